From an optimization exercise on the open Yosys and OpenROAD flow, aimed at small area; shortcuts taken in it are not production practice. RTL that was checked went through simulation tests only; none was proved equivalent to the original. The runs stand in the order in which they began. Some may have run side by side, so a run need not build on the results above it, and the first need not be the original design. The series may have gaps, and a smaller design here may also do less where the tests do not look. No functional check of the RTL was part of runs 3, 4 and 7 to 10. No activity file was given, so power comes from the tool's default toggle rates.

==> design/flow/design.v <==
`timescale 1ns / 1ps
module TIMING_GEN(
    input wire clk,
    input wire rst,
    output reg hsync_out,
    output reg vsync_out,
    output wire [11:0] rgb_out,
    output wire [10:0] vcount_out,
    output wire [10:0] hcount_out,
    output reg vblank_out,
    output reg hblank_out
    );
localparam
    X_AREA = 1024,
    X_LINE = 1344,
    SYNCL_X = 136,
    SYNCP_X = 24,
    Y_AREA = 768,
    Y_LINE = 806,
    SYNCL_Y = 6,
    SYNCP_Y = 3;
reg vs_nxt, hs_nxt, hblank_nxt, vblank_nxt;
reg [10:0] hcount;
reg [10:0] vcount;
reg [10:0] hcount_nxt, vcount_nxt;
always @(posedge clk)
begin
    if (rst)
    begin
        vsync_out <= 0;
        hsync_out <= 0;
        hblank_out <= 0;
        vblank_out <= 0;
        hcount <= 0;
        vcount <= 0;
    end
    else
    begin
        vsync_out <= vs_nxt;
        hsync_out <= hs_nxt;
        hblank_out <= hblank_nxt;
        vblank_out <= vblank_nxt;
        hcount <= hcount_nxt;
        vcount <= vcount_nxt;
    end
end
always @*
begin
    if ((hcount + 1) <= X_LINE)
        begin
            hcount_nxt = hcount + 1;
            vcount_nxt = vcount;
        end
    else
        begin
            hcount_nxt = 0;
            if ((vcount + 1) < Y_LINE)
                vcount_nxt =  vcount + 1;
            else
                vcount_nxt = 0;
        end
end
always @*
begin
    if ((hcount >= (X_AREA + SYNCP_X)) && (hcount < (X_AREA + SYNCP_X + SYNCL_X)))
        hs_nxt = 1'b1;
    else
        hs_nxt = 1'b0;
    if ((vcount >= (Y_AREA + SYNCP_Y)) && (vcount < (Y_AREA + SYNCP_Y + SYNCL_Y)))
        vs_nxt = 1'b1;
    else
        vs_nxt = 1'b0;
end
always @*
begin
    if (((hcount + 1) >= X_AREA) && (hcount < X_LINE))
        hblank_nxt = 1'b1;
    else
        hblank_nxt = 1'b0;
end
always @*
begin
    if ((vcount >= Y_AREA) && ((vcount + 1) < Y_LINE))
        vblank_nxt = 1'b1;
    else
        vblank_nxt = 1'b0;
end
assign vcount_out = vcount_nxt;
assign hcount_out = hcount;
assign rgb_out = 12'h000;
endmodule
`timescale 1ns / 1ps
module GRAM_DECODER(
    input wire [10:0] hcount,
    input wire [10:0] vcount,
    input wire [15:0] block_data,
    output wire [11:0] block_addr,
    output wire [5:0] char_number,
    output wire [2:0] char_color,
    output wire [2:0] texture_number,
    output wire inversion
    );
assign char_number = block_data[5:0];
assign char_color = block_data[10:8];
assign texture_number = block_data[14:12];
assign inversion = block_data[15];
assign block_addr = (((vcount/32)*32 + (hcount/32))*4);
endmodule
`timescale 1ns / 1ps
module CLOCKER
#(parameter WIDTH = 32)
(
    input wire clk,
    input wire rst,
    input wire [WIDTH-1:0] in,
    output reg [WIDTH-1:0] out
);
always @(posedge clk)
begin
    if(rst)
        out <= 0;
    else
        out <= in;
end
endmodule
`timescale 1ns / 1ps
module FRAME_GENERATOR(
    input wire clk,
    input wire rst,
    input wire hsync,
    input wire vsync,
    input wire [10:0] vcount,
    input wire [10:0] hcount,
    input wire vblank,
    input wire hblank,
    output reg hsync_out,
    output reg vsync_out,
    output reg [11:0] rgb_out,
    output reg [10:0] vcount_out,
    output reg [10:0] hcount_out,
    output reg vblank_out,
    output reg hblank_out
    );
reg [11:0] rgb_out_nxt;
always @*
    if(hblank||vblank)
        rgb_out_nxt = 12'h000;
    else 
    begin
        if (((hcount == 0) || (hcount == 1023) || (vcount == 0) || (vcount == 767)))
            rgb_out_nxt = 12'h0f0;
        else
            rgb_out_nxt = 12'h000;
    end
always @(posedge clk)
begin
    if (rst)
    begin
    vsync_out <= 0;
    hsync_out <= 0;
    hblank_out <= 0;
    vblank_out <= 0;
    vcount_out <= 0;
    hcount_out <= 0;
    rgb_out <= 0;
    end
    else
    begin
    vsync_out <= vsync;
    hsync_out <= hsync;
    hblank_out <= hblank;
    vblank_out <= vblank;
    vcount_out <= vcount;
    hcount_out <= hcount;
    rgb_out <= rgb_out_nxt;
    end
end
endmodule
module BLOCK_GEN(
    input wire clk,
    input wire rst,
    input wire hsync,
    input wire vsync,
    input wire [10:0] vcount,
    input wire [10:0] hcount,
    input wire vblank,
    input wire hblank,
    input wire [11:0] rgb_in,
    output reg hsync_out,
    output reg vsync_out,
    output reg [11:0] rgb_out,
    output reg [10:0] vcount_out,
    output reg [10:0] hcount_out,
    output reg vblank_out,
    output reg hblank_out,
    input wire [2:0] texture_number,
    input wire inversion,
    output wire [12:0] texture_addr,
    input wire [11:0] texture_rgb
    );
reg [11:0] rgb_out_nxt;
always @*
begin
    if(hblank||vblank)
        rgb_out_nxt = 12'h000;
    else 
        if (rgb_in != 12'h0f0)
            if (inversion)
                rgb_out_nxt = ~texture_rgb;
            else
             rgb_out_nxt = texture_rgb;
        else
            rgb_out_nxt = 12'h0f0;
end
always @(posedge clk)
begin
    if (rst)
    begin
    vsync_out <= 0;
    hsync_out <= 0;
    hblank_out <= 0;
    vblank_out <= 0;
    vcount_out <= 0;
    hcount_out <= 0;
    rgb_out <= 0;
    end
    else
    begin
    vsync_out <= vsync;
    hsync_out <= hsync;
    hblank_out <= hblank;
    vblank_out <= vblank;
    vcount_out <= vcount;
    hcount_out <= hcount;
    rgb_out <= rgb_out_nxt;
    end
end
assign texture_addr[9:0] = ((vcount%32)*32 + (hcount%32));
assign texture_addr[12:10] = texture_number;
endmodule
`timescale 1ns / 1ps
module CHAR_ROM
#(parameter
    DATA_WIDTH = 32,
    ADDR_WIDTH = 11
)
(
    input wire [5:0] char_number,
    input wire [4:0] char_line,
    output wire [31:0] line_data
);
wire [ADDR_WIDTH:0] addr;
reg [DATA_WIDTH-1:0] font[0:2**ADDR_WIDTH-1];
initial $readmemh("fonts.mem",font);    
assign addr = char_number*32 + char_line;
assign line_data = font[addr];
endmodule
module TEXT_GEN(
    input wire clk,
    input wire rst,
    input wire hsync,
    input wire vsync,
    input wire [11:0] rgb,
    input wire [10:0] vcount,
    input wire [10:0] hcount,
    input wire vblank,
    input wire hblank,
    output reg hsync_out,
    output reg vsync_out,
    output reg [11:0] rgb_out,
    output reg [10:0] vcount_out,
    output reg [10:0] hcount_out,
    output reg vblank_out,
    output reg hblank_out,
    output wire [4:0] char_line,
    input wire [31:0] line_data,
    input wire [2:0] color
    );
reg [11:0] rgb_out_nxt;
wire [4:0] pixel_addr;
reg [11:0] font_color;
always @*
begin
    if(color[2])
        font_color[11:8] = 4'hf;
    else
        font_color[11:8] = 4'h0;
    if(color[1])
        font_color[7:4] = 4'hf;
    else
        font_color[7:4] = 4'h0;
    if(color[0])
        font_color[3:0] = 4'hf;
    else
        font_color[3:0] = 4'h0;
end
always @*
begin
    if(hblank||vblank)
        rgb_out_nxt = 12'h000;
    else 
        if (line_data[pixel_addr])
            rgb_out_nxt = font_color;
        else
            rgb_out_nxt = rgb;
end
always @(posedge clk)
begin
    if (rst)
    begin
    vsync_out <= 0;
    hsync_out <= 0;
    hblank_out <= 0;
    vblank_out <= 0;
    vcount_out <= 0;
    hcount_out <= 0;
    rgb_out <= 0;
    end
    else
    begin
    vsync_out <= vsync;
    hsync_out <= hsync;
    hblank_out <= hblank;
    vblank_out <= vblank;
    vcount_out <= vcount;
    hcount_out <= hcount;
    rgb_out <= rgb_out_nxt;
    end
end
assign pixel_addr = (31 - (hcount % 32));
assign char_line = vcount % 32;
endmodule
module BRAM_GPU(
        input wire vga_clk,
        input wire rst,
        output wire [3:0] r,
        output wire [3:0] g,
        output wire [3:0] b,
        output wire hs,
        output wire vs,
        output wire [11:0] bram_addr_blk,
        input wire [15:0] bram_rdata_blk,
        output wire [12:0] bram_addr_txtr,
        input wire [11:0] bram_rdata_txtr
);
wire [15:0] block_data;
wire [12:0] texture_addr;
wire [11:0] pixel;
wire [11:0] block_addr;
wire hsync_timing, vsync_timing;
wire [11:0] rgb_timing;
wire [10:0] vcount_timing, hcount_timing; 
wire vblank_timing, hblank_timing;   
TIMING_GEN timing_generator(
    .clk(vga_clk),
    .rst(rst),
    .hsync_out(hsync_timing),
    .vsync_out(vsync_timing),
    .rgb_out(rgb_timing),
    .vblank_out(vblank_timing),
    .hblank_out(hblank_timing),
    .vcount_out(vcount_timing),
    .hcount_out(hcount_timing)
);
wire hsync_block, vsync_block;
wire [11:0] rgb_block;
wire [10:0] vcount_block, hcount_block; 
wire vblank_block, hblank_block;  
wire [5:0] char_number;
wire [2:0] char_color;
wire [2:0] texture_number;
wire inversion;
GRAM_DECODER block_decoder(
    .hcount(hcount_timing),
    .vcount(vcount_timing),
    .block_data(block_data),
    .block_addr(block_addr),
    .char_number(char_number),
    .char_color(char_color),
    .texture_number(texture_number),
    .inversion(inversion)
);
wire [5:0] char_number_clocked;
wire [2:0] char_color_clocked;
CLOCKER #(.WIDTH(6)) number_clocker
(
    .clk(vga_clk),
    .rst(rst),
    .in(char_number),
    .out(char_number_clocked)
);
CLOCKER #(.WIDTH(3)) color_clocker
(
    .clk(vga_clk),
    .rst(rst),
    .in(char_color),
    .out(char_color_clocked)
);
wire hsync_frame, vsync_frame;
wire [10:0] vcount_frame, hcount_frame; 
wire vblank_frame, hblank_frame;
wire [11:0] rgb_frame;  
FRAME_GENERATOR FRAME_GEN(
    .clk(vga_clk),
    .rst(rst),
    .hsync(hsync_timing),
    .vsync(vsync_timing),
    .vblank(vblank_timing),
    .hblank(hblank_timing),
    .vcount(vcount_timing),
    .hcount(hcount_timing),
    .hsync_out(hsync_frame),
    .vsync_out(vsync_frame),
    .vblank_out(vblank_frame),
    .hblank_out(hblank_frame),
    .vcount_out(vcount_frame),
    .hcount_out(hcount_frame),
    .rgb_out(rgb_frame)
);
BLOCK_GEN block_generator(
    .clk(vga_clk),
    .rst(rst),
    .rgb_in(rgb_frame),
    .hsync(hsync_frame),
    .vsync(vsync_frame),
    .vblank(vblank_frame),
    .hblank(hblank_frame),
    .vcount(vcount_frame),
    .hcount(hcount_frame),
    .hsync_out(hsync_block),
    .vsync_out(vsync_block),
    .rgb_out(rgb_block),
    .vblank_out(vblank_block),
    .hblank_out(hblank_block),
    .vcount_out(vcount_block),
    .hcount_out(hcount_block),
    .texture_number(texture_number),
    .inversion(inversion),
    .texture_addr(texture_addr),
    .texture_rgb(pixel)
);
wire [4:0] char_line;
wire [31:0] line_data;
CHAR_ROM character_rom(
    .char_number(char_number_clocked),
    .char_line(char_line),
    .line_data(line_data)
);
TEXT_GEN text_generator(
    .clk(vga_clk),
    .rst(rst),
    .hsync(hsync_block),
    .vsync(vsync_block),
    .rgb(rgb_block),
    .vblank(vblank_block),
    .hblank(hblank_block),
    .vcount(vcount_block),
    .hcount(hcount_block),
    .hsync_out(hs),
    .vsync_out(vs),
    .rgb_out({r,g,b}),
    .vblank_out(),
    .hblank_out(),
    .vcount_out(),
    .hcount_out(),
    .color(char_color_clocked),
    .char_line(char_line),
    .line_data(line_data)
);
assign block_data = bram_rdata_blk;
assign bram_addr_blk = block_addr;
assign pixel = bram_rdata_txtr;
assign bram_addr_txtr = texture_addr;
endmodule
==> design/flow/fonts.mem <==
00000000
00000000
00000000
00000000
00000000
00000000
00000000
00000000
00000000
00000000
00000000
00000000
00000000
00000000
00000000
00000000
00000000
00000000
00000000
00000000
00000000
00000000
00000000
00000000
00000000
00000000
00000000
00000000
00000000
00000000
00000000
00000000
00000000
00000000
00000000
00000000
00ffff00
00ffff00
03f00fc0
03f00fc0
03f03fc0
03f03fc0
03f0ffc0
03f0ffc0
03f0ffc0
03f0ffc0
03f3cfc0
03f3cfc0
03f3cfc0
03f3cfc0
03ff0fc0
03ff0fc0
03ff0fc0
03ff0fc0
03fc0fc0
03fc0fc0
03f00fc0
03f00fc0
00ffff00
00ffff00
00000000
00000000
00000000
00000000
00000000
00000000
00000000
00000000
0003c000
0003c000
0003c000
0003c000
000fc000
000fc000
03ffc000
03ffc000
03ffc000
03ffc000
000fc000
000fc000
000fc000
000fc000
000fc000
000fc000
000fc000
000fc000
000fc000
000fc000
000fc000
000fc000
03ffff00
03ffff00
00000000
00000000
00000000
00000000
00000000
00000000
00000000
00000000
00fffc00
00fffc00
03f03f00
03f03f00
03f00fc0
03f00fc0
00000fc0
00000fc0
00003f00
00003f00
0000fc00
0000fc00
0003f000
0003f000
000fc000
000fc000
003f0000
003f0000
00fc0fc0
00fc0fc0
03f00fc0
03f00fc0
03ffffc0
03ffffc0
00000000
00000000
00000000
00000000
00000000
00000000
00000000
00000000
00fffc00
00fffc00
03f03f00
03f03f00
03f00fc0
03f00fc0
00000fc0
00000fc0
00003f00
00003f00
000ff000
000ff000
000ff000
000ff000
00003f00
00003f00
00000fc0
00000fc0
03f00fc0
03f00fc0
03f03f00
03f03f00
00fffc00
00fffc00
00000000
00000000
00000000
00000000
00000000
00000000
00000000
00000000
0000fc00
0000fc00
0003fc00
0003fc00
000ffc00
000ffc00
003cfc00
003cfc00
00f0fc00
00f0fc00
03c0fc00
03c0fc00
03ffffc0
03ffffc0
03ffffc0
03ffffc0
0000fc00
0000fc00
0000fc00
0000fc00
0000fc00
0000fc00
000fffc0
000fffc0
00000000
00000000
00000000
00000000
00000000
00000000
00000000
00000000
03ffffc0
03ffffc0
03f00000
03f00000
03f00000
03f00000
03f00000
03f00000
03f00000
03f00000
03fffc00
03fffc00
03ffff00
03ffff00
00003fc0
00003fc0
00000fc0
00000fc0
03f00fc0
03f00fc0
03f03f00
03f03f00
00fffc00
00fffc00
00000000
00000000
00000000
00000000
00000000
00000000
00000000
00000000
000ffc00
000ffc00
003f0000
003f0000
00fc0000
00fc0000
03f00000
03f00000
03f00000
03f00000
03ffff00
03ffff00
03ffffc0
03ffffc0
03f00fc0
03f00fc0
03f00fc0
03f00fc0
03f00fc0
03f00fc0
03f00fc0
03f00fc0
00ffff00
00ffff00
00000000
00000000
00000000
00000000
00000000
00000000
00000000
00000000
03fffff0
03fffff0
03f003f0
03f003f0
03f003f0
03f003f0
03f003f0
03f003f0
000003f0
000003f0
00000fc0
00000fc0
00003f00
00003f00
0000fc00
0000fc00
0003f000
0003f000
000fc000
000fc000
000fc000
000fc000
000fc000
000fc000
00000000
00000000
00000000
00000000
00000000
00000000
00000000
00000000
00ffff00
00ffff00
03f00fc0
03f00fc0
03f00fc0
03f00fc0
03f00fc0
03f00fc0
03ff0fc0
03ff0fc0
003ffc00
003ffc00
003ffc00
003ffc00
03f0ffc0
03f0ffc0
03f00fc0
03f00fc0
03f00fc0
03f00fc0
03f00fc0
03f00fc0
00ffff00
00ffff00
00000000
00000000
00000000
00000000
00000000
00000000
00000000
00000000
00ffff00
00ffff00
03f00fc0
03f00fc0
03f00fc0
03f00fc0
03f00fc0
03f00fc0
03f00fc0
03f00fc0
03ffffc0
03ffffc0
00ffffc0
00ffffc0
00000fc0
00000fc0
00000fc0
00000fc0
00003f00
00003f00
0000fc00
0000fc00
003ff000
003ff000
00000000
00000000
00000000
00000000
00000000
00000000
00000000
00000000
000ff000
000ff000
003ffc00
003ffc00
00fc3f00
00fc3f00
03f00fc0
03f00fc0
03f00fc0
03f00fc0
03f00fc0
03f00fc0
03f00fc0
03f00fc0
03ffffc0
03ffffc0
03f00fc0
03f00fc0
03f00fc0
03f00fc0
03f00fc0
03f00fc0
03f00fc0
03f00fc0
00000000
00000000
00000000
00000000
00000000
00000000
00000000
00000000
03ffff00
03ffff00
00fc0fc0
00fc0fc0
00fc0fc0
00fc0fc0
00fc0fc0
00fc0fc0
00fc0fc0
00fc0fc0
00ffff00
00ffff00
00ffff00
00ffff00
00fc0fc0
00fc0fc0
00fc0fc0
00fc0fc0
00fc0fc0
00fc0fc0
00fc0fc0
00fc0fc0
03ffff00
03ffff00
00000000
00000000
00000000
00000000
00000000
00000000
00000000
00000000
003fff00
003fff00
00fc0fc0
00fc0fc0
03f00fc0
03f00fc0
03f00000
03f00000
03f00000
03f00000
03f00000
03f00000
03f00000
03f00000
03f00000
03f00000
03f00000
03f00000
03f00fc0
03f00fc0
00fc0fc0
00fc0fc0
003fff00
003fff00
00000000
00000000
00000000
00000000
00000000
00000000
00000000
00000000
03fffc00
03fffc00
00fc3f00
00fc3f00
00fc0fc0
00fc0fc0
00fc0fc0
00fc0fc0
00fc0fc0
00fc0fc0
00fc0fc0
00fc0fc0
00fc0fc0
00fc0fc0
00fc0fc0
00fc0fc0
00fc0fc0
00fc0fc0
00fc0fc0
00fc0fc0
00fc3f00
00fc3f00
03fffc00
03fffc00
00000000
00000000
00000000
00000000
00000000
00000000
00000000
00000000
03ffffc0
03ffffc0
00fc03c0
00fc03c0
00fc00c0
00fc00c0
00fc0000
00fc0000
00fc0f00
00fc0f00
00ffff00
00ffff00
00ffff00
00ffff00
00fc0f00
00fc0f00
00fc0000
00fc0000
00fc00c0
00fc00c0
00fc03c0
00fc03c0
03ffffc0
03ffffc0
00000000
00000000
00000000
00000000
00000000
00000000
00000000
00000000
03ffffc0
03ffffc0
00fc03c0
00fc03c0
00fc00c0
00fc00c0
00fc0000
00fc0000
00fc0f00
00fc0f00
00ffff00
00ffff00
00ffff00
00ffff00
00fc0f00
00fc0f00
00fc0000
00fc0000
00fc0000
00fc0000
00fc0000
00fc0000
03ff0000
03ff0000
00000000
00000000
00000000
00000000
00000000
00000000
00000000
00000000
003fff00
003fff00
00fc0fc0
00fc0fc0
03f00fc0
03f00fc0
03f00fc0
03f00fc0
03f00000
03f00000
03f00000
03f00000
03f00000
03f00000
03f0ffc0
03f0ffc0
03f00fc0
03f00fc0
03f00fc0
03f00fc0
00fc0fc0
00fc0fc0
003fffc0
003fffc0
00000000
00000000
00000000
00000000
00000000
00000000
00000000
00000000
03f03f00
03f03f00
03f03f00
03f03f00
03f03f00
03f03f00
03f03f00
03f03f00
03f03f00
03f03f00
03ffff00
03ffff00
03ffff00
03ffff00
03f03f00
03f03f00
03f03f00
03f03f00
03f03f00
03f03f00
03f03f00
03f03f00
03f03f00
03f03f00
00000000
00000000
00000000
00000000
00000000
00000000
00000000
00000000
00fffc00
00fffc00
000fc000
000fc000
000fc000
000fc000
000fc000
000fc000
000fc000
000fc000
000fc000
000fc000
000fc000
000fc000
000fc000
000fc000
000fc000
000fc000
000fc000
000fc000
000fc000
000fc000
00fffc00
00fffc00
00000000
00000000
00000000
00000000
00000000
00000000
00000000
00000000
0003fff0
0003fff0
00003f00
00003f00
00003f00
00003f00
00003f00
00003f00
00003f00
00003f00
00003f00
00003f00
00003f00
00003f00
0fc03f00
0fc03f00
0fc03f00
0fc03f00
0fc03f00
0fc03f00
0fc03f00
0fc03f00
00fffc00
00fffc00
00000000
00000000
00000000
00000000
00000000
00000000
00000000
00000000
03fc0fc0
03fc0fc0
00fc0fc0
00fc0fc0
00fc3f00
00fc3f00
00fcfc00
00fcfc00
00fff000
00fff000
00ffc000
00ffc000
00ffc000
00ffc000
00fff000
00fff000
00fcfc00
00fcfc00
00fc3f00
00fc3f00
00fc0fc0
00fc0fc0
03fc0fc0
03fc0fc0
00000000
00000000
00000000
00000000
00000000
00000000
00000000
00000000
03ff0000
03ff0000
00fc0000
00fc0000
00fc0000
00fc0000
00fc0000
00fc0000
00fc0000
00fc0000
00fc0000
00fc0000
00fc0000
00fc0000
00fc0000
00fc0000
00fc00c0
00fc00c0
00fc03c0
00fc03c0
00fc0fc0
00fc0fc0
03ffffc0
03ffffc0
00000000
00000000
00000000
00000000
00000000
00000000
00000000
00000000
03f003f0
03f003f0
03fc0ff0
03fc0ff0
03ff3ff0
03ff3ff0
03fffff0
03fffff0
03fffff0
03fffff0
03f3f3f0
03f3f3f0
03f0c3f0
03f0c3f0
03f003f0
03f003f0
03f003f0
03f003f0
03f003f0
03f003f0
03f003f0
03f003f0
03f003f0
03f003f0
00000000
00000000
00000000
00000000
00000000
00000000
00000000
00000000
03f003f0
03f003f0
03f003f0
03f003f0
03fc03f0
03fc03f0
03ff03f0
03ff03f0
03ffc3f0
03ffc3f0
03f3f3f0
03f3f3f0
03f0fff0
03f0fff0
03f03ff0
03f03ff0
03f00ff0
03f00ff0
03f003f0
03f003f0
03f003f0
03f003f0
03f003f0
03f003f0
00000000
00000000
00000000
00000000
00000000
00000000
00000000
00000000
000ffc00
000ffc00
003fff00
003fff00
00fc0fc0
00fc0fc0
03f003f0
03f003f0
03f003f0
03f003f0
03f003f0
03f003f0
03f003f0
03f003f0
03f003f0
03f003f0
03f003f0
03f003f0
00fc0fc0
00fc0fc0
003fff00
003fff00
000ffc00
000ffc00
00000000
00000000
00000000
00000000
00000000
00000000
00000000
00000000
03ffff00
03ffff00
00fc0fc0
00fc0fc0
00fc0fc0
00fc0fc0
00fc0fc0
00fc0fc0
00fc0fc0
00fc0fc0
00ffff00
00ffff00
00ffff00
00ffff00
00fc0000
00fc0000
00fc0000
00fc0000
00fc0000
00fc0000
00fc0000
00fc0000
03ff0000
03ff0000
00000000
00000000
00000000
00000000
00000000
00000000
00000000
00000000
000ffc00
000ffc00
00ff3fc0
00ff3fc0
00fc0fc0
00fc0fc0
03f003f0
03f003f0
03f003f0
03f003f0
03f003f0
03f003f0
03f003f0
03f003f0
03f03ff0
03f03ff0
03f0fff0
03f0fff0
00ffffc0
00ffffc0
00ffffc0
00ffffc0
00000fc0
00000fc0
0000fff0
0000fff0
00000000
00000000
00000000
00000000
00000000
00000000
03ffff00
03ffff00
00fc0fc0
00fc0fc0
00fc0fc0
00fc0fc0
00fc0fc0
00fc0fc0
00fc0fc0
00fc0fc0
00ffff00
00ffff00
00ffff00
00ffff00
00fc3f00
00fc3f00
00fc0fc0
00fc0fc0
00fc0fc0
00fc0fc0
00fc0fc0
00fc0fc0
03fc0fc0
03fc0fc0
00000000
00000000
00000000
00000000
00000000
00000000
00000000
00000000
00ffff00
00ffff00
03f00fc0
03f00fc0
03f00fc0
03f00fc0
03f00fc0
03f00fc0
03f00000
03f00000
00fffc00
00fffc00
003fff00
003fff00
00000fc0
00000fc0
03f00fc0
03f00fc0
03f00fc0
03f00fc0
03f00fc0
03f00fc0
00ffff00
00ffff00
00000000
00000000
00000000
00000000
00000000
00000000
00000000
00000000
03fffff0
03fffff0
03c3f0f0
03c3f0f0
0303f030
0303f030
0003f000
0003f000
0003f000
0003f000
0003f000
0003f000
0003f000
0003f000
0003f000
0003f000
0003f000
0003f000
0003f000
0003f000
0003f000
0003f000
003fff00
003fff00
00000000
00000000
00000000
00000000
00000000
00000000
00000000
00000000
03f03f00
03f03f00
03f03f00
03f03f00
03f03f00
03f03f00
03f03f00
03f03f00
03f03f00
03f03f00
03f03f00
03f03f00
03f03f00
03f03f00
03f03f00
03f03f00
03f03f00
03f03f00
03f03f00
03f03f00
03f03f00
03f03f00
00fffc00
00fffc00
00000000
00000000
00000000
00000000
00000000
00000000
00000000
00000000
03f03f00
03f03f00
03f03f00
03f03f00
03f03f00
03f03f00
03f03f00
03f03f00
03f03f00
03f03f00
03f03f00
03f03f00
03f03f00
03f03f00
03f03f00
03f03f00
03f03f00
03f03f00
00fcfc00
00fcfc00
003ff000
003ff000
000fc000
000fc000
00000000
00000000
00000000
00000000
00000000
00000000
00000000
00000000
03f003f0
03f003f0
03f003f0
03f003f0
03f003f0
03f003f0
03f003f0
03f003f0
03f003f0
03f003f0
03f0c3f0
03f0c3f0
03f0c3f0
03f0c3f0
03f0c3f0
03f0c3f0
00ffffc0
00ffffc0
00ffffc0
00ffffc0
003f3f00
003f3f00
003f3f00
003f3f00
00000000
00000000
00000000
00000000
00000000
00000000
00000000
00000000
03f03f00
03f03f00
03f03f00
03f03f00
03f03f00
03f03f00
00fcfc00
00fcfc00
003ff000
003ff000
000fc000
000fc000
000fc000
000fc000
003ff000
003ff000
00fcfc00
00fcfc00
03f03f00
03f03f00
03f03f00
03f03f00
03f03f00
03f03f00
00000000
00000000
00000000
00000000
00000000
00000000
00000000
00000000
03f03f00
03f03f00
03f03f00
03f03f00
03f03f00
03f03f00
03f03f00
03f03f00
03f03f00
03f03f00
00fcfc00
00fcfc00
003ff000
003ff000
000fc000
000fc000
000fc000
000fc000
000fc000
000fc000
000fc000
000fc000
00fffc00
00fffc00
00000000
00000000
00000000
00000000
00000000
00000000
00000000
00000000
03ffffc0
03ffffc0
03f00fc0
03f00fc0
03c00fc0
03c00fc0
03003f00
03003f00
0000fc00
0000fc00
0003f000
0003f000
000fc000
000fc000
003f0000
003f0000
00fc00c0
00fc00c0
03f003c0
03f003c0
03f00fc0
03f00fc0
03ffffc0
03ffffc0
00000000
00000000
00000000
00000000
00000000
00000000
00000000
00000000
003f0000
003f0000
00ffc000
00ffc000
00ffc000
00ffc000
00ffc000
00ffc000
00ffc000
00ffc000
00ffc000
00ffc000
003f0000
003f0000
003f0000
003f0000
00000000
00000000
00000000
00000000
003f0000
003f0000
003f0000
003f0000
003f0000
003f0000
00000000
00000000
00000000
00000000
000ff000
000ff000
00ffff00
00ffff00
03fc3fc0
03fc3fc0
03c00fc0
03c00fc0
00000fc0
00000fc0
00003f00
00003f00
0000fc00
0000fc00
0003f000
0003f000
0003f000
0003f000
00000000
00000000
00000000
00000000
0003f000
0003f000
0003f000
0003f000
0003f000
0003f000
00000000
00000000
00000000
00000000
00f00f00
00f00f00
00f00f00
00f00f00
00f00f00
00f00f00
3ffffffc
3ffffffc
3ffffffc
3ffffffc
00f00f00
00f00f00
00f00f00
00f00f00
00f00f00
00f00f00
00f00f00
00f00f00
3ffffffc
3ffffffc
3ffffffc
3ffffffc
00f00f00
00f00f00
00f00f00
00f00f00
00f00f00
00f00f00
00000000
00000000
00000000
00000000
000c3000
000c3000
000c3000
000c3000
00ffffc0
00ffffc0
03ffffc0
03ffffc0
03cc3000
03cc3000
03cc3000
03cc3000
03ffff00
03ffff00
00ffffc0
00ffffc0
000c33c0
000c33c0
000c33c0
000c33c0
03ffffc0
03ffffc0
03ffff00
03ffff00
000c3000
000c3000
000c3000
000c3000
00000000
00000000
00000000
00000000
00000000
00000000
00000000
00000000
00fc0300
00fc0300
00fc0f00
00fc0f00
00fc3f00
00fc3f00
0000fc00
0000fc00
0003f000
0003f000
000fc000
000fc000
003f0000
003f0000
00fc3f00
00fc3f00
00f03f00
00f03f00
00c03f00
00c03f00
00000000
00000000
00000000
00000000
00000000
00000000
00000000
00000000
00000000
00000000
00ff0000
00ff0000
03c3c000
03c3c000
03c3c000
03c3c000
03c3c000
03c3c000
00ff0000
00ff0000
00ff00c0
00ff00c0
00ffc3c0
00ffc3c0
03c3ffc0
03c3ffc0
03c0ff00
03c0ff00
03c0fc00
03c0fc00
03c3ff00
03c3ff00
00ffc3c0
00ffc3c0
00000000
00000000
00000000
00000000
00000000
00000000
00000000
00000000
0000ff00
0000ff00
0003f000
0003f000
000fc000
000fc000
003f0000
003f0000
00fc0000
00fc0000
00fc0000
00fc0000
00fc0000
00fc0000
00fc0000
00fc0000
003f0000
003f0000
000fc000
000fc000
0003f000
0003f000
0000ff00
0000ff00
00000000
00000000
00000000
00000000
00000000
00000000
00000000
00000000
00ff0000
00ff0000
000fc000
000fc000
0003f000
0003f000
0000fc00
0000fc00
00003f00
00003f00
00003f00
00003f00
00003f00
00003f00
00003f00
00003f00
0000fc00
0000fc00
0003f000
0003f000
000fc000
000fc000
00ff0000
00ff0000
00000000
00000000
00000000
00000000
00000000
00000000
00000000
00000000
003fff00
003fff00
003f0000
003f0000
003f0000
003f0000
003f0000
003f0000
003f0000
003f0000
003f0000
003f0000
003f0000
003f0000
003f0000
003f0000
003f0000
003f0000
003f0000
003f0000
003f0000
003f0000
003fff00
003fff00
00000000
00000000
00000000
00000000
00000000
00000000
00000000
00000000
003fff00
003fff00
00003f00
00003f00
00003f00
00003f00
00003f00
00003f00
00003f00
00003f00
00003f00
00003f00
00003f00
00003f00
00003f00
00003f00
00003f00
00003f00
00003f00
00003f00
00003f00
00003f00
003fff00
003fff00
00000000
00000000
00000000
00000000
00000000
00000000
00000000
00000000
0003ffc0
0003ffc0
000fc000
000fc000
000fc000
000fc000
000fc000
000fc000
003f0000
003f0000
03f00000
03f00000
03f00000
03f00000
003f0000
003f0000
000fc000
000fc000
000fc000
000fc000
000fc000
000fc000
0003ffc0
0003ffc0
00000000
00000000
00000000
00000000
00000000
00000000
00000000
00000000
00000000
00000000
00000000
00000000
000fc000
000fc000
000fc000
000fc000
000fc000
000fc000
00000000
00000000
00000000
00000000
000fc000
000fc000
000fc000
000fc000
000fc000
000fc000
00000000
00000000
00000000
00000000
00000000
00000000
00000000
00000000
00000000
00000000
00000000
00000000
03ffc000
03ffc000
0003f000
0003f000
0003f000
0003f000
0003f000
0003f000
0000fc00
0000fc00
00000fc0
00000fc0
00000fc0
00000fc0
0000fc00
0000fc00
0003f000
0003f000
0003f000
0003f000
0003f000
0003f000
03ffc000
03ffc000
00000000
00000000
00000000
00000000
00000000
00000000
00000000
00000000
0003c000
0003c000
0303c0c0
0303c0c0
00c3c300
00c3c300
003ffc00
003ffc00
003ffc00
003ffc00
0ffffff0
0ffffff0
0ffffff0
0ffffff0
003ffc00
003ffc00
003ffc00
003ffc00
00c3c300
00c3c300
0303c0c0
0303c0c0
0003c000
0003c000
00000000
00000000
00000000
00000000
00000000
00000000
00000000
00000000
00000000
00000000
00000000
00000000
0003c000
0003c000
0003c000
0003c000
0003c000
0003c000
00ffff00
00ffff00
00ffff00
00ffff00
0003c000
0003c000
0003c000
0003c000
0003c000
0003c000
00000000
00000000
00000000
00000000
00000000
00000000
00000000
00000000
00000000
00000000
00000000
00000000
00000000
00000000
00000000
00000000
00000000
00000000
00000000
00000000
00000000
00000000
03ffffc0
03ffffc0
03ffffc0
03ffffc0
00000000
00000000
00000000
00000000
00000000
00000000
00000000
00000000
00000000
00000000
00000000
00000000
00000000
00000000
00000000
00000000
00000000
00000000
0000000c
0000000c
0000003c
0000003c
000000fc
000000fc
000003f0
000003f0
00000fc0
00000fc0
00003f00
00003f00
0000fc00
0000fc00
0003f000
0003f000
000fc000
000fc000
003f0000
003f0000
00fc0000
00fc0000
03f00000
03f00000
00000000
00000000
00000000
00000000
00000000
00000000
00003f00
00003f00
0000fc00
0000fc00
0003f000
0003f000
000fc000
000fc000
003f0000
003f0000
00fc0000
00fc0000
03f00000
03f00000
03f00000
03f00000
00fc0000
00fc0000
003f0000
003f0000
000fc000
000fc000
0003f000
0003f000
0000fc00
0000fc00
00003f00
00003f00
00000000
00000000
00000000
00000000
00000000
00000000
00000000
00000000
00000000
00000000
00000000
00000000
0ffffff0
0ffffff0
0ffffff0
0ffffff0
00000000
00000000
00000000
00000000
0ffffff0
0ffffff0
0ffffff0
0ffffff0
00000000
00000000
00000000
00000000
00000000
00000000
00000000
00000000
00000000
00000000
00000000
00000000
03f00000
03f00000
00fc0000
00fc0000
003f0000
003f0000
000fc000
000fc000
0003f000
0003f000
0000fc00
0000fc00
00003f00
00003f00
00003f00
00003f00
0000fc00
0000fc00
0003f000
0003f000
000fc000
000fc000
003f0000
003f0000
00fc0000
00fc0000
03f00000
03f00000
00000000
00000000
00000000
00000000
00000000
00000000
00C00000
00C00000
00FC0000
00FC0000
00C3C000
00C3C000
00C03C00
00C03FC0
3FDC03C0
3FC0003C
00C0003F
00C00003
00C0003C
00C0003C
00C803C0
3FDC03C0
3FC83C00
00C03C00
00C3C000
00C3C000
00FC0000
00FC0000
00C00000
00C00000
00000000
00000000
00000000
00000000
00000000
00000000
001FF87F
001FF87F
01FFFF9E
01FFFF9E
0781FE06
0781FE06
1E007E18
1E007E18
18001FF8
18001FF8
78001FFE
78001FFE
78001FFE
78001FFE
7E007FFE
7E007FFE
7F81FFFE
7F81FFFE
7FFFFFFE
7FFFFFFE
1FFFFFF8
1FFFFFF8
1FFFFFF8
1FFFFFF8
07FFFFE0
07FFFFE0
01FFFF80
01FFFF80
001FF800
001FF800
007FF800
007FFE00
01800600
01800180
06000180
0603C060
0603C060
060C3060
060C3060
060C3060
060C3060
0603C060
0603C060
06030060
018001F8
018001F8
067FFF86
067FFF86
06600606
06600606
18600006
18600006
181FFFF8
181FFFF8
18180180
18180180
181FE060
079FE060
078061E0
01F86060
01F81F80
00001F80
00030000
000FC000
000CC000
00FCFC00
00FCFC00
03030300
0F0303C0
0C0000C0
0C0000C0
0C3030C0
0C3030C0
0C3030C0
0C3030C0
0C3030C0
0C0000C0
0C0000C0
03000300
03000300
0CFFFCC0
0CFFFCC0
0CC00CC0
30C00C30
30C00C30
30F03C30
30F03C30
30C00C30
300FC030
0F0FC3C0
0F0CC3C0
0C0CC0C0
0FF03FC0
0FF03FC0
00000000
00002000
00005000
00002000
00003000
00003000
00033000
00033000
0003F000
0003F000
00030000
00030000
00030000
08330000
17330000
0BF31000
03F31800
0033FC00
0033FC00
00031800
00031600
00030600
00030600
00000600
00000600
00000600
00000200
00000500
00000200
00000000
00000000
00000000
00000000
00002000
00005000
00002000
00003000
00003000
00033000
00033000
0003F000
0003F000
00030000
00030000
00030000
08330000
17330000
0BF31000
03F31800
0033FC00
0033FC00
00031800
00031600
00030600
00030600
00000600
00000600
00000600
00000200
00000500
00000200
00000000
00000000
00000000
00000000
00002000
00005000
00002000
00003000
00003000
00033000
00033000
0003F000
0003F000
00030000
00030000
00030000
08330000
17330000
0BF31000
03F31800
0033FC00
0033FC00
00031800
00031600
00030600
00030600
00000600
00000600
00000600
00000200
00000500
00000200
00000000
00000000
00000000
==> design/flow/run.sh <==
#!/bin/bash
# synth_recipe.tcl (not shown) runs the flow's synth.tcl, then flattens the netlist and writes it again
# the make line also repeats each setting of config.mk as NAME=value (left out here)
make -C /OpenROAD-flow-scripts/flow DESIGN_CONFIG=/design/flow/config.mk WORK_HOME=/design/flow/orfs CLKGATE_MAP_FILE= SYNTH_SCRIPT=/design/flow/synth_recipe.tcl finish
==> design/flow/config.mk <==
export PLATFORM = sky130hd
export DESIGN_NAME = BRAM_GPU
export DESIGN_NICKNAME = BRAM_GPU
export VERILOG_FILES = /design/flow/design.v
export SDC_FILE = /design/flow/constraint.sdc
export NUM_CORES = 4
export LEC_CHECK = 0
export CAP_MARGIN = 20
export CORE_MARGIN = 2
export CORE_UTILIZATION = 40
export SLEW_MARGIN = 20
export SYNTH_MEMORY_MAX_BITS = 131072
==> design/flow/constraint.sdc <==
create_clock -name core_clock -period 10.0 [get_ports {vga_clk}]
set_input_delay 2.0000 -clock core_clock [delete_from_list [all_inputs] [get_ports {vga_clk}]]
set_output_delay 2.0000 -clock core_clock [all_outputs]
set_load 0.01 [all_outputs]
==> flow_summary.yaml, run 1 <==
timing:
  slew_viol_final: 0
  tightest_slew_ps: 1310
  final_hold_viol_count: 0
  rsz0062_at_grt: "false"
  min_period_ps: 6270
  setup_viol: 0
  period_share_pct: 62.7
  fmax_mhz: 159
  max_slew_margin_pct: 12.0
  skew_ps: 15.4
  setup-tns-final_ps: 0
run_status:
  outcome: "finished clean"
worst_setup_path:
  slowest_delay_ps: 710
  path_delay_family: "simple AND/OR/NAND/NOR gates"
  cpMostUsedCell: "ha_1"
  crit_type: "flip-flop to output port"
  worstSetupEndpointType: "output port"
  path_cells: "nand4_1 > or4b_2 > a32oi_1 > a221o_1 > nor2_1 > a22oi_1 > inv_1 > ha_1 > ha_1 > nand3b_1 > xnor2_1 > clkdlybuf4s50_1"
  required_ps: 8000
  startpoint_type: "flip-flop"
  critPathSlowestCell: "or4b_2"
  critPathMaxFanout: 9
  crit_buf_inv: 2
  cp_data_arrival_time_ps: 4270
power_and_ir_drop:
  power_switching_share_pct: 36.1
  seqPwrFrac_pct: 38.8
  combPwrFrac_pct: 25.0
  ir_worst_vdd_mv: 0.0887
  internal_power_mw: 0.592
  switchingPower_mw: 0.335
  power.leakage_nw: 4.20
  p_clk_share_pct: 36.2
  power_density_nw_per_um2: 71.5
floorplan:
  rows: 64
  die_w_um: 179
  dieArea_um2: 32100
  die_h_um: 179
  ios: 69
  core_um2: 30300
  start_util_pct: 40.4
clock_tree:
  path_clk_slew_ps: 80
  cts_buffers: 9
  htreeDepth: 3
  postCtsSetupRepairBufs: 0
  tritoncts: "yes"
  cts_root_buf: "clkbuf_16"
  cts_resized: 0
  cts_hold_buf: 0
  cts.sinks: 85
  clockBufferDepth: 2
  insertion_delay_ps: 350
finish:
  drive_gt1_share_pct: 8.64
  final_cell_mix: "a21oi_1, nand2_1, nor2_1"
  nFillCells: 3235
  area_growth_pct: 5.60
  fin_nets: 1754
  final_util_pct: 42.7
  multi_input_area_um2: 9230
  layout_commonest_cell: "a21oi_1"
  regArea_um2: 1720
  final_cell_area_um2: 12900
  layout.cells.non_filler: 2102
drt:
  avgRoutedWirePerCell_um: 38.3
  drt_iter0_markers: 3528
  drc: 0
  drt-total-wl_mm: 80.5
  post_drt_via_cell_ratio: 7.82
  vias: 16400
  first_pass_iters: 11
  drtAntennaViolNets: 0
place:
  globalplace.congestion: 1.13
  io_buffers: 57
  dp.cells: 2080
  place_area_um2: 12600
  dpl.hpwl_mm: 55.6
yosys:
  synth_adder_area_share_pct: 2.94
  avgSynthCellArea_um2: 6.88
  yosysUniqueCellTypes: 104
  synth_top_area_cell: "dfxtp_1"
  netlist_instances: 1782
  synth_compound_area_share_pct: 39.3
  yosysWarnings: 7
  synthArstFlopShare_pct: 0
  synth-simple-area-share_pct: 28.1
  synth_xor_area_share_pct: 2.00
  synth_top_family_by_area: "compound AO/OA/AOI/OAI gates"
  seq_area_frac_synth_pct: 13.9
  synth_flop_cell: "dfxtp_1"
  synth_edf_count: 0
  synth_seq_cells: 85
  synth_top_area_share_pct: 13.9
  netlist_area_um2: 12300
  yosys-top-cells-area: "dfxtp_1, a21oi_1, o21ai_0"
  synthMuxAreaShare_pct: 2.56
global_routing:
  antenna_found_initial: 10
  grt_max_degree: 156
  grt_overflow: 0
  grt_pass1_vias: 14800
  track_usage_pct: 49.4
  grt_first_pass_wirelength_mm: 112
worst_hold_path:
  hold_class: "flip-flop to flip-flop"
job:
  max-cap-violations: 0
-- worst paths after layout --
check                                                 from                              endpoint  slack (ps)  cells after the start
setup / recovery     timing_generator.hcount[6]$_SDFF_PP0_                     bram_addr_blk[11]        3730                     12
hold reg to reg      timing_generator.hsync_out$_SDFF_PP0_        FRAME_GEN.hsync_out$_SDFF_PP0_         450                      1
hold / removal       timing_generator.hsync_out$_SDFF_PP0_        FRAME_GEN.hsync_out$_SDFF_PP0_         450                      1
setup reg to reg  block_generator.vcount_out[2]$_SDFF_PP0_  text_generator.rgb_out[1]$_SDFF_PP0_        4010                     14
-- metrics by stage --
step / setup slack [ps] / hold WS, ps / power [mW]
after detailed placement: 4200 / 421 / 0.578
after CTS: 3780 / 447 / 0.912
final: 3730 / 447 / 0.926
after global placement: 4190 / 416 / 0.580
after floorplan: 4790 / 414 / 0.491
after global routing: 3420 / 466 / 0.947
-- registers in the layout, indices dropped and copies added, names as in the netlist, 3 cells and up --
name / cells
FRAME_GEN.hcount_out: 5
FRAME_GEN.vcount_out: 11
block_generator.hcount_out: 5
block_generator.rgb_out: 12
block_generator.vcount_out: 5
color_clocker.out: 3
number_clocker.out: 6
text_generator.rgb_out: 12
timing_generator.hcount: 11
-- synth_stat cells, types with 18 or more instances --
library cell and count:
inv_1 34, a21oi_1 139, nor2_1 130, nand2_1 133, buf_6 32, nor2b_1 80, buf_4 22, a211oi_1 31
buf_2 59, clkbuf_1 93, o211ai_1 50, nor3_1 56, nand2b_1 50, o21ai_0 129, a311oi_1 18, xnor2_1 19
ha_1 28, dfxtp_1 85, and2_1 18, o2111ai_1 20, nand3_1 56, o21ai_1 18, a31oi_1 50, o22ai_1 21
-- power groups by stage --
stage	combinational, mW	sequential, mW	clock [mW]
5_1_grt	0.231	0.361	0.355
2_1_floorplan	0.129	0.361	0
6_report	0.232	0.360	0.335
4_1_cts	0.211	0.359	0.341
3_3_place_gp	0.213	0.367	0
3_5_place_dp	0.210	0.367	0
-- per-layer routing --
metal / GRT usage [%] / wire length [um] / vias to the layer above
li1: - / - / 6577
met1: 61.5 / 29400 / 7649
met2: 65.1 / 29600 / 1655
met3: 23.4 / 13400 / 537
met4: 36.3 / 8050 / 10
met5: 0 / 61 / -
-- final cells by class --
type | instances | area share (%)
multi-input cells | 1444 | 71.3
flip-flops and latches | 85 | 13.3
repair buffers | 120 | 8.19
well taps | 396 | 3.83
clock buffers | 9 | 1.74
inverters | 36 | 1.04
clock inverters | 7 | 0.560
diodes | 5 | 0.0966
-- cells by family (layout without fill, tap and decap cells) --
family	after synthesis	in the layout
adders and majority gates	29	29
AOI/OAI and AO/OA	701	701
buffers and inverters	254	172
and+or+nand+nor	658	658
xor gates and xnor gates	28	28
muxes	26	26
other	1	7
DFF	85	85
==> run 2, diff against run 1 <==
==> design/flow/design.v (replaced) <==
module CHAR_ROM(
    input wire [5:0] char_number,
    input wire [4:0] char_line,
    input wire [4:0] column,
    output wire pixel
);
wire [15:0] a = {char_number, char_line, column};
wire y;
wire n0, n1, n2, n3, n4, n5, n6, n7, n8, n9, n10, n11, n12, n13, n14, n15, n16, n17, n18, n19, n20, n21, n22, n23, n24, n25, n26, n27, n28, n29, n30, n31, n32, n33, n34, n35, n36, n37, n38, n39, n40, n41, n42, n43, n44, n45, n46, n47, n48, n49, n50, n51, n52, n53, n54, n55, n56, n57, n58, n59, n60, n61, n62, n63, n64, n65, n66, n67, n68, n69, n70, n71, n72, n73, n74, n75, n76, n77, n78, n79, n80, n81, n82, n83, n84, n85, n86, n87, n88, n89, n90, n91, n92, n93, n94, n95, n96, n97, n98, n99, n100, n101, n102, n103, n104, n105, n106, n107, n108, n109, n110, n111, n112, n113, n114, n115, n116, n117, n118, n119, n120, n121, n122, n123, n124, n125, n126, n127, n128, n129, n130, n131, n132, n133, n134, n135, n136, n137, n138, n139, n140, n141, n142, n143, n144, n145, n146, n147, n148, n149, n150, n151, n152, n153, n154, n155, n156, n157, n158, n159, n160, n161, n162, n163, n164, n165, n166, n167, n168, n169, n170, n171, n172, n173, n174, n175, n176, n177, n178, n179, n180, n181, n182, n183, n184, n185, n186, n187, n188, n189, n190, n191, n192, n193, n194, n195, n196, n197, n198, n199, n200, n201, n202, n203, n204, n205, n206, n207, n208, n209, n210, n211, n212, n213, n214, n215, n216, n217, n218, n219, n220, n221, n222, n223, n224, n225, n226, n227, n228, n229, n230, n231, n232, n233, n234, n235, n236, n237, n238, n239, n240, n241, n242, n243, n244, n245, n246, n247, n248, n249, n250, n251, n252, n253, n254, n255, n256, n257, n258, n259, n260, n261, n262, n263, n264, n265, n266, n267, n268, n269, n270, n271, n272, n273, n274, n275, n276, n277, n278, n279, n280, n281, n282, n283, n284, n285, n286, n287, n288, n289, n290, n291, n292, n293, n294, n295, n296, n297, n298, n299, n300, n301, n302, n303, n304, n305, n306, n307, n308, n309, n310, n311, n312, n313, n314, n315, n316, n317, n318, n319, n320, n321, n322, n323, n324, n325, n326, n327, n328, n329, n330, n331, n332, n333, n334, n335, n336, n337, n338, n339, n340, n341, n342, n343, n344, n345, n346, n347, n348, n349, n350, n351, n352, n353, n354, n355, n356, n357, n358, n359, n360, n361, n362, n363, n364, n365, n366, n367, n368, n369, n370, n371, n372, n373, n374, n375, n376, n377, n378, n379, n380, n381, n382, n383, n384, n385, n386, n387, n388, n389, n390, n391, n392, n393, n394, n395, n396, n397, n398, n399, n400, n401, n402, n403, n404, n405, n406, n407, n408, n409, n410, n411, n412, n413, n414, n415, n416, n417, n418, n419, n420, n421, n422, n423, n424, n425, n426, n427, n428, n429, n430, n431, n432, n433, n434, n435, n436, n437, n438, n439, n440, n441, n442, n443, n444, n445, n446, n447, n448, n449, n450, n451, n452, n453, n454, n455, n456, n457, n458, n459, n460, n461, n462, n463, n464, n465, n466, n467, n468, n469, n470, n471, n472, n473, n474, n475, n476, n477, n478, n479, n480, n481, n482, n483, n484, n485, n486, n487, n488, n489, n490, n491, n492, n493, n494, n495, n496, n497, n498, n499, n500, n501, n502, n503, n504, n505, n506, n507, n508, n509, n510, n511, n512, n513, n514, n515, n516, n517, n518, n519, n520, n521, n522, n523, n524, n525, n526, n527, n528, n529, n530, n531, n532, n533, n534, n535, n536, n537, n538, n539, n540, n541, n542, n543, n544, n545, n546, n547, n548, n549, n550, n551, n552, n553, n554, n555, n556, n557, n558, n559, n560, n561, n562, n563, n564, n565, n566, n567, n568, n569, n570, n571, n572, n573, n574, n575, n576, n577, n578, n579, n580, n581, n582, n583, n584, n585, n586, n587, n588, n589, n590, n591, n592, n593, n594, n595, n596, n597, n598, n599, n600, n601, n602, n603, n604, n605, n606, n607, n608, n609, n610, n611, n612, n613, n614, n615, n616, n617, n618, n619, n620, n621, n622, n623, n624, n625, n626, n627, n628, n629, n630, n631, n632, n633, n634, n635, n636, n637, n638, n639, n640, n641, n642, n643, n644, n645, n646, n647, n648, n649, n650, n651, n652, n653, n654, n655, n656, n657, n658, n659, n660, n661, n662, n663, n664, n665, n666, n667, n668, n669, n670, n671, n672, n673, n674, n675, n676, n677, n678, n679, n680, n681, n682, n683, n684, n685, n686, n687, n688, n689, n690, n691, n692, n693, n694, n695, n696, n697, n698, n699, n700, n701, n702, n703, n704, n705, n706, n707, n708, n709, n710, n711, n712, n713, n714, n715, n716, n717, n718, n719, n720, n721, n722, n723, n724, n725, n726, n727, n728, n729, n730, n731, n732, n733, n734, n735, n736, n737, n738, n739, n740, n741, n742, n743, n744, n745, n746, n747, n748, n749, n750, n751, n752, n753, n754, n755, n756, n757, n758, n759, n760, n761, n762, n763, n764, n765, n766, n767, n768, n769, n770, n771, n772, n773, n774, n775, n776, n777, n778, n779, n780, n781, n782, n783, n784, n785, n786, n787, n788, n789, n790, n791, n792, n793, n794, n795, n796, n797, n798, n799, n800, n801, n802, n803, n804, n805, n806, n807, n808, n809, n810, n811, n812, n813, n814, n815, n816, n817, n818, n819, n820, n821, n822, n823, n824, n825, n826, n827, n828, n829, n830, n831, n832, n833, n834, n835, n836, n837, n838, n839, n840, n841, n842, n843, n844, n845, n846, n847, n848, n849, n850, n851, n852, n853, n854, n855, n856, n857, n858, n859, n860, n861, n862, n863, n864, n865, n866, n867, n868, n869, n870, n871, n872, n873, n874, n875, n876, n877, n878, n879, n880, n881, n882, n883, n884, n885, n886, n887, n888, n889, n890, n891, n892, n893, n894, n895, n896, n897, n898, n899, n900, n901, n902, n903, n904, n905, n906, n907, n908, n909, n910, n911, n912, n913, n914, n915, n916, n917, n918, n919, n920, n921, n922, n923, n924, n925, n926, n927, n928, n929, n930, n931, n932, n933, n934, n935, n936, n937, n938, n939, n940, n941, n942, n943, n944, n945, n946, n947, n948, n949, n950, n951, n952, n953, n954, n955, n956, n957, n958, n959, n960, n961, n962, n963, n964, n965, n966, n967, n968, n969, n970, n971, n972, n973, n974, n975, n976, n977, n978, n979, n980, n981, n982, n983, n984, n985, n986, n987, n988, n989, n990, n991, n992, n993, n994, n995, n996, n997, n998, n999, n1000, n1001, n1002, n1003, n1004, n1005, n1006, n1007, n1008, n1009, n1010, n1011, n1012, n1013, n1014, n1015, n1016, n1017, n1018, n1019, n1020, n1021, n1022, n1023, n1024, n1025, n1026, n1027, n1028, n1029, n1030, n1031, n1032, n1033, n1034, n1035, n1036, n1037, n1038, n1039, n1040, n1041, n1042, n1043, n1044, n1045, n1046, n1047, n1048, n1049, n1050, n1051, n1052, n1053, n1054, n1055, n1056, n1057, n1058, n1059, n1060, n1061, n1062, n1063, n1064, n1065, n1066, n1067, n1068, n1069, n1070, n1071, n1072, n1073, n1074, n1075, n1076, n1077, n1078, n1079, n1080, n1081, n1082, n1083, n1084, n1085, n1086, n1087, n1088, n1089, n1090, n1091, n1092, n1093, n1094, n1095, n1096, n1097, n1098, n1099, n1100, n1101, n1102, n1103, n1104, n1105, n1106, n1107, n1108, n1109, n1110, n1111, n1112, n1113, n1114, n1115, n1116, n1117, n1118, n1119, n1120, n1121, n1122, n1123, n1124, n1125, n1126, n1127, n1128, n1129, n1130, n1131, n1132, n1133, n1134, n1135, n1136, n1137, n1138, n1139, n1140, n1141, n1142, n1143, n1144, n1145, n1146, n1147, n1148, n1149, n1150, n1151, n1152, n1153, n1154, n1155, n1156, n1157, n1158, n1159, n1160, n1161, n1162, n1163, n1164, n1165, n1166, n1167, n1168, n1169, n1170, n1171, n1172, n1173, n1174, n1175, n1176, n1177, n1178, n1179, n1180, n1181, n1182, n1183, n1184, n1185, n1186, n1187, n1188, n1189, n1190, n1191, n1192, n1193, n1194, n1195, n1196, n1197, n1198, n1199, n1200, n1201, n1202, n1203, n1204, n1205, n1206, n1207, n1208, n1209, n1210, n1211, n1212, n1213, n1214, n1215, n1216, n1217, n1218, n1219, n1220, n1221, n1222, n1223, n1224, n1225, n1226, n1227, n1228, n1229, n1230, n1231, n1232, n1233, n1234, n1235, n1236, n1237, n1238, n1239, n1240, n1241, n1242, n1243, n1244, n1245, n1246, n1247, n1248, n1249, n1250, n1251, n1252, n1253, n1254, n1255, n1256, n1257, n1258, n1259, n1260, n1261, n1262, n1263, n1264, n1265, n1266, n1267, n1268, n1269, n1270, n1271, n1272, n1273, n1274, n1275, n1276, n1277, n1278, n1279, n1280, n1281, n1282, n1283, n1284, n1285, n1286, n1287, n1288, n1289, n1290, n1291, n1292, n1293, n1294, n1295, n1296, n1297, n1298, n1299, n1300, n1301, n1302, n1303, n1304, n1305, n1306, n1307;
assign n0 = (a[10]&~a[11]);
assign n1 = (~a[8]&~a[9]);
assign n2 = (a[8]&a[9]);
assign n3 = (~n1&~n2);
assign n4 = (a[1]&a[2]);
assign n5 = (~a[3]&~a[4]);
assign n6 = (n4&n5);
assign n7 = (n3&n6);
assign n8 = (a[3]&~a[4]);
assign n9 = (a[2]&n8);
assign n10 = (a[6]&a[8]);
assign n11 = (~a[6]&~a[8]);
assign n12 = (~n10&~n11);
assign n13 = (a[7]&a[9]);
assign n14 = (~a[7]&~a[9]);
assign n15 = (~n13&~n14);
assign n16 = (~n12&n15);
assign n17 = (n9&n16);
assign n18 = (a[8]&n13);
assign n19 = (~a[8]&n14);
assign n20 = (~n18&~n19);
assign n21 = (n8&n20);
assign n22 = (~n4&n21);
assign n23 = (~n17&~n22);
assign n24 = (~a[3]&a[4]);
assign n25 = (~a[1]&~a[2]);
assign n26 = (n24&n25);
assign n27 = (~n9&~n26);
assign n28 = (n3&~n27);
assign n29 = (~n23&~n28);
assign n30 = (~n7&~n29);
assign n31 = (a[9]&~n10);
assign n32 = (~a[9]&~n11);
assign n33 = (n25&~n32);
assign n34 = (~n31&n33);
assign n35 = (~n30&~n34);
assign n36 = (~a[7]&a[9]);
assign n37 = (n10&n36);
assign n38 = (a[7]&~a[9]);
assign n39 = (n11&n38);
assign n40 = (~n37&~n39);
assign n41 = (a[7]&~a[8]);
assign n42 = (a[6]&n41);
assign n43 = (~a[6]&~a[7]);
assign n44 = (a[8]&n43);
assign n45 = (~n42&~n44);
assign n46 = (a[2]&~n45);
assign n47 = (n40&~n46);
assign n48 = (n24&~n47);
assign n49 = (n40&n45);
assign n50 = (a[3]&a[4]);
assign n51 = (n25&n50);
assign n52 = (~n49&n51);
assign n53 = (n47&n52);
assign n54 = (~n48&~n53);
assign n55 = (~n35&n54);
assign n56 = (n0&~n55);
assign n57 = (n6&~n40);
assign n58 = (~n22&~n57);
assign n59 = (n8&~n40);
assign n60 = (~a[10]&~n59);
assign n61 = (n58&n60);
assign n62 = (~a[2]&~a[3]);
assign n63 = (~a[8]&n38);
assign n64 = (~a[7]&n2);
assign n65 = (~n63&~n64);
assign n66 = (n62&~n65);
assign n67 = (~a[2]&a[3]);
assign n68 = (~a[1]&n3);
assign n69 = (n67&n68);
assign n70 = (~n66&~n69);
assign n71 = (a[6]&~a[8]);
assign n72 = (~a[6]&n2);
assign n73 = (~n71&~n72);
assign n74 = (n15&n73);
assign n75 = (~n10&n26);
assign n76 = (~n74&n75);
assign n77 = (a[4]&~n76);
assign n78 = (~n70&n77);
assign n79 = (a[2]&~a[3]);
assign n80 = (a[4]&n79);
assign n81 = (a[1]&~n12);
assign n82 = (~n3&n81);
assign n83 = (n20&~n82);
assign n84 = (n80&n83);
assign n85 = (~n78&~n84);
assign n86 = (n61&n85);
assign n87 = (~n8&~n24);
assign n88 = (n16&~n87);
assign n89 = (n58&~n88);
assign n90 = (~a[1]&n44);
assign n91 = (~a[1]&n42);
assign n92 = (n15&n80);
assign n93 = (~n91&n92);
assign n94 = (~n90&n93);
assign n95 = (a[10]&~n52);
assign n96 = (~n94&n95);
assign n97 = (n89&n96);
assign n98 = (a[11]&~n97);
assign n99 = (~n86&n98);
assign n100 = (~a[10]&~a[11]);
assign n101 = (a[6]&a[9]);
assign n102 = (a[8]&n101);
assign n103 = (~a[9]&n11);
assign n104 = (~n102&~n103);
assign n105 = (~a[7]&n11);
assign n106 = (a[7]&n10);
assign n107 = (~n105&~n106);
assign n108 = (a[3]&n25);
assign n109 = (n107&n108);
assign n110 = (n104&n109);
assign n111 = (~n80&~n110);
assign n112 = (n20&~n111);
assign n113 = (n89&~n112);
assign n114 = (n100&~n113);
assign n115 = (a[12]&~n114);
assign n116 = (~n99&n115);
assign n117 = (~n56&n116);
assign n118 = (~a[8]&a[9]);
assign n119 = (~n36&~n118);
assign n120 = (a[6]&a[7]);
assign n121 = (a[1]&n120);
assign n122 = (~a[8]&~n121);
assign n123 = (~n119&~n122);
assign n124 = (~a[2]&a[4]);
assign n125 = (~a[3]&n124);
assign n126 = (~n9&~n125);
assign n127 = (n16&~n126);
assign n128 = (n51&~n103);
assign n129 = (~n80&~n128);
assign n130 = (~a[7]&a[8]);
assign n131 = (~n41&~n130);
assign n132 = (a[6]&n118);
assign n133 = (n131&~n132);
assign n134 = (~n129&~n133);
assign n135 = (~n16&n126);
assign n136 = (n134&n135);
assign n137 = (~n127&~n136);
assign n138 = (~n123&n137);
assign n139 = (~n94&~n138);
assign n140 = (~n2&n93);
assign n141 = (~n139&~n140);
assign n142 = (n24&~n141);
assign n143 = (~a[2]&n8);
assign n144 = (~a[7]&~a[8]);
assign n145 = (~a[9]&~n144);
assign n146 = (n11&n36);
assign n147 = (~n145&~n146);
assign n148 = (~n4&~n25);
assign n149 = (n20&~n148);
assign n150 = (n40&~n149);
assign n151 = (~n1&n25);
assign n152 = (n8&~n151);
assign n153 = (~n150&n152);
assign n154 = (n147&~n153);
assign n155 = (n143&~n154);
assign n156 = (~a[1]&n118);
assign n157 = (a[8]&~a[9]);
assign n158 = (~n42&~n157);
assign n159 = (~n156&n158);
assign n160 = (a[1]&n79);
assign n161 = (~n108&~n160);
assign n162 = (n87&~n161);
assign n163 = (a[7]&n101);
assign n164 = (n162&~n163);
assign n165 = (~n159&n164);
assign n166 = (~a[10]&~n17);
assign n167 = (~n165&n166);
assign n168 = (~n155&n167);
assign n169 = (~n142&n168);
assign n170 = (~a[2]&n63);
assign n171 = (n43&n157);
assign n172 = (~n63&~n171);
assign n173 = (a[1]&n157);
assign n174 = (~n172&~n173);
assign n175 = (~n170&n174);
assign n176 = (a[6]&n38);
assign n177 = (a[1]&~a[8]);
assign n178 = (n176&n177);
assign n179 = (~n1&~n18);
assign n180 = (~a[2]&n179);
assign n181 = (~n178&~n180);
assign n182 = (~n175&n181);
assign n183 = (a[6]&~a[7]);
assign n184 = (n118&n183);
assign n185 = (n182&~n184);
assign n186 = (n8&~n185);
assign n187 = (~a[6]&n14);
assign n188 = (n162&~n187);
assign n189 = (~n80&~n188);
assign n190 = (n179&~n189);
assign n191 = (~a[1]&n157);
assign n192 = (~n172&~n191);
assign n193 = (~n184&~n192);
assign n194 = (n125&~n193);
assign n195 = (n80&n91);
assign n196 = (a[10]&~n195);
assign n197 = (~n194&n196);
assign n198 = (~n190&n197);
assign n199 = (~n186&n198);
assign n200 = (a[11]&~n199);
assign n201 = (~n169&n200);
assign n202 = (~n4&~n146);
assign n203 = (~n25&~n147);
assign n204 = (~n202&n203);
assign n205 = (a[9]&~n131);
assign n206 = (n25&n205);
assign n207 = (n156&n183);
assign n208 = (~n206&~n207);
assign n209 = (~n12&n38);
assign n210 = (a[2]&n209);
assign n211 = (~n41&~n132);
assign n212 = (~a[2]&~n120);
assign n213 = (~n211&n212);
assign n214 = (~n210&~n213);
assign n215 = (n208&n214);
assign n216 = (~n204&n215);
assign n217 = (n24&~n216);
assign n218 = (a[1]&~n107);
assign n219 = (a[4]&n145);
assign n220 = (~n218&n219);
assign n221 = (n67&n220);
assign n222 = (~a[4]&n4);
assign n223 = (~n8&~n222);
assign n224 = (a[2]&a[3]);
assign n225 = (a[9]&~n224);
assign n226 = (~n223&~n225);
assign n227 = (n32&n224);
assign n228 = (~a[1]&~a[6]);
assign n229 = (n118&n228);
assign n230 = (~n131&~n229);
assign n231 = (~n227&n230);
assign n232 = (n226&n231);
assign n233 = (~n221&~n232);
assign n234 = (~n217&n233);
assign n235 = (n100&~n234);
assign n236 = (~n67&~n74);
assign n237 = (n25&~n107);
assign n238 = (n21&~n237);
assign n239 = (~n236&n238);
assign n240 = (~a[6]&a[7]);
assign n241 = (~n183&~n240);
assign n242 = (~n3&~n241);
assign n243 = (n107&~n242);
assign n244 = (n162&n243);
assign n245 = (~a[7]&n101);
assign n246 = (~a[7]&n118);
assign n247 = (~n245&~n246);
assign n248 = (~n209&n247);
assign n249 = (n125&~n248);
assign n250 = (n20&n80);
assign n251 = (~n218&n250);
assign n252 = (~n249&~n251);
assign n253 = (~n244&n252);
assign n254 = (~n239&n253);
assign n255 = (n0&~n254);
assign n256 = (~a[12]&~n255);
assign n257 = (~n235&n256);
assign n258 = (~n201&n257);
assign n259 = (~n117&~n258);
assign n260 = (a[13]&~n259);
assign n261 = (n16&n241);
assign n262 = (~n37&~n261);
assign n263 = (a[2]&~n119);
assign n264 = (~n4&n39);
assign n265 = (~n263&~n264);
assign n266 = (n262&n265);
assign n267 = (n24&~n266);
assign n268 = (~n4&n267);
assign n269 = (a[4]&~n161);
assign n270 = (a[1]&n43);
assign n271 = (a[9]&n270);
assign n272 = (~a[6]&n41);
assign n273 = (~n132&~n272);
assign n274 = (~n271&n273);
assign n275 = (n269&~n274);
assign n276 = (n6&~n102);
assign n277 = (~n143&~n276);
assign n278 = (n41&n101);
assign n279 = (~n130&~n278);
assign n280 = (n147&n279);
assign n281 = (~n277&~n280);
assign n282 = (a[1]&a[4]);
assign n283 = (~a[2]&n282);
assign n284 = (~a[3]&n283);
assign n285 = (n36&n284);
assign n286 = (a[11]&~n285);
assign n287 = (~n281&n286);
assign n288 = (~n275&n287);
assign n289 = (~n268&n288);
assign n290 = (n83&n107);
assign n291 = (~n15&n51);
assign n292 = (~n80&~n291);
assign n293 = (n290&~n292);
assign n294 = (~n49&n143);
assign n295 = (n16&n125);
assign n296 = (~a[11]&~n295);
assign n297 = (n15&n284);
assign n298 = (n6&~n45);
assign n299 = (~n297&~n298);
assign n300 = (n296&n299);
assign n301 = (~n294&n300);
assign n302 = (~n293&n301);
assign n303 = (~n289&~n302);
assign n304 = (n166&~n303);
assign n305 = (a[9]&n269);
assign n306 = (~n9&~n305);
assign n307 = (~n171&~n178);
assign n308 = (~a[7]&n191);
assign n309 = (n247&~n308);
assign n310 = (n307&n309);
assign n311 = (~n306&~n310);
assign n312 = (a[1]&n183);
assign n313 = (~a[7]&~n312);
assign n314 = (n157&~n313);
assign n315 = (~n246&~n314);
assign n316 = (~n121&n143);
assign n317 = (~n315&n316);
assign n318 = (n131&~n240);
assign n319 = (n7&n318);
assign n320 = (~n4&n24);
assign n321 = (n20&n320);
assign n322 = (n0&~n321);
assign n323 = (~n319&n322);
assign n324 = (~n317&n323);
assign n325 = (~n311&n324);
assign n326 = (n182&n262);
assign n327 = (n8&~n326);
assign n328 = (~n44&~n118);
assign n329 = (~n173&n328);
assign n330 = (n188&~n329);
assign n331 = (a[10]&a[11]);
assign n332 = (~n330&n331);
assign n333 = (~n267&n332);
assign n334 = (~n327&n333);
assign n335 = (~n325&~n334);
assign n336 = (~n304&n335);
assign n337 = (a[12]&~n336);
assign n338 = (~a[10]&a[11]);
assign n339 = (a[8]&~n241);
assign n340 = (~n224&~n339);
assign n341 = (~a[1]&n1);
assign n342 = (~n223&~n341);
assign n343 = (~n340&n342);
assign n344 = (n24&n37);
assign n345 = (~n26&~n344);
assign n346 = (~n343&n345);
assign n347 = (n338&~n346);
assign n348 = (~n245&~n272);
assign n349 = (a[9]&n91);
assign n350 = (n348&~n349);
assign n351 = (n9&~n218);
assign n352 = (n350&n351);
assign n353 = (~n3&n45);
assign n354 = (~n161&~n353);
assign n355 = (n87&~n354);
assign n356 = (~n31&~n120);
assign n357 = (n284&~n356);
assign n358 = (n0&~n357);
assign n359 = (~n76&n358);
assign n360 = (~n355&n359);
assign n361 = (~n352&n360);
assign n362 = (~n347&~n361);
assign n363 = (n20&~n362);
assign n364 = (n81&n118);
assign n365 = (n350&~n364);
assign n366 = (n9&~n365);
assign n367 = (n26&~n248);
assign n368 = (~a[9]&n10);
assign n369 = (n143&~n368);
assign n370 = (n230&n369);
assign n371 = (n51&~n279);
assign n372 = (~n295&~n371);
assign n373 = (~n370&n372);
assign n374 = (~n367&n373);
assign n375 = (~n120&n157);
assign n376 = (~n11&~n131);
assign n377 = (~n375&~n376);
assign n378 = (~a[1]&n38);
assign n379 = (n377&~n378);
assign n380 = (n6&n36);
assign n381 = (~n80&~n380);
assign n382 = (~n379&~n381);
assign n383 = (n38&n284);
assign n384 = (~n161&~n307);
assign n385 = (~n383&~n384);
assign n386 = (~n382&n385);
assign n387 = (n374&n386);
assign n388 = (~n366&n387);
assign n389 = (n331&~n388);
assign n390 = (~a[12]&~n389);
assign n391 = (~n363&n390);
assign n392 = (~n337&~n391);
assign n393 = (~a[13]&~n392);
assign n394 = (~a[14]&~n393);
assign n395 = (~n260&n394);
assign n396 = (~a[1]&n10);
assign n397 = (~a[9]&n396);
assign n398 = (~a[2]&~n14);
assign n399 = (~n131&n398);
assign n400 = (a[2]&n246);
assign n401 = (n348&~n400);
assign n402 = (~n399&n401);
assign n403 = (~n397&n402);
assign n404 = (n80&~n403);
assign n405 = (n144&~n270);
assign n406 = (n143&~n405);
assign n407 = (n6&n104);
assign n408 = (~n318&n407);
assign n409 = (~n406&~n408);
assign n410 = (n20&~n409);
assign n411 = (n137&~n410);
assign n412 = (~n404&n411);
assign n413 = (n0&~n412);
assign n414 = (a[9]&n41);
assign n415 = (n377&~n414);
assign n416 = (n51&~n415);
assign n417 = (~n209&~n246);
assign n418 = (~n87&~n101);
assign n419 = (~n284&~n418);
assign n420 = (~n417&~n419);
assign n421 = (~n250&~n420);
assign n422 = (n58&n421);
assign n423 = (~n416&n422);
assign n424 = (n100&~n423);
assign n425 = (n24&~n40);
assign n426 = (~a[10]&~n425);
assign n427 = (~n222&~n283);
assign n428 = (~n172&~n427);
assign n429 = (n20&n125);
assign n430 = (~a[1]&n124);
assign n431 = (n63&n430);
assign n432 = (~n429&~n431);
assign n433 = (~n428&n432);
assign n434 = (n426&n433);
assign n435 = (~n153&n434);
assign n436 = (n20&n24);
assign n437 = (~n25&n436);
assign n438 = (n4&n101);
assign n439 = (n437&~n438);
assign n440 = (~n37&n160);
assign n441 = (~n143&~n440);
assign n442 = (n20&~n441);
assign n443 = (~n8&~n26);
assign n444 = (n37&~n443);
assign n445 = (a[10]&~n444);
assign n446 = (~n442&n445);
assign n447 = (~n439&n446);
assign n448 = (a[11]&~n447);
assign n449 = (~n435&n448);
assign n450 = (a[12]&~n449);
assign n451 = (~n424&n450);
assign n452 = (~n413&n451);
assign n453 = (~n111&n145);
assign n454 = (n88&~n344);
assign n455 = (n58&~n454);
assign n456 = (a[11]&n455);
assign n457 = (~n453&n456);
assign n458 = (a[7]&n191);
assign n459 = (~n261&~n458);
assign n460 = (n125&~n459);
assign n461 = (n38&n396);
assign n462 = (n157&~n461);
assign n463 = (n9&~n270);
assign n464 = (n462&n463);
assign n465 = (n246&n284);
assign n466 = (~n67&~n160);
assign n467 = (n20&~n466);
assign n468 = (n118&~n120);
assign n469 = (n80&n468);
assign n470 = (~a[11]&~n469);
assign n471 = (~n467&n470);
assign n472 = (~n465&n471);
assign n473 = (~n464&n472);
assign n474 = (~n460&n473);
assign n475 = (~a[10]&~n474);
assign n476 = (~n457&n475);
assign n477 = (n62&~n157);
assign n478 = (~n10&n477);
assign n479 = (~a[1]&n79);
assign n480 = (~n478&~n479);
assign n481 = (~n32&~n318);
assign n482 = (~n25&~n211);
assign n483 = (~n44&~n482);
assign n484 = (~n481&n483);
assign n485 = (~n480&~n484);
assign n486 = (n49&n67);
assign n487 = (n161&~n486);
assign n488 = (~n36&~n72);
assign n489 = (~n3&~n42);
assign n490 = (n488&n489);
assign n491 = (~n487&~n490);
assign n492 = (a[4]&~n491);
assign n493 = (~n485&n492);
assign n494 = (a[1]&~a[9]);
assign n495 = (~n45&~n494);
assign n496 = (~n63&~n495);
assign n497 = (n224&~n496);
assign n498 = (n67&~n353);
assign n499 = (n3&n45);
assign n500 = (n160&n499);
assign n501 = (~a[4]&~n500);
assign n502 = (~n498&n501);
assign n503 = (~n497&n502);
assign n504 = (n331&~n503);
assign n505 = (~n493&n504);
assign n506 = (~a[1]&~n45);
assign n507 = (n65&~n506);
assign n508 = (n224&~n507);
assign n509 = (~a[1]&~n3);
assign n510 = (n498&~n509);
assign n511 = (~n508&~n510);
assign n512 = (n501&n511);
assign n513 = (~n87&~n160);
assign n514 = (~n40&n513);
assign n515 = (a[4]&~n514);
assign n516 = (n70&n515);
assign n517 = (n67&n499);
assign n518 = (a[1]&n3);
assign n519 = (n45&~n518);
assign n520 = (n79&~n519);
assign n521 = (~n517&~n520);
assign n522 = (n516&n521);
assign n523 = (n0&~n522);
assign n524 = (~n512&n523);
assign n525 = (~a[12]&~n524);
assign n526 = (~n505&n525);
assign n527 = (~n476&n526);
assign n528 = (a[13]&a[14]);
assign n529 = (~n527&n528);
assign n530 = (~n452&n529);
assign n531 = (~a[4]&n20);
assign n532 = (~n74&~n161);
assign n533 = (n531&n532);
assign n534 = (~n79&~n533);
assign n535 = (~n43&n118);
assign n536 = (n104&~n131);
assign n537 = (a[9]&n536);
assign n538 = (~n535&~n537);
assign n539 = (~n534&~n538);
assign n540 = (n59&~n264);
assign n541 = (~n39&~n344);
assign n542 = (n124&~n541);
assign n543 = (~n540&~n542);
assign n544 = (~n439&n543);
assign n545 = (~n539&n544);
assign n546 = (n100&~n545);
assign n547 = (a[12]&~n546);
assign n548 = (n50&n206);
assign n549 = (n80&n123);
assign n550 = (~n344&~n549);
assign n551 = (~n548&n550);
assign n552 = (n61&n551);
assign n553 = (~a[9]&n91);
assign n554 = (~n462&~n553);
assign n555 = (a[2]&~n87);
assign n556 = (~n554&n555);
assign n557 = (~n90&n157);
assign n558 = (n43&n156);
assign n559 = (~n557&~n558);
assign n560 = (n125&~n559);
assign n561 = (a[10]&~n467);
assign n562 = (~n560&n561);
assign n563 = (~n556&n562);
assign n564 = (a[11]&~n563);
assign n565 = (~n552&n564);
assign n566 = (~n124&~n148);
assign n567 = (n427&n566);
assign n568 = (n3&~n15);
assign n569 = (~n567&n568);
assign n570 = (n49&~n569);
assign n571 = (n80&~n570);
assign n572 = (~a[1]&~n499);
assign n573 = (~n218&n429);
assign n574 = (~n572&n573);
assign n575 = (n3&n574);
assign n576 = (a[8]&n38);
assign n577 = (~n246&~n576);
assign n578 = (n9&~n577);
assign n579 = (~n65&n108);
assign n580 = (~n578&~n579);
assign n581 = (n58&n580);
assign n582 = (~n575&n581);
assign n583 = (~n571&n582);
assign n584 = (n0&~n583);
assign n585 = (~n565&~n584);
assign n586 = (n547&n585);
assign n587 = (~a[13]&a[14]);
assign n588 = (~n39&~n245);
assign n589 = (n125&~n588);
assign n590 = (n0&~n589);
assign n591 = (~n134&n590);
assign n592 = (~n35&n591);
assign n593 = (n20&~n27);
assign n594 = (~n514&~n593);
assign n595 = (a[10]&~n594);
assign n596 = (a[11]&~n595);
assign n597 = (n51&~n172);
assign n598 = (~a[10]&~n597);
assign n599 = (~n140&n598);
assign n600 = (n455&n599);
assign n601 = (~n596&~n600);
assign n602 = (~n592&n601);
assign n603 = (~n224&~n430);
assign n604 = (~n261&~n603);
assign n605 = (n87&~n160);
assign n606 = (n20&n338);
assign n607 = (~n605&n606);
assign n608 = (~n604&n607);
assign n609 = (~a[12]&~n608);
assign n610 = (~n602&n609);
assign n611 = (n587&~n610);
assign n612 = (~n586&n611);
assign n613 = (~a[15]&~n612);
assign n614 = (~n530&n613);
assign n615 = (~n395&n614);
assign n616 = (~n81&n353);
assign n617 = (n9&n107);
assign n618 = (~n616&n617);
assign n619 = (n6&n261);
assign n620 = (a[10]&~n425);
assign n621 = (~n619&n620);
assign n622 = (n143&~n577);
assign n623 = (~n109&n622);
assign n624 = (a[3]&n40);
assign n625 = (~n131&n430);
assign n626 = (~n624&n625);
assign n627 = (~n623&~n626);
assign n628 = (n621&n627);
assign n629 = (~n618&n628);
assign n630 = (~n25&n59);
assign n631 = (n426&~n437);
assign n632 = (~n630&n631);
assign n633 = (a[11]&~n632);
assign n634 = (~n629&n633);
assign n635 = (n25&~n536);
assign n636 = (a[2]&~n229);
assign n637 = (n577&n636);
assign n638 = (~n397&n637);
assign n639 = (a[1]&~n3);
assign n640 = (a[4]&~n639);
assign n641 = (~n638&n640);
assign n642 = (~n635&n641);
assign n643 = (~a[4]&~n68);
assign n644 = (~n47&n643);
assign n645 = (~a[10]&~n644);
assign n646 = (~n642&n645);
assign n647 = (~n87&~n620);
assign n648 = (n8&~n25);
assign n649 = (n20&n648);
assign n650 = (~n647&~n649);
assign n651 = (~a[11]&~n650);
assign n652 = (~n646&n651);
assign n653 = (a[13]&~n652);
assign n654 = (~n634&n653);
assign n655 = (~n141&n220);
assign n656 = (n4&~n488);
assign n657 = (a[2]&n19);
assign n658 = (a[6]&n657);
assign n659 = (a[6]&n4);
assign n660 = (n63&~n659);
assign n661 = (~n658&~n660);
assign n662 = (~n656&n661);
assign n663 = (n8&~n662);
assign n664 = (a[6]&n144);
assign n665 = (n488&~n664);
assign n666 = (n125&~n665);
assign n667 = (~a[10]&~n666);
assign n668 = (n385&n667);
assign n669 = (~n663&n668);
assign n670 = (~n655&n669);
assign n671 = (~n3&~n107);
assign n672 = (~n67&~n79);
assign n673 = (~n87&~n672);
assign n674 = (~n671&n673);
assign n675 = (a[10]&~n569);
assign n676 = (~n674&n675);
assign n677 = (a[11]&~n676);
assign n678 = (~n670&n677);
assign n679 = (~a[1]&~n13);
assign n680 = (n80&n679);
assign n681 = (~n131&~n161);
assign n682 = (~n397&n681);
assign n683 = (~n680&~n682);
assign n684 = (~n318&~n364);
assign n685 = (~n683&n684);
assign n686 = (n8&n148);
assign n687 = (~n402&n686);
assign n688 = (~n314&~n558);
assign n689 = (n125&~n688);
assign n690 = (~n40&n125);
assign n691 = (a[3]&n222);
assign n692 = (~n248&n691);
assign n693 = (~n690&~n692);
assign n694 = (~n689&n693);
assign n695 = (~n687&n694);
assign n696 = (~n685&n695);
assign n697 = (n100&~n696);
assign n698 = (~n145&n488);
assign n699 = (n0&~n33);
assign n700 = (~n443&n699);
assign n701 = (~n698&n700);
assign n702 = (~a[13]&~n701);
assign n703 = (~n697&n702);
assign n704 = (~n678&n703);
assign n705 = (~n654&~n704);
assign n706 = (a[12]&~n705);
assign n707 = (~n147&~n558);
assign n708 = (~a[7]&n10);
assign n709 = (~a[2]&~n708);
assign n710 = (~n707&n709);
assign n711 = (a[3]&~n710);
assign n712 = (a[2]&n494);
assign n713 = (~n318&n712);
assign n714 = (~n711&~n713);
assign n715 = (n119&n224);
assign n716 = (~n461&n715);
assign n717 = (~a[4]&~n716);
assign n718 = (~n714&n717);
assign n719 = (a[1]&~n538);
assign n720 = (~a[9]&~n106);
assign n721 = (n25&n720);
assign n722 = (a[2]&~n396);
assign n723 = (~n720&n722);
assign n724 = (n436&~n723);
assign n725 = (~n721&n724);
assign n726 = (~n719&n725);
assign n727 = (~n718&~n726);
assign n728 = (a[11]&~n727);
assign n729 = (a[10]&~n728);
assign n730 = (n148&n550);
assign n731 = (~n2&~n163);
assign n732 = (n25&~n731);
assign n733 = (~n730&~n732);
assign n734 = (n436&~n733);
assign n735 = (n160&n731);
assign n736 = (n2&~n270);
assign n737 = (n143&~n736);
assign n738 = (~n735&~n737);
assign n739 = (~n19&~n738);
assign n740 = (~n64&~n349);
assign n741 = (n9&~n740);
assign n742 = (~a[11]&~n741);
assign n743 = (~n739&n742);
assign n744 = (~n734&n743);
assign n745 = (n183&n518);
assign n746 = (n173&n240);
assign n747 = (~a[2]&n131);
assign n748 = (~n746&n747);
assign n749 = (~n745&n748);
assign n750 = (n8&~n638);
assign n751 = (~n749&n750);
assign n752 = (n6&~n49);
assign n753 = (n338&~n752);
assign n754 = (~n574&n753);
assign n755 = (~n571&n754);
assign n756 = (~n751&n755);
assign n757 = (~n744&~n756);
assign n758 = (~n729&n757);
assign n759 = (n205&n355);
assign n760 = (n2&n25);
assign n761 = (~n205&~n467);
assign n762 = (~n760&~n761);
assign n763 = (~n156&~n414);
assign n764 = (~n461&n763);
assign n765 = (n124&~n764);
assign n766 = (~n762&~n765);
assign n767 = (~n2&~n13);
assign n768 = (n5&~n767);
assign n769 = (n0&~n768);
assign n770 = (~n766&n769);
assign n771 = (~n759&n770);
assign n772 = (~a[13]&~n771);
assign n773 = (~n758&n772);
assign n774 = (~n14&n73);
assign n775 = (~n4&~n774);
assign n776 = (n21&~n414);
assign n777 = (~n775&n776);
assign n778 = (n10&n38);
assign n779 = (n247&~n778);
assign n780 = (n51&~n779);
assign n781 = (~a[10]&~n780);
assign n782 = (~n533&n781);
assign n783 = (~n777&n782);
assign n784 = (n320&~n538);
assign n785 = (~a[1]&n62);
assign n786 = (~n118&~n376);
assign n787 = (n785&~n786);
assign n788 = (~n119&n160);
assign n789 = (n158&n788);
assign n790 = (~n787&~n789);
assign n791 = (a[4]&~n790);
assign n792 = (~n784&~n791);
assign n793 = (n783&n792);
assign n794 = (n45&n518);
assign n795 = (~a[2]&~n794);
assign n796 = (n577&n795);
assign n797 = (n8&~n796);
assign n798 = (a[1]&~n131);
assign n799 = (~n353&n798);
assign n800 = (a[2]&~n799);
assign n801 = (n797&~n800);
assign n802 = (n125&~n507);
assign n803 = (n9&n68);
assign n804 = (n620&~n803);
assign n805 = (~n802&n804);
assign n806 = (~n801&n805);
assign n807 = (a[11]&~n806);
assign n808 = (~n793&n807);
assign n809 = (~n577&n723);
assign n810 = (~a[7]&n157);
assign n811 = (~n4&n810);
assign n812 = (~n25&~n229);
assign n813 = (~n184&n812);
assign n814 = (~n811&n813);
assign n815 = (n399&~n489);
assign n816 = (~n553&~n815);
assign n817 = (n814&n816);
assign n818 = (~n809&n817);
assign n819 = (n8&~n635);
assign n820 = (~n818&n819);
assign n821 = (n375&~n746);
assign n822 = (~n178&~n821);
assign n823 = (~n537&n822);
assign n824 = (n80&~n823);
assign n825 = (n284&n537);
assign n826 = (~n689&~n825);
assign n827 = (~n824&n826);
assign n828 = (~n820&n827);
assign n829 = (n0&~n828);
assign n830 = (n162&n495);
assign n831 = (~n305&n830);
assign n832 = (~a[6]&n36);
assign n833 = (~n176&~n832);
assign n834 = (n118&n282);
assign n835 = (n45&~n834);
assign n836 = (n833&n835);
assign n837 = (~n87&~n836);
assign n838 = (n107&n148);
assign n839 = (~n126&n838);
assign n840 = (n51&n118);
assign n841 = (~a[4]&n157);
assign n842 = (~n161&n841);
assign n843 = (~n840&~n842);
assign n844 = (~n839&n843);
assign n845 = (~n837&n844);
assign n846 = (~n831&n845);
assign n847 = (n100&~n846);
assign n848 = (a[13]&~n847);
assign n849 = (~n829&n848);
assign n850 = (~n808&n849);
assign n851 = (~n773&~n850);
assign n852 = (~a[12]&~n851);
assign n853 = (~a[14]&~n852);
assign n854 = (~n706&n853);
assign n855 = (~a[0]&~a[1]);
assign n856 = (a[5]&a[6]);
assign n857 = (~a[7]&~n856);
assign n858 = (a[8]&~n857);
assign n859 = (~n767&~n858);
assign n860 = (a[5]&a[9]);
assign n861 = (~n318&~n860);
assign n862 = (~n36&~n861);
assign n863 = (~n859&~n862);
assign n864 = (~n855&~n863);
assign n865 = (a[0]&a[1]);
assign n866 = (~n855&~n865);
assign n867 = (~n859&~n866);
assign n868 = (~n864&~n867);
assign n869 = (n1&n183);
assign n870 = (n120&n860);
assign n871 = (~n375&~n870);
assign n872 = (n858&n871);
assign n873 = (~n869&~n872);
assign n874 = (n865&~n873);
assign n875 = (~n868&~n874);
assign n876 = (n79&~n875);
assign n877 = (n123&n865);
assign n878 = (n855&n873);
assign n879 = (~n468&~n855);
assign n880 = (~n865&~n879);
assign n881 = (~a[5]&~a[6]);
assign n882 = (~n856&~n881);
assign n883 = (n18&n882);
assign n884 = (~n105&~n883);
assign n885 = (~n880&n884);
assign n886 = (~n878&~n885);
assign n887 = (~n877&~n886);
assign n888 = (n67&~n887);
assign n889 = (n62&n865);
assign n890 = (n859&n889);
assign n891 = (~n888&~n890);
assign n892 = (~n876&n891);
assign n893 = (~a[4]&~n892);
assign n894 = (n241&~n720);
assign n895 = (~n241&~n882);
assign n896 = (n1&n895);
assign n897 = (~a[5]&n18);
assign n898 = (~n896&~n897);
assign n899 = (~n894&n898);
assign n900 = (~n866&n899);
assign n901 = (a[5]&n38);
assign n902 = (n866&~n901);
assign n903 = (n158&n902);
assign n904 = (~n339&n903);
assign n905 = (~n900&~n904);
assign n906 = (~a[2]&~n905);
assign n907 = (a[2]&~n880);
assign n908 = (~n25&~n866);
assign n909 = (n3&n120);
assign n910 = (n908&~n909);
assign n911 = (n50&~n910);
assign n912 = (~n907&n911);
assign n913 = (~n906&n912);
assign n914 = (~n64&~n883);
assign n915 = (~a[0]&~n914);
assign n916 = (~a[5]&n810);
assign n917 = (a[5]&n42);
assign n918 = (~n187&~n917);
assign n919 = (~n916&n918);
assign n920 = (~n915&n919);
assign n921 = (~a[1]&~n920);
assign n922 = (~a[1]&n12);
assign n923 = (a[5]&a[8]);
assign n924 = (~a[5]&~a[8]);
assign n925 = (~n923&~n924);
assign n926 = (~n922&~n925);
assign n927 = (~n313&n376);
assign n928 = (n926&n927);
assign n929 = (a[1]&a[5]);
assign n930 = (n103&n929);
assign n931 = (~n105&~n930);
assign n932 = (n101&~n131);
assign n933 = (~n746&~n932);
assign n934 = (n931&n933);
assign n935 = (~n928&n934);
assign n936 = (~n921&n935);
assign n937 = (n9&~n936);
assign n938 = (a[0]&n120);
assign n939 = (a[9]&n938);
assign n940 = (~n916&~n917);
assign n941 = (~n939&n940);
assign n942 = (~a[0]&~n767);
assign n943 = (n339&n942);
assign n944 = (~n171&~n278);
assign n945 = (a[1]&n944);
assign n946 = (~n943&n945);
assign n947 = (n941&n946);
assign n948 = (a[0]&a[7]);
assign n949 = (n72&n948);
assign n950 = (~a[5]&n42);
assign n951 = (~n949&~n950);
assign n952 = (~n932&n951);
assign n953 = (~n39&~n708);
assign n954 = (a[5]&~n953);
assign n955 = (a[7]&n881);
assign n956 = (n157&n955);
assign n957 = (~a[1]&~n956);
assign n958 = (~n954&n957);
assign n959 = (n952&n958);
assign n960 = (~n947&~n959);
assign n961 = (~n105&~n960);
assign n962 = (n125&~n961);
assign n963 = (n865&n899);
assign n964 = (~a[9]&~n882);
assign n965 = (n144&~n855);
assign n966 = (~n964&n965);
assign n967 = (n105&n855);
assign n968 = (~n163&~n865);
assign n969 = (~n967&n968);
assign n970 = (~n966&n969);
assign n971 = (n80&~n970);
assign n972 = (~n963&n971);
assign n973 = (a[10]&~n972);
assign n974 = (~n962&n973);
assign n975 = (~n937&n974);
assign n976 = (~n913&n975);
assign n977 = (~n893&n976);
assign n978 = (~n161&~n866);
assign n979 = (~n41&n488);
assign n980 = (n978&~n979);
assign n981 = (~n176&~n246);
assign n982 = (~n865&~n981);
assign n983 = (~n157&n224);
assign n984 = (~n982&n983);
assign n985 = (~n980&~n984);
assign n986 = (~n105&~n985);
assign n987 = (~n328&~n865);
assign n988 = (~a[0]&n191);
assign n989 = (~n36&~n42);
assign n990 = (n866&~n989);
assign n991 = (~n988&~n990);
assign n992 = (~n987&n991);
assign n993 = (n79&~n992);
assign n994 = (~n2&~n869);
assign n995 = (n865&~n994);
assign n996 = (~n481&~n995);
assign n997 = (n67&~n996);
assign n998 = (n376&~n865);
assign n999 = (n2&~n43);
assign n1000 = (~n1&n62);
assign n1001 = (~n855&n1000);
assign n1002 = (~n999&n1001);
assign n1003 = (~n998&n1002);
assign n1004 = (~a[4]&~n1003);
assign n1005 = (~n997&n1004);
assign n1006 = (~n993&n1005);
assign n1007 = (~n986&n1006);
assign n1008 = (~n14&n731);
assign n1009 = (n224&~n1008);
assign n1010 = (a[3]&n187);
assign n1011 = (~n170&~n657);
assign n1012 = (~n1010&n1011);
assign n1013 = (~n38&~n368);
assign n1014 = (n62&~n1013);
assign n1015 = (n11&n14);
assign n1016 = (~n18&~n1015);
assign n1017 = (n866&n1016);
assign n1018 = (~n1014&n1017);
assign n1019 = (n1012&n1018);
assign n1020 = (~n1009&n1019);
assign n1021 = (~n79&~n978);
assign n1022 = (~a[3]&n855);
assign n1023 = (a[6]&~n1022);
assign n1024 = (~n179&n1023);
assign n1025 = (~n187&~n1024);
assign n1026 = (~n1021&n1025);
assign n1027 = (n1&n241);
assign n1028 = (~n4&~n999);
assign n1029 = (~n1027&n1028);
assign n1030 = (n908&n1029);
assign n1031 = (~n105&n477);
assign n1032 = (n224&n869);
assign n1033 = (a[4]&~n1032);
assign n1034 = (~n1031&n1033);
assign n1035 = (~n1030&n1034);
assign n1036 = (~n1026&n1035);
assign n1037 = (~n1020&n1036);
assign n1038 = (~n1007&~n1037);
assign n1039 = (~a[10]&~n1038);
assign n1040 = (a[11]&~n1039);
assign n1041 = (~n977&n1040);
assign n1042 = (~n3&~n45);
assign n1043 = (a[0]&~n577);
assign n1044 = (n895&n1043);
assign n1045 = (~n1042&~n1044);
assign n1046 = (~n4&~n1045);
assign n1047 = (~n245&~n955);
assign n1048 = (n3&n855);
assign n1049 = (~n1047&n1048);
assign n1050 = (n4&~n944);
assign n1051 = (n20&n25);
assign n1052 = (~n1050&~n1051);
assign n1053 = (~n1049&n1052);
assign n1054 = (~n1046&n1053);
assign n1055 = (n8&~n1054);
assign n1056 = (n576&n882);
assign n1057 = (~n146&~n1056);
assign n1058 = (a[3]&~n1057);
assign n1059 = (n3&~n241);
assign n1060 = (~a[3]&~n15);
assign n1061 = (n1059&n1060);
assign n1062 = (n148&~n1061);
assign n1063 = (~n1058&n1062);
assign n1064 = (n157&n895);
assign n1065 = (~n161&~n184);
assign n1066 = (~n1064&n1065);
assign n1067 = (n785&n944);
assign n1068 = (a[1]&n224);
assign n1069 = (~n778&n1068);
assign n1070 = (a[4]&~n1069);
assign n1071 = (~n1067&n1070);
assign n1072 = (~n1066&n1071);
assign n1073 = (~n1063&n1072);
assign n1074 = (n5&~n25);
assign n1075 = (n118&n895);
assign n1076 = (n157&n240);
assign n1077 = (~n1075&~n1076);
assign n1078 = (n1074&~n1077);
assign n1079 = (a[10]&~n1078);
assign n1080 = (~n1073&n1079);
assign n1081 = (~n1055&n1080);
assign n1082 = (n68&n833);
assign n1083 = (~n794&~n1082);
assign n1084 = (n125&~n1083);
assign n1085 = (~n3&n107);
assign n1086 = (~a[2]&~n1085);
assign n1087 = (~n8&n20);
assign n1088 = (n241&~n648);
assign n1089 = (~n223&~n1088);
assign n1090 = (~n1087&n1089);
assign n1091 = (~n1086&n1090);
assign n1092 = (~n1084&~n1091);
assign n1093 = (~a[1]&~n49);
assign n1094 = (n224&~n799);
assign n1095 = (~n1093&n1094);
assign n1096 = (~n1092&~n1095);
assign n1097 = (~n207&n459);
assign n1098 = (n80&~n1097);
assign n1099 = (~a[10]&~n1098);
assign n1100 = (~n1096&n1099);
assign n1101 = (~a[11]&~n1100);
assign n1102 = (~n1081&n1101);
assign n1103 = (~a[12]&~n1102);
assign n1104 = (~n1041&n1103);
assign n1105 = (~n43&n923);
assign n1106 = (a[1]&~n106);
assign n1107 = (~n1105&n1106);
assign n1108 = (n144&~n882);
assign n1109 = (~n119&~n1108);
assign n1110 = (a[0]&~n1109);
assign n1111 = (~a[0]&~n246);
assign n1112 = (~n1110&~n1111);
assign n1113 = (~n1107&~n1112);
assign n1114 = (~n942&n1107);
assign n1115 = (a[0]&~a[5]);
assign n1116 = (a[6]&n1115);
assign n1117 = (a[8]&n1116);
assign n1118 = (n80&~n1117);
assign n1119 = (~n1114&n1118);
assign n1120 = (~n1113&n1119);
assign n1121 = (~a[0]&a[5]);
assign n1122 = (~a[7]&~n1121);
assign n1123 = (n177&~n1122);
assign n1124 = (~n44&~n1123);
assign n1125 = (n929&n938);
assign n1126 = (n144&n1116);
assign n1127 = (~n1125&~n1126);
assign n1128 = (n1124&n1127);
assign n1129 = (~a[9]&~n1128);
assign n1130 = (~n865&~n882);
assign n1131 = (a[7]&~n881);
assign n1132 = (n118&~n1131);
assign n1133 = (~n1130&n1132);
assign n1134 = (~n1129&~n1133);
assign n1135 = (n125&~n1134);
assign n1136 = (a[5]&n855);
assign n1137 = (~n1116&~n1136);
assign n1138 = (~n4&n576);
assign n1139 = (n1074&n1138);
assign n1140 = (~n1137&n1139);
assign n1141 = (~n489&~n870);
assign n1142 = (n691&n1141);
assign n1143 = (~n100&~n1142);
assign n1144 = (~n1140&n1143);
assign n1145 = (n619&~n860);
assign n1146 = (~n81&~n926);
assign n1147 = (n622&~n1146);
assign n1148 = (~n1145&~n1147);
assign n1149 = (n1144&n1148);
assign n1150 = (~n1135&n1149);
assign n1151 = (~n1120&n1150);
assign n1152 = (~n2&~n896);
assign n1153 = (n240&~n1152);
assign n1154 = (~n157&n183);
assign n1155 = (a[5]&n19);
assign n1156 = (~n1154&~n1155);
assign n1157 = (~n1153&n1156);
assign n1158 = (~a[1]&~n1157);
assign n1159 = (n494&n895);
assign n1160 = (n2&n121);
assign n1161 = (a[1]&n881);
assign n1162 = (n64&n1161);
assign n1163 = (~n1160&~n1162);
assign n1164 = (~n1159&n1163);
assign n1165 = (a[5]&n12);
assign n1166 = (n518&n1165);
assign n1167 = (~n745&~n1166);
assign n1168 = (n1164&n1167);
assign n1169 = (n62&n1168);
assign n1170 = (~n1158&n1169);
assign n1171 = (~n157&~n176);
assign n1172 = (~n184&n1171);
assign n1173 = (~n858&n1172);
assign n1174 = (n1077&n1173);
assign n1175 = (~a[1]&~n1174);
assign n1176 = (a[1]&~n955);
assign n1177 = (n859&n1176);
assign n1178 = (a[3]&~n1177);
assign n1179 = (~n1175&n1178);
assign n1180 = (n241&~n767);
assign n1181 = (~n535&~n1180);
assign n1182 = (~n896&n1181);
assign n1183 = (~a[1]&~n1182);
assign n1184 = (~n39&~n102);
assign n1185 = (a[5]&~n1184);
assign n1186 = (~n146&~n897);
assign n1187 = (~n1185&n1186);
assign n1188 = (a[1]&~n1187);
assign n1189 = (~a[5]&n178);
assign n1190 = (a[2]&~n1189);
assign n1191 = (~n1188&n1190);
assign n1192 = (~n1183&n1191);
assign n1193 = (a[4]&~n224);
assign n1194 = (~n1192&n1193);
assign n1195 = (~n1179&n1194);
assign n1196 = (~n1170&n1195);
assign n1197 = (~n664&~n1153);
assign n1198 = (~a[1]&~n1197);
assign n1199 = (~a[1]&~a[5]);
assign n1200 = (n1015&~n1199);
assign n1201 = (~n245&~n930);
assign n1202 = (~n1200&n1201);
assign n1203 = (~n1189&n1202);
assign n1204 = (~n1198&n1203);
assign n1205 = (n9&~n1204);
assign n1206 = (~n1175&n1191);
assign n1207 = (~a[2]&~n1177);
assign n1208 = (n5&~n1207);
assign n1209 = (~n1206&n1208);
assign n1210 = (n1168&~n1183);
assign n1211 = (n143&~n1210);
assign n1212 = (n100&~n1211);
assign n1213 = (~n1209&n1212);
assign n1214 = (~n1205&n1213);
assign n1215 = (~n1196&n1214);
assign n1216 = (~n1151&~n1215);
assign n1217 = (a[12]&~n1216);
assign n1218 = (n528&~n1217);
assign n1219 = (~n1104&n1218);
assign n1220 = (~n329&~n981);
assign n1221 = (~n229&~n1220);
assign n1222 = (n62&~n1221);
assign n1223 = (n79&~n688);
assign n1224 = (n67&~n822);
assign n1225 = (~a[1]&n224);
assign n1226 = (~n172&n1225);
assign n1227 = (a[4]&~n1226);
assign n1228 = (~n1224&n1227);
assign n1229 = (~n1223&n1228);
assign n1230 = (~n1222&n1229);
assign n1231 = (~a[3]&n290);
assign n1232 = (n123&~n672);
assign n1233 = (~n1231&n1232);
assign n1234 = (n313&~n736);
assign n1235 = (n224&~n328);
assign n1236 = (~n1234&n1235);
assign n1237 = (~a[4]&~n1236);
assign n1238 = (~n1233&n1237);
assign n1239 = (n0&~n1238);
assign n1240 = (~n1230&n1239);
assign n1241 = (n797&n1082);
assign n1242 = (~a[10]&~n619);
assign n1243 = (n80&n242);
assign n1244 = (~n149&n1243);
assign n1245 = (~n73&~n132);
assign n1246 = (n284&n1245);
assign n1247 = (~n1244&~n1246);
assign n1248 = (n1242&n1247);
assign n1249 = (~n802&n1248);
assign n1250 = (~n801&n1249);
assign n1251 = (~n1241&n1250);
assign n1252 = (n87&n672);
assign n1253 = (n1059&~n1252);
assign n1254 = (a[10]&~n1253);
assign n1255 = (a[11]&~n1254);
assign n1256 = (~n1251&n1255);
assign n1257 = (n100&n261);
assign n1258 = (~n355&n1257);
assign n1259 = (a[12]&~n1258);
assign n1260 = (~n1256&n1259);
assign n1261 = (~n1240&n1260);
assign n1262 = (~n125&~n290);
assign n1263 = (n78&n1262);
assign n1264 = (n125&n290);
assign n1265 = (~n242&~n1068);
assign n1266 = (~n131&~n223);
assign n1267 = (~n1265&n1266);
assign n1268 = (~n1098&~n1267);
assign n1269 = (~n1264&n1268);
assign n1270 = (~n1263&n1269);
assign n1271 = (n0&~n1270);
assign n1272 = (a[1]&n49);
assign n1273 = (~n1093&~n1272);
assign n1274 = (n833&~n1273);
assign n1275 = (n3&n24);
assign n1276 = (~n1274&n1275);
assign n1277 = (~a[1]&~n47);
assign n1278 = (a[2]&~n833);
assign n1279 = (~a[3]&~n1278);
assign n1280 = (n531&~n1279);
assign n1281 = (~n1277&n1280);
assign n1282 = (a[3]&n833);
assign n1283 = (n124&~n1282);
assign n1284 = (~n1281&~n1283);
assign n1285 = (~n1276&n1284);
assign n1286 = (n3&n241);
assign n1287 = (~n1087&~n1286);
assign n1288 = (~a[1]&~n1287);
assign n1289 = (n795&~n1288);
assign n1290 = (~n87&n261);
assign n1291 = (~n785&~n1068);
assign n1292 = (n3&~n1291);
assign n1293 = (a[10]&~n1292);
assign n1294 = (~n1290&n1293);
assign n1295 = (a[11]&~n1294);
assign n1296 = (~n1289&n1295);
assign n1297 = (~n1285&n1296);
assign n1298 = (n100&n833);
assign n1299 = (n28&n1298);
assign n1300 = (~a[12]&~n1299);
assign n1301 = (~n1297&n1300);
assign n1302 = (~n1271&n1301);
assign n1303 = (n587&~n1302);
assign n1304 = (~n1261&n1303);
assign n1305 = (a[15]&~n1304);
assign n1306 = (~n1219&n1305);
assign n1307 = (~n854&n1306);
assign y = (~n615&~n1307);
assign pixel = y;
endmodule
module BRAM_GPU(
        input wire vga_clk,
        input wire rst,
        output wire [3:0] r,
        output wire [3:0] g,
        output wire [3:0] b,
        output wire hs,
        output wire vs,
        output wire [11:0] bram_addr_blk,
        input wire [15:0] bram_rdata_blk,
        output wire [12:0] bram_addr_txtr,
        input wire [11:0] bram_rdata_txtr
);
reg [10:0] hc;       
reg [9:0] vc;        
reg first;           
reg [11:0] pix;
reg [11:0] rgb;
wire h_last = hc[10] & hc[8] & hc[6];
wire h_pre  = hc[10] & hc[8] & (&hc[5:0]);
wire v_last = vc[9] & vc[8] & vc[5] & vc[2] & vc[0];
wire [10:0] hc_nxt = h_last ? 11'd0 : hc + 11'd1;
wire [9:0]  vc_nxt = h_pre ? (v_last ? 10'd0 : vc + 10'd1) : vc;
always @(posedge vga_clk)
    if (rst) begin
        hc <= 11'd1344;
        vc <= 10'd0;
    end else begin
        hc <= hc_nxt;
        vc <= vc_nxt;
    end
always @(posedge vga_clk)
    first <= rst;
assign bram_addr_blk = {vc_nxt[9:5] + {4'd0, hc_nxt[10]}, hc_nxt[9:5], 2'b00};
assign bram_addr_txtr = {bram_rdata_blk[14:12], vc[4:0], hc[4:0]};
wire h0 = (hc == 11'd0);
assign hs = (hc >= 11'd1051) && (hc < 11'd1187);
wire vs_prev = (h0 || hc == 11'd1 || hc == 11'd2 || h_last);
assign vs = vs_prev ? (vc >= 10'd772 && vc < 10'd778) : (vc >= 10'd771 && vc < 10'd777);
wire hblank = hc[10];
wire vblank = h0 ? (vc >= 10'd769) : (vc >= 10'd768 && !v_last);
wire blank = (hblank | vblank) & ~first;
wire border = (h0 || hc == 11'd1023 || vc == 10'd0 || vc == 10'd767) & ~first;
wire glyph;
CHAR_ROM character_rom(
    .char_number(bram_rdata_blk[5:0]),
    .char_line(vc[4:0]),
    .column(hc[4:0]),
    .pixel(glyph)
);
wire [11:0] font_color = {{4{bram_rdata_blk[10]}}, {4{bram_rdata_blk[9]}}, {4{bram_rdata_blk[8]}}};
wire [11:0] texel = bram_rdata_txtr ^ {12{bram_rdata_blk[15]}};
wire [11:0] pix_nxt = blank ? 12'h000 :
                      glyph ? font_color :
                      border ? 12'h0f0 : texel;
always @(posedge vga_clk)
    if (rst) begin
        pix <= 12'h000;
        rgb <= 12'h000;
    end else begin
        pix <= pix_nxt;
        rgb <= pix;
    end
assign {r, g, b} = rgb;
endmodule
--- a/design/flow/config.mk
+++ b/design/flow/config.mk
@@ -6,4 +6,5 @@
 export NUM_CORES = 4
 export LEC_CHECK = 0
+export ABC_AREA = 1
 export CAP_MARGIN = 20
 export CORE_MARGIN = 2
removed: design/flow/fonts.mem
==> run 2 against run 1 <==
Core utilization increased by 1.4 points. Die area decreased by 35%. Non-clock buffer count decreased by 47. Via count decreased by 34%. Area after synthesis decreased by 36%. Critical path depth increased by 2. Flip-flop and latch count decreased by 39. Clock power decreased by about 50%. Combinational power decreased by 14%. Final cell count decreased by 19%. Synthesized cell count decreased by 19%. Hold slack got worse by 45 ps.
==> flow_summary.yaml, run 2 <==
timing:
  tightest_slew_ps: 1130
  max_slew_margin_pct: 24.3
  skew_ps: 3.99
  setup-tns-final_ps: 0
  setup_viol: 0
  fmax_mhz: 165
  rsz0062_at_grt: "false"
  final_hold_viol_count: 0
  period_share_pct: 60.6
  slew_viol_final: 0
  min_period_ps: 6060
clock_tree:
  postCtsSetupRepairBufs: 0
  clockBufferDepth: 2
  cts_root_buf: "clkbuf_16"
  cts_hold_buf: 0
  path_clk_slew_ps: 70
  cts.sinks: 46
  cts_buffers: 5
  insertion_delay_ps: 290
  cts_resized: 0
  htreeDepth: 2
  tritoncts: "yes"
drt:
  drc: 0
  drtAntennaViolNets: 0
  avgRoutedWirePerCell_um: 27.4
  post_drt_via_cell_ratio: 6.38
  drt_iter0_markers: 1737
  first_pass_iters: 7
  drt-total-wl_mm: 46.9
  vias: 10900
worst_setup_path:
  critPathMaxFanout: 17
  critPathSlowestCell: "dfxtp_1"
  cp_data_arrival_time_ps: 4060
  r2r_slack_ps: 5200
  reg2reg_from: "vc[4]$_SDFFE_PP0P_"
  crit_end: "bram_addr_blk[11]"
  path_cells: "ha_1 > nand2_1 > nor3_1 > inv_2 > nor2_2 > inv_2 > nor2_1 > nand2_1 > xor2_1 > nor2_1 > ha_1 > nand3_1 > xnor2_1 > clkdlybuf4s50_1"
  startpoint_type: "flip-flop"
  required_ps: 8000
  reg2regPathDepth: 19
  cp-startpoint: "hc[0]$_SDFF_PP0_"
  crit_type: "flip-flop to output port"
  slowest_delay_ps: 780
  crit_buf_inv: 3
  r2r-end: "pix[4]$_SDFF_PP0_"
  path_delay_family: "simple AND/OR/NAND/NOR gates"
  cp.depth: 14
  worstSetupEndpointType: "output port"
floorplan:
  rows: 51
  start_util_pct: 40.5
  die_w_um: 144
  die_h_um: 144
  dieArea_um2: 20800
  ios: 69
  core_um2: 19400
global_routing:
  track_usage_pct: 45.6
  grt_pass1_vias: 10200
  grt_first_pass_wirelength_mm: 68.1
  antenna_found_initial: 1
  grt_overflow: 0
  grt_max_degree: 46
yosys:
  synthMuxAreaShare_pct: 0
  yosys-top-cells-count: "nand2_1, nor2_1, inv_1, nand3_1, a21oi_1"
  avgSynthCellArea_um2: 5.45
  synth_top_area_cell: "nand2_1"
  seq_area_frac_synth_pct: 11.7
  netlist_area_um2: 7860
  synth_top_family_by_area: "simple AND/OR/NAND/NOR gates"
  synth_edf_count: 0
  yosysWarnings: 1
  synth_flop_cell: "dfxtp_1"
  synthArstFlopShare_pct: 0
  synth_xor_area_share_pct: 2.56
  synth_adder_area_share_pct: 8.59
  synth-simple-area-share_pct: 45.3
  synth_top_area_share_pct: 20.1
  yosysUniqueCellTypes: 48
  yosys-top-cells-area: "nand2_1, dfxtp_1, nand3_1"
  post-synth-top-count-cell: "nand2_1"
  synth_seq_cells: 46
  netlist_instances: 1443
  synth_compound_area_share_pct: 17.9
place:
  dp.cells: 1705
  globalplace.congestion: 1.14
  io_buffers: 57
  dpl.hpwl_mm: 34.3
finish:
  fin_nets: 1531
  multi_input_area_um2: 5850
  layout.cells.non_filler: 1713
  regArea_um2: 922
  final_cell_mix: "nand2_1, nor2_1, inv_1"
  final_util_pct: 44.1
  diodes: 0
  nFillCells: 2205
  area_growth_pct: 8.71
  reg_top3: "pix (12), rgb (12), hc (11)"
  drive_gt1_share_pct: 5.73
  layout_commonest_cell: "nand2_1"
power_and_ir_drop:
  power_density_nw_per_um2: 66.5
  finalPower_mw: 0.568
  ir_worst_vdd_mv: 0.139
  power.leakage_nw: 4.20
run_status:
  outcome: "finished clean"
worst_hold_path:
  hold_depth: 2
  hold_class: "flip-flop to flip-flop"
job:
  max-cap-violations: 0
## run 2: changes by cell type in the layout (fill, tap and decap cells not counted), moves of 50 or more
cell      before  now
inv_1         34  140
nand2b_1      50    0
nand2_1      133  422
o21ai_0      128   77
nor2b_1       78    0
nand3_1       56  136
nor2_1       130  180
## run 2: power by group
| part | switching, mW | total [mW] | internal (mW) |
|---|---|---|---|
| sequential | 0.00894 | 0.202 | 0.193 |
| clock | 0.0736 | 0.167 | 0.0939 |
| combinational | 0.136 | 0.199 | 0.0621 |
## run 2: worst min path at each step
stage | start | end | slack, ps
final | pix[7]$_SDFF_PP0_ | rgb[7]$_SDFF_PP0_ | 400
after global routing | pix[0]$_SDFF_PP0_ | rgb[0]$_SDFF_PP0_ | 420
after CTS | pix[7]$_SDFF_PP0_ | rgb[7]$_SDFF_PP0_ | 400
after detailed placement | pix[7]$_SDFF_PP0_ | rgb[7]$_SDFF_PP0_ | 390
after global placement | pix[10]$_SDFF_PP0_ | rgb[10]$_SDFF_PP0_ | 390
after floorplan | pix[0]$_SDFF_PP0_ | rgb[0]$_SDFF_PP0_ | 390
## run 2: routing by layer
metal	vias up	global-route usage, %	share of wire, %
met5	-	0	0.051
met4	2	35.2	10
met3	311	17.0	15
met2	1043	66.0	40
met1	4875	54.2	35
li1	4692	-	-
## run 2: worst register-to-register path, stage by stage (launching register included)
cell,delay [ps]
dfxtp_1,330
buf_4,350
inv_1,120
buf_4,260
ha_1,490
inv_1,240
nor2_4,280
nand2_1,230
o21ai_1,340
a21oi_1,80
o211ai_1,910
nand3_1,220
nand2_1,130
nand2_1,50
nor2_1,90
nor2_1,50
nand2_2,140
nand2_2,180
nand2_1,110
a21oi_1,60
## run 2: logic make-up (layout without fill, tap and decap cells)
| logic type | count (synthesis) | count (layout) |
|---|---|---|
| AO/OA/AOI/OAI | 252 | 252 |
| adder cells (fa/ha/maj) | 54 | 54 |
| XOR/XNOR | 23 | 23 |
| AND/OR/NAND/NOR | 833 | 833 |
| other | 1 | 2 |
| flip-flops | 46 | 46 |
| buffers and inverters | 234 | 238 |
## run 2: final cells by class
class	count	area share, %
inverters	157	7.01
multi-input cells	1164	68.5
repair buffers	73	8.08
well taps	265	3.88
clock buffers	5	1.46
flip-flops and latches	46	10.8
clock inverters	3	0.293
## run 2: metrics by stage
stage / worst slack (ps) / hold WS [ps] / area (um^2)
finish: 3940 / 401 / 8550
global route: 3600 / 417 / 8550
CTS: 3990 / 403 / 8550
detailed placement: 4310 / 394 / 8400
global placement: 4400 / 390 / 8400
floorplan: 5550 / 388 / 7870
==> run 3, diff against run 2 <==
==> design/flow/design.v (replaced) <==
module CHAR_ROM(
    input wire [5:0] char_number,
    input wire [4:0] char_line,
    input wire [4:0] column,
    output wire pixel
);
wire [15:0] a = {char_number, char_line, column};
wire y;
wire n0, n1, n2, n3, n4, n5, n6, n7, n8, n9, n10, n11, n12, n13, n14, n15, n16, n17, n18, n19, n20, n21, n22, n23, n24, n25, n26, n27, n28, n29, n30, n31, n32, n33, n34, n35, n36, n37, n38, n39, n40, n41, n42, n43, n44, n45, n46, n47, n48, n49, n50, n51, n52, n53, n54, n55, n56, n57, n58, n59, n60, n61, n62, n63, n64, n65, n66, n67, n68, n69, n70, n71, n72, n73, n74, n75, n76, n77, n78, n79, n80, n81, n82, n83, n84, n85, n86, n87, n88, n89, n90, n91, n92, n93, n94, n95, n96, n97, n98, n99, n100, n101, n102, n103, n104, n105, n106, n107, n108, n109, n110, n111, n112, n113, n114, n115, n116, n117, n118, n119, n120, n121, n122, n123, n124, n125, n126, n127, n128, n129, n130, n131, n132, n133, n134, n135, n136, n137, n138, n139, n140, n141, n142, n143, n144, n145, n146, n147, n148, n149, n150, n151, n152, n153, n154, n155, n156, n157, n158, n159, n160, n161, n162, n163, n164, n165, n166, n167, n168, n169, n170, n171, n172, n173, n174, n175, n176, n177, n178, n179, n180, n181, n182, n183, n184, n185, n186, n187, n188, n189, n190, n191, n192, n193, n194, n195, n196, n197, n198, n199, n200, n201, n202, n203, n204, n205, n206, n207, n208, n209, n210, n211, n212, n213, n214, n215, n216, n217, n218, n219, n220, n221, n222, n223, n224, n225, n226, n227, n228, n229, n230, n231, n232, n233, n234, n235, n236, n237, n238, n239, n240, n241, n242, n243, n244, n245, n246, n247, n248, n249, n250, n251, n252, n253, n254, n255, n256, n257, n258, n259, n260, n261, n262, n263, n264, n265, n266, n267, n268, n269, n270, n271, n272, n273, n274, n275, n276, n277, n278, n279, n280, n281, n282, n283, n284, n285, n286, n287, n288, n289, n290, n291, n292, n293, n294, n295, n296, n297, n298, n299, n300, n301, n302, n303, n304, n305, n306, n307, n308, n309, n310, n311, n312, n313, n314, n315, n316, n317, n318, n319, n320, n321, n322, n323, n324, n325, n326, n327, n328, n329, n330, n331, n332, n333, n334, n335, n336, n337, n338, n339, n340, n341, n342, n343, n344, n345, n346, n347, n348, n349, n350, n351, n352, n353, n354, n355, n356, n357, n358, n359, n360, n361, n362, n363, n364, n365, n366, n367, n368, n369, n370, n371, n372, n373, n374, n375, n376, n377, n378, n379, n380, n381, n382, n383, n384, n385, n386, n387, n388, n389, n390, n391, n392, n393, n394, n395, n396, n397, n398, n399, n400, n401, n402, n403, n404, n405, n406, n407, n408, n409, n410, n411, n412, n413, n414, n415, n416, n417, n418, n419, n420, n421, n422, n423, n424, n425, n426, n427, n428, n429, n430, n431, n432, n433, n434, n435, n436, n437, n438, n439, n440, n441, n442, n443, n444, n445, n446, n447, n448, n449, n450, n451, n452, n453, n454, n455, n456, n457, n458, n459, n460, n461, n462, n463, n464, n465, n466, n467, n468, n469, n470, n471, n472, n473, n474, n475, n476, n477, n478, n479, n480, n481, n482, n483, n484, n485, n486, n487, n488, n489, n490, n491, n492, n493, n494, n495, n496, n497, n498, n499, n500, n501, n502, n503, n504, n505, n506, n507, n508, n509, n510, n511, n512, n513, n514, n515, n516, n517, n518, n519, n520, n521, n522, n523, n524, n525, n526, n527, n528, n529, n530, n531, n532, n533, n534, n535, n536, n537, n538, n539, n540, n541, n542, n543, n544, n545, n546, n547, n548, n549, n550, n551, n552, n553, n554, n555, n556, n557, n558, n559, n560, n561, n562, n563, n564, n565, n566, n567, n568, n569, n570, n571, n572, n573, n574, n575, n576, n577, n578, n579, n580, n581, n582, n583, n584, n585, n586, n587, n588, n589, n590, n591, n592, n593, n594, n595, n596, n597, n598, n599, n600, n601, n602, n603, n604, n605, n606, n607, n608, n609, n610, n611, n612, n613, n614, n615, n616, n617, n618, n619, n620, n621, n622, n623, n624, n625, n626, n627, n628, n629, n630, n631, n632, n633, n634, n635, n636, n637, n638, n639, n640, n641, n642, n643, n644, n645, n646, n647, n648, n649, n650, n651, n652, n653, n654, n655, n656, n657, n658, n659, n660, n661, n662, n663, n664, n665, n666, n667, n668, n669, n670, n671, n672, n673, n674, n675, n676, n677, n678, n679, n680, n681, n682, n683, n684, n685, n686, n687, n688, n689, n690, n691, n692, n693, n694, n695, n696, n697, n698, n699, n700, n701, n702, n703, n704, n705, n706, n707, n708, n709, n710, n711, n712, n713, n714, n715, n716, n717, n718, n719, n720, n721, n722, n723, n724, n725, n726, n727, n728, n729, n730, n731, n732, n733, n734, n735, n736, n737, n738, n739, n740, n741, n742, n743, n744, n745, n746, n747, n748, n749, n750, n751, n752, n753, n754, n755, n756, n757, n758, n759, n760, n761, n762, n763, n764, n765, n766, n767, n768, n769, n770, n771, n772, n773, n774, n775, n776, n777, n778, n779, n780, n781, n782, n783, n784, n785, n786, n787, n788, n789, n790, n791, n792, n793, n794, n795, n796, n797, n798, n799, n800, n801, n802, n803, n804, n805, n806, n807, n808, n809, n810, n811, n812, n813, n814, n815, n816, n817, n818, n819, n820, n821, n822, n823, n824, n825, n826, n827, n828, n829, n830, n831, n832, n833, n834, n835, n836, n837, n838, n839, n840, n841, n842, n843, n844, n845, n846, n847, n848, n849, n850, n851, n852, n853, n854, n855, n856, n857, n858, n859, n860, n861, n862, n863, n864, n865, n866, n867, n868, n869, n870, n871, n872, n873, n874, n875, n876, n877, n878, n879, n880, n881, n882, n883, n884, n885, n886, n887, n888, n889, n890, n891, n892, n893, n894, n895, n896, n897, n898, n899, n900, n901, n902, n903, n904, n905, n906, n907, n908, n909, n910, n911, n912, n913, n914, n915, n916, n917, n918, n919, n920, n921, n922, n923, n924, n925, n926, n927, n928, n929, n930, n931, n932, n933, n934, n935, n936, n937, n938, n939, n940, n941, n942, n943, n944, n945, n946, n947, n948, n949, n950, n951, n952, n953, n954, n955, n956, n957, n958, n959, n960, n961, n962, n963, n964, n965, n966, n967, n968, n969, n970, n971, n972, n973, n974, n975, n976, n977, n978, n979, n980, n981, n982, n983, n984, n985, n986, n987, n988, n989, n990, n991, n992, n993, n994, n995, n996, n997, n998, n999, n1000, n1001, n1002, n1003, n1004, n1005, n1006, n1007, n1008, n1009, n1010, n1011, n1012, n1013, n1014, n1015, n1016, n1017, n1018, n1019, n1020, n1021, n1022, n1023, n1024, n1025, n1026, n1027, n1028, n1029, n1030, n1031, n1032, n1033, n1034, n1035, n1036, n1037, n1038, n1039, n1040, n1041, n1042, n1043, n1044, n1045, n1046, n1047, n1048, n1049, n1050, n1051, n1052, n1053, n1054, n1055, n1056, n1057, n1058, n1059, n1060, n1061, n1062, n1063, n1064, n1065, n1066, n1067, n1068, n1069, n1070, n1071, n1072, n1073, n1074, n1075, n1076, n1077, n1078, n1079, n1080, n1081, n1082, n1083, n1084, n1085, n1086, n1087, n1088, n1089, n1090, n1091, n1092, n1093, n1094, n1095, n1096, n1097, n1098, n1099, n1100, n1101, n1102, n1103, n1104, n1105, n1106, n1107, n1108, n1109, n1110, n1111, n1112, n1113, n1114, n1115, n1116, n1117, n1118, n1119, n1120, n1121, n1122, n1123, n1124, n1125, n1126, n1127, n1128, n1129, n1130, n1131, n1132, n1133, n1134, n1135, n1136, n1137, n1138, n1139, n1140, n1141, n1142, n1143, n1144, n1145, n1146, n1147, n1148, n1149, n1150, n1151, n1152;
assign n0 = (a[6]&a[7]);
assign n1 = (~a[8]&n0);
assign n2 = (~a[6]&~a[7]);
assign n3 = (a[8]&n2);
assign n4 = (~n1&~n3);
assign n5 = (~a[1]&~a[2]);
assign n6 = (a[3]&n5);
assign n7 = (~a[3]&a[4]);
assign n8 = (a[2]&n7);
assign n9 = (~n6&~n8);
assign n10 = (~n4&~n9);
assign n11 = (a[3]&~a[4]);
assign n12 = (~n7&~n11);
assign n13 = (~a[6]&~a[8]);
assign n14 = (a[6]&a[8]);
assign n15 = (~n13&~n14);
assign n16 = (~a[7]&~a[9]);
assign n17 = (a[7]&a[9]);
assign n18 = (~n16&~n17);
assign n19 = (~n15&n18);
assign n20 = (~n12&n19);
assign n21 = (a[1]&a[2]);
assign n22 = (~a[3]&~n21);
assign n23 = (~a[4]&~n22);
assign n24 = (a[7]&~a[8]);
assign n25 = (~a[9]&n24);
assign n26 = (~a[6]&n25);
assign n27 = (a[8]&a[9]);
assign n28 = (a[6]&~a[7]);
assign n29 = (n27&n28);
assign n30 = (~n26&~n29);
assign n31 = (a[7]&a[8]);
assign n32 = (a[9]&n31);
assign n33 = (~a[7]&~a[8]);
assign n34 = (~a[9]&n33);
assign n35 = (~n32&~n34);
assign n36 = (~n21&n35);
assign n37 = (n30&~n36);
assign n38 = (n23&~n37);
assign n39 = (~n20&~n38);
assign n40 = (~a[8]&~a[9]);
assign n41 = (~n27&~n40);
assign n42 = (a[3]&~n5);
assign n43 = (n23&~n42);
assign n44 = (n19&n43);
assign n45 = (~n41&~n44);
assign n46 = (~n39&n45);
assign n47 = (a[10]&~a[11]);
assign n48 = (~a[3]&n21);
assign n49 = (~a[2]&a[3]);
assign n50 = (~n48&~n49);
assign n51 = (~a[4]&n41);
assign n52 = (~n50&n51);
assign n53 = (n47&~n52);
assign n54 = (~n46&n53);
assign n55 = (~n10&n54);
assign n56 = (n6&~n19);
assign n57 = (~n8&~n56);
assign n58 = (n35&~n57);
assign n59 = (n5&n7);
assign n60 = (a[2]&a[3]);
assign n61 = (~a[4]&n60);
assign n62 = (~n59&~n61);
assign n63 = (a[11]&n62);
assign n64 = (~a[10]&~n63);
assign n65 = (~n58&n64);
assign n66 = (~n0&~n2);
assign n67 = (n41&n66);
assign n68 = (~a[7]&a[8]);
assign n69 = (~n24&~n68);
assign n70 = (~n67&~n69);
assign n71 = (n6&n70);
assign n72 = (a[10]&a[11]);
assign n73 = (~a[1]&~n66);
assign n74 = (n8&n18);
assign n75 = (~n73&n74);
assign n76 = (n72&~n75);
assign n77 = (~n71&n76);
assign n78 = (~n65&~n77);
assign n79 = (n39&~n78);
assign n80 = (~a[10]&a[11]);
assign n81 = (~n38&n80);
assign n82 = (n6&n41);
assign n83 = (~a[7]&n27);
assign n84 = (~n25&~n83);
assign n85 = (a[4]&n22);
assign n86 = (~n84&n85);
assign n87 = (~n82&~n86);
assign n88 = (n4&~n41);
assign n89 = (n8&~n88);
assign n90 = (n87&~n89);
assign n91 = (n81&n90);
assign n92 = (a[13]&~a[14]);
assign n93 = (~n91&n92);
assign n94 = (~n79&n93);
assign n95 = (~n55&n94);
assign n96 = (n20&n68);
assign n97 = (~n48&n96);
assign n98 = (~n5&n7);
assign n99 = (n35&n98);
assign n100 = (~n96&n99);
assign n101 = (~n97&~n100);
assign n102 = (~a[2]&n11);
assign n103 = (a[6]&n27);
assign n104 = (n48&~n103);
assign n105 = (~n102&~n104);
assign n106 = (n101&n105);
assign n107 = (a[11]&n35);
assign n108 = (~a[7]&a[9]);
assign n109 = (~a[6]&a[8]);
assign n110 = (n108&~n109);
assign n111 = (a[3]&a[4]);
assign n112 = (n5&n111);
assign n113 = (~n8&~n112);
assign n114 = (n110&~n113);
assign n115 = (a[8]&~a[9]);
assign n116 = (~a[9]&n0);
assign n117 = (~n115&~n116);
assign n118 = (n2&n115);
assign n119 = (a[1]&n25);
assign n120 = (~n118&~n119);
assign n121 = (~a[1]&n28);
assign n122 = (n120&~n121);
assign n123 = (~n117&~n122);
assign n124 = (~n110&~n123);
assign n125 = (n61&~n124);
assign n126 = (~n114&~n125);
assign n127 = (~n107&n126);
assign n128 = (~n106&~n127);
assign n129 = (a[10]&~n128);
assign n130 = (~a[2]&n7);
assign n131 = (~n61&~n130);
assign n132 = (~a[1]&a[9]);
assign n133 = (~n130&n132);
assign n134 = (~n131&~n133);
assign n135 = (n27&n134);
assign n136 = (~n39&~n135);
assign n137 = (a[8]&n0);
assign n138 = (~n33&~n137);
assign n139 = (~a[9]&n13);
assign n140 = (~n32&~n139);
assign n141 = (~n9&n140);
assign n142 = (n138&n141);
assign n143 = (~a[8]&n108);
assign n144 = (n98&n143);
assign n145 = (~a[11]&~n144);
assign n146 = (~n142&n145);
assign n147 = (~n136&n146);
assign n148 = (n11&n35);
assign n149 = (~n82&n148);
assign n150 = (a[8]&n5);
assign n151 = (~n5&~n21);
assign n152 = (n30&n151);
assign n153 = (~n150&~n152);
assign n154 = (n149&n153);
assign n155 = (~a[2]&a[4]);
assign n156 = (n118&n151);
assign n157 = (~n25&~n156);
assign n158 = (n155&~n157);
assign n159 = (a[2]&~a[4]);
assign n160 = (a[1]&n159);
assign n161 = (~n120&n160);
assign n162 = (~n158&~n161);
assign n163 = (n7&~n30);
assign n164 = (n35&n130);
assign n165 = (n80&~n164);
assign n166 = (~n163&n165);
assign n167 = (n162&n166);
assign n168 = (~n154&n167);
assign n169 = (~n147&~n168);
assign n170 = (~n129&n169);
assign n171 = (~a[8]&a[9]);
assign n172 = (~n2&n171);
assign n173 = (~n1&~n68);
assign n174 = (~n172&n173);
assign n175 = (~n113&~n174);
assign n176 = (~n19&~n175);
assign n177 = (n4&~n67);
assign n178 = (~n6&~n48);
assign n179 = (~n177&~n178);
assign n180 = (a[7]&~a[9]);
assign n181 = (n14&n180);
assign n182 = (~n110&~n181);
assign n183 = (~n26&n182);
assign n184 = (n130&~n183);
assign n185 = (~n179&~n184);
assign n186 = (a[2]&~n19);
assign n187 = (~n31&n186);
assign n188 = (n149&~n187);
assign n189 = (n8&~n37);
assign n190 = (~n188&~n189);
assign n191 = (n185&n190);
assign n192 = (~n176&~n191);
assign n193 = (~a[3]&n19);
assign n194 = (n35&~n50);
assign n195 = (~a[4]&~n33);
assign n196 = (n194&n195);
assign n197 = (~n193&n196);
assign n198 = (~n192&~n197);
assign n199 = (n47&~n198);
assign n200 = (~n170&~n199);
assign n201 = (a[14]&~n200);
assign n202 = (a[13]&~n201);
assign n203 = (a[1]&n130);
assign n204 = (n108&n203);
assign n205 = (n19&n61);
assign n206 = (~a[10]&~n205);
assign n207 = (~n204&n206);
assign n208 = (~n17&n195);
assign n209 = (a[9]&n2);
assign n210 = (n0&n171);
assign n211 = (~n209&~n210);
assign n212 = (~n208&n211);
assign n213 = (~n105&~n212);
assign n214 = (a[4]&~n178);
assign n215 = (~n26&~n172);
assign n216 = (n214&~n215);
assign n217 = (~n213&~n216);
assign n218 = (n207&n217);
assign n219 = (~a[8]&n2);
assign n220 = (~n137&~n219);
assign n221 = (~n27&n220);
assign n222 = (~n191&~n221);
assign n223 = (~n8&~n102);
assign n224 = (~a[9]&n2);
assign n225 = (~n178&~n224);
assign n226 = (n223&~n225);
assign n227 = (~n41&~n108);
assign n228 = (n116&n178);
assign n229 = (n227&~n228);
assign n230 = (~n226&~n229);
assign n231 = (a[6]&~a[8]);
assign n232 = (n108&n231);
assign n233 = (n157&~n232);
assign n234 = (~n131&~n233);
assign n235 = (~n230&~n234);
assign n236 = (n11&n70);
assign n237 = (n7&n19);
assign n238 = (~n236&~n237);
assign n239 = (~n235&~n238);
assign n240 = (a[4]&~a[9]);
assign n241 = (n41&~n240);
assign n242 = (~n226&n241);
assign n243 = (a[10]&~n242);
assign n244 = (~n239&n243);
assign n245 = (~n222&n244);
assign n246 = (~n218&~n245);
assign n247 = (a[2]&~a[3]);
assign n248 = (~n43&~n247);
assign n249 = (n177&n248);
assign n250 = (~n162&n249);
assign n251 = (a[9]&~n177);
assign n252 = (~n248&n251);
assign n253 = (~n250&~n252);
assign n254 = (~n19&n253);
assign n255 = (n85&~n254);
assign n256 = (~n246&~n255);
assign n257 = (a[11]&~n256);
assign n258 = (~n0&n102);
assign n259 = (~n43&~n258);
assign n260 = (~n143&~n181);
assign n261 = (n4&n41);
assign n262 = (n11&n261);
assign n263 = (~a[1]&~n69);
assign n264 = (~n21&~n263);
assign n265 = (n262&n264);
assign n266 = (a[8]&n265);
assign n267 = (n260&~n266);
assign n268 = (~n259&~n267);
assign n269 = (n7&n35);
assign n270 = (~n21&n269);
assign n271 = (a[10]&~n270);
assign n272 = (n126&n271);
assign n273 = (~n268&n272);
assign n274 = (n180&n203);
assign n275 = (~n120&~n185);
assign n276 = (~n274&~n275);
assign n277 = (~a[2]&~n238);
assign n278 = (n276&~n277);
assign n279 = (~n67&~n263);
assign n280 = (~n113&~n279);
assign n281 = (n5&n18);
assign n282 = (n280&~n281);
assign n283 = (~n4&n48);
assign n284 = (n207&~n283);
assign n285 = (~n282&n284);
assign n286 = (n278&n285);
assign n287 = (~a[11]&~n286);
assign n288 = (~n273&n287);
assign n289 = (~a[14]&~n288);
assign n290 = (~n257&n289);
assign n291 = (~n202&~n290);
assign n292 = (~n95&~n291);
assign n293 = (n101&n253);
assign n294 = (~a[10]&~n293);
assign n295 = (~a[11]&~n294);
assign n296 = (a[9]&~n69);
assign n297 = (a[2]&~n66);
assign n298 = (n17&~n297);
assign n299 = (n48&~n298);
assign n300 = (n8&~n17);
assign n301 = (~n6&~n300);
assign n302 = (~n299&n301);
assign n303 = (a[4]&~n302);
assign n304 = (~n163&~n303);
assign n305 = (n296&~n304);
assign n306 = (n81&~n305);
assign n307 = (~a[1]&n0);
assign n308 = (n115&~n307);
assign n309 = (a[2]&n308);
assign n310 = (a[6]&~a[9]);
assign n311 = (~a[1]&a[2]);
assign n312 = (n24&n311);
assign n313 = (n310&n312);
assign n314 = (~n309&~n313);
assign n315 = (~n12&~n314);
assign n316 = (n115&n203);
assign n317 = (~n115&~n219);
assign n318 = (n2&~n132);
assign n319 = (n130&~n318);
assign n320 = (~n317&n319);
assign n321 = (~n316&~n320);
assign n322 = (a[10]&~n194);
assign n323 = (n321&n322);
assign n324 = (~n315&n323);
assign n325 = (~n306&~n324);
assign n326 = (~n295&n325);
assign n327 = (~a[13]&a[14]);
assign n328 = (n11&n21);
assign n329 = (~n59&~n328);
assign n330 = (~n4&~n329);
assign n331 = (~n84&n130);
assign n332 = (~n330&~n331);
assign n333 = (n7&n332);
assign n334 = (~a[3]&~a[4]);
assign n335 = (n21&~n30);
assign n336 = (n334&n335);
assign n337 = (~n333&~n336);
assign n338 = (a[2]&~n33);
assign n339 = (n15&n338);
assign n340 = (n37&~n339);
assign n341 = (a[1]&~n220);
assign n342 = (a[2]&n69);
assign n343 = (~n341&~n342);
assign n344 = (~n340&n343);
assign n345 = (~n337&n344);
assign n346 = (~n69&~n329);
assign n347 = (n148&~n346);
assign n348 = (n6&~n84);
assign n349 = (~n347&~n348);
assign n350 = (~n345&n349);
assign n351 = (n47&~n350);
assign n352 = (n327&~n351);
assign n353 = (~n326&n352);
assign n354 = (~a[15]&~n353);
assign n355 = (~n292&n354);
assign n356 = (a[1]&~n4);
assign n357 = (n41&~n356);
assign n358 = (~n227&~n308);
assign n359 = (~n357&n358);
assign n360 = (n75&~n359);
assign n361 = (~n192&~n359);
assign n362 = (a[4]&~n75);
assign n363 = (~n361&n362);
assign n364 = (~n360&~n363);
assign n365 = (~a[9]&~n191);
assign n366 = (~n364&n365);
assign n367 = (n11&n25);
assign n368 = (n126&n367);
assign n369 = (n15&~n35);
assign n370 = (~n108&~n369);
assign n371 = (n134&~n370);
assign n372 = (~a[10]&~n371);
assign n373 = (n276&n372);
assign n374 = (~n368&n373);
assign n375 = (~n366&n374);
assign n376 = (~n0&~n40);
assign n377 = (~n24&~n376);
assign n378 = (~n310&n377);
assign n379 = (~n223&~n378);
assign n380 = (~n18&~n69);
assign n381 = (~a[1]&a[4]);
assign n382 = (~n159&~n381);
assign n383 = (~n151&n382);
assign n384 = (n380&~n383);
assign n385 = (a[10]&~n384);
assign n386 = (~n379&n385);
assign n387 = (a[11]&~n386);
assign n388 = (~n375&n387);
assign n389 = (~a[10]&~a[11]);
assign n390 = (n31&~n178);
assign n391 = (a[3]&~n2);
assign n392 = (n16&n391);
assign n393 = (n138&~n392);
assign n394 = (~n390&n393);
assign n395 = (~n302&n394);
assign n396 = (~n5&~n115);
assign n397 = (~a[2]&n219);
assign n398 = (n396&~n397);
assign n399 = (~n21&~n398);
assign n400 = (~n18&n21);
assign n401 = (~n339&~n400);
assign n402 = (n148&n401);
assign n403 = (~n399&n402);
assign n404 = (~n121&n320);
assign n405 = (~n163&~n404);
assign n406 = (~n403&n405);
assign n407 = (~n395&n406);
assign n408 = (n389&~n407);
assign n409 = (~a[13]&~a[14]);
assign n410 = (~a[9]&~n13);
assign n411 = (n5&n410);
assign n412 = (~a[4]&~n5);
assign n413 = (~n411&~n412);
assign n414 = (a[8]&~n0);
assign n415 = (~n18&~n414);
assign n416 = (~n12&n47);
assign n417 = (~n415&n416);
assign n418 = (~n413&n417);
assign n419 = (n409&~n418);
assign n420 = (~n408&n419);
assign n421 = (~n388&n420);
assign n422 = (a[13]&a[14]);
assign n423 = (a[0]&a[1]);
assign n424 = (~n260&n423);
assign n425 = (n2&n171);
assign n426 = (a[1]&n40);
assign n427 = (~a[0]&n426);
assign n428 = (~n425&~n427);
assign n429 = (~n424&n428);
assign n430 = (a[5]&~n429);
assign n431 = (~a[1]&~a[6]);
assign n432 = (~n0&~n431);
assign n433 = (~a[5]&~a[8]);
assign n434 = (a[0]&n433);
assign n435 = (~n139&n434);
assign n436 = (n432&n435);
assign n437 = (n120&~n436);
assign n438 = (~n430&n437);
assign n439 = (n130&~n438);
assign n440 = (a[1]&~n109);
assign n441 = (n69&n440);
assign n442 = (~n423&~n441);
assign n443 = (~n14&~n442);
assign n444 = (~a[0]&n14);
assign n445 = (~n31&~n444);
assign n446 = (a[5]&~n445);
assign n447 = (a[9]&n8);
assign n448 = (~a[0]&~a[1]);
assign n449 = (~n33&n448);
assign n450 = (~n137&~n449);
assign n451 = (n447&n450);
assign n452 = (~n446&n451);
assign n453 = (a[5]&a[6]);
assign n454 = (~a[8]&~n453);
assign n455 = (a[0]&n69);
assign n456 = (~n454&n455);
assign n457 = (a[0]&~a[5]);
assign n458 = (~n14&~n219);
assign n459 = (n457&~n458);
assign n460 = (~n456&~n459);
assign n461 = (n452&n460);
assign n462 = (~n443&n461);
assign n463 = (~n0&n171);
assign n464 = (n117&~n463);
assign n465 = (n0&n433);
assign n466 = (n464&~n465);
assign n467 = (n328&~n466);
assign n468 = (~n181&~n425);
assign n469 = (n21&n334);
assign n470 = (~n468&n469);
assign n471 = (a[7]&n115);
assign n472 = (~n143&~n471);
assign n473 = (n102&~n472);
assign n474 = (~n470&~n473);
assign n475 = (~a[5]&~a[6]);
assign n476 = (a[1]&~n475);
assign n477 = (~n453&~n476);
assign n478 = (a[8]&~n477);
assign n479 = (a[1]&a[3]);
assign n480 = (~n475&~n479);
assign n481 = (n454&~n480);
assign n482 = (~n478&~n481);
assign n483 = (~n474&~n482);
assign n484 = (a[5]&n448);
assign n485 = (n14&n457);
assign n486 = (~n484&~n485);
assign n487 = (~n5&n334);
assign n488 = (n471&n487);
assign n489 = (~n486&n488);
assign n490 = (a[6]&n108);
assign n491 = (n130&n490);
assign n492 = (n433&n491);
assign n493 = (~n389&~n492);
assign n494 = (~n489&n493);
assign n495 = (~n483&n494);
assign n496 = (~n467&n495);
assign n497 = (~n462&n496);
assign n498 = (~n439&n497);
assign n499 = (~a[5]&a[7]);
assign n500 = (~a[6]&n499);
assign n501 = (a[6]&~n499);
assign n502 = (~n500&~n501);
assign n503 = (n25&n502);
assign n504 = (n27&n499);
assign n505 = (n27&n453);
assign n506 = (~n425&~n505);
assign n507 = (~n504&n506);
assign n508 = (~n503&n507);
assign n509 = (a[1]&~n508);
assign n510 = (a[2]&~n509);
assign n511 = (~n40&n500);
assign n512 = (~n232&~n511);
assign n513 = (~n31&n117);
assign n514 = (~n505&n513);
assign n515 = (n512&n514);
assign n516 = (~a[1]&~n515);
assign n517 = (~a[7]&n453);
assign n518 = (n296&~n517);
assign n519 = (~a[6]&n433);
assign n520 = (a[1]&~n519);
assign n521 = (n518&n520);
assign n522 = (~n516&~n521);
assign n523 = (~n510&~n522);
assign n524 = (a[3]&~n523);
assign n525 = (~n500&~n517);
assign n526 = (n40&n525);
assign n527 = (a[8]&n66);
assign n528 = (n317&~n527);
assign n529 = (~n526&n528);
assign n530 = (~a[1]&n529);
assign n531 = (n510&~n530);
assign n532 = (a[5]&~n180);
assign n533 = (~n27&~n66);
assign n534 = (~n532&n533);
assign n535 = (~n0&~n115);
assign n536 = (a[1]&~n535);
assign n537 = (~n534&n536);
assign n538 = (n132&n527);
assign n539 = (~a[8]&n517);
assign n540 = (~a[2]&~a[3]);
assign n541 = (~n232&n540);
assign n542 = (~n539&n541);
assign n543 = (~n538&n542);
assign n544 = (~a[1]&n34);
assign n545 = (~n519&n544);
assign n546 = (~n132&n475);
assign n547 = (~n84&n546);
assign n548 = (~n545&~n547);
assign n549 = (n543&n548);
assign n550 = (~n537&n549);
assign n551 = (a[4]&~n550);
assign n552 = (~n531&n551);
assign n553 = (~n524&n552);
assign n554 = (n510&~n516);
assign n555 = (~a[2]&~n521);
assign n556 = (n334&~n555);
assign n557 = (~n554&n556);
assign n558 = (~n259&n529);
assign n559 = (~n537&~n558);
assign n560 = (~a[6]&a[9]);
assign n561 = (~n440&~n476);
assign n562 = (n560&~n561);
assign n563 = (n102&~n562);
assign n564 = (~n559&n563);
assign n565 = (n426&n502);
assign n566 = (~n27&~n433);
assign n567 = (a[7]&n431);
assign n568 = (~n566&n567);
assign n569 = (~n490&~n568);
assign n570 = (~n545&n569);
assign n571 = (~n565&n570);
assign n572 = (~a[6]&n171);
assign n573 = (n61&~n572);
assign n574 = (~n571&n573);
assign n575 = (n389&~n574);
assign n576 = (~n564&n575);
assign n577 = (~n557&n576);
assign n578 = (~n553&n577);
assign n579 = (~n498&~n578);
assign n580 = (n422&~n579);
assign n581 = (~n3&~n411);
assign n582 = (n431&~n581);
assign n583 = (~a[2]&n356);
assign n584 = (~a[2]&n68);
assign n585 = (~n312&~n584);
assign n586 = (~n583&n585);
assign n587 = (~n582&n586);
assign n588 = (~a[4]&a[9]);
assign n589 = (~n240&~n588);
assign n590 = (a[3]&~n589);
assign n591 = (~n587&n590);
assign n592 = (a[7]&~n431);
assign n593 = (n130&n171);
assign n594 = (~n336&~n593);
assign n595 = (~n592&~n594);
assign n596 = (n172&n328);
assign n597 = (n151&~n468);
assign n598 = (a[8]&~n2);
assign n599 = (~a[9]&n598);
assign n600 = (a[2]&~n121);
assign n601 = (n599&n600);
assign n602 = (~n597&~n601);
assign n603 = (n7&~n602);
assign n604 = (~n596&~n603);
assign n605 = (~n595&n604);
assign n606 = (~n591&n605);
assign n607 = (n47&~n606);
assign n608 = (n265&~n297);
assign n609 = (n151&n163);
assign n610 = (n61&n380);
assign n611 = (n332&~n610);
assign n612 = (n98&n369);
assign n613 = (~n470&~n612);
assign n614 = (n611&n613);
assign n615 = (~n609&n614);
assign n616 = (~n608&n615);
assign n617 = (n80&~n616);
assign n618 = (~n103&~n139);
assign n619 = (~n178&n618);
assign n620 = (n12&~n619);
assign n621 = (n389&~n468);
assign n622 = (~n620&n621);
assign n623 = (~n155&~n159);
assign n624 = (~n49&~n247);
assign n625 = (n623&n624);
assign n626 = (n67&n72);
assign n627 = (~n625&n626);
assign n628 = (n327&~n627);
assign n629 = (~n622&n628);
assign n630 = (~n617&n629);
assign n631 = (~n607&n630);
assign n632 = (n4&n5);
assign n633 = (~n5&n472);
assign n634 = (~n632&~n633);
assign n635 = (~n121&~n584);
assign n636 = (n115&~n635);
assign n637 = (~n21&~n40);
assign n638 = (n24&n637);
assign n639 = (~n339&n638);
assign n640 = (~n636&~n639);
assign n641 = (~n634&n640);
assign n642 = (n389&n641);
assign n643 = (n7&~n642);
assign n644 = (~a[2]&~n4);
assign n645 = (~n357&~n644);
assign n646 = (n389&~n645);
assign n647 = (n149&~n646);
assign n648 = (~n643&~n647);
assign n649 = (a[10]&~n42);
assign n650 = (~a[11]&~n649);
assign n651 = (~n163&~n650);
assign n652 = (~n648&~n651);
assign n653 = (~n56&~n474);
assign n654 = (n177&n280);
assign n655 = (n61&~n177);
assign n656 = (~n346&~n655);
assign n657 = (~n654&n656);
assign n658 = (~n653&n657);
assign n659 = (n72&~n658);
assign n660 = (~n12&~n30);
assign n661 = (~n269&~n660);
assign n662 = (~n5&n80);
assign n663 = (~n661&n662);
assign n664 = (n92&~n663);
assign n665 = (~n659&n664);
assign n666 = (~n652&n665);
assign n667 = (a[15]&~n666);
assign n668 = (~n631&n667);
assign n669 = (~n580&n668);
assign n670 = (~n421&n669);
assign n671 = (~n355&~n670);
assign n672 = (a[12]&~n671);
assign n673 = (n21&n246);
assign n674 = (~n14&n358);
assign n675 = (n398&n674);
assign n676 = (n5&~n358);
assign n677 = (n269&~n676);
assign n678 = (~n675&n677);
assign n679 = (~n673&n678);
assign n680 = (n468&n469);
assign n681 = (a[2]&~n358);
assign n682 = (n11&~n681);
assign n683 = (~n680&~n682);
assign n684 = (~a[9]&~n33);
assign n685 = (~n60&~n684);
assign n686 = (~n192&n685);
assign n687 = (~n683&~n686);
assign n688 = (n72&~n687);
assign n689 = (~n679&n688);
assign n690 = (a[9]&~n407);
assign n691 = (~n101&~n690);
assign n692 = (~n50&n261);
assign n693 = (~a[11]&n5);
assign n694 = (n11&~n693);
assign n695 = (~n4&n694);
assign n696 = (~n692&~n695);
assign n697 = (~n328&~n696);
assign n698 = (~n69&~n359);
assign n699 = (~n697&~n698);
assign n700 = (~n105&~n699);
assign n701 = (~n68&~n210);
assign n702 = (a[1]&n231);
assign n703 = (~n16&~n702);
assign n704 = (~n62&n703);
assign n705 = (~n701&n704);
assign n706 = (n389&~n705);
assign n707 = (~n700&n706);
assign n708 = (~n691&n707);
assign n709 = (n15&n653);
assign n710 = (~n263&~n342);
assign n711 = (n262&~n710);
assign n712 = (~n102&~n203);
assign n713 = (~n69&~n712);
assign n714 = (n80&~n283);
assign n715 = (~n713&n714);
assign n716 = (~n711&n715);
assign n717 = (~n709&n716);
assign n718 = (~n345&n717);
assign n719 = (~n5&~n12);
assign n720 = (~n69&n719);
assign n721 = (n5&~n68);
assign n722 = (~n334&n721);
assign n723 = (~n720&~n722);
assign n724 = (n358&~n723);
assign n725 = (n194&~n296);
assign n726 = (n47&~n725);
assign n727 = (~n724&n726);
assign n728 = (n409&~n727);
assign n729 = (~n718&n728);
assign n730 = (~n708&n729);
assign n731 = (~n689&n730);
assign n732 = (a[5]&~a[6]);
assign n733 = (~n191&n732);
assign n734 = (n115&~n525);
assign n735 = (~n29&~n465);
assign n736 = (~n734&n735);
assign n737 = (~n733&n736);
assign n738 = (~n329&~n737);
assign n739 = (~n376&~n526);
assign n740 = (~n209&~n504);
assign n741 = (~n739&n740);
assign n742 = (n423&~n741);
assign n743 = (~n448&n475);
assign n744 = (~n453&~n743);
assign n745 = (~a[9]&~n744);
assign n746 = (~n423&~n448);
assign n747 = (~n431&~n746);
assign n748 = (n33&~n747);
assign n749 = (~n745&n748);
assign n750 = (~n742&~n749);
assign n751 = (n8&~n750);
assign n752 = (~n518&~n746);
assign n753 = (a[2]&~n448);
assign n754 = (n518&n753);
assign n755 = (a[5]&n32);
assign n756 = (~a[2]&~n423);
assign n757 = (n334&~n756);
assign n758 = (~n377&n757);
assign n759 = (~n755&n758);
assign n760 = (~n754&n759);
assign n761 = (~n752&n760);
assign n762 = (a[5]&n1);
assign n763 = (n16&~n231);
assign n764 = (~n517&n763);
assign n765 = (~n762&~n764);
assign n766 = (n151&~n765);
assign n767 = (~n210&~n219);
assign n768 = (~n766&n767);
assign n769 = (~n131&~n768);
assign n770 = (n43&~n746);
assign n771 = (a[7]&~n453);
assign n772 = (~n517&~n771);
assign n773 = (n27&~n772);
assign n774 = (n69&n310);
assign n775 = (~n773&~n774);
assign n776 = (n770&~n775);
assign n777 = (~n0&~n746);
assign n778 = (~n66&~n423);
assign n779 = (n27&n130);
assign n780 = (~n778&n779);
assign n781 = (~n777&n780);
assign n782 = (n0&n447);
assign n783 = (n72&~n782);
assign n784 = (~n781&n783);
assign n785 = (~n776&n784);
assign n786 = (~n769&n785);
assign n787 = (~n761&n786);
assign n788 = (~n751&n787);
assign n789 = (n5&~n741);
assign n790 = (n0&n41);
assign n791 = (~n746&~n790);
assign n792 = (~n789&n791);
assign n793 = (~a[2]&~n448);
assign n794 = (n0&n27);
assign n795 = (~n527&n535);
assign n796 = (~n503&n795);
assign n797 = (~n794&~n796);
assign n798 = (n793&~n797);
assign n799 = (~n463&n753);
assign n800 = (n111&~n799);
assign n801 = (~n798&n800);
assign n802 = (~n792&n801);
assign n803 = (n359&~n756);
assign n804 = (n32&n502);
assign n805 = (~n423&n463);
assign n806 = (~n219&~n805);
assign n807 = (~n804&n806);
assign n808 = (~n803&n807);
assign n809 = (~n753&~n756);
assign n810 = (a[8]&n809);
assign n811 = (~n793&~n810);
assign n812 = (~n96&n811);
assign n813 = (n11&~n812);
assign n814 = (~n808&n813);
assign n815 = (~n802&~n814);
assign n816 = (n788&n815);
assign n817 = (~n738&n816);
assign n818 = (n317&n770);
assign n819 = (~n624&~n793);
assign n820 = (~n224&n819);
assign n821 = (~n809&~n820);
assign n822 = (~a[7]&~n151);
assign n823 = (a[6]&~n41);
assign n824 = (~n822&n823);
assign n825 = (~n821&~n824);
assign n826 = (a[2]&~n701);
assign n827 = (~n118&~n826);
assign n828 = (a[3]&~n827);
assign n829 = (~a[2]&n40);
assign n830 = (n746&~n829);
assign n831 = (~n34&~n830);
assign n832 = (~a[3]&n599);
assign n833 = (~n831&~n832);
assign n834 = (~n828&n833);
assign n835 = (~n825&~n834);
assign n836 = (a[4]&~n835);
assign n837 = (~n818&~n836);
assign n838 = (n310&~n819);
assign n839 = (n560&n819);
assign n840 = (~n35&~n839);
assign n841 = (~n838&n840);
assign n842 = (~n837&~n841);
assign n843 = (~a[9]&~n753);
assign n844 = (n598&~n843);
assign n845 = (a[0]&n21);
assign n846 = (~n40&~n845);
assign n847 = (~n756&n846);
assign n848 = (~n844&n847);
assign n849 = (n472&~n572);
assign n850 = (n793&~n849);
assign n851 = (a[6]&n753);
assign n852 = (~n84&n851);
assign n853 = (~n850&~n852);
assign n854 = (~n848&n853);
assign n855 = (n334&~n854);
assign n856 = (n7&~n753);
assign n857 = (~n393&n756);
assign n858 = (n18&n231);
assign n859 = (~n845&n858);
assign n860 = (n11&~n859);
assign n861 = (~n857&n860);
assign n862 = (~n856&~n861);
assign n863 = (n317&~n862);
assign n864 = (n80&~n863);
assign n865 = (~n855&n864);
assign n866 = (~n842&n865);
assign n867 = (n456&~n525);
assign n868 = (n4&~n867);
assign n869 = (n18&~n21);
assign n870 = (~n400&~n869);
assign n871 = (~n868&~n870);
assign n872 = (n448&~n512);
assign n873 = (~n5&~n872);
assign n874 = (~n871&n873);
assign n875 = (n148&~n874);
assign n876 = (~n632&~n869);
assign n877 = (~a[3]&~n876);
assign n878 = (a[4]&~n877);
assign n879 = (n261&~n391);
assign n880 = (a[5]&~n21);
assign n881 = (~a[6]&n471);
assign n882 = (n880&n881);
assign n883 = (n181&~n880);
assign n884 = (~n5&~n883);
assign n885 = (~n882&n884);
assign n886 = (~n879&n885);
assign n887 = (~a[8]&n21);
assign n888 = (n178&~n887);
assign n889 = (~n232&~n734);
assign n890 = (~n888&n889);
assign n891 = (~n886&~n890);
assign n892 = (n878&n891);
assign n893 = (a[5]&n69);
assign n894 = (~n499&~n893);
assign n895 = (n67&n487);
assign n896 = (~n894&n895);
assign n897 = (n47&~n896);
assign n898 = (~n892&n897);
assign n899 = (~n875&n898);
assign n900 = (n7&~n472);
assign n901 = (n185&n900);
assign n902 = (~n259&n369);
assign n903 = (n203&n261);
assign n904 = (n389&~n903);
assign n905 = (~n902&n904);
assign n906 = (~n901&n905);
assign n907 = (~n20&n329);
assign n908 = (n41&~n907);
assign n909 = (a[4]&~n19);
assign n910 = (n908&n909);
assign n911 = (n11&~n69);
assign n912 = (~n335&n911);
assign n913 = (n641&n912);
assign n914 = (~n910&~n913);
assign n915 = (n906&n914);
assign n916 = (n422&~n915);
assign n917 = (~n899&n916);
assign n918 = (~n866&n917);
assign n919 = (~n817&n918);
assign n920 = (~a[10]&~n336);
assign n921 = (~n908&~n920);
assign n922 = (a[2]&~n4);
assign n923 = (n30&~n922);
assign n924 = (~a[1]&~n923);
assign n925 = (n19&~n623);
assign n926 = (n12&n41);
assign n927 = (~n925&n926);
assign n928 = (~n924&~n927);
assign n929 = (~n130&~n928);
assign n930 = (n66&n383);
assign n931 = (~n41&n382);
assign n932 = (n107&~n931);
assign n933 = (~n930&n932);
assign n934 = (~n583&n933);
assign n935 = (~n929&n934);
assign n936 = (~n921&n935);
assign n937 = (n47&n164);
assign n938 = (n41&n389);
assign n939 = (~n62&n938);
assign n940 = (~n937&~n939);
assign n941 = (~n19&~n940);
assign n942 = (n23&~n30);
assign n943 = (n112&~n468);
assign n944 = (~n346&~n943);
assign n945 = (~n942&n944);
assign n946 = (~n901&n945);
assign n947 = (n47&~n946);
assign n948 = (~n941&~n947);
assign n949 = (~n936&n948);
assign n950 = (n327&~n949);
assign n951 = (a[8]&n154);
assign n952 = (~n143&~n180);
assign n953 = (~n951&n952);
assign n954 = (~n21&n231);
assign n955 = (n11&~n954);
assign n956 = (~n953&n955);
assign n957 = (n182&~n911);
assign n958 = (n6&~n957);
assign n959 = (~n7&~n179);
assign n960 = (~n108&n174);
assign n961 = (n151&~n458);
assign n962 = (~n6&~n961);
assign n963 = (~n960&n962);
assign n964 = (~n959&n963);
assign n965 = (~n958&~n964);
assign n966 = (~a[9]&~n5);
assign n967 = (n0&n21);
assign n968 = (~n966&~n967);
assign n969 = (a[4]&~n968);
assign n970 = (~n965&~n969);
assign n971 = (n80&~n970);
assign n972 = (~n956&n971);
assign n973 = (~n3&~n115);
assign n974 = (~n210&n973);
assign n975 = (n43&~n974);
assign n976 = (~n1&~n171);
assign n977 = (~n118&n976);
assign n978 = (n214&~n977);
assign n979 = (~n12&~n66);
assign n980 = (~n131&n151);
assign n981 = (~n979&~n980);
assign n982 = (~n978&n981);
assign n983 = (~n975&n982);
assign n984 = (~n378&~n983);
assign n985 = (n389&~n984);
assign n986 = (a[2]&n33);
assign n987 = (n703&~n986);
assign n988 = (n150&n560);
assign n989 = (a[6]&~n637);
assign n990 = (~n988&~n989);
assign n991 = (n987&n990);
assign n992 = (~n298&n991);
assign n993 = (n347&~n992);
assign n994 = (~n380&n973);
assign n995 = (~n283&n994);
assign n996 = (a[2]&~n592);
assign n997 = (~n396&~n996);
assign n998 = (n7&~n997);
assign n999 = (~n995&n998);
assign n1000 = (n47&~n404);
assign n1001 = (~n999&n1000);
assign n1002 = (~n993&n1001);
assign n1003 = (n72&~n163);
assign n1004 = (~n265&n1003);
assign n1005 = (n611&n1004);
assign n1006 = (n92&~n1005);
assign n1007 = (~n1002&n1006);
assign n1008 = (~n985&n1007);
assign n1009 = (~n972&n1008);
assign n1010 = (~n950&~n1009);
assign n1011 = (~n919&n1010);
assign n1012 = (~n731&n1011);
assign n1013 = (a[15]&~n1012);
assign n1014 = (~a[3]&~n364);
assign n1015 = (~n425&~n684);
assign n1016 = (~n154&n1015);
assign n1017 = (n11&~n186);
assign n1018 = (~n1016&n1017);
assign n1019 = (~n178&~n588);
assign n1020 = (~n464&n1019);
assign n1021 = (n80&~n1020);
assign n1022 = (~n1018&n1021);
assign n1023 = (~n1014&n1022);
assign n1024 = (a[6]&~n901);
assign n1025 = (~a[6]&n145);
assign n1026 = (~n660&n1025);
assign n1027 = (~n1024&~n1026);
assign n1028 = (a[9]&n329);
assign n1029 = (a[4]&n115);
assign n1030 = (~n440&n1029);
assign n1031 = (n69&~n1030);
assign n1032 = (~a[9]&n50);
assign n1033 = (~n1031&~n1032);
assign n1034 = (~n1028&n1033);
assign n1035 = (n66&n593);
assign n1036 = (n706&~n1035);
assign n1037 = (~n1034&n1036);
assign n1038 = (~n1027&n1037);
assign n1039 = (n47&n191);
assign n1040 = (n72&n235);
assign n1041 = (~a[14]&~n1040);
assign n1042 = (~n1039&n1041);
assign n1043 = (~n1038&n1042);
assign n1044 = (~n1023&n1043);
assign n1045 = (n7&n27);
assign n1046 = (~n57&n684);
assign n1047 = (n39&~n1046);
assign n1048 = (~n1045&~n1047);
assign n1049 = (n80&~n1048);
assign n1050 = (n22&n24);
assign n1051 = (~n31&n479);
assign n1052 = (~n13&~n60);
assign n1053 = (~n1051&n1052);
assign n1054 = (~n599&n1053);
assign n1055 = (~n377&n1054);
assign n1056 = (~n1050&~n1055);
assign n1057 = (~a[11]&~n297);
assign n1058 = (a[4]&~n1057);
assign n1059 = (n87&~n1058);
assign n1060 = (~n33&~n310);
assign n1061 = (~a[1]&~n1060);
assign n1062 = (~n14&~n115);
assign n1063 = (~n1061&n1062);
assign n1064 = (a[11]&n540);
assign n1065 = (~n1063&n1064);
assign n1066 = (~n1059&~n1065);
assign n1067 = (~n1056&n1066);
assign n1068 = (~n14&~n84);
assign n1069 = (~a[11]&n83);
assign n1070 = (a[11]&n1);
assign n1071 = (~n1069&~n1070);
assign n1072 = (~n1068&n1071);
assign n1073 = (n61&~n1072);
assign n1074 = (a[10]&~n1073);
assign n1075 = (~n697&n1074);
assign n1076 = (~n1067&n1075);
assign n1077 = (~n321&~n432);
assign n1078 = (n11&n308);
assign n1079 = (~n356&n1078);
assign n1080 = (n8&n572);
assign n1081 = (~n144&n389);
assign n1082 = (~n1080&n1081);
assign n1083 = (~n194&n1082);
assign n1084 = (~n1079&n1083);
assign n1085 = (~n1077&n1084);
assign n1086 = (a[14]&~n1085);
assign n1087 = (~n1076&n1086);
assign n1088 = (~n1049&n1087);
assign n1089 = (a[13]&~n1088);
assign n1090 = (~n1044&n1089);
assign n1091 = (n21&n108);
assign n1092 = (~n407&n1091);
assign n1093 = (~n2&n703);
assign n1094 = (n513&n1093);
assign n1095 = (n149&n1094);
assign n1096 = (~n113&~n701);
assign n1097 = (n8&n180);
assign n1098 = (~n491&~n1097);
assign n1099 = (~n440&~n1098);
assign n1100 = (~n1096&~n1099);
assign n1101 = (~n1095&n1100);
assign n1102 = (n278&n1101);
assign n1103 = (~n1092&n1102);
assign n1104 = (n72&~n1103);
assign n1105 = (n60&~n441);
assign n1106 = (~n1094&n1105);
assign n1107 = (~n341&~n458);
assign n1108 = (a[1]&n16);
assign n1109 = (~a[6]&n180);
assign n1110 = (n540&~n1109);
assign n1111 = (~n1108&n1110);
assign n1112 = (~n1107&n1111);
assign n1113 = (n35&n47);
assign n1114 = (~n620&n1113);
assign n1115 = (~n1112&n1114);
assign n1116 = (~n1106&n1115);
assign n1117 = (n23&n527);
assign n1118 = (~n40&n61);
assign n1119 = (n329&~n1118);
assign n1120 = (~n1117&n1119);
assign n1121 = (~n96&n1120);
assign n1122 = (n35&n80);
assign n1123 = (~n1121&n1122);
assign n1124 = (n409&~n1123);
assign n1125 = (~n1116&n1124);
assign n1126 = (~n1104&n1125);
assign n1127 = (~n48&n660);
assign n1128 = (n35&~n62);
assign n1129 = (a[11]&~n1128);
assign n1130 = (~n1127&n1129);
assign n1131 = (~a[9]&n71);
assign n1132 = (~a[10]&~n1131);
assign n1133 = (~n360&n1132);
assign n1134 = (~n1130&~n1133);
assign n1135 = (~a[11]&~n1045);
assign n1136 = (~n39&n1135);
assign n1137 = (~n1134&~n1136);
assign n1138 = (~n175&~n491);
assign n1139 = (n54&n1138);
assign n1140 = (~n1137&~n1139);
assign n1141 = (n35&n62);
assign n1142 = (n468&~n1141);
assign n1143 = (n12&~n48);
assign n1144 = (n80&~n1143);
assign n1145 = (~n1142&n1144);
assign n1146 = (n327&~n1145);
assign n1147 = (~n1140&n1146);
assign n1148 = (~a[15]&~n1147);
assign n1149 = (~n1126&n1148);
assign n1150 = (~n1090&n1149);
assign n1151 = (~n1013&~n1150);
assign n1152 = (~a[12]&~n1151);
assign y = ~((~n672&~n1152));
assign pixel = y;
endmodule
module BRAM_GPU(
        input wire vga_clk,
        input wire rst,
        output wire [3:0] r,
        output wire [3:0] g,
        output wire [3:0] b,
        output wire hs,
        output wire vs,
        output wire [11:0] bram_addr_blk,
        input wire [15:0] bram_rdata_blk,
        output wire [12:0] bram_addr_txtr,
        input wire [11:0] bram_rdata_txtr
);
reg [10:0] hc;       
reg [9:0] vc;        
reg first;           
reg [11:0] npix;     
reg [11:0] rgb;
wire h_last = hc[10] & hc[8] & hc[6];                   
wire h_pre  = hc[10] & hc[8] & (&hc[5:0]);              
wire v_last = vc[9] & vc[8] & vc[5] & vc[2] & vc[0];     
wire [10:0] hc_nxt = h_last ? 11'd0 : hc + 11'd1;
wire [9:0]  vc_nxt = h_pre ? (v_last ? 10'd0 : vc + 10'd1) : vc;
always @(posedge vga_clk)
    if (rst) begin
        hc <= 11'd1344;
        vc <= 10'd0;
    end else begin
        hc <= hc_nxt;
        vc <= vc_nxt;
    end
always @(posedge vga_clk)
    first <= rst;
assign bram_addr_blk = {vc_nxt[9:5] + {4'd0, hc_nxt[10]}, hc_nxt[9:5], 2'b00};
assign bram_addr_txtr = {bram_rdata_blk[14:12], vc[4:0], hc[4:0]};
wire h0 = ~|hc;
wire vtop = vc[9] & vc[8] & ~|vc[7:4];                  
assign hs = hc[10] & ~hc[9] & ~hc[8] & (hc[7:0] >= 8'd27) & (hc[7:0] < 8'd163);
wire vs_prev = (~|hc[10:2] & ~(hc[1] & hc[0])) | h_last;   
assign vs = vtop & (vs_prev ? (vc[3:0] >= 4'd4 && vc[3:0] <= 4'd9)
                            : (vc[3:0] >= 4'd3 && vc[3:0] <= 4'd8));
wire v768 = vtop & ~|vc[3:0];
wire vblank = vc[9] & vc[8] & ~(h0 ? v768 : v_last);
wire blank = ((hc[10] | vblank) & ~first) | rst;
wire border = (h0 || (~hc[10] & &hc[9:0]) || ~|vc || vc == 10'd767) & ~first;
wire glyph;
CHAR_ROM character_rom(
    .char_number(bram_rdata_blk[5:0]),
    .char_line(vc[4:0]),
    .column(hc[4:0]),
    .pixel(glyph)
);
wire inv = bram_rdata_blk[15];
wire m_glyph = glyph & ~blank;
wire m_tex = ~glyph & ~border & ~blank;
wire m_border = ~glyph & border & ~blank;
wire tp = m_tex & ~inv;           
wire tn = m_tex & inv;            
wire [2:0] fc = {3{m_glyph}} & bram_rdata_blk[10:8];
wire [2:0] on  = fc | {1'b0, m_border, 1'b0};
wire [2:0] p1 = on | {3{tp}};
wire [2:0] p0 = on | {3{tn}};
genvar i;
generate for (i = 0; i < 12; i = i + 1) begin : px
    always @(posedge vga_clk)
        npix[i] <= ~(bram_rdata_txtr[i] ? p1[i/4] : p0[i/4]);
end endgenerate
always @(posedge vga_clk)
    rgb <= ~(npix | {12{rst}});
assign {r, g, b} = rgb;
endmodule
==> design/flow/flow/run.sh (new file) <==
#!/bin/bash
# The standard layout (standard.sh) with two changes:
#  - synthesis maps the logic with an area-oriented ABC script (flow/abc_area.script:
#    map -a, no ABC buffering or resizing) and leaves adders to ABC instead of
#    extracting half/full adder cells; registers are mapped exactly as standard.sh does;
#  - the port buffers inserted at global placement are sky130_fd_sc_hd__buf_1.
# Each step's full log stays under orfs/logs; make's own output goes to *.log here.
set -euo pipefail
W=$(pwd)
rm -rf "$W/scripts"
cp -r "$FLOW_HOME/scripts" "$W/scripts"
cp "$W/flow/abc_area.script" "$W/scripts/abc_area.script"
bash standard.sh SCRIPTS_DIR="$W/scripts" ADDER_MAP_FILE= synth > make_synth.log 2>&1
bash standard.sh BUFFER_PORTS_ARGS="-buffer_cell sky130_fd_sc_hd__buf_1" finish > make_finish.log 2>&1
==> design/flow/flow/abc_area.script (new file) <==
strash
dc2
dch -f
map -a
topo
stime -c
==> design/flow/standard.sh (new file) <==
#!/bin/bash
# synth_recipe.tcl (not shown) runs the flow's synth.tcl, then flattens the netlist and writes it again
# the make line also repeats each setting of config.mk as NAME=value (left out here)
make -C /OpenROAD-flow-scripts/flow DESIGN_CONFIG=/design/flow/config.mk WORK_HOME=/design/flow/orfs CLKGATE_MAP_FILE= SYNTH_SCRIPT=/design/flow/synth_recipe.tcl "${@:-finish}"
--- a/design/flow/config.mk
+++ b/design/flow/config.mk
@@ -9,5 +9,5 @@
 export CAP_MARGIN = 20
 export CORE_MARGIN = 2
-export CORE_UTILIZATION = 40
+export CORE_UTILIZATION = 70
 export SLEW_MARGIN = 20
 export SYNTH_MEMORY_MAX_BITS = 131072
removed: design/flow/run.sh
==> run 3 against run 2 <==
The run now fails in global routing (5_1_grt). Area after synthesis down 28%. Synthesized cell count is 28% lower.
==> flow_summary.yaml, run 3 <==
yosys:
  netlist_instances: 1032
  yosys-top-cells-area: "nor2_1, dfxtp_1, clkinv_1"
  synth_top_area_share_pct: 18.2
  post-synth-top-count-cell: "nor2_1"
  synth_flop_cell: "dfxtp_1"
  yosysUniqueCellTypes: 41
  yosys-top-cells-count: "nor2_1, clkinv_1, nand2_1, a21oi_1, o21ai_0"
  netlist_area_um2: 5660
  synth_seq_cells: 46
  synth_top_area_cell: "nor2_1"
  yosysWarnings: 1
  seq_area_frac_synth_pct: 16.3
  synthArstFlopShare_pct: 0
  avgSynthCellArea_um2: 5.48
  synth_edf_count: 0
clock_tree:
  cts_root_buf: "clkbuf_8"
  cts_resized: 0
  cts.sinks: 46
  clockBufferDepth: 2
  htreeDepth: 2
  cts_buffers: 5
  cts_hold_buf: 0
  postCtsSetupRepairBufs: 0
place:
  dpl.hpwl_mm: 21.3
  globalplace.congestion: 1.56
  io_buffers: 57
floorplan:
  start_util_pct: 72.8
  die_h_um: 93.9
  ios: 69
  rows: 32
  die_w_um: 93.9
global_routing:
  grt_max_degree: 24
  track_usage_pct: 73.9
  grt_pass1_vias: 9085
  grt_overflow: 7
  grt_first_pass_wirelength_mm: 49.3
run_status:
  outcome: "stopped before the end"
  error_line: "[ERROR GRT-0116] Global routing finished with congestion. Check the congestion regions in the DRC Viewer."
  lastStage: "global routing (5_1_grt)"
[run 3: cell count changes after synthesis, moves of 12 or more]
cell       before  now
nor3_1         19   46
o2111ai_1       4   17
o21ai_1        16    0
inv_2          12    0
xnor2_1        14    1
clkbuf_1       15    0
ha_1           54    0
nand3_1       136   45
buf_2          24    0
inv_1         140    0
nand2_2        21    0
clkinv_1        1  152
nand2_1       422  115
nor2_1        180  274
[run 3: worst max path at each step]
stage / from / cells past startpoint / endpoint
2_1_floorplan: hc[1]$_SDFF_PP0_ / 26 / bram_addr_blk[11]
3_3_place_gp: hc[2]$_SDFF_PP0_ / 29 / bram_addr_blk[11]
3_5_place_dp: hc[2]$_SDFF_PP0_ / 29 / bram_addr_blk[11]
4_1_cts: hc[2]$_SDFF_PP0_ / 29 / bram_addr_blk[11]
[run 3: layer usage]
layer,GRT overflow,GRT usage [%]
met2,3,87.1
met1,0,76.0
met5,0,36.5
met3,2,64.8
met4,2,62.8
[run 3: per-stage QoR]
stage	util, %	cell area [um^2]	worst slack [ps]	power, mW	instances
floorplan	-	5660	3300	0.286	1033
CTS	78.2	6080	2490	0.463	1195
global placement	76.8	5960	3090	0.324	1187
detailed placement	76.8	5960	2880	0.325	1187
[run 3: power groups by stage]
stage	clock network (mW)	logic [mW]	registers [mW]
after CTS	0.141	0.123	0.200
after detailed placement	0	0.121	0.204
after global placement	0	0.120	0.204
after floorplan	0	0.0795	0.206
[run 3: cells by family after synthesis]
family,count (synthesis),share of synthesized area [%]
xor gates and xnor gates,2,0.310
and+or+nand+nor,506,36.8
buffers and inverters,172,12.7
other,1,0.0663
DFF,46,16.3
AOI/OAI and AO/OA,305,33.8
==> run 4, diff against run 3 <==
--- a/design/flow/config.mk
+++ b/design/flow/config.mk
@@ -9,5 +9,5 @@
 export CAP_MARGIN = 20
 export CORE_MARGIN = 2
-export CORE_UTILIZATION = 70
+export CORE_UTILIZATION = 40
 export SLEW_MARGIN = 20
 export SYNTH_MEMORY_MAX_BITS = 131072
==> run 4 against run 3 <==
The run now finishes clean. Area after synthesis is the same. Synthesized cell count did not move.
==> flow_summary.yaml, run 4 <==
worst_setup_path:
  crit_type: "flip-flop to output port"
  startpoint_type: "flip-flop"
  crit_end: "bram_addr_blk[11]"
  worstSetupEndpointType: "output port"
  r2r-end: "npix[4]$_DFF_P_"
  critPathMaxFanout: 13
  required_ps: 8000
  cp_data_arrival_time_ps: 5250
  reg2regPathDepth: 21
  r2r_slack_ps: 2800
  cp-startpoint: "hc[3]$_SDFF_PP0_"
  reg2reg_from: "vc[1]$_SDFFE_PP0P_"
run_status:
  outcome: "finished clean"
floorplan:
  rows: 43
  dieArea_um2: 15100
  core_um2: 13800
  start_util_pct: 40.9
  die_w_um: 123
  die_h_um: 123
  ios: 69
drt:
  vias: 9423
  drt_iter0_markers: 2657
  drtAntennaViolNets: 0
  first_pass_iters: 17
  drt-total-wl_mm: 40.0
  avgRoutedWirePerCell_um: 31.0
  drc: 0
  post_drt_via_cell_ratio: 7.31
global_routing:
  track_usage_pct: 54.7
  antenna_found_initial: 8
  grt_overflow: 0
  grt_max_degree: 25
  grt_first_pass_wirelength_mm: 58.6
  grt_pass1_vias: 8720
timing:
  final_hold_viol_count: 0
  max_slew_margin_pct: 25.8
  min_period_ps: 7250
  skew_ps: 3.05
  setup-tns-final_ps: 0
  fmax_mhz: 138
  tightest_slew_ps: 1110
  rsz0062_at_grt: "false"
  worst_slack_ps: 2750
  slew_viol_final: 0
  period_share_pct: 72.5
  setup_viol: 0
clock_tree:
  htreeDepth: 2
  cts_buffers: 5
  insertion_delay_ps: 290
  cts_hold_buf: 0
  cts_resized: 0
  cts_root_buf: "clkbuf_16"
  tritoncts: "yes"
  postCtsSetupRepairBufs: 0
  clockBufferDepth: 2
  cts.sinks: 46
  path_clk_slew_ps: 60
place:
  pre_cts_ws_ps: 3300
  io_buffers: 57
  dpl.hpwl_mm: 27.8
  globalplace.congestion: 1.26
yosys:
  yosysWarnings: 1
  synthArstFlopShare_pct: 0
  seq_area_frac_synth_pct: 16.3
  netlist_instances: 1032
  synth_seq_cells: 46
  synth_flop_cell: "dfxtp_1"
  yosysUniqueCellTypes: 41
  netlist_area_um2: 5660
  synth_edf_count: 0
  post-synth-top-count-cell: "nor2_1"
  yosys-top-cells-area: "nor2_1, dfxtp_1, clkinv_1"
  avgSynthCellArea_um2: 5.48
  yosys-top-cells-count: "nor2_1, clkinv_1, nand2_1, a21oi_1, o21ai_0"
  synth_top_area_share_pct: 18.2
  synth_top_area_cell: "nor2_1"
power_and_ir_drop:
  finalPower_mw: 0.530
  power.leakage_nw: 2.14
  ir_worst_vdd_mv: 0.133
  power_density_nw_per_um2: 83.6
finish:
  area_growth_pct: 12.1
  drive_gt1_share_pct: 3.89
  reg_top3: "npix (12), rgb (12), hc (11)"
  fin_nets: 1134
  layout_commonest_cell: "nor2_1"
  final_cell_mix: "nor2_1, clkinv_1, nand2_1"
job:
  max-cap-violations: 0
worst_hold_path:
  hold_class: "flip-flop to flip-flop"
==> run 4: cell counts after synthesis <==
No cell type changed its count.
==> run 4: logic make-up after synthesis <==
logic type / count (synthesis) / share of synthesized area [%]
and+or+nand+nor: 506 / 36.8
other: 1 / 0.0663
buffers and inverters: 172 / 12.7
DFF: 46 / 16.3
xor gates and xnor gates: 2 / 0.310
AOI/OAI and AO/OA: 305 / 33.8
==> run 4: metrics by stage <==
step | hold slack [ps] | std cells | instance area (um^2) | util, %
5_1_grt | 385 | 1288 | 6340 | 45.8
4_1_cts | 373 | 1284 | 6310 | 45.6
3_3_place_gp | 364 | 1276 | 6140 | 44.4
3_5_place_dp | 365 | 1276 | 6140 | 44.4
2_1_floorplan | 363 | 1033 | 5660 | -
6_report | 373 | 1289 | 6340 | 45.9
==> run 4: how the worst min path moves through the flow <==
stage,start,end,depth (start not counted)
6_report,npix[1]$_DFF_P_,rgb[1]$_DFF_P_,1
5_1_grt,npix[3]$_DFF_P_,rgb[3]$_DFF_P_,1
4_1_cts,npix[10]$_DFF_P_,rgb[10]$_DFF_P_,1
3_5_place_dp,npix[0]$_DFF_P_,rgb[0]$_DFF_P_,1
3_3_place_gp,npix[9]$_DFF_P_,rgb[9]$_DFF_P_,1
2_1_floorplan,npix[0]$_DFF_P_,rgb[0]$_DFF_P_,1
==> run 4: cell type report <==
type,instances,area [um^2]
Fill cell,1533,7490
Multi-Input combinational cell,815,4030
Sequential cell,46,921
Inverter,152,571
Timing Repair Buffer,84,417
Tap cell,180,225
Clock buffer,6,129
Clock inverter,2,37.5
Antenna cell,4,10.0
==> run 4: worst max-delay path, cell delays in order, from the launching register on <==
cell      delay (ps)
dfxtp_1          300
buf_4            220
clkinv_1         470
nor2_1           500
clkinv_1         280
nor2_1           270
clkinv_1         130
nor2_1           150
clkinv_1         120
nor2_1           270
clkinv_1         270
nor2_1           250
clkinv_1         130
nor3_1           220
nor2_1            70
nor3_1           240
clkinv_1         130
nor2_1           250
nand2_1          140
nor3_1           200
a21oi_1           60
a21oi_1          120
buf_1            160
==> run 4: layer usage <==
metal | vias to the layer above | wire [um] | part of all wire (%) | GRT usage, %
met1 | 4110 | 12900 | 32 | 57.7
met2 | 1088 | 14400 | 36 | 69.3
met3 | 451 | 7750 | 19 | 41.7
met4 | 4 | 4850 | 12 | 45.4
li1 | 3770 | - | - | -
met5 | - | 89 | 0.22 | 12.5
==> run 4: where the power goes <==
part	leakage (nW)	total, mW	internal, mW	switching, mW
combinational	1.69	0.144	0.0379	0.106
sequential	0.376	0.200	0.194	0.00572
clock	0.0771	0.186	0.118	0.0684
==> run 5, diff against run 4 <==
==> design/flow/design.v (replaced) <==
module CHAR_ROM(
    input wire [5:0] char_number,
    input wire [4:0] char_line,
    input wire [4:0] column,
    output wire pixel
);
wire [15:0] a = {char_number, char_line, column};
wire y;
wire n0, n1, n2, n3, n4, n5, n6, n7, n8, n9, n10, n11, n12, n13, n14, n15, n16, n17, n18, n19, n20, n21, n22, n23, n24, n25, n26, n27, n28, n29, n30, n31, n32, n33, n34, n35, n36, n37, n38, n39, n40, n41, n42, n43, n44, n45, n46, n47, n48, n49, n50, n51, n52, n53, n54, n55, n56, n57, n58, n59, n60, n61, n62, n63, n64, n65, n66, n67, n68, n69, n70, n71, n72, n73, n74, n75, n76, n77, n78, n79, n80, n81, n82, n83, n84, n85, n86, n87, n88, n89, n90, n91, n92, n93, n94, n95, n96, n97, n98, n99, n100, n101, n102, n103, n104, n105, n106, n107, n108, n109, n110, n111, n112, n113, n114, n115, n116, n117, n118, n119, n120, n121, n122, n123, n124, n125, n126, n127, n128, n129, n130, n131, n132, n133, n134, n135, n136, n137, n138, n139, n140, n141, n142, n143, n144, n145, n146, n147, n148, n149, n150, n151, n152, n153, n154, n155, n156, n157, n158, n159, n160, n161, n162, n163, n164, n165, n166, n167, n168, n169, n170, n171, n172, n173, n174, n175, n176, n177, n178, n179, n180, n181, n182, n183, n184, n185, n186, n187, n188, n189, n190, n191, n192, n193, n194, n195, n196, n197, n198, n199, n200, n201, n202, n203, n204, n205, n206, n207, n208, n209, n210, n211, n212, n213, n214, n215, n216, n217, n218, n219, n220, n221, n222, n223, n224, n225, n226, n227, n228, n229, n230, n231, n232, n233, n234, n235, n236, n237, n238, n239, n240, n241, n242, n243, n244, n245, n246, n247, n248, n249, n250, n251, n252, n253, n254, n255, n256, n257, n258, n259, n260, n261, n262, n263, n264, n265, n266, n267, n268, n269, n270, n271, n272, n273, n274, n275, n276, n277, n278, n279, n280, n281, n282, n283, n284, n285, n286, n287, n288, n289, n290, n291, n292, n293, n294, n295, n296, n297, n298, n299, n300, n301, n302, n303, n304, n305, n306, n307, n308, n309, n310, n311, n312, n313, n314, n315, n316, n317, n318, n319, n320, n321, n322, n323, n324, n325, n326, n327, n328, n329, n330, n331, n332, n333, n334, n335, n336, n337, n338, n339, n340, n341, n342, n343, n344, n345, n346, n347, n348, n349, n350, n351, n352, n353, n354, n355, n356, n357, n358, n359, n360, n361, n362, n363, n364, n365, n366, n367, n368, n369, n370, n371, n372, n373, n374, n375, n376, n377, n378, n379, n380, n381, n382, n383, n384, n385, n386, n387, n388, n389, n390, n391, n392, n393, n394, n395, n396, n397, n398, n399, n400, n401, n402, n403, n404, n405, n406, n407, n408, n409, n410, n411, n412, n413, n414, n415, n416, n417, n418, n419, n420, n421, n422, n423, n424, n425, n426, n427, n428, n429, n430, n431, n432, n433, n434, n435, n436, n437, n438, n439, n440, n441, n442, n443, n444, n445, n446, n447, n448, n449, n450, n451, n452, n453, n454, n455, n456, n457, n458, n459, n460, n461, n462, n463, n464, n465, n466, n467, n468, n469, n470, n471, n472, n473, n474, n475, n476, n477, n478, n479, n480, n481, n482, n483, n484, n485, n486, n487, n488, n489, n490, n491, n492, n493, n494, n495, n496, n497, n498, n499, n500, n501, n502, n503, n504, n505, n506, n507, n508, n509, n510, n511, n512, n513, n514, n515, n516, n517, n518, n519, n520, n521, n522, n523, n524, n525, n526, n527, n528, n529, n530, n531, n532, n533, n534, n535, n536, n537, n538, n539, n540, n541, n542, n543, n544, n545, n546, n547, n548, n549, n550, n551, n552, n553, n554, n555, n556, n557, n558, n559, n560, n561, n562, n563, n564, n565, n566, n567, n568, n569, n570, n571, n572, n573, n574, n575, n576, n577, n578, n579, n580, n581, n582, n583, n584, n585, n586, n587, n588, n589, n590, n591, n592, n593, n594, n595, n596, n597, n598, n599, n600, n601, n602, n603, n604, n605, n606, n607, n608, n609, n610, n611, n612, n613, n614, n615, n616, n617, n618, n619, n620, n621, n622, n623, n624, n625, n626, n627, n628, n629, n630, n631, n632, n633, n634, n635, n636, n637, n638, n639, n640, n641, n642, n643, n644, n645, n646, n647, n648, n649, n650, n651, n652, n653, n654, n655, n656, n657, n658, n659, n660, n661, n662, n663, n664, n665, n666, n667, n668, n669, n670, n671, n672, n673, n674, n675, n676, n677, n678, n679, n680, n681, n682, n683, n684, n685, n686, n687, n688, n689, n690, n691, n692, n693, n694, n695, n696, n697, n698, n699, n700, n701, n702, n703, n704, n705, n706, n707, n708, n709, n710, n711, n712, n713, n714, n715, n716, n717, n718, n719, n720, n721, n722, n723, n724, n725, n726, n727, n728, n729, n730, n731, n732, n733, n734, n735, n736, n737, n738, n739, n740, n741, n742, n743, n744, n745, n746, n747, n748, n749, n750, n751, n752, n753, n754, n755, n756, n757, n758, n759, n760, n761, n762, n763, n764, n765, n766, n767, n768, n769, n770, n771, n772, n773, n774, n775, n776, n777, n778, n779, n780, n781, n782, n783, n784, n785, n786, n787, n788, n789, n790, n791, n792, n793, n794, n795, n796, n797, n798, n799, n800, n801, n802, n803, n804, n805, n806, n807, n808, n809, n810, n811, n812, n813, n814, n815, n816, n817, n818, n819, n820, n821, n822, n823, n824, n825, n826, n827, n828, n829, n830, n831, n832, n833, n834, n835, n836, n837, n838, n839, n840, n841, n842, n843, n844, n845, n846, n847, n848, n849, n850, n851, n852, n853, n854, n855, n856, n857, n858, n859, n860, n861, n862, n863, n864, n865, n866, n867, n868, n869, n870, n871, n872, n873, n874, n875, n876, n877, n878, n879, n880, n881, n882, n883, n884, n885, n886, n887, n888, n889, n890, n891, n892, n893, n894, n895, n896, n897, n898, n899, n900, n901, n902, n903, n904, n905, n906, n907, n908, n909, n910, n911, n912, n913, n914, n915, n916, n917, n918, n919, n920, n921, n922, n923, n924, n925, n926, n927, n928, n929, n930, n931, n932, n933, n934, n935, n936, n937, n938, n939, n940, n941, n942, n943, n944, n945, n946, n947, n948, n949, n950, n951, n952, n953, n954, n955, n956, n957, n958, n959, n960, n961, n962, n963, n964, n965, n966, n967, n968, n969, n970, n971, n972, n973, n974, n975, n976, n977, n978, n979, n980, n981, n982, n983, n984, n985, n986, n987, n988, n989, n990, n991, n992, n993, n994, n995, n996, n997, n998, n999;
assign n0 = (a[8]&a[9]);
assign n1 = (~a[8]&~a[9]);
assign n2 = (~n0&~n1);
assign n3 = (~a[3]&a[4]);
assign n4 = (~a[2]&n3);
assign n5 = (a[7]&a[9]);
assign n6 = (~a[7]&~a[9]);
assign n7 = (~n5&~n6);
assign n8 = (n4&n7);
assign n9 = (~n2&n8);
assign n10 = (a[6]&a[7]);
assign n11 = (~a[8]&~n10);
assign n12 = (~a[6]&~a[7]);
assign n13 = (a[8]&~n12);
assign n14 = (~n11&~n13);
assign n15 = (a[3]&~a[4]);
assign n16 = (a[2]&n15);
assign n17 = (~n4&~n16);
assign n18 = (~a[1]&~a[2]);
assign n19 = (a[1]&a[2]);
assign n20 = (~n18&~n19);
assign n21 = (~n17&~n20);
assign n22 = (n14&n21);
assign n23 = (~n9&~n22);
assign n24 = (~a[6]&a[7]);
assign n25 = (a[6]&~a[7]);
assign n26 = (~n24&~n25);
assign n27 = (n2&~n26);
assign n28 = (~n14&~n27);
assign n29 = (n7&n28);
assign n30 = (~n3&~n15);
assign n31 = (n29&~n30);
assign n32 = (a[7]&a[8]);
assign n33 = (a[9]&~n32);
assign n34 = (~a[7]&~a[8]);
assign n35 = (~a[9]&~n34);
assign n36 = (~n33&~n35);
assign n37 = (n15&~n36);
assign n38 = (~n19&n37);
assign n39 = (~a[3]&~n19);
assign n40 = (~a[4]&~n39);
assign n41 = (~n32&~n34);
assign n42 = (a[6]&~a[9]);
assign n43 = (~a[6]&a[9]);
assign n44 = (~n42&~n43);
assign n45 = (~n2&n44);
assign n46 = (n41&n45);
assign n47 = (n40&n46);
assign n48 = (~n38&~n47);
assign n49 = (~n31&n48);
assign n50 = (a[1]&~n49);
assign n51 = (n2&n50);
assign n52 = (a[3]&n18);
assign n53 = (~a[3]&n19);
assign n54 = (~n52&~n53);
assign n55 = (~n26&~n54);
assign n56 = (~a[2]&n2);
assign n57 = (~n41&~n56);
assign n58 = (~n55&~n57);
assign n59 = (~n3&n58);
assign n60 = (~n50&~n58);
assign n61 = (~n59&~n60);
assign n62 = (~n51&n61);
assign n63 = (n23&n62);
assign n64 = (a[4]&~n32);
assign n65 = (~a[3]&n34);
assign n66 = (n64&~n65);
assign n67 = (~n28&~n66);
assign n68 = (a[6]&a[8]);
assign n69 = (~n11&~n68);
assign n70 = (n8&~n69);
assign n71 = (~n28&~n54);
assign n72 = (~n70&~n71);
assign n73 = (n4&n26);
assign n74 = (n14&n20);
assign n75 = (n1&~n74);
assign n76 = (~a[9]&n12);
assign n77 = (~n17&n20);
assign n78 = (n76&n77);
assign n79 = (n17&~n30);
assign n80 = (~n54&~n76);
assign n81 = (~n79&~n80);
assign n82 = (~n78&n81);
assign n83 = (~n75&~n82);
assign n84 = (~n73&n83);
assign n85 = (n72&~n84);
assign n86 = (n30&n85);
assign n87 = (a[6]&a[9]);
assign n88 = (a[8]&n87);
assign n89 = (n30&n88);
assign n90 = (~n36&~n89);
assign n91 = (~n86&n90);
assign n92 = (n3&~n18);
assign n93 = (~n88&~n92);
assign n94 = (n91&~n93);
assign n95 = (a[1]&~n45);
assign n96 = (n94&~n95);
assign n97 = (n2&~n52);
assign n98 = (n3&~n19);
assign n99 = (~n36&n98);
assign n100 = (~n2&~n99);
assign n101 = (~n97&~n100);
assign n102 = (n37&~n101);
assign n103 = (~n40&~n98);
assign n104 = (~n28&~n103);
assign n105 = (a[9]&~n10);
assign n106 = (n3&~n20);
assign n107 = (n105&n106);
assign n108 = (~n104&~n107);
assign n109 = (~n32&~n108);
assign n110 = (a[2]&n109);
assign n111 = (n102&~n110);
assign n112 = (n72&~n111);
assign n113 = (~n96&n112);
assign n114 = (~n67&~n113);
assign n115 = (a[2]&a[3]);
assign n116 = (~n35&~n115);
assign n117 = (~n114&n116);
assign n118 = (n63&n117);
assign n119 = (~n63&n73);
assign n120 = (a[10]&n91);
assign n121 = (~n119&n120);
assign n122 = (~n118&n121);
assign n123 = (~a[2]&n14);
assign n124 = (a[1]&n14);
assign n125 = (n2&~n124);
assign n126 = (~n123&~n125);
assign n127 = (~n122&~n126);
assign n128 = (~n54&n122);
assign n129 = (~a[11]&n102);
assign n130 = (~n128&n129);
assign n131 = (~n127&n130);
assign n132 = (a[10]&a[11]);
assign n133 = (~n39&~n115);
assign n134 = (~a[4]&n133);
assign n135 = (n2&n134);
assign n136 = (n7&n135);
assign n137 = (n72&n136);
assign n138 = (n16&~n28);
assign n139 = (a[2]&~a[3]);
assign n140 = (~n52&~n139);
assign n141 = (a[4]&~n140);
assign n142 = (~a[1]&n41);
assign n143 = (~n27&~n142);
assign n144 = (n141&~n143);
assign n145 = (n28&n144);
assign n146 = (~n138&~n145);
assign n147 = (n21&n41);
assign n148 = (n146&~n147);
assign n149 = (~n137&n148);
assign n150 = (n132&~n149);
assign n151 = (~a[10]&a[11]);
assign n152 = (~n36&n151);
assign n153 = (~n15&~n21);
assign n154 = (a[8]&~a[9]);
assign n155 = (~a[2]&~n154);
assign n156 = (~a[1]&~n42);
assign n157 = (n155&n156);
assign n158 = (~n153&~n157);
assign n159 = (n45&n158);
assign n160 = (~n92&~n159);
assign n161 = (n152&~n160);
assign n162 = (~a[10]&~a[11]);
assign n163 = (~n26&n31);
assign n164 = (~n162&~n163);
assign n165 = (a[2]&n14);
assign n166 = (n2&n41);
assign n167 = (~n19&n166);
assign n168 = (~n165&n167);
assign n169 = (n2&~n18);
assign n170 = (~n41&n169);
assign n171 = (n14&n18);
assign n172 = (~n170&~n171);
assign n173 = (~n168&n172);
assign n174 = (n162&n173);
assign n175 = (n3&~n174);
assign n176 = (~n164&n175);
assign n177 = (a[13]&~a[14]);
assign n178 = (~n176&n177);
assign n179 = (~n161&n178);
assign n180 = (~n150&n179);
assign n181 = (~n131&n180);
assign n182 = (~n16&~n21);
assign n183 = (~a[5]&n24);
assign n184 = (~n25&~n183);
assign n185 = (a[5]&a[6]);
assign n186 = (a[1]&n1);
assign n187 = (~n185&n186);
assign n188 = (n184&n187);
assign n189 = (a[9]&~n26);
assign n190 = (a[1]&~a[6]);
assign n191 = (~a[8]&n24);
assign n192 = (~n190&~n191);
assign n193 = (n189&n192);
assign n194 = (~n188&~n193);
assign n195 = (~n182&~n194);
assign n196 = (a[9]&n3);
assign n197 = (~n13&n196);
assign n198 = (~n94&n197);
assign n199 = (n94&~n197);
assign n200 = (~n198&~n199);
assign n201 = (~n1&~n113);
assign n202 = (~n200&n201);
assign n203 = (~n79&~n92);
assign n204 = (~n19&~n203);
assign n205 = (~a[5]&~a[6]);
assign n206 = (~n185&~n205);
assign n207 = (~n26&~n206);
assign n208 = (n1&n207);
assign n209 = (n34&~n208);
assign n210 = (~n87&n209);
assign n211 = (n204&~n210);
assign n212 = (~a[9]&~n19);
assign n213 = (~n182&n212);
assign n214 = (~n211&~n213);
assign n215 = (n2&n10);
assign n216 = (~n35&~n215);
assign n217 = (~n205&~n216);
assign n218 = (n191&n217);
assign n219 = (~n11&~n32);
assign n220 = (~a[9]&n219);
assign n221 = (~a[5]&a[7]);
assign n222 = (n220&n221);
assign n223 = (~n218&~n222);
assign n224 = (a[1]&~a[8]);
assign n225 = (n5&n224);
assign n226 = (~n76&~n225);
assign n227 = (~a[5]&~n226);
assign n228 = (a[7]&~a[9]);
assign n229 = (n185&n228);
assign n230 = (n32&~n44);
assign n231 = (~n229&~n230);
assign n232 = (~n227&n231);
assign n233 = (n223&n232);
assign n234 = (~n214&n233);
assign n235 = (~n202&n234);
assign n236 = (~n195&~n235);
assign n237 = (~a[1]&n154);
assign n238 = (a[9]&~n205);
assign n239 = (n190&n238);
assign n240 = (~n237&~n239);
assign n241 = (~n236&n240);
assign n242 = (~a[8]&n12);
assign n243 = (a[9]&n242);
assign n244 = (~n218&~n243);
assign n245 = (n19&~n244);
assign n246 = (n0&n185);
assign n247 = (n19&~n246);
assign n248 = (n11&~n189);
assign n249 = (~n247&~n248);
assign n250 = (n0&n221);
assign n251 = (~n222&~n250);
assign n252 = (~n249&n251);
assign n253 = (~n245&n252);
assign n254 = (a[9]&n41);
assign n255 = (~a[7]&a[8]);
assign n256 = (n185&n255);
assign n257 = (n254&~n256);
assign n258 = (~n183&n257);
assign n259 = (~a[1]&n258);
assign n260 = (n140&~n258);
assign n261 = (n30&~n260);
assign n262 = (~n53&~n261);
assign n263 = (~n259&~n262);
assign n264 = (~n253&n263);
assign n265 = (n162&~n264);
assign n266 = (~n241&n265);
assign n267 = (~a[5]&~a[8]);
assign n268 = (a[5]&a[8]);
assign n269 = (~n267&~n268);
assign n270 = (~n114&n269);
assign n271 = (n137&~n270);
assign n272 = (~a[0]&a[5]);
assign n273 = (~a[7]&~n272);
assign n274 = (n1&~n273);
assign n275 = (~a[8]&a[9]);
assign n276 = (~n258&n275);
assign n277 = (~n229&~n276);
assign n278 = (a[0]&~n277);
assign n279 = (~n274&~n278);
assign n280 = (a[1]&~n279);
assign n281 = (n12&n154);
assign n282 = (a[0]&~a[5]);
assign n283 = (~a[9]&~n282);
assign n284 = (n34&n206);
assign n285 = (~n283&n284);
assign n286 = (~n281&~n285);
assign n287 = (~n280&n286);
assign n288 = (n4&~n287);
assign n289 = (~a[0]&~a[1]);
assign n290 = (a[6]&n5);
assign n291 = (a[3]&~n290);
assign n292 = (a[5]&~n291);
assign n293 = (~n289&n292);
assign n294 = (n289&~n292);
assign n295 = (a[0]&a[1]);
assign n296 = (~a[2]&~n295);
assign n297 = (~a[4]&~n296);
assign n298 = (~n35&~n275);
assign n299 = (n32&~n205);
assign n300 = (~a[3]&~n299);
assign n301 = (~n298&~n300);
assign n302 = (n297&n301);
assign n303 = (~n294&n302);
assign n304 = (~n293&n303);
assign n305 = (n48&n304);
assign n306 = (a[2]&~n289);
assign n307 = (~n13&~n295);
assign n308 = (n306&~n307);
assign n309 = (n28&n282);
assign n310 = (~n308&~n309);
assign n311 = (a[0]&~n45);
assign n312 = (~n272&~n282);
assign n313 = (~n311&n312);
assign n314 = (~n310&~n313);
assign n315 = (n133&~n225);
assign n316 = (~n298&n315);
assign n317 = (a[0]&~n41);
assign n318 = (n207&n317);
assign n319 = (a[8]&n10);
assign n320 = (a[2]&~n319);
assign n321 = (~n34&n289);
assign n322 = (n196&~n321);
assign n323 = (n320&n322);
assign n324 = (~n318&n323);
assign n325 = (~n316&n324);
assign n326 = (~n314&n325);
assign n327 = (~n162&~n326);
assign n328 = (~n305&n327);
assign n329 = (~n288&n328);
assign n330 = (~n271&n329);
assign n331 = (~n266&~n330);
assign n332 = (a[14]&~n331);
assign n333 = (a[13]&~n332);
assign n334 = (a[10]&~a[11]);
assign n335 = (a[7]&~n18);
assign n336 = (~a[8]&n105);
assign n337 = (a[4]&~n336);
assign n338 = (~n335&~n337);
assign n339 = (n62&~n338);
assign n340 = (n142&n335);
assign n341 = (~n255&~n340);
assign n342 = (n42&~n341);
assign n343 = (a[2]&~a[7]);
assign n344 = (~a[1]&~n24);
assign n345 = (~n343&n344);
assign n346 = (n154&~n345);
assign n347 = (~n342&~n346);
assign n348 = (~n86&~n347);
assign n349 = (~a[1]&n14);
assign n350 = (a[2]&~n349);
assign n351 = (n219&~n350);
assign n352 = (~n340&~n351);
assign n353 = (~n348&n352);
assign n354 = (~a[8]&n18);
assign n355 = (a[4]&~a[9]);
assign n356 = (a[9]&n15);
assign n357 = (~n355&~n356);
assign n358 = (~n354&~n357);
assign n359 = (~n353&n358);
assign n360 = (n29&n98);
assign n361 = (n19&n275);
assign n362 = (~n146&n361);
assign n363 = (~n360&~n362);
assign n364 = (~n62&n363);
assign n365 = (~n359&n364);
assign n366 = (~n339&~n365);
assign n367 = (n334&~n366);
assign n368 = (~n242&~n319);
assign n369 = (n91&~n368);
assign n370 = (n162&~n369);
assign n371 = (~n88&~n182);
assign n372 = (n19&n88);
assign n373 = (n153&n372);
assign n374 = (~n3&~n40);
assign n375 = (~n373&~n374);
assign n376 = (~n371&n375);
assign n377 = (n29&~n376);
assign n378 = (n48&n163);
assign n379 = (n125&~n142);
assign n380 = (~n48&n379);
assign n381 = (~n378&~n380);
assign n382 = (~n19&~n381);
assign n383 = (~n377&n382);
assign n384 = (n16&n166);
assign n385 = (n23&~n384);
assign n386 = (~n26&n36);
assign n387 = (n92&n386);
assign n388 = (n151&~n387);
assign n389 = (~n137&n388);
assign n390 = (n385&n389);
assign n391 = (~n383&n390);
assign n392 = (~a[2]&a[4]);
assign n393 = (~n139&~n392);
assign n394 = (n30&n393);
assign n395 = (n27&~n394);
assign n396 = (n132&~n395);
assign n397 = (~a[13]&a[14]);
assign n398 = (~n396&n397);
assign n399 = (~n391&n398);
assign n400 = (~n370&n399);
assign n401 = (~n367&n400);
assign n402 = (n54&n144);
assign n403 = (n154&n402);
assign n404 = (n41&~n54);
assign n405 = (n26&n404);
assign n406 = (~n144&n405);
assign n407 = (~n403&~n406);
assign n408 = (~n63&n173);
assign n409 = (n37&~n147);
assign n410 = (~n10&~n17);
assign n411 = (~n166&n410);
assign n412 = (~n409&~n411);
assign n413 = (a[2]&~n69);
assign n414 = (n155&~n242);
assign n415 = (~n413&~n414);
assign n416 = (~n412&~n415);
assign n417 = (n173&~n416);
assign n418 = (~n319&~n417);
assign n419 = (~n408&~n418);
assign n420 = (n4&n419);
assign n421 = (~n36&n133);
assign n422 = (~n420&~n421);
assign n423 = (~a[4]&n125);
assign n424 = (n348&n423);
assign n425 = (n422&~n424);
assign n426 = (a[7]&n425);
assign n427 = (n407&~n426);
assign n428 = (a[1]&n27);
assign n429 = (~n41&~n428);
assign n430 = (~n204&n407);
assign n431 = (~n429&~n430);
assign n432 = (~n63&~n431);
assign n433 = (~a[9]&~n432);
assign n434 = (~n427&n433);
assign n435 = (~n113&n355);
assign n436 = (a[3]&n32);
assign n437 = (n435&~n436);
assign n438 = (~a[4]&n19);
assign n439 = (~n392&~n438);
assign n440 = (a[9]&n439);
assign n441 = (~n154&~n440);
assign n442 = (~n412&n441);
assign n443 = (n151&~n442);
assign n444 = (~n437&n443);
assign n445 = (~n434&n444);
assign n446 = (~a[2]&n32);
assign n447 = (a[6]&n6);
assign n448 = (~n446&~n447);
assign n449 = (n94&~n448);
assign n450 = (~n420&~n449);
assign n451 = (n190&n275);
assign n452 = (n404&~n451);
assign n453 = (n102&n416);
assign n454 = (~n452&~n453);
assign n455 = (~n163&n454);
assign n456 = (~a[1]&a[6]);
assign n457 = (n154&n456);
assign n458 = (~n455&~n457);
assign n459 = (n450&~n458);
assign n460 = (~n275&n402);
assign n461 = (n459&~n460);
assign n462 = (~n45&~n162);
assign n463 = (n461&~n462);
assign n464 = (~a[8]&~n7);
assign n465 = (n158&~n464);
assign n466 = (n334&~n465);
assign n467 = (~n20&n439);
assign n468 = (n166&~n467);
assign n469 = (~n79&n132);
assign n470 = (~n468&n469);
assign n471 = (~a[14]&~n470);
assign n472 = (~n466&n471);
assign n473 = (~n463&n472);
assign n474 = (~n445&n473);
assign n475 = (~n401&~n474);
assign n476 = (~n333&n475);
assign n477 = (~n181&~n476);
assign n478 = (a[12]&~n477);
assign n479 = (n152&~n374);
assign n480 = (n21&n479);
assign n481 = (n2&~n30);
assign n482 = (n7&n30);
assign n483 = (~n394&n482);
assign n484 = (~n481&~n483);
assign n485 = (a[10]&~n21);
assign n486 = (~n31&n485);
assign n487 = (~n484&~n486);
assign n488 = (~n480&~n487);
assign n489 = (~n4&~n123);
assign n490 = (~n49&~n489);
assign n491 = (~n434&~n490);
assign n492 = (~n31&~n94);
assign n493 = (n416&~n492);
assign n494 = (a[3]&n7);
assign n495 = (n144&~n494);
assign n496 = (n162&~n495);
assign n497 = (n407&n496);
assign n498 = (~n493&n497);
assign n499 = (n491&n498);
assign n500 = (~n182&n499);
assign n501 = (~n26&n30);
assign n502 = (~n55&~n501);
assign n503 = (a[11]&~n74);
assign n504 = (n502&n503);
assign n505 = (~n500&~n504);
assign n506 = (~n488&~n505);
assign n507 = (~n41&n141);
assign n508 = (n72&n507);
assign n509 = (n2&n508);
assign n510 = (n4&~n28);
assign n511 = (~n47&~n147);
assign n512 = (~n510&n511);
assign n513 = (~n509&n512);
assign n514 = (n334&~n513);
assign n515 = (~n506&~n514);
assign n516 = (n397&~n515);
assign n517 = (~n0&n368);
assign n518 = (~n113&~n517);
assign n519 = (a[9]&~n25);
assign n520 = (~a[8]&~n519);
assign n521 = (~n17&n520);
assign n522 = (~n83&~n521);
assign n523 = (~n36&~n522);
assign n524 = (a[2]&n319);
assign n525 = (~n275&~n524);
assign n526 = (~n115&n525);
assign n527 = (~n33&~n526);
assign n528 = (a[9]&n12);
assign n529 = (~a[4]&~n216);
assign n530 = (~n528&~n529);
assign n531 = (n376&~n530);
assign n532 = (~n527&~n531);
assign n533 = (n523&~n532);
assign n534 = (~n82&n275);
assign n535 = (a[10]&~n534);
assign n536 = (~n533&n535);
assign n537 = (~n518&n536);
assign n538 = (~a[8]&~n12);
assign n539 = (~n42&n538);
assign n540 = (n141&n539);
assign n541 = (~a[10]&~n540);
assign n542 = (~n531&n541);
assign n543 = (~n493&n542);
assign n544 = (~n537&~n543);
assign n545 = (n19&n544);
assign n546 = (~n523&n544);
assign n547 = (n200&~n546);
assign n548 = (~n545&~n547);
assign n549 = (n40&~n527);
assign n550 = (~n117&n549);
assign n551 = (n132&~n550);
assign n552 = (~n548&n551);
assign n553 = (n94&n461);
assign n554 = (a[11]&~n190);
assign n555 = (~n20&~n554);
assign n556 = (n14&n15);
assign n557 = (~n555&n556);
assign n558 = (~n35&~n125);
assign n559 = (~n557&n558);
assign n560 = (n376&~n559);
assign n561 = (~a[8]&~n349);
assign n562 = (n33&~n182);
assign n563 = (~n561&n562);
assign n564 = (n162&~n563);
assign n565 = (~n560&n564);
assign n566 = (~n553&n565);
assign n567 = (n16&~n173);
assign n568 = (n151&~n567);
assign n569 = (n432&n568);
assign n570 = (~a[13]&~a[14]);
assign n571 = (n62&n215);
assign n572 = (~n18&~n34);
assign n573 = (~n354&~n572);
assign n574 = (~n30&n33);
assign n575 = (~n573&n574);
assign n576 = (n334&~n575);
assign n577 = (~n316&n576);
assign n578 = (~n571&n577);
assign n579 = (n570&~n578);
assign n580 = (~n569&n579);
assign n581 = (~n566&n580);
assign n582 = (~n552&n581);
assign n583 = (~n21&~n275);
assign n584 = (n72&n583);
assign n585 = (~n454&~n584);
assign n586 = (~n220&~n585);
assign n587 = (n409&~n586);
assign n588 = (~a[6]&n0);
assign n589 = (~n5&~n588);
assign n590 = (n407&n589);
assign n591 = (n94&~n590);
assign n592 = (n334&~n591);
assign n593 = (~n587&n592);
assign n594 = (n450&n593);
assign n595 = (n26&~n482);
assign n596 = (a[4]&~a[8]);
assign n597 = (~a[4]&a[8]);
assign n598 = (~n596&~n597);
assign n599 = (~n54&~n598);
assign n600 = (~n45&n599);
assign n601 = (~n595&~n600);
assign n602 = (n91&~n601);
assign n603 = (n77&n601);
assign n604 = (n162&~n603);
assign n605 = (~n602&n604);
assign n606 = (n132&n385);
assign n607 = (n381&n606);
assign n608 = (~n19&~n154);
assign n609 = (~a[4]&~n608);
assign n610 = (~n68&~n275);
assign n611 = (n18&~n610);
assign n612 = (~n609&~n611);
assign n613 = (~n31&n612);
assign n614 = (n494&~n613);
assign n615 = (a[3]&a[9]);
assign n616 = (~n212&~n615);
assign n617 = (~n18&~n616);
assign n618 = (n109&~n617);
assign n619 = (n151&~n618);
assign n620 = (~n614&n619);
assign n621 = (n177&~n620);
assign n622 = (~n607&n621);
assign n623 = (~n605&n622);
assign n624 = (~n594&n623);
assign n625 = (~n141&~n238);
assign n626 = (a[9]&n141);
assign n627 = (n206&~n626);
assign n628 = (~n43&~n627);
assign n629 = (~n625&~n628);
assign n630 = (~n502&~n629);
assign n631 = (a[4]&~n44);
assign n632 = (n184&~n631);
assign n633 = (n502&~n632);
assign n634 = (~n630&~n633);
assign n635 = (~a[3]&n18);
assign n636 = (~n634&n635);
assign n637 = (~n147&n634);
assign n638 = (~n19&~n221);
assign n639 = (~n10&~n638);
assign n640 = (a[6]&n638);
assign n641 = (~n639&~n640);
assign n642 = (~n12&~n289);
assign n643 = (~a[4]&~n642);
assign n644 = (a[3]&~n18);
assign n645 = (~n643&n644);
assign n646 = (~n641&n645);
assign n647 = (~a[4]&n42);
assign n648 = (n2&~n647);
assign n649 = (~n8&n648);
assign n650 = (~n646&n649);
assign n651 = (~n508&n650);
assign n652 = (~n637&n651);
assign n653 = (~n636&n652);
assign n654 = (~n18&n45);
assign n655 = (~n169&~n654);
assign n656 = (~n318&~n655);
assign n657 = (~n48&~n656);
assign n658 = (n334&~n657);
assign n659 = (~n653&n658);
assign n660 = (n102&n173);
assign n661 = (~n585&n660);
assign n662 = (~n173&n508);
assign n663 = (n134&n386);
assign n664 = (n4&n125);
assign n665 = (~n377&n664);
assign n666 = (~n663&~n665);
assign n667 = (~n662&n666);
assign n668 = (~n661&n667);
assign n669 = (n162&n668);
assign n670 = (~a[1]&a[5]);
assign n671 = (n24&n154);
assign n672 = (~n670&n671);
assign n673 = (~n256&~n672);
assign n674 = (n223&n673);
assign n675 = (n77&n220);
assign n676 = (n674&n675);
assign n677 = (n36&~n221);
assign n678 = (~n257&~n677);
assign n679 = (~n42&~n678);
assign n680 = (n298&~n679);
assign n681 = (~n230&~n680);
assign n682 = (~n289&~n295);
assign n683 = (~a[4]&~n682);
assign n684 = (~n54&n683);
assign n685 = (~n681&n684);
assign n686 = (n12&~n17);
assign n687 = (~a[9]&~n13);
assign n688 = (n17&~n687);
assign n689 = (n296&~n688);
assign n690 = (~n686&n689);
assign n691 = (~n11&n690);
assign n692 = (n306&~n678);
assign n693 = (~a[3]&n297);
assign n694 = (~n692&n693);
assign n695 = (~n691&~n694);
assign n696 = (~a[2]&~a[9]);
assign n697 = (n682&~n696);
assign n698 = (~n257&~n697);
assign n699 = (~n319&~n698);
assign n700 = (~n695&n699);
assign n701 = (~n685&~n700);
assign n702 = (~n676&n701);
assign n703 = (a[0]&n19);
assign n704 = (~n209&~n703);
assign n705 = (~n250&~n319);
assign n706 = (~n528&n705);
assign n707 = (~n208&n706);
assign n708 = (~a[0]&n456);
assign n709 = (n205&~n289);
assign n710 = (~n295&~n709);
assign n711 = (~n708&n710);
assign n712 = (n707&~n711);
assign n713 = (n3&~n712);
assign n714 = (~n704&n713);
assign n715 = (n18&~n707);
assign n716 = (~n215&~n682);
assign n717 = (~n715&n716);
assign n718 = (n306&~n336);
assign n719 = (a[3]&a[4]);
assign n720 = (~n718&n719);
assign n721 = (~n717&n720);
assign n722 = (~n714&~n721);
assign n723 = (~n10&n13);
assign n724 = (n155&~n289);
assign n725 = (~n723&n724);
assign n726 = (~n217&n725);
assign n727 = (~n722&~n726);
assign n728 = (~a[0]&n18);
assign n729 = (~n306&~n728);
assign n730 = (a[3]&n25);
assign n731 = (~n728&n730);
assign n732 = (~n729&~n731);
assign n733 = (n15&~n732);
assign n734 = (n11&n296);
assign n735 = (n32&n206);
assign n736 = (~n734&~n735);
assign n737 = (n733&~n736);
assign n738 = (~n3&~n37);
assign n739 = (n10&~n738);
assign n740 = (n255&n733);
assign n741 = (~n739&~n740);
assign n742 = (~n296&~n741);
assign n743 = (~n737&~n742);
assign n744 = (a[9]&~n743);
assign n745 = (n21&~n674);
assign n746 = (n17&~n733);
assign n747 = (n242&~n746);
assign n748 = (n132&~n747);
assign n749 = (~n745&n748);
assign n750 = (~n744&n749);
assign n751 = (~n727&n750);
assign n752 = (n702&n751);
assign n753 = (n115&~n228);
assign n754 = (~n11&n753);
assign n755 = (n682&~n754);
assign n756 = (~n690&n755);
assign n757 = (a[6]&~n2);
assign n758 = (~n58&n757);
assign n759 = (~n20&~n80);
assign n760 = (~n682&~n757);
assign n761 = (~n759&n760);
assign n762 = (~n758&~n761);
assign n763 = (~n756&n762);
assign n764 = (~n45&n308);
assign n765 = (n45&~n308);
assign n766 = (n219&n296);
assign n767 = (~a[3]&~n766);
assign n768 = (~n765&n767);
assign n769 = (~n764&n768);
assign n770 = (~a[4]&~n769);
assign n771 = (n24&~n729);
assign n772 = (n36&~n731);
assign n773 = (~n771&n772);
assign n774 = (~n770&~n773);
assign n775 = (~n763&n774);
assign n776 = (n684&~n758);
assign n777 = (n3&~n306);
assign n778 = (~n7&~n296);
assign n779 = (a[6]&~n703);
assign n780 = (~n254&n779);
assign n781 = (~n778&n780);
assign n782 = (n15&~n781);
assign n783 = (~n777&~n782);
assign n784 = (~n776&n783);
assign n785 = (~n154&~n242);
assign n786 = (~n784&n785);
assign n787 = (n151&~n786);
assign n788 = (~n775&n787);
assign n789 = (a[13]&a[14]);
assign n790 = (~n788&n789);
assign n791 = (~n752&n790);
assign n792 = (~n669&n791);
assign n793 = (~n659&n792);
assign n794 = (~a[12]&~n793);
assign n795 = (~n624&n794);
assign n796 = (~n582&n795);
assign n797 = (~n516&n796);
assign n798 = (~n478&~n797);
assign n799 = (a[15]&~n798);
assign n800 = (~n122&~n132);
assign n801 = (n19&n105);
assign n802 = (~n459&n801);
assign n803 = (~n50&n102);
assign n804 = (~a[11]&~n803);
assign n805 = (~a[1]&n87);
assign n806 = (~n191&~n805);
assign n807 = (n102&~n806);
assign n808 = (n219&~n228);
assign n809 = (n141&n808);
assign n810 = (~n807&~n809);
assign n811 = (~n804&n810);
assign n812 = (~n202&n811);
assign n813 = (~n802&n812);
assign n814 = (n491&n813);
assign n815 = (~n800&~n814);
assign n816 = (~n355&n723);
assign n817 = (n182&~n816);
assign n818 = (n1&n20);
assign n819 = (n479&~n818);
assign n820 = (~n817&n819);
assign n821 = (~a[14]&~n820);
assign n822 = (~n815&n821);
assign n823 = (n92&n336);
assign n824 = (~n113&n823);
assign n825 = (n162&~n824);
assign n826 = (n425&n825);
assign n827 = (a[4]&n254);
assign n828 = (~n49&~n827);
assign n829 = (n151&~n828);
assign n830 = (~n435&n829);
assign n831 = (n7&~n17);
assign n832 = (~n101&~n831);
assign n833 = (a[6]&a[11]);
assign n834 = (~n125&~n833);
assign n835 = (~n832&n834);
assign n836 = (~n41&n133);
assign n837 = (~n5&~n224);
assign n838 = (~a[3]&~n837);
assign n839 = (n140&~n838);
assign n840 = (~n836&n839);
assign n841 = (~a[11]&~n165);
assign n842 = (~n14&~n189);
assign n843 = (a[4]&~n842);
assign n844 = (~n841&n843);
assign n845 = (~n840&n844);
assign n846 = (n125&n133);
assign n847 = (a[10]&~n557);
assign n848 = (~n846&n847);
assign n849 = (~n845&n848);
assign n850 = (~n835&n849);
assign n851 = (a[14]&~n850);
assign n852 = (~n830&n851);
assign n853 = (~n826&n852);
assign n854 = (a[13]&~n853);
assign n855 = (~n14&n139);
assign n856 = (~n452&~n855);
assign n857 = (~n7&~n171);
assign n858 = (~n856&~n857);
assign n859 = (a[4]&~n254);
assign n860 = (n858&n859);
assign n861 = (~a[10]&~n860);
assign n862 = (~n19&n163);
assign n863 = (~n36&~n182);
assign n864 = (a[11]&~n863);
assign n865 = (~n862&n864);
assign n866 = (~n861&~n865);
assign n867 = (~a[11]&n828);
assign n868 = (~n866&~n867);
assign n869 = (~n58&n134);
assign n870 = (~n2&~n869);
assign n871 = (~n49&n870);
assign n872 = (~n135&n334);
assign n873 = (~n871&n872);
assign n874 = (n64&~n242);
assign n875 = (~n85&n874);
assign n876 = (n873&~n875);
assign n877 = (~n868&~n876);
assign n878 = (~n182&n368);
assign n879 = (n479&~n878);
assign n880 = (n397&~n879);
assign n881 = (~n877&n880);
assign n882 = (~n854&~n881);
assign n883 = (~n822&n882);
assign n884 = (~n133&~n458);
assign n885 = (n35&~n884);
assign n886 = (a[4]&~n419);
assign n887 = (n32&~n886);
assign n888 = (n885&~n887);
assign n889 = (~n525&~n668);
assign n890 = (n564&~n889);
assign n891 = (~n888&n890);
assign n892 = (n197&n666);
assign n893 = (~n31&~n892);
assign n894 = (~n114&n893);
assign n895 = (~n858&~n894);
assign n896 = (~n507&~n885);
assign n897 = (n91&~n896);
assign n898 = (n151&~n897);
assign n899 = (~n895&n898);
assign n900 = (n113&n334);
assign n901 = (n132&~n523);
assign n902 = (n177&~n901);
assign n903 = (~n900&n902);
assign n904 = (~n899&n903);
assign n905 = (~n891&n904);
assign n906 = (~a[12]&~n905);
assign n907 = (~n883&n906);
assign n908 = (a[11]&~n360);
assign n909 = (~n544&n908);
assign n910 = (~n34&~n113);
assign n911 = (n135&~n910);
assign n912 = (n27&n204);
assign n913 = (n454&n912);
assign n914 = (~a[9]&~n23);
assign n915 = (~a[9]&~n409);
assign n916 = (~n16&~n141);
assign n917 = (~a[7]&~n916);
assign n918 = (~n915&n917);
assign n919 = (~n914&~n918);
assign n920 = (~n588&~n919);
assign n921 = (n334&~n920);
assign n922 = (~n99&n921);
assign n923 = (~n913&n922);
assign n924 = (~n911&n923);
assign n925 = (n570&~n924);
assign n926 = (~n909&n925);
assign n927 = (~n499&n926);
assign n928 = (~n41&~n154);
assign n929 = (n134&~n928);
assign n930 = (~n419&n929);
assign n931 = (~n114&~n930);
assign n932 = (n334&~n931);
assign n933 = (n21&n87);
assign n934 = (~n255&~n910);
assign n935 = (n141&~n934);
assign n936 = (~n824&~n828);
assign n937 = (~n935&n936);
assign n938 = (~n933&~n937);
assign n939 = (~a[11]&~n938);
assign n940 = (a[10]&~n376);
assign n941 = (~a[9]&n354);
assign n942 = (~n654&~n941);
assign n943 = (~n30&~n942);
assign n944 = (~a[9]&~n439);
assign n945 = (~n125&n944);
assign n946 = (~n4&n151);
assign n947 = (~n21&n946);
assign n948 = (~n945&n947);
assign n949 = (~n943&n948);
assign n950 = (~n36&~n949);
assign n951 = (~n940&n950);
assign n952 = (~n921&n951);
assign n953 = (~n939&n952);
assign n954 = (~n932&~n953);
assign n955 = (n789&~n954);
assign n956 = (n48&n151);
assign n957 = (~n461&n827);
assign n958 = (n956&~n957);
assign n959 = (n132&~n348);
assign n960 = (n422&n959);
assign n961 = (a[9]&~n140);
assign n962 = (~n28&n961);
assign n963 = (~n114&n962);
assign n964 = (n94&~n377);
assign n965 = (n377&n945);
assign n966 = (n162&~n965);
assign n967 = (~n964&n966);
assign n968 = (~n963&n967);
assign n969 = (n404&n494);
assign n970 = (n334&~n969);
assign n971 = (~n409&n970);
assign n972 = (~n63&n971);
assign n973 = (n397&~n972);
assign n974 = (~n968&n973);
assign n975 = (~n960&n974);
assign n976 = (~n958&n975);
assign n977 = (~n101&n956);
assign n978 = (~n171&n873);
assign n979 = (~n977&~n978);
assign n980 = (a[11]&n2);
assign n981 = (~n14&~n980);
assign n982 = (n79&~n981);
assign n983 = (~n979&~n982);
assign n984 = (~n132&~n171);
assign n985 = (n141&~n984);
assign n986 = (n858&n985);
assign n987 = (~n28&n141);
assign n988 = (n162&~n987);
assign n989 = (n984&~n988);
assign n990 = (n49&~n989);
assign n991 = (~n986&n990);
assign n992 = (n177&~n991);
assign n993 = (~n983&n992);
assign n994 = (a[12]&~n993);
assign n995 = (~n976&n994);
assign n996 = (~n955&n995);
assign n997 = (~n927&n996);
assign n998 = (~n907&~n997);
assign n999 = (~a[15]&~n998);
assign y = (~n799&~n999);
assign pixel = y;
endmodule
module BRAM_GPU(
        input wire vga_clk,
        input wire rst,
        output wire [3:0] r,
        output wire [3:0] g,
        output wire [3:0] b,
        output wire hs,
        output wire vs,
        output wire [11:0] bram_addr_blk,
        input wire [15:0] bram_rdata_blk,
        output wire [12:0] bram_addr_txtr,
        input wire [11:0] bram_rdata_txtr
);
reg [10:0] hc;       
reg [9:0] vc;        
reg first;           
reg [11:0] npix;     
reg [11:0] rgb;
wire h_last = hc[10] & hc[8] & hc[6];                   
wire h_pre  = hc[10] & hc[8] & (&hc[5:0]);              
wire v_last = vc[9] & vc[8] & vc[5] & vc[2] & vc[0];     
wire [10:0] hc_nxt = h_last ? 11'd0 : hc + 11'd1;
wire [9:0]  vc_nxt = h_pre ? (v_last ? 10'd0 : vc + 10'd1) : vc;
always @(posedge vga_clk)
    if (rst) begin
        hc <= 11'd1344;
        vc <= 10'd0;
    end else begin
        hc <= hc_nxt;
        vc <= vc_nxt;
    end
always @(posedge vga_clk)
    first <= rst;
assign bram_addr_blk = {vc_nxt[9:5] + {4'd0, hc_nxt[10]}, hc_nxt[9:5], 2'b00};
assign bram_addr_txtr = {bram_rdata_blk[14:12], vc[4:0], hc[4:0]};
wire h0 = ~|hc;
wire vtop = vc[9] & vc[8] & ~|vc[7:4];                  
assign hs = hc[10] & ~hc[9] & ~hc[8] & (hc[7:0] >= 8'd27) & (hc[7:0] < 8'd163);
wire vs_prev = (~|hc[10:2] & ~(hc[1] & hc[0])) | h_last;   
assign vs = vtop & (vs_prev ? (vc[3:0] >= 4'd4 && vc[3:0] <= 4'd9)
                            : (vc[3:0] >= 4'd3 && vc[3:0] <= 4'd8));
wire v768 = vtop & ~|vc[3:0];
wire vblank = vc[9] & vc[8] & ~(h0 ? v768 : v_last);
wire blank = ((hc[10] | vblank) & ~first) | rst;
wire border = (h0 || (~hc[10] & &hc[9:0]) || ~|vc || vc == 10'd767) & ~first;
wire glyph;
CHAR_ROM character_rom(
    .char_number(bram_rdata_blk[5:0]),
    .char_line(vc[4:0]),
    .column(hc[4:0]),
    .pixel(glyph)
);
wire inv = bram_rdata_blk[15];
wire m_glyph = glyph & ~blank;
wire m_tex = ~glyph & ~border & ~blank;
wire m_border = ~glyph & border & ~blank;
wire tp = m_tex & ~inv;           
wire tn = m_tex & inv;            
wire [2:0] fc = {3{m_glyph}} & bram_rdata_blk[10:8];
wire [2:0] on  = fc | {1'b0, m_border, 1'b0};
wire [2:0] p1 = on | {3{tp}};
wire [2:0] p0 = on | {3{tn}};
genvar i;
generate for (i = 0; i < 12; i = i + 1) begin : px
    always @(posedge vga_clk)
        npix[i] <= ~(bram_rdata_txtr[i] ? p1[i/4] : p0[i/4]);
end endgenerate
always @(posedge vga_clk)
    rgb <= ~(npix | {12{rst}});
assign {r, g, b} = rgb;
endmodule
==> run 5 against run 4 <==
Cell area decreased by 5.9%. Flip-flop and latch count unchanged. Routed wire length decreased by 16%. First-iteration DRC count decreased by 52%. Largest power group unchanged.
==> flow_summary.yaml, run 5 <==
run_status:
  outcome: "finished clean"
worst_setup_path:
  cpMostUsedCell: "nand2_1"
  r2r_slack_ps: 1880
  path_delay_family: "simple AND/OR/NAND/NOR gates"
  reg2reg_from: "hc[3]$_SDFF_PP0_"
  crit_type: "flip-flop to flip-flop"
  required_ps: 10180
  slowest_delay_ps: 980
  critPathMaxFanout: 14
  cp-startpoint: "hc[3]$_SDFF_PP0_"
  startpoint_type: "flip-flop"
  r2r-end: "npix[1]$_DFF_P_"
  reg2regPathDepth: 32
  critPathSlowestCell: "a21boi_0"
  cp_data_arrival_time_ps: 8290
  crit_buf_inv: 6
  worstSetupEndpointType: "flip-flop"
global_routing:
  grt_first_pass_wirelength_mm: 48.1
  grt_pass1_vias: 7489
  antenna_found_initial: 2
  track_usage_pct: 46.8
  grt_overflow: 0
  grt_max_degree: 24
finish:
  final_cell_mix: "nor2_1, clkinv_1, a21oi_1"
  layout.cells.non_filler: 1201
  fin_nets: 1057
  reg_top3: "npix (12), rgb (12), hc (11)"
  final_util_pct: 47.3
  drive_gt1_share_pct: 5.84
  layout_commonest_cell: "nor2_1"
  final_cell_area_um2: 5970
  area_growth_pct: 15.3
place:
  pre_cts_ws_ps: 2650
  place_area_um2: 5790
  dp.cells: 1192
  globalplace.congestion: 1.19
  dpl.hpwl_mm: 25.3
  io_buffers: 57
floorplan:
  rows: 41
  core_um2: 12600
  start_util_pct: 41.0
  dieArea_um2: 13900
  die_h_um: 118
  ios: 69
  die_w_um: 118
yosys:
  post-synth-top-count-cell: "nor2_1"
  yosys-top-cells-area: "dfxtp_1, nor2_1, clkinv_1"
  synth_flop_cell: "dfxtp_1"
  netlist_instances: 938
  avgSynthCellArea_um2: 5.52
  synth_seq_cells: 46
  yosysWarnings: 1
  netlist_area_um2: 5180
  synth_top_area_cell: "dfxtp_1"
  synth_top_area_share_pct: 17.8
  yosysUniqueCellTypes: 37
  synth_edf_count: 0
  seq_area_frac_synth_pct: 17.8
  yosys-top-cells-count: "nor2_1, clkinv_1, a21oi_1, nand2_1, o21ai_0"
  synthArstFlopShare_pct: 0
drt:
  post_drt_via_cell_ratio: 6.74
  drtAntennaViolNets: 0
  vias: 8095
  drc: 0
  first_pass_iters: 8
  drt_iter0_markers: 1272
  avgRoutedWirePerCell_um: 27.9
  drt-total-wl_mm: 33.5
timing:
  slew_viol_final: 0
  rsz0062_at_grt: "false"
  setup_viol: 0
  period_share_pct: 81.2
  fmax_mhz: 123
  min_period_ps: 8120
  skew_ps: 4.40
  tightest_slew_ps: 1230
  holdWs_ps: 378
  worst_slack_ps: 1880
  setup-tns-final_ps: 0
  max_slew_margin_pct: 17.5
  final_hold_viol_count: 0
power_and_ir_drop:
  power_switching_share_pct: 32.3
  power_density_nw_per_um2: 85.7
  ir_worst_vdd_mv: 0.135
  seqPwrFrac_pct: 39.8
  switchingPower_mw: 0.165
  p_clk_share_pct: 36.9
  finalPower_mw: 0.511
  power.leakage_nw: 2.03
  combPwrFrac_pct: 23.3
  internal_power_mw: 0.346
worst_hold_path:
  hp-start: "npix[0]$_DFF_P_"
  hold_class: "flip-flop to flip-flop"
  whs_endpoint: "rgb[0]$_DFF_P_"
  hold_depth: 1
clock_tree:
  clockBufferDepth: 2
  postCtsSetupRepairBufs: 0
  htreeDepth: 2
  cts_root_buf: "clkbuf_16"
  cts_resized: 0
  cts.sinks: 46
  path_clk_slew_ps: 60
  cts_hold_buf: 0
  tritoncts: "yes"
  cts_buffers: 5
  insertion_delay_ps: 290
job:
  max-cap-violations: 0
[run 5: cell types whose count changed after synthesis, sizes merged, moves of 6 or more]
| cell | previous run | this run |
|---|---|---|
| nor2 | 274 | 232 |
| nand2 | 115 | 96 |
| nand3 | 45 | 30 |
| o2111ai | 17 | 2 |
| clkinv | 152 | 145 |
| nor4 | 9 | 16 |
| o211ai | 16 | 10 |
| o21ai | 79 | 85 |
[run 5: layer usage]
metal / track usage, % / share of wire (%) / vias to the layer above
met2: 69.8 / 40 / 807
li1: - / - / 3433
met4: 38.9 / 11 / 2
met1: 53.7 / 33 / 3572
met3: 16.1 / 15 / 281
met5: 0 / 0.039 / -
[run 5: final cells by class]
cell class / instances / area, um^2
antenna: 1 / 2.50
clock buffer: 5 / 125
clock inverter: 3 / 43.8
fill: 1425 / 6650
inverter: 145 / 544
multi-input combinational: 728 / 3570
sequential: 46 / 921
tap: 172 / 215
timing repair buffer: 101 / 544
[run 5: power groups by stage]
| stage | Combinational, mW | Sequential [mW] | Clock (mW) |
|---|---|---|---|
| after CTS | 0.113 | 0.203 | 0.189 |
| after floorplan | 0.0740 | 0.206 | 0 |
| final | 0.119 | 0.203 | 0.189 |
| after detailed placement | 0.113 | 0.207 | 0 |
| after global routing | 0.127 | 0.204 | 0.195 |
| after global placement | 0.112 | 0.206 | 0 |
[run 5: kinds of logic after synthesis]
| group | share of synthesized area (%) |
|---|---|
| AND/OR/NAND/NOR | 35.1 |
| AO/OA/AOI/OAI | 32.9 |
| buffers and inverters | 13.4 |
| flip-flops | 17.8 |
| XOR/XNOR | 0.677 |
| other | 0.0724 |
[run 5: how the worst max path moves through the flow]
stage,slack (ps),end,cells past startpoint
3_5_place_dp,2650,npix[2]$_DFF_P_,35
5_1_grt,1710,npix[7]$_DFF_P_,32
2_1_floorplan,4430,bram_addr_blk[11],20
3_3_place_gp,2610,npix[11]$_DFF_P_,35
4_1_cts,2590,npix[2]$_DFF_P_,35
6_report,1880,npix[1]$_DFF_P_,32
==> run 6, diff against run 5 <==
==> design/flow/flow/abc_area.script (replaced) <==
&get -n
&st
&dch -f
&nf -p -R 1000 -F 8 -A 8
&put
topo
stime -c
--- a/design/flow/config.mk
+++ b/design/flow/config.mk
@@ -10,4 +10,5 @@
 export CORE_MARGIN = 2
 export CORE_UTILIZATION = 40
+export CTS_BUF_LIST = sky130_fd_sc_hd__clkbuf_8
 export SLEW_MARGIN = 20
 export SYNTH_MEMORY_MAX_BITS = 131072
==> run 6 against run 5 <==
Still clean. Routed wire length fell by 7.2%. Non-clock buffer count fell by 4. Maximum frequency rose by 5.7%. Clock power fell by 25%. Via count fell by 5.0%. Critical endpoint is now npix[5]$_DFF_P_.
==> flow_summary.yaml, run 6 <==
run_status:
  outcome: "finished clean"
clock_tree:
  cts_root_buf: "clkbuf_8"
  postCtsSetupRepairBufs: 0
  htreeDepth: 2
  cts_resized: 0
  tritoncts: "yes"
  insertion_delay_ps: 320
  clockBufferDepth: 2
  cts.sinks: 46
  cts_hold_buf: 0
  cts_buffers: 5
  path_clk_slew_ps: 80
power_and_ir_drop:
  switchingPower_mw: 0.173
  internal_power_mw: 0.312
  power_density_nw_per_um2: 84.1
  seqPwrFrac_pct: 42.7
  p_clk_share_pct: 29.0
  power.leakage_nw: 1.92
  power_switching_share_pct: 35.7
  ir_worst_vdd_mv: 0.0939
  combPwrFrac_pct: 28.2
drt:
  drt-total-wl_mm: 31.1
  drc: 0
  drtAntennaViolNets: 0
  wl_met2_mm: 12.5
  wl_met3_mm: 4.90
  drt-met1-wl_mm: 11.0
  post_drt_via_cell_ratio: 7.25
  vias: 7689
  first_pass_iters: 6
  maxUsedRoutingLayer: "met4"
  avgRoutedWirePerCell_um: 29.3
  drt_iter0_markers: 1299
yosys:
  synth_top_area_cell: "dfxtp_1"
  seq_area_frac_synth_pct: 18.2
  synth_edf_count: 0
  yosys-top-cells-area: "dfxtp_1, a21oi_1, nor2_1"
  netlist_area_um2: 5070
  synthArstFlopShare_pct: 0
  netlist_instances: 802
  post-synth-top-count-cell: "nor2_1"
  synth_top_area_share_pct: 18.2
  synth_seq_cells: 46
  yosysWarnings: 1
  yosys-top-cells-count: "nor2_1, a21oi_1, nand2_1, o21ai_0, dfxtp_1"
  synth_flop_cell: "dfxtp_1"
  yosysUniqueCellTypes: 54
  avgSynthCellArea_um2: 6.33
worst_setup_path:
  worstSetupEndpointType: "flip-flop"
  critPathMaxFanout: 22
  reg2regPathDepth: 27
  critPathSlowestCell: "dfxtp_1"
  crit_type: "flip-flop to flip-flop"
  cp_data_arrival_time_ps: 7880
  startpoint_type: "flip-flop"
  slowest_delay_ps: 880
  required_ps: 10200
  cpMostUsedCell: "nand2_1"
timing:
  setup_viol: 0
  fmax_mhz: 130
  rsz0062_at_grt: "false"
  holdWs_ps: 379
  skew_ps: 5.60
  period_share_pct: 76.8
  max_slew_margin_pct: 24.7
  setup-tns-final_ps: 0
  tightest_slew_ps: 1130
  final_hold_viol_count: 0
  slew_viol_final: 0
  min_period_ps: 7680
floorplan:
  rows: 41
  start_util_pct: 40.5
  die_h_um: 117
  die_w_um: 117
  dieArea_um2: 13600
  ios: 69
  core_um2: 12500
worst_hold_path:
  hold_depth: 1
  hold_class: "flip-flop to flip-flop"
global_routing:
  track_usage_pct: 46.1
  grt_overflow: 0
  grt_pass1_vias: 7136
  grt_max_degree: 44
  antenna_found_initial: 0
  grt_first_pass_wirelength_mm: 45.4
finish:
  nFillCells: 1426
  layout_commonest_cell: "nor2_1"
  reg_top3: "npix (12), rgb (12), hc (11)"
  final_cell_mix: "nor2_1, a21oi_1, nand2_1"
  fin_nets: 917
  final_cell_area_um2: 5770
  diodes: 0
  area_growth_pct: 13.7
  layout.cells.non_filler: 1060
  drive_gt1_share_pct: 5.52
place:
  dpl.hpwl_mm: 22.0
  io_buffers: 57
  dp.cells: 1052
  place_area_um2: 5660
  globalplace.congestion: 1.19
job:
  max-cap-violations: 0
run 6: cell types whose count changed after synthesis, moves of 8 or more:
cell	change
and3_1	+9
nor2_1	-99
nor3_1	-11
xnor2_1	+8
clkinv_1	-138
nor2b_1	+17
nand2b_1	+18
o21ai_0	-8
a31oi_1	+8
or2_0	+10
nand2_1	-9
run 6: power by group through the flow:
stage	logic [mW]	registers, mW	clock network, mW
after floorplan	0.0824	0.212	0
after global placement	0.130	0.210	0
after detailed placement	0.130	0.211	0
after CTS	0.130	0.207	0.144
after global routing	0.147	0.209	0.150
final	0.137	0.207	0.141
run 6: logic make-up after synthesis:
| family | share of synthesized area [%] |
|---|---|
| buffers and inverters | 3.48 |
| other | 0.0739 |
| and+or+nand+nor | 36.7 |
| muxes | 1.60 |
| AOI/OAI and AO/OA | 37.6 |
| DFF | 18.2 |
| xor gates and xnor gates | 2.42 |
run 6: worst paths after layout:
path	startpoint	to	slack (ps)
worst max-delay path	vc[1]$_SDFFE_PP0P_	npix[5]$_DFF_P_	2320
worst min-delay path	npix[6]$_DFF_P_	rgb[6]$_DFF_P_	380
worst max register to register	vc[1]$_SDFFE_PP0P_	npix[5]$_DFF_P_	2320
worst min register to register	npix[6]$_DFF_P_	rgb[6]$_DFF_P_	380
run 6: critical path, delay by kind of cell (launching register included):
kind | cells | cell delay [ps]
compound gates | 12 | 3160
flops | 1 | 880
mux | 1 | 120
simple gates | 14 | 3390
run 6: routing by layer:
| layer | track usage, % | vias up |
|---|---|---|
| met3 | 19.6 | 269 |
| met2 | 64.7 | 765 |
| met1 | 56.2 | 3434 |
| li1 | - | 3221 |
| met5 | 0 | - |
| met4 | 33.2 | 0 |
run 6: stage by stage:
stage / worst slack [ps] / utilization (%) / power (mW)
4_1_cts: 2880 / 46.1 / 0.481
3_3_place_gp: 2640 / 45.2 / 0.340
5_1_grt: 2210 / 46.1 / 0.505
2_1_floorplan: 4250 / - / 0.295
6_report: 2320 / 46.1 / 0.485
3_5_place_dp: 2880 / 45.2 / 0.341
run 6: final cells by class:
cell class | instances | area, um^2 | area share (%)
clock inverters | 3 | 41.3 | 0.716
multi-input cells | 730 | 3980 | 69.0
repair buffers | 97 | 514 | 8.91
clock buffers | 5 | 68.8 | 1.19
well taps | 172 | 215 | 3.73
inverters | 7 | 26.3 | 0.455
flip-flops and latches | 46 | 922 | 16.0
==> run 7, diff against run 6 <==
==> design/flow/design.v (replaced) <==
module CHAR_ROM(
    input wire [5:0] char_number,
    input wire [4:0] char_line,
    input wire [4:0] column,
    output wire pixel
);
wire [15:0] a = {char_number, char_line, column};
wire y;
wire n0, n1, n2, n3, n4, n5, n6, n7, n8, n9, n10, n11, n12, n13, n14, n15, n16, n17, n18, n19, n20, n21, n22, n23, n24, n25, n26, n27, n28, n29, n30, n31, n32, n33, n34, n35, n36, n37, n38, n39, n40, n41, n42, n43, n44, n45, n46, n47, n48, n49, n50, n51, n52, n53, n54, n55, n56, n57, n58, n59, n60, n61, n62, n63, n64, n65, n66, n67, n68, n69, n70, n71, n72, n73, n74, n75, n76, n77, n78, n79, n80, n81, n82, n83, n84, n85, n86, n87, n88, n89, n90, n91, n92, n93, n94, n95, n96, n97, n98, n99, n100, n101, n102, n103, n104, n105, n106, n107, n108, n109, n110, n111, n112, n113, n114, n115, n116, n117, n118, n119, n120, n121, n122, n123, n124, n125, n126, n127, n128, n129, n130, n131, n132, n133, n134, n135, n136, n137, n138, n139, n140, n141, n142, n143, n144, n145, n146, n147, n148, n149, n150, n151, n152, n153, n154, n155, n156, n157, n158, n159, n160, n161, n162, n163, n164, n165, n166, n167, n168, n169, n170, n171, n172, n173, n174, n175, n176, n177, n178, n179, n180, n181, n182, n183, n184, n185, n186, n187, n188, n189, n190, n191, n192, n193, n194, n195, n196, n197, n198, n199, n200, n201, n202, n203, n204, n205, n206, n207, n208, n209, n210, n211, n212, n213, n214, n215, n216, n217, n218, n219, n220, n221, n222, n223, n224, n225, n226, n227, n228, n229, n230, n231, n232, n233, n234, n235, n236, n237, n238, n239, n240, n241, n242, n243, n244, n245, n246, n247, n248, n249, n250, n251, n252, n253, n254, n255, n256, n257, n258, n259, n260, n261, n262, n263, n264, n265, n266, n267, n268, n269, n270, n271, n272, n273, n274, n275, n276, n277, n278, n279, n280, n281, n282, n283, n284, n285, n286, n287, n288, n289, n290, n291, n292, n293, n294, n295, n296, n297, n298, n299, n300, n301, n302, n303, n304, n305, n306, n307, n308, n309, n310, n311, n312, n313, n314, n315, n316, n317, n318, n319, n320, n321, n322, n323, n324, n325, n326, n327, n328, n329, n330, n331, n332, n333, n334, n335, n336, n337, n338, n339, n340, n341, n342, n343, n344, n345, n346, n347, n348, n349, n350, n351, n352, n353, n354, n355, n356, n357, n358, n359, n360, n361, n362, n363, n364, n365, n366, n367, n368, n369, n370, n371, n372, n373, n374, n375, n376, n377, n378, n379, n380, n381, n382, n383, n384, n385, n386, n387, n388, n389, n390, n391, n392, n393, n394, n395, n396, n397, n398, n399, n400, n401, n402, n403, n404, n405, n406, n407, n408, n409, n410, n411, n412, n413, n414, n415, n416, n417, n418, n419, n420, n421, n422, n423, n424, n425, n426, n427, n428, n429, n430, n431, n432, n433, n434, n435, n436, n437, n438, n439, n440, n441, n442, n443, n444, n445, n446, n447, n448, n449, n450, n451, n452, n453, n454, n455, n456, n457, n458, n459, n460, n461, n462, n463, n464, n465, n466, n467, n468, n469, n470, n471, n472, n473, n474, n475, n476, n477, n478, n479, n480, n481, n482, n483, n484, n485, n486, n487, n488, n489, n490, n491, n492, n493, n494, n495, n496, n497, n498, n499, n500, n501, n502, n503, n504, n505, n506, n507, n508, n509, n510, n511, n512, n513, n514, n515, n516, n517, n518, n519, n520, n521, n522, n523, n524, n525, n526, n527, n528, n529, n530, n531, n532, n533, n534, n535, n536, n537, n538, n539, n540, n541, n542, n543, n544, n545, n546, n547, n548, n549, n550, n551, n552, n553, n554, n555, n556, n557, n558, n559, n560, n561, n562, n563, n564, n565, n566, n567, n568, n569, n570, n571, n572, n573, n574, n575, n576, n577, n578, n579, n580, n581, n582, n583, n584, n585, n586, n587, n588, n589, n590, n591, n592, n593, n594, n595, n596, n597, n598, n599, n600, n601, n602, n603, n604, n605, n606, n607, n608, n609, n610, n611, n612, n613, n614, n615, n616, n617, n618, n619, n620, n621, n622, n623, n624, n625, n626, n627, n628, n629, n630, n631, n632, n633, n634, n635, n636, n637, n638, n639, n640, n641, n642, n643, n644, n645, n646, n647, n648, n649, n650, n651, n652, n653, n654, n655, n656, n657, n658, n659, n660, n661, n662, n663, n664, n665, n666, n667, n668, n669, n670, n671, n672, n673, n674, n675, n676, n677, n678, n679, n680, n681, n682, n683, n684, n685, n686, n687, n688, n689, n690, n691, n692, n693, n694, n695, n696, n697, n698, n699, n700, n701, n702, n703, n704, n705, n706, n707, n708, n709, n710, n711, n712, n713, n714, n715, n716, n717, n718, n719, n720, n721, n722, n723, n724, n725, n726, n727, n728, n729, n730, n731, n732, n733, n734, n735, n736, n737, n738, n739, n740, n741, n742, n743, n744, n745, n746, n747, n748, n749, n750, n751, n752, n753, n754, n755, n756, n757, n758, n759, n760, n761, n762, n763, n764, n765, n766, n767, n768, n769, n770, n771, n772, n773, n774, n775, n776, n777, n778, n779, n780, n781, n782, n783, n784, n785, n786, n787, n788, n789, n790, n791, n792, n793, n794, n795, n796, n797, n798, n799, n800, n801, n802, n803, n804, n805, n806, n807, n808, n809, n810, n811, n812, n813, n814, n815, n816, n817, n818, n819, n820, n821, n822, n823, n824, n825, n826, n827, n828, n829, n830, n831, n832, n833, n834, n835, n836, n837, n838, n839, n840, n841, n842, n843, n844, n845, n846, n847, n848, n849, n850, n851, n852, n853, n854, n855, n856, n857, n858, n859, n860, n861, n862, n863, n864, n865, n866, n867, n868, n869, n870, n871, n872, n873, n874, n875, n876, n877, n878, n879, n880, n881, n882, n883, n884, n885, n886, n887, n888, n889, n890, n891, n892, n893, n894, n895, n896, n897, n898, n899, n900, n901, n902, n903, n904, n905, n906, n907, n908, n909, n910, n911, n912, n913, n914, n915, n916, n917, n918, n919, n920, n921, n922, n923, n924, n925, n926, n927, n928, n929, n930, n931, n932, n933, n934, n935, n936, n937, n938, n939, n940, n941, n942, n943, n944, n945, n946, n947, n948, n949, n950, n951, n952, n953, n954, n955, n956, n957, n958, n959, n960, n961, n962, n963, n964, n965, n966, n967, n968, n969, n970, n971, n972, n973, n974, n975, n976, n977, n978, n979, n980, n981, n982, n983, n984, n985, n986;
assign n0 = (~a[13]&a[14]);
assign n1 = (a[3]&~a[4]);
assign n2 = (a[2]&n1);
assign n3 = (~a[1]&~a[2]);
assign n4 = (a[1]&a[2]);
assign n5 = (~n3&~n4);
assign n6 = (~a[3]&a[4]);
assign n7 = (~a[2]&n6);
assign n8 = (~n2&~n7);
assign n9 = (~n5&~n8);
assign n10 = (~n2&~n9);
assign n11 = (a[7]&a[8]);
assign n12 = (a[9]&~n11);
assign n13 = (~a[7]&~a[8]);
assign n14 = (~a[9]&~n13);
assign n15 = (~n12&~n14);
assign n16 = (n6&~n15);
assign n17 = (~a[6]&a[7]);
assign n18 = (a[6]&~a[7]);
assign n19 = (~n17&~n18);
assign n20 = (a[3]&n3);
assign n21 = (~a[3]&n4);
assign n22 = (~n20&~n21);
assign n23 = (~n19&~n22);
assign n24 = (n16&~n23);
assign n25 = (a[6]&a[7]);
assign n26 = (~a[8]&~n25);
assign n27 = (~n11&~n26);
assign n28 = (a[6]&a[8]);
assign n29 = (n27&~n28);
assign n30 = (~a[8]&a[9]);
assign n31 = (a[8]&~a[9]);
assign n32 = (~n30&~n31);
assign n33 = (~n19&~n32);
assign n34 = (~n29&~n33);
assign n35 = (~a[7]&a[9]);
assign n36 = (a[7]&~a[9]);
assign n37 = (~n35&~n36);
assign n38 = (~n1&~n6);
assign n39 = (~n37&~n38);
assign n40 = (n34&n39);
assign n41 = (n1&~n15);
assign n42 = (~n4&n41);
assign n43 = (~a[6]&a[9]);
assign n44 = (~a[3]&~a[8]);
assign n45 = (n43&n44);
assign n46 = (~n11&~n13);
assign n47 = (~n22&n46);
assign n48 = (~n45&n47);
assign n49 = (~n2&~n34);
assign n50 = (a[2]&~a[3]);
assign n51 = (~n20&~n50);
assign n52 = (a[4]&~n51);
assign n53 = (~n4&n46);
assign n54 = (~n33&~n53);
assign n55 = (n52&~n54);
assign n56 = (n34&~n55);
assign n57 = (~n49&~n56);
assign n58 = (~n26&n57);
assign n59 = (~a[6]&~a[7]);
assign n60 = (~a[8]&~n59);
assign n61 = (a[8]&a[9]);
assign n62 = (~n60&~n61);
assign n63 = (~a[2]&n62);
assign n64 = (n9&n46);
assign n65 = (n41&~n64);
assign n66 = (~a[4]&~n4);
assign n67 = (~a[2]&~a[4]);
assign n68 = (a[2]&a[4]);
assign n69 = (~n67&~n68);
assign n70 = (~n66&n69);
assign n71 = (~n5&~n70);
assign n72 = (~n32&n46);
assign n73 = (~n71&n72);
assign n74 = (~n8&~n25);
assign n75 = (~n73&n74);
assign n76 = (~n65&~n75);
assign n77 = (~n63&~n76);
assign n78 = (n3&~n32);
assign n79 = (n41&~n78);
assign n80 = (n77&n79);
assign n81 = (~n58&n80);
assign n82 = (~n48&~n81);
assign n83 = (~a[6]&~a[9]);
assign n84 = (a[6]&a[9]);
assign n85 = (~n83&~n84);
assign n86 = (n32&~n85);
assign n87 = (~a[4]&n86);
assign n88 = (~n82&n87);
assign n89 = (~n42&~n88);
assign n90 = (~n40&n89);
assign n91 = (~a[3]&~n90);
assign n92 = (~n24&~n91);
assign n93 = (a[1]&~n90);
assign n94 = (~a[2]&~n93);
assign n95 = (~n46&~n94);
assign n96 = (~n92&~n95);
assign n97 = (n9&n29);
assign n98 = (n24&n32);
assign n99 = (~n52&n98);
assign n100 = (~n97&~n99);
assign n101 = (n96&n100);
assign n102 = (~a[2]&a[3]);
assign n103 = (~n21&~n102);
assign n104 = (~a[4]&~n103);
assign n105 = (~n32&n104);
assign n106 = (~a[7]&n30);
assign n107 = (n28&n36);
assign n108 = (~a[8]&~a[9]);
assign n109 = (n17&n108);
assign n110 = (~n107&~n109);
assign n111 = (~n106&n110);
assign n112 = (n7&~n111);
assign n113 = (~n22&~n34);
assign n114 = (~n112&~n113);
assign n115 = (~n46&n114);
assign n116 = (n105&n115);
assign n117 = (~n85&n116);
assign n118 = (n19&n21);
assign n119 = (~a[2]&~n38);
assign n120 = (~n9&n119);
assign n121 = (~n118&~n120);
assign n122 = (n46&~n121);
assign n123 = (~n117&~n122);
assign n124 = (~n101&n123);
assign n125 = (~n22&n29);
assign n126 = (~n55&~n125);
assign n127 = (a[3]&~n37);
assign n128 = (~n126&~n127);
assign n129 = (~n9&n114);
assign n130 = (~n52&~n104);
assign n131 = (~n108&~n130);
assign n132 = (n5&n29);
assign n133 = (~n38&n132);
assign n134 = (~n131&~n133);
assign n135 = (~n7&~n134);
assign n136 = (n114&~n135);
assign n137 = (a[9]&n28);
assign n138 = (~n136&~n137);
assign n139 = (n38&~n138);
assign n140 = (~n15&~n139);
assign n141 = (a[4]&~n3);
assign n142 = (~n137&~n141);
assign n143 = (n140&~n142);
assign n144 = (~a[1]&~a[6]);
assign n145 = (a[8]&n144);
assign n146 = (n28&n37);
assign n147 = (~n145&~n146);
assign n148 = (n143&~n147);
assign n149 = (a[1]&~a[8]);
assign n150 = (~a[7]&~a[9]);
assign n151 = (~n149&~n150);
assign n152 = (n7&n151);
assign n153 = (n62&n152);
assign n154 = (~n148&~n153);
assign n155 = (~n129&~n154);
assign n156 = (~n15&~n103);
assign n157 = (~n155&~n156);
assign n158 = (~n128&~n157);
assign n159 = (~a[7]&n157);
assign n160 = (~a[9]&~n159);
assign n161 = (~n158&n160);
assign n162 = (~n124&n161);
assign n163 = (~a[4]&~n29);
assign n164 = (~a[2]&~n163);
assign n165 = (~n90&n164);
assign n166 = (~n162&~n165);
assign n167 = (~n40&~n143);
assign n168 = (n77&~n167);
assign n169 = (~a[10]&~a[11]);
assign n170 = (~n128&n169);
assign n171 = (~n168&n170);
assign n172 = (n166&n171);
assign n173 = (~n10&n172);
assign n174 = (n22&~n38);
assign n175 = (~n19&~n174);
assign n176 = (a[11]&~n132);
assign n177 = (~n175&n176);
assign n178 = (~n173&~n177);
assign n179 = (a[10]&~n40);
assign n180 = (~n9&n179);
assign n181 = (~n104&~n174);
assign n182 = (~n6&n181);
assign n183 = (~a[10]&a[11]);
assign n184 = (~n15&n183);
assign n185 = (~n182&n184);
assign n186 = (n9&n185);
assign n187 = (~n32&~n38);
assign n188 = (~n37&n38);
assign n189 = (n69&n188);
assign n190 = (~n187&~n189);
assign n191 = (~n186&n190);
assign n192 = (~n180&~n191);
assign n193 = (~n178&n192);
assign n194 = (a[10]&~a[11]);
assign n195 = (~n32&n52);
assign n196 = (n115&n195);
assign n197 = (n7&~n34);
assign n198 = (~n64&~n197);
assign n199 = (~n196&n198);
assign n200 = (~n88&n199);
assign n201 = (n194&~n200);
assign n202 = (~n193&~n201);
assign n203 = (n0&~n202);
assign n204 = (n8&n12);
assign n205 = (n38&n59);
assign n206 = (~a[9]&~n205);
assign n207 = (~n204&~n206);
assign n208 = (~n134&~n207);
assign n209 = (~n37&n60);
assign n210 = (~n8&n209);
assign n211 = (~n208&~n210);
assign n212 = (a[10]&n211);
assign n213 = (a[4]&~a[9]);
assign n214 = (~n84&~n213);
assign n215 = (n179&~n214);
assign n216 = (~n212&~n215);
assign n217 = (a[1]&~n86);
assign n218 = (n143&~n217);
assign n219 = (n6&n12);
assign n220 = (~n5&~n25);
assign n221 = (n219&n220);
assign n222 = (~n11&~n34);
assign n223 = (~n181&n222);
assign n224 = (~n221&~n223);
assign n225 = (a[2]&~n224);
assign n226 = (n79&~n225);
assign n227 = (n114&~n226);
assign n228 = (~n218&n227);
assign n229 = (a[6]&n134);
assign n230 = (a[9]&~n229);
assign n231 = (n28&n134);
assign n232 = (~n230&~n231);
assign n233 = (~n228&~n232);
assign n234 = (~n216&~n233);
assign n235 = (n4&n137);
assign n236 = (n10&n235);
assign n237 = (~n10&~n137);
assign n238 = (~n182&~n237);
assign n239 = (~n236&n238);
assign n240 = (~n37&n214);
assign n241 = (~a[4]&n46);
assign n242 = (~n17&n241);
assign n243 = (~n240&~n242);
assign n244 = (n239&~n243);
assign n245 = (a[6]&~a[9]);
assign n246 = (n60&~n245);
assign n247 = (n52&n246);
assign n248 = (~a[10]&~n247);
assign n249 = (~n244&n248);
assign n250 = (~n168&n249);
assign n251 = (~n234&~n250);
assign n252 = (n4&n251);
assign n253 = (n211&n251);
assign n254 = (n143&~n219);
assign n255 = (~n28&n143);
assign n256 = (n219&~n255);
assign n257 = (~n254&~n256);
assign n258 = (~n253&n257);
assign n259 = (~n252&~n258);
assign n260 = (a[10]&a[11]);
assign n261 = (~a[4]&a[9]);
assign n262 = (a[8]&n25);
assign n263 = (a[2]&n262);
assign n264 = (~n13&~n263);
assign n265 = (n104&n264);
assign n266 = (~n261&~n265);
assign n267 = (a[4]&~n11);
assign n268 = (~a[3]&n13);
assign n269 = (n267&~n268);
assign n270 = (~n34&~n269);
assign n271 = (~n228&~n270);
assign n272 = (a[9]&~n271);
assign n273 = (~n57&n272);
assign n274 = (~n266&~n273);
assign n275 = (n260&~n274);
assign n276 = (~n259&n275);
assign n277 = (n3&n29);
assign n278 = (~n3&~n37);
assign n279 = (a[2]&n132);
assign n280 = (n53&~n279);
assign n281 = (~n278&~n280);
assign n282 = (~n32&~n281);
assign n283 = (~n277&~n282);
assign n284 = (n2&~n283);
assign n285 = (n183&~n284);
assign n286 = (n124&n285);
assign n287 = (a[1]&n29);
assign n288 = (~n32&~n287);
assign n289 = (~n14&~n288);
assign n290 = (a[1]&~a[2]);
assign n291 = (n29&n290);
assign n292 = (n289&~n291);
assign n293 = (n239&~n292);
assign n294 = (n27&~n108);
assign n295 = (n151&n294);
assign n296 = (~n10&n295);
assign n297 = (n169&~n296);
assign n298 = (~n293&n297);
assign n299 = (~a[13]&~a[14]);
assign n300 = (n78&~n114);
assign n301 = (a[9]&n46);
assign n302 = (a[9]&n3);
assign n303 = (~n38&~n302);
assign n304 = (~n187&~n303);
assign n305 = (n301&~n304);
assign n306 = (~n14&~n106);
assign n307 = (~n103&~n306);
assign n308 = (n194&~n307);
assign n309 = (~n305&n308);
assign n310 = (~n300&n309);
assign n311 = (n299&~n310);
assign n312 = (~n298&n311);
assign n313 = (~n286&n312);
assign n314 = (~n276&n313);
assign n315 = (~a[4]&n32);
assign n316 = (n7&~n32);
assign n317 = (n15&n104);
assign n318 = (~n316&~n317);
assign n319 = (~n196&n318);
assign n320 = (n19&~n278);
assign n321 = (~n277&n320);
assign n322 = (~n319&~n321);
assign n323 = (~n30&n129);
assign n324 = (~n82&~n323);
assign n325 = (n79&n283);
assign n326 = (~n324&n325);
assign n327 = (~n322&~n326);
assign n328 = (~a[4]&~n327);
assign n329 = (~n19&~n47);
assign n330 = (~n90&n329);
assign n331 = (~n328&~n330);
assign n332 = (~n315&~n331);
assign n333 = (n100&~n332);
assign n334 = (~n46&~n66);
assign n335 = (~n241&~n334);
assign n336 = (n40&n335);
assign n337 = (n260&~n336);
assign n338 = (n333&n337);
assign n339 = (a[9]&~n13);
assign n340 = (~n28&n339);
assign n341 = (~n125&~n340);
assign n342 = (n143&~n341);
assign n343 = (~a[9]&n27);
assign n344 = (~n324&~n343);
assign n345 = (n65&~n344);
assign n346 = (n194&~n345);
assign n347 = (~n342&n346);
assign n348 = (n154&n347);
assign n349 = (n19&~n188);
assign n350 = (~a[4]&a[8]);
assign n351 = (a[4]&~a[8]);
assign n352 = (~n350&~n351);
assign n353 = (~n22&~n352);
assign n354 = (~n86&n353);
assign n355 = (~n349&~n354);
assign n356 = (n140&~n355);
assign n357 = (n5&~n8);
assign n358 = (n355&n357);
assign n359 = (n169&~n358);
assign n360 = (~n356&n359);
assign n361 = (n65&n224);
assign n362 = (~a[9]&n4);
assign n363 = (~a[3]&a[9]);
assign n364 = (~n3&~n363);
assign n365 = (~n362&n364);
assign n366 = (~n224&~n365);
assign n367 = (~n28&~n30);
assign n368 = (n3&~n367);
assign n369 = (~n9&~n368);
assign n370 = (n127&~n369);
assign n371 = (n183&~n370);
assign n372 = (~n366&n371);
assign n373 = (~n361&n372);
assign n374 = (a[13]&~a[14]);
assign n375 = (~n373&n374);
assign n376 = (~n360&n375);
assign n377 = (~n348&n376);
assign n378 = (~n338&n377);
assign n379 = (~n228&n339);
assign n380 = (n6&~n43);
assign n381 = (~a[0]&~a[1]);
assign n382 = (n23&n381);
assign n383 = (~a[6]&n382);
assign n384 = (n245&~n382);
assign n385 = (~n6&~n384);
assign n386 = (~n383&n385);
assign n387 = (~n380&~n386);
assign n388 = (n15&~n387);
assign n389 = (a[2]&~n381);
assign n390 = (~n26&~n389);
assign n391 = (~a[9]&~n390);
assign n392 = (~n29&n391);
assign n393 = (a[0]&n4);
assign n394 = (~a[3]&~n393);
assign n395 = (a[0]&a[1]);
assign n396 = (~a[2]&~n395);
assign n397 = (n27&n396);
assign n398 = (n394&~n397);
assign n399 = (~n392&n398);
assign n400 = (~a[4]&~n399);
assign n401 = (~n381&~n395);
assign n402 = (n6&~n59);
assign n403 = (~n108&~n402);
assign n404 = (~a[2]&~n403);
assign n405 = (n401&~n404);
assign n406 = (~n15&~n405);
assign n407 = (a[2]&n294);
assign n408 = (~a[9]&n59);
assign n409 = (~n407&~n408);
assign n410 = (a[3]&~n409);
assign n411 = (~n406&~n410);
assign n412 = (a[3]&~n381);
assign n413 = (~a[3]&~n395);
assign n414 = (~n59&~n413);
assign n415 = (~n412&n414);
assign n416 = (~n389&~n396);
assign n417 = (~n415&~n416);
assign n418 = (a[6]&n32);
assign n419 = (~n417&~n418);
assign n420 = (a[9]&~n22);
assign n421 = (~n419&~n420);
assign n422 = (~n411&n421);
assign n423 = (~n400&~n422);
assign n424 = (~n388&n423);
assign n425 = (n6&~n389);
assign n426 = (~a[0]&n20);
assign n427 = (~n393&~n426);
assign n428 = (~n37&~n427);
assign n429 = (a[3]&n37);
assign n430 = (~n396&n429);
assign n431 = (~a[6]&~n394);
assign n432 = (~n430&~n431);
assign n433 = (~n428&n432);
assign n434 = (~a[4]&~n433);
assign n435 = (~n425&~n434);
assign n436 = (~n62&~n435);
assign n437 = (n183&~n436);
assign n438 = (~n424&n437);
assign n439 = (~n379&n438);
assign n440 = (~n1&~n425);
assign n441 = (a[8]&n389);
assign n442 = (~n440&~n441);
assign n443 = (~n143&~n442);
assign n444 = (~a[8]&n59);
assign n445 = (~a[5]&a[6]);
assign n446 = (a[5]&~a[6]);
assign n447 = (~n445&~n446);
assign n448 = (n11&n447);
assign n449 = (n26&~n396);
assign n450 = (n261&~n449);
assign n451 = (~n448&n450);
assign n452 = (~n444&~n451);
assign n453 = (~n27&~n381);
assign n454 = (n104&~n395);
assign n455 = (~n453&n454);
assign n456 = (~n452&~n455);
assign n457 = (~n443&n456);
assign n458 = (n25&n419);
assign n459 = (a[5]&n18);
assign n460 = (~a[5]&n17);
assign n461 = (~n459&~n460);
assign n462 = (~n22&n108);
assign n463 = (~n461&n462);
assign n464 = (~n401&~n463);
assign n465 = (a[9]&n26);
assign n466 = (a[2]&a[3]);
assign n467 = (~n465&n466);
assign n468 = (~n464&~n467);
assign n469 = (~a[5]&n11);
assign n470 = (~n19&~n469);
assign n471 = (n420&~n470);
assign n472 = (~n468&~n471);
assign n473 = (~n458&n472);
assign n474 = (a[1]&n11);
assign n475 = (~n469&~n474);
assign n476 = (n83&~n475);
assign n477 = (a[8]&n459);
assign n478 = (n108&~n447);
assign n479 = (a[7]&n478);
assign n480 = (~n477&~n479);
assign n481 = (~n476&n480);
assign n482 = (n19&n61);
assign n483 = (~n26&~n482);
assign n484 = (~a[2]&n401);
assign n485 = (~n483&n484);
assign n486 = (n481&n485);
assign n487 = (~a[9]&n447);
assign n488 = (n13&~n487);
assign n489 = (n394&~n488);
assign n490 = (a[4]&~n489);
assign n491 = (~n486&n490);
assign n492 = (~n473&n491);
assign n493 = (n9&~n481);
assign n494 = (a[5]&~a[7]);
assign n495 = (~n469&~n494);
assign n496 = (n61&~n495);
assign n497 = (~a[9]&n13);
assign n498 = (~a[6]&n61);
assign n499 = (~n107&~n498);
assign n500 = (~n497&n499);
assign n501 = (~n496&n500);
assign n502 = (n104&n415);
assign n503 = (~n501&n502);
assign n504 = (a[7]&a[9]);
assign n505 = (~n396&n504);
assign n506 = (n380&n505);
assign n507 = (n260&~n506);
assign n508 = (~n503&n507);
assign n509 = (~n493&n508);
assign n510 = (a[5]&a[6]);
assign n511 = (n35&n510);
assign n512 = (n389&~n469);
assign n513 = (~n511&n512);
assign n514 = (n306&n513);
assign n515 = (~a[3]&~n262);
assign n516 = (~n514&n515);
assign n517 = (n301&~n459);
assign n518 = (~n401&~n517);
assign n519 = (~a[4]&~n396);
assign n520 = (a[4]&~n26);
assign n521 = (a[9]&~n59);
assign n522 = (n396&n521);
assign n523 = (n520&n522);
assign n524 = (~n519&~n523);
assign n525 = (~n518&~n524);
assign n526 = (n516&n525);
assign n527 = (n343&n357);
assign n528 = (n481&n527);
assign n529 = (~n526&~n528);
assign n530 = (n509&n529);
assign n531 = (~n492&n530);
assign n532 = (~n457&n531);
assign n533 = (~a[5]&a[8]);
assign n534 = (a[5]&~a[8]);
assign n535 = (~n533&~n534);
assign n536 = (a[0]&~n535);
assign n537 = (~n461&n536);
assign n538 = (n32&n85);
assign n539 = (~n3&~n538);
assign n540 = (~n537&n539);
assign n541 = (~n89&~n540);
assign n542 = (~n46&~n319);
assign n543 = (a[4]&a[9]);
assign n544 = (n460&~n543);
assign n545 = (~a[7]&n543);
assign n546 = (~n459&~n545);
assign n547 = (~n544&n546);
assign n548 = (a[3]&~n547);
assign n549 = (n3&~n548);
assign n550 = (~a[3]&n17);
assign n551 = (~n18&~n550);
assign n552 = (n174&~n551);
assign n553 = (n11&n38);
assign n554 = (n547&~n553);
assign n555 = (~n552&n554);
assign n556 = (~n549&~n555);
assign n557 = (~n97&~n556);
assign n558 = (~n18&~n460);
assign n559 = (~n3&~n558);
assign n560 = (~n4&~n510);
assign n561 = (a[6]&~n5);
assign n562 = (~n560&~n561);
assign n563 = (~n559&~n562);
assign n564 = (~n59&~n381);
assign n565 = (~a[4]&~n564);
assign n566 = (a[3]&~n565);
assign n567 = (~n563&n566);
assign n568 = (~a[4]&n28);
assign n569 = (~n32&~n568);
assign n570 = (~n567&n569);
assign n571 = (~n557&n570);
assign n572 = (~n542&n571);
assign n573 = (n194&~n572);
assign n574 = (~n541&n573);
assign n575 = (n169&n327);
assign n576 = (a[13]&a[14]);
assign n577 = (~n575&n576);
assign n578 = (~n574&n577);
assign n579 = (~n532&n578);
assign n580 = (~n439&n579);
assign n581 = (~a[12]&~n580);
assign n582 = (~n378&n581);
assign n583 = (~n314&n582);
assign n584 = (~n203&n583);
assign n585 = (~n19&~n101);
assign n586 = (~n60&n101);
assign n587 = (n7&~n586);
assign n588 = (~n585&n587);
assign n589 = (a[10]&n140);
assign n590 = (~n588&n589);
assign n591 = (~n3&n590);
assign n592 = (n166&~n288);
assign n593 = (~n590&n592);
assign n594 = (~n591&~n593);
assign n595 = (~a[11]&n79);
assign n596 = (~n594&n595);
assign n597 = (n169&n283);
assign n598 = (~n19&n40);
assign n599 = (~n169&~n598);
assign n600 = (n6&~n599);
assign n601 = (~n597&n600);
assign n602 = (~n57&~n64);
assign n603 = (~n116&n602);
assign n604 = (n260&~n603);
assign n605 = (~n16&~n598);
assign n606 = (~n3&n183);
assign n607 = (~n605&n606);
assign n608 = (~n604&~n607);
assign n609 = (~n601&n608);
assign n610 = (~n596&n609);
assign n611 = (n374&~n610);
assign n612 = (n124&~n471);
assign n613 = (~n124&n481);
assign n614 = (n4&~n613);
assign n615 = (~n612&n614);
assign n616 = (n19&~n446);
assign n617 = (~a[1]&a[8]);
assign n618 = (~n339&~n617);
assign n619 = (~n616&n618);
assign n620 = (a[8]&~n213);
assign n621 = (~n19&n620);
assign n622 = (n10&~n621);
assign n623 = (a[1]&~n533);
assign n624 = (~n510&n623);
assign n625 = (n339&~n624);
assign n626 = (n622&n625);
assign n627 = (~n619&~n626);
assign n628 = (~n4&~n38);
assign n629 = (~n444&n628);
assign n630 = (~n478&n629);
assign n631 = (~n627&n630);
assign n632 = (~n460&n517);
assign n633 = (~n290&n632);
assign n634 = (~n21&~n51);
assign n635 = (~n632&~n634);
assign n636 = (n26&~n521);
assign n637 = (n38&~n636);
assign n638 = (~n635&n637);
assign n639 = (~n633&n638);
assign n640 = (a[1]&n479);
assign n641 = (a[7]&~n145);
assign n642 = (n521&~n641);
assign n643 = (~a[5]&n144);
assign n644 = (a[1]&a[6]);
assign n645 = (n497&~n644);
assign n646 = (~n643&n645);
assign n647 = (~n642&~n646);
assign n648 = (~n640&n647);
assign n649 = (~n10&~n648);
assign n650 = (n169&~n649);
assign n651 = (~n639&n650);
assign n652 = (~n631&n651);
assign n653 = (~n615&n652);
assign n654 = (~n271&~n535);
assign n655 = (n116&~n654);
assign n656 = (~n381&~n445);
assign n657 = (~a[5]&n381);
assign n658 = (~n32&~n657);
assign n659 = (~n656&n658);
assign n660 = (n36&n519);
assign n661 = (n659&n660);
assign n662 = (~n1&~n661);
assign n663 = (n289&~n659);
assign n664 = (~n662&~n663);
assign n665 = (n89&n664);
assign n666 = (a[6]&n36);
assign n667 = (a[0]&~n666);
assign n668 = (a[5]&~n667);
assign n669 = (~a[8]&~n150);
assign n670 = (~n632&n669);
assign n671 = (~n668&~n670);
assign n672 = (~a[0]&~n108);
assign n673 = (a[1]&~n672);
assign n674 = (~n671&n673);
assign n675 = (a[0]&n13);
assign n676 = (n445&n675);
assign n677 = (n106&~n447);
assign n678 = (a[8]&n408);
assign n679 = (~n677&~n678);
assign n680 = (~n676&n679);
assign n681 = (~n674&n680);
assign n682 = (n7&~n681);
assign n683 = (a[0]&n477);
assign n684 = (~n28&n46);
assign n685 = (~n395&n684);
assign n686 = (~a[0]&~n623);
assign n687 = (~a[1]&~a[8]);
assign n688 = (~n447&n687);
assign n689 = (~n686&~n688);
assign n690 = (~n685&n689);
assign n691 = (~n683&n690);
assign n692 = (a[9]&~n262);
assign n693 = (a[2]&n6);
assign n694 = (~n13&n381);
assign n695 = (n693&~n694);
assign n696 = (n692&n695);
assign n697 = (~n691&n696);
assign n698 = (~n169&~n697);
assign n699 = (~n682&n698);
assign n700 = (~n665&n699);
assign n701 = (~n655&n700);
assign n702 = (n576&~n701);
assign n703 = (~n653&n702);
assign n704 = (n213&~n228);
assign n705 = (n183&~n704);
assign n706 = (a[9]&~n70);
assign n707 = (~n31&~n706);
assign n708 = (~n76&n707);
assign n709 = (n705&~n708);
assign n710 = (~n553&~n709);
assign n711 = (~n162&~n710);
assign n712 = (n32&n55);
assign n713 = (~a[1]&n28);
assign n714 = (~n82&~n713);
assign n715 = (~n598&~n714);
assign n716 = (n154&n715);
assign n717 = (~n712&n716);
assign n718 = (~n86&~n169);
assign n719 = (n717&~n718);
assign n720 = (~n38&~n69);
assign n721 = (n260&~n720);
assign n722 = (~n73&n721);
assign n723 = (~a[2]&n144);
assign n724 = (~n37&~n723);
assign n725 = (~a[8]&~n724);
assign n726 = (~n141&n303);
assign n727 = (~n725&n726);
assign n728 = (n194&~n727);
assign n729 = (n299&~n728);
assign n730 = (~n722&n729);
assign n731 = (~n719&n730);
assign n732 = (~n711&n731);
assign n733 = (n96&n520);
assign n734 = (~a[2]&n27);
assign n735 = (~a[1]&n684);
assign n736 = (~n734&~n735);
assign n737 = (~n55&n736);
assign n738 = (n92&n737);
assign n739 = (a[6]&n737);
assign n740 = (a[3]&n261);
assign n741 = (~n213&~n740);
assign n742 = (a[3]&~n3);
assign n743 = (~a[8]&~n742);
assign n744 = (~n741&~n743);
assign n745 = (~n739&~n744);
assign n746 = (~n738&~n745);
assign n747 = (~n9&~n59);
assign n748 = (~n4&n6);
assign n749 = (n59&~n748);
assign n750 = (n30&~n749);
assign n751 = (~n747&n750);
assign n752 = (~n746&~n751);
assign n753 = (~n733&~n752);
assign n754 = (n194&~n753);
assign n755 = (~n3&n6);
assign n756 = (n85&n755);
assign n757 = (n15&n756);
assign n758 = (n183&~n757);
assign n759 = (~n116&n758);
assign n760 = (n333&n759);
assign n761 = (~n262&~n444);
assign n762 = (n140&~n761);
assign n763 = (n169&~n762);
assign n764 = (n38&~n69);
assign n765 = (n33&~n764);
assign n766 = (n260&~n765);
assign n767 = (n0&~n766);
assign n768 = (~n763&n767);
assign n769 = (~n760&n768);
assign n770 = (~n754&n769);
assign n771 = (a[12]&~n770);
assign n772 = (~n732&n771);
assign n773 = (~n703&n772);
assign n774 = (~n611&n773);
assign n775 = (~n584&~n774);
assign n776 = (a[15]&~n775);
assign n777 = (n140&n265);
assign n778 = (~n271&~n777);
assign n779 = (n194&~n778);
assign n780 = (~n65&~n101);
assign n781 = (n61&n780);
assign n782 = (~n90&~n781);
assign n783 = (n141&n465);
assign n784 = (~n228&n783);
assign n785 = (n52&n111);
assign n786 = (~a[11]&~n785);
assign n787 = (~n784&n786);
assign n788 = (~n782&n787);
assign n789 = (~a[9]&~n100);
assign n790 = (~a[9]&~n65);
assign n791 = (~n2&~n52);
assign n792 = (~a[7]&~n791);
assign n793 = (~n790&n792);
assign n794 = (~n789&~n793);
assign n795 = (~n498&~n794);
assign n796 = (n194&~n795);
assign n797 = (~n9&~n598);
assign n798 = (~n3&~n797);
assign n799 = (~n20&~n70);
assign n800 = (~a[9]&~n799);
assign n801 = (~n288&n800);
assign n802 = (~n7&n183);
assign n803 = (~n801&n802);
assign n804 = (~n798&n803);
assign n805 = (a[10]&~n239);
assign n806 = (~n15&~n805);
assign n807 = (~n804&n806);
assign n808 = (~n796&n807);
assign n809 = (~n788&n808);
assign n810 = (~n779&~n809);
assign n811 = (n576&~n810);
assign n812 = (~n4&n16);
assign n813 = (n34&n812);
assign n814 = (a[11]&~n813);
assign n815 = (~n251&n814);
assign n816 = (n31&n228);
assign n817 = (~n106&~n816);
assign n818 = (n104&~n817);
assign n819 = (~n77&n330);
assign n820 = (n796&~n812);
assign n821 = (~n819&n820);
assign n822 = (~n818&n821);
assign n823 = (n299&~n822);
assign n824 = (~n815&n823);
assign n825 = (~n172&n824);
assign n826 = (n47&n127);
assign n827 = (n194&~n826);
assign n828 = (n780&n827);
assign n829 = (~n34&~n51);
assign n830 = (n272&n829);
assign n831 = (n143&n239);
assign n832 = (n70&n109);
assign n833 = (~n239&n832);
assign n834 = (n169&~n833);
assign n835 = (~n831&n834);
assign n836 = (~n830&n835);
assign n837 = (n89&n183);
assign n838 = (a[4]&n339);
assign n839 = (~n717&n838);
assign n840 = (n837&~n839);
assign n841 = (~a[1]&n19);
assign n842 = (a[8]&~n841);
assign n843 = (~n279&~n842);
assign n844 = (~a[9]&~n38);
assign n845 = (~n843&n844);
assign n846 = (n260&~n845);
assign n847 = (n157&n846);
assign n848 = (n0&~n847);
assign n849 = (~n840&n848);
assign n850 = (~n836&n849);
assign n851 = (~n828&n850);
assign n852 = (n29&n52);
assign n853 = (n23&n104);
assign n854 = (n32&~n853);
assign n855 = (~n90&n854);
assign n856 = (~n105&n194);
assign n857 = (~n855&n856);
assign n858 = (~n852&n857);
assign n859 = (n20&n46);
assign n860 = (~n33&n859);
assign n861 = (~n37&n50);
assign n862 = (~n132&n861);
assign n863 = (~n860&~n862);
assign n864 = (a[4]&~n863);
assign n865 = (n260&~n864);
assign n866 = (~a[1]&~n34);
assign n867 = (~n169&~n866);
assign n868 = (~n34&n52);
assign n869 = (~n867&~n868);
assign n870 = (~n865&~n869);
assign n871 = (n90&~n870);
assign n872 = (~n98&~n195);
assign n873 = (n837&n872);
assign n874 = (n374&~n873);
assign n875 = (~n871&n874);
assign n876 = (~n858&n875);
assign n877 = (a[12]&~n876);
assign n878 = (~n851&n877);
assign n879 = (~n825&n878);
assign n880 = (~n811&n879);
assign n881 = (~n260&~n590);
assign n882 = (n4&n35);
assign n883 = (~n716&n882);
assign n884 = (n79&~n93);
assign n885 = (~a[11]&~n884);
assign n886 = (~a[8]&n143);
assign n887 = (~n6&~n143);
assign n888 = (~n886&~n887);
assign n889 = (~n228&n888);
assign n890 = (n246&~n644);
assign n891 = (n79&n890);
assign n892 = (n52&n294);
assign n893 = (~n891&~n892);
assign n894 = (~n889&n893);
assign n895 = (~n885&n894);
assign n896 = (~n883&n895);
assign n897 = (n166&n896);
assign n898 = (~n881&~n897);
assign n899 = (n5&n108);
assign n900 = (~n622&~n899);
assign n901 = (n185&n900);
assign n902 = (~a[14]&~n901);
assign n903 = (~n898&n902);
assign n904 = (~a[11]&~n90);
assign n905 = (~n864&~n904);
assign n906 = (~n838&~n905);
assign n907 = (~a[10]&~n906);
assign n908 = (n267&~n444);
assign n909 = (~n136&n908);
assign n910 = (n857&~n909);
assign n911 = (n40&n53);
assign n912 = (~n10&~n15);
assign n913 = (a[11]&~n912);
assign n914 = (~n911&n913);
assign n915 = (~n910&~n914);
assign n916 = (~n907&n915);
assign n917 = (~n10&n761);
assign n918 = (n185&~n917);
assign n919 = (a[14]&~n918);
assign n920 = (~n916&n919);
assign n921 = (~a[13]&~n920);
assign n922 = (~n903&n921);
assign n923 = (~n131&n778);
assign n924 = (~n40&~n52);
assign n925 = (n13&~n924);
assign n926 = (a[9]&~n925);
assign n927 = (~n923&~n926);
assign n928 = (n219&~n288);
assign n929 = (~n271&~n928);
assign n930 = (n863&~n929);
assign n931 = (n183&~n930);
assign n932 = (~n927&n931);
assign n933 = (~n30&~n263);
assign n934 = (~n327&~n933);
assign n935 = (a[4]&~n229);
assign n936 = (n11&~n935);
assign n937 = (~n156&~n598);
assign n938 = (~a[9]&~n937);
assign n939 = (~n936&n938);
assign n940 = (n297&~n939);
assign n941 = (~n934&n940);
assign n942 = (n194&n228);
assign n943 = (a[11]&n212);
assign n944 = (n374&~n943);
assign n945 = (~n942&n944);
assign n946 = (~n941&n945);
assign n947 = (~n932&n946);
assign n948 = (a[11]&n543);
assign n949 = (~n19&n948);
assign n950 = (~n90&~n949);
assign n951 = (n705&~n950);
assign n952 = (n147&~n474);
assign n953 = (~a[9]&n1);
assign n954 = (~n952&n953);
assign n955 = (n169&~n954);
assign n956 = (~n784&n955);
assign n957 = (n157&n956);
assign n958 = (a[1]&n267);
assign n959 = (a[3]&~n958);
assign n960 = (~n149&~n504);
assign n961 = (n6&~n960);
assign n962 = (~n959&~n961);
assign n963 = (a[6]&a[11]);
assign n964 = (~n5&~n963);
assign n965 = (~a[4]&~n964);
assign n966 = (~a[2]&a[11]);
assign n967 = (~n965&~n966);
assign n968 = (~n962&~n967);
assign n969 = (~n693&~n968);
assign n970 = (~n29&~n949);
assign n971 = (~n969&~n970);
assign n972 = (n39&~n963);
assign n973 = (n103&n972);
assign n974 = (~n288&n973);
assign n975 = (~n103&n288);
assign n976 = (a[10]&~n975);
assign n977 = (~n974&n976);
assign n978 = (~n971&n977);
assign n979 = (n576&~n978);
assign n980 = (~n957&n979);
assign n981 = (~n951&n980);
assign n982 = (~a[12]&~n981);
assign n983 = (~n947&n982);
assign n984 = (~n922&n983);
assign n985 = (~n880&~n984);
assign n986 = (~a[15]&~n985);
assign y = (~n776&~n986);
assign pixel = y;
endmodule
module BRAM_GPU(
        input wire vga_clk,
        input wire rst,
        output wire [3:0] r,
        output wire [3:0] g,
        output wire [3:0] b,
        output wire hs,
        output wire vs,
        output wire [11:0] bram_addr_blk,
        input wire [15:0] bram_rdata_blk,
        output wire [12:0] bram_addr_txtr,
        input wire [11:0] bram_rdata_txtr
);
reg [10:0] hc;       
reg [9:0] vc;        
reg first;           
reg [11:0] npix;     
reg [11:0] rgb;
wire h_last = hc[10] & hc[8] & hc[6];                   
wire h_pre  = hc[10] & hc[8] & (&hc[5:0]);              
wire v_last = vc[9] & vc[8] & vc[5] & vc[2] & vc[0];     
wire [10:0] hc_nxt = h_last ? 11'd0 : hc + 11'd1;
wire [9:0]  vc_nxt = h_pre ? (v_last ? 10'd0 : vc + 10'd1) : vc;
always @(posedge vga_clk)
    if (rst) begin
        hc <= 11'd1344;
        vc <= 10'd0;
    end else begin
        hc <= hc_nxt;
        vc <= vc_nxt;
    end
always @(posedge vga_clk)
    first <= rst;
assign bram_addr_blk = {vc_nxt[9:5] + {4'd0, hc_nxt[10]}, hc_nxt[9:5], 2'b00};
assign bram_addr_txtr = {bram_rdata_blk[14:12], vc[4:0], hc[4:0]};
wire h0 = ~|hc;
wire vtop = vc[9] & vc[8] & ~|vc[7:4];                  
assign hs = hc[10] & ~hc[9] & ~hc[8] & (hc[7:0] >= 8'd27) & (hc[7:0] < 8'd163);
wire vs_prev = (~|hc[10:2] & ~(hc[1] & hc[0])) | h_last;   
assign vs = vtop & (vs_prev ? (vc[3:0] >= 4'd4 && vc[3:0] <= 4'd9)
                            : (vc[3:0] >= 4'd3 && vc[3:0] <= 4'd8));
wire v768 = vtop & ~|vc[3:0];
wire vblank = vc[9] & vc[8] & ~(h0 ? v768 : v_last);
wire blank = ((hc[10] | vblank) & ~first) | rst;
wire border = (h0 || (~hc[10] & &hc[9:0]) || ~|vc || vc == 10'd767) & ~first;
wire glyph;
CHAR_ROM character_rom(
    .char_number(bram_rdata_blk[5:0]),
    .char_line(vc[4:0]),
    .column(hc[4:0]),
    .pixel(glyph)
);
wire inv = bram_rdata_blk[15];
wire m_glyph = glyph & ~blank;
wire m_tex = ~glyph & ~border & ~blank;
wire m_border = ~glyph & border & ~blank;
wire tp = m_tex & ~inv;           
wire tn = m_tex & inv;            
wire [2:0] fc = {3{m_glyph}} & bram_rdata_blk[10:8];
wire [2:0] on  = fc | {1'b0, m_border, 1'b0};
wire [2:0] p1 = on | {3{tp}};
wire [2:0] p0 = on | {3{tn}};
genvar i;
generate for (i = 0; i < 12; i = i + 1) begin : px
    always @(posedge vga_clk)
        npix[i] <= ~(bram_rdata_txtr[i] ? p1[i/4] : p0[i/4]);
end endgenerate
always @(posedge vga_clk)
    rgb <= ~(npix | {12{rst}});
assign {r, g, b} = rgb;
endmodule
--- a/design/flow/flow/run.sh
+++ b/design/flow/flow/run.sh
@@ -11,4 +11,4 @@
 cp -r "$FLOW_HOME/scripts" "$W/scripts"
 cp "$W/flow/abc_area.script" "$W/scripts/abc_area.script"
-bash standard.sh SCRIPTS_DIR="$W/scripts" ADDER_MAP_FILE= synth > make_synth.log 2>&1
+bash standard.sh SCRIPTS_DIR="$W/scripts" ADDER_MAP_FILE= SYNTH_INSBUF=0 synth > make_synth.log 2>&1
 bash standard.sh BUFFER_PORTS_ARGS="-buffer_cell sky130_fd_sc_hd__buf_1" finish > make_finish.log 2>&1
--- a/design/flow/config.mk
+++ b/design/flow/config.mk
@@ -11,4 +11,5 @@
 export CORE_UTILIZATION = 40
 export CTS_BUF_LIST = sky130_fd_sc_hd__clkbuf_8
+export GPL_TIMING_DRIVEN = 0
 export SLEW_MARGIN = 20
 export SYNTH_MEMORY_MAX_BITS = 131072
==> run 7 against run 6 <==
Global-route usage is 3.7 points lower. Routed wire length fell by 9.6%. Critical path depth rose by 2. Critical endpoint is now npix[3]$_DFF_P_.
==> flow_summary.yaml, run 7 <==
run_status:
  outcome: "finished clean"
clock_tree:
  cts.sinks: 46
  tritoncts: "yes"
  insertion_delay_ps: 310
  postCtsSetupRepairBufs: 0
  path_clk_slew_ps: 90
  htreeDepth: 2
  cts_hold_buf: 0
  clockBufferDepth: 2
  cts_root_buf: "clkbuf_8"
  cts_buffers: 5
worst_setup_path:
  critPathSlowestCell: "dfxtp_2"
  crit_type: "flip-flop to flip-flop"
  cp-startpoint: "hc[3]$_SDFF_PP0_"
  reg2reg_from: "hc[3]$_SDFF_PP0_"
  slowest_delay_ps: 800
  startpoint_type: "flip-flop"
  cp_data_arrival_time_ps: 9920
  critPathMaxFanout: 28
  worstSetupEndpointType: "flip-flop"
  required_ps: 10180
  cpMostUsedCell: "o21ai_0"
timing:
  period_share_pct: 97.4
  tightest_slew_ps: 1190
  min_period_ps: 9740
  slew_viol_final: 0
  max_slew_margin_pct: 19.9
  setup_viol: 0
  holdWs_ps: 372
  skew_ps: 14.3
  fmax_mhz: 103
  final_hold_viol_count: 0
  setup-tns-final_ps: 0
  rsz0062_at_grt: "false"
yosys:
  synth_edf_count: 0
  yosysUniqueCellTypes: 51
  yosys-top-cells-count: "nor2_1, nand2_1, a21oi_1, o21ai_0, dfxtp_1"
  synth_seq_cells: 46
  yosys-top-cells-area: "dfxtp_1, a21oi_1, nor2_1"
  yosysWarnings: 1
  avgSynthCellArea_um2: 6.27
  post-synth-top-count-cell: "nor2_1"
  seq_area_frac_synth_pct: 19.0
  synth_top_area_cell: "dfxtp_1"
  netlist_area_um2: 4860
  netlist_instances: 774
  synth_flop_cell: "dfxtp_1"
  synthArstFlopShare_pct: 0
  synth_top_area_share_pct: 19.0
worst_hold_path:
  hp-start: "npix[7]$_DFF_P_"
  hold_class: "flip-flop to flip-flop"
drt:
  vias: 7279
  first_pass_iters: 8
  drc: 0
  drt_iter0_markers: 1351
  drt-total-wl_mm: 28.1
  post_drt_via_cell_ratio: 7.35
  avgRoutedWirePerCell_um: 28.3
  drtAntennaViolNets: 0
job:
  max-cap-violations: 0
global_routing:
  track_usage_pct: 42.4
  grt_pass1_vias: 6594
  grt_first_pass_wirelength_mm: 41.6
  antenna_found_initial: 0
  grt_max_degree: 39
  grt_overflow: 0
power_and_ir_drop:
  power_density_nw_per_um2: 82.9
  ir_worst_vdd_mv: 0.0778
  power.leakage_nw: 1.70
  finalPower_mw: 0.454
finish:
  layout_commonest_cell: "nor2_1"
  diodes: 0
  final_cell_mix: "nor2_1, nand2_1, a21oi_1"
  reg_top3: "npix (12), rgb (12), hc (11)"
  area_growth_pct: 12.7
  fin_nets: 873
  drive_gt1_share_pct: 3.91
  layout.cells.non_filler: 991
place:
  dpl.hpwl_mm: 19.5
  dp.cells: 983
  globalplace.congestion: 1.07
  io_buffers: 57
floorplan:
  die_h_um: 114
  rows: 40
  die_w_um: 114
  start_util_pct: 40.8
  ios: 69
  core_um2: 11900
  dieArea_um2: 13000
-- run 7: kinds of logic (layout without fill, tap and decap cells) --
group | Yosys count | after routing | share of synthesized area (%)
simple gates | 381 | 381 | 36.4
compound gates | 313 | 313 | 39.2
flops | 46 | 46 | 19.0
xor+xnor | 19 | 19 | 3.43
buf+inv | 8 | 77 | 0.618
mux | 6 | 6 | 1.29
other cells | 1 | 2 | 0.0772
-- run 7: per-stage QoR --
step | worst slack, ps | cell area (um^2) | utilization [%]
5_1_grt | 174 | 5470 | 45.9
6_report | 258 | 5470 | 45.9
3_5_place_dp | -549 | 5350 | 44.9
4_1_cts | 101 | 5440 | 45.7
3_3_place_gp | -1050 | 5260 | 44.1
2_1_floorplan | 3760 | 4860 | -
-- run 7: final timing paths --
kind / slack (ps) / depth (start not counted) / end
max reg2reg: 260 / 29 / npix[3]$_DFF_P_
min reg2reg: 370 / 1 / rgb[7]$_DFF_P_
max: 260 / 29 / npix[3]$_DFF_P_
min: 370 / 1 / rgb[7]$_DFF_P_
-- run 7: repair_timing --
item                                    CTS  global route
resized for setup                         2             7
endpoints found under the hold margin     0             0
endpoints found under the setup margin   12            12
-- run 7: power breakdown --
part           total, mW  internal, mW  switching, mW  leakage [nW]
combinational      0.119        0.0351         0.0841          1.28
clock              0.118        0.0500         0.0679        0.0408
sequential         0.217         0.195         0.0212         0.380
-- run 7: critical path: cells and delay by family, from the launching register on --
family	cells	cell delay, ps
DFF	1	800
buffers and inverters	2	760
and+or+nand+nor	13	3840
AOI/OAI and AO/OA	14	4190
-- run 7: area by class of cell --
class                      count  area (um^2)
tap                          147          184
timing repair buffer          61          278
clock buffer                   5         68.8
sequential                    46          931
clock inverter                 3         23.8
inverter                       8         33.8
fill                        1309         6440
multi-input combinational    721         3950
-- run 7: routing by layer --
| layer | routed length (um) | vias up | GRT usage, % |
|---|---|---|---|
| li1 | - | 3119 | - |
| met1 | 10600 | 3298 | 57.6 |
| met2 | 11300 | 702 | 59.3 |
| met3 | 4330 | 160 | 14.5 |
| met4 | 1840 | 0 | 21.5 |
| met5 | 0 | - | 0 |
==> run 8, diff against run 7 <==
--- a/design/flow/config.mk
+++ b/design/flow/config.mk
@@ -7,9 +7,8 @@
 export LEC_CHECK = 0
 export ABC_AREA = 1
-export CAP_MARGIN = 20
+export CAP_MARGIN = 0
 export CORE_MARGIN = 2
 export CORE_UTILIZATION = 40
 export CTS_BUF_LIST = sky130_fd_sc_hd__clkbuf_8
-export GPL_TIMING_DRIVEN = 0
-export SLEW_MARGIN = 20
+export SLEW_MARGIN = 0
 export SYNTH_MEMORY_MAX_BITS = 131072
==> run 8 against run 7 <==
Largest power group unchanged. Clock-buffer cell count stayed put. Synthesized cell count unchanged. Maximum frequency increased by 18%. First-iteration DRC count grew 3.3%. Sequential power shrank 4%. Global-route usage fell by 0.34 points. Critical path depth up 1. Flip-flop and latch count is the same. Via count rose by 1.2%. Clock power increased by about 20%. Core utilization grew 1.5 points. Worst setup slack better by 1500 ps.
==> flow_summary.yaml, run 8 <==
clock_tree:
  cts.sinks: 46
  clockBufferDepth: 2
  postCtsSetupRepairBufs: 0
  cts_resized: 0
  cts_hold_buf: 0
  cts_buffers: 5
  cts_root_buf: "clkbuf_8"
  insertion_delay_ps: 300
  tritoncts: "yes"
  htreeDepth: 2
  path_clk_slew_ps: 90
timing:
  worst_slack_ps: 1770
  period_share_pct: 82.3
  final_hold_viol_count: 0
  min_period_ps: 8230
  tightest_slew_ps: 1250
  setup_viol: 0
  fmax_mhz: 121
  slew_viol_final: 0
  setup-tns-final_ps: 0
  max_slew_margin_pct: 15.8
  rsz0062_at_grt: "false"
  skew_ps: 10.3
yosys:
  yosys-top-cells-count: "nor2_1, nand2_1, a21oi_1, o21ai_0, dfxtp_1"
  yosysUniqueCellTypes: 51
  yosys-top-cells-area: "dfxtp_1, a21oi_1, nor2_1"
  synth_seq_cells: 46
  synth_edf_count: 0
  synth_top_area_share_pct: 19.0
  yosysWarnings: 1
  netlist_area_um2: 4860
  synthArstFlopShare_pct: 0
  seq_area_frac_synth_pct: 19.0
  post-synth-top-count-cell: "nor2_1"
  synth_top_area_cell: "dfxtp_1"
  netlist_instances: 774
  avgSynthCellArea_um2: 6.27
  synth_flop_cell: "dfxtp_1"
floorplan:
  die_h_um: 114
  ios: 69
  core_um2: 11900
  start_util_pct: 40.8
  rows: 40
  die_w_um: 114
  dieArea_um2: 13000
finish:
  drive_gt1_share_pct: 5.35
  final_util_pct: 47.5
  final_cell_mix: "nor2_1, nand2_1, a21oi_1"
  final_cell_area_um2: 5660
  fin_nets: 907
  reg_top3: "npix (12), rgb (12), hc (11)"
  area_growth_pct: 16.5
  layout_commonest_cell: "nor2_1"
  diodes: 0
run_status:
  outcome: "finished clean"
worst_setup_path:
  slowest_delay_ps: 580
  worstSetupEndpointType: "flip-flop"
  cpMostUsedCell: "o21ai_0"
  startpoint_type: "flip-flop"
  critPathSlowestCell: "nand2_1"
  cp_data_arrival_time_ps: 8430
  critPathMaxFanout: 9
  crit_buf_inv: 3
  crit_type: "flip-flop to flip-flop"
  required_ps: 10190
  path_delay_family: "simple AND/OR/NAND/NOR gates"
drt:
  drtAntennaViolNets: 0
  first_pass_iters: 7
  drt_iter0_markers: 1396
  post_drt_via_cell_ratio: 7.19
  avgRoutedWirePerCell_um: 27.3
  drt-total-wl_mm: 28.0
  vias: 7369
  drc: 0
place:
  pre_cts_ws_ps: 2390
  io_buffers: 57
  globalplace.congestion: 1.13
  place_area_um2: 5540
  dpl.hpwl_mm: 19.8
global_routing:
  grt_first_pass_wirelength_mm: 41.3
  track_usage_pct: 42.1
  grt_max_degree: 49
  grt_pass1_vias: 6620
  grt_overflow: 0
  antenna_found_initial: 0
worst_hold_path:
  hold_class: "flip-flop to flip-flop"
power_and_ir_drop:
  finalPower_mw: 0.478
  power.leakage_nw: 1.86
  power_density_nw_per_um2: 84.5
  ir_worst_vdd_mv: 0.0825
job:
  max-cap-violations: 0
[run 8: cell counts after synthesis]
No cell type changed its count.
[run 8: final cells by class]
class | instances | area [um^2]
clock inverters | 3 | 43.8
flip-flops and latches | 46 | 922
clock buffers | 5 | 68.8
repair buffers | 95 | 499
inverters | 8 | 30.0
multi-input cells | 721 | 3910
fillers | 1324 | 6250
well taps | 147 | 184
[run 8: worst paths after layout]
path                                        from         endpoint  slack (ps)  cells after the start
worst min-delay path             npix[7]$_DFF_P_   rgb[7]$_DFF_P_         370                      1
worst max-delay path            hc[3]$_SDFF_PP0_  npix[3]$_DFF_P_        1770                     30
worst min register to register   npix[7]$_DFF_P_   rgb[7]$_DFF_P_         370                      1
worst max register to register  hc[3]$_SDFF_PP0_  npix[3]$_DFF_P_        1770                     30
[run 8: layer usage]
layer | routed length [um] | track usage (%)
met4 | 2350 | 24.2
met2 | 10700 | 58.7
met3 | 4560 | 13.7
met5 | 0 | 0
met1 | 10400 | 56.5
[run 8: kinds of logic after synthesis]
family	synth area share (%)
and+or+nand+nor	36.4
AOI/OAI and AO/OA	39.2
DFF	19.0
xor gates and xnor gates	3.43
buffers and inverters	0.618
muxes	1.29
other	0.0772
[run 8: metrics by stage]
stage | hold WS [ps] | std cells
3_3_place_gp | 363 | 1017
4_1_cts | 374 | 1025
5_1_grt | 388 | 1025
6_report | 372 | 1025
3_5_place_dp | 366 | 1017
2_1_floorplan | 363 | 775
[run 8: report_power, final]
| part | internal, mW | switching, mW |
|---|---|---|
| registers | 0.195 | 0.0123 |
| clock network | 0.0750 | 0.0669 |
| logic | 0.0381 | 0.0904 |
==> run 9, diff against run 8 <==
--- a/design/flow/config.mk
+++ b/design/flow/config.mk
@@ -7,8 +7,10 @@
 export LEC_CHECK = 0
 export ABC_AREA = 1
-export CAP_MARGIN = 0
+export CAP_MARGIN = 20
 export CORE_MARGIN = 2
 export CORE_UTILIZATION = 40
 export CTS_BUF_LIST = sky130_fd_sc_hd__clkbuf_8
-export SLEW_MARGIN = 0
+export GPL_TIMING_DRIVEN = 0
+export SETUP_SLACK_MARGIN = 0.8
+export SLEW_MARGIN = 20
 export SYNTH_MEMORY_MAX_BITS = 131072
==> run 9 against run 8 <==
Area after synthesis unchanged. Sequential power up 4%. Clock skew up 2.8 ps. Via count down 0.92%. Cell area down 2.8%. Routed wire length up 0.15%. Hold slack about the same. Global-route usage up 0.14 points. Largest cell class unchanged.
==> flow_summary.yaml, run 9 <==
run_status:
  outcome: "finished clean"
finish:
  fin_nets: 873
  final_util_pct: 46.2
  final_cell_area_um2: 5500
  layout_commonest_cell: "nor2_1"
  reg_top3: "npix (12), rgb (12), hc (11)"
  nFillCells: 1309
  diodes: 0
  drive_gt1_share_pct: 4.74
  regArea_um2: 933
  multi_input_area_um2: 3970
  area_growth_pct: 13.2
  final_cell_mix: "nor2_1, nand2_1, a21oi_1"
worst_setup_path:
  critPathMaxFanout: 21
  crit_end: "npix[3]$_DFF_P_"
  startpoint_type: "flip-flop"
  worstSetupEndpointType: "flip-flop"
  reg2reg_from: "hc[2]$_SDFF_PP0_"
  slowest_delay_ps: 790
  cp-startpoint: "hc[2]$_SDFF_PP0_"
  cp_data_arrival_time_ps: 9300
  r2r_slack_ps: 880
  crit_type: "flip-flop to flip-flop"
  required_ps: 10180
  reg2regPathDepth: 28
  r2r-end: "npix[3]$_DFF_P_"
  critPathSlowestCell: "dfxtp_2"
timing:
  slew_viol_final: 0
  final_hold_viol_count: 0
  max_slew_margin_pct: 25.7
  period_share_pct: 91.2
  skew_ps: 13.0
  fmax_mhz: 110
  worst_slack_ps: 876
  holdWs_ps: 372
  setup_viol: 0
  rsz0062_at_grt: "false"
  tightest_slew_ps: 1120
  min_period_ps: 9120
floorplan:
  core_um2: 11900
  die_h_um: 114
  rows: 40
  die_w_um: 114
  ios: 69
  start_util_pct: 40.8
  dieArea_um2: 13000
yosys:
  synth_xor_area_share_pct: 3.43
  yosysUniqueCellTypes: 51
  yosys-top-cells-area: "dfxtp_1, a21oi_1, nor2_1"
  synthArstFlopShare_pct: 0
  synth_seq_cells: 46
  seq_area_frac_synth_pct: 19.0
  yosysWarnings: 1
  synth_compound_area_share_pct: 39.2
  synth_flop_cell: "dfxtp_1"
  synthMuxAreaShare_pct: 1.29
  yosys-top-cells-count: "nor2_1, nand2_1, a21oi_1, o21ai_0, dfxtp_1"
  synth-simple-area-share_pct: 36.4
  synth_edf_count: 0
  netlist_area_um2: 4860
  post-synth-top-count-cell: "nor2_1"
  synth_top_family_by_area: "compound AO/OA/AOI/OAI gates"
  synth_adder_area_share_pct: 0
  netlist_instances: 774
  synth_top_area_cell: "dfxtp_1"
  avgSynthCellArea_um2: 6.27
  synth_top_area_share_pct: 19.0
drt:
  avgRoutedWirePerCell_um: 28.3
  first_pass_iters: 8
  drtAntennaViolNets: 0
  drt_iter0_markers: 1215
  drt-total-wl_mm: 28.1
  drc: 0
  vias: 7301
  post_drt_via_cell_ratio: 7.37
clock_tree:
  insertion_delay_ps: 310
  cts_root_buf: "clkbuf_8"
  htreeDepth: 2
  tritoncts: "yes"
  cts_hold_buf: 0
  path_clk_slew_ps: 100
  cts_buffers: 5
  cts.sinks: 46
  clockBufferDepth: 2
global_routing:
  grt_max_degree: 39
  grt_pass1_vias: 6578
  antenna_found_initial: 0
  grt_first_pass_wirelength_mm: 41.4
  grt_overflow: 0
  track_usage_pct: 42.2
place:
  dpl.hpwl_mm: 19.5
  globalplace.congestion: 1.07
  place_area_um2: 5350
  pre_cts_ws_ps: -549
  io_buffers: 57
power_and_ir_drop:
  ir_worst_vdd_mv: 0.0776
  internal_power_mw: 0.281
  power_density_nw_per_um2: 82.4
  p_clk_share_pct: 25.9
  power_switching_share_pct: 38.1
  power.leakage_nw: 1.70
  switchingPower_mw: 0.172
  seqPwrFrac_pct: 47.8
  finalPower_mw: 0.453
  combPwrFrac_pct: 26.3
worst_hold_path:
  hold_class: "flip-flop to flip-flop"
job:
  max-cap-violations: 0
-- run 9: worst min-delay path by stage --
stage | start | depth (start not counted) | end | slack, ps
2_1_floorplan | npix[0]$_DFF_P_ | 1 | rgb[0]$_DFF_P_ | 360
3_3_place_gp | npix[7]$_DFF_P_ | 1 | rgb[7]$_DFF_P_ | 360
3_5_place_dp | npix[4]$_DFF_P_ | 1 | rgb[4]$_DFF_P_ | 370
4_1_cts | npix[7]$_DFF_P_ | 1 | rgb[7]$_DFF_P_ | 370
5_1_grt | npix[2]$_DFF_P_ | 1 | rgb[2]$_DFF_P_ | 390
6_report | npix[7]$_DFF_P_ | 1 | rgb[7]$_DFF_P_ | 370
-- run 9: kinds of logic (layout without fill, tap and decap cells) --
logic type | Yosys count | count (layout)
DFF | 46 | 46
muxes | 6 | 6
buffers and inverters | 8 | 77
xor gates and xnor gates | 19 | 19
other | 1 | 2
AOI/OAI and AO/OA | 313 | 313
and+or+nand+nor | 381 | 381
-- run 9: power groups by stage --
| stage | clock (mW) | combinational [mW] | sequential, mW |
|---|---|---|---|
| 2_1_floorplan | 0 | 0.0678 | 0.214 |
| 3_3_place_gp | 0 | 0.112 | 0.219 |
| 3_5_place_dp | 0 | 0.111 | 0.220 |
| 4_1_cts | 0.120 | 0.113 | 0.215 |
| 5_1_grt | 0.128 | 0.127 | 0.218 |
| 6_report | 0.117 | 0.119 | 0.217 |
-- run 9: critical path: cells and delay by family (launching register included) --
kind | cells | cell delay (ps)
AOI/OAI and AO/OA | 16 | 4770
and+or+nand+nor | 10 | 2630
DFF | 1 | 790
buffers and inverters | 2 | 770
-- run 9: layout make-up --
type	instances	area share (%)
multi-input cells	721	72.3
clock inverters	3	0.432
flip-flops and latches	46	17.0
repair buffers	61	5.05
inverters	8	0.683
well taps	147	3.34
clock buffers	5	1.25
-- run 9: metrics by stage --
step / instances / setup TNS (ps)
floorplan: 775 / 0
global placement: 979 / -12300
detailed placement: 983 / -6390
CTS: 991 / 0
global route: 991 / 0
finish: 991 / 0
-- run 9: layer usage --
metal  vias to the layer above  share of wire [%]  global-route usage, %
met4                         0                6.9                   22.2
met3                       165                 15                   13.7
met5                         -                  0                      0
met1                      3353                 38                   57.6
li1                       3128                  -                      -
met2                       655                 40                   58.8
-- run 9: timing repair --
| action | in CTS | in global routing |
|---|---|---|
| setup buffers | 0 | 0 |
| setup endpoints to repair | 12 | 12 |
| gates resized for setup | 7 | 13 |
| cloned | 0 | 0 |
==> run 10, diff against run 9 <==
--- a/design/flow/config.mk
+++ b/design/flow/config.mk
@@ -12,5 +12,5 @@
 export CTS_BUF_LIST = sky130_fd_sc_hd__clkbuf_8
 export GPL_TIMING_DRIVEN = 0
-export SETUP_SLACK_MARGIN = 0.8
+export SETUP_SLACK_MARGIN = 0.4
 export SLEW_MARGIN = 20
 export SYNTH_MEMORY_MAX_BITS = 131072
==> run 10 against run 9 <==
Still clean on timing, DRC and antenna. Flip-flop and latch count unchanged. Cell area down 0.48%. Sequential share of layout area up 0.081 points. First-iteration DRC count up 8.1%. Sequential power about the same. Die area unchanged. Worst setup slack worse by 360 ps. Maximum frequency down 3.8%. Critical path depth up 1. Area after synthesis unchanged. Via count down 0.36%. Critical path type unchanged. Largest cell class unchanged.
==> flow_summary.yaml, run 10 <==
timing:
  slew_viol_final: 0
  tightest_slew_ps: 1110
  min_period_ps: 9490
  max_slew_margin_pct: 25.4
  period_share_pct: 94.9
  holdWs_ps: 373
  setup-tns-final_ps: 0
  fmax_mhz: 105
  skew_ps: 13.4
  rsz0062_at_grt: "false"
  setup_viol: 0
  final_hold_viol_count: 0
floorplan:
  core_um2: 11900
  start_util_pct: 40.8
  dieArea_um2: 13000
  ios: 69
  die_w_um: 114
  rows: 40
  die_h_um: 114
place:
  dp.cells: 983
  io_buffers: 57
  place_area_um2: 5350
  dpl.hpwl_mm: 19.5
  globalplace.congestion: 1.07
worst_hold_path:
  hold_class: "flip-flop to flip-flop"
drt:
  post_drt_via_cell_ratio: 7.34
  drc: 0
  drt-total-wl_mm: 28.1
  first_pass_iters: 7
  avgRoutedWirePerCell_um: 28.4
  drtAntennaViolNets: 0
  drt_iter0_markers: 1313
  vias: 7275
global_routing:
  grt_first_pass_wirelength_mm: 41.6
  grt_overflow: 0
  grt_max_degree: 39
  antenna_found_initial: 0
  grt_pass1_vias: 6574
  track_usage_pct: 42.4
run_status:
  outcome: "finished clean"
yosys:
  yosys-top-cells-count: "nor2_1, nand2_1, a21oi_1, o21ai_0, dfxtp_1"
  synth_top_area_share_pct: 19.0
  synth_seq_cells: 46
  synth_top_area_cell: "dfxtp_1"
  post-synth-top-count-cell: "nor2_1"
  yosysWarnings: 1
  yosysUniqueCellTypes: 51
  synthArstFlopShare_pct: 0
  synth_flop_cell: "dfxtp_1"
  netlist_instances: 774
  netlist_area_um2: 4860
  seq_area_frac_synth_pct: 19.0
  avgSynthCellArea_um2: 6.27
  synth_edf_count: 0
  yosys-top-cells-area: "dfxtp_1, a21oi_1, nor2_1"
finish:
  layout_commonest_cell: "nor2_1"
  diodes: 0
  area_growth_pct: 12.7
  final_cell_mix: "nor2_1, nand2_1, a21oi_1"
  final_cell_area_um2: 5470
  reg_top3: "npix (12), rgb (12), hc (11)"
  layout.cells.non_filler: 991
  fin_nets: 873
  drive_gt1_share_pct: 3.79
worst_setup_path:
  r2r-end: "npix[3]$_DFF_P_"
  crit_buf_inv: 1
  path_delay_family: "compound AO/OA/AOI/OAI gates"
  cp-startpoint: "hc[1]$_SDFF_PP0_"
  slowest_delay_ps: 910
  startpoint_type: "flip-flop"
  cp.depth: 29
  cp_data_arrival_time_ps: 9670
  required_ps: 10180
  critPathSlowestCell: "nor2_1"
  cpMostUsedCell: "nand2_1"
  reg2regPathDepth: 29
  crit_type: "flip-flop to flip-flop"
  crit_end: "npix[3]$_DFF_P_"
  worstSetupEndpointType: "flip-flop"
  r2r_slack_ps: 510
  reg2reg_from: "hc[1]$_SDFF_PP0_"
  critPathMaxFanout: 28
power_and_ir_drop:
  seqPwrFrac_pct: 47.7
  combPwrFrac_pct: 26.3
  internal_power_mw: 0.280
  power.leakage_nw: 1.70
  p_clk_share_pct: 26.1
  switchingPower_mw: 0.174
  power_switching_share_pct: 38.2
  finalPower_mw: 0.454
  ir_worst_vdd_mv: 0.0776
  power_density_nw_per_um2: 82.9
clock_tree:
  clockBufferDepth: 2
  tritoncts: "yes"
  cts.sinks: 46
  cts_root_buf: "clkbuf_8"
  htreeDepth: 2
  cts_hold_buf: 0
  postCtsSetupRepairBufs: 0
  cts_buffers: 5
  path_clk_slew_ps: 90
  insertion_delay_ps: 310
job:
  max-cap-violations: 0
run 10: cell counts after synthesis:
Identical to the previous run, type by type.
run 10: layout make-up:
type                       count  area, um^2
fill                        1309        6440
multi-input combinational    721        3950
sequential                    46         933
timing repair buffer          61         278
tap                          147         184
clock buffer                   5        68.8
inverter                       8        33.8
clock inverter                 3        23.8
run 10: cells by family (layout without fill, tap and decap cells):
family	count (synthesis)	after routing	synth area share, %
AOI/OAI and AO/OA	313	313	39.2
xor gates and xnor gates	19	19	3.43
buffers and inverters	8	77	0.618
DFF	46	46	19.0
muxes	6	6	1.29
other	1	2	0.0772
and+or+nand+nor	381	381	36.4
run 10: metrics by stage:
step	util [%]	setup WS [ps]
after global routing	45.9	473
after floorplan	-	3760
after CTS	45.7	603
final	45.9	514
after detailed placement	44.9	-549
after global placement	44.1	-1050
run 10: repair_timing:
action,in CTS,in global routing
endpoints found under the hold margin,0,0
setup endpoints to repair,12,12
resized for setup,3,7
run 10: worst min path at each step:
stage                               start        endpoint  slack [ps]  depth (start not counted)
final                     npix[7]$_DFF_P_  rgb[7]$_DFF_P_         370                          1
after CTS                 npix[7]$_DFF_P_  rgb[7]$_DFF_P_         370                          1
after floorplan           npix[0]$_DFF_P_  rgb[0]$_DFF_P_         360                          1
after global placement    npix[7]$_DFF_P_  rgb[7]$_DFF_P_         360                          1
after global routing      npix[2]$_DFF_P_  rgb[2]$_DFF_P_         390                          1
after detailed placement  npix[4]$_DFF_P_  rgb[4]$_DFF_P_         370                          1
run 10: power groups by stage:
stage	logic, mW	registers [mW]	clock network (mW)
final	0.119	0.216	0.118
after global routing	0.127	0.218	0.128
after CTS	0.112	0.215	0.120
after detailed placement	0.111	0.220	0
after global placement	0.112	0.219	0
after floorplan	0.0678	0.214	0
run 10: per-layer routing:
| layer | track usage [%] | routed length [um] | part of all wire (%) | vias up |
|---|---|---|---|---|
| met5 | 0 | 0 | 0 | - |
| met4 | 21.6 | 1830 | 6.5 | 0 |
| met3 | 14.1 | 4370 | 16 | 152 |
| met2 | 59.2 | 11300 | 40 | 702 |
| met1 | 57.7 | 10600 | 38 | 3297 |
| li1 | - | - | - | 3124 |
==> run 11, diff against run 10 <==
==> design/flow/design.v (replaced) <==
module CHAR_ROM(
    input wire [5:0] char_number,
    input wire [4:0] char_line,
    input wire [4:0] column,
    output wire pixel
);
wire [15:0] a = {char_number, char_line, column};
wire y;
wire n0, n1, n2, n3, n4, n5, n6, n7, n8, n9, n10, n11, n12, n13, n14, n15, n16, n17, n18, n19, n20, n21, n22, n23, n24, n25, n26, n27, n28, n29, n30, n31, n32, n33, n34, n35, n36, n37, n38, n39, n40, n41, n42, n43, n44, n45, n46, n47, n48, n49, n50, n51, n52, n53, n54, n55, n56, n57, n58, n59, n60, n61, n62, n63, n64, n65, n66, n67, n68, n69, n70, n71, n72, n73, n74, n75, n76, n77, n78, n79, n80, n81, n82, n83, n84, n85, n86, n87, n88, n89, n90, n91, n92, n93, n94, n95, n96, n97, n98, n99, n100, n101, n102, n103, n104, n105, n106, n107, n108, n109, n110, n111, n112, n113, n114, n115, n116, n117, n118, n119, n120, n121, n122, n123, n124, n125, n126, n127, n128, n129, n130, n131, n132, n133, n134, n135, n136, n137, n138, n139, n140, n141, n142, n143, n144, n145, n146, n147, n148, n149, n150, n151, n152, n153, n154, n155, n156, n157, n158, n159, n160, n161, n162, n163, n164, n165, n166, n167, n168, n169, n170, n171, n172, n173, n174, n175, n176, n177, n178, n179, n180, n181, n182, n183, n184, n185, n186, n187, n188, n189, n190, n191, n192, n193, n194, n195, n196, n197, n198, n199, n200, n201, n202, n203, n204, n205, n206, n207, n208, n209, n210, n211, n212, n213, n214, n215, n216, n217, n218, n219, n220, n221, n222, n223, n224, n225, n226, n227, n228, n229, n230, n231, n232, n233, n234, n235, n236, n237, n238, n239, n240, n241, n242, n243, n244, n245, n246, n247, n248, n249, n250, n251, n252, n253, n254, n255, n256, n257, n258, n259, n260, n261, n262, n263, n264, n265, n266, n267, n268, n269, n270, n271, n272, n273, n274, n275, n276, n277, n278, n279, n280, n281, n282, n283, n284, n285, n286, n287, n288, n289, n290, n291, n292, n293, n294, n295, n296, n297, n298, n299, n300, n301, n302, n303, n304, n305, n306, n307, n308, n309, n310, n311, n312, n313, n314, n315, n316, n317, n318, n319, n320, n321, n322, n323, n324, n325, n326, n327, n328, n329, n330, n331, n332, n333, n334, n335, n336, n337, n338, n339, n340, n341, n342, n343, n344, n345, n346, n347, n348, n349, n350, n351, n352, n353, n354, n355, n356, n357, n358, n359, n360, n361, n362, n363, n364, n365, n366, n367, n368, n369, n370, n371, n372, n373, n374, n375, n376, n377, n378, n379, n380, n381, n382, n383, n384, n385, n386, n387, n388, n389, n390, n391, n392, n393, n394, n395, n396, n397, n398, n399, n400, n401, n402, n403, n404, n405, n406, n407, n408, n409, n410, n411, n412, n413, n414, n415, n416, n417, n418, n419, n420, n421, n422, n423, n424, n425, n426, n427, n428, n429, n430, n431, n432, n433, n434, n435, n436, n437, n438, n439, n440, n441, n442, n443, n444, n445, n446, n447, n448, n449, n450, n451, n452, n453, n454, n455, n456, n457, n458, n459, n460, n461, n462, n463, n464, n465, n466, n467, n468, n469, n470, n471, n472, n473, n474, n475, n476, n477, n478, n479, n480, n481, n482, n483, n484, n485, n486, n487, n488, n489, n490, n491, n492, n493, n494, n495, n496, n497, n498, n499, n500, n501, n502, n503, n504, n505, n506, n507, n508, n509, n510, n511, n512, n513, n514, n515, n516, n517, n518, n519, n520, n521, n522, n523, n524, n525, n526, n527, n528, n529, n530, n531, n532, n533, n534, n535, n536, n537, n538, n539, n540, n541, n542, n543, n544, n545, n546, n547, n548, n549, n550, n551, n552, n553, n554, n555, n556, n557, n558, n559, n560, n561, n562, n563, n564, n565, n566, n567, n568, n569, n570, n571, n572, n573, n574, n575, n576, n577, n578, n579, n580, n581, n582, n583, n584, n585, n586, n587, n588, n589, n590, n591, n592, n593, n594, n595, n596, n597, n598, n599, n600, n601, n602, n603, n604, n605, n606, n607, n608, n609, n610, n611, n612, n613, n614, n615, n616, n617, n618, n619, n620, n621, n622, n623, n624, n625, n626, n627, n628, n629, n630, n631, n632, n633, n634, n635, n636, n637, n638, n639, n640, n641, n642, n643, n644, n645, n646, n647, n648, n649, n650, n651, n652, n653, n654, n655, n656, n657, n658, n659, n660, n661, n662, n663, n664, n665, n666, n667, n668, n669, n670, n671, n672, n673, n674, n675, n676, n677, n678, n679, n680, n681, n682, n683, n684, n685, n686, n687, n688, n689, n690, n691, n692, n693, n694, n695, n696, n697, n698, n699, n700, n701, n702, n703, n704, n705, n706, n707, n708, n709, n710, n711, n712, n713, n714, n715, n716, n717, n718, n719, n720, n721, n722, n723, n724, n725, n726, n727, n728, n729, n730, n731, n732, n733, n734, n735, n736, n737, n738, n739, n740, n741, n742, n743, n744, n745, n746, n747, n748, n749, n750, n751, n752, n753, n754, n755, n756, n757, n758, n759, n760, n761, n762, n763, n764, n765, n766, n767, n768, n769, n770, n771, n772, n773, n774, n775, n776, n777, n778, n779, n780, n781, n782, n783, n784, n785, n786, n787, n788, n789, n790, n791, n792, n793, n794, n795, n796, n797, n798, n799, n800, n801, n802, n803, n804, n805, n806, n807, n808, n809, n810, n811, n812, n813, n814, n815, n816, n817, n818, n819, n820, n821, n822, n823, n824, n825, n826, n827, n828, n829, n830, n831, n832, n833, n834, n835, n836, n837, n838, n839, n840, n841, n842, n843, n844, n845, n846, n847, n848, n849, n850, n851, n852, n853, n854, n855, n856, n857, n858, n859, n860, n861, n862, n863, n864, n865, n866, n867, n868, n869, n870, n871, n872, n873, n874, n875, n876, n877, n878, n879, n880, n881, n882, n883, n884, n885, n886, n887, n888, n889, n890, n891, n892, n893, n894, n895, n896, n897, n898, n899, n900, n901, n902, n903, n904, n905, n906, n907, n908, n909, n910, n911, n912, n913, n914, n915, n916, n917, n918, n919, n920, n921, n922, n923, n924, n925, n926, n927, n928, n929, n930, n931, n932, n933, n934, n935, n936, n937, n938, n939, n940, n941, n942, n943, n944, n945, n946, n947, n948, n949, n950, n951, n952;
assign n0 = (a[10]&a[11]);
assign n1 = (a[6]&a[7]);
assign n2 = (~a[6]&~a[7]);
assign n3 = (~n1&~n2);
assign n4 = (~a[8]&~a[9]);
assign n5 = (a[8]&a[9]);
assign n6 = (~n4&~n5);
assign n7 = (a[7]&~a[9]);
assign n8 = (~a[7]&a[9]);
assign n9 = (~n7&~n8);
assign n10 = (~a[3]&a[4]);
assign n11 = (~a[2]&n10);
assign n12 = (~n9&n11);
assign n13 = (~n6&n12);
assign n14 = (a[1]&a[2]);
assign n15 = (~a[1]&~a[2]);
assign n16 = (~n14&~n15);
assign n17 = (a[3]&~a[4]);
assign n18 = (a[2]&n17);
assign n19 = (~n11&~n18);
assign n20 = (~n16&~n19);
assign n21 = (~a[7]&~a[8]);
assign n22 = (a[7]&a[8]);
assign n23 = (~n21&~n22);
assign n24 = (n20&n23);
assign n25 = (~n3&n24);
assign n26 = (~n13&~n25);
assign n27 = (n3&n6);
assign n28 = (a[6]&a[8]);
assign n29 = (~n21&~n28);
assign n30 = (~n3&n29);
assign n31 = (~n27&~n30);
assign n32 = (~n10&~n17);
assign n33 = (~n9&~n32);
assign n34 = (n31&n33);
assign n35 = (~n6&n9);
assign n36 = (n17&~n35);
assign n37 = (~n24&n36);
assign n38 = (~n14&n37);
assign n39 = (~a[3]&n14);
assign n40 = (a[3]&n15);
assign n41 = (~n39&~n40);
assign n42 = (~a[8]&~n1);
assign n43 = (~n22&~n42);
assign n44 = (a[1]&n27);
assign n45 = (n23&~n44);
assign n46 = (a[3]&n44);
assign n47 = (~n45&~n46);
assign n48 = (~n43&n47);
assign n49 = (~n41&~n48);
assign n50 = (~n18&~n31);
assign n51 = (a[2]&~a[3]);
assign n52 = (~n40&~n51);
assign n53 = (a[4]&~n52);
assign n54 = (n23&n53);
assign n55 = (~a[1]&n54);
assign n56 = (n31&~n55);
assign n57 = (~n50&~n56);
assign n58 = (~n42&n57);
assign n59 = (n6&n15);
assign n60 = (n36&~n59);
assign n61 = (~a[8]&~n2);
assign n62 = (~n5&~n61);
assign n63 = (~a[2]&n62);
assign n64 = (n6&n23);
assign n65 = (a[4]&n14);
assign n66 = (~a[4]&n15);
assign n67 = (~n65&~n66);
assign n68 = (n64&n67);
assign n69 = (~n1&~n19);
assign n70 = (~n68&n69);
assign n71 = (~n37&~n70);
assign n72 = (~n63&~n71);
assign n73 = (n60&n72);
assign n74 = (~n58&n73);
assign n75 = (~n49&~n74);
assign n76 = (~a[6]&~a[9]);
assign n77 = (~n28&~n76);
assign n78 = (~n6&n77);
assign n79 = (~n6&~n78);
assign n80 = (~a[4]&n79);
assign n81 = (~n75&n80);
assign n82 = (~n38&~n81);
assign n83 = (~n34&n82);
assign n84 = (n3&n51);
assign n85 = (~n49&~n84);
assign n86 = (n15&n30);
assign n87 = (n9&~n86);
assign n88 = (~n85&~n87);
assign n89 = (n83&~n88);
assign n90 = (~n32&n41);
assign n91 = (n3&~n90);
assign n92 = (a[4]&~n35);
assign n93 = (~n91&n92);
assign n94 = (~n23&~n52);
assign n95 = (n93&n94);
assign n96 = (n6&n11);
assign n97 = (~a[2]&a[3]);
assign n98 = (~n39&~n97);
assign n99 = (~a[4]&~n98);
assign n100 = (n35&n99);
assign n101 = (~n96&~n100);
assign n102 = (~n95&n101);
assign n103 = (a[8]&n1);
assign n104 = (~a[8]&n2);
assign n105 = (~n103&~n104);
assign n106 = (n15&~n105);
assign n107 = (n9&~n15);
assign n108 = (~n3&n107);
assign n109 = (~n106&~n108);
assign n110 = (~n102&n109);
assign n111 = (n10&~n14);
assign n112 = (a[8]&~a[9]);
assign n113 = (~n8&~n112);
assign n114 = (a[8]&~n1);
assign n115 = (~n113&~n114);
assign n116 = (~a[6]&a[7]);
assign n117 = (n4&n116);
assign n118 = (~n115&~n117);
assign n119 = (n111&~n118);
assign n120 = (~n31&~n41);
assign n121 = (~n119&~n120);
assign n122 = (~n20&n121);
assign n123 = (~a[8]&a[9]);
assign n124 = (n122&~n123);
assign n125 = (~n75&~n124);
assign n126 = (~a[1]&n3);
assign n127 = (n9&~n126);
assign n128 = (a[2]&n127);
assign n129 = (~n9&n15);
assign n130 = (n6&~n129);
assign n131 = (~n128&n130);
assign n132 = (n60&~n131);
assign n133 = (~n125&n132);
assign n134 = (~n110&~n133);
assign n135 = (~n89&~n134);
assign n136 = (n83&~n93);
assign n137 = (~a[3]&~n136);
assign n138 = (~n135&n137);
assign n139 = (n26&n138);
assign n140 = (n3&~n139);
assign n141 = (~n61&n139);
assign n142 = (n11&~n141);
assign n143 = (~n140&n142);
assign n144 = (~n41&~n79);
assign n145 = (n32&~n144);
assign n146 = (~n35&~n145);
assign n147 = (a[10]&n146);
assign n148 = (~n143&n147);
assign n149 = (~n0&~n148);
assign n150 = (n10&~n15);
assign n151 = (~n99&~n150);
assign n152 = (~n47&~n151);
assign n153 = (~n139&~n152);
assign n154 = (~n35&~n98);
assign n155 = (n22&n96);
assign n156 = (a[4]&~n15);
assign n157 = (a[6]&n5);
assign n158 = (~n156&~n157);
assign n159 = (n146&~n158);
assign n160 = (~a[8]&n11);
assign n161 = (~n159&~n160);
assign n162 = (~a[8]&n159);
assign n163 = (~n161&~n162);
assign n164 = (a[6]&n9);
assign n165 = (~a[1]&~a[6]);
assign n166 = (~n164&~n165);
assign n167 = (~n113&~n166);
assign n168 = (n163&n167);
assign n169 = (~n155&~n168);
assign n170 = (~n122&~n169);
assign n171 = (~n154&~n170);
assign n172 = (a[3]&~n9);
assign n173 = (n30&~n41);
assign n174 = (n27&n53);
assign n175 = (~n55&~n174);
assign n176 = (~n173&n175);
assign n177 = (~n172&~n176);
assign n178 = (~n171&~n177);
assign n179 = (~a[7]&n171);
assign n180 = (~a[9]&~n179);
assign n181 = (~n178&n180);
assign n182 = (~n153&n181);
assign n183 = (a[3]&~n30);
assign n184 = (~a[2]&~n183);
assign n185 = (~n83&n184);
assign n186 = (~n182&~n185);
assign n187 = (~a[1]&n28);
assign n188 = (~n75&~n187);
assign n189 = (n23&n34);
assign n190 = (n169&~n189);
assign n191 = (~n188&n190);
assign n192 = (a[11]&~n8);
assign n193 = (n14&~n192);
assign n194 = (~n191&n193);
assign n195 = (~n16&~n164);
assign n196 = (a[9]&~n22);
assign n197 = (n10&n196);
assign n198 = (n195&n197);
assign n199 = (~n90&~n99);
assign n200 = (~n22&~n31);
assign n201 = (~n199&n200);
assign n202 = (~n198&~n201);
assign n203 = (a[2]&~n202);
assign n204 = (n60&~n203);
assign n205 = (a[1]&~n79);
assign n206 = (n159&~n205);
assign n207 = (n121&~n206);
assign n208 = (~n204&n207);
assign n209 = (n163&~n208);
assign n210 = (~n19&n60);
assign n211 = (~a[11]&~n210);
assign n212 = (~n7&~n42);
assign n213 = (n54&n212);
assign n214 = (a[6]&a[9]);
assign n215 = (~a[1]&n214);
assign n216 = (a[7]&~a[8]);
assign n217 = (~a[6]&n216);
assign n218 = (~n215&~n217);
assign n219 = (n60&~n218);
assign n220 = (~n213&~n219);
assign n221 = (~n211&n220);
assign n222 = (~n209&n221);
assign n223 = (~n194&n222);
assign n224 = (n186&n223);
assign n225 = (~n149&~n224);
assign n226 = (~n18&~n20);
assign n227 = (a[4]&~a[9]);
assign n228 = (a[8]&~n227);
assign n229 = (n3&n228);
assign n230 = (n226&~n229);
assign n231 = (n32&~n39);
assign n232 = (~a[10]&a[11]);
assign n233 = (~n35&n232);
assign n234 = (~n231&n233);
assign n235 = (n4&n16);
assign n236 = (n234&~n235);
assign n237 = (~n230&n236);
assign n238 = (~a[14]&~n237);
assign n239 = (~n225&n238);
assign n240 = (~n208&n227);
assign n241 = (n232&~n240);
assign n242 = (n83&n241);
assign n243 = (~n1&n123);
assign n244 = (n156&n243);
assign n245 = (~n208&n244);
assign n246 = (~a[10]&~a[11]);
assign n247 = (a[1]&n30);
assign n248 = (n6&~n247);
assign n249 = (~a[4]&n248);
assign n250 = (~a[9]&~n32);
assign n251 = (a[1]&~a[8]);
assign n252 = (~n42&~n251);
assign n253 = (~a[1]&n103);
assign n254 = (n252&~n253);
assign n255 = (n250&n254);
assign n256 = (n249&n255);
assign n257 = (n246&~n256);
assign n258 = (~n245&n257);
assign n259 = (n171&n258);
assign n260 = (~a[2]&a[4]);
assign n261 = (~n16&~n199);
assign n262 = (~n260&~n261);
assign n263 = (n30&n262);
assign n264 = (a[4]&a[9]);
assign n265 = (n105&n264);
assign n266 = (~n30&~n265);
assign n267 = (a[11]&~n266);
assign n268 = (~n263&~n267);
assign n269 = (~a[8]&~n32);
assign n270 = (~a[2]&n22);
assign n271 = (~n269&~n270);
assign n272 = (~n129&~n271);
assign n273 = (~n53&~n272);
assign n274 = (~n37&n273);
assign n275 = (~n268&~n274);
assign n276 = (a[6]&a[11]);
assign n277 = (n98&~n276);
assign n278 = (n33&n277);
assign n279 = (~n248&n278);
assign n280 = (~n98&n248);
assign n281 = (a[10]&~n280);
assign n282 = (~n279&n281);
assign n283 = (~n275&n282);
assign n284 = (a[9]&~n21);
assign n285 = (a[4]&n284);
assign n286 = (n232&n285);
assign n287 = (a[14]&~n286);
assign n288 = (~n283&n287);
assign n289 = (~n259&n288);
assign n290 = (~n242&n289);
assign n291 = (a[13]&~n290);
assign n292 = (n91&n99);
assign n293 = (~n6&~n292);
assign n294 = (~n83&n293);
assign n295 = (n6&n99);
assign n296 = (a[10]&~a[11]);
assign n297 = (~n295&n296);
assign n298 = (~n294&n297);
assign n299 = (a[4]&~n22);
assign n300 = (~a[3]&n21);
assign n301 = (n299&~n300);
assign n302 = (~n31&~n301);
assign n303 = (~n208&~n302);
assign n304 = (a[2]&n103);
assign n305 = (~n21&~n304);
assign n306 = (n99&n305);
assign n307 = (n146&n306);
assign n308 = (~n303&~n307);
assign n309 = (~a[9]&n2);
assign n310 = (~n41&~n309);
assign n311 = (n32&~n310);
assign n312 = (~n112&~n196);
assign n313 = (n19&~n312);
assign n314 = (~n311&n313);
assign n315 = (n308&~n314);
assign n316 = (n121&n315);
assign n317 = (~n104&n299);
assign n318 = (~n316&n317);
assign n319 = (n298&~n318);
assign n320 = (a[4]&n88);
assign n321 = (n83&~n320);
assign n322 = (~a[11]&~n285);
assign n323 = (~n321&n322);
assign n324 = (~a[10]&~n323);
assign n325 = (~n14&n189);
assign n326 = (~n35&~n226);
assign n327 = (a[11]&~n326);
assign n328 = (~n325&n327);
assign n329 = (~n324&~n328);
assign n330 = (~n319&n329);
assign n331 = (n105&~n226);
assign n332 = (n234&~n331);
assign n333 = (~a[13]&a[14]);
assign n334 = (~n332&n333);
assign n335 = (~n330&n334);
assign n336 = (~n291&~n335);
assign n337 = (~n239&n336);
assign n338 = (~n34&~n53);
assign n339 = (n21&~n338);
assign n340 = (a[9]&~n339);
assign n341 = (~n315&~n340);
assign n342 = (n197&~n248);
assign n343 = (~n303&~n342);
assign n344 = (~n88&~n343);
assign n345 = (n232&~n344);
assign n346 = (~n341&n345);
assign n347 = (~n123&~n304);
assign n348 = (~n134&~n347);
assign n349 = (~n154&~n189);
assign n350 = (a[1]&n103);
assign n351 = (~a[4]&n22);
assign n352 = (~a[9]&~n351);
assign n353 = (~n350&n352);
assign n354 = (~n349&n353);
assign n355 = (n196&n252);
assign n356 = (~n226&n355);
assign n357 = (n246&~n356);
assign n358 = (~n354&n357);
assign n359 = (~n348&n358);
assign n360 = (n208&n296);
assign n361 = (~a[9]&n19);
assign n362 = (~n9&n61);
assign n363 = (~n361&n362);
assign n364 = (n16&n30);
assign n365 = (~n196&n364);
assign n366 = (~n313&~n365);
assign n367 = (~n363&n366);
assign n368 = (~n311&~n367);
assign n369 = (n0&~n368);
assign n370 = (a[13]&~a[14]);
assign n371 = (~n369&n370);
assign n372 = (~n360&n371);
assign n373 = (~n359&n372);
assign n374 = (~n346&n373);
assign n375 = (~a[15]&~n374);
assign n376 = (~n337&n375);
assign n377 = (~n15&n148);
assign n378 = (n186&~n248);
assign n379 = (~n148&n378);
assign n380 = (~n377&~n379);
assign n381 = (~n121&~n380);
assign n382 = (n151&~n157);
assign n383 = (n39&n157);
assign n384 = (~n231&~n383);
assign n385 = (~n382&n384);
assign n386 = (~n6&~n216);
assign n387 = (~n247&n386);
assign n388 = (n385&~n387);
assign n389 = (~n381&n388);
assign n390 = (n357&~n389);
assign n391 = (~n214&~n227);
assign n392 = (~n34&~n391);
assign n393 = (n368&~n392);
assign n394 = (~n208&~n361);
assign n395 = (~n315&n394);
assign n396 = (~n393&~n395);
assign n397 = (a[10]&~n396);
assign n398 = (~n34&~n159);
assign n399 = (n72&~n398);
assign n400 = (a[6]&~a[9]);
assign n401 = (n61&~n400);
assign n402 = (n53&n401);
assign n403 = (~n7&~n43);
assign n404 = (~a[4]&~n403);
assign n405 = (a[9]&n2);
assign n406 = (~n404&~n405);
assign n407 = (n385&~n406);
assign n408 = (~n402&~n407);
assign n409 = (~n399&n408);
assign n410 = (~a[10]&~n409);
assign n411 = (~n397&~n410);
assign n412 = (~n368&~n411);
assign n413 = (a[9]&~n28);
assign n414 = (n15&~n413);
assign n415 = (~n15&n413);
assign n416 = (~a[3]&~n415);
assign n417 = (~n414&n416);
assign n418 = (n146&n417);
assign n419 = (~n412&~n418);
assign n420 = (n14&~n411);
assign n421 = (~n419&~n420);
assign n422 = (a[9]&~n303);
assign n423 = (~n57&n422);
assign n424 = (~a[4]&a[9]);
assign n425 = (~n306&~n424);
assign n426 = (~n423&~n425);
assign n427 = (n0&~n426);
assign n428 = (~n421&n427);
assign n429 = (n18&n131);
assign n430 = (n232&~n429);
assign n431 = (n153&n430);
assign n432 = (~a[13]&~a[14]);
assign n433 = (n59&~n121);
assign n434 = (~n21&n196);
assign n435 = (~n15&~n32);
assign n436 = (~n250&~n435);
assign n437 = (~n269&n436);
assign n438 = (n434&~n437);
assign n439 = (n154&~n434);
assign n440 = (n296&~n439);
assign n441 = (~n438&n440);
assign n442 = (~n433&n441);
assign n443 = (n432&~n442);
assign n444 = (~n431&n443);
assign n445 = (~n428&n444);
assign n446 = (~n390&n445);
assign n447 = (n20&n234);
assign n448 = (~n9&n32);
assign n449 = (~n51&~n97);
assign n450 = (n448&~n449);
assign n451 = (n6&~n32);
assign n452 = (~n450&~n451);
assign n453 = (a[10]&~n20);
assign n454 = (~n34&n453);
assign n455 = (~n452&~n454);
assign n456 = (~n447&~n455);
assign n457 = (~n177&n246);
assign n458 = (~n399&n457);
assign n459 = (n186&n458);
assign n460 = (~n226&n459);
assign n461 = (a[11]&~n364);
assign n462 = (~n91&n461);
assign n463 = (~n460&~n462);
assign n464 = (~n456&~n463);
assign n465 = (n11&~n31);
assign n466 = (~n24&~n465);
assign n467 = (~n95&n466);
assign n468 = (~n81&n467);
assign n469 = (n296&~n468);
assign n470 = (~n464&~n469);
assign n471 = (n333&~n470);
assign n472 = (a[3]&n14);
assign n473 = (n264&~n472);
assign n474 = (n3&~n49);
assign n475 = (~n81&n474);
assign n476 = (~n83&n475);
assign n477 = (n26&~n476);
assign n478 = (~n473&n477);
assign n479 = (~a[7]&~n478);
assign n480 = (~a[5]&a[6]);
assign n481 = (a[5]&~a[6]);
assign n482 = (~n480&~n481);
assign n483 = (~n264&n482);
assign n484 = (~n111&~n483);
assign n485 = (n3&~n484);
assign n486 = (n22&n32);
assign n487 = (~n24&~n486);
assign n488 = (~n485&n487);
assign n489 = (~n479&n488);
assign n490 = (~n14&n481);
assign n491 = (a[3]&~n490);
assign n492 = (~n15&~n491);
assign n493 = (a[5]&n16);
assign n494 = (~n3&~n493);
assign n495 = (n40&~n481);
assign n496 = (~a[0]&~a[1]);
assign n497 = (n17&n496);
assign n498 = (~n495&~n497);
assign n499 = (~n494&n498);
assign n500 = (~n492&n499);
assign n501 = (~a[4]&n28);
assign n502 = (n6&~n501);
assign n503 = (~n12&n502);
assign n504 = (~n500&n503);
assign n505 = (~n95&n504);
assign n506 = (~n489&n505);
assign n507 = (n3&n482);
assign n508 = (a[0]&~n23);
assign n509 = (n507&n508);
assign n510 = (~n15&~n78);
assign n511 = (~n509&n510);
assign n512 = (~n82&~n511);
assign n513 = (n296&~n512);
assign n514 = (~n506&n513);
assign n515 = (n134&n246);
assign n516 = (~n208&n284);
assign n517 = (a[0]&a[1]);
assign n518 = (~n496&~n517);
assign n519 = (~n41&~n518);
assign n520 = (~n30&n519);
assign n521 = (a[6]&~n6);
assign n522 = (a[2]&~n496);
assign n523 = (~a[2]&~n517);
assign n524 = (~n522&~n523);
assign n525 = (~n521&n524);
assign n526 = (~n520&~n525);
assign n527 = (~a[9]&n21);
assign n528 = (n32&n449);
assign n529 = (n212&n528);
assign n530 = (n518&~n529);
assign n531 = (~n527&~n530);
assign n532 = (~n2&~n32);
assign n533 = (~a[9]&n216);
assign n534 = (n32&n309);
assign n535 = (~n533&~n534);
assign n536 = (~n532&n535);
assign n537 = (~a[2]&~n536);
assign n538 = (~n531&~n537);
assign n539 = (n526&~n538);
assign n540 = (a[3]&~n519);
assign n541 = (n91&~n265);
assign n542 = (n540&n541);
assign n543 = (~n266&~n540);
assign n544 = (~a[3]&~n519);
assign n545 = (~n196&n522);
assign n546 = (~n312&~n545);
assign n547 = (n544&n546);
assign n548 = (~n92&~n547);
assign n549 = (~n543&n548);
assign n550 = (~n542&n549);
assign n551 = (~n539&~n550);
assign n552 = (n195&~n518);
assign n553 = (~n199&n552);
assign n554 = (n10&~n522);
assign n555 = (n9&~n523);
assign n556 = (a[6]&~n555);
assign n557 = (n17&~n556);
assign n558 = (~n554&~n557);
assign n559 = (~n553&n558);
assign n560 = (~n62&~n559);
assign n561 = (n232&~n560);
assign n562 = (~n551&n561);
assign n563 = (~n516&n562);
assign n564 = (~n196&n482);
assign n565 = (n21&~n564);
assign n566 = (n544&~n565);
assign n567 = (a[8]&n523);
assign n568 = (n1&~n567);
assign n569 = (~a[0]&n165);
assign n570 = (n3&~n569);
assign n571 = (n567&n570);
assign n572 = (~n568&~n571);
assign n573 = (n264&~n572);
assign n574 = (n566&n573);
assign n575 = (n1&~n526);
assign n576 = (~a[5]&n22);
assign n577 = (n3&~n576);
assign n578 = (a[9]&~n577);
assign n579 = (~n41&n578);
assign n580 = (~n243&n449);
assign n581 = (n4&n507);
assign n582 = (~n518&~n581);
assign n583 = (~n580&~n582);
assign n584 = (~n579&~n583);
assign n585 = (~n575&n584);
assign n586 = (a[4]&~n566);
assign n587 = (~n585&n586);
assign n588 = (~n574&~n587);
assign n589 = (~n44&~n576);
assign n590 = (n76&~n589);
assign n591 = (~n482&n533);
assign n592 = (a[5]&n28);
assign n593 = (~a[7]&n592);
assign n594 = (~n591&~n593);
assign n595 = (~n590&n594);
assign n596 = (~a[2]&~n112);
assign n597 = (~n496&n596);
assign n598 = (n572&n597);
assign n599 = (n595&n598);
assign n600 = (~n588&~n599);
assign n601 = (~n17&~n554);
assign n602 = (a[8]&n522);
assign n603 = (~n601&~n602);
assign n604 = (~n159&~n603);
assign n605 = (n43&n523);
assign n606 = (n42&~n523);
assign n607 = (a[3]&a[9]);
assign n608 = (~n564&n607);
assign n609 = (~n606&n608);
assign n610 = (~n605&n609);
assign n611 = (~n104&~n610);
assign n612 = (~n519&~n611);
assign n613 = (~n604&n612);
assign n614 = (n434&~n592);
assign n615 = (~n42&~n614);
assign n616 = (~a[5]&a[9]);
assign n617 = (~a[6]&n616);
assign n618 = (~n8&~n617);
assign n619 = (a[9]&~n482);
assign n620 = (n618&~n619);
assign n621 = (n615&~n620);
assign n622 = (~n23&n400);
assign n623 = (~n621&~n622);
assign n624 = (n519&~n623);
assign n625 = (~n518&~n614);
assign n626 = (n522&n614);
assign n627 = (n35&~n616);
assign n628 = (~a[3]&~n103);
assign n629 = (~n523&n628);
assign n630 = (~n627&n629);
assign n631 = (~n626&n630);
assign n632 = (~n625&n631);
assign n633 = (~n624&~n632);
assign n634 = (~a[4]&~n633);
assign n635 = (n16&~n19);
assign n636 = (~a[9]&n43);
assign n637 = (n635&n636);
assign n638 = (n595&n637);
assign n639 = (n20&~n595);
assign n640 = (n0&~n639);
assign n641 = (~n638&n640);
assign n642 = (~n634&n641);
assign n643 = (~n613&n642);
assign n644 = (~n600&n643);
assign n645 = (a[13]&a[14]);
assign n646 = (~n644&n645);
assign n647 = (~n563&n646);
assign n648 = (~n515&n647);
assign n649 = (~n514&n648);
assign n650 = (~n134&n249);
assign n651 = (n477&~n650);
assign n652 = (~n23&~n82);
assign n653 = (n82&n189);
assign n654 = (n0&~n653);
assign n655 = (~n652&n654);
assign n656 = (n651&n655);
assign n657 = (~n125&~n636);
assign n658 = (n37&~n657);
assign n659 = (a[9]&n29);
assign n660 = (~n173&~n659);
assign n661 = (n159&~n660);
assign n662 = (n296&~n661);
assign n663 = (n169&n662);
assign n664 = (~n658&n663);
assign n665 = (~n3&~n448);
assign n666 = (~a[4]&a[8]);
assign n667 = (a[4]&~a[8]);
assign n668 = (~n666&~n667);
assign n669 = (~n41&~n668);
assign n670 = (~n189&n669);
assign n671 = (~n665&~n670);
assign n672 = (n146&~n671);
assign n673 = (n635&n671);
assign n674 = (n246&~n673);
assign n675 = (~n672&n674);
assign n676 = (~a[9]&~n14);
assign n677 = (~n607&~n676);
assign n678 = (~n15&~n677);
assign n679 = (~n202&~n678);
assign n680 = (n37&n202);
assign n681 = (n15&~n29);
assign n682 = (~n20&~n681);
assign n683 = (n172&~n682);
assign n684 = (n232&~n683);
assign n685 = (~n680&n684);
assign n686 = (~n679&n685);
assign n687 = (n370&~n686);
assign n688 = (~n675&n687);
assign n689 = (~n664&n688);
assign n690 = (~n656&n689);
assign n691 = (a[15]&~n690);
assign n692 = (~n649&n691);
assign n693 = (~n471&n692);
assign n694 = (~n446&n693);
assign n695 = (~n376&~n694);
assign n696 = (~a[12]&~n695);
assign n697 = (n296&~n308);
assign n698 = (~n37&~n139);
assign n699 = (n5&n698);
assign n700 = (~n83&~n699);
assign n701 = (n53&n118);
assign n702 = (~a[11]&~n701);
assign n703 = (~n245&n702);
assign n704 = (~n700&n703);
assign n705 = (~n34&n262);
assign n706 = (a[9]&~n262);
assign n707 = (~n248&~n706);
assign n708 = (~n705&n707);
assign n709 = (n14&n17);
assign n710 = (~n11&n232);
assign n711 = (~n709&n710);
assign n712 = (~n708&n711);
assign n713 = (~a[9]&~n37);
assign n714 = (~n53&n226);
assign n715 = (~a[7]&n660);
assign n716 = (~n714&n715);
assign n717 = (~n713&n716);
assign n718 = (~a[9]&~n26);
assign n719 = (n296&~n718);
assign n720 = (~n717&n719);
assign n721 = (a[10]&~n385);
assign n722 = (~n35&~n721);
assign n723 = (~n720&n722);
assign n724 = (~n712&n723);
assign n725 = (~n704&n724);
assign n726 = (~n697&~n725);
assign n727 = (n645&~n726);
assign n728 = (~n143&n255);
assign n729 = (n0&n171);
assign n730 = (~n728&n729);
assign n731 = (~n6&n54);
assign n732 = (n296&~n731);
assign n733 = (n698&n732);
assign n734 = (n82&n232);
assign n735 = (n191&~n731);
assign n736 = (n285&~n735);
assign n737 = (n734&~n736);
assign n738 = (~n31&~n52);
assign n739 = (n422&n738);
assign n740 = (n159&n385);
assign n741 = (~n260&~n709);
assign n742 = (n117&~n741);
assign n743 = (n246&~n742);
assign n744 = (~n740&n743);
assign n745 = (~n739&n744);
assign n746 = (n333&~n745);
assign n747 = (~n737&n746);
assign n748 = (~n733&n747);
assign n749 = (~n730&n748);
assign n750 = (~n35&n111);
assign n751 = (n31&n750);
assign n752 = (a[11]&~n751);
assign n753 = (n411&n752);
assign n754 = (~n409&~n477);
assign n755 = (~n21&~n208);
assign n756 = (n295&~n755);
assign n757 = (n720&~n750);
assign n758 = (~n756&n757);
assign n759 = (~n754&n758);
assign n760 = (n432&~n759);
assign n761 = (~n753&n760);
assign n762 = (~n459&n761);
assign n763 = (n30&n53);
assign n764 = (~n174&n246);
assign n765 = (n83&n764);
assign n766 = (~n298&~n765);
assign n767 = (~n763&~n766);
assign n768 = (n0&n321);
assign n769 = (n6&n53);
assign n770 = (n734&~n769);
assign n771 = (n370&~n770);
assign n772 = (~n9&n295);
assign n773 = (n121&n772);
assign n774 = (~n24&~n773);
assign n775 = (~n57&n774);
assign n776 = (n0&~n775);
assign n777 = (~n10&~n189);
assign n778 = (~n15&~n35);
assign n779 = (a[11]&~n778);
assign n780 = (~a[10]&~n779);
assign n781 = (~n777&n780);
assign n782 = (n10&n189);
assign n783 = (~n781&~n782);
assign n784 = (~n776&n783);
assign n785 = (~n86&n246);
assign n786 = (~n131&n785);
assign n787 = (n370&~n786);
assign n788 = (~n784&n787);
assign n789 = (~n6&~n91);
assign n790 = (n788&n789);
assign n791 = (~n771&~n790);
assign n792 = (~n768&~n791);
assign n793 = (~n767&n792);
assign n794 = (~a[15]&~n793);
assign n795 = (~n762&n794);
assign n796 = (~n749&n795);
assign n797 = (~n727&n796);
assign n798 = (~a[11]&n370);
assign n799 = (n60&n798);
assign n800 = (~n380&n799);
assign n801 = (n39&n578);
assign n802 = (n153&~n801);
assign n803 = (n14&~n595);
assign n804 = (~n153&~n803);
assign n805 = (~n802&~n804);
assign n806 = (~a[8]&~n618);
assign n807 = (~n615&~n806);
assign n808 = (~n52&~n807);
assign n809 = (a[1]&a[9]);
assign n810 = (n807&n809);
assign n811 = (n32&~n810);
assign n812 = (~n808&n811);
assign n813 = (~n1&n31);
assign n814 = (~a[5]&n216);
assign n815 = (~n481&~n814);
assign n816 = (a[1]&~n815);
assign n817 = (a[9]&~n816);
assign n818 = (n226&n817);
assign n819 = (~n813&n818);
assign n820 = (~n44&~n816);
assign n821 = (n112&~n820);
assign n822 = (~n21&n32);
assign n823 = (~n581&~n822);
assign n824 = (~n821&n823);
assign n825 = (~n819&n824);
assign n826 = (n803&n825);
assign n827 = (~n14&~n825);
assign n828 = (~n166&~n481);
assign n829 = (n527&~n828);
assign n830 = (n3&n35);
assign n831 = (~n214&~n830);
assign n832 = (~n127&~n831);
assign n833 = (~n829&~n832);
assign n834 = (~n226&~n833);
assign n835 = (~n827&~n834);
assign n836 = (~n826&n835);
assign n837 = (~n812&~n836);
assign n838 = (n246&~n837);
assign n839 = (~n805&n838);
assign n840 = (a[5]&~a[9]);
assign n841 = (~n616&~n840);
assign n842 = (~n303&n841);
assign n843 = (n773&~n842);
assign n844 = (~a[3]&~n22);
assign n845 = (~n523&~n844);
assign n846 = (~a[5]&n496);
assign n847 = (~n480&~n496);
assign n848 = (~n846&~n847);
assign n849 = (n845&n848);
assign n850 = (~n183&~n849);
assign n851 = (~a[4]&~n850);
assign n852 = (a[0]&~n618);
assign n853 = (~n7&~n852);
assign n854 = (n251&~n853);
assign n855 = (a[0]&n480);
assign n856 = (~n619&~n855);
assign n857 = (n21&~n856);
assign n858 = (a[8]&n309);
assign n859 = (n1&n517);
assign n860 = (~a[0]&n251);
assign n861 = (~n859&~n860);
assign n862 = (n840&~n861);
assign n863 = (~n858&~n862);
assign n864 = (~n857&n863);
assign n865 = (~n854&n864);
assign n866 = (~n19&~n865);
assign n867 = (~n851&~n866);
assign n868 = (n35&n851);
assign n869 = (~n867&~n868);
assign n870 = (n82&n869);
assign n871 = (n22&~n507);
assign n872 = (~a[0]&~n871);
assign n873 = (n21&~n482);
assign n874 = (~a[1]&~n28);
assign n875 = (n23&n874);
assign n876 = (~n593&~n875);
assign n877 = (~n873&n876);
assign n878 = (~n872&n877);
assign n879 = (a[1]&~n592);
assign n880 = (~a[0]&~n21);
assign n881 = (~n879&n880);
assign n882 = (n51&n264);
assign n883 = (~n881&n882);
assign n884 = (~n439&n883);
assign n885 = (~n878&n884);
assign n886 = (~n246&~n885);
assign n887 = (~n870&n886);
assign n888 = (~n843&n887);
assign n889 = (n645&~n888);
assign n890 = (~n839&n889);
assign n891 = (~n14&n424);
assign n892 = (~n112&~n891);
assign n893 = (~n71&n892);
assign n894 = (n241&~n893);
assign n895 = (~n486&~n894);
assign n896 = (~n182&~n895);
assign n897 = (~n79&~n246);
assign n898 = (n735&~n897);
assign n899 = (~a[6]&n15);
assign n900 = (~n9&~n899);
assign n901 = (~a[8]&~n900);
assign n902 = (~n156&~n436);
assign n903 = (~n901&n902);
assign n904 = (n296&~n903);
assign n905 = (n19&~n32);
assign n906 = (n0&~n68);
assign n907 = (~n905&n906);
assign n908 = (n432&~n907);
assign n909 = (~n904&n908);
assign n910 = (~n898&n909);
assign n911 = (~n896&n910);
assign n912 = (~n42&n138);
assign n913 = (~a[4]&n912);
assign n914 = (~a[8]&n71);
assign n915 = (n6&n159);
assign n916 = (~n914&n915);
assign n917 = (~a[2]&n43);
assign n918 = (~n875&~n917);
assign n919 = (n175&n918);
assign n920 = (~a[8]&n15);
assign n921 = (~n227&~n424);
assign n922 = (a[3]&~n921);
assign n923 = (~n920&n922);
assign n924 = (~n919&n923);
assign n925 = (n31&~n111);
assign n926 = (~n20&~n31);
assign n927 = (n123&~n926);
assign n928 = (~n925&n927);
assign n929 = (~n924&~n928);
assign n930 = (~n916&n929);
assign n931 = (~n912&~n930);
assign n932 = (n296&~n931);
assign n933 = (~n913&n932);
assign n934 = (n150&n830);
assign n935 = (n232&~n934);
assign n936 = (~n773&n935);
assign n937 = (n651&n936);
assign n938 = (~n105&n146);
assign n939 = (n246&~n938);
assign n940 = (n27&~n528);
assign n941 = (n0&~n940);
assign n942 = (n333&~n941);
assign n943 = (~n939&n942);
assign n944 = (~n937&n943);
assign n945 = (~n933&n944);
assign n946 = (a[15]&~n788);
assign n947 = (~n945&n946);
assign n948 = (~n911&n947);
assign n949 = (~n890&n948);
assign n950 = (~n800&n949);
assign n951 = (~n797&~n950);
assign n952 = (a[12]&~n951);
assign y = (~n696&~n952);
assign pixel = y;
endmodule
module BRAM_GPU(
        input wire vga_clk,
        input wire rst,
        output wire [3:0] r,
        output wire [3:0] g,
        output wire [3:0] b,
        output wire hs,
        output wire vs,
        output wire [11:0] bram_addr_blk,
        input wire [15:0] bram_rdata_blk,
        output wire [12:0] bram_addr_txtr,
        input wire [11:0] bram_rdata_txtr
);
reg [10:0] hc;       
reg [9:0] vc;        
reg first;           
reg [11:0] npix;     
reg [11:0] rgb;
wire h_last = hc[10] & hc[8] & hc[6];                   
wire h_pre  = hc[10] & hc[8] & (&hc[5:0]);              
wire v_last = vc[9] & vc[8] & vc[5] & vc[2] & vc[0];     
wire [10:0] hc_nxt = h_last ? 11'd0 : hc + 11'd1;
wire [9:0]  vc_nxt = h_pre ? (v_last ? 10'd0 : vc + 10'd1) : vc;
always @(posedge vga_clk)
    if (rst) begin
        hc <= 11'd1344;
        vc <= 10'd0;
    end else begin
        hc <= hc_nxt;
        vc <= vc_nxt;
    end
always @(posedge vga_clk)
    first <= rst;
assign bram_addr_blk = {vc_nxt[9:5] + {4'd0, hc_nxt[10]}, hc_nxt[9:5], 2'b00};
assign bram_addr_txtr = {bram_rdata_blk[14:12], vc[4:0], hc[4:0]};
wire h0 = ~|hc;
wire vtop = vc[9] & vc[8] & ~|vc[7:4];                  
assign hs = hc[10] & ~hc[9] & ~hc[8] & (hc[7:0] >= 8'd27) & (hc[7:0] < 8'd163);
wire vs_prev = (~|hc[10:2] & ~(hc[1] & hc[0])) | h_last;   
assign vs = vtop & (vs_prev ? (vc[3:0] >= 4'd4 && vc[3:0] <= 4'd9)
                            : (vc[3:0] >= 4'd3 && vc[3:0] <= 4'd8));
wire v768 = vtop & ~|vc[3:0];
wire vblank = vc[9] & vc[8] & ~(h0 ? v768 : v_last);
wire blank = ((hc[10] | vblank) & ~first) | rst;
wire border = (h0 || (~hc[10] & &hc[9:0]) || ~|vc || vc == 10'd767) & ~first;
wire glyph;
CHAR_ROM character_rom(
    .char_number(bram_rdata_blk[5:0]),
    .char_line(vc[4:0]),
    .column(hc[4:0]),
    .pixel(glyph)
);
wire inv = bram_rdata_blk[15];
wire m_glyph = glyph & ~blank;
wire m_tex = ~glyph & ~border & ~blank;
wire m_border = ~glyph & border & ~blank;
wire tp = m_tex & ~inv;           
wire tn = m_tex & inv;            
wire [2:0] fc = {3{m_glyph}} & bram_rdata_blk[10:8];
wire [2:0] on  = fc | {1'b0, m_border, 1'b0};
wire [2:0] p1 = on | {3{tp}};
wire [2:0] p0 = on | {3{tn}};
genvar i;
generate for (i = 0; i < 12; i = i + 1) begin : px
    always @(posedge vga_clk)
        npix[i] <= ~(bram_rdata_txtr[i] ? p1[i/4] : p0[i/4]);
end endgenerate
always @(posedge vga_clk)
    rgb <= ~(npix | {12{rst}});
assign {r, g, b} = rgb;
endmodule
==> design/flow/flow/run.sh (replaced) <==
#!/bin/bash
# The standard layout (standard.sh) with these changes:
#  - synthesis maps the logic with an area-oriented ABC script (flow/abc_area.script:
#    &nf area mapping, no ABC buffering or resizing), leaves adders to ABC instead of
#    extracting half/full adder cells, and inserts no buffers on pass-through wires;
#    registers are mapped exactly as standard.sh does;
#  - the port buffers inserted at global placement are sky130_fd_sc_hd__buf_1.
# Each step's full log stays under orfs/logs; make's own output goes to make_*.log here.
set -euo pipefail
W=$(pwd)
rm -rf "$W/scripts"
cp -r "$FLOW_HOME/scripts" "$W/scripts"
cp "$W/flow/abc_area.script" "$W/scripts/abc_area.script"
bash standard.sh SCRIPTS_DIR="$W/scripts" ADDER_MAP_FILE= SYNTH_INSBUF=0 synth > make_synth.log 2>&1
bash standard.sh BUFFER_PORTS_ARGS="-buffer_cell sky130_fd_sc_hd__buf_1" finish > make_finish.log 2>&1
--- a/design/flow/config.mk
+++ b/design/flow/config.mk
@@ -12,5 +12,5 @@
 export CTS_BUF_LIST = sky130_fd_sc_hd__clkbuf_8
 export GPL_TIMING_DRIVEN = 0
-export SETUP_SLACK_MARGIN = 0.4
+export SETUP_SLACK_MARGIN = 0.8
 export SLEW_MARGIN = 20
 export SYNTH_MEMORY_MAX_BITS = 131072
==> run 11 against run 10 <==
Sequential power about the same. Combinational power about the same. Maximum frequency up 0.85%. Clock skew up 2.5 ps. Synthesized cell count down 2.2%. Global-route usage up 2.7 points. Clock-buffer cell count unchanged. Sequential share of layout area up 0.45 points. Core utilization up 0.62 points. Critical path type unchanged.
==> flow_summary.yaml, run 11 <==
yosys:
  yosysWarnings: 1
  synth_edf_count: 0
  netlist_instances: 757
  synth_top_area_share_pct: 19.5
  yosys-top-cells-area: "dfxtp_1, nor2_1, a21oi_1"
  synth_top_area_cell: "dfxtp_1"
  netlist_area_um2: 4730
  yosys-top-cells-count: "nor2_1, nand2_1, a21oi_1, o21ai_0, dfxtp_1"
  synthArstFlopShare_pct: 0
  synth_flop_cell: "dfxtp_1"
  yosysUniqueCellTypes: 50
  avgSynthCellArea_um2: 6.25
  synth_seq_cells: 46
  seq_area_frac_synth_pct: 19.5
  post-synth-top-count-cell: "nor2_1"
worst_hold_path:
  hold_class: "flip-flop to flip-flop"
global_routing:
  track_usage_pct: 45.1
  antenna_found_initial: 1
  grt_overflow: 0
  grt_max_degree: 35
  grt_pass1_vias: 6937
  grt_first_pass_wirelength_mm: 43.4
worst_setup_path:
  cpMostUsedCell: "nand2_1"
  crit_type: "flip-flop to flip-flop"
  r2r_slack_ps: 590
  crit_buf_inv: 1
  startpoint_type: "flip-flop"
  required_ps: 10180
  critPathMaxFanout: 21
  path_delay_family: "simple AND/OR/NAND/NOR gates"
  worstSetupEndpointType: "flip-flop"
  critPathSlowestCell: "nor3_2"
  slowest_delay_ps: 800
  cp_data_arrival_time_ps: 9590
clock_tree:
  cts_root_buf: "clkbuf_8"
  postCtsSetupRepairBufs: 0
  cts_buffers: 5
  cts.sinks: 46
  htreeDepth: 2
  insertion_delay_ps: 300
  cts_hold_buf: 0
  tritoncts: "yes"
  clockBufferDepth: 2
  path_clk_slew_ps: 100
drt:
  avgRoutedWirePerCell_um: 30.4
  drt-total-wl_mm: 29.5
  vias: 7617
  post_drt_via_cell_ratio: 7.86
  first_pass_iters: 21
  drc: 0
  drtAntennaViolNets: 0
  drt_iter0_markers: 2035
floorplan:
  ios: 69
  dieArea_um2: 12700
  rows: 39
  die_w_um: 113
  core_um2: 11500
  die_h_um: 113
  start_util_pct: 41.3
job:
  max-cap-violations: 0
finish:
  multi_input_area_um2: 3840
  final_cell_mix: "nor2_1, nand2_1, a21oi_1"
  layout.cells.non_filler: 969
  final_cell_area_um2: 5340
  regArea_um2: 935
  layout_commonest_cell: "nor2_1"
  drive_gt1_share_pct: 4.12
  fin_nets: 854
  nFillCells: 1173
  reg_top3: "npix (12), rgb (12), hc (11)"
  area_growth_pct: 12.8
timing:
  worst_slack_ps: 594
  period_share_pct: 94.1
  setup-tns-final_ps: 0
  rsz0062_at_grt: "false"
  skew_ps: 15.9
  fmax_mhz: 106
  setup_viol: 0
  min_period_ps: 9410
  tightest_slew_ps: 1210
  final_hold_viol_count: 0
  slew_viol_final: 0
  max_slew_margin_pct: 19.5
power_and_ir_drop:
  power.leakage_nw: 1.75
  ir_worst_vdd_mv: 0.106
  finalPower_mw: 0.461
  power_density_nw_per_um2: 86.4
place:
  place_area_um2: 5180
  pre_cts_ws_ps: -72.7
  io_buffers: 57
  globalplace.congestion: 1.20
  dp.cells: 959
  dpl.hpwl_mm: 20.3
run_status:
  outcome: "finished clean"
-- run 11: changes by cell type after synthesis, moves of 5 or more --
cell | before | now
nor2_1 | 118 | 137
nor3_1 | 30 | 35
nor2b_1 | 13 | 6
a21oi_1 | 100 | 88
nand2_1 | 112 | 103
o21ai_0 | 82 | 71
a211oi_1 | 13 | 18
-- run 11: kinds of logic (layout without fill, tap and decap cells) --
group                      after synthesis  after routing  share of synthesized area, %
and+or+nand+nor                        386            386                          36.9
DFF                                     46             46                          19.5
adders and majority gates                1              1                         0.211
AOI/OAI and AO/OA                      290            290                          38.1
other                                    1              3                        0.0792
xor gates and xnor gates                17             17                          3.14
muxes                                    6              6                          1.27
buffers and inverters                   10             77                         0.793
-- run 11: area by class of cell --
class | count | area share [%]
Clock buffer | 5 | 1.29
Tap cell | 143 | 3.35
Sequential cell | 46 | 17.5
Multi-Input combinational cell | 702 | 72.0
Inverter | 10 | 0.797
Timing Repair Buffer | 59 | 4.52
Antenna cell | 1 | 0.0469
Clock inverter | 3 | 0.515
-- run 11: power by group --
part / total [mW] / switching, mW / internal, mW
logic: 0.121 / 0.0852 / 0.0361
registers: 0.217 / 0.0220 / 0.195
clock network: 0.123 / 0.0710 / 0.0519
-- run 11: what timing repair did --
action,in CTS,in global routing
gates cloned,0,0
gates resized for setup,7,13
endpoints found under the setup margin,12,12
-- run 11: worst paths after layout --
path	from	end	cells past startpoint
worst min register to register	npix[4]$_DFF_P_	rgb[4]$_DFF_P_	1
worst max register to register	hc[2]$_SDFF_PP0_	npix[4]$_DFF_P_	28
worst min-delay path	npix[4]$_DFF_P_	rgb[4]$_DFF_P_	1
worst max-delay path	hc[2]$_SDFF_PP0_	npix[4]$_DFF_P_	28
-- run 11: through the flow --
stage	util, %	hold slack, ps
final	46.6	384
after global routing	46.5	389
after CTS	46.1	385
after detailed placement	45.2	367
after global placement	44.7	370
after floorplan	-	363
-- run 11: routing by layer --
| layer | vias to the layer above | wire, um | GRT usage [%] | share of wire [%] |
|---|---|---|---|---|
| met4 | 2 | 2930 | 27.6 | 10 |
| met2 | 893 | 11500 | 64.1 | 39 |
| met3 | 310 | 5310 | 24.7 | 18 |
| li1 | 3034 | - | - | - |
| met1 | 3378 | 9680 | 52.7 | 33 |
| met5 | - | 40 | 0 | 0.14 |
==> run 12, diff against run 11 <==
--- a/design/flow/flow/run.sh
+++ b/design/flow/flow/run.sh
@@ -13,3 +13,3 @@
 cp "$W/flow/abc_area.script" "$W/scripts/abc_area.script"
 bash standard.sh SCRIPTS_DIR="$W/scripts" ADDER_MAP_FILE= SYNTH_INSBUF=0 synth > make_synth.log 2>&1
-bash standard.sh BUFFER_PORTS_ARGS="-buffer_cell sky130_fd_sc_hd__buf_1" finish > make_finish.log 2>&1
+bash standard.sh BUFFER_PORTS_ARGS="-buffer_cell sky130_fd_sc_hd__buf_1" CTS_ARGS="-sink_clustering_enable -repair_clock_nets -buf_list sky130_fd_sc_hd__clkbuf_8 -sink_clustering_size 24 -dont_use_dummy_load" finish > make_finish.log 2>&1
--- a/design/flow/config.mk
+++ b/design/flow/config.mk
@@ -9,8 +9,8 @@
 export CAP_MARGIN = 20
 export CORE_MARGIN = 2
-export CORE_UTILIZATION = 40
+export CORE_UTILIZATION = 35
 export CTS_BUF_LIST = sky130_fd_sc_hd__clkbuf_8
 export GPL_TIMING_DRIVEN = 0
-export SETUP_SLACK_MARGIN = 0.8
+export SETUP_SLACK_MARGIN = 0.5
 export SLEW_MARGIN = 20
 export SYNTH_MEMORY_MAX_BITS = 131072
==> run 12 against run 11 <==
Sequential power about the same. Routed wire length is 0.11% lower. Synthesized cell count is the same. Sequential share of layout area fell by 0.12 points. Total power decreased by 2.7%. Clock skew rose by 3.9 ps. Via count fell by 5.7%. Core utilization down 6.0 points. Largest cell class unchanged. Highest routed layer is now met4.
==> flow_summary.yaml, run 12 <==
yosys:
  yosysUniqueCellTypes: 50
  yosysWarnings: 1
  seq_area_frac_synth_pct: 19.5
  yosys-top-cells-count: "nor2_1, nand2_1, a21oi_1, o21ai_0, dfxtp_1"
  synth_top_area_cell: "dfxtp_1"
  yosys-top-cells-area: "dfxtp_1, nor2_1, a21oi_1"
  netlist_area_um2: 4730
  netlist_instances: 757
  synth_edf_count: 0
  post-synth-top-count-cell: "nor2_1"
  synth_flop_cell: "dfxtp_1"
  synth_top_area_share_pct: 19.5
  synth_seq_cells: 46
  avgSynthCellArea_um2: 6.25
  synthArstFlopShare_pct: 0
finish:
  multi_input_area_um2: 3850
  layout_commonest_cell: "nor2_1"
  regArea_um2: 933
  nFillCells: 1514
  final_cell_mix: "nor2_1, nand2_1, a21oi_1"
  reg_top3: "npix (12), rgb (12), hc (11)"
  diodes: 0
  area_growth_pct: 13.4
  final_cell_area_um2: 5370
  fin_nets: 855
  drive_gt1_share_pct: 3.52
worst_setup_path:
  worstSetupEndpointType: "flip-flop"
  cp_data_arrival_time_ps: 9730
  critPathMaxFanout: 23
  crit_type: "flip-flop to flip-flop"
  startpoint_type: "flip-flop"
  required_ps: 10200
global_routing:
  antenna_found_initial: 0
  grt_overflow: 0
  grt_max_degree: 35
  grt_first_pass_wirelength_mm: 42.6
  grt_pass1_vias: 6470
  track_usage_pct: 39.6
timing:
  setup-tns-final_ps: 0
  setup_viol: 0
  period_share_pct: 95.3
  final_hold_viol_count: 0
  min_period_ps: 9530
  rsz0062_at_grt: "false"
  fmax_mhz: 105
  tightest_slew_ps: 1210
  slew_viol_final: 0
  skew_ps: 19.8
  max_slew_margin_pct: 19.3
drt:
  post_drt_via_cell_ratio: 7.19
  first_pass_iters: 9
  drt-total-wl_mm: 29.4
  drt_iter0_markers: 1421
  avgRoutedWirePerCell_um: 29.5
  drc: 0
  vias: 7181
  drtAntennaViolNets: 0
floorplan:
  core_um2: 13200
  die_h_um: 120
  start_util_pct: 35.8
  rows: 42
  ios: 69
  die_w_um: 120
  dieArea_um2: 14500
clock_tree:
  cts_root_buf: "clkbuf_8"
  clockBufferDepth: 2
  postCtsSetupRepairBufs: 0
  insertion_delay_ps: 310
  cts_buffers: 5
  cts_hold_buf: 0
  path_clk_slew_ps: 90
  htreeDepth: 2
  cts_resized: 4
  tritoncts: "yes"
  cts.sinks: 46
run_status:
  outcome: "finished clean"
power_and_ir_drop:
  ir_worst_vdd_mv: 0.0746
  power_density_nw_per_um2: 83.6
  power.leakage_nw: 1.74
place:
  place_area_um2: 5230
  globalplace.congestion: 1.07
  io_buffers: 57
  dpl.hpwl_mm: 21.4
worst_hold_path:
  hold_class: "flip-flop to flip-flop"
job:
  max-cap-violations: 0
-- run 12: cell counts after synthesis --
No cell type changed its count.
-- run 12: worst paths after layout --
check / startpoint / endpoint / slack, ps / depth (start not counted)
max: vc[2]$_SDFFE_PP0P_ / npix[6]$_DFF_P_ / 470 / 25
max reg2reg: vc[2]$_SDFFE_PP0P_ / npix[6]$_DFF_P_ / 470 / 25
min reg2reg: npix[8]$_DFF_P_ / rgb[8]$_DFF_P_ / 380 / 1
min: npix[8]$_DFF_P_ / rgb[8]$_DFF_P_ / 380 / 1
-- run 12: per-layer routing --
layer  part of all wire (%)  GRT usage, %  routed length (um)  vias to the layer above
li1                       -             -                   -                     3036
met1                     39          53.8               11500                     3262
met2                     38          54.2               11300                      698
met3                     16          15.0                4650                      185
met4                    6.8          19.9                2020                        0
met5                      0             0                   0                        -
-- run 12: report_power, final --
group / internal (mW) / total (mW) / switching (mW)
clock network: 0.0453 / 0.108 / 0.0629
registers: 0.195 / 0.216 / 0.0208
logic: 0.0360 / 0.125 / 0.0887
-- run 12: area by class of cell --
type | instances | area share [%]
Multi-Input combinational cell | 702 | 71.7
Sequential cell | 46 | 17.4
Timing Repair Buffer | 60 | 4.78
Tap cell | 176 | 4.10
Clock buffer | 5 | 1.28
Inverter | 10 | 0.722
-- run 12: stage by stage --
stage	power, mW	setup slack [ps]	utilization (%)	std cells	hold WS, ps
after floorplan	0.283	3480	-	758	363
after global placement	0.338	-2050	39.1	991	363
after detailed placement	0.337	-149	39.5	992	365
after CTS	0.441	523	40.1	997	379
after global routing	0.465	549	40.5	999	389
final	0.449	466	40.5	999	378
-- run 12: cell families (layout without fill, tap and decap cells) --
kind of cell    after synthesis  count (layout)  synth area share [%]
flops                        46              46                  19.5
compound gates              290             290                  38.1
buf+inv                      10              75                 0.793
xor+xnor                     17              17                  3.14
fa+ha+maj                     1               1                 0.211
other cells                   1               2                0.0792
simple gates                386             386                  36.9
mux                           6               6                  1.27
-- run 12: critical path, cell delays in order, from the launching register on --
cell      delay [ps]
dfxtp_1          970
nand2_1          510
nand2b_1         690
nand3_1          560
nand2_1          700
o21ai_0          430
nor2_1           180
nor3b_1           70
nor2_1           410
nor3_1           220
a21oi_4          410
and2_0           400
a221oi_2         180
and2_0           260
a31oi_1          540
or3_1            220
o21ai_0          160
nor4_1           590
a32oi_1           90
o22ai_1          220
a221oi_1         160
o31ai_2          700
nor2b_1          370
a21oi_1          140
nand2b_1         150
mux2i_1           90
==> run 13, diff against run 12 <==
--- a/design/flow/flow/run.sh
+++ b/design/flow/flow/run.sh
@@ -13,3 +13,3 @@
 cp "$W/flow/abc_area.script" "$W/scripts/abc_area.script"
 bash standard.sh SCRIPTS_DIR="$W/scripts" ADDER_MAP_FILE= SYNTH_INSBUF=0 synth > make_synth.log 2>&1
-bash standard.sh BUFFER_PORTS_ARGS="-buffer_cell sky130_fd_sc_hd__buf_1" CTS_ARGS="-sink_clustering_enable -repair_clock_nets -buf_list sky130_fd_sc_hd__clkbuf_8 -sink_clustering_size 24 -dont_use_dummy_load" finish > make_finish.log 2>&1
+bash standard.sh BUFFER_PORTS_ARGS="-buffer_cell sky130_fd_sc_hd__buf_1" CTS_ARGS="-sink_clustering_enable -repair_clock_nets -buf_list sky130_fd_sc_hd__clkbuf_8 -dont_use_dummy_load" finish > make_finish.log 2>&1
==> run 13 against run 12 <==
Still clean. Sequential power barely moved. Flip-flop and latch count did not move. First-iteration DRC count did not move. Final cell count did not move. Register-to-register slack barely moved. Synthesized cell count did not move. Global-route usage did not move. Critical path depth did not move. Die area did not move. Non-clock buffer count did not move.
==> flow_summary.yaml, run 13 <==
run_status:
  outcome: "finished clean"
finish:
  reg_top3: "npix (12), rgb (12), hc (11)"
  final_cell_area_um2: 5370
  area_growth_pct: 13.4
  drive_gt1_share_pct: 3.52
  fin_nets: 855
  layout_commonest_cell: "nor2_1"
  final_cell_mix: "nor2_1, nand2_1, a21oi_1"
  diodes: 0
power_and_ir_drop:
  p_clk_share_pct: 24.1
  ir_worst_vdd_mv: 0.0746
  seqPwrFrac_pct: 48.1
  combPwrFrac_pct: 27.8
  finalPower_mw: 0.449
  power.leakage_nw: 1.74
  power_density_nw_per_um2: 83.6
  internal_power_mw: 0.277
  power_switching_share_pct: 38.4
  switchingPower_mw: 0.172
drt:
  first_pass_iters: 9
  vias: 7181
  avgRoutedWirePerCell_um: 29.5
  drc: 0
  drt-total-wl_mm: 29.4
  drtAntennaViolNets: 0
  drt_iter0_markers: 1421
  post_drt_via_cell_ratio: 7.19
clock_tree:
  htreeDepth: 2
  tritoncts: "yes"
  path_clk_slew_ps: 90
  insertion_delay_ps: 310
  cts_hold_buf: 0
  cts.sinks: 46
  cts_root_buf: "clkbuf_8"
  clockBufferDepth: 2
  cts_buffers: 5
  postCtsSetupRepairBufs: 0
yosys:
  synth_edf_count: 0
  post-synth-top-count-cell: "nor2_1"
  synthArstFlopShare_pct: 0
  yosysWarnings: 1
  synth_flop_cell: "dfxtp_1"
  synth_top_area_share_pct: 19.5
  netlist_area_um2: 4730
  synth_top_area_cell: "dfxtp_1"
  seq_area_frac_synth_pct: 19.5
  synth_seq_cells: 46
  yosys-top-cells-area: "dfxtp_1, nor2_1, a21oi_1"
  yosys-top-cells-count: "nor2_1, nand2_1, a21oi_1, o21ai_0, dfxtp_1"
  yosysUniqueCellTypes: 50
  avgSynthCellArea_um2: 6.25
  netlist_instances: 757
timing:
  min_period_ps: 9530
  tightest_slew_ps: 1210
  period_share_pct: 95.3
  skew_ps: 19.8
  holdWs_ps: 378
  worst_slack_ps: 466
  max_slew_margin_pct: 19.3
  slew_viol_final: 0
  final_hold_viol_count: 0
  setup_viol: 0
  fmax_mhz: 105
  setup-tns-final_ps: 0
  rsz0062_at_grt: "false"
worst_setup_path:
  worstSetupEndpointType: "flip-flop"
  slowest_delay_ps: 970
  startpoint_type: "flip-flop"
  critPathSlowestCell: "dfxtp_1"
  crit_buf_inv: 0
  crit_type: "flip-flop to flip-flop"
  cp_data_arrival_time_ps: 9730
  cp.depth: 25
  critPathMaxFanout: 23
  required_ps: 10200
  reg2regPathDepth: 25
  path_delay_family: "simple AND/OR/NAND/NOR gates"
global_routing:
  grt_first_pass_wirelength_mm: 42.6
  antenna_found_initial: 0
  grt_overflow: 0
  track_usage_pct: 39.6
  grt_max_degree: 35
  grt_pass1_vias: 6470
worst_hold_path:
  hold_depth: 1
  hold_class: "flip-flop to flip-flop"
floorplan:
  start_util_pct: 35.8
  die_w_um: 120
  core_um2: 13200
  ios: 69
  die_h_um: 120
  dieArea_um2: 14500
  rows: 42
job:
  max-cap-violations: 0
place:
  globalplace.congestion: 1.07
  io_buffers: 57
  dpl.hpwl_mm: 21.4
  pre_cts_ws_ps: -149
  place_area_um2: 5230
[run 13: final cells by class]
type / instances / area [um^2]
well taps: 176 / 220
flip-flops and latches: 46 / 933
clock buffers: 5 / 68.8
multi-input cells: 702 / 3850
inverters: 10 / 38.8
repair buffers: 60 / 256
fillers: 1514 / 7870
[run 13: cells by family after synthesis]
family          synth area share [%]
mux                             1.27
xor+xnor                        3.14
compound gates                  38.1
flops                           19.5
buf+inv                        0.793
fa+ha+maj                      0.211
simple gates                    36.9
other cells                   0.0792
[run 13: timing repair]
action	4_1_cts	5_1_grt
pin swaps	0	0
resized for setup	4	10
endpoints found under the setup margin	12	12
[run 13: path summary, 6_finish.rpt]
kind,from,end,slack (ps)
min reg2reg,npix[8]$_DFF_P_,rgb[8]$_DFF_P_,380
max reg2reg,vc[2]$_SDFFE_PP0P_,npix[6]$_DFF_P_,470
min,npix[8]$_DFF_P_,rgb[8]$_DFF_P_,380
max,vc[2]$_SDFFE_PP0P_,npix[6]$_DFF_P_,470
[run 13: worst reg2reg max path, delay by kind of cell (launching register included)]
family,cells,cell delay (ps)
AOI/OAI and AO/OA,10,3030
DFF,1,970
muxes,1,90
and+or+nand+nor,14,5350
[run 13: power groups by stage]
stage	Combinational, mW	Clock, mW	Sequential (mW)
after floorplan	0.0675	0	0.215
after global placement	0.119	0	0.219
after detailed placement	0.117	0	0.219
after CTS	0.118	0.108	0.215
after global routing	0.131	0.117	0.218
final	0.125	0.108	0.216
[run 13: per-layer routing]
layer	GRT usage (%)	vias to the layer above	share of wire (%)
met2	54.2	698	38
met4	19.9	0	6.8
met5	0	-	0
met1	53.8	3262	39
li1	-	3036	-
met3	15.0	185	16
[run 13: per-stage QoR]
step	util [%]	cells
floorplan	-	758
global placement	39.1	991
detailed placement	39.5	992
CTS	40.1	997
global route	40.5	999
finish	40.5	999
==> run 14, diff against run 13 <==
--- a/design/flow/flow/run.sh
+++ b/design/flow/flow/run.sh
@@ -5,5 +5,6 @@
 #    extracting half/full adder cells, and inserts no buffers on pass-through wires;
 #    registers are mapped exactly as standard.sh does;
-#  - the port buffers inserted at global placement are sky130_fd_sc_hd__buf_1.
+#  - the port buffers inserted at global placement are sky130_fd_sc_hd__buf_1;
+#  - clock tree synthesis uses clkbuf_8 buffers and inserts no dummy loads.
 # Each step's full log stays under orfs/logs; make's own output goes to make_*.log here.
 set -euo pipefail
==> run 14 against run 13 <==
Worst setup slack did not move. Final cell count did not move. Hold slack did not move. First-iteration DRC count did not move. Still clean on timing, DRC and antenna. Via count did not move. Sequential power barely moved. Flip-flop and latch count did not move. Clock skew did not move.
==> flow_summary.yaml, run 14 <==
drt:
  first_pass_iters: 9
  post_drt_via_cell_ratio: 7.19
  drt-total-wl_mm: 29.4
  vias: 7181
  avgRoutedWirePerCell_um: 29.5
  drtAntennaViolNets: 0
  drt_iter0_markers: 1421
  drc: 0
worst_hold_path:
  hold_class: "flip-flop to flip-flop"
power_and_ir_drop:
  power.leakage_nw: 1.74
  ir_worst_vdd_mv: 0.0746
  internal_power_mw: 0.277
  combPwrFrac_pct: 27.8
  p_clk_share_pct: 24.1
  finalPower_mw: 0.449
  seqPwrFrac_pct: 48.1
  switchingPower_mw: 0.172
  power_density_nw_per_um2: 83.6
  power_switching_share_pct: 38.4
clock_tree:
  cts_buffers: 5
  cts.sinks: 46
  clockBufferDepth: 2
  cts_hold_buf: 0
  insertion_delay_ps: 310
  cts_root_buf: "clkbuf_8"
  postCtsSetupRepairBufs: 0
  path_clk_slew_ps: 90
  tritoncts: "yes"
  htreeDepth: 2
worst_setup_path:
  startpoint_type: "flip-flop"
  required_ps: 10200
  critPathMaxFanout: 23
  critPathSlowestCell: "dfxtp_1"
  slowest_delay_ps: 970
  crit_type: "flip-flop to flip-flop"
  path_delay_family: "simple AND/OR/NAND/NOR gates"
  crit_buf_inv: 0
  worstSetupEndpointType: "flip-flop"
  cp_data_arrival_time_ps: 9730
finish:
  diodes: 0
  reg_top3: "npix (12), rgb (12), hc (11)"
  final_cell_mix: "nor2_1, nand2_1, a21oi_1"
  layout_commonest_cell: "nor2_1"
  fin_nets: 855
  layout.cells.non_filler: 999
  drive_gt1_share_pct: 3.52
  final_util_pct: 40.5
  area_growth_pct: 13.4
yosys:
  synthArstFlopShare_pct: 0
  avgSynthCellArea_um2: 6.25
  yosys-top-cells-area: "dfxtp_1, nor2_1, a21oi_1"
  post-synth-top-count-cell: "nor2_1"
  synth_seq_cells: 46
  seq_area_frac_synth_pct: 19.5
  yosysWarnings: 1
  synth_edf_count: 0
  netlist_instances: 757
  synth_flop_cell: "dfxtp_1"
  synth_top_area_cell: "dfxtp_1"
  yosys-top-cells-count: "nor2_1, nand2_1, a21oi_1, o21ai_0, dfxtp_1"
  netlist_area_um2: 4730
  synth_top_area_share_pct: 19.5
  yosysUniqueCellTypes: 50
global_routing:
  track_usage_pct: 39.6
  antenna_found_initial: 0
  grt_max_degree: 35
  grt_pass1_vias: 6470
  grt_first_pass_wirelength_mm: 42.6
  grt_overflow: 0
place:
  pre_cts_ws_ps: -149
  dp.cells: 992
  io_buffers: 57
  dpl.hpwl_mm: 21.4
  globalplace.congestion: 1.07
timing:
  period_share_pct: 95.3
  max_slew_margin_pct: 19.3
  min_period_ps: 9530
  setup_viol: 0
  rsz0062_at_grt: "false"
  worst_slack_ps: 466
  final_hold_viol_count: 0
  skew_ps: 19.8
  fmax_mhz: 105
  slew_viol_final: 0
  tightest_slew_ps: 1210
  setup-tns-final_ps: 0
floorplan:
  die_h_um: 120
  die_w_um: 120
  ios: 69
  core_um2: 13200
  dieArea_um2: 14500
  rows: 42
  start_util_pct: 35.8
run_status:
  outcome: "finished clean"
job:
  max-cap-violations: 0
-- run 14: cell counts after synthesis --
No cell type changed its count.
-- run 14: path summary, 6_finish.rpt --
| path | startpoint | cells after the start | slack [ps] | to |
|---|---|---|---|---|
| hold reg to reg | npix[8]$_DFF_P_ | 1 | 380 | rgb[8]$_DFF_P_ |
| hold / removal | npix[8]$_DFF_P_ | 1 | 380 | rgb[8]$_DFF_P_ |
| setup / recovery | vc[2]$_SDFFE_PP0P_ | 25 | 470 | npix[6]$_DFF_P_ |
| setup reg to reg | vc[2]$_SDFFE_PP0P_ | 25 | 470 | npix[6]$_DFF_P_ |
-- run 14: final cells by class --
class                      count  area [um^2]
timing repair buffer          60          256
fill                        1514         7870
multi-input combinational    702         3850
sequential                    46          933
inverter                      10         38.8
tap                          176          220
clock buffer                   5         68.8
-- run 14: power by group through the flow --
stage	clock network [mW]	logic, mW	registers, mW
floorplan	0	0.0675	0.215
global placement	0	0.119	0.219
detailed placement	0	0.117	0.219
CTS	0.108	0.118	0.215
global route	0.117	0.131	0.218
finish	0.108	0.125	0.216
-- run 14: worst register-to-register path, stage by stage (launching register included) --
cell and delay (ps):
dfxtp_1 970, nand2_1 520, nand2b_1 690, nand3_1 560
nand2_1 700, o21ai_0 430, nor2_1 180, nor3b_1 70
nor2_1 410, nor3_1 220, a21oi_4 410, and2_0 400
a221oi_2 180, and2_0 260, a31oi_1 540, or3_1 220
o21ai_0 160, nor4_1 590, a32oi_1 90, o22ai_1 220
a221oi_1 160, o31ai_2 700, nor2b_1 380, a21oi_1 140
nand2b_1 150, mux2i_1 90
-- run 14: cell families (layout without fill, tap and decap cells) --
group                      count (synthesis)  count (layout)  share of synthesized area (%)
muxes                                      6               6                           1.27
DFF                                       46              46                           19.5
adders and majority gates                  1               1                          0.211
AOI/OAI and AO/OA                        290             290                           38.1
buffers and inverters                     10              75                          0.793
other                                      1               2                         0.0792
and+or+nand+nor                          386             386                           36.9
xor gates and xnor gates                  17              17                           3.14
-- run 14: per-stage QoR --
| stage | cell area (um^2) | hold slack (ps) |
|---|---|---|
| after floorplan | 4740 | 363 |
| after CTS | 5310 | 379 |
| final | 5370 | 378 |
| after global routing | 5370 | 389 |
| after detailed placement | 5230 | 365 |
| after global placement | 5170 | 363 |
-- run 14: timing repair --
action,in CTS,in global routing
endpoints found under the setup margin,12,12
gates cloned,0,0
resized for setup,4,10
-- run 14: layer usage --
layer,vias up,wire (um),GRT usage [%]
li1,3036,-,-
met1,3262,11500,53.8
met2,698,11300,54.2
met3,185,4650,15.0
met4,0,2020,19.9
met5,-,0,0
==> run 15, diff against run 14 <==
--- a/design/flow/config.mk
+++ b/design/flow/config.mk
@@ -12,5 +12,5 @@
 export CTS_BUF_LIST = sky130_fd_sc_hd__clkbuf_8
 export GPL_TIMING_DRIVEN = 0
-export SETUP_SLACK_MARGIN = 0.5
+export SETUP_SLACK_MARGIN = 0.3
 export SLEW_MARGIN = 20
 export SYNTH_MEMORY_MAX_BITS = 131072
==> run 15 against run 14 <==
Cell area down 0.16%. First-iteration DRC count is 1.3% lower. Routed wire length barely moved. Largest cell class unchanged. Clock-buffer cell count stayed put. Combinational power barely moved. Clock skew about the same. Synthesized cell count unchanged. Non-clock buffer count unchanged. Still clean on timing, DRC and antenna. Die area stayed put. Register-to-register slack got worse by 50 ps. Largest power group unchanged.
==> flow_summary.yaml, run 15 <==
yosys:
  yosysUniqueCellTypes: 50
  synth_top_area_share_pct: 19.5
  synth_seq_cells: 46
  synth_flop_cell: "dfxtp_1"
  post-synth-top-count-cell: "nor2_1"
  yosysWarnings: 1
  yosys-top-cells-count: "nor2_1, nand2_1, a21oi_1, o21ai_0, dfxtp_1"
  netlist_area_um2: 4730
  avgSynthCellArea_um2: 6.25
  yosys-top-cells-area: "dfxtp_1, nor2_1, a21oi_1"
  netlist_instances: 757
  synth_edf_count: 0
  synth_top_area_cell: "dfxtp_1"
  synthArstFlopShare_pct: 0
  seq_area_frac_synth_pct: 19.5
worst_hold_path:
  hold_class: "flip-flop to flip-flop"
  hp-start: "npix[8]$_DFF_P_"
drt:
  first_pass_iters: 6
  drtAntennaViolNets: 0
  drt-total-wl_mm: 29.4
  vias: 7203
  drc: 0
  drt_iter0_markers: 1402
  avgRoutedWirePerCell_um: 29.4
  post_drt_via_cell_ratio: 7.20
timing:
  rsz0062_at_grt: "false"
  holdWs_ps: 378
  setup_viol: 0
  period_share_pct: 95.9
  tightest_slew_ps: 1210
  setup-tns-final_ps: 0
  skew_ps: 19.9
  max_slew_margin_pct: 18.8
  min_period_ps: 9590
  fmax_mhz: 104
  slew_viol_final: 0
  final_hold_viol_count: 0
clock_tree:
  path_clk_slew_ps: 90
  cts_buffers: 5
  cts.sinks: 46
  cts_hold_buf: 0
  postCtsSetupRepairBufs: 0
  htreeDepth: 2
  insertion_delay_ps: 310
  tritoncts: "yes"
  cts_root_buf: "clkbuf_8"
  clockBufferDepth: 2
worst_setup_path:
  worstSetupEndpointType: "flip-flop"
  cp_data_arrival_time_ps: 9790
  crit_type: "flip-flop to flip-flop"
  critPathMaxFanout: 23
  cp-startpoint: "vc[2]$_SDFFE_PP0P_"
  reg2reg_from: "vc[2]$_SDFFE_PP0P_"
  startpoint_type: "flip-flop"
  required_ps: 10200
power_and_ir_drop:
  p_clk_share_pct: 24.1
  power_switching_share_pct: 38.4
  seqPwrFrac_pct: 48.1
  ir_worst_vdd_mv: 0.0746
  switchingPower_mw: 0.172
  internal_power_mw: 0.277
  power.leakage_nw: 1.74
  finalPower_mw: 0.449
  combPwrFrac_pct: 27.8
  power_density_nw_per_um2: 83.8
global_routing:
  grt_pass1_vias: 6470
  grt_first_pass_wirelength_mm: 42.6
  grt_max_degree: 35
  grt_overflow: 0
  track_usage_pct: 39.6
  antenna_found_initial: 0
finish:
  fin_nets: 855
  nFillCells: 1519
  layout_commonest_cell: "nor2_1"
  final_util_pct: 40.5
  drive_gt1_share_pct: 3.40
  final_cell_mix: "nor2_1, nand2_1, a21oi_1"
  reg_top3: "npix (12), rgb (12), hc (11)"
  area_growth_pct: 13.2
place:
  dpl.hpwl_mm: 21.4
  io_buffers: 57
  globalplace.congestion: 1.07
floorplan:
  core_um2: 13200
  start_util_pct: 35.8
  rows: 42
  dieArea_um2: 14500
  die_h_um: 120
  ios: 69
  die_w_um: 120
run_status:
  outcome: "finished clean"
job:
  max-cap-violations: 0
[run 15: cell counts after synthesis]
Identical to the previous run, type by type.
[run 15: cell type report]
class | count | area (um^2) | area share [%]
tap | 176 | 220 | 4.11
clock buffer | 5 | 68.8 | 1.28
antenna | 1 | 2.50 | 0.0467
timing repair buffer | 60 | 256 | 4.79
inverter | 10 | 41.3 | 0.770
multi-input combinational | 702 | 3840 | 71.6
sequential | 46 | 933 | 17.4
[run 15: path summary, 6_finish.rpt]
path         depth (start not counted)  slack [ps]               to
min reg2reg                          1         380   rgb[8]$_DFF_P_
max reg2reg                         26         410  npix[6]$_DFF_P_
max                                 26         410  npix[6]$_DFF_P_
min                                  1         380   rgb[8]$_DFF_P_
[run 15: logic make-up after synthesis]
group | share of synthesized area [%]
AOI/OAI and AO/OA | 38.1
adders and majority gates | 0.211
buffers and inverters | 0.793
DFF | 19.5
and+or+nand+nor | 36.9
xor gates and xnor gates | 3.14
muxes | 1.27
other | 0.0792
[run 15: per-stage QoR]
step / cell area [um^2] / worst slack, ps / std cells
after floorplan: 4740 / 3480 / 758
after global placement: 5170 / -2050 / 991
after detailed placement: 5230 / -149 / 992
after CTS: 5310 / 332 / 997
after global routing: 5360 / 374 / 999
final: 5360 / 414 / 1000
[run 15: per-layer routing]
layer | global-route usage [%] | vias to the layer above | share of wire, %
met3 | 15.0 | 173 | 15
met4 | 19.9 | 0 | 6.7
li1 | - | 3038 | -
met2 | 54.2 | 675 | 38
met5 | 0 | - | 0
met1 | 53.8 | 3317 | 40
[run 15: worst max-delay path, stage by stage (launching register included)]
cell and delay, ps:
dfxtp_1 980, nand2_1 700, nand2_1 630, nor2_2 180, nor3_2 760, a31o_1 350
o21ai_0 300, nor3b_1 270, nor2_1 160, nor3_1 600, a21oi_4 170, and2_0 350
nand2b_1 140, a221oi_2 100, and2_0 260, a31oi_1 560, or3_1 220, o21ai_0 160
nor4_1 580, a32oi_1 90, o22ai_1 220, a221oi_1 160, o31ai_2 750, nor2b_1 370
a21oi_1 140, nand2b_1 150, mux2i_1 90
[run 15: what timing repair did]
| action | CTS | global route |
|---|---|---|
| resized for setup | 2 | 9 |
| pin swaps | 0 | 0 |
| endpoints found under the hold margin | 0 | 0 |
| setup endpoints to repair | 12 | 12 |
| gates cloned | 0 | 0 |
[run 15: power by group through the flow]
| stage | sequential, mW | combinational, mW | clock (mW) |
|---|---|---|---|
| 2_1_floorplan | 0.215 | 0.0675 | 0 |
| 3_3_place_gp | 0.219 | 0.119 | 0 |
| 3_5_place_dp | 0.219 | 0.117 | 0 |
| 4_1_cts | 0.215 | 0.118 | 0.108 |
| 5_1_grt | 0.218 | 0.131 | 0.117 |
| 6_report | 0.216 | 0.125 | 0.108 |

[port drivers added, routing unchanged]
No port has a modelled driver above. Below, the same layouts with a new extraction and two added sets of constraints.
Step 1 assumes that a clkbuf_16 drives the clock port and a buf_2 every other input.
Step 2 adds t to the input delays and takes it off the output delays; t is the mean of the earliest and latest rising clock arrival at the registers after step 1. Input paths then give back, and output paths get back, about the clock's delay inside the block.
a / b / c = no drivers / after step 1 / after step 2; a / b = the first two.
| run | t, ns | setup WS [ns] | worst setup path after step 2 | cell pins on the clock port's net |
|---|---|---|---|---|
| run 1 | 0.387 | 3.727 / 3.679 / 4.012 | register to register | 1 |
| run 2 | 0.326 | 3.935 / 3.900 / 4.226 | register to output | 1 |
| run 4 | 0.319 | 2.746 / 2.715 / 2.799 | register to register | 1 |
| run 5 | 0.325 | 1.882 / 1.882 / 1.882 | register to register | 1 |
| run 6 | 0.359 | 2.321 / 2.321 / 2.321 | register to register | 1 |
| run 7 | 0.331 | 0.258 / 0.258 / 0.258 | register to register | 1 |
| run 8 | 0.330 | 1.767 / 1.767 / 1.767 | register to register | 1 |
| run 9 | 0.330 | 0.876 / 0.876 / 0.876 | register to register | 1 |
| run 10 | 0.332 | 0.514 / 0.514 / 0.514 | register to register | 1 |
| run 11 | 0.329 | 0.594 / 0.594 / 0.594 | register to register | 1 |
| run 12 | 0.328 | 0.466 / 0.466 / 0.466 | register to register | 1 |
| run 13 | 0.328 | 0.466 / 0.466 / 0.466 | register to register | 1 |
| run 14 | 0.328 | 0.466 / 0.466 / 0.466 | register to register | 1 |
| run 15 | 0.329 | 0.414 / 0.413 / 0.413 | register to register | 1 |
After both steps every run listed still meets setup and hold. For run 15, which loses most, drivers alone change the setup slack by -0.001 ns; drivers and shift together by -0.001 ns.
